From an optimization exercise on the open Yosys and OpenROAD flow, aimed at small area; shortcuts taken in it are not production practice. At most, simulation tests tie the RTL to the original design; equivalence was not proved. Order is by start time. A run may have started before the one above it ended, and the first run may already hold edits. The series may have gaps, and a smaller design here may also do less where the tests do not look. The RTL of runs 6 and 7 was laid out without a check of its function.

**flow/run.sh**
```bash
#!/bin/bash
# synth_recipe.tcl (not shown) runs the flow's synth.tcl, then flattens the netlist and writes it again
# the make line also repeats each setting of config.mk as NAME=value (left out here)
make -C /OpenROAD-flow-scripts/flow DESIGN_CONFIG=/design/flow/config.mk WORK_HOME=/design/flow/orfs CLKGATE_MAP_FILE= SYNTH_SCRIPT=/design/flow/synth_recipe.tcl finish
```
**flow/config.mk**
```make
export PLATFORM = sky130hd
export DESIGN_NAME = mq
export DESIGN_NICKNAME = mq
export VERILOG_FILES = /design/flow/design.v
export SDC_FILE = /design/flow/constraint.sdc
export NUM_CORES = 4
export LEC_CHECK = 0
export CAP_MARGIN = 20
export CORE_MARGIN = 2
export CORE_UTILIZATION = 45
export PLACE_DENSITY = 0.6
export SLEW_MARGIN = 20
```
**flow/constraint.sdc**
```tcl
create_clock -name core_clock -period 12.0 [get_ports {clk}]
set_input_delay 2.4000 -clock core_clock [delete_from_list [all_inputs] [get_ports {clk}]]
set_output_delay 2.4000 -clock core_clock [all_outputs]
set_load 0.01 [all_outputs]
```
**flow/design.v**
```verilog
`timescale 1ns/10ps
module mq
     (  
	   MQ_out,
	   word_last_flag,
	   stop,
	   data_valid_pass_reg,
	   flush_over,
	   word_last_valid,
	   bit_enough_to_bpc,
	   one_codeblock_over,
	   PCXD,
	   flush,
	   clk,
	   rst,
	   rst_syn,
	   start_aga,
	   song_require,
	   block_all_bp_over);
output [15:0]MQ_out;  
output word_last_flag;
output stop;
output[1:0] data_valid_pass_reg;
output flush_over;
output[1:0]word_last_valid;
output bit_enough_to_bpc;
output one_codeblock_over;
input[7:0] PCXD;
input flush;           	
input clk,rst;
input rst_syn;
input start_aga;
input [13:0]song_require;
input block_all_bp_over;
reg flush_reg;
always @(posedge clk or negedge rst)
 if(!rst)
   flush_reg<=1'b0;
 else if(rst_syn)
	flush_reg<=1'b0;
 else if(start_aga) 
   flush_reg<=1'b0;
 else
   flush_reg<=flush;
reg[7:0] PCXD_reg;
always @(posedge clk or negedge rst)
 if(!rst)
	PCXD_reg<=8'b0;
  else if(rst_syn)
	PCXD_reg<=8'b0;
 else if(start_aga) begin
   PCXD_reg<=8'b0;
 end
 else
   PCXD_reg<=PCXD;
wire shift_judge_stop_end;
wire D=PCXD_reg[0];
wire[4:0]CX=PCXD_reg[5:1];
wire[1:0]pass=PCXD_reg[7:6];   
wire start_MQ=(pass==2'b00)? shift_judge_stop_end:1;
reg[4:0] cx_delay_for_stop;
reg[1:0] count_stop;
always @(posedge clk or negedge rst) begin
  if(!rst) begin
    cx_delay_for_stop <=5'b0;
  end
  else if(rst_syn)begin
	cx_delay_for_stop <=5'b0;
  end
  else if(start_aga) begin
    cx_delay_for_stop <=5'b0;
  end
  else if( flush_over==1'b1) begin
    cx_delay_for_stop <=5'b0;
  end
  else if(count_stop==1'b1) begin
    cx_delay_for_stop <= CX;
  end
end
parameter ind_cx0=6,
          ind_cx1=8,
		  ind_cx2_17=0,
		  ind_cx18=92;
reg[1:0] fsm_for_out_vlid_n;
reg[1:0] fsm_for_out_vlid;
parameter idle_out=2'b00,
          top_valid_out=2'b01,
		  normal_valid_out=2'b10;
always @(posedge clk or negedge rst) begin
  if(!rst) begin
    fsm_for_out_vlid <=2'b00;
  end
  else if(rst_syn)begin
	 fsm_for_out_vlid <=2'b00;
  end
  else if(start_aga) begin
    fsm_for_out_vlid <=2'b00;
  end
  else begin
    fsm_for_out_vlid <= fsm_for_out_vlid_n;
  end
end
always @(*) begin
  fsm_for_out_vlid_n = fsm_for_out_vlid;
  case(fsm_for_out_vlid)
    idle_out:             begin
	                       if({CX,D}!=6'b0) begin
						     if(pass!=2'b11) begin
							   fsm_for_out_vlid_n = normal_valid_out;
							 end
							 else begin
							   fsm_for_out_vlid_n = top_valid_out;
							 end
						   end
                           else begin
						       fsm_for_out_vlid_n = idle_out;
                           end
                         end	
    top_valid_out:        begin
                            if((pass==2'b10)||(pass==2'b01)) begin
							   fsm_for_out_vlid_n = normal_valid_out;
							end
                            else if(flush_over==1'b1) begin
                               fsm_for_out_vlid_n = idle_out;
                            end
                            else begin
                               fsm_for_out_vlid_n =  top_valid_out;
                            end
                          end	
	normal_valid_out:     begin
                            if(flush_over==1'b1) begin
                              fsm_for_out_vlid_n = idle_out;
                            end
                            else begin
                              fsm_for_out_vlid_n =  normal_valid_out;
                            end
                          end	
	default:			  begin			 
                             fsm_for_out_vlid_n =2'b11;
						  end
  endcase
end
wire top_valid;
wire normal_valid;
assign top_valid = (fsm_for_out_vlid == top_valid_out);
assign normal_valid = (fsm_for_out_vlid == normal_valid_out);
reg stop_delay;
reg flush_over;
reg [15:0]Qe1; 
wire MPS1;
wire D_eq_MPS1;
reg D_eq_MPS1_delay;
reg[4:0] CX1;
wire CX_eq_CX1;
reg[1:0] pass1;
wire pass_eq_pass1;
reg [6:0]NMPS1;
reg [6:0]NLPS1;
reg [6:0]index;
wire[6:0]index_next;  
wire[6:0]index_final;       
reg [6:0]index_cx0_sp,index_cx1_sp,index_cx2_sp,index_cx3_sp,index_cx4_sp,index_cx5_sp,index_cx6_sp;
reg [6:0]index_cx7_sp,index_cx8_sp,index_cx9_sp,index_cx10_sp,index_cx11_sp,index_cx12_sp,index_cx13_sp;
reg [6:0]index_cx14_sp,index_cx15_sp,index_cx16_sp,index_cx17_sp,index_cx18_sp;
reg [6:0]index_cx0_mrp,index_cx1_mrp,index_cx2_mrp,index_cx3_mrp,index_cx4_mrp,index_cx5_mrp,index_cx6_mrp;
reg [6:0]index_cx7_mrp,index_cx8_mrp,index_cx9_mrp,index_cx10_mrp,index_cx11_mrp,index_cx12_mrp,index_cx13_mrp;
reg [6:0]index_cx14_mrp,index_cx15_mrp,index_cx16_mrp,index_cx17_mrp,index_cx18_mrp;
reg [6:0]index_cx0_cp,index_cx1_cp,index_cx2_cp,index_cx3_cp,index_cx4_cp,index_cx5_cp,index_cx6_cp;
reg [6:0]index_cx7_cp,index_cx8_cp,index_cx9_cp,index_cx10_cp,index_cx11_cp,index_cx12_cp,index_cx13_cp;
reg [6:0]index_cx14_cp,index_cx15_cp,index_cx16_cp,index_cx17_cp,index_cx18_cp;
always @(*)
  begin
      case({pass,CX})
    	7'b0100000:   index=index_cx0_sp;
    	7'b0100001:   index=index_cx1_sp;
    	7'b0100010:   index=index_cx2_sp;
    	7'b0100011:   index=index_cx3_sp;
    	7'b0100100:   index=index_cx4_sp;
    	7'b0100101:   index=index_cx5_sp;   
    	7'b0100110:   index=index_cx6_sp;
    	7'b0100111:   index=index_cx7_sp;
    	7'b0101000:   index=index_cx8_sp;
    	7'b0101001:   index=index_cx9_sp;
    	7'b0101010:   index=index_cx10_sp;
    	7'b0101011:   index=index_cx11_sp;
    	7'b0101100:   index=index_cx12_sp;
    	7'b0101101:   index=index_cx13_sp;
    	7'b0101110:   index=index_cx14_sp;
    	7'b0101111:   index=index_cx15_sp;
    	7'b0110000:   index=index_cx16_sp;
    	7'b0110001:   index=index_cx17_sp;
    	7'b0110010:   index=index_cx18_sp;
		7'b1000000:   index=index_cx0_mrp;
    	7'b1000001:   index=index_cx1_mrp;
    	7'b1000010:   index=index_cx2_mrp;
    	7'b1000011:   index=index_cx3_mrp;
    	7'b1000100:   index=index_cx4_mrp;
    	7'b1000101:   index=index_cx5_mrp;   
    	7'b1000110:   index=index_cx6_mrp;
    	7'b1000111:   index=index_cx7_mrp;
    	7'b1001000:   index=index_cx8_mrp;
    	7'b1001001:   index=index_cx9_mrp;
    	7'b1001010:   index=index_cx10_mrp;
    	7'b1001011:   index=index_cx11_mrp;
    	7'b1001100:   index=index_cx12_mrp;
    	7'b1001101:   index=index_cx13_mrp;
    	7'b1001110:   index=index_cx14_mrp;
    	7'b1001111:   index=index_cx15_mrp;
    	7'b1010000:   index=index_cx16_mrp;
    	7'b1010001:   index=index_cx17_mrp;
    	7'b1010010:   index=index_cx18_mrp;
		7'b1100000:   index=index_cx0_cp;
    	7'b1100001:   index=index_cx1_cp;
    	7'b1100010:   index=index_cx2_cp;
    	7'b1100011:   index=index_cx3_cp;
    	7'b1100100:   index=index_cx4_cp;
    	7'b1100101:   index=index_cx5_cp;   
    	7'b1100110:   index=index_cx6_cp;
    	7'b1100111:   index=index_cx7_cp;
    	7'b1101000:   index=index_cx8_cp;
    	7'b1101001:   index=index_cx9_cp;
    	7'b1101010:   index=index_cx10_cp;
    	7'b1101011:   index=index_cx11_cp;
    	7'b1101100:   index=index_cx12_cp;
    	7'b1101101:   index=index_cx13_cp;
    	7'b1101110:   index=index_cx14_cp;
    	7'b1101111:   index=index_cx15_cp;
    	7'b1110000:   index=index_cx16_cp;
    	7'b1110001:   index=index_cx17_cp;
    	7'b1110010:   index=index_cx18_cp;
    	default:      index=7'b0;
      endcase
    end
 assign MPS1=(index_final[0]);
 assign D_eq_MPS1=(D==MPS1);
 always @(posedge clk or negedge rst)
  if(!rst)
	D_eq_MPS1_delay<=0;
   else if(rst_syn)begin
	D_eq_MPS1_delay<=0;
   end
  else if(start_aga) begin
   D_eq_MPS1_delay<=0;
  end
  else if(start_MQ&&(!stop_delay))
   D_eq_MPS1_delay<=D_eq_MPS1;
 always @(posedge clk or negedge rst)
	if(!rst)
		CX1<=0;
	else if(rst_syn)begin
		CX1<=0;
	end
	else if(start_aga) begin
		CX1<=0;
	end	 
	else if(shift_judge_stop_end)
		CX1<= cx_delay_for_stop;
	else if(start_MQ&&(!stop_delay))
		CX1<=CX;
 always @(posedge clk or negedge rst)
   if(!rst)
     pass1<=0;
	else if(rst_syn)begin
		 pass1<=0;
	end
   else if(start_aga) begin
     pass1<=0;
   end
   else if(shift_judge_stop_end)
     pass1<=pass1;
   else if(start_MQ&&(!stop_delay))
     pass1<=pass;
   else if(stop_delay==1'b1)
     pass1<= pass1;   
   else if(start_MQ==0)
     pass1<=0;
assign CX_eq_CX1=(CX1==CX);
assign pass_eq_pass1=(pass1==pass); 
wire renorm;
wire sel_index;
reg[6:0] index_delay;
always @(posedge clk or negedge rst) begin
  if(!rst) begin
    index_delay<=7'b0;
  end
  else if(rst_syn)begin
	index_delay<=7'b0;
  end
  else if(start_aga) begin
    index_delay<=7'b0;
  end
  else if(flush_over) begin
    index_delay<=7'b0;
  end
  else if(count_stop==1'b1) begin
    index_delay<=index_final;
  end
end
assign sel_index=(pass_eq_pass1 && CX_eq_CX1 && renorm);
assign index_final=(shift_judge_stop_end)? index_delay:(sel_index)? index_next:index;
reg[3:0] count_Qe0;
always @(posedge clk or negedge rst)
  if(!rst)
    begin
      Qe1<=16'b0;NMPS1<=0;NLPS1<=0;count_Qe0<=4'b0;
    end
	 else if(rst_syn)begin
		 Qe1<=16'b0;NMPS1<=0;NLPS1<=0;count_Qe0<=4'b0;
	 end
  else if(start_aga)
    begin
      Qe1<=16'b0;NMPS1<=0;NLPS1<=0;count_Qe0<=4'b0;
    end	
  else if(start_MQ&&(!stop_delay))
  case(index_final)
    0:
      begin
        Qe1<=16'h5601;NMPS1<=2;NLPS1<=3; count_Qe0<=1;
      end
    1:
      begin
        Qe1<=16'h5601;NMPS1<=3;NLPS1<=2; count_Qe0<=1;
      end
    2:
      begin
        Qe1<=16'h3401;NMPS1<=4;NLPS1<=12; count_Qe0<=2;
      end
    3:
      begin
        Qe1<=16'h3401;NMPS1<=5;NLPS1<=13; count_Qe0<=2;
      end
    4:
      begin
        Qe1<=16'h1801;NMPS1<=6;NLPS1<=18; count_Qe0<=3;
      end
    5:
      begin
        Qe1<=16'h1801;NMPS1<=7;NLPS1<=19; count_Qe0<=3;
      end
    6:
      begin
        Qe1<=16'h0ac1;NMPS1<=8;NLPS1<=24; count_Qe0<=4;
      end
    7:
      begin
        Qe1<=16'h0ac1;NMPS1<=9;NLPS1<=25; count_Qe0<=4;
      end
    8:
      begin
        Qe1<=16'h0521;NMPS1<=10;NLPS1<=58; count_Qe0<=5;
      end
    9:
      begin
        Qe1<=16'h0521;NMPS1<=11;NLPS1<=59; count_Qe0<=5;
      end
    10:
      begin
        Qe1<=16'h0221;NMPS1<=76;NLPS1<=66; count_Qe0<=6;
      end 
    11:
      begin
        Qe1<=16'h0221;NMPS1<=77;NLPS1<=67; count_Qe0<=6;
      end  
    12:
      begin
        Qe1<=16'h5601;NMPS1<=14;NLPS1<=13; count_Qe0<=1;
      end 
    13:
      begin
        Qe1<=16'h5601;NMPS1<=15;NLPS1<=12; count_Qe0<=1;
      end
    14:
      begin
        Qe1<=16'h5401;NMPS1<=16;NLPS1<=28; count_Qe0<=1;
      end 
    15:
      begin
        Qe1<=16'h5401;NMPS1<=17;NLPS1<=29; count_Qe0<=1;
      end  
    16:
      begin
        Qe1<=16'h4801;NMPS1<=18;NLPS1<=28; count_Qe0<=1;
      end 
    17:
      begin
        Qe1<=16'h4801;NMPS1<=19;NLPS1<=29; count_Qe0<=1;
      end
    18:
      begin
        Qe1<=16'h3801;NMPS1<=20;NLPS1<=28; count_Qe0<=2;
      end 
    19:
      begin
        Qe1<=16'h3801;NMPS1<=21;NLPS1<=29; count_Qe0<=2;
      end  
    20:
      begin
        Qe1<=16'h3001;NMPS1<=22;NLPS1<=34; count_Qe0<=2;
      end 
    21:
      begin
        Qe1<=16'h3001;NMPS1<=23;NLPS1<=35; count_Qe0<=2;
      end
    22:
      begin
        Qe1<=16'h2401;NMPS1<=24;NLPS1<=36; count_Qe0<=2;
      end 
    23:
      begin
        Qe1<=16'h2401;NMPS1<=25;NLPS1<=37; count_Qe0<=2;
      end  
    24:
      begin
        Qe1<=16'h1c01;NMPS1<=26;NLPS1<=40; count_Qe0<=3;
      end 
    25:
      begin
        Qe1<=16'h1c01;NMPS1<=27;NLPS1<=41; count_Qe0<=3;
      end  
    26:
      begin
        Qe1<=16'h1601;NMPS1<=58;NLPS1<=42; count_Qe0<=3;
      end 
    27:
      begin
        Qe1<=16'h1601;NMPS1<=59;NLPS1<=43; count_Qe0<=3;
      end  
    28:
      begin
        Qe1<=16'h5601;NMPS1<=30;NLPS1<=29; count_Qe0<=1;
      end 
    29:
      begin
        Qe1<=16'h5601;NMPS1<=31;NLPS1<=28; count_Qe0<=1;
      end 
    30:
      begin
        Qe1<=16'h5401;NMPS1<=32;NLPS1<=28; count_Qe0<=1;
      end
    31:
      begin
        Qe1<=16'h5401;NMPS1<=33;NLPS1<=29; count_Qe0<=1;
      end
    32:
      begin
        Qe1<=16'h5101;NMPS1<=34;NLPS1<=30; count_Qe0<=1;
      end
    33:
      begin
        Qe1<=16'h5101;NMPS1<=35;NLPS1<=31; count_Qe0<=1;
      end
    34:
      begin
        Qe1<=16'h4801;NMPS1<=36;NLPS1<=32; count_Qe0<=1;
      end
    35:
      begin
        Qe1<=16'h4801;NMPS1<=37;NLPS1<=33; count_Qe0<=1;
      end
    36:
      begin
        Qe1<=16'h3801;NMPS1<=38;NLPS1<=34; count_Qe0<=2;
      end
    37:
      begin
        Qe1<=16'h3801;NMPS1<=39;NLPS1<=35; count_Qe0<=2;
      end
    38:
      begin
        Qe1<=16'h3401;NMPS1<=40;NLPS1<=36; count_Qe0<=2;
      end
    39:
      begin
        Qe1<=16'h3401;NMPS1<=41;NLPS1<=37; count_Qe0<=2;
      end
    40:
      begin
        Qe1<=16'h3001;NMPS1<=42;NLPS1<=38; count_Qe0<=2;
      end 
    41:
      begin
        Qe1<=16'h3001;NMPS1<=43;NLPS1<=39; count_Qe0<=2;
      end  
    42:
      begin
        Qe1<=16'h2801;NMPS1<=44;NLPS1<=38; count_Qe0<=2;
      end 
    43:
      begin
        Qe1<=16'h2801;NMPS1<=45;NLPS1<=39; count_Qe0<=2;
      end
    44:
      begin
        Qe1<=16'h2401;NMPS1<=46;NLPS1<=40; count_Qe0<=2;
      end 
    45:
      begin
        Qe1<=16'h2401;NMPS1<=47;NLPS1<=41; count_Qe0<=2;
      end  
    46:
      begin
        Qe1<=16'h2201;NMPS1<=48;NLPS1<=42; count_Qe0<=2;
      end 
    47:
      begin
        Qe1<=16'h2201;NMPS1<=49;NLPS1<=43; count_Qe0<=2;
      end
    48:
      begin
        Qe1<=16'h1c01;NMPS1<=50;NLPS1<=44; count_Qe0<=3;
      end 
    49:
      begin
        Qe1<=16'h1c01;NMPS1<=51;NLPS1<=45; count_Qe0<=3;
      end  
    50:
      begin
        Qe1<=16'h1801;NMPS1<=52;NLPS1<=46; count_Qe0<=3;
      end 
    51:
      begin
        Qe1<=16'h1801;NMPS1<=53;NLPS1<=47; count_Qe0<=3;
      end
    52:
      begin
        Qe1<=16'h1601;NMPS1<=54;NLPS1<=48; count_Qe0<=3;
      end 
    53:
      begin
        Qe1<=16'h1601;NMPS1<=55;NLPS1<=49; count_Qe0<=3;
      end  
    54:
      begin
        Qe1<=16'h1401;NMPS1<=56;NLPS1<=50; count_Qe0<=3;
      end 
    55:
      begin
        Qe1<=16'h1401;NMPS1<=57;NLPS1<=51; count_Qe0<=3;
      end  
    56:
      begin
        Qe1<=16'h1201;NMPS1<=58;NLPS1<=52; count_Qe0<=3;
      end 
    57:
      begin
        Qe1<=16'h1201;NMPS1<=59;NLPS1<=53; count_Qe0<=3;
      end  
    58:
      begin
        Qe1<=16'h1101;NMPS1<=60;NLPS1<=54; count_Qe0<=3;
      end 
    59:
      begin
        Qe1<=16'h1101;NMPS1<=61;NLPS1<=55; count_Qe0<=3;
      end   
    60:
      begin
        Qe1<=16'h0ac1;NMPS1<=62;NLPS1<=56; count_Qe0<=4;
      end
    61:
      begin
        Qe1<=16'h0ac1;NMPS1<=63;NLPS1<=57; count_Qe0<=4;
      end
    62:
      begin
        Qe1<=16'h09c1;NMPS1<=64;NLPS1<=58; count_Qe0<=4;
      end
    63:
      begin
        Qe1<=16'h09c1;NMPS1<=65;NLPS1<=59; count_Qe0<=4;
      end
    64:
      begin
        Qe1<=16'h08a1;NMPS1<=66;NLPS1<=60; count_Qe0<=4;
      end
    65:
      begin
        Qe1<=16'h08a1;NMPS1<=67;NLPS1<=61; count_Qe0<=4;
      end
    66:
      begin
        Qe1<=16'h0521;NMPS1<=68;NLPS1<=62; count_Qe0<=5;
      end
    67:
      begin
        Qe1<=16'h0521;NMPS1<=69;NLPS1<=63; count_Qe0<=5;
      end
    68:
      begin
        Qe1<=16'h0441;NMPS1<=70;NLPS1<=64; count_Qe0<=5;
      end
    69:
      begin
        Qe1<=16'h0441;NMPS1<=71;NLPS1<=65; count_Qe0<=5;
      end
    70:
      begin
        Qe1<=16'h02a1;NMPS1<=72;NLPS1<=66; count_Qe0<=6;
      end 
    71:
      begin
        Qe1<=16'h02a1;NMPS1<=73;NLPS1<=67; count_Qe0<=6;
      end  
    72:
      begin
        Qe1<=16'h0221;NMPS1<=74;NLPS1<=68; count_Qe0<=6;
      end 
    73:
      begin
        Qe1<=16'h0221;NMPS1<=75;NLPS1<=69; count_Qe0<=6;
      end
    74:
      begin
        Qe1<=16'h0141;NMPS1<=76;NLPS1<=70; count_Qe0<=7;
      end 
    75:
      begin
        Qe1<=16'h0141;NMPS1<=77;NLPS1<=71; count_Qe0<=7;
      end  
    76:
      begin
        Qe1<=16'h0111;NMPS1<=78;NLPS1<=72; count_Qe0<=7;
      end 
    77:
      begin
        Qe1<=16'h0111;NMPS1<=79;NLPS1<=73; count_Qe0<=7;
      end
    78:
      begin
        Qe1<=16'h0085;NMPS1<=80;NLPS1<=74; count_Qe0<=8;
      end 
    79:
      begin
        Qe1<=16'h0085;NMPS1<=81;NLPS1<=75; count_Qe0<=8;
      end  
    80:
      begin
        Qe1<=16'h0049;NMPS1<=82;NLPS1<=76; count_Qe0<=9;
      end 
    81:
      begin
        Qe1<=16'h0049;NMPS1<=83;NLPS1<=77; count_Qe0<=9;
      end
    82:
      begin
        Qe1<=16'h0025;NMPS1<=84;NLPS1<=78; count_Qe0<=10;
      end 
    83:
      begin
        Qe1<=16'h0025;NMPS1<=85;NLPS1<=79; count_Qe0<=10;
      end  
    84:
      begin
        Qe1<=16'h0015;NMPS1<=86;NLPS1<=80; count_Qe0<=11;
      end 
    85:
      begin
        Qe1<=16'h0015;NMPS1<=87;NLPS1<=81; count_Qe0<=11;
      end  
    86:
      begin
        Qe1<=16'h0009;NMPS1<=88;NLPS1<=82; count_Qe0<=12;
      end 
    87:
      begin
        Qe1<=16'h0009;NMPS1<=89;NLPS1<=83; count_Qe0<=12;
      end  
    88:
      begin
        Qe1<=16'h0005;NMPS1<=90;NLPS1<=84; count_Qe0<=13;
      end 
    89:
      begin
        Qe1<=16'h0005;NMPS1<=91;NLPS1<=85; count_Qe0<=13;
      end   
    90:
      begin
        Qe1<=16'h0001;NMPS1<=90;NLPS1<=86; count_Qe0<=15;
      end 
    91:
      begin
        Qe1<=16'h0001;NMPS1<=91;NLPS1<=87; count_Qe0<=15;
      end  
    92:
      begin
        Qe1<=16'h5601;NMPS1<=92;NLPS1<=92; count_Qe0<=1;
      end 
    93:
      begin
        Qe1<=16'h5601;NMPS1<=93;NLPS1<=93; count_Qe0<=1;
      end  
    default:
      begin
        Qe1<=16'b0;NMPS1<=7'b0;NLPS1<=7'b0;count_Qe0<=4'b0;
      end    
  endcase
reg[3:0] count_flush_delay0;
parameter  sidle=2'b00;
parameter  s_flush_wait=2'b01;
parameter  s_flush=2'b11;
reg[1:0] state,nxstate;
always @(posedge clk or negedge rst)
  if(!rst)
   state<=sidle;
	else if(rst_syn)begin
		state<=sidle;
	end  
  else if(start_aga) begin
   state<=sidle;
  end   
  else 
   state<=nxstate;
always @(*)
  case(state)
  sidle:            if(flush_reg)
	                  nxstate=s_flush_wait;
			        else
			          nxstate=sidle;
  s_flush_wait:     if(!start_MQ)	
                      nxstate=s_flush;
					else
					  nxstate=s_flush_wait;
  s_flush:          if(count_flush_delay0==10)
	                  nxstate=sidle;
			        else
			          nxstate=s_flush;
  default:          nxstate=sidle;
  endcase	
always @(posedge clk or negedge rst)
  if(!rst)
    count_flush_delay0<=0;
  else if(rst_syn)
	count_flush_delay0<=0;
  else if(start_aga) 
    count_flush_delay0<=0;
  else if(flush_over)
    count_flush_delay0<=0;
  else if(state==s_flush)
    count_flush_delay0<=count_flush_delay0+1;
  else if(count_flush_delay0==11)
    count_flush_delay0<=0;
wire flush_en_delay0_0=(!flush_over)?((state==s_flush)&&(count_flush_delay0==0)):0;
wire flush_en_delay0_1=(!flush_over)?(count_flush_delay0==1):0;
wire flush_en_delay0_2=(!flush_over)?(count_flush_delay0==2):0;
wire flush_en_delay0_3=(!flush_over)?(count_flush_delay0==3):0;
wire flush_en_delay0_4=(!flush_over)?(count_flush_delay0==4):0;
wire flush_en_delay0_5=(!flush_over)?(count_flush_delay0==5):0;
wire flush_en_delay0_6=(!flush_over)?(count_flush_delay0==6):0;
wire flush_en_delay0_7=(!flush_over)?(count_flush_delay0==7):0;
wire flush_en_delay0_8=(!flush_over)?(count_flush_delay0==8):0;
wire flush_en_delay0_9=(!flush_over)?(count_flush_delay0==9):0;
wire flush_en_delay0_10=(!flush_over)?(count_flush_delay0==10):0;
wire flush_en_delay0_11=(!flush_over)?(count_flush_delay0==11):0;
reg start_MQ_delay1;
always @(posedge clk or negedge rst)
  if(!rst)
    start_MQ_delay1<=0;
  else if(rst_syn)
	start_MQ_delay1<=0;
  else if(start_aga)
    start_MQ_delay1<=0;
  else if((!flush_over)&&(!stop_delay))
    start_MQ_delay1<=start_MQ;
reg flush_delay1;
always @(posedge clk or negedge rst)
  if(!rst)
    flush_delay1<=0;
  else if(rst_syn)
	flush_delay1<=0;
  else if(start_aga)
    flush_delay1<=0;	
  else if(flush_over)
    flush_delay1<=0;
  else
    flush_delay1<=((state==s_flush)||(count_flush_delay0==11));
reg flush_en_delay1_sp,flush_en_delay1_mrp,flush_en_delay1_cp;
reg flush_en_delay1_0,flush_en_delay1_1,flush_en_delay1_2,flush_en_delay1_3,flush_en_delay1_4;
reg flush_en_delay1_5,flush_en_delay1_6,flush_en_delay1_7,flush_en_delay1_8;
reg flush_en_delay1_9,flush_en_delay1_10,flush_en_delay1_11;
always @(posedge clk or negedge rst)
  if(!rst)
    flush_en_delay1_0<=0;
  else if(rst_syn)
	flush_en_delay1_0<=0;
  else if(start_aga)
    flush_en_delay1_0<=0;
  else if(flush_over)
    flush_en_delay1_0<=0;
  else
    flush_en_delay1_0<=flush_en_delay0_0;
always @(posedge clk or negedge rst)
  if(!rst)
    flush_en_delay1_1<=0;
  else if(rst_syn)
	flush_en_delay1_1<=0;
  else if(start_aga) 
    flush_en_delay1_1<=0;
  else if(flush_over)
    flush_en_delay1_1<=0;
  else
    flush_en_delay1_1<=flush_en_delay0_1;
always @(posedge clk or negedge rst)
  if(!rst)
    flush_en_delay1_2<=0;
  else if(rst_syn)
	flush_en_delay1_2<=0;
  else if(start_aga) 
    flush_en_delay1_2<=0;		
  else if(flush_over)
    flush_en_delay1_2<=0;
  else
    flush_en_delay1_2<=flush_en_delay0_2;
always @(posedge clk or negedge rst)
  if(!rst)
    flush_en_delay1_3<=0;
  else if(rst_syn)
	flush_en_delay1_3<=0;
  else if(start_aga) 
    flush_en_delay1_3<=0;	
  else if(flush_over)
    flush_en_delay1_3<=0;
  else
    flush_en_delay1_3<=flush_en_delay0_3;
always @(posedge clk or negedge rst)
  if(!rst)
    flush_en_delay1_4<=0;
  else if(rst_syn)
	flush_en_delay1_4<=0;
  else if(start_aga) 
    flush_en_delay1_4<=0;
  else if(flush_over)
    flush_en_delay1_4<=0;
  else
    flush_en_delay1_4<=flush_en_delay0_4;
always @(posedge clk or negedge rst)
  if(!rst)
    flush_en_delay1_5<=0;
  else if(rst_syn)
	flush_en_delay1_5<=0;
  else if(start_aga) 
    flush_en_delay1_5<=0;
  else if(flush_over)
    flush_en_delay1_5<=0;
  else
    flush_en_delay1_5<=flush_en_delay0_5;
always @(posedge clk or negedge rst)
  if(!rst)
    flush_en_delay1_6<=0;
  else if(rst_syn)
	flush_en_delay1_6<=0;
  else if(start_aga) 
    flush_en_delay1_6<=0;
  else if(flush_over)
    flush_en_delay1_6<=0;
  else
    flush_en_delay1_6<=flush_en_delay0_6;
always @(posedge clk or negedge rst)
  if(!rst)
    flush_en_delay1_7<=0;
  else if(rst_syn)
	flush_en_delay1_7<=0;
  else if(start_aga) 
    flush_en_delay1_7<=0;
  else if(flush_over)
    flush_en_delay1_7<=0;
  else
    flush_en_delay1_7<=flush_en_delay0_7;
always @(posedge clk or negedge rst)
  if(!rst)
    flush_en_delay1_8<=0;
  else if(rst_syn)
	flush_en_delay1_8<=0;
  else if(start_aga) 
    flush_en_delay1_8<=0;	
  else if(flush_over)
    flush_en_delay1_8<=0;
  else
    flush_en_delay1_8<=flush_en_delay0_8;
always @(posedge clk or negedge rst)
  if(!rst)
    flush_en_delay1_9<=0;
  else if(rst_syn)
	flush_en_delay1_9<=0;
  else if(start_aga) 
    flush_en_delay1_9<=0;
  else if(flush_over)
    flush_en_delay1_9<=0;
  else
    flush_en_delay1_9<=flush_en_delay0_9;
always @(posedge clk or negedge rst)
  if(!rst)
    flush_en_delay1_10<=0;
  else if(rst_syn)
	flush_en_delay1_10<=0;
  else if(start_aga) 
    flush_en_delay1_10<=0;	
  else if(flush_over)
    flush_en_delay1_10<=0;
  else
    flush_en_delay1_10<=flush_en_delay0_10;
always @(posedge clk or negedge rst)
  if(!rst)
    flush_en_delay1_11<=0;
  else if(rst_syn)
	flush_en_delay1_11<=0;
  else if(start_aga) 
    flush_en_delay1_11<=0;
  else if(flush_over)
    flush_en_delay1_11<=0;
  else
    flush_en_delay1_11<=flush_en_delay0_11;
always @(posedge clk or negedge rst)
  if(!rst)
    flush_en_delay1_sp<=0;
  else if(rst_syn)
	flush_en_delay1_sp<=0;	
  else if(start_aga) 
    flush_en_delay1_sp<=0;
  else if(flush_over)
    flush_en_delay1_sp<=0;
  else
    flush_en_delay1_sp<=(flush_en_delay0_0||flush_en_delay0_2);
always @(posedge clk or negedge rst)
  if(!rst)
    flush_en_delay1_mrp<=0;
  else if(rst_syn)
	flush_en_delay1_mrp<=0;
  else if(start_aga) 
    flush_en_delay1_mrp<=0;
  else if(flush_over)
    flush_en_delay1_mrp<=0;
  else
    flush_en_delay1_mrp<=(flush_en_delay0_4||flush_en_delay0_6);
always @(posedge clk or negedge rst)
  if(!rst)
    flush_en_delay1_cp<=0;
  else if(rst_syn)
	flush_en_delay1_cp<=0;
  else if(start_aga) 
    flush_en_delay1_cp<=0;
  else if(flush_over)
    flush_en_delay1_cp<=0;
  else
    flush_en_delay1_cp<=(flush_en_delay0_8||flush_en_delay0_10);
wire space_judge;
wire[15:0]A_sub_Qe;
wire[15:0]A_sub_Qe_shift_1;
wire[15:0]A_sub_Qe_shift_2;
reg [1:0]count_A0_1;
assign renorm =(space_judge)? 1:(A_sub_Qe<16'h8000);
reg [15:0]A;
wire[15:0] A_temp;
assign index_next=(D_eq_MPS1_delay)?NMPS1:NLPS1;
wire [16:0]Qe1_t2={Qe1,1'b0};
assign space_judge=(D_eq_MPS1_delay)?(A<Qe1_t2):(A>=Qe1_t2);
assign A_sub_Qe=A-Qe1;
assign A_sub_Qe_shift_1={A_sub_Qe[14:0],1'b0};
assign A_sub_Qe_shift_2={A_sub_Qe[13:0],2'b0};
reg[15:0]A_temp_1;
always @(*)
 case(count_A0_1)
     0:  A_temp_1=A_sub_Qe;
     1:  A_temp_1=A_sub_Qe_shift_1;
     2:  A_temp_1=A_sub_Qe_shift_2;
 default:  A_temp_1=15'b0;
 endcase
reg[15:0] A_temp_2;
always @(*)
  case(count_Qe0)
    1:     A_temp_2={Qe1[14:0],1'b0};
	2:     A_temp_2={Qe1[13:0],2'b0};
	3:     A_temp_2={Qe1[12:0],3'b0};
	4:     A_temp_2={Qe1[11:0],4'b0};
	5:     A_temp_2={Qe1[10:0],5'b0};
	6:     A_temp_2={Qe1[9:0],6'b0};
	7:     A_temp_2={Qe1[8:0],7'b0};
	8:     A_temp_2={Qe1[7:0],8'b0};
	9:     A_temp_2={Qe1[6:0],9'b0};
    10:    A_temp_2={Qe1[5:0],10'b0};
	11:    A_temp_2={Qe1[4:0],11'b0};
	12:    A_temp_2={Qe1[3:0],12'b0};
	13:    A_temp_2={Qe1[2:0],13'b0};
	15:    A_temp_2={Qe1[0],15'b0};
default:   A_temp_2=16'b0;
  endcase
assign A_temp=(space_judge)? A_temp_2:A_temp_1;
always @(*)
  begin
    if(A_sub_Qe[15]==1'b1)
      count_A0_1=0;
    else if(A_sub_Qe[14]==1'b1)
      count_A0_1=1;
    else if(A_sub_Qe[13]==1'b1)
      count_A0_1=2;
    else
	  count_A0_1=2'b1;
  end
reg[3:0]count_A0; 
always @(*)
 if(space_judge)
  count_A0=count_Qe0;
 else 
  count_A0=count_A0_1;
 reg[15:0]A_sp,A_mrp,A_cp;
always @(posedge clk or negedge rst)
  begin
    if(!rst)
	  begin
	    A_sp<=16'h8000;
		A_mrp<=16'h8000;
		A_cp<=16'h8000;
	  end
	else if(rst_syn)begin
		A_sp<=16'h8000;
		A_mrp<=16'h8000;
		A_cp<=16'h8000;
	end
	else if(start_aga) begin
        A_sp<=16'h8000;
		A_mrp<=16'h8000;
		A_cp<=16'h8000;
	end
	else if(flush_over)
	  begin
	    A_sp<=16'h8000;
		A_mrp<=16'h8000;
		A_cp<=16'h8000;
	  end
	else if(start_MQ_delay1&&(!stop_delay))
	  begin
	    case(pass1)
	       2'b01:   A_sp<=A_temp;
	       2'b10:   A_mrp<=A_temp;
	       2'b11:   A_cp<=A_temp;
		endcase
	  end
  end
always @(*) 
 begin
   case(pass1)
    2'b01:     A=A_sp;
    2'b10:     A=A_mrp;
    2'b11:     A=A_cp;
    default:   A=16'b0;
   endcase
 end
always @(posedge clk or negedge rst)
  begin
    if(!rst)
	  begin
       index_cx0_sp<=ind_cx0;
       index_cx1_sp<=ind_cx1;
       index_cx2_sp<=ind_cx2_17; 
       index_cx3_sp<=ind_cx2_17;
       index_cx4_sp<=ind_cx2_17;
       index_cx5_sp<=ind_cx2_17; 
       index_cx6_sp<=ind_cx2_17;
       index_cx7_sp<=ind_cx2_17;
       index_cx8_sp<=ind_cx2_17;
       index_cx9_sp<=ind_cx2_17;
       index_cx10_sp<=ind_cx2_17;
       index_cx11_sp<=ind_cx2_17;
       index_cx12_sp<=ind_cx2_17;
       index_cx13_sp<=ind_cx2_17;
       index_cx14_sp<=ind_cx2_17;
       index_cx15_sp<=ind_cx2_17;
       index_cx16_sp<=ind_cx2_17;
       index_cx17_sp<=ind_cx2_17;
       index_cx18_sp<=ind_cx18;
	   index_cx0_mrp<=ind_cx0;
       index_cx1_mrp<=ind_cx1;
       index_cx2_mrp<=ind_cx2_17; 
       index_cx3_mrp<=ind_cx2_17;
       index_cx4_mrp<=ind_cx2_17;
       index_cx5_mrp<=ind_cx2_17; 
       index_cx6_mrp<=ind_cx2_17;
       index_cx7_mrp<=ind_cx2_17;
       index_cx8_mrp<=ind_cx2_17;
       index_cx9_mrp<=ind_cx2_17;
       index_cx10_mrp<=ind_cx2_17;
       index_cx11_mrp<=ind_cx2_17;
       index_cx12_mrp<=ind_cx2_17;
       index_cx13_mrp<=ind_cx2_17;
       index_cx14_mrp<=ind_cx2_17;
       index_cx15_mrp<=ind_cx2_17;
       index_cx16_mrp<=ind_cx2_17;
       index_cx17_mrp<=ind_cx2_17;
       index_cx18_mrp<=ind_cx18;
	   index_cx0_cp<=ind_cx0;
       index_cx1_cp<=ind_cx1;
       index_cx2_cp<=ind_cx2_17; 
       index_cx3_cp<=ind_cx2_17;
       index_cx4_cp<=ind_cx2_17;
       index_cx5_cp<=ind_cx2_17; 
       index_cx6_cp<=ind_cx2_17;
       index_cx7_cp<=ind_cx2_17;
       index_cx8_cp<=ind_cx2_17;
       index_cx9_cp<=ind_cx2_17;
       index_cx10_cp<=ind_cx2_17;
       index_cx11_cp<=ind_cx2_17;
       index_cx12_cp<=ind_cx2_17;
       index_cx13_cp<=ind_cx2_17;
       index_cx14_cp<=ind_cx2_17;
       index_cx15_cp<=ind_cx2_17;
       index_cx16_cp<=ind_cx2_17;
       index_cx17_cp<=ind_cx2_17;
       index_cx18_cp<=ind_cx18;
     end
	 else if(rst_syn)
	 begin
		index_cx0_sp<=ind_cx0;
		index_cx1_sp<=ind_cx1;
		index_cx2_sp<=ind_cx2_17; 
		index_cx3_sp<=ind_cx2_17;
		index_cx4_sp<=ind_cx2_17;
		index_cx5_sp<=ind_cx2_17; 
		index_cx6_sp<=ind_cx2_17;
		index_cx7_sp<=ind_cx2_17;
		index_cx8_sp<=ind_cx2_17;
		index_cx9_sp<=ind_cx2_17;
		index_cx10_sp<=ind_cx2_17;
		index_cx11_sp<=ind_cx2_17;
		index_cx12_sp<=ind_cx2_17;
		index_cx13_sp<=ind_cx2_17;
		index_cx14_sp<=ind_cx2_17;
		index_cx15_sp<=ind_cx2_17;
		index_cx16_sp<=ind_cx2_17;
		index_cx17_sp<=ind_cx2_17;
		index_cx18_sp<=ind_cx18;
		index_cx0_mrp<=ind_cx0;
		index_cx1_mrp<=ind_cx1;
		index_cx2_mrp<=ind_cx2_17;
		index_cx3_mrp<=ind_cx2_17;
		index_cx4_mrp<=ind_cx2_17;
		index_cx5_mrp<=ind_cx2_17;
		index_cx6_mrp<=ind_cx2_17;
		index_cx7_mrp<=ind_cx2_17;
		index_cx8_mrp<=ind_cx2_17;
		index_cx9_mrp<=ind_cx2_17;
		index_cx10_mrp<=ind_cx2_17;
		index_cx11_mrp<=ind_cx2_17;
		index_cx12_mrp<=ind_cx2_17;
		index_cx13_mrp<=ind_cx2_17;
		index_cx14_mrp<=ind_cx2_17;
		index_cx15_mrp<=ind_cx2_17;
		index_cx16_mrp<=ind_cx2_17;
		index_cx17_mrp<=ind_cx2_17;
		index_cx18_mrp<=ind_cx18;
		index_cx0_cp<=ind_cx0;
		index_cx1_cp<=ind_cx1;
		index_cx2_cp<=ind_cx2_17; 
		index_cx3_cp<=ind_cx2_17;
		index_cx4_cp<=ind_cx2_17;
		index_cx5_cp<=ind_cx2_17; 
		index_cx6_cp<=ind_cx2_17;
		index_cx7_cp<=ind_cx2_17;
		index_cx8_cp<=ind_cx2_17;
		index_cx9_cp<=ind_cx2_17;
		index_cx10_cp<=ind_cx2_17;
		index_cx11_cp<=ind_cx2_17;
		index_cx12_cp<=ind_cx2_17;
		index_cx13_cp<=ind_cx2_17;
		index_cx14_cp<=ind_cx2_17;
		index_cx15_cp<=ind_cx2_17;
		index_cx16_cp<=ind_cx2_17;
		index_cx17_cp<=ind_cx2_17;
		index_cx18_cp<=ind_cx18; 
	 end
	 else if(start_aga)
	  begin
       index_cx0_sp<=ind_cx0;
       index_cx1_sp<=ind_cx1;
       index_cx2_sp<=ind_cx2_17; 
       index_cx3_sp<=ind_cx2_17;
       index_cx4_sp<=ind_cx2_17;
       index_cx5_sp<=ind_cx2_17; 
       index_cx6_sp<=ind_cx2_17;
       index_cx7_sp<=ind_cx2_17;
       index_cx8_sp<=ind_cx2_17;
       index_cx9_sp<=ind_cx2_17;
       index_cx10_sp<=ind_cx2_17;
       index_cx11_sp<=ind_cx2_17;
       index_cx12_sp<=ind_cx2_17;
       index_cx13_sp<=ind_cx2_17;
       index_cx14_sp<=ind_cx2_17;
       index_cx15_sp<=ind_cx2_17;
       index_cx16_sp<=ind_cx2_17;
       index_cx17_sp<=ind_cx2_17;
       index_cx18_sp<=ind_cx18;
	   index_cx0_mrp<=ind_cx0;
       index_cx1_mrp<=ind_cx1;
       index_cx2_mrp<=ind_cx2_17; 
       index_cx3_mrp<=ind_cx2_17;
       index_cx4_mrp<=ind_cx2_17;
       index_cx5_mrp<=ind_cx2_17; 
       index_cx6_mrp<=ind_cx2_17;
       index_cx7_mrp<=ind_cx2_17;
       index_cx8_mrp<=ind_cx2_17;
       index_cx9_mrp<=ind_cx2_17;
       index_cx10_mrp<=ind_cx2_17;
       index_cx11_mrp<=ind_cx2_17;
       index_cx12_mrp<=ind_cx2_17;
       index_cx13_mrp<=ind_cx2_17;
       index_cx14_mrp<=ind_cx2_17;
       index_cx15_mrp<=ind_cx2_17;
       index_cx16_mrp<=ind_cx2_17;
       index_cx17_mrp<=ind_cx2_17;
       index_cx18_mrp<=ind_cx18;
	   index_cx0_cp<=ind_cx0;
       index_cx1_cp<=ind_cx1;
       index_cx2_cp<=ind_cx2_17; 
       index_cx3_cp<=ind_cx2_17;
       index_cx4_cp<=ind_cx2_17;
       index_cx5_cp<=ind_cx2_17; 
       index_cx6_cp<=ind_cx2_17;
       index_cx7_cp<=ind_cx2_17;
       index_cx8_cp<=ind_cx2_17;
       index_cx9_cp<=ind_cx2_17;
       index_cx10_cp<=ind_cx2_17;
       index_cx11_cp<=ind_cx2_17;
       index_cx12_cp<=ind_cx2_17;
       index_cx13_cp<=ind_cx2_17;
       index_cx14_cp<=ind_cx2_17;
       index_cx15_cp<=ind_cx2_17;
       index_cx16_cp<=ind_cx2_17;
       index_cx17_cp<=ind_cx2_17;
       index_cx18_cp<=ind_cx18;
     end
    else if(flush_over)
      begin
       index_cx0_sp<=ind_cx0;
       index_cx1_sp<=ind_cx1;
       index_cx2_sp<=ind_cx2_17;
       index_cx3_sp<=ind_cx2_17;
       index_cx4_sp<=ind_cx2_17;
       index_cx5_sp<=ind_cx2_17; 
       index_cx6_sp<=ind_cx2_17;
       index_cx7_sp<=ind_cx2_17;
       index_cx8_sp<=ind_cx2_17;
       index_cx9_sp<=ind_cx2_17;
       index_cx10_sp<=ind_cx2_17;
       index_cx11_sp<=ind_cx2_17;
       index_cx12_sp<=ind_cx2_17;
       index_cx13_sp<=ind_cx2_17;
       index_cx14_sp<=ind_cx2_17;
       index_cx15_sp<=ind_cx2_17;
       index_cx16_sp<=ind_cx2_17;
       index_cx17_sp<=ind_cx2_17;
       index_cx18_sp<=ind_cx18;
	   index_cx0_mrp<=ind_cx0;
       index_cx1_mrp<=ind_cx1;
       index_cx2_mrp<=ind_cx2_17; 
       index_cx3_mrp<=ind_cx2_17;
       index_cx4_mrp<=ind_cx2_17;
       index_cx5_mrp<=ind_cx2_17; 
       index_cx6_mrp<=ind_cx2_17;
       index_cx7_mrp<=ind_cx2_17;
       index_cx8_mrp<=ind_cx2_17;
       index_cx9_mrp<=ind_cx2_17;
       index_cx10_mrp<=ind_cx2_17;
       index_cx11_mrp<=ind_cx2_17;
       index_cx12_mrp<=ind_cx2_17;
       index_cx13_mrp<=ind_cx2_17;
       index_cx14_mrp<=ind_cx2_17;
       index_cx15_mrp<=ind_cx2_17;
       index_cx16_mrp<=ind_cx2_17;
       index_cx17_mrp<=ind_cx2_17;
       index_cx18_mrp<=ind_cx18;
	   index_cx0_cp<=ind_cx0;
       index_cx1_cp<=ind_cx1;
       index_cx2_cp<=ind_cx2_17; 
       index_cx3_cp<=ind_cx2_17;
       index_cx4_cp<=ind_cx2_17;
       index_cx5_cp<=ind_cx2_17; 
       index_cx6_cp<=ind_cx2_17;
       index_cx7_cp<=ind_cx2_17;
       index_cx8_cp<=ind_cx2_17;
       index_cx9_cp<=ind_cx2_17;
       index_cx10_cp<=ind_cx2_17;
       index_cx11_cp<=ind_cx2_17;
       index_cx12_cp<=ind_cx2_17;
       index_cx13_cp<=ind_cx2_17;
       index_cx14_cp<=ind_cx2_17;
       index_cx15_cp<=ind_cx2_17;
       index_cx16_cp<=ind_cx2_17;
       index_cx17_cp<=ind_cx2_17;
       index_cx18_cp<=ind_cx18;
      end
    else if(start_MQ_delay1&&renorm&&(!stop_delay))   
	  begin
       case({pass1,CX1})
           7'b0100000:   index_cx0_sp<=index_next;
           7'b0100001:   index_cx1_sp<=index_next;
           7'b0100010:   index_cx2_sp<=index_next;
           7'b0100011:   index_cx3_sp<=index_next;
           7'b0100100:   index_cx4_sp<=index_next;
           7'b0100101:   index_cx5_sp<=index_next;
           7'b0100110:   index_cx6_sp<=index_next;
           7'b0100111:   index_cx7_sp<=index_next;
           7'b0101000:   index_cx8_sp<=index_next;
           7'b0101001:   index_cx9_sp<=index_next;
           7'b0101010:  index_cx10_sp<=index_next;
           7'b0101011:  index_cx11_sp<=index_next;
           7'b0101100:  index_cx12_sp<=index_next;
           7'b0101101:  index_cx13_sp<=index_next;
           7'b0101110:  index_cx14_sp<=index_next;
           7'b0101111:  index_cx15_sp<=index_next;
           7'b0110000:  index_cx16_sp<=index_next;
           7'b0110001:  index_cx17_sp<=index_next;
           7'b0110010:  index_cx18_sp<=index_next;
		   7'b1000000:   index_cx0_mrp<=index_next;
           7'b1000001:   index_cx1_mrp<=index_next;
           7'b1000010:   index_cx2_mrp<=index_next;
           7'b1000011:   index_cx3_mrp<=index_next;
           7'b1000100:   index_cx4_mrp<=index_next;
           7'b1000101:   index_cx5_mrp<=index_next;
           7'b1000110:   index_cx6_mrp<=index_next;
           7'b1000111:   index_cx7_mrp<=index_next;
           7'b1001000:   index_cx8_mrp<=index_next;
           7'b1001001:   index_cx9_mrp<=index_next;
           7'b1001010:  index_cx10_mrp<=index_next;
           7'b1001011:  index_cx11_mrp<=index_next;
           7'b1001100:  index_cx12_mrp<=index_next;
           7'b1001101:  index_cx13_mrp<=index_next;
           7'b1001110:  index_cx14_mrp<=index_next;
           7'b1001111:  index_cx15_mrp<=index_next;
           7'b1010000:  index_cx16_mrp<=index_next;
           7'b1010001:  index_cx17_mrp<=index_next;
           7'b1010010:  index_cx18_mrp<=index_next;
		   7'b1100000:   index_cx0_cp<=index_next;
           7'b1100001:   index_cx1_cp<=index_next;
           7'b1100010:   index_cx2_cp<=index_next;
           7'b1100011:   index_cx3_cp<=index_next;
           7'b1100100:   index_cx4_cp<=index_next;
           7'b1100101:   index_cx5_cp<=index_next;
           7'b1100110:   index_cx6_cp<=index_next;
           7'b1100111:   index_cx7_cp<=index_next;
           7'b1101000:   index_cx8_cp<=index_next;
           7'b1101001:   index_cx9_cp<=index_next;
           7'b1101010:  index_cx10_cp<=index_next;
           7'b1101011:  index_cx11_cp<=index_next;
           7'b1101100:  index_cx12_cp<=index_next;
           7'b1101101:  index_cx13_cp<=index_next;
           7'b1101110:  index_cx14_cp<=index_next;
           7'b1101111:  index_cx15_cp<=index_next;
           7'b1110000:  index_cx16_cp<=index_next;
           7'b1110001:  index_cx17_cp<=index_next;
           7'b1110010:  index_cx18_cp<=index_next;
          default: 
            begin
              index_cx0_sp<=7'b0;
              index_cx1_sp<=7'b0;
              index_cx2_sp<=7'b0;
              index_cx3_sp<=7'b0;
              index_cx4_sp<=7'b0;
              index_cx5_sp<=7'b0; 
              index_cx6_sp<=7'b0;
              index_cx7_sp<=7'b0;
              index_cx8_sp<=7'b0;
              index_cx9_sp<=7'b0;
              index_cx10_sp<=7'b0;
              index_cx11_sp<=7'b0;
              index_cx12_sp<=7'b0;
              index_cx13_sp<=7'b0;
              index_cx14_sp<=7'b0;
              index_cx15_sp<=7'b0;
              index_cx16_sp<=7'b0;
              index_cx17_sp<=7'b0;
              index_cx18_sp<=7'b0;
			  index_cx0_mrp<=7'b0;
              index_cx1_mrp<=7'b0;
              index_cx2_mrp<=7'b0;
              index_cx3_mrp<=7'b0;
              index_cx4_mrp<=7'b0;
              index_cx5_mrp<=7'b0; 
              index_cx6_mrp<=7'b0;
              index_cx7_mrp<=7'b0;
              index_cx8_mrp<=7'b0;
              index_cx9_mrp<=7'b0;
              index_cx10_mrp<=7'b0;
              index_cx11_mrp<=7'b0;
              index_cx12_mrp<=7'b0;
              index_cx13_mrp<=7'b0;
              index_cx14_mrp<=7'b0;
              index_cx15_mrp<=7'b0;
              index_cx16_mrp<=7'b0;
              index_cx17_mrp<=7'b0;
              index_cx18_mrp<=7'b0;
			  index_cx0_cp<=7'b0;
              index_cx1_cp<=7'b0;
              index_cx2_cp<=7'b0;
              index_cx3_cp<=7'b0;
              index_cx4_cp<=7'b0;
              index_cx5_cp<=7'b0; 
              index_cx6_cp<=7'b0;
              index_cx7_cp<=7'b0;
              index_cx8_cp<=7'b0;
              index_cx9_cp<=7'b0;
              index_cx10_cp<=7'b0;
              index_cx11_cp<=7'b0;
              index_cx12_cp<=7'b0;
              index_cx13_cp<=7'b0;
              index_cx14_cp<=7'b0;
              index_cx15_cp<=7'b0;
              index_cx16_cp<=7'b0;
              index_cx17_cp<=7'b0;
              index_cx18_cp<=7'b0;
            end
          endcase
     end
  end	
 reg start_MQ_delay2;
always @(posedge clk or negedge rst)
  if(!rst)
    start_MQ_delay2<=0;
  else if(rst_syn)
	start_MQ_delay2<=0;
  else if(start_aga) 
    start_MQ_delay2<=0;
  else if((!flush_over)&&(!stop_delay))
    start_MQ_delay2<=start_MQ_delay1;
reg[1:0] pass2;
always @(posedge clk or negedge rst)
  if(!rst)
    pass2<=0;
  else if(rst_syn)
	pass2<=0;
  else if(start_aga)
    pass2<=0;
  else if(start_MQ_delay1&&(!stop_delay))
    pass2<=pass1;
  else if(start_MQ_delay1==0)
    pass2<=0;
reg space_judge_delay;
always @(posedge clk or negedge rst)
  if(!rst)
    space_judge_delay<=0;
  else if(rst_syn)
	space_judge_delay<=0;
  else if(start_aga)
    space_judge_delay<=0;
  else if(start_MQ_delay1&&(!stop_delay))
    space_judge_delay<=space_judge;
reg[15:0] Qe1_delay;
always @(posedge clk or negedge rst)
  if(!rst)
    Qe1_delay<=0;
  else if(rst_syn)
	Qe1_delay<=0;
  else if(start_aga) 
    Qe1_delay<=0;
  else if(start_MQ_delay1&&(!stop_delay))
    Qe1_delay<=Qe1;
reg[3:0] count_A0_delay1;
always @(posedge clk or negedge rst)
 if(!rst)
   count_A0_delay1<=0;
 else if(rst_syn)
	count_A0_delay1<=0;
 else if(start_aga) 
   count_A0_delay1<=0;
 else if(start_MQ_delay1&&(!stop_delay))
   count_A0_delay1<=count_A0;
reg flush_delay2;
always @(posedge clk or negedge rst)
  if(!rst)
    flush_delay2<=0;
  else if(rst_syn)
	flush_delay2<=0;
  else if(start_aga) 
    flush_delay2<=0;
  else if(flush_over)
    flush_delay2<=0;
  else
    flush_delay2<=flush_delay1;
reg flush_en_delay2_sp,flush_en_delay2_mrp,flush_en_delay2_cp;
reg flush_en_delay2_0,flush_en_delay2_3,flush_en_delay2_6;
reg flush_en_delay2_1,flush_en_delay2_4,flush_en_delay2_7;
reg flush_en_delay2_2,flush_en_delay2_5,flush_en_delay2_8;
reg flush_en_delay2_9,flush_en_delay2_10,flush_en_delay2_11;
always @(posedge clk or negedge rst)
  if(!rst)
    flush_en_delay2_0<=0;
  else if(rst_syn)
	flush_en_delay2_0<=0;
  else if(start_aga) 
    flush_en_delay2_0<=0;
  else if(flush_over)
    flush_en_delay2_0<=0;
  else
    flush_en_delay2_0<=flush_en_delay1_0;
always @(posedge clk or negedge rst)
  if(!rst)
    flush_en_delay2_3<=0;
  else if(rst_syn)
	flush_en_delay2_3<=0;
  else if(start_aga) 
    flush_en_delay2_3<=0;
  else if(flush_over)
    flush_en_delay2_3<=0;
  else
    flush_en_delay2_3<=flush_en_delay1_3;
always @(posedge clk or negedge rst)
  if(!rst)
    flush_en_delay2_6<=0;
  else if(rst_syn)
	flush_en_delay2_6<=0;
  else if(start_aga) 
    flush_en_delay2_6<=0;
  else if(flush_over)
    flush_en_delay2_6<=0;
  else
    flush_en_delay2_6<=flush_en_delay1_6;
always @(posedge clk or negedge rst)
  if(!rst)
    flush_en_delay2_1<=0;
  else if(rst_syn)
	flush_en_delay2_1<=0;
  else if(start_aga) 
    flush_en_delay2_1<=0;
  else if(flush_over)
    flush_en_delay2_1<=0;
  else
    flush_en_delay2_1<=flush_en_delay1_1;
always @(posedge clk or negedge rst)
  if(!rst)
    flush_en_delay2_4<=0;
  else if(rst_syn)
	flush_en_delay2_4<=0;
  else if(start_aga) 
    flush_en_delay2_4<=0;
  else if(flush_over)
    flush_en_delay2_4<=0;
  else
    flush_en_delay2_4<=flush_en_delay1_4;
always @(posedge clk or negedge rst)
  if(!rst)
    flush_en_delay2_7<=0;
  else if(rst_syn)
	flush_en_delay2_7<=0;
  else if(start_aga)
    flush_en_delay2_7<=0;
  else if(flush_over)
    flush_en_delay2_7<=0;
  else
    flush_en_delay2_7<=flush_en_delay1_7;
always @(posedge clk or negedge rst)
  if(!rst)
    flush_en_delay2_2<=0;
  else if(rst_syn)
	flush_en_delay2_2<=0;
  else if(start_aga) 
    flush_en_delay2_2<=0;
  else if(flush_over)
    flush_en_delay2_2<=0;
  else
    flush_en_delay2_2<=flush_en_delay1_2;
always @(posedge clk or negedge rst)
  if(!rst)
    flush_en_delay2_5<=0;
  else if(rst_syn)
	flush_en_delay2_5<=0;
  else if(start_aga) 
    flush_en_delay2_5<=0;
  else if(flush_over)
    flush_en_delay2_5<=0;
  else
    flush_en_delay2_5<=flush_en_delay1_5;
always @(posedge clk or negedge rst)
  if(!rst)
    flush_en_delay2_8<=0;
  else if(rst_syn)
	flush_en_delay2_8<=0;
  else if(start_aga)
    flush_en_delay2_8<=0;
  else if(flush_over)
    flush_en_delay2_8<=0;
  else
    flush_en_delay2_8<=flush_en_delay1_8;
always @(posedge clk or negedge rst)
  if(!rst)
    flush_en_delay2_9<=0;
  else if(rst_syn)
	flush_en_delay2_9<=0;
  else if(start_aga) 
    flush_en_delay2_9<=0;
  else if(flush_over)
    flush_en_delay2_9<=0;
  else
    flush_en_delay2_9<=flush_en_delay1_9;
always @(posedge clk or negedge rst)
  if(!rst)
    flush_en_delay2_10<=0;
  else if(rst_syn)
	flush_en_delay2_10<=0;
  else if(start_aga)
    flush_en_delay2_10<=0;
  else if(flush_over)
    flush_en_delay2_10<=0;
  else
    flush_en_delay2_10<=flush_en_delay1_10;
always @(posedge clk or negedge rst)
  if(!rst)
    flush_en_delay2_11<=0;
  else if(rst_syn)
	flush_en_delay2_11<=0;	
  else if(start_aga)
    flush_en_delay2_11<=0;
  else if(flush_over)
    flush_en_delay2_11<=0;
  else
    flush_en_delay2_11<=flush_en_delay1_11;	
always @(posedge clk or negedge rst)
  if(!rst)
    flush_en_delay2_sp<=0;
  else if(rst_syn)
	flush_en_delay2_sp<=0;
  else if(start_aga) 
    flush_en_delay2_sp<=0;
  else if(flush_over)
    flush_en_delay2_sp<=0;
  else
    flush_en_delay2_sp<=flush_en_delay1_sp;
always @(posedge clk or negedge rst)
  if(!rst)
    flush_en_delay2_mrp<=0;
  else if(rst_syn)
	flush_en_delay2_mrp<=0;
  else if(start_aga) 
    flush_en_delay2_mrp<=0;
  else if(flush_over)
    flush_en_delay2_mrp<=0;
  else
    flush_en_delay2_mrp<=flush_en_delay1_mrp;
always @(posedge clk or negedge rst)
  if(!rst)
    flush_en_delay2_cp<=0;
  else if(rst_syn)
	flush_en_delay2_cp<=0;
  else if(start_aga) 
    flush_en_delay2_cp<=0;
  else if(flush_over)
    flush_en_delay2_cp<=0;
  else
    flush_en_delay2_cp<=flush_en_delay1_cp;
reg [15:0]C16,C16_temp,C16_temp_reg;
reg carry_C16,carry_C16_reg; 
always @(*)
  begin
	C16_temp=C16;
	carry_C16=0;
	if(start_MQ_delay2)
		begin
		  if(space_judge_delay)
			begin
			  C16_temp=C16;
			end
		  else if(!space_judge_delay)
			begin
			  {carry_C16,C16_temp}=C16+Qe1_delay;
			end
		end
	else
	  begin
		C16_temp=16'b0;
		carry_C16=1'b0;
	  end
	end
reg[15:0] C16_temp_shift;
always @(*)
  case(count_A0_delay1)
    0:    C16_temp_shift=C16_temp;
	1:    C16_temp_shift={C16_temp[14:0],1'b0};
	2:    C16_temp_shift={C16_temp[13:0],2'b0};
	3:    C16_temp_shift={C16_temp[12:0],3'b0};
	4:    C16_temp_shift={C16_temp[11:0],4'b0};
	5:    C16_temp_shift={C16_temp[10:0],5'b0};
	6:    C16_temp_shift={C16_temp[9:0],6'b0};
	7:    C16_temp_shift={C16_temp[8:0],7'b0};
	8:    C16_temp_shift={C16_temp[7:0],8'b0};
	9:    C16_temp_shift={C16_temp[6:0],9'b0};
    10:   C16_temp_shift={C16_temp[5:0],10'b0};
	11:   C16_temp_shift={C16_temp[4:0],11'b0};
	12:   C16_temp_shift={C16_temp[3:0],12'b0};
	13:   C16_temp_shift={C16_temp[2:0],13'b0};
	15:   C16_temp_shift={C16_temp[0],15'b0};
default:  C16_temp_shift=16'b0;
  endcase  
reg[15:0]C16_sp,C16_mrp,C16_cp;
always @(posedge clk or negedge rst)
  begin
    if(!rst)
	  begin
		C16_sp<=16'h0000;
		C16_mrp<=16'h0000;
		C16_cp<=16'h0000;
	  end
	else if(rst_syn)
	begin
		C16_sp<=16'h0000;
		C16_mrp<=16'h0000;
	    C16_cp<=16'h0000;
	end
	else if(start_aga) begin
	    C16_sp<=16'h0000;
		C16_mrp<=16'h0000;
		C16_cp<=16'h0000;
	end
	else if(flush_over)
	  begin
		C16_sp<=16'h0000;
		C16_mrp<=16'h0000;
		C16_cp<=16'h0000;
	  end
	else if(start_MQ_delay2&&(!stop_delay))
	  begin
	    case(pass2)
	       2'b01:   C16_sp<=C16_temp_shift;
	       2'b10:   C16_mrp<=C16_temp_shift;
	       2'b11:   C16_cp<=C16_temp_shift;
	    endcase
	  end
  end
always @(*)
  begin
   case(pass2)
     2'b01:     C16=C16_sp;
     2'b10:     C16=C16_mrp;
     2'b11:     C16=C16_cp;
     default:   C16=16'b0;
   endcase
  end
always @(posedge clk or negedge rst)
  if(!rst)
    C16_temp_reg<=0;
  else if(rst_syn)
	C16_temp_reg<=0;
  else if(start_aga) 
    C16_temp_reg<=0;
  else if(start_MQ_delay2&&(!stop_delay))
    C16_temp_reg<=C16_temp;
always @(posedge clk or negedge rst)
  begin
    if(!rst)
      carry_C16_reg<=0;
	else if(rst_syn)
	  carry_C16_reg<=0;
	else if(start_aga) 
      carry_C16_reg<=0;
    else if(start_MQ_delay2&&(!stop_delay))
      carry_C16_reg<=carry_C16;
  end
reg[3:0] count_A0_reg;
always @(posedge clk or negedge rst)
 if(!rst)
   count_A0_reg<=0;
 else if(rst_syn)
   count_A0_reg<=0;
 else if(start_aga) 
   count_A0_reg<=0;
 else if(start_MQ_delay2&&(!stop_delay))
   count_A0_reg<=count_A0_delay1;
reg start_MQ_delay3;
always @(posedge clk or negedge rst)
  if(!rst)
    start_MQ_delay3<=0;
  else if(rst_syn)
	start_MQ_delay3<=0;	
  else if(start_aga) 
    start_MQ_delay3<=0;
  else if((!flush_over)&&(!stop_delay))
    start_MQ_delay3<=start_MQ_delay2;
reg[1:0] pass3;
always @(posedge clk or negedge rst)
  if(!rst)
    pass3<=0;
  else if(rst_syn)
	pass3<=0;
  else if(start_aga) 
    pass3<=0;
  else if(start_MQ_delay2&&(!stop_delay))
    pass3<=pass2;
  else if(start_MQ_delay2==0)
    pass3<=0;
reg flush_delay3;
always @(posedge clk or negedge rst)
  if(!rst)
    flush_delay3<=0;
  else if(rst_syn)
	flush_delay3<=0;
  else if(start_aga) 
    flush_delay3<=0;
  else if(flush_over)
    flush_delay3<=0;
  else
    flush_delay3<=flush_delay2;
reg flush_en_delay3_sp,flush_en_delay3_mrp,flush_en_delay3_cp;
reg flush_en_delay3_0,flush_en_delay3_3,flush_en_delay3_6;
reg flush_en_delay3_1,flush_en_delay3_4,flush_en_delay3_7;
reg flush_en_delay3_2,flush_en_delay3_5,flush_en_delay3_8;
reg flush_en_delay3_9,flush_en_delay3_10,flush_en_delay3_11;
always @(posedge clk or negedge rst)
  if(!rst)
    flush_en_delay3_0<=0;
	else if(rst_syn)
		flush_en_delay3_0<=0;
  else if(start_aga) begin
    flush_en_delay3_0<=0;
  end
  else if(flush_over)
    flush_en_delay3_0<=0;
  else
    flush_en_delay3_0<=flush_en_delay2_0;
always @(posedge clk or negedge rst)
  if(!rst)
    flush_en_delay3_3<=0;
	else if(rst_syn)
		flush_en_delay3_3<=0;
  else if(start_aga) begin
    flush_en_delay3_3<=0;
  end	
  else if(flush_over)
    flush_en_delay3_3<=0;
  else
    flush_en_delay3_3<=flush_en_delay2_3;
always @(posedge clk or negedge rst)
  if(!rst)
    flush_en_delay3_6<=0;
  else if(rst_syn)
	flush_en_delay3_6<=0;
  else if(start_aga)
    flush_en_delay3_6<=0;
  else if(flush_over)
    flush_en_delay3_6<=0;
  else
    flush_en_delay3_6<=flush_en_delay2_6;
always @(posedge clk or negedge rst)
  if(!rst)
    flush_en_delay3_1<=0;
  else if(rst_syn)
	flush_en_delay3_1<=0;
  else if(start_aga) 
    flush_en_delay3_1<=0;
  else if(flush_over)
    flush_en_delay3_1<=0;
  else
    flush_en_delay3_1<=flush_en_delay2_1;
always @(posedge clk or negedge rst)
  if(!rst)
    flush_en_delay3_4<=0;
  else if(rst_syn)
	flush_en_delay3_4<=0;
  else if(start_aga) 
    flush_en_delay3_4<=0;	
  else if(flush_over)
    flush_en_delay3_4<=0;
  else
    flush_en_delay3_4<=flush_en_delay2_4;
always @(posedge clk or negedge rst)
  if(!rst)
    flush_en_delay3_7<=0;
  else if(rst_syn)
	flush_en_delay3_7<=0;
  else if(start_aga) 
    flush_en_delay3_7<=0;	
  else if(flush_over)
    flush_en_delay3_7<=0;
  else
    flush_en_delay3_7<=flush_en_delay2_7;
always @(posedge clk or negedge rst)
  if(!rst)
    flush_en_delay3_2<=0;
  else if(rst_syn)
	flush_en_delay3_2<=0;
  else if(start_aga) 
    flush_en_delay3_2<=0;
  else if(flush_over)
    flush_en_delay3_2<=0;
  else
    flush_en_delay3_2<=flush_en_delay2_2;
always @(posedge clk or negedge rst)
  if(!rst)
    flush_en_delay3_5<=0;
  else if(rst_syn)
	flush_en_delay3_5<=0;
  else if(start_aga) 
    flush_en_delay3_5<=0;
  else if(flush_over)
    flush_en_delay3_5<=0;
  else
    flush_en_delay3_5<=flush_en_delay2_5;
always @(posedge clk or negedge rst)
  if(!rst)
    flush_en_delay3_8<=0;
  else if(rst_syn)
	flush_en_delay3_8<=0;
  else if(start_aga) 
    flush_en_delay3_8<=0;
  else if(flush_over)
    flush_en_delay3_8<=0;
  else
    flush_en_delay3_8<=flush_en_delay2_8;
always @(posedge clk or negedge rst)
  if(!rst)
    flush_en_delay3_9<=0;
  else if(rst_syn)
	flush_en_delay3_9<=0;
  else if(start_aga)
    flush_en_delay3_9<=0;
  else if(flush_over)
    flush_en_delay3_9<=0;
  else
    flush_en_delay3_9<=flush_en_delay2_9;
always @(posedge clk or negedge rst)
  if(!rst)
    flush_en_delay3_10<=0;
  else if(rst_syn)
	flush_en_delay3_10<=0;
  else if(start_aga) 
    flush_en_delay3_10<=0;
  else if(flush_over)
    flush_en_delay3_10<=0;
  else
    flush_en_delay3_10<=flush_en_delay2_10;
always @(posedge clk or negedge rst)
  if(!rst)
    flush_en_delay3_11<=0;
  else if(rst_syn)
	flush_en_delay3_11<=0;
  else if(start_aga) 
    flush_en_delay3_11<=0;
  else if(flush_over)
    flush_en_delay3_11<=0;
  else
    flush_en_delay3_11<=flush_en_delay2_11;
always @(posedge clk or negedge rst)
  if(!rst)
    flush_en_delay3_sp<=0;
  else if(rst_syn)
	flush_en_delay3_sp<=0;
  else if(start_aga) 
    flush_en_delay3_sp<=0;
  else if(flush_over)
    flush_en_delay3_sp<=0;
  else
    flush_en_delay3_sp<=flush_en_delay2_sp;
always @(posedge clk or negedge rst)
  if(!rst)
    flush_en_delay3_mrp<=0;
  else if(rst_syn)
	flush_en_delay3_mrp<=0;
  else if(start_aga) 
    flush_en_delay3_mrp<=0;
  else if(flush_over)
    flush_en_delay3_mrp<=0;
  else
    flush_en_delay3_mrp<=flush_en_delay2_mrp;
always @(posedge clk or negedge rst)
  if(!rst)
    flush_en_delay3_cp<=0;
  else if(rst_syn)
	flush_en_delay3_cp<=0;
  else if(start_aga) 
    flush_en_delay3_cp<=0;
  else if(flush_over)
    flush_en_delay3_cp<=0;
  else
    flush_en_delay3_cp<=flush_en_delay2_cp;
reg [27:0]C,C_temp;
reg [7:0]B;
reg [3:0]CT;
wire[11:0]C12_temp;
assign C12_temp=C[27:16]+carry_C16_reg;
reg [16:0]Temp;
always @(*)
   case({flush_en_delay3_0,flush_en_delay3_4,flush_en_delay3_8})
     3'b100:    Temp=C[15:0]+A_sp;
     3'b010:    Temp=C[15:0]+A_mrp;
     3'b001:    Temp=C[15:0]+A_cp;
	 default:   Temp=16'b0;
   endcase
 wire C_lt_Temp=(Temp>17'hffff);
 wire [27:0]C_set1={C[27:16],16'hffff};
 wire [27:0]C_temp_flush=(C_lt_Temp)?C_set1:(C_set1-16'h8000);
 reg[27:0] C_temp_flush_reg;
 always @(posedge clk or negedge rst)
   if(!rst)
     C_temp_flush_reg<=0;
	else if(rst_syn)
		C_temp_flush_reg<=0;
   else if(start_aga) begin
    C_temp_flush_reg<=0;
  end
  else
     C_temp_flush_reg<=C_temp_flush;
wire [3:0]num_shift;
assign num_shift=(flush_delay3)?CT:count_A0_reg;
always @(*)
  if(start_MQ_delay3)
    C_temp={C12_temp,C16_temp_reg};
  else if(flush_en_delay3_1||flush_en_delay3_5||flush_en_delay3_9)
    C_temp=C_temp_flush_reg;
  else if(flush_en_delay3_2||flush_en_delay3_6||flush_en_delay3_10)
    C_temp=C;
  else 
    C_temp=28'b0;
wire B_eq_ff=(B==8'hff);
wire B_eq_fe=(B==8'hfe);
reg [3:0]CT_add_1;
reg [7:0]B1;
reg B_add1;
always@(*)
  begin
    CT_add_1=7;B_add1=0;  
  case(CT)
    1:if(B_eq_ff) 
        begin
          B1=C_temp[26:19]; 
        end
      else if(C_temp[26]==1)
        begin
          B_add1=1;    
          if(B_eq_fe)
            B1={1'b0,C_temp[25:19]};
          else
            begin
              CT_add_1=8;
              B1=C_temp[25:18];
            end
        end
      else
        begin
          CT_add_1=8;
          B1=C_temp[25:18];
        end
    2:if(B_eq_ff) 
        begin
          B1=C_temp[25:18]; 
        end
      else if(C_temp[25]==1)
        begin
          B_add1=1;   
          if(B_eq_fe)
            B1={1'b0,C_temp[24:18]};
          else
            begin
              CT_add_1=8;
              B1=C_temp[24:17];
            end
        end
      else
        begin
          CT_add_1=8;
          B1=C_temp[24:17];
        end
    3:if(B_eq_ff) 
        begin
          B1=C_temp[24:17]; 
        end
      else if(C_temp[24]==1)
        begin
          B_add1=1;   
          if(B_eq_fe)
            B1={1'b0,C_temp[23:17]};
          else
            begin
              CT_add_1=8;
              B1=C_temp[23:16];
            end
        end
      else
        begin
          CT_add_1=8;
          B1=C_temp[23:16];
        end
    4:if(B_eq_ff) 
        begin
          B1=C_temp[23:16]; 
        end
      else if(C_temp[23]==1)
        begin
          B_add1=1;   
          if(B_eq_fe)
            B1={1'b0,C_temp[22:16]};
          else
            begin
              CT_add_1=8;
              B1=C_temp[22:15];
            end
        end
      else
        begin
          CT_add_1=8;
          B1=C_temp[22:15];
        end
    5:if(B_eq_ff) 
        begin
          B1=C_temp[22:15]; 
        end
      else if(C_temp[22]==1)
        begin
          B_add1=1;   
          if(B_eq_fe)
            B1={1'b0,C_temp[21:15]};
          else
            begin
              CT_add_1=8;
              B1=C_temp[21:14];
            end
        end
      else
        begin
          CT_add_1=8;
          B1=C_temp[21:14];
        end
    6:if(B_eq_ff) 
        begin
          B1=C_temp[21:14]; 
        end
      else if(C_temp[21]==1)
        begin
          B_add1=1;   
          if(B_eq_fe)
            B1={1'b0,C_temp[20:14]};
          else
            begin
              CT_add_1=8;
              B1=C_temp[20:13];
            end
        end
      else
        begin
          CT_add_1=8;
          B1=C_temp[20:13];
        end
    7:if(B_eq_ff) 
        begin
          B1=C_temp[20:13]; 
        end
      else if(C_temp[20]==1)
        begin
          B_add1=1;   
          if(B_eq_fe)
            B1={1'b0,C_temp[19:13]};
          else
            begin
              CT_add_1=8;
              B1=C_temp[19:12];
            end
        end
      else
        begin
          CT_add_1=8;
          B1=C_temp[19:12];
        end
    8:if(B_eq_ff) 
        begin
          B1=C_temp[19:12]; 
        end
      else if(C_temp[19]==1)
        begin
          B_add1=1;   
          if(B_eq_fe)
            B1={1'b0,C_temp[18:12]};
          else
            begin
              CT_add_1=8;
              B1=C_temp[18:11];
            end
        end
      else
        begin
          CT_add_1=8;
          B1=C_temp[18:11];
        end
    9:if(B_eq_ff) 
        begin
          B1=C_temp[18:11]; 
        end
      else if(C_temp[18]==1)
        begin
          B_add1=1;   
          if(B_eq_fe)
            B1={1'b0,C_temp[17:11]};
          else
            begin
              CT_add_1=8;
              B1=C_temp[17:10];
            end
        end
      else
        begin
          CT_add_1=8;
          B1=C_temp[17:10];
        end
    10:if(B_eq_ff) 
        begin
          B1=C_temp[17:10]; 
        end
      else if(C_temp[17]==1)
        begin
          B_add1=1;   
          if(B_eq_fe)
            B1={1'b0,C_temp[16:10]};
          else
            begin
              CT_add_1=8;
              B1=C_temp[16:9];
            end
        end
      else
        begin
          CT_add_1=8;
          B1=C_temp[16:9];
        end
    11:if(B_eq_ff) 
        begin
          B1=C_temp[16:9]; 
        end
      else if(C_temp[16]==1)
        begin
          B_add1=1;   
          if(B_eq_fe)
            B1={1'b0,C_temp[15:9]};
          else
            begin
              CT_add_1=8;
              B1=C_temp[15:8];
            end
        end
      else
        begin
          CT_add_1=8;
          B1=C_temp[15:8];
        end
    12:if(B_eq_ff) 
        begin
          B1=C_temp[15:8]; 
        end
      else if(C_temp[15]==1)
        begin
          B_add1=1;   
          if(B_eq_fe)
            B1={1'b0,C_temp[14:8]};
          else
            begin
              CT_add_1=8;
              B1=C_temp[14:7];
            end
        end
      else
        begin
          CT_add_1=8;
          B1=C_temp[14:7];
        end
     default:
        begin
          CT_add_1=4'b0;
          B_add1=1'b0;
          B1=8'b0;
        end 
  endcase
  end
wire [4:0]CT_plus_add_1_7=CT+7;
wire [4:0]CT_plus_add_1_8=CT+8;
wire SA_st_CT=(count_A0_reg<CT);
wire Bout_flag_flush;
assign Bout_flag_flush=(flush_delay3)? 1:0;
reg[1:0] Bout_flag_normal_f;
always @(*)
  if(SA_st_CT)
   Bout_flag_normal_f=0;
  else if(count_A0_reg>=CT+8)
   Bout_flag_normal_f=2;
  else if(count_A0_reg<CT+7)
   Bout_flag_normal_f=1;
  else if(CT_add_1[3])
   Bout_flag_normal_f=1;  
  else 
   Bout_flag_normal_f=2; 
reg fsm_for_first_sp;
reg fsm_for_first_sp_n;
always @(posedge clk or negedge rst) begin
  if(!rst) begin
    fsm_for_first_sp <=1'b0;
  end
  else if(rst_syn)begin
	fsm_for_first_sp <=1'b0;
  end
  else if(start_aga) begin
    fsm_for_first_sp <=1'b0;
  end
  else begin
    fsm_for_first_sp <= fsm_for_first_sp_n;
  end
end
always @(*) begin
  fsm_for_first_sp_n = fsm_for_first_sp;
  case(fsm_for_first_sp)
    0:             begin
	                 if((Bout_flag_normal_f!=0)&&(start_MQ_delay3==1)&&(pass3==2'b01)) begin
					  fsm_for_first_sp_n =1;
					 end
					 else begin
					  fsm_for_first_sp_n =0;
					 end
				   end
    1:             begin
	                if(flush_over==1) begin
					  fsm_for_first_sp_n =0;
					end
					else begin
					  fsm_for_first_sp_n =1;
					end
				   end
  endcase
end
reg fsm_for_first_mrp;
reg fsm_for_first_mrp_n;
always @(posedge clk or negedge rst) begin
  if(!rst) begin
    fsm_for_first_mrp <=1'b0;
  end
  else if(rst_syn)begin
	fsm_for_first_mrp <=1'b0;
  end
  else if(start_aga) begin
    fsm_for_first_mrp <=1'b0;
  end
  else begin
    fsm_for_first_mrp <= fsm_for_first_mrp_n;
  end
end
always @(*) begin
  fsm_for_first_mrp_n = fsm_for_first_mrp;
  case(fsm_for_first_mrp)
    0:             begin
	                 if((Bout_flag_normal_f!=0)&&(start_MQ_delay3==1)&&(pass3==2'b10)) begin
					  fsm_for_first_mrp_n =1;
					 end
					 else begin
					  fsm_for_first_mrp_n =0;
					 end
				   end
    1:             begin
	                if(flush_over==1) begin
					  fsm_for_first_mrp_n =0;
					end
					else begin
					  fsm_for_first_mrp_n =1;
					end
				   end
  endcase
end
reg fsm_for_first_cp;
reg fsm_for_first_cp_n;
always @(posedge clk or negedge rst) begin
  if(!rst) begin
    fsm_for_first_cp <=1'b0;
  end
  else if(rst_syn)begin
	fsm_for_first_cp <=1'b0;
  end
  else if(start_aga) begin
    fsm_for_first_cp <=1'b0;
  end
  else begin
    fsm_for_first_cp <= fsm_for_first_cp_n;
  end
end
always @(*) begin
  fsm_for_first_cp_n = fsm_for_first_cp;
  case(fsm_for_first_cp)
    0:             begin
	                 if((Bout_flag_normal_f!=0)&&(start_MQ_delay3==1)&&(pass3==2'b11)) begin
					  fsm_for_first_cp_n =1;
					 end
					 else begin
					  fsm_for_first_cp_n =0;
					 end
				   end
    1:             begin
	                if(flush_over==1) begin
					  fsm_for_first_cp_n =0;
					end
					else begin
					  fsm_for_first_cp_n =1;
					end
				   end
  endcase
end
reg stop_en;
wire[1:0] Bout_flag_normal;
assign Bout_flag_normal=(((fsm_for_first_sp==0)&&(pass3==2'b01))||((fsm_for_first_mrp==0)&&(pass3==2'b10))||((fsm_for_first_cp==0)&&(pass3==2'b11)))? ((stop_en==1'b1)? 3:0):Bout_flag_normal_f;
 reg[27:0] MASK_1,MASK_2;
 wire[3:0] SA_sub_CT=count_A0_reg-CT;
reg[1:0] sel_mask;
always @(*)begin
 case(CT_add_1)
  4'b0111:    sel_mask=2'b01;
  4'b1000:    sel_mask=2'b10;
  default: sel_mask=2'b00;
 endcase
 end
 always @(*)
   begin
     MASK_1=28'b0000000011111111111111111111;
	 MASK_2=28'b0000000001111111111111111111;
	 if(Bout_flag_flush)
	  begin
	    MASK_1=28'b0000000011111111111111111111;
	    MASK_2=28'b0000000001111111111111111111;
	  end
	 else if(!SA_st_CT)
	   begin
	    MASK_1=MASK_1<<(SA_sub_CT);
		MASK_2=MASK_2<<(SA_sub_CT);
	   end
	 else 
	  begin
	    MASK_1=28'b1;
		MASK_2=28'b1;
	  end	  
   end
reg[27:0] MASK;
always @(*)
 if(sel_mask==2'b01)
	MASK=MASK_1;
 else if(sel_mask==2'b10)
	MASK=MASK_2;
 else 
    MASK=28'b1;
 wire[27:0] C_temp_shift;
 assign C_temp_shift=C_temp<<num_shift;
 wire[27:0] C_temp_shift_fill0;
 assign C_temp_shift_fill0=C_temp_shift&MASK;
 reg[27:0] C_updated_1;
 always @(*)
  if(num_shift==0)
   C_updated_1=C_temp;
  else if(SA_st_CT&&(!flush_delay3)) 
   C_updated_1=C_temp_shift;
  else 
   C_updated_1=C_temp_shift_fill0;
 wire[27:0] C_aux;
 assign C_aux=C_temp<<CT;
wire[3:0] CT_f_1= CT-count_A0_reg; 
wire[3:0] CT_f_2_1= CT_plus_add_1_7-num_shift; 
wire[3:0] CT_f_2_2= CT_plus_add_1_8-num_shift; 
reg[3:0]CT_f;
always @(*)
    begin	   
	  if(SA_st_CT&&(!flush_delay3))  
        CT_f=CT_f_1;
      else if(CT_add_1[3])
        CT_f=CT_f_2_2;
	  else
	    CT_f=CT_f_2_1;
    end
always @(*)
  if(count_A0_reg>=CT+8)
    stop_en=1;
  else if(count_A0_reg<CT+7)
    stop_en=0;
  else if(CT_add_1==7)
    stop_en=1;
  else stop_en=0;
always @(posedge clk or negedge rst)
   if(!rst)
    count_stop<=0;
  else if(rst_syn)
	count_stop<=0;	
  else if(start_aga) 
    count_stop<=0;
  else if(flush_over)
    count_stop<=0;
  else if((count_stop!=0)||((stop_en)&&(count_stop==0)))
    count_stop<=count_stop+1;
wire stop_for_pipline4;
assign stop_for_pipline4=((count_stop==0)&&(stop_en))||(count_stop==1);
wire stop;
assign stop=(((count_stop==0)&&(stop_en))||(count_stop==1)||(count_stop==2));
always @(posedge clk or negedge rst)
  if(!rst)
   stop_delay<=0;
  else if(rst_syn)
   stop_delay<=0;
  else if(start_aga) 
   stop_delay<=0;
  else if(flush_over)
   stop_delay<=0;
  else 
   stop_delay<=stop;
reg stop_delay_delay;   
always @(posedge clk or negedge rst) begin
  if(!rst) begin
   stop_delay_delay <=0;
  end
  else if(rst_syn)begin
	stop_delay_delay <=0;
  end
  else if(start_aga) begin
   stop_delay_delay <=0;
  end
  else if(flush_over) begin
   stop_delay_delay <=0;
  end
  else begin
   stop_delay_delay <=stop_delay;
  end
end
assign shift_judge_stop_end = ((stop_delay_delay==1'b1)&&(stop_delay==1'b0));
reg stop_for_pipline4_delay;
always @(posedge clk or negedge rst)
  if(!rst)
   stop_for_pipline4_delay<=0;
   else if(rst_syn)begin
	stop_for_pipline4_delay<=0;
   end
  else if(start_aga) begin
   stop_for_pipline4_delay<=0;
  end
  else if(flush_over)
   stop_for_pipline4_delay<=0;
  else 
   stop_for_pipline4_delay<=stop_for_pipline4;
reg[1:0] sel_mask_delay;
reg[27:0] C_aux_delay;
reg[3:0] SA_sub_CT_delay;
reg[3:0] CT_add_1_delay;
reg[7:0] B1_delay;
reg[1:0] pass3_delay;
always @(posedge clk or negedge rst)
  if(!rst)
    sel_mask_delay<=0;
  else if(rst_syn)begin
  	sel_mask_delay<=0;
  end
  else if(start_aga) begin
    sel_mask_delay<=0;
  end
  else if(flush)
    sel_mask_delay<=0;
  else if(count_stop==0)
    sel_mask_delay<=sel_mask;
always @(posedge clk or negedge rst)
  if(!rst)
    C_aux_delay<=0;
  else if(rst_syn)
	C_aux_delay<=0;
  else if(start_aga) 
    C_aux_delay<=0;
  else if(flush)
    C_aux_delay<=0;
  else if(count_stop==0)
    C_aux_delay<=C_aux;
always @(posedge clk or negedge rst)
  if(!rst)
    SA_sub_CT_delay<=0;
  else if(rst_syn)
	SA_sub_CT_delay<=0;
  else if(start_aga) 
    SA_sub_CT_delay<=0;
  else if(flush)
    SA_sub_CT_delay<=0;
  else if(count_stop==0)
    SA_sub_CT_delay<=SA_sub_CT;
always @(posedge clk or negedge rst)
  if(!rst)
    CT_add_1_delay<=0;
  else if(rst_syn)
	CT_add_1_delay<=0;
  else if(start_aga) 
    CT_add_1_delay<=0;
  else if(flush)
    CT_add_1_delay<=0;
  else if(count_stop==0)
    CT_add_1_delay<=CT_add_1;
always @(posedge clk or negedge rst)
  if(!rst)
    B1_delay<=0;
  else if(rst_syn)
	B1_delay<=0;
  else if(start_aga) 
    B1_delay<=0;
  else if(flush)
    B1_delay<=0;
  else if(count_stop==0)
    B1_delay<=B1;
always @(posedge clk or negedge rst)
  if(!rst)
    pass3_delay<=0;
  else if(rst_syn)
	pass3_delay<=0;
  else if(start_aga)
    pass3_delay<=0;
  else if(flush)
    pass3_delay<=0;
  else if(count_stop==0)
    pass3_delay<=pass3;
reg [3:0] SA_sub_CT_S_1;
reg [3:0] CT_add_1_S_1;
reg [1:0] sel_mask_S;
reg [27:0] C_aux_S_1;
reg [7:0] B1_S_1;
reg[27:0] MASK_S;
always @(posedge clk or negedge rst)
  if(!rst)
    sel_mask_S<=0;
	else if(rst_syn)
	  sel_mask_S<=0;
  else if(start_aga) 
    sel_mask_S<=0;
  else if((stop_delay)&&(count_stop==1))
    sel_mask_S<=sel_mask_delay;
always @(posedge clk or negedge rst)
  if(!rst)
    C_aux_S_1<=0;
  else if(rst_syn)
	C_aux_S_1<=0;
  else if(start_aga) 
    C_aux_S_1<=0;
  else if((stop_delay)&&(count_stop==1))
    C_aux_S_1<=C_aux_delay;
always @(posedge clk or negedge rst)
  if(!rst)
    SA_sub_CT_S_1<=0;
  else if(rst_syn)
	SA_sub_CT_S_1<=0;
  else if(start_aga) 
    SA_sub_CT_S_1<=0;
  else if((stop_delay)&&(count_stop==1))
    SA_sub_CT_S_1<=SA_sub_CT_delay;
always @(posedge clk or negedge rst)
  if(!rst)
    CT_add_1_S_1<=0;
  else if(rst_syn)
	CT_add_1_S_1<=0;
  else if(start_aga) 
    CT_add_1_S_1<=0;
  else if((stop_delay)&&(count_stop==1))
    CT_add_1_S_1<=CT_add_1_delay;
always @(posedge clk or negedge rst)
  if(!rst)
    B1_S_1<=0;
  else if(rst_syn)
	B1_S_1<=0;
  else if(start_aga) 
    B1_S_1<=0;
  else if((stop_delay)&&(count_stop==1))
    B1_S_1<=B1_delay;
always @(*)
 if(sel_mask_S==2'b01)
	MASK_S=28'b0000000011111111111111111111;
 else if(sel_mask_S==2'b10)
	MASK_S=28'b0000000001111111111111111111;
 else 
    MASK_S=28'b1;
wire[27:0] C_temp_S_1;
assign C_temp_S_1=C_aux_S_1 & MASK_S;
wire[27:0] C_temp_shift_S_1;
assign C_temp_shift_S_1=C_temp_S_1 << CT_add_1_S_1 ;
wire[4:0] Sub_2_S;
assign Sub_2_S=SA_sub_CT_S_1 - CT_add_1_S_1 ;
reg [4:0] Sub_2_S_2;
reg [3:0] CT_add_1_S_2;
reg [3:0] SA_sub_CT_S_2;
reg [27:0] C_temp_shift_S_2;
reg [27:0] C_temp_S_2;
reg [7:0] B1_S_2;
always @(posedge clk or negedge rst)
  if(!rst)
    Sub_2_S_2<=0;
  else if(rst_syn)
	Sub_2_S_2<=0;	
  else if(start_aga) 
    Sub_2_S_2<=0;
  else if((stop_delay)&&(count_stop==2))
    Sub_2_S_2<=Sub_2_S;
always @(posedge clk or negedge rst)
  if(!rst)
    CT_add_1_S_2<=0;
  else if(rst_syn)
	CT_add_1_S_2<=0;
  else if(start_aga) 
    CT_add_1_S_2<=0;
  else if((stop_delay)&&(count_stop==2))
    CT_add_1_S_2<=CT_add_1_S_1;
always @(posedge clk or negedge rst)
  if(!rst)
    SA_sub_CT_S_2<=0;
  else if(rst_syn)
	SA_sub_CT_S_2<=0;
  else if(start_aga) 
    SA_sub_CT_S_2<=0;
  else if((stop_delay)&&(count_stop==2))
    SA_sub_CT_S_2<=SA_sub_CT_S_1;
always @(posedge clk or negedge rst)
  if(!rst)
    C_temp_shift_S_2<=0;
  else if(rst_syn)
	C_temp_shift_S_2<=0;
  else if(start_aga) 
    C_temp_shift_S_2<=0;
  else if((stop_delay)&&(count_stop==2))
    C_temp_shift_S_2<=C_temp_shift_S_1;
always @(posedge clk or negedge rst)
  if(!rst)
    C_temp_S_2<=0;
  else if(rst_syn)
	C_temp_S_2<=0;
  else if(start_aga) 
    C_temp_S_2<=0;
  else if((stop_delay)&&(count_stop==2))
    C_temp_S_2<=C_temp_S_1;
always @(posedge clk or negedge rst)
  if(!rst)
    B1_S_2<=0;
  else if(rst_syn)
    B1_S_2<=0;
  else if(start_aga)
    B1_S_2<=0;
  else if((stop_delay)&&(count_stop==2))
    B1_S_2<=B1_S_1;
reg[27:0] MASK_C2;
reg [3:0]CT_add_2;
wire sel_mask_2=(CT_add_2== 7);
always @(*)
 if(sel_mask_2)
	MASK_C2=28'b0000000011111111111111111111;
 else 
	MASK_C2=28'b0000000001111111111111111111;
wire[27:0] C_updated_2;
assign C_updated_2=((C_temp_shift_S_2 & MASK_C2) << Sub_2_S_2);
wire[27:0] C_mux;
assign C_mux=(count_stop==3)? C_updated_2:C_updated_1;
reg[27:0] C_sp,C_mrp,C_cp;
 always @(posedge clk or negedge rst)
  if(!rst)
    begin
	  C_sp<=28'b0;
	  C_mrp<=28'b0;
	  C_cp<=28'b0;
	end
	else if(rst_syn)
		begin
			C_sp<=28'b0;
			C_mrp<=28'b0;
			C_cp<=28'b0;
		end
  else if(start_aga) begin
      C_sp<=28'b0;
	  C_mrp<=28'b0;
	  C_cp<=28'b0;
  end
  else if(flush_over)
    begin
	  C_sp<=28'b0;
	  C_mrp<=28'b0;
	  C_cp<=28'b0;
	end
  else if((start_MQ_delay3&&(!stop_for_pipline4_delay))||flush_delay3)
    begin 
	  if(count_stop==3)
	   begin
	     if(pass3_delay==2'b01)
		  C_sp<=C_mux;
		 else if(pass3_delay==2'b10)
		  C_mrp<=C_mux;
		 else if(pass3_delay==2'b11)
		  C_cp<=C_mux;
	   end
	  else
       begin
	     if((pass3==2'b01)||(flush_en_delay3_1))
		  C_sp<=C_mux;
		 else if((pass3==2'b10)||(flush_en_delay3_5))
		  C_mrp<=C_mux;
		 else if((pass3==2'b11)||(flush_en_delay3_9))
		  C_cp<=C_mux;
	   end
	end
 always @(*)
 if((pass3==2'b01)||(flush_en_delay3_sp))
   C=C_sp;
  else if((pass3==2'b10)||(flush_en_delay3_mrp))
   C=C_mrp;
  else if((pass3==2'b11)||(flush_en_delay3_cp))
   C=C_cp;
  else 
   C=28'b0;
wire B1_eq_ff=(B1_S_2==8'hff);
wire B1_eq_fe=(B1_S_2==8'hfe);
reg [7:0]B2;
always@(*)
  begin
    CT_add_2=7; 
  case(CT_add_1_S_2)
	7:if(B1_eq_ff) 
        begin
          B2=C_temp_S_2[20:13]; 
        end
      else if(C_temp_S_2[20]==1)
        begin
          if(B1_eq_fe)
            B2={1'b0,C_temp_S_2[19:13]};
          else
            begin
              CT_add_2=8;
              B2=C_temp_S_2[19:12];
            end
        end
      else
        begin
          CT_add_2=8;
          B2=C_temp_S_2[19:12];
        end
    8:if(B1_eq_ff) 
        begin
          B2=C_temp_S_2[19:12]; 
        end
      else if(C_temp_S_2[19]==1)
        begin
          if(B1_eq_fe)
            B2={1'b0,C_temp_S_2[18:12]};
          else
            begin
              CT_add_2=8;
              B2=C_temp_S_2[18:11];
            end
        end
      else
        begin
          CT_add_2=8;
          B2=C_temp_S_2[18:11];
        end
	default:
        begin
          CT_add_2=4'b0;
          B2=8'b0;
        end 
  endcase
  end
wire [3:0] CT_s;
wire [4:0] CT_add_all=CT_add_1_S_2 + CT_add_2; 
assign CT_s=CT_add_all-SA_sub_CT_S_2;
wire[3:0] CT_mux;
wire sel_CT=(count_stop==3);
assign CT_mux=(sel_CT)? CT_s:CT_f;
reg[3:0] CT_sp,CT_mrp,CT_cp;
always @(posedge clk or negedge rst)
  begin
    if(!rst)
	  begin
	    CT_sp<=4'b1100;
		CT_mrp<=4'b1100;
		CT_cp<=4'b1100;
	  end
	else if(rst_syn)
		begin
			CT_sp<=4'b1100;
		    CT_mrp<=4'b1100;
			CT_cp<=4'b1100;
		end
    else if(start_aga) begin
      CT_sp<=4'b1100;
	  CT_mrp<=4'b1100;
	  CT_cp<=4'b1100;
    end
	else if(flush_over)
	  begin
	    CT_sp<=4'b1100;
		CT_mrp<=4'b1100;
		CT_cp<=4'b1100;
	  end
	else if((start_MQ_delay3&&(!stop_for_pipline4_delay))||flush_delay3)
	  begin
	    if(count_stop==3)
		  begin
	        if(pass3_delay==2'b01)
		      CT_sp<=CT_mux;
		    else if(pass3_delay==2'b10)
		      CT_mrp<=CT_mux;
		    else if(pass3_delay==2'b11)
		      CT_cp<=CT_mux;
	      end
		else
		  begin
            if((pass3==2'b01)||(flush_en_delay3_1))
		      CT_sp<=CT_mux;
		    else if((pass3==2'b10)||(flush_en_delay3_5))
		      CT_mrp<=CT_mux;
		    else if((pass3==2'b11)||(flush_en_delay3_9))
		      CT_cp<=CT_mux; 
          end
	  end
	end
 always @(*)
  if((pass3==2'b01)||(flush_en_delay3_1)||(flush_en_delay3_2))
   CT=CT_sp;
  else if((pass3==2'b10)||(flush_en_delay3_5)||(flush_en_delay3_6))
   CT=CT_mrp;
  else if((pass3==2'b11)||(flush_en_delay3_9)||(flush_en_delay3_10))
   CT=CT_cp;
  else
   CT=4'b0;
wire sel_B=(count_stop==3);
wire[7:0] B_mux;
assign B_mux=(sel_B)? B2:B1;
reg[7:0] B_sp,B_mrp,B_cp;
 always @(posedge clk or negedge rst)
  if(!rst)
    begin
	  B_sp<=8'b0;
	  B_mrp<=8'b0;
	  B_cp<=8'b0;
	end
	else if(rst_syn)
		begin
			B_sp<=8'b0;
		    B_mrp<=8'b0;
		    B_cp<=8'b0;
		end
    else if(start_aga) begin
      B_sp<=8'b0;
	  B_mrp<=8'b0;
	  B_cp<=8'b0;
    end
  else if(flush_over)
    begin
	  B_sp<=8'b0;
	  B_mrp<=8'b0;
	  B_cp<=8'b0;
	end
  else if((start_MQ_delay3&&(!stop_for_pipline4_delay))||flush_delay3)
    begin
	  if(count_stop==3)
	    begin
	      if(pass3_delay==2'b01)
		    B_sp<=B_mux;
		  else if(pass3_delay==2'b10)
		    B_mrp<=B_mux;
		  else if(pass3_delay==2'b11)
		    B_cp<=B_mux;
	    end
	  else
	    begin
		  if(((pass3==2'b01)&&(Bout_flag_normal_f[0]==1))||(flush_en_delay3_1)||(flush_en_delay3_2))
		    B_sp<=B_mux;
		  else if(((pass3==2'b10)&&(Bout_flag_normal_f[0]==1))||(flush_en_delay3_5)||(flush_en_delay3_6))
		    B_mrp<=B_mux;
		  else if(((pass3==2'b11)&&(Bout_flag_normal_f[0]==1))||(flush_en_delay3_9)||(flush_en_delay3_10))
		    B_cp<=B_mux;
	    end
	end
 always @(*)
  if((pass3==2'b01)||(flush_en_delay3_1)||(flush_en_delay3_2)||(flush_en_delay3_3))
   B=B_sp;
  else if((pass3==2'b10)||(flush_en_delay3_5)||(flush_en_delay3_6)||(flush_en_delay3_7))
   B=B_mrp;
  else if((pass3==2'b11)||(flush_en_delay3_9)||(flush_en_delay3_10)||(flush_en_delay3_11))
   B=B_cp;
  else
   B=8'b0;
wire work_en=(start_MQ_delay3&&(count_stop==0));
reg work_en_reg;
always @(posedge clk or negedge rst)
 if(!rst)
   work_en_reg<=0;
 else if(rst_syn)
	work_en_reg<=0;
 else work_en_reg<=work_en;
reg [1:0]Bout_flag_reg;
always @(posedge clk or negedge rst)
   if(!rst)
     Bout_flag_reg<=2'b00;
   else if(rst_syn)
	 Bout_flag_reg<=2'b00;
   else if(start_aga) 
     Bout_flag_reg<=2'b00;
   else 
     case({work_en,flush_delay3})
        2'b10:  Bout_flag_reg<=Bout_flag_normal;
        2'b01:	begin
		         if(((flush_en_delay3_1)&&(fsm_for_first_sp==0))||((flush_en_delay3_5)&&(fsm_for_first_mrp==0))||((flush_en_delay3_9)&&(fsm_for_first_cp==0))) begin
		          Bout_flag_reg<=0;
				 end
				 else begin
				  Bout_flag_reg<=Bout_flag_flush;	
				 end
				end	
       default: Bout_flag_reg<=2'b00;
	 endcase
reg[7:0] B_reg;
always @(posedge clk or negedge rst)
   if(!rst)
     B_reg<=8'b0;
   else if(rst_syn)
	 B_reg<=8'b0;
   else if(start_aga) 
     B_reg<=8'b0;
   else if(flush_over)
     B_reg<=8'b0;
   else if(work_en||flush_delay3)
     B_reg<=B;
reg[7:0] B1_reg;
always @(posedge clk or negedge rst)
   if(!rst)
     B1_reg<=8'b0;
   else if(rst_syn)
	 B1_reg<=8'b0;
   else if(start_aga) 
     B1_reg<=8'b0;
   else if(flush_over)
     B1_reg<=8'b0;
   else if(work_en)
     B1_reg<=B1;
reg B_add1_reg;
always @(posedge clk or negedge rst)
  if(!rst)
    begin
      B_add1_reg<=0; 
    end
	else if(rst_syn)begin
		B_add1_reg<=0; 
	end
  else if(start_aga) begin
     B_add1_reg<=0;
   end
  else if(flush_over)
    begin
      B_add1_reg<=0; 
    end
  else if(work_en||flush_en_delay3_1||flush_en_delay3_2||flush_en_delay3_5||flush_en_delay3_6||flush_en_delay3_9||flush_en_delay3_10)
    begin
      B_add1_reg<=B_add1; 
    end
 else  
    begin
      B_add1_reg<=0;
	end
reg flush_delay4;
always @(posedge clk or negedge rst)
  if(!rst)
    flush_delay4<=0;
  else if(rst_syn)begin
	flush_delay4<=0;
  end
  else if(start_aga) begin
    flush_delay4<=0;
  end
  else if(!flush_over)
    flush_delay4<=flush_delay3;
reg flush_en_delay4_1;
always @(posedge clk or negedge rst)
  if(!rst)
    flush_en_delay4_1<=0;
	else if(rst_syn)begin
	  flush_en_delay4_1<=0;
	end
  else if(start_aga) begin
    flush_en_delay4_1<=0;
  end
  else if(!flush_over)
    flush_en_delay4_1<=flush_en_delay3_1;
reg flush_en_delay4_2;
always @(posedge clk or negedge rst)
  if(!rst)
    flush_en_delay4_2<=0;
	else if(rst_syn)begin
		flush_en_delay4_2<=0;
	end
  else if(start_aga) begin
    flush_en_delay4_2<=0;
  end
  else if(!flush_over)
    flush_en_delay4_2<=flush_en_delay3_2;
reg flush_en_delay4_3;
always @(posedge clk or negedge rst)
  if(!rst)
    flush_en_delay4_3<=0;
  else if(rst_syn)
	  flush_en_delay4_3<=0;
  else if(start_aga) begin
    flush_en_delay4_3<=0;
  end
  else if(!flush_over)
    flush_en_delay4_3<=flush_en_delay3_3;
reg flush_en_delay4_5;
always @(posedge clk or negedge rst)
  if(!rst)
    flush_en_delay4_5<=0;
  else if(rst_syn)
    flush_en_delay4_5<=0;
  else if(start_aga) 
    flush_en_delay4_5<=0;
  else if(!flush_over)
    flush_en_delay4_5<=flush_en_delay3_5;
reg flush_en_delay4_6;
always @(posedge clk or negedge rst)
  if(!rst)
    flush_en_delay4_6<=0;
	else if(rst_syn)
	  flush_en_delay4_6<=0;
  else if(start_aga) 
    flush_en_delay4_6<=0;
  else if(!flush_over)
    flush_en_delay4_6<=flush_en_delay3_6;	
reg flush_en_delay4_7;
always @(posedge clk or negedge rst)
  if(!rst)
    flush_en_delay4_7<=0;
   else if(rst_syn)
		flush_en_delay4_7<=0;
  else if(start_aga) 
    flush_en_delay4_7<=0;
  else if(!flush_over)
    flush_en_delay4_7<=flush_en_delay3_7;
reg flush_en_delay4_9;
always @(posedge clk or negedge rst)
  if(!rst)
    flush_en_delay4_9<=0;
	else if(rst_syn)
	  flush_en_delay4_9<=0;
  else if(start_aga)
    flush_en_delay4_9<=0;
  else if(!flush_over)
    flush_en_delay4_9<=flush_en_delay3_9;
reg flush_en_delay4_10;
always @(posedge clk or negedge rst)
  if(!rst)
    flush_en_delay4_10<=0;
	else if(rst_syn)
	  flush_en_delay4_10<=0;
  else if(start_aga)
    flush_en_delay4_10<=0;
  else if(!flush_over)
    flush_en_delay4_10<=flush_en_delay3_10;
reg flush_en_delay4_11;
always @(posedge clk or negedge rst)
  if(!rst)
    flush_en_delay4_11<=0;
  else if(rst_syn)
	flush_en_delay4_11<=0;
  else if(start_aga) 
    flush_en_delay4_11<=0;
  else if(!flush_over)
    flush_en_delay4_11<=flush_en_delay3_11;
reg[1:0] pass4;
always @(posedge clk or negedge rst)
  if(!rst)
    pass4<=0;
  else if(rst_syn)
	pass4<=0;
  else if(start_aga) 
    pass4<=0;
  else if(work_en)
    pass4<=pass3;
  else if(start_MQ_delay3==0)
    pass4<=0;
reg [7:0]cache_sp,cache_mrp,cache_cp;
reg cache_flag_sp,cache_flag_mrp,cache_flag_cp;
wire en_sp,en_mrp,en_cp;
assign en_sp=((pass4==2'b01)||((flush_en_delay4_1)&&(fsm_for_first_sp==1))||flush_en_delay4_2);
assign en_mrp=((pass4==2'b10)||((flush_en_delay4_5)&&(fsm_for_first_mrp==1))||flush_en_delay4_6);
assign en_cp=((pass4==2'b11)||((flush_en_delay4_9)&&(fsm_for_first_cp==1))||flush_en_delay4_10);
wire [7:0]B_to_fifo=B_add1_reg?(B_reg+1):B_reg; 
always @(posedge clk or negedge rst)
  if(!rst)
     begin
      cache_sp<=8'b0;
	  cache_mrp<=8'b0;
	  cache_cp<=8'b0;
      cache_flag_sp<=0;
	  cache_flag_mrp<=0;
	  cache_flag_cp<=0;
     end 
	else if(rst_syn)
		begin
			cache_sp<=8'b0;
		    cache_mrp<=8'b0;
		    cache_cp<=8'b0;
		    cache_flag_sp<=0;
		    cache_flag_mrp<=0;
		    cache_flag_cp<=0;
		end
   else if(start_aga) begin
      cache_sp<=8'b0;
	  cache_mrp<=8'b0;
	  cache_cp<=8'b0;
      cache_flag_sp<=0;
	  cache_flag_mrp<=0;
	  cache_flag_cp<=0;
   end
   else if(flush_over)
     begin
      cache_sp<=8'b0;
	  cache_mrp<=8'b0;
	  cache_cp<=8'b0;
      cache_flag_sp<=0;
	  cache_flag_mrp<=0;
	  cache_flag_cp<=0;    
     end 
   else if(work_en_reg||flush_delay4)
     begin
      if(en_sp) 
	   begin
	     if(Bout_flag_reg==3) begin
		   cache_sp<=B1_reg;
		   cache_flag_sp<=1;
		 end
		 else if(cache_flag_sp==0)
          begin
	       if(Bout_flag_reg==1)
	        begin
	         cache_sp<=B_to_fifo;
	         cache_flag_sp<=1;
            end
	       else if(Bout_flag_reg==2)
		     cache_flag_sp<=0;
          end
         else if(cache_flag_sp==1)
          begin
           if(Bout_flag_reg==1)
              cache_flag_sp<=0;
	       else if(Bout_flag_reg==2)
	          begin
		       cache_sp<=B1_reg;
		       cache_flag_sp<=1;
       	      end   
          end
	   end  
	  else if(en_mrp)
	   begin
	    if(Bout_flag_reg==3) begin
		   cache_mrp<=B1_reg;
		   cache_flag_mrp<=1;
		 end
		else if(cache_flag_mrp==0)
          begin
	       if(Bout_flag_reg==1)
	        begin
	         cache_mrp<=B_to_fifo;
	         cache_flag_mrp<=1;
            end
	       else if(Bout_flag_reg==2)
		     cache_flag_mrp<=0;
          end
         else if(cache_flag_mrp==1)
          begin
           if(Bout_flag_reg==1)
              cache_flag_mrp<=0;
	       else if(Bout_flag_reg==2)
	          begin
		       cache_mrp<=B1_reg;
		       cache_flag_mrp<=1;
       	      end   
          end
	   end  
	  else if(en_cp)
	   begin
	    if(Bout_flag_reg==3) begin
		   cache_cp<=B1_reg;
		   cache_flag_cp<=1;
		 end
		else if(cache_flag_cp==0)
          begin
	       if(Bout_flag_reg==1)
	        begin
	         cache_cp<=B_to_fifo;
	         cache_flag_cp<=1;
            end
	       else if(Bout_flag_reg==2)
		     cache_flag_cp<=0;
          end
         else if(cache_flag_cp==1)
          begin
           if(Bout_flag_reg==1)
              cache_flag_cp<=0;
	       else if(Bout_flag_reg==2)
	          begin
		       cache_cp<=B1_reg;
		       cache_flag_cp<=1;
       	      end   
          end
	   end  
	 end	 
reg [2:0]sel3;
reg [15:0]data_to_fifo;
always @(*)
  if(en_sp||flush_en_delay4_3)
    case(sel3)  
      0:data_to_fifo={B_to_fifo,cache_sp};
      1:data_to_fifo={B1_reg,B_to_fifo};
      2:data_to_fifo={8'b0,cache_sp};
      3:data_to_fifo={8'b0,B_to_fifo};
      default:data_to_fifo=16'b0;
    endcase
  else if(en_mrp||flush_en_delay4_7)
    case(sel3)  
      0:data_to_fifo={B_to_fifo,cache_mrp};
      1:data_to_fifo={B1_reg,B_to_fifo};
      2:data_to_fifo={8'b0,cache_mrp};
      3:data_to_fifo={8'b0,B_to_fifo};
      default:data_to_fifo=16'b0;
    endcase
  else if(en_cp||flush_en_delay4_11)
    case(sel3)  
      0:data_to_fifo={B_to_fifo,cache_cp};
      1:data_to_fifo={B1_reg,B_to_fifo};
      2:data_to_fifo={8'b0,cache_cp};
      3:data_to_fifo={8'b0,B_to_fifo};
      default:data_to_fifo=16'b0;
    endcase
  else 
     data_to_fifo=16'b0;
reg [15:0] MQ_out; 
always @(posedge clk or negedge rst)
  if(!rst)
     MQ_out<=16'b0;
  else if(rst_syn)
	MQ_out<=16'b0;
  else if(start_aga) 
     MQ_out<=16'b0;
  else
     MQ_out<=data_to_fifo;
wire[1:0]  Bout_flag_reg_sp;
wire[1:0]  Bout_flag_reg_mrp;
wire[1:0]  Bout_flag_reg_cp;
assign Bout_flag_reg_sp=((pass4==2'b01)||((flush_en_delay4_1)&&(fsm_for_first_sp==1))||flush_en_delay4_2)? Bout_flag_reg:2'b0;
assign Bout_flag_reg_mrp=((pass4==2'b10)||((flush_en_delay4_5)&&(fsm_for_first_mrp==1))||flush_en_delay4_6)? Bout_flag_reg:2'b0;
assign Bout_flag_reg_cp=((pass4==2'b11)||((flush_en_delay4_9)&&(fsm_for_first_cp==1))||flush_en_delay4_10)? Bout_flag_reg:2'b0;
wire [1:0]sum_flag_sp=(Bout_flag_reg_sp==3)? 1:(cache_flag_sp+Bout_flag_reg_sp); 
wire [1:0]sum_flag_mrp=(Bout_flag_reg_mrp==3)? 1:(cache_flag_mrp+Bout_flag_reg_mrp); 
wire [1:0]sum_flag_cp=(Bout_flag_reg_cp==3)? 1:(cache_flag_cp+Bout_flag_reg_cp); 
reg word_last_flag;   
always @(posedge clk or negedge rst)
  if(!rst)
    word_last_flag<=0;
  else if(rst_syn)
	word_last_flag<=0;
  else if(start_aga) 
    word_last_flag<=0;
  else if(flush_en_delay4_2||flush_en_delay4_6||flush_en_delay4_10)
         case({flush_en_delay4_2,flush_en_delay4_6,flush_en_delay4_10})
		   3'b100:  word_last_flag<=(sum_flag_sp>1)?1:0;
		   3'b010:  word_last_flag<=(sum_flag_mrp>1)?1:0;
		   3'b001:  word_last_flag<=(sum_flag_cp>1)?1:0;
           default: word_last_flag<=1'b0;
         endcase
  else if(flush_en_delay4_3||flush_en_delay4_7||flush_en_delay4_11)  
         case({flush_en_delay4_3,flush_en_delay4_7,flush_en_delay4_11})
		   3'b100:  if(cache_flag_sp==1)
                          begin
                            if(B_to_fifo!=8'hff)
                              word_last_flag<=1;
                            else
                              word_last_flag<=0;
                          end
                    else if(B_to_fifo!=8'hff)
                              word_last_flag<=0; 
		   3'b010:  if(cache_flag_mrp==1)
                          begin
                            if(B_to_fifo!=8'hff)
                              word_last_flag<=1;
                            else
                              word_last_flag<=0;
                          end
                    else if(B_to_fifo!=8'hff)
                              word_last_flag<=0; 
		   3'b001:  if(cache_flag_cp==1)
                          begin
                            if(B_to_fifo!=8'hff)
                              word_last_flag<=1;
                            else
                              word_last_flag<=0;
                          end
                    else if(B_to_fifo!=8'hff)
                              word_last_flag<=0; 
		   default: word_last_flag<=1'b0;
         endcase
reg[1:0]word_last_valid;
always @(posedge clk or negedge rst)
  if(!rst)
    word_last_valid<=2'b00;
	else if(rst_syn)
	  word_last_valid<=2'b00;
  else if(start_aga)
    word_last_valid<=2'b00;
  else if(flush_en_delay4_2||flush_en_delay4_6||flush_en_delay4_10||flush_en_delay4_3||flush_en_delay4_7||flush_en_delay4_11)
    case({(flush_en_delay4_2||flush_en_delay4_3),(flush_en_delay4_6||flush_en_delay4_7),(flush_en_delay4_10||flush_en_delay4_11)})
     3'b100:  word_last_valid<=2'b01;
     3'b010:  word_last_valid<=2'b10;
     3'b001:  word_last_valid<=2'b11;
     default: word_last_valid<=2'b00;
    endcase
  else
    word_last_valid<=2'b00;
always @(*)
  begin
    sel3=7;
    if(flush_en_delay4_3)
	    begin
          if((cache_flag_sp==1)&&(B_to_fifo!=8'hff))
            sel3=0;
          else if((cache_flag_sp==1)&&(B_to_fifo==8'hff))
            sel3=2;
          else if((cache_flag_sp==0)&&(B_to_fifo!=8'hff))
            sel3=3;
        end
	else if(flush_en_delay4_7)
	    begin
          if((cache_flag_mrp==1)&&(B_to_fifo!=8'hff))
            sel3=0;
          else if((cache_flag_mrp==1)&&(B_to_fifo==8'hff))
            sel3=2;
          else if((cache_flag_mrp==0)&&(B_to_fifo!=8'hff))
            sel3=3;
        end
	else if(flush_en_delay4_11)
	    begin
          if((cache_flag_cp==1)&&(B_to_fifo!=8'hff))
            sel3=0;
          else if((cache_flag_cp==1)&&(B_to_fifo==8'hff))
            sel3=2;
          else if((cache_flag_cp==0)&&(B_to_fifo!=8'hff))
            sel3=3;
        end
    else if(((cache_flag_sp==1)&&(Bout_flag_reg)&&en_sp)||((cache_flag_mrp==1)&&(Bout_flag_reg)&&en_mrp)||((cache_flag_cp==1)&&(Bout_flag_reg)&&en_cp))
      sel3=0;
    else if(((cache_flag_sp==0)&&(Bout_flag_reg==2)&&(pass4==2'b01))||((cache_flag_mrp==0)&&(Bout_flag_reg==2)&&(pass4==2'b10))||((cache_flag_cp==0)&&(Bout_flag_reg==2)&&(pass4==2'b11)))
      sel3=1;
  end
wire data_valid_usual=(!flush_over)&&((sum_flag_sp>1)||(sum_flag_mrp>1)||(sum_flag_cp>1))&&((work_en_reg)||flush_delay4);
wire data_valid;
assign data_valid=(flush_en_delay4_3||flush_en_delay4_7||flush_en_delay4_11)?(flush_en_delay4_3&&((cache_flag_sp==1)||(B_to_fifo!=8'hff)))||(flush_en_delay4_7&&((cache_flag_mrp==1)||(B_to_fifo!=8'hff)))||(flush_en_delay4_11&&((cache_flag_cp==1)||(B_to_fifo!=8'hff))):data_valid_usual;
reg[1:0] data_valid_pass;
always @(*) begin
  if(data_valid_usual)
     case({en_sp,en_mrp,en_cp})   
      3'b100:    begin
	              if(normal_valid) begin
				    data_valid_pass=2'b01;
                  end
                  else begin
                    data_valid_pass=2'b00;
                  end
                 end
      3'b010:    begin
	              if(normal_valid) begin
				    data_valid_pass=2'b10;
                  end
                  else begin
                    data_valid_pass=2'b00;
                  end
                 end
      3'b001:    begin
	              if((top_valid)||(normal_valid)) begin
				    data_valid_pass=2'b11;
                  end
                  else begin
                    data_valid_pass=2'b00;
                  end
                 end
     default:    data_valid_pass=2'b00;
    endcase
  else if((flush_en_delay4_3||flush_en_delay4_7||flush_en_delay4_11)&& data_valid)
    case({flush_en_delay4_3,flush_en_delay4_7,flush_en_delay4_11})
      3'b100:   begin
	              if(normal_valid) begin
				    data_valid_pass=2'b01;
                  end
                  else begin
                    data_valid_pass=2'b00;
                  end
                 end
      3'b010:   begin
	              if(normal_valid) begin
				    data_valid_pass=2'b10;
                  end
                  else begin
                    data_valid_pass=2'b00;
                  end
                 end
      3'b001:   begin
	              if((top_valid)||(normal_valid)) begin
				    data_valid_pass=2'b11;
                  end
                  else begin
                    data_valid_pass=2'b00;
                  end
                 end
      default:  data_valid_pass=2'b00;
    endcase
  else 
    data_valid_pass=2'b00;
end
reg[1:0] data_valid_pass_reg;
always @(posedge clk or negedge rst)
  if(!rst)
     data_valid_pass_reg<=2'b00;
  else if(rst_syn)
	data_valid_pass_reg<=2'b00;
  else
     data_valid_pass_reg<=data_valid_pass;
reg flush_delay5_11,flush_delay6_11;
always @(posedge clk or negedge rst)
  if(!rst)
    begin
      flush_delay5_11<=0;
      flush_delay6_11<=0;
      flush_over<=0;
    end
	else if(rst_syn)
		begin
			flush_delay5_11<=0;
			flush_delay6_11<=0;
			flush_over<=0;	
		end
  else if(start_aga) begin
      flush_delay5_11<=0;
      flush_delay6_11<=0;
      flush_over<=0;
  end
  else if(!flush_over)
    begin
      flush_delay5_11<=flush_en_delay4_11;
      flush_delay6_11<=flush_delay5_11;
      flush_over<=flush_delay6_11;
    end
  else
    begin
      flush_delay5_11<=0;
      flush_delay6_11<=0;
      flush_over<=0;
    end
reg [13:0]count_mq_out;
reg flush_delay5;
reg one_codeblock_over;
always @(posedge clk or negedge rst)begin
	if(!rst)begin
		one_codeblock_over<=0;
	end
	else if(rst_syn)begin
		one_codeblock_over<=0;
	end
	else if((block_all_bp_over&&flush_over)||(start_aga==1'b1))begin
		one_codeblock_over<=1;
	end
	else begin
		one_codeblock_over<=0;
	end
end	
always @(posedge clk or negedge rst)begin
	if(!rst)begin
		count_mq_out<=0;
	end
	else if(rst_syn)begin
		count_mq_out<=0;
	end
	else if((block_all_bp_over&&flush_over)||(start_aga==1'b1))begin
		count_mq_out<=0;
	end
	else if(flush_delay5==0)begin
		if(data_valid_pass_reg!=0)begin
			count_mq_out<=count_mq_out+2;
		end
	end
	else if(flush_delay5==1)begin
		if(word_last_valid==0)begin
			if(data_valid_pass_reg!=0)begin
				count_mq_out<=count_mq_out+2;				
			end
		end
		else if(word_last_valid!=0)begin
			if((data_valid_pass_reg!=0)&&(word_last_flag==1'b1))begin
				count_mq_out<=count_mq_out+2;				
			end
			else if((data_valid_pass_reg!=0)&&(word_last_flag==1'b0))begin
				count_mq_out<=count_mq_out+1;
			end
		end
	end
end
reg bit_enough_to_bpc;
always @(posedge clk or negedge rst)begin
	if(!rst)begin
		bit_enough_to_bpc<=0;
	end
	else if(rst_syn)begin
		bit_enough_to_bpc<=0;
	end
	else if(flush_over)begin
		if(count_mq_out>=song_require)begin
			bit_enough_to_bpc<=1;
		end
		else begin
			bit_enough_to_bpc<=0;
		end
	end
	else begin
			bit_enough_to_bpc<=0;
	end	
end	
always @(posedge clk or negedge rst)
  if(!rst)
    flush_delay5<=0;
  else if(rst_syn)begin
	flush_delay5<=0;
  end  
 else if(start_aga) begin
    flush_delay5<=0;
 end
  else if(!flush_over)
    flush_delay5<=flush_delay4;
endmodule
```
==> metrics.md, run 1 <==
| Metric | Value |
|---|---|
| Unique masters post-synth | `120` |
| Biggest regs | `C_cp x27, C_mrp x27, C_sp x27` |
| Share of cells above drive strength 1 | `approximately 11%` |
| Skew final | `105 ps` |
| Die H | `378 um` |
| Setup CP Type | `register to output pin` |
| Footprint of the multi-input gates | `roughly 0.035 sq mm` |
| Worst R2R Setup Slack | `between 4000 and 5000 ps` |
| Setup Buffers After CTS | `0` |
| Die area | `between 0.1 and 0.15 sq mm` |
| Via count | `59,851` |
| CP Launch Type | `register` |
| Crit path largest cell delay | `690 ps` |
| Initial antenna violation count | `9` |
| Vias in the first global route | `between 50,000 and 60,000` |
| Ys flop type | `dfrtp_1` |
| H-tree depth | `3` |
| Register area | `0.0255 sq mm` |
| Clock Latency Late Sink | `810 ps` |
| CP max-delay cell | `dfrtp_1` |
| Final wirelength | `264 mm` |
| Wire per inst | `29.0 um` |
| Routed vias/inst | `6.56` |
| Post-Synthesis Cell Area | `0.0631 sq mm` |
| Total negative setup slack | `0 ps` |
| Final Max Tran Viols | `0` |
| Nets | `7,333` |
| Ys async rst share | `100%` |
| Hold crit path type | `register to register` |
| Mapped Nets | `between 7,000 and 8,000` |
| ANT nets after route | `0` |
| Yosys reg bits | `1,019` |
| CTS max path bufs | `3` |
| CTS Buf Count | `113` |
| Critical path fanouts, max | `27` |
| First drt pass iteration count | `8` |
| Worst slew margin | `between 10% and 20%` |
| CTS Sinks | `1,019` |
| Sequential fraction of the synthesis area | `40.5%` |
| RSZ-0062 raised after global routing | `no` |
| Post-synth EDFFs | `0` |
| Largest net degree at the start of global routing | `154` |
| Fin crit share | `79.0%` |
| Pre-CTS setup slack | `roughly 3300 ps` |
| Met3 global-route usage | `under 10%` |
| DIE WIDTH | `378 um` |
| Outcome | `no timing/DRC/antenna violations` |
| Worst-Margin Slew | `1310 ps` |
| Gp weighted congestion | `1.05` |
| CP cell instances | `nand2b_1, buf_4, nand2_1, a32oi_1, ha_1, ha_1, o2111a_1, a311o_1, nand2_1, or2_2, a211oi_2, buf_4, nor2_1, o21a_1, a211oi_4, a31oi_1, nor2b_1, nor2_1, nand2_1, clkdlybuf4s50_1` |
| GR Overflow Total | `0` |
| Global Route Usage Sum | `a little over a third` |
| # fillers | `13,272` |
| Root Buffer | `clkbuf_16` |
| Area growth, synth to finish | `10.6%` |
| CTS Hold Buffers Added | `0` |
| PnR worst setup slack | `2520 ps` |
| MaxCap Viol Count | `0` |
| Standard-cell row count | `137` |
| DPL Wire Length | `187 mm` |
| Final Critical Period | `9480 ps` |
| Most frequent CP cell | `nand2_1` |
| Hold Vio Cnt, Final | `0` |
| Met1 Use GR | `46.9%` |
| CP arrival | `7080 ps` |
| Mean Syn Cell Area | `8.63 sq um` |
| Syn Inst Count | `about 7,300` |
| Core ar. | `0.139 sq mm` |
| GR Layer Usage met2 | `55.6%` |
| I/O Buffers | `52` |
| Post-route DRC | `0` |
| First-pass GRT wire length | `391 mm` |
| Initial DRC Count | `7,455` |
| Finish-stage setup viols | `0` |
| Resize count post-CTS | `0` |
| Peak Freq | `106 MHz` |
| TritonCTS clock tree | `yes` |
| CP endpoint kind | `output pin` |
| Worst EP required | `9600 ps` |
| Ports | `53` |
| Clock transition at path regs | `approximately 60 ps` |
| Synthesis Warnings | `1` |
| GRT busiest layer | `met2` |
| Starting Density | `45.3%` |
==> kinds of logic after synthesis <==
group / count (synthesis) / synth area share, %
XOR/XNOR: 72 / 0.999
buffers and inverters: 684 / 4.23
adder cells (fa/ha/maj): 152 / 3.11
AO/OA/AOI/OAI: 2382 / 25.2
multiplexers: 468 / 8.03
flip-flops: 1019 / 40.5
AND/OR/NAND/NOR: 2538 / 18.0
==> cells in the final DEF (no fill, tap or decap), drive strengths merged, types with 79 or more instances in the layout <==
master,n
a211oi,111
a21oi,508
a22o,228
a22oi,134
and3,79
buf,220
clkbuf,165
dfrtp,989
ha,143
inv,130
mux2,197
mux2i,263
nand2,961
nand3,187
nor2,801
nor3,124
o21ai,616
o22ai,96
o31ai,101
==> worst max-delay path: cells and delay by family (launching register included) <==
kind	cells	cell delay (ps)
AO/OA/AOI/OAI	7	2240
flip-flops	1	690
AND/OR/NAND/NOR	8	1760
adder cells (fa/ha/maj)	2	490
buffers and inverters	3	1130
==> cell usage after synthesis (all sizes together), types with 65 or more instances <==
| library cell | n | share of area [%] |
|---|---|---|
| a21oi | 508 | 4.0 |
| nand2 | 961 | 5.7 |
| dfrtp | 989 | 39 |
| a211oi | 111 | 1.4 |
| inv | 128 | 0.76 |
| nor2 | 801 | 4.8 |
| mux2 | 197 | 3.6 |
| o31ai | 101 | 1.2 |
| and3 | 79 | 0.78 |
| buf | 109 | 0.81 |
| a22oi | 134 | 1.6 |
| ha | 143 | 2.8 |
| a31oi | 78 | 0.78 |
| nor3 | 124 | 1.0 |
| a22o | 228 | 3.2 |
| nand3 | 187 | 1.5 |
| and2 | 65 | 0.64 |
| mux2i | 263 | 4.2 |
| clkbuf | 439 | 2.6 |
| o22ai | 96 | 0.97 |
| o21ai | 616 | 4.9 |
==> final cells by class <==
type	instances	share of cell area, %
clock inverters	46	1.04
clock buffers	164	4.68
repair buffers	272	3.19
inverters	136	0.732
flip-flops and latches	1019	36.6
diodes	1	0.00359
multi-input cells	5612	50.4
well taps	1876	3.36
==> metal layers <==
metal  vias up  wire, um
met2      3130    117000
met5         -        55
met1     29441    106000
met4         8     19900
li1      26446         -
met3       826     21900
==> final timing paths <==
path	from	endpoint	cells past startpoint
min in group asynchronous	rst	count_A0_delay1[3]$_DFFE_PN0P_	1
min reg2reg	flush_en_delay1_mrp$_DFF_PN0_	flush_en_delay2_mrp$_DFF_PN0_	1
min	flush_en_delay1_mrp$_DFF_PN0_	flush_en_delay2_mrp$_DFF_PN0_	1
max in group asynchronous	rst	B1_reg[3]$_DFFE_PN0P_	3
max	pass3[0]$_DFFE_PN0P_	stop	20
max reg2reg	pass3[0]$_DFFE_PN0P_	CT_mrp[2]$_DFFE_PN1P_	23
==> stage by stage <==
step           hold WS [ps]  area, sq um  utilization [%]  cells
2_1_floorplan           439        63100                -   7315
3_3_place_gp            457        65700             47.2   8913
3_5_place_dp            464        65700             47.2   8914
4_1_cts                 436        69700             50.0   9124
5_1_grt                 446        69800             50.1   9125
6_report                445        69800             50.1   9126
Power of run 1 is not shown: the default activity estimate is doubtful for this run.
==> run 2: changes to the inputs <==
--- a/flow/design.v
+++ b/flow/design.v
@@ -301,397 +301,61 @@
 reg[3:0] count_Qe0;
+reg [6:0] idx1;
+reg [15:0] Qe1_sh;
 always @(posedge clk or negedge rst)
-  if(!rst)
-    begin
-      Qe1<=16'b0;NMPS1<=0;NLPS1<=0;count_Qe0<=4'b0;
-    end
-	 else if(rst_syn)begin
-		 Qe1<=16'b0;NMPS1<=0;NLPS1<=0;count_Qe0<=4'b0;
-	 end
-  else if(start_aga)
-    begin
-      Qe1<=16'b0;NMPS1<=0;NLPS1<=0;count_Qe0<=4'b0;
-    end	
-  else if(start_MQ&&(!stop_delay))
-  case(index_final)
-    0:
-      begin
-        Qe1<=16'h5601;NMPS1<=2;NLPS1<=3; count_Qe0<=1;
-      end
-    1:
-      begin
-        Qe1<=16'h5601;NMPS1<=3;NLPS1<=2; count_Qe0<=1;
-      end
-    2:
-      begin
-        Qe1<=16'h3401;NMPS1<=4;NLPS1<=12; count_Qe0<=2;
-      end
-    3:
-      begin
-        Qe1<=16'h3401;NMPS1<=5;NLPS1<=13; count_Qe0<=2;
-      end
-    4:
-      begin
-        Qe1<=16'h1801;NMPS1<=6;NLPS1<=18; count_Qe0<=3;
-      end
-    5:
-      begin
-        Qe1<=16'h1801;NMPS1<=7;NLPS1<=19; count_Qe0<=3;
-      end
-    6:
-      begin
-        Qe1<=16'h0ac1;NMPS1<=8;NLPS1<=24; count_Qe0<=4;
-      end
-    7:
-      begin
-        Qe1<=16'h0ac1;NMPS1<=9;NLPS1<=25; count_Qe0<=4;
-      end
-    8:
-      begin
-        Qe1<=16'h0521;NMPS1<=10;NLPS1<=58; count_Qe0<=5;
-      end
-    9:
-      begin
-        Qe1<=16'h0521;NMPS1<=11;NLPS1<=59; count_Qe0<=5;
-      end
-    10:
-      begin
-        Qe1<=16'h0221;NMPS1<=76;NLPS1<=66; count_Qe0<=6;
-      end 
-    11:
-      begin
-        Qe1<=16'h0221;NMPS1<=77;NLPS1<=67; count_Qe0<=6;
-      end  
-    12:
-      begin
-        Qe1<=16'h5601;NMPS1<=14;NLPS1<=13; count_Qe0<=1;
-      end 
-    13:
-      begin
-        Qe1<=16'h5601;NMPS1<=15;NLPS1<=12; count_Qe0<=1;
-      end
-    14:
-      begin
-        Qe1<=16'h5401;NMPS1<=16;NLPS1<=28; count_Qe0<=1;
-      end 
-    15:
-      begin
-        Qe1<=16'h5401;NMPS1<=17;NLPS1<=29; count_Qe0<=1;
-      end  
-    16:
-      begin
-        Qe1<=16'h4801;NMPS1<=18;NLPS1<=28; count_Qe0<=1;
-      end 
-    17:
-      begin
-        Qe1<=16'h4801;NMPS1<=19;NLPS1<=29; count_Qe0<=1;
-      end
-    18:
-      begin
-        Qe1<=16'h3801;NMPS1<=20;NLPS1<=28; count_Qe0<=2;
-      end 
-    19:
-      begin
-        Qe1<=16'h3801;NMPS1<=21;NLPS1<=29; count_Qe0<=2;
-      end  
-    20:
-      begin
-        Qe1<=16'h3001;NMPS1<=22;NLPS1<=34; count_Qe0<=2;
-      end 
-    21:
-      begin
-        Qe1<=16'h3001;NMPS1<=23;NLPS1<=35; count_Qe0<=2;
-      end
-    22:
-      begin
-        Qe1<=16'h2401;NMPS1<=24;NLPS1<=36; count_Qe0<=2;
-      end 
-    23:
-      begin
-        Qe1<=16'h2401;NMPS1<=25;NLPS1<=37; count_Qe0<=2;
-      end  
-    24:
-      begin
-        Qe1<=16'h1c01;NMPS1<=26;NLPS1<=40; count_Qe0<=3;
-      end 
-    25:
-      begin
-        Qe1<=16'h1c01;NMPS1<=27;NLPS1<=41; count_Qe0<=3;
-      end  
-    26:
-      begin
-        Qe1<=16'h1601;NMPS1<=58;NLPS1<=42; count_Qe0<=3;
-      end 
-    27:
-      begin
-        Qe1<=16'h1601;NMPS1<=59;NLPS1<=43; count_Qe0<=3;
-      end  
-    28:
-      begin
-        Qe1<=16'h5601;NMPS1<=30;NLPS1<=29; count_Qe0<=1;
-      end 
-    29:
-      begin
-        Qe1<=16'h5601;NMPS1<=31;NLPS1<=28; count_Qe0<=1;
-      end 
-    30:
-      begin
-        Qe1<=16'h5401;NMPS1<=32;NLPS1<=28; count_Qe0<=1;
-      end
-    31:
-      begin
-        Qe1<=16'h5401;NMPS1<=33;NLPS1<=29; count_Qe0<=1;
-      end
-    32:
-      begin
-        Qe1<=16'h5101;NMPS1<=34;NLPS1<=30; count_Qe0<=1;
-      end
-    33:
-      begin
-        Qe1<=16'h5101;NMPS1<=35;NLPS1<=31; count_Qe0<=1;
-      end
-    34:
-      begin
-        Qe1<=16'h4801;NMPS1<=36;NLPS1<=32; count_Qe0<=1;
-      end
-    35:
-      begin
-        Qe1<=16'h4801;NMPS1<=37;NLPS1<=33; count_Qe0<=1;
-      end
-    36:
-      begin
-        Qe1<=16'h3801;NMPS1<=38;NLPS1<=34; count_Qe0<=2;
-      end
-    37:
-      begin
-        Qe1<=16'h3801;NMPS1<=39;NLPS1<=35; count_Qe0<=2;
-      end
-    38:
-      begin
-        Qe1<=16'h3401;NMPS1<=40;NLPS1<=36; count_Qe0<=2;
-      end
-    39:
-      begin
-        Qe1<=16'h3401;NMPS1<=41;NLPS1<=37; count_Qe0<=2;
-      end
-    40:
-      begin
-        Qe1<=16'h3001;NMPS1<=42;NLPS1<=38; count_Qe0<=2;
-      end 
-    41:
-      begin
-        Qe1<=16'h3001;NMPS1<=43;NLPS1<=39; count_Qe0<=2;
-      end  
-    42:
-      begin
-        Qe1<=16'h2801;NMPS1<=44;NLPS1<=38; count_Qe0<=2;
-      end 
-    43:
-      begin
-        Qe1<=16'h2801;NMPS1<=45;NLPS1<=39; count_Qe0<=2;
-      end
-    44:
-      begin
-        Qe1<=16'h2401;NMPS1<=46;NLPS1<=40; count_Qe0<=2;
-      end 
-    45:
-      begin
-        Qe1<=16'h2401;NMPS1<=47;NLPS1<=41; count_Qe0<=2;
-      end  
-    46:
-      begin
-        Qe1<=16'h2201;NMPS1<=48;NLPS1<=42; count_Qe0<=2;
-      end 
-    47:
-      begin
-        Qe1<=16'h2201;NMPS1<=49;NLPS1<=43; count_Qe0<=2;
-      end
-    48:
-      begin
-        Qe1<=16'h1c01;NMPS1<=50;NLPS1<=44; count_Qe0<=3;
-      end 
-    49:
-      begin
-        Qe1<=16'h1c01;NMPS1<=51;NLPS1<=45; count_Qe0<=3;
-      end  
-    50:
-      begin
-        Qe1<=16'h1801;NMPS1<=52;NLPS1<=46; count_Qe0<=3;
-      end 
-    51:
-      begin
-        Qe1<=16'h1801;NMPS1<=53;NLPS1<=47; count_Qe0<=3;
-      end
-    52:
-      begin
-        Qe1<=16'h1601;NMPS1<=54;NLPS1<=48; count_Qe0<=3;
-      end 
-    53:
-      begin
-        Qe1<=16'h1601;NMPS1<=55;NLPS1<=49; count_Qe0<=3;
-      end  
-    54:
-      begin
-        Qe1<=16'h1401;NMPS1<=56;NLPS1<=50; count_Qe0<=3;
-      end 
-    55:
-      begin
-        Qe1<=16'h1401;NMPS1<=57;NLPS1<=51; count_Qe0<=3;
-      end  
-    56:
-      begin
-        Qe1<=16'h1201;NMPS1<=58;NLPS1<=52; count_Qe0<=3;
-      end 
-    57:
-      begin
-        Qe1<=16'h1201;NMPS1<=59;NLPS1<=53; count_Qe0<=3;
-      end  
-    58:
-      begin
-        Qe1<=16'h1101;NMPS1<=60;NLPS1<=54; count_Qe0<=3;
-      end 
-    59:
-      begin
-        Qe1<=16'h1101;NMPS1<=61;NLPS1<=55; count_Qe0<=3;
-      end   
-    60:
-      begin
-        Qe1<=16'h0ac1;NMPS1<=62;NLPS1<=56; count_Qe0<=4;
-      end
-    61:
-      begin
-        Qe1<=16'h0ac1;NMPS1<=63;NLPS1<=57; count_Qe0<=4;
-      end
-    62:
-      begin
-        Qe1<=16'h09c1;NMPS1<=64;NLPS1<=58; count_Qe0<=4;
-      end
-    63:
-      begin
-        Qe1<=16'h09c1;NMPS1<=65;NLPS1<=59; count_Qe0<=4;
-      end
-    64:
-      begin
-        Qe1<=16'h08a1;NMPS1<=66;NLPS1<=60; count_Qe0<=4;
-      end
-    65:
-      begin
-        Qe1<=16'h08a1;NMPS1<=67;NLPS1<=61; count_Qe0<=4;
-      end
-    66:
-      begin
-        Qe1<=16'h0521;NMPS1<=68;NLPS1<=62; count_Qe0<=5;
-      end
-    67:
-      begin
-        Qe1<=16'h0521;NMPS1<=69;NLPS1<=63; count_Qe0<=5;
-      end
-    68:
-      begin
-        Qe1<=16'h0441;NMPS1<=70;NLPS1<=64; count_Qe0<=5;
-      end
-    69:
-      begin
-        Qe1<=16'h0441;NMPS1<=71;NLPS1<=65; count_Qe0<=5;
-      end
-    70:
-      begin
-        Qe1<=16'h02a1;NMPS1<=72;NLPS1<=66; count_Qe0<=6;
-      end 
-    71:
-      begin
-        Qe1<=16'h02a1;NMPS1<=73;NLPS1<=67; count_Qe0<=6;
-      end  
-    72:
-      begin
-        Qe1<=16'h0221;NMPS1<=74;NLPS1<=68; count_Qe0<=6;
-      end 
-    73:
-      begin
-        Qe1<=16'h0221;NMPS1<=75;NLPS1<=69; count_Qe0<=6;
-      end
-    74:
-      begin
-        Qe1<=16'h0141;NMPS1<=76;NLPS1<=70; count_Qe0<=7;
-      end 
-    75:
-      begin
-        Qe1<=16'h0141;NMPS1<=77;NLPS1<=71; count_Qe0<=7;
-      end  
-    76:
-      begin
-        Qe1<=16'h0111;NMPS1<=78;NLPS1<=72; count_Qe0<=7;
-      end 
-    77:
-      begin
-        Qe1<=16'h0111;NMPS1<=79;NLPS1<=73; count_Qe0<=7;
-      end
-    78:
-      begin
-        Qe1<=16'h0085;NMPS1<=80;NLPS1<=74; count_Qe0<=8;
-      end 
-    79:
-      begin
-        Qe1<=16'h0085;NMPS1<=81;NLPS1<=75; count_Qe0<=8;
-      end  
-    80:
-      begin
-        Qe1<=16'h0049;NMPS1<=82;NLPS1<=76; count_Qe0<=9;
-      end 
-    81:
-      begin
-        Qe1<=16'h0049;NMPS1<=83;NLPS1<=77; count_Qe0<=9;
-      end
-    82:
-      begin
-        Qe1<=16'h0025;NMPS1<=84;NLPS1<=78; count_Qe0<=10;
-      end 
-    83:
-      begin
-        Qe1<=16'h0025;NMPS1<=85;NLPS1<=79; count_Qe0<=10;
-      end  
-    84:
-      begin
-        Qe1<=16'h0015;NMPS1<=86;NLPS1<=80; count_Qe0<=11;
-      end 
-    85:
-      begin
-        Qe1<=16'h0015;NMPS1<=87;NLPS1<=81; count_Qe0<=11;
-      end  
-    86:
-      begin
-        Qe1<=16'h0009;NMPS1<=88;NLPS1<=82; count_Qe0<=12;
-      end 
-    87:
-      begin
-        Qe1<=16'h0009;NMPS1<=89;NLPS1<=83; count_Qe0<=12;
-      end  
-    88:
-      begin
-        Qe1<=16'h0005;NMPS1<=90;NLPS1<=84; count_Qe0<=13;
-      end 
-    89:
-      begin
-        Qe1<=16'h0005;NMPS1<=91;NLPS1<=85; count_Qe0<=13;
-      end   
-    90:
-      begin
-        Qe1<=16'h0001;NMPS1<=90;NLPS1<=86; count_Qe0<=15;
-      end 
-    91:
-      begin
-        Qe1<=16'h0001;NMPS1<=91;NLPS1<=87; count_Qe0<=15;
-      end  
-    92:
-      begin
-        Qe1<=16'h5601;NMPS1<=92;NLPS1<=92; count_Qe0<=1;
-      end 
-    93:
-      begin
-        Qe1<=16'h5601;NMPS1<=93;NLPS1<=93; count_Qe0<=1;
-      end  
-    default:
-      begin
-        Qe1<=16'b0;NMPS1<=7'b0;NLPS1<=7'b0;count_Qe0<=4'b0;
-      end    
-  endcase
+  if(!rst) idx1<=7'd96;
+  else if(rst_syn) idx1<=7'd96;
+  else if(start_aga) idx1<=7'd96;
+  else if(start_MQ&&(!stop_delay)) idx1<=index_final;
+always @(*) begin
+  Qe1[0] = (idx1==7'd0)|(idx1==7'd1)|(idx1==7'd2)|(idx1==7'd3)|(idx1==7'd4)|(idx1==7'd5)|(idx1==7'd6)|(idx1==7'd7)|(idx1==7'd8)|(idx1==7'd9)|(idx1==7'd10)|(idx1==7'd11)|(idx1==7'd12)|(idx1==7'd13)|(idx1==7'd14)|(idx1==7'd15)|(idx1==7'd16)|(idx1==7'd17)|(idx1==7'd18)|(idx1==7'd19)|(idx1==7'd20)|(idx1==7'd21)|(idx1==7'd22)|(idx1==7'd23)|(idx1==7'd24)|(idx1==7'd25)|(idx1==7'd26)|(idx1==7'd27)|(idx1==7'd28)|(idx1==7'd29)|(idx1==7'd30)|(idx1==7'd31)|(idx1==7'd32)|(idx1==7'd33)|(idx1==7'd34)|(idx1==7'd35)|(idx1==7'd36)|(idx1==7'd37)|(idx1==7'd38)|(idx1==7'd39)|(idx1==7'd40)|(idx1==7'd41)|(idx1==7'd42)|(idx1==7'd43)|(idx1==7'd44)|(idx1==7'd45)|(idx1==7'd46)|(idx1==7'd47)|(idx1==7'd48)|(idx1==7'd49)|(idx1==7'd50)|(idx1==7'd51)|(idx1==7'd52)|(idx1==7'd53)|(idx1==7'd54)|(idx1==7'd55)|(idx1==7'd56)|(idx1==7'd57)|(idx1==7'd58)|(idx1==7'd59)|(idx1==7'd60)|(idx1==7'd61)|(idx1==7'd62)|(idx1==7'd63)|(idx1==7'd64)|(idx1==7'd65)|(idx1==7'd66)|(idx1==7'd67)|(idx1==7'd68)|(idx1==7'd69)|(idx1==7'd70)|(idx1==7'd71)|(idx1==7'd72)|(idx1==7'd73)|(idx1==7'd74)|(idx1==7'd75)|(idx1==7'd76)|(idx1==7'd77)|(idx1==7'd78)|(idx1==7'd79)|(idx1==7'd80)|(idx1==7'd81)|(idx1==7'd82)|(idx1==7'd83)|(idx1==7'd84)|(idx1==7'd85)|(idx1==7'd86)|(idx1==7'd87)|(idx1==7'd88)|(idx1==7'd89)|(idx1==7'd90)|(idx1==7'd91)|(idx1==7'd92)|(idx1==7'd93);
+  Qe1[1] = 1'b0;
+  Qe1[2] = (idx1==7'd78)|(idx1==7'd79)|(idx1==7'd82)|(idx1==7'd83)|(idx1==7'd84)|(idx1==7'd85)|(idx1==7'd88)|(idx1==7'd89);
+  Qe1[3] = (idx1==7'd80)|(idx1==7'd81)|(idx1==7'd86)|(idx1==7'd87);
+  Qe1[4] = (idx1==7'd76)|(idx1==7'd77)|(idx1==7'd84)|(idx1==7'd85);
+  Qe1[5] = (idx1==7'd8)|(idx1==7'd9)|(idx1==7'd10)|(idx1==7'd11)|(idx1==7'd64)|(idx1==7'd65)|(idx1==7'd66)|(idx1==7'd67)|(idx1==7'd70)|(idx1==7'd71)|(idx1==7'd72)|(idx1==7'd73)|(idx1==7'd82)|(idx1==7'd83);
+  Qe1[6] = (idx1==7'd6)|(idx1==7'd7)|(idx1==7'd60)|(idx1==7'd61)|(idx1==7'd62)|(idx1==7'd63)|(idx1==7'd68)|(idx1==7'd69)|(idx1==7'd74)|(idx1==7'd75)|(idx1==7'd80)|(idx1==7'd81);
+  Qe1[7] = (idx1==7'd6)|(idx1==7'd7)|(idx1==7'd60)|(idx1==7'd61)|(idx1==7'd62)|(idx1==7'd63)|(idx1==7'd64)|(idx1==7'd65)|(idx1==7'd70)|(idx1==7'd71)|(idx1==7'd78)|(idx1==7'd79);
+  Qe1[8] = (idx1==7'd8)|(idx1==7'd9)|(idx1==7'd32)|(idx1==7'd33)|(idx1==7'd58)|(idx1==7'd59)|(idx1==7'd62)|(idx1==7'd63)|(idx1==7'd66)|(idx1==7'd67)|(idx1==7'd74)|(idx1==7'd75)|(idx1==7'd76)|(idx1==7'd77);
+  Qe1[9] = (idx1==7'd0)|(idx1==7'd1)|(idx1==7'd6)|(idx1==7'd7)|(idx1==7'd10)|(idx1==7'd11)|(idx1==7'd12)|(idx1==7'd13)|(idx1==7'd26)|(idx1==7'd27)|(idx1==7'd28)|(idx1==7'd29)|(idx1==7'd46)|(idx1==7'd47)|(idx1==7'd52)|(idx1==7'd53)|(idx1==7'd56)|(idx1==7'd57)|(idx1==7'd60)|(idx1==7'd61)|(idx1==7'd70)|(idx1==7'd71)|(idx1==7'd72)|(idx1==7'd73)|(idx1==7'd92)|(idx1==7'd93);
+  Qe1[10] = (idx1==7'd0)|(idx1==7'd1)|(idx1==7'd2)|(idx1==7'd3)|(idx1==7'd8)|(idx1==7'd9)|(idx1==7'd12)|(idx1==7'd13)|(idx1==7'd14)|(idx1==7'd15)|(idx1==7'd22)|(idx1==7'd23)|(idx1==7'd24)|(idx1==7'd25)|(idx1==7'd26)|(idx1==7'd27)|(idx1==7'd28)|(idx1==7'd29)|(idx1==7'd30)|(idx1==7'd31)|(idx1==7'd38)|(idx1==7'd39)|(idx1==7'd44)|(idx1==7'd45)|(idx1==7'd48)|(idx1==7'd49)|(idx1==7'd52)|(idx1==7'd53)|(idx1==7'd54)|(idx1==7'd55)|(idx1==7'd66)|(idx1==7'd67)|(idx1==7'd68)|(idx1==7'd69)|(idx1==7'd92)|(idx1==7'd93);
+  Qe1[11] = (idx1==7'd4)|(idx1==7'd5)|(idx1==7'd6)|(idx1==7'd7)|(idx1==7'd16)|(idx1==7'd17)|(idx1==7'd18)|(idx1==7'd19)|(idx1==7'd24)|(idx1==7'd25)|(idx1==7'd34)|(idx1==7'd35)|(idx1==7'd36)|(idx1==7'd37)|(idx1==7'd42)|(idx1==7'd43)|(idx1==7'd48)|(idx1==7'd49)|(idx1==7'd50)|(idx1==7'd51)|(idx1==7'd60)|(idx1==7'd61)|(idx1==7'd62)|(idx1==7'd63)|(idx1==7'd64)|(idx1==7'd65);
+  Qe1[12] = (idx1==7'd0)|(idx1==7'd1)|(idx1==7'd2)|(idx1==7'd3)|(idx1==7'd4)|(idx1==7'd5)|(idx1==7'd12)|(idx1==7'd13)|(idx1==7'd14)|(idx1==7'd15)|(idx1==7'd18)|(idx1==7'd19)|(idx1==7'd20)|(idx1==7'd21)|(idx1==7'd24)|(idx1==7'd25)|(idx1==7'd26)|(idx1==7'd27)|(idx1==7'd28)|(idx1==7'd29)|(idx1==7'd30)|(idx1==7'd31)|(idx1==7'd32)|(idx1==7'd33)|(idx1==7'd36)|(idx1==7'd37)|(idx1==7'd38)|(idx1==7'd39)|(idx1==7'd40)|(idx1==7'd41)|(idx1==7'd48)|(idx1==7'd49)|(idx1==7'd50)|(idx1==7'd51)|(idx1==7'd52)|(idx1==7'd53)|(idx1==7'd54)|(idx1==7'd55)|(idx1==7'd56)|(idx1==7'd57)|(idx1==7'd58)|(idx1==7'd59)|(idx1==7'd92)|(idx1==7'd93);
+  Qe1[13] = (idx1==7'd2)|(idx1==7'd3)|(idx1==7'd18)|(idx1==7'd19)|(idx1==7'd20)|(idx1==7'd21)|(idx1==7'd22)|(idx1==7'd23)|(idx1==7'd36)|(idx1==7'd37)|(idx1==7'd38)|(idx1==7'd39)|(idx1==7'd40)|(idx1==7'd41)|(idx1==7'd42)|(idx1==7'd43)|(idx1==7'd44)|(idx1==7'd45)|(idx1==7'd46)|(idx1==7'd47);
+  Qe1[14] = (idx1==7'd0)|(idx1==7'd1)|(idx1==7'd12)|(idx1==7'd13)|(idx1==7'd14)|(idx1==7'd15)|(idx1==7'd16)|(idx1==7'd17)|(idx1==7'd28)|(idx1==7'd29)|(idx1==7'd30)|(idx1==7'd31)|(idx1==7'd32)|(idx1==7'd33)|(idx1==7'd34)|(idx1==7'd35)|(idx1==7'd92)|(idx1==7'd93);
+  Qe1[15] = 1'b0;
+  NMPS1[0] = (idx1==7'd1)|(idx1==7'd3)|(idx1==7'd5)|(idx1==7'd7)|(idx1==7'd9)|(idx1==7'd11)|(idx1==7'd13)|(idx1==7'd15)|(idx1==7'd17)|(idx1==7'd19)|(idx1==7'd21)|(idx1==7'd23)|(idx1==7'd25)|(idx1==7'd27)|(idx1==7'd29)|(idx1==7'd31)|(idx1==7'd33)|(idx1==7'd35)|(idx1==7'd37)|(idx1==7'd39)|(idx1==7'd41)|(idx1==7'd43)|(idx1==7'd45)|(idx1==7'd47)|(idx1==7'd49)|(idx1==7'd51)|(idx1==7'd53)|(idx1==7'd55)|(idx1==7'd57)|(idx1==7'd59)|(idx1==7'd61)|(idx1==7'd63)|(idx1==7'd65)|(idx1==7'd67)|(idx1==7'd69)|(idx1==7'd71)|(idx1==7'd73)|(idx1==7'd75)|(idx1==7'd77)|(idx1==7'd79)|(idx1==7'd81)|(idx1==7'd83)|(idx1==7'd85)|(idx1==7'd87)|(idx1==7'd89)|(idx1==7'd91)|(idx1==7'd93);
+  NMPS1[1] = (idx1==7'd0)|(idx1==7'd1)|(idx1==7'd4)|(idx1==7'd5)|(idx1==7'd8)|(idx1==7'd9)|(idx1==7'd12)|(idx1==7'd13)|(idx1==7'd16)|(idx1==7'd17)|(idx1==7'd20)|(idx1==7'd21)|(idx1==7'd24)|(idx1==7'd25)|(idx1==7'd26)|(idx1==7'd27)|(idx1==7'd28)|(idx1==7'd29)|(idx1==7'd32)|(idx1==7'd33)|(idx1==7'd36)|(idx1==7'd37)|(idx1==7'd40)|(idx1==7'd41)|(idx1==7'd44)|(idx1==7'd45)|(idx1==7'd48)|(idx1==7'd49)|(idx1==7'd52)|(idx1==7'd53)|(idx1==7'd56)|(idx1==7'd57)|(idx1==7'd60)|(idx1==7'd61)|(idx1==7'd64)|(idx1==7'd65)|(idx1==7'd68)|(idx1==7'd69)|(idx1==7'd72)|(idx1==7'd73)|(idx1==7'd76)|(idx1==7'd77)|(idx1==7'd80)|(idx1==7'd81)|(idx1==7'd84)|(idx1==7'd85)|(idx1==7'd88)|(idx1==7'd89)|(idx1==7'd90)|(idx1==7'd91);
+  NMPS1[2] = (idx1==7'd2)|(idx1==7'd3)|(idx1==7'd4)|(idx1==7'd5)|(idx1==7'd10)|(idx1==7'd11)|(idx1==7'd12)|(idx1==7'd13)|(idx1==7'd18)|(idx1==7'd19)|(idx1==7'd20)|(idx1==7'd21)|(idx1==7'd28)|(idx1==7'd29)|(idx1==7'd34)|(idx1==7'd35)|(idx1==7'd36)|(idx1==7'd37)|(idx1==7'd42)|(idx1==7'd43)|(idx1==7'd44)|(idx1==7'd45)|(idx1==7'd50)|(idx1==7'd51)|(idx1==7'd52)|(idx1==7'd53)|(idx1==7'd58)|(idx1==7'd59)|(idx1==7'd60)|(idx1==7'd61)|(idx1==7'd66)|(idx1==7'd67)|(idx1==7'd68)|(idx1==7'd69)|(idx1==7'd74)|(idx1==7'd75)|(idx1==7'd76)|(idx1==7'd77)|(idx1==7'd82)|(idx1==7'd83)|(idx1==7'd84)|(idx1==7'd85)|(idx1==7'd92)|(idx1==7'd93);
+  NMPS1[3] = (idx1==7'd6)|(idx1==7'd7)|(idx1==7'd8)|(idx1==7'd9)|(idx1==7'd10)|(idx1==7'd11)|(idx1==7'd12)|(idx1==7'd13)|(idx1==7'd22)|(idx1==7'd23)|(idx1==7'd24)|(idx1==7'd25)|(idx1==7'd26)|(idx1==7'd27)|(idx1==7'd28)|(idx1==7'd29)|(idx1==7'd38)|(idx1==7'd39)|(idx1==7'd40)|(idx1==7'd41)|(idx1==7'd42)|(idx1==7'd43)|(idx1==7'd44)|(idx1==7'd45)|(idx1==7'd54)|(idx1==7'd55)|(idx1==7'd56)|(idx1==7'd57)|(idx1==7'd58)|(idx1==7'd59)|(idx1==7'd60)|(idx1==7'd61)|(idx1==7'd70)|(idx1==7'd71)|(idx1==7'd72)|(idx1==7'd73)|(idx1==7'd74)|(idx1==7'd75)|(idx1==7'd76)|(idx1==7'd77)|(idx1==7'd86)|(idx1==7'd87)|(idx1==7'd88)|(idx1==7'd89)|(idx1==7'd90)|(idx1==7'd91)|(idx1==7'd92)|(idx1==7'd93);
+  NMPS1[4] = (idx1==7'd14)|(idx1==7'd15)|(idx1==7'd16)|(idx1==7'd17)|(idx1==7'd18)|(idx1==7'd19)|(idx1==7'd20)|(idx1==7'd21)|(idx1==7'd22)|(idx1==7'd23)|(idx1==7'd24)|(idx1==7'd25)|(idx1==7'd26)|(idx1==7'd27)|(idx1==7'd28)|(idx1==7'd29)|(idx1==7'd46)|(idx1==7'd47)|(idx1==7'd48)|(idx1==7'd49)|(idx1==7'd50)|(idx1==7'd51)|(idx1==7'd52)|(idx1==7'd53)|(idx1==7'd54)|(idx1==7'd55)|(idx1==7'd56)|(idx1==7'd57)|(idx1==7'd58)|(idx1==7'd59)|(idx1==7'd60)|(idx1==7'd61)|(idx1==7'd78)|(idx1==7'd79)|(idx1==7'd80)|(idx1==7'd81)|(idx1==7'd82)|(idx1==7'd83)|(idx1==7'd84)|(idx1==7'd85)|(idx1==7'd86)|(idx1==7'd87)|(idx1==7'd88)|(idx1==7'd89)|(idx1==7'd90)|(idx1==7'd91)|(idx1==7'd92)|(idx1==7'd93);
+  NMPS1[5] = (idx1==7'd26)|(idx1==7'd27)|(idx1==7'd30)|(idx1==7'd31)|(idx1==7'd32)|(idx1==7'd33)|(idx1==7'd34)|(idx1==7'd35)|(idx1==7'd36)|(idx1==7'd37)|(idx1==7'd38)|(idx1==7'd39)|(idx1==7'd40)|(idx1==7'd41)|(idx1==7'd42)|(idx1==7'd43)|(idx1==7'd44)|(idx1==7'd45)|(idx1==7'd46)|(idx1==7'd47)|(idx1==7'd48)|(idx1==7'd49)|(idx1==7'd50)|(idx1==7'd51)|(idx1==7'd52)|(idx1==7'd53)|(idx1==7'd54)|(idx1==7'd55)|(idx1==7'd56)|(idx1==7'd57)|(idx1==7'd58)|(idx1==7'd59)|(idx1==7'd60)|(idx1==7'd61);
+  NMPS1[6] = (idx1==7'd10)|(idx1==7'd11)|(idx1==7'd62)|(idx1==7'd63)|(idx1==7'd64)|(idx1==7'd65)|(idx1==7'd66)|(idx1==7'd67)|(idx1==7'd68)|(idx1==7'd69)|(idx1==7'd70)|(idx1==7'd71)|(idx1==7'd72)|(idx1==7'd73)|(idx1==7'd74)|(idx1==7'd75)|(idx1==7'd76)|(idx1==7'd77)|(idx1==7'd78)|(idx1==7'd79)|(idx1==7'd80)|(idx1==7'd81)|(idx1==7'd82)|(idx1==7'd83)|(idx1==7'd84)|(idx1==7'd85)|(idx1==7'd86)|(idx1==7'd87)|(idx1==7'd88)|(idx1==7'd89)|(idx1==7'd90)|(idx1==7'd91)|(idx1==7'd92)|(idx1==7'd93);
+  NLPS1[0] = (idx1==7'd0)|(idx1==7'd3)|(idx1==7'd5)|(idx1==7'd7)|(idx1==7'd9)|(idx1==7'd11)|(idx1==7'd12)|(idx1==7'd15)|(idx1==7'd17)|(idx1==7'd19)|(idx1==7'd21)|(idx1==7'd23)|(idx1==7'd25)|(idx1==7'd27)|(idx1==7'd28)|(idx1==7'd31)|(idx1==7'd33)|(idx1==7'd35)|(idx1==7'd37)|(idx1==7'd39)|(idx1==7'd41)|(idx1==7'd43)|(idx1==7'd45)|(idx1==7'd47)|(idx1==7'd49)|(idx1==7'd51)|(idx1==7'd53)|(idx1==7'd55)|(idx1==7'd57)|(idx1==7'd59)|(idx1==7'd61)|(idx1==7'd63)|(idx1==7'd65)|(idx1==7'd67)|(idx1==7'd69)|(idx1==7'd71)|(idx1==7'd73)|(idx1==7'd75)|(idx1==7'd77)|(idx1==7'd79)|(idx1==7'd81)|(idx1==7'd83)|(idx1==7'd85)|(idx1==7'd87)|(idx1==7'd89)|(idx1==7'd91)|(idx1==7'd93);
+  NLPS1[1] = (idx1==7'd0)|(idx1==7'd1)|(idx1==7'd4)|(idx1==7'd5)|(idx1==7'd8)|(idx1==7'd9)|(idx1==7'd10)|(idx1==7'd11)|(idx1==7'd20)|(idx1==7'd21)|(idx1==7'd26)|(idx1==7'd27)|(idx1==7'd32)|(idx1==7'd33)|(idx1==7'd36)|(idx1==7'd37)|(idx1==7'd40)|(idx1==7'd41)|(idx1==7'd42)|(idx1==7'd43)|(idx1==7'd46)|(idx1==7'd47)|(idx1==7'd50)|(idx1==7'd51)|(idx1==7'd54)|(idx1==7'd55)|(idx1==7'd58)|(idx1==7'd59)|(idx1==7'd62)|(idx1==7'd63)|(idx1==7'd66)|(idx1==7'd67)|(idx1==7'd70)|(idx1==7'd71)|(idx1==7'd74)|(idx1==7'd75)|(idx1==7'd78)|(idx1==7'd79)|(idx1==7'd82)|(idx1==7'd83)|(idx1==7'd86)|(idx1==7'd87)|(idx1==7'd90)|(idx1==7'd91);
+  NLPS1[2] = (idx1==7'd2)|(idx1==7'd3)|(idx1==7'd12)|(idx1==7'd13)|(idx1==7'd14)|(idx1==7'd15)|(idx1==7'd16)|(idx1==7'd17)|(idx1==7'd18)|(idx1==7'd19)|(idx1==7'd22)|(idx1==7'd23)|(idx1==7'd28)|(idx1==7'd29)|(idx1==7'd30)|(idx1==7'd31)|(idx1==7'd32)|(idx1==7'd33)|(idx1==7'd38)|(idx1==7'd39)|(idx1==7'd40)|(idx1==7'd41)|(idx1==7'd42)|(idx1==7'd43)|(idx1==7'd48)|(idx1==7'd49)|(idx1==7'd50)|(idx1==7'd51)|(idx1==7'd56)|(idx1==7'd57)|(idx1==7'd58)|(idx1==7'd59)|(idx1==7'd64)|(idx1==7'd65)|(idx1==7'd66)|(idx1==7'd67)|(idx1==7'd72)|(idx1==7'd73)|(idx1==7'd74)|(idx1==7'd75)|(idx1==7'd80)|(idx1==7'd81)|(idx1==7'd82)|(idx1==7'd83)|(idx1==7'd88)|(idx1==7'd89)|(idx1==7'd90)|(idx1==7'd91)|(idx1==7'd92)|(idx1==7'd93);
+  NLPS1[3] = (idx1==7'd2)|(idx1==7'd3)|(idx1==7'd6)|(idx1==7'd7)|(idx1==7'd8)|(idx1==7'd9)|(idx1==7'd12)|(idx1==7'd13)|(idx1==7'd14)|(idx1==7'd15)|(idx1==7'd16)|(idx1==7'd17)|(idx1==7'd18)|(idx1==7'd19)|(idx1==7'd24)|(idx1==7'd25)|(idx1==7'd26)|(idx1==7'd27)|(idx1==7'd28)|(idx1==7'd29)|(idx1==7'd30)|(idx1==7'd31)|(idx1==7'd32)|(idx1==7'd33)|(idx1==7'd44)|(idx1==7'd45)|(idx1==7'd46)|(idx1==7'd47)|(idx1==7'd48)|(idx1==7'd49)|(idx1==7'd50)|(idx1==7'd51)|(idx1==7'd60)|(idx1==7'd61)|(idx1==7'd62)|(idx1==7'd63)|(idx1==7'd64)|(idx1==7'd65)|(idx1==7'd66)|(idx1==7'd67)|(idx1==7'd76)|(idx1==7'd77)|(idx1==7'd78)|(idx1==7'd79)|(idx1==7'd80)|(idx1==7'd81)|(idx1==7'd82)|(idx1==7'd83)|(idx1==7'd92)|(idx1==7'd93);
+  NLPS1[4] = (idx1==7'd4)|(idx1==7'd5)|(idx1==7'd6)|(idx1==7'd7)|(idx1==7'd8)|(idx1==7'd9)|(idx1==7'd14)|(idx1==7'd15)|(idx1==7'd16)|(idx1==7'd17)|(idx1==7'd18)|(idx1==7'd19)|(idx1==7'd28)|(idx1==7'd29)|(idx1==7'd30)|(idx1==7'd31)|(idx1==7'd32)|(idx1==7'd33)|(idx1==7'd52)|(idx1==7'd53)|(idx1==7'd54)|(idx1==7'd55)|(idx1==7'd56)|(idx1==7'd57)|(idx1==7'd58)|(idx1==7'd59)|(idx1==7'd60)|(idx1==7'd61)|(idx1==7'd62)|(idx1==7'd63)|(idx1==7'd64)|(idx1==7'd65)|(idx1==7'd66)|(idx1==7'd67)|(idx1==7'd84)|(idx1==7'd85)|(idx1==7'd86)|(idx1==7'd87)|(idx1==7'd88)|(idx1==7'd89)|(idx1==7'd90)|(idx1==7'd91)|(idx1==7'd92)|(idx1==7'd93);
+  NLPS1[5] = (idx1==7'd8)|(idx1==7'd9)|(idx1==7'd20)|(idx1==7'd21)|(idx1==7'd22)|(idx1==7'd23)|(idx1==7'd24)|(idx1==7'd25)|(idx1==7'd26)|(idx1==7'd27)|(idx1==7'd34)|(idx1==7'd35)|(idx1==7'd36)|(idx1==7'd37)|(idx1==7'd38)|(idx1==7'd39)|(idx1==7'd40)|(idx1==7'd41)|(idx1==7'd42)|(idx1==7'd43)|(idx1==7'd44)|(idx1==7'd45)|(idx1==7'd46)|(idx1==7'd47)|(idx1==7'd48)|(idx1==7'd49)|(idx1==7'd50)|(idx1==7'd51)|(idx1==7'd52)|(idx1==7'd53)|(idx1==7'd54)|(idx1==7'd55)|(idx1==7'd56)|(idx1==7'd57)|(idx1==7'd58)|(idx1==7'd59)|(idx1==7'd60)|(idx1==7'd61)|(idx1==7'd62)|(idx1==7'd63)|(idx1==7'd64)|(idx1==7'd65)|(idx1==7'd66)|(idx1==7'd67);
+  NLPS1[6] = (idx1==7'd10)|(idx1==7'd11)|(idx1==7'd68)|(idx1==7'd69)|(idx1==7'd70)|(idx1==7'd71)|(idx1==7'd72)|(idx1==7'd73)|(idx1==7'd74)|(idx1==7'd75)|(idx1==7'd76)|(idx1==7'd77)|(idx1==7'd78)|(idx1==7'd79)|(idx1==7'd80)|(idx1==7'd81)|(idx1==7'd82)|(idx1==7'd83)|(idx1==7'd84)|(idx1==7'd85)|(idx1==7'd86)|(idx1==7'd87)|(idx1==7'd88)|(idx1==7'd89)|(idx1==7'd90)|(idx1==7'd91)|(idx1==7'd92)|(idx1==7'd93);
+  count_Qe0[0] = (idx1==7'd0)|(idx1==7'd1)|(idx1==7'd4)|(idx1==7'd5)|(idx1==7'd8)|(idx1==7'd9)|(idx1==7'd12)|(idx1==7'd13)|(idx1==7'd14)|(idx1==7'd15)|(idx1==7'd16)|(idx1==7'd17)|(idx1==7'd24)|(idx1==7'd25)|(idx1==7'd26)|(idx1==7'd27)|(idx1==7'd28)|(idx1==7'd29)|(idx1==7'd30)|(idx1==7'd31)|(idx1==7'd32)|(idx1==7'd33)|(idx1==7'd34)|(idx1==7'd35)|(idx1==7'd48)|(idx1==7'd49)|(idx1==7'd50)|(idx1==7'd51)|(idx1==7'd52)|(idx1==7'd53)|(idx1==7'd54)|(idx1==7'd55)|(idx1==7'd56)|(idx1==7'd57)|(idx1==7'd58)|(idx1==7'd59)|(idx1==7'd66)|(idx1==7'd67)|(idx1==7'd68)|(idx1==7'd69)|(idx1==7'd74)|(idx1==7'd75)|(idx1==7'd76)|(idx1==7'd77)|(idx1==7'd80)|(idx1==7'd81)|(idx1==7'd84)|(idx1==7'd85)|(idx1==7'd88)|(idx1==7'd89)|(idx1==7'd90)|(idx1==7'd91)|(idx1==7'd92)|(idx1==7'd93);
+  count_Qe0[1] = (idx1==7'd2)|(idx1==7'd3)|(idx1==7'd4)|(idx1==7'd5)|(idx1==7'd10)|(idx1==7'd11)|(idx1==7'd18)|(idx1==7'd19)|(idx1==7'd20)|(idx1==7'd21)|(idx1==7'd22)|(idx1==7'd23)|(idx1==7'd24)|(idx1==7'd25)|(idx1==7'd26)|(idx1==7'd27)|(idx1==7'd36)|(idx1==7'd37)|(idx1==7'd38)|(idx1==7'd39)|(idx1==7'd40)|(idx1==7'd41)|(idx1==7'd42)|(idx1==7'd43)|(idx1==7'd44)|(idx1==7'd45)|(idx1==7'd46)|(idx1==7'd47)|(idx1==7'd48)|(idx1==7'd49)|(idx1==7'd50)|(idx1==7'd51)|(idx1==7'd52)|(idx1==7'd53)|(idx1==7'd54)|(idx1==7'd55)|(idx1==7'd56)|(idx1==7'd57)|(idx1==7'd58)|(idx1==7'd59)|(idx1==7'd70)|(idx1==7'd71)|(idx1==7'd72)|(idx1==7'd73)|(idx1==7'd74)|(idx1==7'd75)|(idx1==7'd76)|(idx1==7'd77)|(idx1==7'd82)|(idx1==7'd83)|(idx1==7'd84)|(idx1==7'd85)|(idx1==7'd90)|(idx1==7'd91);
+  count_Qe0[2] = (idx1==7'd6)|(idx1==7'd7)|(idx1==7'd8)|(idx1==7'd9)|(idx1==7'd10)|(idx1==7'd11)|(idx1==7'd60)|(idx1==7'd61)|(idx1==7'd62)|(idx1==7'd63)|(idx1==7'd64)|(idx1==7'd65)|(idx1==7'd66)|(idx1==7'd67)|(idx1==7'd68)|(idx1==7'd69)|(idx1==7'd70)|(idx1==7'd71)|(idx1==7'd72)|(idx1==7'd73)|(idx1==7'd74)|(idx1==7'd75)|(idx1==7'd76)|(idx1==7'd77)|(idx1==7'd86)|(idx1==7'd87)|(idx1==7'd88)|(idx1==7'd89)|(idx1==7'd90)|(idx1==7'd91);
+  count_Qe0[3] = (idx1==7'd78)|(idx1==7'd79)|(idx1==7'd80)|(idx1==7'd81)|(idx1==7'd82)|(idx1==7'd83)|(idx1==7'd84)|(idx1==7'd85)|(idx1==7'd86)|(idx1==7'd87)|(idx1==7'd88)|(idx1==7'd89)|(idx1==7'd90)|(idx1==7'd91);
+  Qe1_sh[0] = 1'b0;
+  Qe1_sh[1] = (idx1==7'd0)|(idx1==7'd1)|(idx1==7'd12)|(idx1==7'd13)|(idx1==7'd14)|(idx1==7'd15)|(idx1==7'd16)|(idx1==7'd17)|(idx1==7'd28)|(idx1==7'd29)|(idx1==7'd30)|(idx1==7'd31)|(idx1==7'd32)|(idx1==7'd33)|(idx1==7'd34)|(idx1==7'd35)|(idx1==7'd92)|(idx1==7'd93);
+  Qe1_sh[2] = (idx1==7'd2)|(idx1==7'd3)|(idx1==7'd18)|(idx1==7'd19)|(idx1==7'd20)|(idx1==7'd21)|(idx1==7'd22)|(idx1==7'd23)|(idx1==7'd36)|(idx1==7'd37)|(idx1==7'd38)|(idx1==7'd39)|(idx1==7'd40)|(idx1==7'd41)|(idx1==7'd42)|(idx1==7'd43)|(idx1==7'd44)|(idx1==7'd45)|(idx1==7'd46)|(idx1==7'd47);
+  Qe1_sh[3] = (idx1==7'd4)|(idx1==7'd5)|(idx1==7'd24)|(idx1==7'd25)|(idx1==7'd26)|(idx1==7'd27)|(idx1==7'd48)|(idx1==7'd49)|(idx1==7'd50)|(idx1==7'd51)|(idx1==7'd52)|(idx1==7'd53)|(idx1==7'd54)|(idx1==7'd55)|(idx1==7'd56)|(idx1==7'd57)|(idx1==7'd58)|(idx1==7'd59);
+  Qe1_sh[4] = (idx1==7'd6)|(idx1==7'd7)|(idx1==7'd60)|(idx1==7'd61)|(idx1==7'd62)|(idx1==7'd63)|(idx1==7'd64)|(idx1==7'd65);
+  Qe1_sh[5] = (idx1==7'd8)|(idx1==7'd9)|(idx1==7'd66)|(idx1==7'd67)|(idx1==7'd68)|(idx1==7'd69);
+  Qe1_sh[6] = (idx1==7'd10)|(idx1==7'd11)|(idx1==7'd70)|(idx1==7'd71)|(idx1==7'd72)|(idx1==7'd73);
+  Qe1_sh[7] = (idx1==7'd74)|(idx1==7'd75)|(idx1==7'd76)|(idx1==7'd77);
+  Qe1_sh[8] = (idx1==7'd78)|(idx1==7'd79);
+  Qe1_sh[9] = (idx1==7'd32)|(idx1==7'd33)|(idx1==7'd64)|(idx1==7'd65)|(idx1==7'd80)|(idx1==7'd81);
+  Qe1_sh[10] = (idx1==7'd0)|(idx1==7'd1)|(idx1==7'd6)|(idx1==7'd7)|(idx1==7'd8)|(idx1==7'd9)|(idx1==7'd12)|(idx1==7'd13)|(idx1==7'd28)|(idx1==7'd29)|(idx1==7'd60)|(idx1==7'd61)|(idx1==7'd62)|(idx1==7'd63)|(idx1==7'd66)|(idx1==7'd67)|(idx1==7'd78)|(idx1==7'd79)|(idx1==7'd82)|(idx1==7'd83)|(idx1==7'd92)|(idx1==7'd93);
+  Qe1_sh[11] = (idx1==7'd0)|(idx1==7'd1)|(idx1==7'd6)|(idx1==7'd7)|(idx1==7'd10)|(idx1==7'd11)|(idx1==7'd12)|(idx1==7'd13)|(idx1==7'd14)|(idx1==7'd15)|(idx1==7'd28)|(idx1==7'd29)|(idx1==7'd30)|(idx1==7'd31)|(idx1==7'd46)|(idx1==7'd47)|(idx1==7'd58)|(idx1==7'd59)|(idx1==7'd60)|(idx1==7'd61)|(idx1==7'd62)|(idx1==7'd63)|(idx1==7'd64)|(idx1==7'd65)|(idx1==7'd68)|(idx1==7'd69)|(idx1==7'd70)|(idx1==7'd71)|(idx1==7'd72)|(idx1==7'd73)|(idx1==7'd76)|(idx1==7'd77)|(idx1==7'd84)|(idx1==7'd85)|(idx1==7'd92)|(idx1==7'd93);
+  Qe1_sh[12] = (idx1==7'd2)|(idx1==7'd3)|(idx1==7'd16)|(idx1==7'd17)|(idx1==7'd22)|(idx1==7'd23)|(idx1==7'd26)|(idx1==7'd27)|(idx1==7'd34)|(idx1==7'd35)|(idx1==7'd38)|(idx1==7'd39)|(idx1==7'd44)|(idx1==7'd45)|(idx1==7'd52)|(idx1==7'd53)|(idx1==7'd56)|(idx1==7'd57)|(idx1==7'd62)|(idx1==7'd63)|(idx1==7'd80)|(idx1==7'd81)|(idx1==7'd82)|(idx1==7'd83)|(idx1==7'd86)|(idx1==7'd87);
+  Qe1_sh[13] = (idx1==7'd0)|(idx1==7'd1)|(idx1==7'd6)|(idx1==7'd7)|(idx1==7'd8)|(idx1==7'd9)|(idx1==7'd12)|(idx1==7'd13)|(idx1==7'd14)|(idx1==7'd15)|(idx1==7'd18)|(idx1==7'd19)|(idx1==7'd24)|(idx1==7'd25)|(idx1==7'd26)|(idx1==7'd27)|(idx1==7'd28)|(idx1==7'd29)|(idx1==7'd30)|(idx1==7'd31)|(idx1==7'd32)|(idx1==7'd33)|(idx1==7'd36)|(idx1==7'd37)|(idx1==7'd42)|(idx1==7'd43)|(idx1==7'd48)|(idx1==7'd49)|(idx1==7'd52)|(idx1==7'd53)|(idx1==7'd54)|(idx1==7'd55)|(idx1==7'd60)|(idx1==7'd61)|(idx1==7'd66)|(idx1==7'd67)|(idx1==7'd70)|(idx1==7'd71)|(idx1==7'd74)|(idx1==7'd75)|(idx1==7'd84)|(idx1==7'd85)|(idx1==7'd88)|(idx1==7'd89)|(idx1==7'd92)|(idx1==7'd93);
+  Qe1_sh[14] = (idx1==7'd2)|(idx1==7'd3)|(idx1==7'd4)|(idx1==7'd5)|(idx1==7'd18)|(idx1==7'd19)|(idx1==7'd20)|(idx1==7'd21)|(idx1==7'd24)|(idx1==7'd25)|(idx1==7'd36)|(idx1==7'd37)|(idx1==7'd38)|(idx1==7'd39)|(idx1==7'd40)|(idx1==7'd41)|(idx1==7'd48)|(idx1==7'd49)|(idx1==7'd50)|(idx1==7'd51);
+  Qe1_sh[15] = (idx1==7'd0)|(idx1==7'd1)|(idx1==7'd2)|(idx1==7'd3)|(idx1==7'd4)|(idx1==7'd5)|(idx1==7'd6)|(idx1==7'd7)|(idx1==7'd8)|(idx1==7'd9)|(idx1==7'd10)|(idx1==7'd11)|(idx1==7'd12)|(idx1==7'd13)|(idx1==7'd14)|(idx1==7'd15)|(idx1==7'd16)|(idx1==7'd17)|(idx1==7'd18)|(idx1==7'd19)|(idx1==7'd20)|(idx1==7'd21)|(idx1==7'd22)|(idx1==7'd23)|(idx1==7'd24)|(idx1==7'd25)|(idx1==7'd26)|(idx1==7'd27)|(idx1==7'd28)|(idx1==7'd29)|(idx1==7'd30)|(idx1==7'd31)|(idx1==7'd32)|(idx1==7'd33)|(idx1==7'd34)|(idx1==7'd35)|(idx1==7'd36)|(idx1==7'd37)|(idx1==7'd38)|(idx1==7'd39)|(idx1==7'd40)|(idx1==7'd41)|(idx1==7'd42)|(idx1==7'd43)|(idx1==7'd44)|(idx1==7'd45)|(idx1==7'd46)|(idx1==7'd47)|(idx1==7'd48)|(idx1==7'd49)|(idx1==7'd50)|(idx1==7'd51)|(idx1==7'd52)|(idx1==7'd53)|(idx1==7'd54)|(idx1==7'd55)|(idx1==7'd56)|(idx1==7'd57)|(idx1==7'd58)|(idx1==7'd59)|(idx1==7'd60)|(idx1==7'd61)|(idx1==7'd62)|(idx1==7'd63)|(idx1==7'd64)|(idx1==7'd65)|(idx1==7'd66)|(idx1==7'd67)|(idx1==7'd68)|(idx1==7'd69)|(idx1==7'd70)|(idx1==7'd71)|(idx1==7'd72)|(idx1==7'd73)|(idx1==7'd74)|(idx1==7'd75)|(idx1==7'd76)|(idx1==7'd77)|(idx1==7'd78)|(idx1==7'd79)|(idx1==7'd80)|(idx1==7'd81)|(idx1==7'd82)|(idx1==7'd83)|(idx1==7'd84)|(idx1==7'd85)|(idx1==7'd86)|(idx1==7'd87)|(idx1==7'd88)|(idx1==7'd89)|(idx1==7'd90)|(idx1==7'd91)|(idx1==7'd92)|(idx1==7'd93);
+end
 reg[3:0] count_flush_delay0;
@@ -753,2 +417,39 @@
 wire flush_en_delay0_11=(!flush_over)?(count_flush_delay0==11):0;
+reg [3:0] fe_E1,fe_E2,fe_E3,fe_E4;
+wire [3:0] fe_E0=(flush_over)?4'd0:(count_flush_delay0==4'd0)?((state==s_flush)?4'd1:4'd0):(count_flush_delay0<=4'd11)?(count_flush_delay0+4'd1):4'd0;
+always @(posedge clk or negedge rst)
+  if(!rst) begin fe_E1<=0; fe_E2<=0; fe_E3<=0; end
+  else if(rst_syn) begin fe_E1<=0; fe_E2<=0; fe_E3<=0; end
+  else if(start_aga) begin fe_E1<=0; fe_E2<=0; fe_E3<=0; end
+  else if(flush_over) begin fe_E1<=0; fe_E2<=0; fe_E3<=0; end
+  else begin fe_E1<=fe_E0; fe_E2<=fe_E1; fe_E3<=fe_E2; end
+always @(posedge clk or negedge rst)
+  if(!rst) fe_E4<=0;
+  else if(rst_syn) fe_E4<=0;
+  else if(start_aga) fe_E4<=0;
+  else if(!flush_over) fe_E4<=fe_E3;
+wire flush_en_delay3_0=(fe_E3==4'd1);
+wire flush_en_delay3_1=(fe_E3==4'd2);
+wire flush_en_delay3_2=(fe_E3==4'd3);
+wire flush_en_delay3_3=(fe_E3==4'd4);
+wire flush_en_delay3_4=(fe_E3==4'd5);
+wire flush_en_delay3_5=(fe_E3==4'd6);
+wire flush_en_delay3_6=(fe_E3==4'd7);
+wire flush_en_delay3_7=(fe_E3==4'd8);
+wire flush_en_delay3_8=(fe_E3==4'd9);
+wire flush_en_delay3_9=(fe_E3==4'd10);
+wire flush_en_delay3_10=(fe_E3==4'd11);
+wire flush_en_delay3_11=(fe_E3==4'd12);
+wire flush_en_delay3_sp=flush_en_delay3_0||flush_en_delay3_2;
+wire flush_en_delay3_mrp=flush_en_delay3_4||flush_en_delay3_6;
+wire flush_en_delay3_cp=flush_en_delay3_8||flush_en_delay3_10;
+wire flush_en_delay4_1=(fe_E4==4'd2);
+wire flush_en_delay4_2=(fe_E4==4'd3);
+wire flush_en_delay4_3=(fe_E4==4'd4);
+wire flush_en_delay4_5=(fe_E4==4'd6);
+wire flush_en_delay4_6=(fe_E4==4'd7);
+wire flush_en_delay4_7=(fe_E4==4'd8);
+wire flush_en_delay4_9=(fe_E4==4'd10);
+wire flush_en_delay4_10=(fe_E4==4'd11);
+wire flush_en_delay4_11=(fe_E4==4'd12);
 reg start_MQ_delay1;
@@ -775,171 +476,2 @@
     flush_delay1<=((state==s_flush)||(count_flush_delay0==11));
-reg flush_en_delay1_sp,flush_en_delay1_mrp,flush_en_delay1_cp;
-reg flush_en_delay1_0,flush_en_delay1_1,flush_en_delay1_2,flush_en_delay1_3,flush_en_delay1_4;
-reg flush_en_delay1_5,flush_en_delay1_6,flush_en_delay1_7,flush_en_delay1_8;
-reg flush_en_delay1_9,flush_en_delay1_10,flush_en_delay1_11;
-always @(posedge clk or negedge rst)
-  if(!rst)
-    flush_en_delay1_0<=0;
-  else if(rst_syn)
-	flush_en_delay1_0<=0;
-  else if(start_aga)
-    flush_en_delay1_0<=0;
-  else if(flush_over)
-    flush_en_delay1_0<=0;
-  else
-    flush_en_delay1_0<=flush_en_delay0_0;
-always @(posedge clk or negedge rst)
-  if(!rst)
-    flush_en_delay1_1<=0;
-  else if(rst_syn)
-	flush_en_delay1_1<=0;
-  else if(start_aga) 
-    flush_en_delay1_1<=0;
-  else if(flush_over)
-    flush_en_delay1_1<=0;
-  else
-    flush_en_delay1_1<=flush_en_delay0_1;
-always @(posedge clk or negedge rst)
-  if(!rst)
-    flush_en_delay1_2<=0;
-  else if(rst_syn)
-	flush_en_delay1_2<=0;
-  else if(start_aga) 
-    flush_en_delay1_2<=0;		
-  else if(flush_over)
-    flush_en_delay1_2<=0;
-  else
-    flush_en_delay1_2<=flush_en_delay0_2;
-always @(posedge clk or negedge rst)
-  if(!rst)
-    flush_en_delay1_3<=0;
-  else if(rst_syn)
-	flush_en_delay1_3<=0;
-  else if(start_aga) 
-    flush_en_delay1_3<=0;	
-  else if(flush_over)
-    flush_en_delay1_3<=0;
-  else
-    flush_en_delay1_3<=flush_en_delay0_3;
-always @(posedge clk or negedge rst)
-  if(!rst)
-    flush_en_delay1_4<=0;
-  else if(rst_syn)
-	flush_en_delay1_4<=0;
-  else if(start_aga) 
-    flush_en_delay1_4<=0;
-  else if(flush_over)
-    flush_en_delay1_4<=0;
-  else
-    flush_en_delay1_4<=flush_en_delay0_4;
-always @(posedge clk or negedge rst)
-  if(!rst)
-    flush_en_delay1_5<=0;
-  else if(rst_syn)
-	flush_en_delay1_5<=0;
-  else if(start_aga) 
-    flush_en_delay1_5<=0;
-  else if(flush_over)
-    flush_en_delay1_5<=0;
-  else
-    flush_en_delay1_5<=flush_en_delay0_5;
-always @(posedge clk or negedge rst)
-  if(!rst)
-    flush_en_delay1_6<=0;
-  else if(rst_syn)
-	flush_en_delay1_6<=0;
-  else if(start_aga) 
-    flush_en_delay1_6<=0;
-  else if(flush_over)
-    flush_en_delay1_6<=0;
-  else
-    flush_en_delay1_6<=flush_en_delay0_6;
-always @(posedge clk or negedge rst)
-  if(!rst)
-    flush_en_delay1_7<=0;
-  else if(rst_syn)
-	flush_en_delay1_7<=0;
-  else if(start_aga) 
-    flush_en_delay1_7<=0;
-  else if(flush_over)
-    flush_en_delay1_7<=0;
-  else
-    flush_en_delay1_7<=flush_en_delay0_7;
-always @(posedge clk or negedge rst)
-  if(!rst)
-    flush_en_delay1_8<=0;
-  else if(rst_syn)
-	flush_en_delay1_8<=0;
-  else if(start_aga) 
-    flush_en_delay1_8<=0;	
-  else if(flush_over)
-    flush_en_delay1_8<=0;
-  else
-    flush_en_delay1_8<=flush_en_delay0_8;
-always @(posedge clk or negedge rst)
-  if(!rst)
-    flush_en_delay1_9<=0;
-  else if(rst_syn)
-	flush_en_delay1_9<=0;
-  else if(start_aga) 
-    flush_en_delay1_9<=0;
-  else if(flush_over)
-    flush_en_delay1_9<=0;
-  else
-    flush_en_delay1_9<=flush_en_delay0_9;
-always @(posedge clk or negedge rst)
-  if(!rst)
-    flush_en_delay1_10<=0;
-  else if(rst_syn)
-	flush_en_delay1_10<=0;
-  else if(start_aga) 
-    flush_en_delay1_10<=0;	
-  else if(flush_over)
-    flush_en_delay1_10<=0;
-  else
-    flush_en_delay1_10<=flush_en_delay0_10;
-always @(posedge clk or negedge rst)
-  if(!rst)
-    flush_en_delay1_11<=0;
-  else if(rst_syn)
-	flush_en_delay1_11<=0;
-  else if(start_aga) 
-    flush_en_delay1_11<=0;
-  else if(flush_over)
-    flush_en_delay1_11<=0;
-  else
-    flush_en_delay1_11<=flush_en_delay0_11;
-always @(posedge clk or negedge rst)
-  if(!rst)
-    flush_en_delay1_sp<=0;
-  else if(rst_syn)
-	flush_en_delay1_sp<=0;	
-  else if(start_aga) 
-    flush_en_delay1_sp<=0;
-  else if(flush_over)
-    flush_en_delay1_sp<=0;
-  else
-    flush_en_delay1_sp<=(flush_en_delay0_0||flush_en_delay0_2);
-always @(posedge clk or negedge rst)
-  if(!rst)
-    flush_en_delay1_mrp<=0;
-  else if(rst_syn)
-	flush_en_delay1_mrp<=0;
-  else if(start_aga) 
-    flush_en_delay1_mrp<=0;
-  else if(flush_over)
-    flush_en_delay1_mrp<=0;
-  else
-    flush_en_delay1_mrp<=(flush_en_delay0_4||flush_en_delay0_6);
-always @(posedge clk or negedge rst)
-  if(!rst)
-    flush_en_delay1_cp<=0;
-  else if(rst_syn)
-	flush_en_delay1_cp<=0;
-  else if(start_aga) 
-    flush_en_delay1_cp<=0;
-  else if(flush_over)
-    flush_en_delay1_cp<=0;
-  else
-    flush_en_delay1_cp<=(flush_en_delay0_8||flush_en_delay0_10);
 wire space_judge;
@@ -985,3 +517,3 @@
   endcase
-assign A_temp=(space_judge)? A_temp_2:A_temp_1;
+assign A_temp=(space_judge)? Qe1_sh:A_temp_1;
 always @(*)
@@ -1475,172 +1007,2 @@
     flush_delay2<=flush_delay1;
-reg flush_en_delay2_sp,flush_en_delay2_mrp,flush_en_delay2_cp;
-reg flush_en_delay2_0,flush_en_delay2_3,flush_en_delay2_6;
-reg flush_en_delay2_1,flush_en_delay2_4,flush_en_delay2_7;
-reg flush_en_delay2_2,flush_en_delay2_5,flush_en_delay2_8;
-reg flush_en_delay2_9,flush_en_delay2_10,flush_en_delay2_11;
-always @(posedge clk or negedge rst)
-  if(!rst)
-    flush_en_delay2_0<=0;
-  else if(rst_syn)
-	flush_en_delay2_0<=0;
-  else if(start_aga) 
-    flush_en_delay2_0<=0;
-  else if(flush_over)
-    flush_en_delay2_0<=0;
-  else
-    flush_en_delay2_0<=flush_en_delay1_0;
-always @(posedge clk or negedge rst)
-  if(!rst)
-    flush_en_delay2_3<=0;
-  else if(rst_syn)
-	flush_en_delay2_3<=0;
-  else if(start_aga) 
-    flush_en_delay2_3<=0;
-  else if(flush_over)
-    flush_en_delay2_3<=0;
-  else
-    flush_en_delay2_3<=flush_en_delay1_3;
-always @(posedge clk or negedge rst)
-  if(!rst)
-    flush_en_delay2_6<=0;
-  else if(rst_syn)
-	flush_en_delay2_6<=0;
-  else if(start_aga) 
-    flush_en_delay2_6<=0;
-  else if(flush_over)
-    flush_en_delay2_6<=0;
-  else
-    flush_en_delay2_6<=flush_en_delay1_6;
-always @(posedge clk or negedge rst)
-  if(!rst)
-    flush_en_delay2_1<=0;
-  else if(rst_syn)
-	flush_en_delay2_1<=0;
-  else if(start_aga) 
-    flush_en_delay2_1<=0;
-  else if(flush_over)
-    flush_en_delay2_1<=0;
-  else
-    flush_en_delay2_1<=flush_en_delay1_1;
-always @(posedge clk or negedge rst)
-  if(!rst)
-    flush_en_delay2_4<=0;
-  else if(rst_syn)
-	flush_en_delay2_4<=0;
-  else if(start_aga) 
-    flush_en_delay2_4<=0;
-  else if(flush_over)
-    flush_en_delay2_4<=0;
-  else
-    flush_en_delay2_4<=flush_en_delay1_4;
-always @(posedge clk or negedge rst)
-  if(!rst)
-    flush_en_delay2_7<=0;
-  else if(rst_syn)
-	flush_en_delay2_7<=0;
-  else if(start_aga)
-    flush_en_delay2_7<=0;
-  else if(flush_over)
-    flush_en_delay2_7<=0;
-  else
-    flush_en_delay2_7<=flush_en_delay1_7;
-always @(posedge clk or negedge rst)
-  if(!rst)
-    flush_en_delay2_2<=0;
-  else if(rst_syn)
-	flush_en_delay2_2<=0;
-  else if(start_aga) 
-    flush_en_delay2_2<=0;
-  else if(flush_over)
-    flush_en_delay2_2<=0;
-  else
-    flush_en_delay2_2<=flush_en_delay1_2;
-always @(posedge clk or negedge rst)
-  if(!rst)
-    flush_en_delay2_5<=0;
-  else if(rst_syn)
-	flush_en_delay2_5<=0;
-  else if(start_aga) 
-    flush_en_delay2_5<=0;
-  else if(flush_over)
-    flush_en_delay2_5<=0;
-  else
-    flush_en_delay2_5<=flush_en_delay1_5;
-always @(posedge clk or negedge rst)
-  if(!rst)
-    flush_en_delay2_8<=0;
-  else if(rst_syn)
-	flush_en_delay2_8<=0;
-  else if(start_aga)
-    flush_en_delay2_8<=0;
-  else if(flush_over)
-    flush_en_delay2_8<=0;
-  else
-    flush_en_delay2_8<=flush_en_delay1_8;
-always @(posedge clk or negedge rst)
-  if(!rst)
-    flush_en_delay2_9<=0;
-  else if(rst_syn)
-	flush_en_delay2_9<=0;
-  else if(start_aga) 
-    flush_en_delay2_9<=0;
-  else if(flush_over)
-    flush_en_delay2_9<=0;
-  else
-    flush_en_delay2_9<=flush_en_delay1_9;
-always @(posedge clk or negedge rst)
-  if(!rst)
-    flush_en_delay2_10<=0;
-  else if(rst_syn)
-	flush_en_delay2_10<=0;
-  else if(start_aga)
-    flush_en_delay2_10<=0;
-  else if(flush_over)
-    flush_en_delay2_10<=0;
-  else
-    flush_en_delay2_10<=flush_en_delay1_10;
-always @(posedge clk or negedge rst)
-  if(!rst)
-    flush_en_delay2_11<=0;
-  else if(rst_syn)
-	flush_en_delay2_11<=0;	
-  else if(start_aga)
-    flush_en_delay2_11<=0;
-  else if(flush_over)
-    flush_en_delay2_11<=0;
-  else
-    flush_en_delay2_11<=flush_en_delay1_11;	
-always @(posedge clk or negedge rst)
-  if(!rst)
-    flush_en_delay2_sp<=0;
-  else if(rst_syn)
-	flush_en_delay2_sp<=0;
-  else if(start_aga) 
-    flush_en_delay2_sp<=0;
-  else if(flush_over)
-    flush_en_delay2_sp<=0;
-  else
-    flush_en_delay2_sp<=flush_en_delay1_sp;
-always @(posedge clk or negedge rst)
-  if(!rst)
-    flush_en_delay2_mrp<=0;
-  else if(rst_syn)
-	flush_en_delay2_mrp<=0;
-  else if(start_aga) 
-    flush_en_delay2_mrp<=0;
-  else if(flush_over)
-    flush_en_delay2_mrp<=0;
-  else
-    flush_en_delay2_mrp<=flush_en_delay1_mrp;
-always @(posedge clk or negedge rst)
-  if(!rst)
-    flush_en_delay2_cp<=0;
-  else if(rst_syn)
-	flush_en_delay2_cp<=0;
-  else if(start_aga) 
-    flush_en_delay2_cp<=0;
-  else if(flush_over)
-    flush_en_delay2_cp<=0;
-  else
-    flush_en_delay2_cp<=flush_en_delay1_cp;
 reg [15:0]C16,C16_temp,C16_temp_reg;
@@ -1796,174 +1158,2 @@
     flush_delay3<=flush_delay2;
-reg flush_en_delay3_sp,flush_en_delay3_mrp,flush_en_delay3_cp;
-reg flush_en_delay3_0,flush_en_delay3_3,flush_en_delay3_6;
-reg flush_en_delay3_1,flush_en_delay3_4,flush_en_delay3_7;
-reg flush_en_delay3_2,flush_en_delay3_5,flush_en_delay3_8;
-reg flush_en_delay3_9,flush_en_delay3_10,flush_en_delay3_11;
-always @(posedge clk or negedge rst)
-  if(!rst)
-    flush_en_delay3_0<=0;
-	else if(rst_syn)
-		flush_en_delay3_0<=0;
-  else if(start_aga) begin
-    flush_en_delay3_0<=0;
-  end
-  else if(flush_over)
-    flush_en_delay3_0<=0;
-  else
-    flush_en_delay3_0<=flush_en_delay2_0;
-always @(posedge clk or negedge rst)
-  if(!rst)
-    flush_en_delay3_3<=0;
-	else if(rst_syn)
-		flush_en_delay3_3<=0;
-  else if(start_aga) begin
-    flush_en_delay3_3<=0;
-  end	
-  else if(flush_over)
-    flush_en_delay3_3<=0;
-  else
-    flush_en_delay3_3<=flush_en_delay2_3;
-always @(posedge clk or negedge rst)
-  if(!rst)
-    flush_en_delay3_6<=0;
-  else if(rst_syn)
-	flush_en_delay3_6<=0;
-  else if(start_aga)
-    flush_en_delay3_6<=0;
-  else if(flush_over)
-    flush_en_delay3_6<=0;
-  else
-    flush_en_delay3_6<=flush_en_delay2_6;
-always @(posedge clk or negedge rst)
-  if(!rst)
-    flush_en_delay3_1<=0;
-  else if(rst_syn)
-	flush_en_delay3_1<=0;
-  else if(start_aga) 
-    flush_en_delay3_1<=0;
-  else if(flush_over)
-    flush_en_delay3_1<=0;
-  else
-    flush_en_delay3_1<=flush_en_delay2_1;
-always @(posedge clk or negedge rst)
-  if(!rst)
-    flush_en_delay3_4<=0;
-  else if(rst_syn)
-	flush_en_delay3_4<=0;
-  else if(start_aga) 
-    flush_en_delay3_4<=0;	
-  else if(flush_over)
-    flush_en_delay3_4<=0;
-  else
-    flush_en_delay3_4<=flush_en_delay2_4;
-always @(posedge clk or negedge rst)
-  if(!rst)
-    flush_en_delay3_7<=0;
-  else if(rst_syn)
-	flush_en_delay3_7<=0;
-  else if(start_aga) 
-    flush_en_delay3_7<=0;	
-  else if(flush_over)
-    flush_en_delay3_7<=0;
-  else
-    flush_en_delay3_7<=flush_en_delay2_7;
-always @(posedge clk or negedge rst)
-  if(!rst)
-    flush_en_delay3_2<=0;
-  else if(rst_syn)
-	flush_en_delay3_2<=0;
-  else if(start_aga) 
-    flush_en_delay3_2<=0;
-  else if(flush_over)
-    flush_en_delay3_2<=0;
-  else
-    flush_en_delay3_2<=flush_en_delay2_2;
-always @(posedge clk or negedge rst)
-  if(!rst)
-    flush_en_delay3_5<=0;
-  else if(rst_syn)
-	flush_en_delay3_5<=0;
-  else if(start_aga) 
-    flush_en_delay3_5<=0;
-  else if(flush_over)
-    flush_en_delay3_5<=0;
-  else
-    flush_en_delay3_5<=flush_en_delay2_5;
-always @(posedge clk or negedge rst)
-  if(!rst)
-    flush_en_delay3_8<=0;
-  else if(rst_syn)
-	flush_en_delay3_8<=0;
-  else if(start_aga) 
-    flush_en_delay3_8<=0;
-  else if(flush_over)
-    flush_en_delay3_8<=0;
-  else
-    flush_en_delay3_8<=flush_en_delay2_8;
-always @(posedge clk or negedge rst)
-  if(!rst)
-    flush_en_delay3_9<=0;
-  else if(rst_syn)
-	flush_en_delay3_9<=0;
-  else if(start_aga)
-    flush_en_delay3_9<=0;
-  else if(flush_over)
-    flush_en_delay3_9<=0;
-  else
-    flush_en_delay3_9<=flush_en_delay2_9;
-always @(posedge clk or negedge rst)
-  if(!rst)
-    flush_en_delay3_10<=0;
-  else if(rst_syn)
-	flush_en_delay3_10<=0;
-  else if(start_aga) 
-    flush_en_delay3_10<=0;
-  else if(flush_over)
-    flush_en_delay3_10<=0;
-  else
-    flush_en_delay3_10<=flush_en_delay2_10;
-always @(posedge clk or negedge rst)
-  if(!rst)
-    flush_en_delay3_11<=0;
-  else if(rst_syn)
-	flush_en_delay3_11<=0;
-  else if(start_aga) 
-    flush_en_delay3_11<=0;
-  else if(flush_over)
-    flush_en_delay3_11<=0;
-  else
-    flush_en_delay3_11<=flush_en_delay2_11;
-always @(posedge clk or negedge rst)
-  if(!rst)
-    flush_en_delay3_sp<=0;
-  else if(rst_syn)
-	flush_en_delay3_sp<=0;
-  else if(start_aga) 
-    flush_en_delay3_sp<=0;
-  else if(flush_over)
-    flush_en_delay3_sp<=0;
-  else
-    flush_en_delay3_sp<=flush_en_delay2_sp;
-always @(posedge clk or negedge rst)
-  if(!rst)
-    flush_en_delay3_mrp<=0;
-  else if(rst_syn)
-	flush_en_delay3_mrp<=0;
-  else if(start_aga) 
-    flush_en_delay3_mrp<=0;
-  else if(flush_over)
-    flush_en_delay3_mrp<=0;
-  else
-    flush_en_delay3_mrp<=flush_en_delay2_mrp;
-always @(posedge clk or negedge rst)
-  if(!rst)
-    flush_en_delay3_cp<=0;
-  else if(rst_syn)
-	flush_en_delay3_cp<=0;
-  else if(start_aga) 
-    flush_en_delay3_cp<=0;
-  else if(flush_over)
-    flush_en_delay3_cp<=0;
-  else
-    flush_en_delay3_cp<=flush_en_delay2_cp;
 reg [27:0]C,C_temp;
@@ -1984,13 +1174,9 @@
  wire [27:0]C_temp_flush=(C_lt_Temp)?C_set1:(C_set1-16'h8000);
- reg[27:0] C_temp_flush_reg;
- always @(posedge clk or negedge rst)
-   if(!rst)
-     C_temp_flush_reg<=0;
-	else if(rst_syn)
-		C_temp_flush_reg<=0;
-   else if(start_aga) begin
-    C_temp_flush_reg<=0;
-  end
-  else
-     C_temp_flush_reg<=C_temp_flush;
+reg [11:0] ctf_hi; reg ctf_b15, ctf_lo;
+always @(posedge clk or negedge rst)
+  if(!rst) begin ctf_hi<=0; ctf_b15<=0; ctf_lo<=0; end
+  else if(rst_syn) begin ctf_hi<=0; ctf_b15<=0; ctf_lo<=0; end
+  else if(start_aga) begin ctf_hi<=0; ctf_b15<=0; ctf_lo<=0; end
+  else begin ctf_hi<=C[27:16]; ctf_b15<=C_lt_Temp; ctf_lo<=1'b1; end
+wire [27:0] C_temp_flush_reg={ctf_hi,ctf_b15&ctf_lo,{15{ctf_lo}}};
 wire [3:0]num_shift;
@@ -2526,7 +1712,2 @@
    stop_for_pipline4_delay<=stop_for_pipline4;
-reg[1:0] sel_mask_delay;
-reg[27:0] C_aux_delay;
-reg[3:0] SA_sub_CT_delay;
-reg[3:0] CT_add_1_delay;
-reg[7:0] B1_delay;
 reg[1:0] pass3_delay;
@@ -2534,59 +1715,2 @@
   if(!rst)
-    sel_mask_delay<=0;
-  else if(rst_syn)begin
-  	sel_mask_delay<=0;
-  end
-  else if(start_aga) begin
-    sel_mask_delay<=0;
-  end
-  else if(flush)
-    sel_mask_delay<=0;
-  else if(count_stop==0)
-    sel_mask_delay<=sel_mask;
-always @(posedge clk or negedge rst)
-  if(!rst)
-    C_aux_delay<=0;
-  else if(rst_syn)
-	C_aux_delay<=0;
-  else if(start_aga) 
-    C_aux_delay<=0;
-  else if(flush)
-    C_aux_delay<=0;
-  else if(count_stop==0)
-    C_aux_delay<=C_aux;
-always @(posedge clk or negedge rst)
-  if(!rst)
-    SA_sub_CT_delay<=0;
-  else if(rst_syn)
-	SA_sub_CT_delay<=0;
-  else if(start_aga) 
-    SA_sub_CT_delay<=0;
-  else if(flush)
-    SA_sub_CT_delay<=0;
-  else if(count_stop==0)
-    SA_sub_CT_delay<=SA_sub_CT;
-always @(posedge clk or negedge rst)
-  if(!rst)
-    CT_add_1_delay<=0;
-  else if(rst_syn)
-	CT_add_1_delay<=0;
-  else if(start_aga) 
-    CT_add_1_delay<=0;
-  else if(flush)
-    CT_add_1_delay<=0;
-  else if(count_stop==0)
-    CT_add_1_delay<=CT_add_1;
-always @(posedge clk or negedge rst)
-  if(!rst)
-    B1_delay<=0;
-  else if(rst_syn)
-	B1_delay<=0;
-  else if(start_aga) 
-    B1_delay<=0;
-  else if(flush)
-    B1_delay<=0;
-  else if(count_stop==0)
-    B1_delay<=B1;
-always @(posedge clk or negedge rst)
-  if(!rst)
     pass3_delay<=0;
@@ -2600,53 +1724,3 @@
     pass3_delay<=pass3;
-reg [3:0] SA_sub_CT_S_1;
-reg [3:0] CT_add_1_S_1;
-reg [1:0] sel_mask_S;
-reg [27:0] C_aux_S_1;
-reg [7:0] B1_S_1;
 reg[27:0] MASK_S;
-always @(posedge clk or negedge rst)
-  if(!rst)
-    sel_mask_S<=0;
-	else if(rst_syn)
-	  sel_mask_S<=0;
-  else if(start_aga) 
-    sel_mask_S<=0;
-  else if((stop_delay)&&(count_stop==1))
-    sel_mask_S<=sel_mask_delay;
-always @(posedge clk or negedge rst)
-  if(!rst)
-    C_aux_S_1<=0;
-  else if(rst_syn)
-	C_aux_S_1<=0;
-  else if(start_aga) 
-    C_aux_S_1<=0;
-  else if((stop_delay)&&(count_stop==1))
-    C_aux_S_1<=C_aux_delay;
-always @(posedge clk or negedge rst)
-  if(!rst)
-    SA_sub_CT_S_1<=0;
-  else if(rst_syn)
-	SA_sub_CT_S_1<=0;
-  else if(start_aga) 
-    SA_sub_CT_S_1<=0;
-  else if((stop_delay)&&(count_stop==1))
-    SA_sub_CT_S_1<=SA_sub_CT_delay;
-always @(posedge clk or negedge rst)
-  if(!rst)
-    CT_add_1_S_1<=0;
-  else if(rst_syn)
-	CT_add_1_S_1<=0;
-  else if(start_aga) 
-    CT_add_1_S_1<=0;
-  else if((stop_delay)&&(count_stop==1))
-    CT_add_1_S_1<=CT_add_1_delay;
-always @(posedge clk or negedge rst)
-  if(!rst)
-    B1_S_1<=0;
-  else if(rst_syn)
-	B1_S_1<=0;
-  else if(start_aga) 
-    B1_S_1<=0;
-  else if((stop_delay)&&(count_stop==1))
-    B1_S_1<=B1_delay;
 always @(*)
@@ -2658,2 +1732,12 @@
     MASK_S=28'b1;
+reg [1:0] sel_mask_S; reg [19:0] C_aux_M; reg [3:0] SA_sub_CT_S_1, CT_add_1_S_1; reg [7:0] B1_S_1;
+always @(posedge clk or negedge rst)
+  if(!rst) begin sel_mask_S<=0; C_aux_M<=0; SA_sub_CT_S_1<=0; CT_add_1_S_1<=0; B1_S_1<=0; end
+  else if(rst_syn) begin sel_mask_S<=0; C_aux_M<=0; SA_sub_CT_S_1<=0; CT_add_1_S_1<=0; B1_S_1<=0; end
+  else if(start_aga) begin sel_mask_S<=0; C_aux_M<=0; SA_sub_CT_S_1<=0; CT_add_1_S_1<=0; B1_S_1<=0; end
+  else if(count_stop==0) begin
+    if(flush) begin sel_mask_S<=0; C_aux_M<=0; SA_sub_CT_S_1<=0; CT_add_1_S_1<=0; B1_S_1<=0; end
+    else begin sel_mask_S<=sel_mask; C_aux_M<=C_aux[19:0]; SA_sub_CT_S_1<=SA_sub_CT; CT_add_1_S_1<=CT_add_1; B1_S_1<=B1; end
+  end
+wire [27:0] C_aux_S_1={8'b0,C_aux_M};
 wire[27:0] C_temp_S_1;
@@ -2664,62 +1748,8 @@
 assign Sub_2_S=SA_sub_CT_S_1 - CT_add_1_S_1 ;
-reg [4:0] Sub_2_S_2;
-reg [3:0] CT_add_1_S_2;
-reg [3:0] SA_sub_CT_S_2;
-reg [27:0] C_temp_shift_S_2;
-reg [27:0] C_temp_S_2;
-reg [7:0] B1_S_2;
-always @(posedge clk or negedge rst)
-  if(!rst)
-    Sub_2_S_2<=0;
-  else if(rst_syn)
-	Sub_2_S_2<=0;	
-  else if(start_aga) 
-    Sub_2_S_2<=0;
-  else if((stop_delay)&&(count_stop==2))
-    Sub_2_S_2<=Sub_2_S;
-always @(posedge clk or negedge rst)
-  if(!rst)
-    CT_add_1_S_2<=0;
-  else if(rst_syn)
-	CT_add_1_S_2<=0;
-  else if(start_aga) 
-    CT_add_1_S_2<=0;
-  else if((stop_delay)&&(count_stop==2))
-    CT_add_1_S_2<=CT_add_1_S_1;
-always @(posedge clk or negedge rst)
-  if(!rst)
-    SA_sub_CT_S_2<=0;
-  else if(rst_syn)
-	SA_sub_CT_S_2<=0;
-  else if(start_aga) 
-    SA_sub_CT_S_2<=0;
-  else if((stop_delay)&&(count_stop==2))
-    SA_sub_CT_S_2<=SA_sub_CT_S_1;
-always @(posedge clk or negedge rst)
-  if(!rst)
-    C_temp_shift_S_2<=0;
-  else if(rst_syn)
-	C_temp_shift_S_2<=0;
-  else if(start_aga) 
-    C_temp_shift_S_2<=0;
-  else if((stop_delay)&&(count_stop==2))
-    C_temp_shift_S_2<=C_temp_shift_S_1;
-always @(posedge clk or negedge rst)
-  if(!rst)
-    C_temp_S_2<=0;
-  else if(rst_syn)
-	C_temp_S_2<=0;
-  else if(start_aga) 
-    C_temp_S_2<=0;
-  else if((stop_delay)&&(count_stop==2))
-    C_temp_S_2<=C_temp_S_1;
-always @(posedge clk or negedge rst)
-  if(!rst)
-    B1_S_2<=0;
-  else if(rst_syn)
-    B1_S_2<=0;
-  else if(start_aga)
-    B1_S_2<=0;
-  else if((stop_delay)&&(count_stop==2))
-    B1_S_2<=B1_S_1;
+wire [4:0] Sub_2_S_2=Sub_2_S;
+wire [3:0] CT_add_1_S_2=CT_add_1_S_1;
+wire [3:0] SA_sub_CT_S_2=SA_sub_CT_S_1;
+wire [27:0] C_temp_shift_S_2=C_temp_shift_S_1;
+wire [27:0] C_temp_S_2=C_temp_S_1;
+wire [7:0] B1_S_2=B1_S_1;
 reg[27:0] MASK_C2;
@@ -3053,97 +2083,2 @@
     flush_delay4<=flush_delay3;
-reg flush_en_delay4_1;
-always @(posedge clk or negedge rst)
-  if(!rst)
-    flush_en_delay4_1<=0;
-	else if(rst_syn)begin
-	  flush_en_delay4_1<=0;
-	end
-  else if(start_aga) begin
-    flush_en_delay4_1<=0;
-  end
-  else if(!flush_over)
-    flush_en_delay4_1<=flush_en_delay3_1;
-reg flush_en_delay4_2;
-always @(posedge clk or negedge rst)
-  if(!rst)
-    flush_en_delay4_2<=0;
-	else if(rst_syn)begin
-		flush_en_delay4_2<=0;
-	end
-  else if(start_aga) begin
-    flush_en_delay4_2<=0;
-  end
-  else if(!flush_over)
-    flush_en_delay4_2<=flush_en_delay3_2;
-reg flush_en_delay4_3;
-always @(posedge clk or negedge rst)
-  if(!rst)
-    flush_en_delay4_3<=0;
-  else if(rst_syn)
-	  flush_en_delay4_3<=0;
-  else if(start_aga) begin
-    flush_en_delay4_3<=0;
-  end
-  else if(!flush_over)
-    flush_en_delay4_3<=flush_en_delay3_3;
-reg flush_en_delay4_5;
-always @(posedge clk or negedge rst)
-  if(!rst)
-    flush_en_delay4_5<=0;
-  else if(rst_syn)
-    flush_en_delay4_5<=0;
-  else if(start_aga) 
-    flush_en_delay4_5<=0;
-  else if(!flush_over)
-    flush_en_delay4_5<=flush_en_delay3_5;
-reg flush_en_delay4_6;
-always @(posedge clk or negedge rst)
-  if(!rst)
-    flush_en_delay4_6<=0;
-	else if(rst_syn)
-	  flush_en_delay4_6<=0;
-  else if(start_aga) 
-    flush_en_delay4_6<=0;
-  else if(!flush_over)
-    flush_en_delay4_6<=flush_en_delay3_6;	
-reg flush_en_delay4_7;
-always @(posedge clk or negedge rst)
-  if(!rst)
-    flush_en_delay4_7<=0;
-   else if(rst_syn)
-		flush_en_delay4_7<=0;
-  else if(start_aga) 
-    flush_en_delay4_7<=0;
-  else if(!flush_over)
-    flush_en_delay4_7<=flush_en_delay3_7;
-reg flush_en_delay4_9;
-always @(posedge clk or negedge rst)
-  if(!rst)
-    flush_en_delay4_9<=0;
-	else if(rst_syn)
-	  flush_en_delay4_9<=0;
-  else if(start_aga)
-    flush_en_delay4_9<=0;
-  else if(!flush_over)
-    flush_en_delay4_9<=flush_en_delay3_9;
-reg flush_en_delay4_10;
-always @(posedge clk or negedge rst)
-  if(!rst)
-    flush_en_delay4_10<=0;
-	else if(rst_syn)
-	  flush_en_delay4_10<=0;
-  else if(start_aga)
-    flush_en_delay4_10<=0;
-  else if(!flush_over)
-    flush_en_delay4_10<=flush_en_delay3_10;
-reg flush_en_delay4_11;
-always @(posedge clk or negedge rst)
-  if(!rst)
-    flush_en_delay4_11<=0;
-  else if(rst_syn)
-	flush_en_delay4_11<=0;
-  else if(start_aga) 
-    flush_en_delay4_11<=0;
-  else if(!flush_over)
-    flush_en_delay4_11<=flush_en_delay3_11;
 reg[1:0] pass4;
==> metrics.md, run 2 <==
| Metric | Value |
|---|---|
| Most common cell after layout, fill and taps aside | `nand2_1` |
| Starting Density | `45.5%` |
| Die H | `361 um` |
| Ports | `53` |
| Wire per inst | `between 20 and 30 um` |
| CP arrival | `7810 ps` |
| Critical path fanouts, max | `63` |
| Ys async rst share | `100%` |
| CTS Sinks | `872` |
| RSZ-0062 raised after global routing | `no` |
| Pre-CTS setup slack | `around 2700 ps` |
| DPL Wire Length | `about 180 mm` |
| Initial antenna violation count | `10` |
| Most frequent cell after synthesis | `nand2_1` |
| CP Buf/Inv Count | `6` |
| H-tree depth | `3` |
| DIE WIDTH | `361 um` |
| Worst-Margin Slew | `1240 ps` |
| Sequential fraction of the synthesis area | `38.1%` |
| Final Max Tran Viols | `0` |
| Top cell type's share of synthesized area | `36.7%` |
| Crit path largest cell delay | `750 ps` |
| Peak Freq | `97.9 MHz` |
| CTS Buf Count | `between 90 and 100` |
| Fin crit share | `about 85%` |
| Mapped Nets | `7,092` |
| Origin of the critical flop-to-flop path | `idx1[4]$_DFFE_PN0P_` |
| Initial DRC Count | `8,937` |
| Setup Buffers After CTS | `0` |
| Total negative setup slack | `0 ps` |
| Largest net degree at the start of global routing | `about 150` |
| Clock transition at path regs | `60 ps` |
| ANT nets after route | `0` |
| Die area | `0.130 sq mm` |
| Placed Instances | `8,288` |
| Core ar. | `0.126 sq mm` |
| Routed vias/inst | `6.78` |
| Outcome | `no timing/DRC/antenna violations` |
| Standard-cell row count | `130` |
| Most frequent CP cell | `buf_4` |
| Worst slew margin | `17.1%` |
| Hold crit path type | `register to register` |
| Worst setup path start | `fe_E3[2]$_DFF_PN0_` |
| Post-synth top area cell | `dfrtp_1` |
| Via count | `57,486` |
| Cell Count, Final, Fillers Out | `about 8,500` |
| Ys flop type | `dfrtp_1` |
| Synthesis Warnings | `1` |
| Hold path start | `C_cp[0]$_DFFE_PN0P_` |
| Root Buffer | `clkbuf_16` |
| Biggest regs | `C_cp x27, C_mrp x27, C_sp x27` |
| Vias in the first global route | `~52,000` |
| Clock Latency Late Sink | `770 ps` |
| Cell family with most CP delay | `compound AO/OA/AOI/OAI gates` |
| CTS Hold Buffers Added | `0` |
| # fillers | `12,126` |
| CP cell instances | `buf_4, inv_2, a21oi_4, a31oi_2, ha_1, inv_1, a211oi_2, o2111a_1, a211o_1, a211oi_1, buf_4, nor2_1, a2111oi_2, and3_1, a31oi_1, buf_4, nor2b_1, nor2_1, nand2_1, clkdlybuf4s50_1` |
| Share of cells above drive strength 1 | `roughly a tenth` |
| Mean Syn Cell Area | `about 8.3 sq um` |
| Hold Vio Cnt, Final | `0` |
| Skew final | `approximately 70 ps` |
| TritonCTS clock tree | `yes` |
| Syn Inst Count | `a little under 7,000` |
| MaxCap Viol Count | `0` |
| Post-synth EDFFs | `0` |
| CP Launch Type | `register` |
| Finish-stage setup viols | `0` |
| Post-Synthesis Cell Area | `0.0573 sq mm` |
| Gp weighted congestion | `1.03` |
| First drt pass iteration count | `9` |
| Yosys reg bits | `872` |
| GR Overflow Total | `0` |
| Post-synth top cells | `987 x nand2_1, 840 x dfrtp_1, 790 x nor2_1` |
| Post-route DRC | `0` |
| Largest cells by area after synthesis | `dfrtp_1 37%, nand2_1 6.5%, o31ai_1 5.2%` |
| Unique masters post-synth | `~110` |
| Worst EP required | `~9600 ps` |
| Global Route Usage Sum | `37.3%` |
| Nets | `roughly 6,900` |
| Resize count post-CTS | `0` |
| CP max-delay cell | `a21oi_4` |
| I/O Buffers | `52` |
| Commonest non-fill, non-tap cells in the layout | `985 x nand2_1, 835 x dfrtp_1, 782 x nor2_1` |
| Area growth, synth to finish | `10.0%` |
| Setup CP Type | `register to output pin` |
| CP endpoint kind | `output pin` |
| First-pass GRT wire length | `around 370 mm` |
| PnR worst setup slack | `around 1800 ps` |
| Final wirelength | `roughly 250 mm` |
| Final Critical Period | `10,210 ps` |
| CTS max path bufs | `3` |
## run 2: changes by cell type in the layout (fill, tap and decap cells not counted), sizes merged, moves of 30 or more
cell     change
mux2i       -81
and3        -31
mux2        -63
dfrtp      -149
nand3       -58
a22o       -117
o21ai      -119
o31ai      +299
o2111ai     +30
## run 2: path summary, 6_finish.rpt
| path | end | slack, ps | cells after the start |
|---|---|---|---|
| worst max-delay path | stop | 1790 | 20 |
| worst min-delay path | C_cp[0]$_DFFE_PN0P_ | 470 | 2 |
| worst max register to register | D_eq_MPS1_delay$_DFFE_PN0P_ | 3460 | 22 |
| worst min register to register | C_cp[0]$_DFFE_PN0P_ | 470 | 2 |
| max in group asynchronous | C_sp[22]$_DFFE_PN0P_ | 8040 | 3 |
| min in group asynchronous | index_cx9_mrp[6]$_DFFE_PN0P_ | 1600 | 1 |
## run 2: layout make-up
| cell class | count | area [sq um] | area share, % |
|---|---|---|---|
| Antenna cell | 1 | 2.50 | 0.00397 |
| Clock buffer | 143 | 2860 | 4.54 |
| Clock inverter | 44 | 624 | 0.990 |
| Inverter | 116 | 435 | 0.690 |
| Multi-Input combinational cell | 5402 | 33100 | 52.6 |
| Sequential cell | 872 | 21900 | 34.7 |
| Tap cell | 1650 | 2060 | 3.27 |
| Timing Repair Buffer | 250 | 2060 | 3.27 |
## run 2: logic make-up (layout without fill, tap and decap cells)
kind of cell    after synthesis  count (layout)  synth area share, %
xor+xnor                     73              73                 1.13
mux                         321             321                 6.07
compound gates             2436            2436                 28.6
other cells                   0               1                    0
simple gates               2433            2433                 18.6
buf+inv                     651             553                 4.39
flops                       872             872                 38.1
fa+ha+maj                   139             139                 3.14
## run 2: metal layers
layer,wire length (um),global-route usage (%)
met1,107000,54.7
met2,103000,52.9
met3,29800,9.81
met4,10000,12.3
met5,141,0
## run 2: per-stage QoR
stage / utilization (%) / instance area (sq um) / hold WS [ps]
2_1_floorplan: - / 57300 / 430
3_3_place_gp: 47.2 / 59500 / 450
3_5_place_dp: 47.2 / 59500 / 464
4_1_cts: 50.0 / 63000 / 478
5_1_grt: 50.0 / 63100 / 492
6_report: 50.0 / 63100 / 473
## run 2: worst register-to-register path: cells and delay by family (launching register included)
kind | cells | cell delay [ps]
flip-flops | 1 | 320
buffers and inverters | 5 | 1740
adder cells (fa/ha/maj) | 1 | 280
AO/OA/AOI/OAI | 7 | 2330
AND/OR/NAND/NOR | 8 | 3600
XOR/XNOR | 1 | 160
Power of run 2 is not shown: the default activity estimate is doubtful for this run.
==> run 3: changes to the inputs <==
--- a/flow/design.v
+++ b/flow/design.v
@@ -35,3 +35,3 @@
 reg flush_reg;
-always @(posedge clk or negedge rst)
+always @(posedge clk)
  if(!rst)
@@ -45,3 +45,3 @@
 reg[7:0] PCXD_reg;
-always @(posedge clk or negedge rst)
+always @(posedge clk)
  if(!rst)
@@ -62,3 +62,3 @@
 reg[1:0] count_stop;
-always @(posedge clk or negedge rst) begin
+always @(posedge clk) begin
   if(!rst) begin
@@ -88,3 +88,3 @@
 		  normal_valid_out=2'b10;
-always @(posedge clk or negedge rst) begin
+always @(posedge clk) begin
   if(!rst) begin
@@ -148,2 +148,4 @@
 reg flush_over;
+reg [4:0] fl_D; reg fl_W;
+wire fl_in=(fl_D>=5'd1)&&(fl_D<=5'd12);
 reg [15:0]Qe1; 
@@ -235,3 +237,3 @@
  assign D_eq_MPS1=(D==MPS1);
- always @(posedge clk or negedge rst)
+ always @(posedge clk)
   if(!rst)
@@ -246,3 +248,3 @@
    D_eq_MPS1_delay<=D_eq_MPS1;
- always @(posedge clk or negedge rst)
+ always @(posedge clk)
 	if(!rst)
@@ -259,3 +261,3 @@
 		CX1<=CX;
- always @(posedge clk or negedge rst)
+ always @(posedge clk)
    if(!rst)
@@ -281,3 +283,3 @@
 reg[6:0] index_delay;
-always @(posedge clk or negedge rst) begin
+always @(posedge clk) begin
   if(!rst) begin
@@ -303,3 +305,3 @@
 reg [15:0] Qe1_sh;
-always @(posedge clk or negedge rst)
+always @(posedge clk)
   if(!rst) idx1<=7'd96;
@@ -360,3 +362,3 @@
 end
-reg[3:0] count_flush_delay0;
+wire [3:0] count_flush_delay0=fl_in?(fl_D[3:0]-4'd1):4'd0;
 parameter  sidle=2'b00;
@@ -364,14 +366,4 @@
 parameter  s_flush=2'b11;
-reg[1:0] state,nxstate;
-always @(posedge clk or negedge rst)
-  if(!rst)
-   state<=sidle;
-	else if(rst_syn)begin
-		state<=sidle;
-	end  
-  else if(start_aga) begin
-   state<=sidle;
-  end   
-  else 
-   state<=nxstate;
+wire [1:0] state=((fl_D>=5'd1)&&(fl_D<=5'd11))?2'b11:(fl_W?2'b01:2'b00);
+reg [1:0] nxstate;
 always @(*)
@@ -392,15 +384,2 @@
   endcase	
-always @(posedge clk or negedge rst)
-  if(!rst)
-    count_flush_delay0<=0;
-  else if(rst_syn)
-	count_flush_delay0<=0;
-  else if(start_aga) 
-    count_flush_delay0<=0;
-  else if(flush_over)
-    count_flush_delay0<=0;
-  else if(state==s_flush)
-    count_flush_delay0<=count_flush_delay0+1;
-  else if(count_flush_delay0==11)
-    count_flush_delay0<=0;
 wire flush_en_delay0_0=(!flush_over)?((state==s_flush)&&(count_flush_delay0==0)):0;
@@ -417,15 +396,6 @@
 wire flush_en_delay0_11=(!flush_over)?(count_flush_delay0==11):0;
-reg [3:0] fe_E1,fe_E2,fe_E3,fe_E4;
+wire [4:0] fl_D3=fl_D-5'd3; wire [4:0] fl_D4=fl_D-5'd4;
+wire [3:0] fe_E3=((fl_D3>=5'd1)&&(fl_D3<=5'd12))?fl_D3[3:0]:4'd0;
+wire [3:0] fe_E4=((fl_D4>=5'd1)&&(fl_D4<=5'd12))?fl_D4[3:0]:4'd0;
 wire [3:0] fe_E0=(flush_over)?4'd0:(count_flush_delay0==4'd0)?((state==s_flush)?4'd1:4'd0):(count_flush_delay0<=4'd11)?(count_flush_delay0+4'd1):4'd0;
-always @(posedge clk or negedge rst)
-  if(!rst) begin fe_E1<=0; fe_E2<=0; fe_E3<=0; end
-  else if(rst_syn) begin fe_E1<=0; fe_E2<=0; fe_E3<=0; end
-  else if(start_aga) begin fe_E1<=0; fe_E2<=0; fe_E3<=0; end
-  else if(flush_over) begin fe_E1<=0; fe_E2<=0; fe_E3<=0; end
-  else begin fe_E1<=fe_E0; fe_E2<=fe_E1; fe_E3<=fe_E2; end
-always @(posedge clk or negedge rst)
-  if(!rst) fe_E4<=0;
-  else if(rst_syn) fe_E4<=0;
-  else if(start_aga) fe_E4<=0;
-  else if(!flush_over) fe_E4<=fe_E3;
 wire flush_en_delay3_0=(fe_E3==4'd1);
@@ -455,3 +425,3 @@
 reg start_MQ_delay1;
-always @(posedge clk or negedge rst)
+always @(posedge clk)
   if(!rst)
@@ -464,14 +434,3 @@
     start_MQ_delay1<=start_MQ;
-reg flush_delay1;
-always @(posedge clk or negedge rst)
-  if(!rst)
-    flush_delay1<=0;
-  else if(rst_syn)
-	flush_delay1<=0;
-  else if(start_aga)
-    flush_delay1<=0;	
-  else if(flush_over)
-    flush_delay1<=0;
-  else
-    flush_delay1<=((state==s_flush)||(count_flush_delay0==11));
+wire flush_delay1=(fl_D>=5'd2)&&(fl_D<=5'd13);
 wire space_judge;
@@ -536,35 +495,2 @@
  reg[15:0]A_sp,A_mrp,A_cp;
-always @(posedge clk or negedge rst)
-  begin
-    if(!rst)
-	  begin
-	    A_sp<=16'h8000;
-		A_mrp<=16'h8000;
-		A_cp<=16'h8000;
-	  end
-	else if(rst_syn)begin
-		A_sp<=16'h8000;
-		A_mrp<=16'h8000;
-		A_cp<=16'h8000;
-	end
-	else if(start_aga) begin
-        A_sp<=16'h8000;
-		A_mrp<=16'h8000;
-		A_cp<=16'h8000;
-	end
-	else if(flush_over)
-	  begin
-	    A_sp<=16'h8000;
-		A_mrp<=16'h8000;
-		A_cp<=16'h8000;
-	  end
-	else if(start_MQ_delay1&&(!stop_delay))
-	  begin
-	    case(pass1)
-	       2'b01:   A_sp<=A_temp;
-	       2'b10:   A_mrp<=A_temp;
-	       2'b11:   A_cp<=A_temp;
-		endcase
-	  end
-  end
 always @(*) 
@@ -578,369 +504,236 @@
  end
-always @(posedge clk or negedge rst)
-  begin
-    if(!rst)
-	  begin
-       index_cx0_sp<=ind_cx0;
-       index_cx1_sp<=ind_cx1;
-       index_cx2_sp<=ind_cx2_17; 
-       index_cx3_sp<=ind_cx2_17;
-       index_cx4_sp<=ind_cx2_17;
-       index_cx5_sp<=ind_cx2_17; 
-       index_cx6_sp<=ind_cx2_17;
-       index_cx7_sp<=ind_cx2_17;
-       index_cx8_sp<=ind_cx2_17;
-       index_cx9_sp<=ind_cx2_17;
-       index_cx10_sp<=ind_cx2_17;
-       index_cx11_sp<=ind_cx2_17;
-       index_cx12_sp<=ind_cx2_17;
-       index_cx13_sp<=ind_cx2_17;
-       index_cx14_sp<=ind_cx2_17;
-       index_cx15_sp<=ind_cx2_17;
-       index_cx16_sp<=ind_cx2_17;
-       index_cx17_sp<=ind_cx2_17;
-       index_cx18_sp<=ind_cx18;
-	   index_cx0_mrp<=ind_cx0;
-       index_cx1_mrp<=ind_cx1;
-       index_cx2_mrp<=ind_cx2_17; 
-       index_cx3_mrp<=ind_cx2_17;
-       index_cx4_mrp<=ind_cx2_17;
-       index_cx5_mrp<=ind_cx2_17; 
-       index_cx6_mrp<=ind_cx2_17;
-       index_cx7_mrp<=ind_cx2_17;
-       index_cx8_mrp<=ind_cx2_17;
-       index_cx9_mrp<=ind_cx2_17;
-       index_cx10_mrp<=ind_cx2_17;
-       index_cx11_mrp<=ind_cx2_17;
-       index_cx12_mrp<=ind_cx2_17;
-       index_cx13_mrp<=ind_cx2_17;
-       index_cx14_mrp<=ind_cx2_17;
-       index_cx15_mrp<=ind_cx2_17;
-       index_cx16_mrp<=ind_cx2_17;
-       index_cx17_mrp<=ind_cx2_17;
-       index_cx18_mrp<=ind_cx18;
-	   index_cx0_cp<=ind_cx0;
-       index_cx1_cp<=ind_cx1;
-       index_cx2_cp<=ind_cx2_17; 
-       index_cx3_cp<=ind_cx2_17;
-       index_cx4_cp<=ind_cx2_17;
-       index_cx5_cp<=ind_cx2_17; 
-       index_cx6_cp<=ind_cx2_17;
-       index_cx7_cp<=ind_cx2_17;
-       index_cx8_cp<=ind_cx2_17;
-       index_cx9_cp<=ind_cx2_17;
-       index_cx10_cp<=ind_cx2_17;
-       index_cx11_cp<=ind_cx2_17;
-       index_cx12_cp<=ind_cx2_17;
-       index_cx13_cp<=ind_cx2_17;
-       index_cx14_cp<=ind_cx2_17;
-       index_cx15_cp<=ind_cx2_17;
-       index_cx16_cp<=ind_cx2_17;
-       index_cx17_cp<=ind_cx2_17;
-       index_cx18_cp<=ind_cx18;
-     end
-	 else if(rst_syn)
-	 begin
-		index_cx0_sp<=ind_cx0;
-		index_cx1_sp<=ind_cx1;
-		index_cx2_sp<=ind_cx2_17; 
-		index_cx3_sp<=ind_cx2_17;
-		index_cx4_sp<=ind_cx2_17;
-		index_cx5_sp<=ind_cx2_17; 
-		index_cx6_sp<=ind_cx2_17;
-		index_cx7_sp<=ind_cx2_17;
-		index_cx8_sp<=ind_cx2_17;
-		index_cx9_sp<=ind_cx2_17;
-		index_cx10_sp<=ind_cx2_17;
-		index_cx11_sp<=ind_cx2_17;
-		index_cx12_sp<=ind_cx2_17;
-		index_cx13_sp<=ind_cx2_17;
-		index_cx14_sp<=ind_cx2_17;
-		index_cx15_sp<=ind_cx2_17;
-		index_cx16_sp<=ind_cx2_17;
-		index_cx17_sp<=ind_cx2_17;
-		index_cx18_sp<=ind_cx18;
-		index_cx0_mrp<=ind_cx0;
-		index_cx1_mrp<=ind_cx1;
-		index_cx2_mrp<=ind_cx2_17;
-		index_cx3_mrp<=ind_cx2_17;
-		index_cx4_mrp<=ind_cx2_17;
-		index_cx5_mrp<=ind_cx2_17;
-		index_cx6_mrp<=ind_cx2_17;
-		index_cx7_mrp<=ind_cx2_17;
-		index_cx8_mrp<=ind_cx2_17;
-		index_cx9_mrp<=ind_cx2_17;
-		index_cx10_mrp<=ind_cx2_17;
-		index_cx11_mrp<=ind_cx2_17;
-		index_cx12_mrp<=ind_cx2_17;
-		index_cx13_mrp<=ind_cx2_17;
-		index_cx14_mrp<=ind_cx2_17;
-		index_cx15_mrp<=ind_cx2_17;
-		index_cx16_mrp<=ind_cx2_17;
-		index_cx17_mrp<=ind_cx2_17;
-		index_cx18_mrp<=ind_cx18;
-		index_cx0_cp<=ind_cx0;
-		index_cx1_cp<=ind_cx1;
-		index_cx2_cp<=ind_cx2_17; 
-		index_cx3_cp<=ind_cx2_17;
-		index_cx4_cp<=ind_cx2_17;
-		index_cx5_cp<=ind_cx2_17; 
-		index_cx6_cp<=ind_cx2_17;
-		index_cx7_cp<=ind_cx2_17;
-		index_cx8_cp<=ind_cx2_17;
-		index_cx9_cp<=ind_cx2_17;
-		index_cx10_cp<=ind_cx2_17;
-		index_cx11_cp<=ind_cx2_17;
-		index_cx12_cp<=ind_cx2_17;
-		index_cx13_cp<=ind_cx2_17;
-		index_cx14_cp<=ind_cx2_17;
-		index_cx15_cp<=ind_cx2_17;
-		index_cx16_cp<=ind_cx2_17;
-		index_cx17_cp<=ind_cx2_17;
-		index_cx18_cp<=ind_cx18; 
-	 end
-	 else if(start_aga)
-	  begin
-       index_cx0_sp<=ind_cx0;
-       index_cx1_sp<=ind_cx1;
-       index_cx2_sp<=ind_cx2_17; 
-       index_cx3_sp<=ind_cx2_17;
-       index_cx4_sp<=ind_cx2_17;
-       index_cx5_sp<=ind_cx2_17; 
-       index_cx6_sp<=ind_cx2_17;
-       index_cx7_sp<=ind_cx2_17;
-       index_cx8_sp<=ind_cx2_17;
-       index_cx9_sp<=ind_cx2_17;
-       index_cx10_sp<=ind_cx2_17;
-       index_cx11_sp<=ind_cx2_17;
-       index_cx12_sp<=ind_cx2_17;
-       index_cx13_sp<=ind_cx2_17;
-       index_cx14_sp<=ind_cx2_17;
-       index_cx15_sp<=ind_cx2_17;
-       index_cx16_sp<=ind_cx2_17;
-       index_cx17_sp<=ind_cx2_17;
-       index_cx18_sp<=ind_cx18;
-	   index_cx0_mrp<=ind_cx0;
-       index_cx1_mrp<=ind_cx1;
-       index_cx2_mrp<=ind_cx2_17; 
-       index_cx3_mrp<=ind_cx2_17;
-       index_cx4_mrp<=ind_cx2_17;
-       index_cx5_mrp<=ind_cx2_17; 
-       index_cx6_mrp<=ind_cx2_17;
-       index_cx7_mrp<=ind_cx2_17;
-       index_cx8_mrp<=ind_cx2_17;
-       index_cx9_mrp<=ind_cx2_17;
-       index_cx10_mrp<=ind_cx2_17;
-       index_cx11_mrp<=ind_cx2_17;
-       index_cx12_mrp<=ind_cx2_17;
-       index_cx13_mrp<=ind_cx2_17;
-       index_cx14_mrp<=ind_cx2_17;
-       index_cx15_mrp<=ind_cx2_17;
-       index_cx16_mrp<=ind_cx2_17;
-       index_cx17_mrp<=ind_cx2_17;
-       index_cx18_mrp<=ind_cx18;
-	   index_cx0_cp<=ind_cx0;
-       index_cx1_cp<=ind_cx1;
-       index_cx2_cp<=ind_cx2_17; 
-       index_cx3_cp<=ind_cx2_17;
-       index_cx4_cp<=ind_cx2_17;
-       index_cx5_cp<=ind_cx2_17; 
-       index_cx6_cp<=ind_cx2_17;
-       index_cx7_cp<=ind_cx2_17;
-       index_cx8_cp<=ind_cx2_17;
-       index_cx9_cp<=ind_cx2_17;
-       index_cx10_cp<=ind_cx2_17;
-       index_cx11_cp<=ind_cx2_17;
-       index_cx12_cp<=ind_cx2_17;
-       index_cx13_cp<=ind_cx2_17;
-       index_cx14_cp<=ind_cx2_17;
-       index_cx15_cp<=ind_cx2_17;
-       index_cx16_cp<=ind_cx2_17;
-       index_cx17_cp<=ind_cx2_17;
-       index_cx18_cp<=ind_cx18;
-     end
-    else if(flush_over)
-      begin
-       index_cx0_sp<=ind_cx0;
-       index_cx1_sp<=ind_cx1;
-       index_cx2_sp<=ind_cx2_17;
-       index_cx3_sp<=ind_cx2_17;
-       index_cx4_sp<=ind_cx2_17;
-       index_cx5_sp<=ind_cx2_17; 
-       index_cx6_sp<=ind_cx2_17;
-       index_cx7_sp<=ind_cx2_17;
-       index_cx8_sp<=ind_cx2_17;
-       index_cx9_sp<=ind_cx2_17;
-       index_cx10_sp<=ind_cx2_17;
-       index_cx11_sp<=ind_cx2_17;
-       index_cx12_sp<=ind_cx2_17;
-       index_cx13_sp<=ind_cx2_17;
-       index_cx14_sp<=ind_cx2_17;
-       index_cx15_sp<=ind_cx2_17;
-       index_cx16_sp<=ind_cx2_17;
-       index_cx17_sp<=ind_cx2_17;
-       index_cx18_sp<=ind_cx18;
-	   index_cx0_mrp<=ind_cx0;
-       index_cx1_mrp<=ind_cx1;
-       index_cx2_mrp<=ind_cx2_17; 
-       index_cx3_mrp<=ind_cx2_17;
-       index_cx4_mrp<=ind_cx2_17;
-       index_cx5_mrp<=ind_cx2_17; 
-       index_cx6_mrp<=ind_cx2_17;
-       index_cx7_mrp<=ind_cx2_17;
-       index_cx8_mrp<=ind_cx2_17;
-       index_cx9_mrp<=ind_cx2_17;
-       index_cx10_mrp<=ind_cx2_17;
-       index_cx11_mrp<=ind_cx2_17;
-       index_cx12_mrp<=ind_cx2_17;
-       index_cx13_mrp<=ind_cx2_17;
-       index_cx14_mrp<=ind_cx2_17;
-       index_cx15_mrp<=ind_cx2_17;
-       index_cx16_mrp<=ind_cx2_17;
-       index_cx17_mrp<=ind_cx2_17;
-       index_cx18_mrp<=ind_cx18;
-	   index_cx0_cp<=ind_cx0;
-       index_cx1_cp<=ind_cx1;
-       index_cx2_cp<=ind_cx2_17; 
-       index_cx3_cp<=ind_cx2_17;
-       index_cx4_cp<=ind_cx2_17;
-       index_cx5_cp<=ind_cx2_17; 
-       index_cx6_cp<=ind_cx2_17;
-       index_cx7_cp<=ind_cx2_17;
-       index_cx8_cp<=ind_cx2_17;
-       index_cx9_cp<=ind_cx2_17;
-       index_cx10_cp<=ind_cx2_17;
-       index_cx11_cp<=ind_cx2_17;
-       index_cx12_cp<=ind_cx2_17;
-       index_cx13_cp<=ind_cx2_17;
-       index_cx14_cp<=ind_cx2_17;
-       index_cx15_cp<=ind_cx2_17;
-       index_cx16_cp<=ind_cx2_17;
-       index_cx17_cp<=ind_cx2_17;
-       index_cx18_cp<=ind_cx18;
-      end
-    else if(start_MQ_delay1&&renorm&&(!stop_delay))   
-	  begin
-       case({pass1,CX1})
-           7'b0100000:   index_cx0_sp<=index_next;
-           7'b0100001:   index_cx1_sp<=index_next;
-           7'b0100010:   index_cx2_sp<=index_next;
-           7'b0100011:   index_cx3_sp<=index_next;
-           7'b0100100:   index_cx4_sp<=index_next;
-           7'b0100101:   index_cx5_sp<=index_next;
-           7'b0100110:   index_cx6_sp<=index_next;
-           7'b0100111:   index_cx7_sp<=index_next;
-           7'b0101000:   index_cx8_sp<=index_next;
-           7'b0101001:   index_cx9_sp<=index_next;
-           7'b0101010:  index_cx10_sp<=index_next;
-           7'b0101011:  index_cx11_sp<=index_next;
-           7'b0101100:  index_cx12_sp<=index_next;
-           7'b0101101:  index_cx13_sp<=index_next;
-           7'b0101110:  index_cx14_sp<=index_next;
-           7'b0101111:  index_cx15_sp<=index_next;
-           7'b0110000:  index_cx16_sp<=index_next;
-           7'b0110001:  index_cx17_sp<=index_next;
-           7'b0110010:  index_cx18_sp<=index_next;
-		   7'b1000000:   index_cx0_mrp<=index_next;
-           7'b1000001:   index_cx1_mrp<=index_next;
-           7'b1000010:   index_cx2_mrp<=index_next;
-           7'b1000011:   index_cx3_mrp<=index_next;
-           7'b1000100:   index_cx4_mrp<=index_next;
-           7'b1000101:   index_cx5_mrp<=index_next;
-           7'b1000110:   index_cx6_mrp<=index_next;
-           7'b1000111:   index_cx7_mrp<=index_next;
-           7'b1001000:   index_cx8_mrp<=index_next;
-           7'b1001001:   index_cx9_mrp<=index_next;
-           7'b1001010:  index_cx10_mrp<=index_next;
-           7'b1001011:  index_cx11_mrp<=index_next;
-           7'b1001100:  index_cx12_mrp<=index_next;
-           7'b1001101:  index_cx13_mrp<=index_next;
-           7'b1001110:  index_cx14_mrp<=index_next;
-           7'b1001111:  index_cx15_mrp<=index_next;
-           7'b1010000:  index_cx16_mrp<=index_next;
-           7'b1010001:  index_cx17_mrp<=index_next;
-           7'b1010010:  index_cx18_mrp<=index_next;
-		   7'b1100000:   index_cx0_cp<=index_next;
-           7'b1100001:   index_cx1_cp<=index_next;
-           7'b1100010:   index_cx2_cp<=index_next;
-           7'b1100011:   index_cx3_cp<=index_next;
-           7'b1100100:   index_cx4_cp<=index_next;
-           7'b1100101:   index_cx5_cp<=index_next;
-           7'b1100110:   index_cx6_cp<=index_next;
-           7'b1100111:   index_cx7_cp<=index_next;
-           7'b1101000:   index_cx8_cp<=index_next;
-           7'b1101001:   index_cx9_cp<=index_next;
-           7'b1101010:  index_cx10_cp<=index_next;
-           7'b1101011:  index_cx11_cp<=index_next;
-           7'b1101100:  index_cx12_cp<=index_next;
-           7'b1101101:  index_cx13_cp<=index_next;
-           7'b1101110:  index_cx14_cp<=index_next;
-           7'b1101111:  index_cx15_cp<=index_next;
-           7'b1110000:  index_cx16_cp<=index_next;
-           7'b1110001:  index_cx17_cp<=index_next;
-           7'b1110010:  index_cx18_cp<=index_next;
-          default: 
-            begin
-              index_cx0_sp<=7'b0;
-              index_cx1_sp<=7'b0;
-              index_cx2_sp<=7'b0;
-              index_cx3_sp<=7'b0;
-              index_cx4_sp<=7'b0;
-              index_cx5_sp<=7'b0; 
-              index_cx6_sp<=7'b0;
-              index_cx7_sp<=7'b0;
-              index_cx8_sp<=7'b0;
-              index_cx9_sp<=7'b0;
-              index_cx10_sp<=7'b0;
-              index_cx11_sp<=7'b0;
-              index_cx12_sp<=7'b0;
-              index_cx13_sp<=7'b0;
-              index_cx14_sp<=7'b0;
-              index_cx15_sp<=7'b0;
-              index_cx16_sp<=7'b0;
-              index_cx17_sp<=7'b0;
-              index_cx18_sp<=7'b0;
-			  index_cx0_mrp<=7'b0;
-              index_cx1_mrp<=7'b0;
-              index_cx2_mrp<=7'b0;
-              index_cx3_mrp<=7'b0;
-              index_cx4_mrp<=7'b0;
-              index_cx5_mrp<=7'b0; 
-              index_cx6_mrp<=7'b0;
-              index_cx7_mrp<=7'b0;
-              index_cx8_mrp<=7'b0;
-              index_cx9_mrp<=7'b0;
-              index_cx10_mrp<=7'b0;
-              index_cx11_mrp<=7'b0;
-              index_cx12_mrp<=7'b0;
-              index_cx13_mrp<=7'b0;
-              index_cx14_mrp<=7'b0;
-              index_cx15_mrp<=7'b0;
-              index_cx16_mrp<=7'b0;
-              index_cx17_mrp<=7'b0;
-              index_cx18_mrp<=7'b0;
-			  index_cx0_cp<=7'b0;
-              index_cx1_cp<=7'b0;
-              index_cx2_cp<=7'b0;
-              index_cx3_cp<=7'b0;
-              index_cx4_cp<=7'b0;
-              index_cx5_cp<=7'b0; 
-              index_cx6_cp<=7'b0;
-              index_cx7_cp<=7'b0;
-              index_cx8_cp<=7'b0;
-              index_cx9_cp<=7'b0;
-              index_cx10_cp<=7'b0;
-              index_cx11_cp<=7'b0;
-              index_cx12_cp<=7'b0;
-              index_cx13_cp<=7'b0;
-              index_cx14_cp<=7'b0;
-              index_cx15_cp<=7'b0;
-              index_cx16_cp<=7'b0;
-              index_cx17_cp<=7'b0;
-              index_cx18_cp<=7'b0;
-            end
-          endcase
-     end
-  end	
+wire ctx_init=(!rst)|rst_syn|start_aga|flush_over;
+wire ctx_we=start_MQ_delay1&&renorm&&(!stop_delay);
+wire ctx_valid=(pass1!=2'b00)&&(CX1<=5'd18);
+wire ctx_zero=ctx_we&&(!ctx_valid);
+wire ctx_sel_0_sp=ctx_we&&(pass1==2'd1)&&(CX1==5'd0);
+wire ctx_w_0_sp=ctx_sel_0_sp&&(!ctx_init);
+wire ctx_h_0_sp=!(ctx_init||ctx_zero||ctx_sel_0_sp);
+always @(posedge clk) index_cx0_sp<=({7{ctx_w_0_sp}}&index_next)|({7{ctx_h_0_sp}}&index_cx0_sp)|({7{ctx_init}}&7'd6);
+wire ctx_sel_1_sp=ctx_we&&(pass1==2'd1)&&(CX1==5'd1);
+wire ctx_w_1_sp=ctx_sel_1_sp&&(!ctx_init);
+wire ctx_h_1_sp=!(ctx_init||ctx_zero||ctx_sel_1_sp);
+always @(posedge clk) index_cx1_sp<=({7{ctx_w_1_sp}}&index_next)|({7{ctx_h_1_sp}}&index_cx1_sp)|({7{ctx_init}}&7'd8);
+wire ctx_sel_2_sp=ctx_we&&(pass1==2'd1)&&(CX1==5'd2);
+wire ctx_w_2_sp=ctx_sel_2_sp&&(!ctx_init);
+wire ctx_h_2_sp=!(ctx_init||ctx_zero||ctx_sel_2_sp);
+always @(posedge clk) index_cx2_sp<=({7{ctx_w_2_sp}}&index_next)|({7{ctx_h_2_sp}}&index_cx2_sp)|({7{ctx_init}}&7'd0);
+wire ctx_sel_3_sp=ctx_we&&(pass1==2'd1)&&(CX1==5'd3);
+wire ctx_w_3_sp=ctx_sel_3_sp&&(!ctx_init);
+wire ctx_h_3_sp=!(ctx_init||ctx_zero||ctx_sel_3_sp);
+always @(posedge clk) index_cx3_sp<=({7{ctx_w_3_sp}}&index_next)|({7{ctx_h_3_sp}}&index_cx3_sp)|({7{ctx_init}}&7'd0);
+wire ctx_sel_4_sp=ctx_we&&(pass1==2'd1)&&(CX1==5'd4);
+wire ctx_w_4_sp=ctx_sel_4_sp&&(!ctx_init);
+wire ctx_h_4_sp=!(ctx_init||ctx_zero||ctx_sel_4_sp);
+always @(posedge clk) index_cx4_sp<=({7{ctx_w_4_sp}}&index_next)|({7{ctx_h_4_sp}}&index_cx4_sp)|({7{ctx_init}}&7'd0);
+wire ctx_sel_5_sp=ctx_we&&(pass1==2'd1)&&(CX1==5'd5);
+wire ctx_w_5_sp=ctx_sel_5_sp&&(!ctx_init);
+wire ctx_h_5_sp=!(ctx_init||ctx_zero||ctx_sel_5_sp);
+always @(posedge clk) index_cx5_sp<=({7{ctx_w_5_sp}}&index_next)|({7{ctx_h_5_sp}}&index_cx5_sp)|({7{ctx_init}}&7'd0);
+wire ctx_sel_6_sp=ctx_we&&(pass1==2'd1)&&(CX1==5'd6);
+wire ctx_w_6_sp=ctx_sel_6_sp&&(!ctx_init);
+wire ctx_h_6_sp=!(ctx_init||ctx_zero||ctx_sel_6_sp);
+always @(posedge clk) index_cx6_sp<=({7{ctx_w_6_sp}}&index_next)|({7{ctx_h_6_sp}}&index_cx6_sp)|({7{ctx_init}}&7'd0);
+wire ctx_sel_7_sp=ctx_we&&(pass1==2'd1)&&(CX1==5'd7);
+wire ctx_w_7_sp=ctx_sel_7_sp&&(!ctx_init);
+wire ctx_h_7_sp=!(ctx_init||ctx_zero||ctx_sel_7_sp);
+always @(posedge clk) index_cx7_sp<=({7{ctx_w_7_sp}}&index_next)|({7{ctx_h_7_sp}}&index_cx7_sp)|({7{ctx_init}}&7'd0);
+wire ctx_sel_8_sp=ctx_we&&(pass1==2'd1)&&(CX1==5'd8);
+wire ctx_w_8_sp=ctx_sel_8_sp&&(!ctx_init);
+wire ctx_h_8_sp=!(ctx_init||ctx_zero||ctx_sel_8_sp);
+always @(posedge clk) index_cx8_sp<=({7{ctx_w_8_sp}}&index_next)|({7{ctx_h_8_sp}}&index_cx8_sp)|({7{ctx_init}}&7'd0);
+wire ctx_sel_9_sp=ctx_we&&(pass1==2'd1)&&(CX1==5'd9);
+wire ctx_w_9_sp=ctx_sel_9_sp&&(!ctx_init);
+wire ctx_h_9_sp=!(ctx_init||ctx_zero||ctx_sel_9_sp);
+always @(posedge clk) index_cx9_sp<=({7{ctx_w_9_sp}}&index_next)|({7{ctx_h_9_sp}}&index_cx9_sp)|({7{ctx_init}}&7'd0);
+wire ctx_sel_10_sp=ctx_we&&(pass1==2'd1)&&(CX1==5'd10);
+wire ctx_w_10_sp=ctx_sel_10_sp&&(!ctx_init);
+wire ctx_h_10_sp=!(ctx_init||ctx_zero||ctx_sel_10_sp);
+always @(posedge clk) index_cx10_sp<=({7{ctx_w_10_sp}}&index_next)|({7{ctx_h_10_sp}}&index_cx10_sp)|({7{ctx_init}}&7'd0);
+wire ctx_sel_11_sp=ctx_we&&(pass1==2'd1)&&(CX1==5'd11);
+wire ctx_w_11_sp=ctx_sel_11_sp&&(!ctx_init);
+wire ctx_h_11_sp=!(ctx_init||ctx_zero||ctx_sel_11_sp);
+always @(posedge clk) index_cx11_sp<=({7{ctx_w_11_sp}}&index_next)|({7{ctx_h_11_sp}}&index_cx11_sp)|({7{ctx_init}}&7'd0);
+wire ctx_sel_12_sp=ctx_we&&(pass1==2'd1)&&(CX1==5'd12);
+wire ctx_w_12_sp=ctx_sel_12_sp&&(!ctx_init);
+wire ctx_h_12_sp=!(ctx_init||ctx_zero||ctx_sel_12_sp);
+always @(posedge clk) index_cx12_sp<=({7{ctx_w_12_sp}}&index_next)|({7{ctx_h_12_sp}}&index_cx12_sp)|({7{ctx_init}}&7'd0);
+wire ctx_sel_13_sp=ctx_we&&(pass1==2'd1)&&(CX1==5'd13);
+wire ctx_w_13_sp=ctx_sel_13_sp&&(!ctx_init);
+wire ctx_h_13_sp=!(ctx_init||ctx_zero||ctx_sel_13_sp);
+always @(posedge clk) index_cx13_sp<=({7{ctx_w_13_sp}}&index_next)|({7{ctx_h_13_sp}}&index_cx13_sp)|({7{ctx_init}}&7'd0);
+wire ctx_sel_14_sp=ctx_we&&(pass1==2'd1)&&(CX1==5'd14);
+wire ctx_w_14_sp=ctx_sel_14_sp&&(!ctx_init);
+wire ctx_h_14_sp=!(ctx_init||ctx_zero||ctx_sel_14_sp);
+always @(posedge clk) index_cx14_sp<=({7{ctx_w_14_sp}}&index_next)|({7{ctx_h_14_sp}}&index_cx14_sp)|({7{ctx_init}}&7'd0);
+wire ctx_sel_15_sp=ctx_we&&(pass1==2'd1)&&(CX1==5'd15);
+wire ctx_w_15_sp=ctx_sel_15_sp&&(!ctx_init);
+wire ctx_h_15_sp=!(ctx_init||ctx_zero||ctx_sel_15_sp);
+always @(posedge clk) index_cx15_sp<=({7{ctx_w_15_sp}}&index_next)|({7{ctx_h_15_sp}}&index_cx15_sp)|({7{ctx_init}}&7'd0);
+wire ctx_sel_16_sp=ctx_we&&(pass1==2'd1)&&(CX1==5'd16);
+wire ctx_w_16_sp=ctx_sel_16_sp&&(!ctx_init);
+wire ctx_h_16_sp=!(ctx_init||ctx_zero||ctx_sel_16_sp);
+always @(posedge clk) index_cx16_sp<=({7{ctx_w_16_sp}}&index_next)|({7{ctx_h_16_sp}}&index_cx16_sp)|({7{ctx_init}}&7'd0);
+wire ctx_sel_17_sp=ctx_we&&(pass1==2'd1)&&(CX1==5'd17);
+wire ctx_w_17_sp=ctx_sel_17_sp&&(!ctx_init);
+wire ctx_h_17_sp=!(ctx_init||ctx_zero||ctx_sel_17_sp);
+always @(posedge clk) index_cx17_sp<=({7{ctx_w_17_sp}}&index_next)|({7{ctx_h_17_sp}}&index_cx17_sp)|({7{ctx_init}}&7'd0);
+wire ctx_sel_18_sp=ctx_we&&(pass1==2'd1)&&(CX1==5'd18);
+wire ctx_w_18_sp=ctx_sel_18_sp&&(!ctx_init);
+wire ctx_h_18_sp=!(ctx_init||ctx_zero||ctx_sel_18_sp);
+always @(posedge clk) index_cx18_sp<=({7{ctx_w_18_sp}}&index_next)|({7{ctx_h_18_sp}}&index_cx18_sp)|({7{ctx_init}}&7'd92);
+wire ctx_sel_0_mrp=ctx_we&&(pass1==2'd2)&&(CX1==5'd0);
+wire ctx_w_0_mrp=ctx_sel_0_mrp&&(!ctx_init);
+wire ctx_h_0_mrp=!(ctx_init||ctx_zero||ctx_sel_0_mrp);
+always @(posedge clk) index_cx0_mrp<=({7{ctx_w_0_mrp}}&index_next)|({7{ctx_h_0_mrp}}&index_cx0_mrp)|({7{ctx_init}}&7'd6);
+wire ctx_sel_1_mrp=ctx_we&&(pass1==2'd2)&&(CX1==5'd1);
+wire ctx_w_1_mrp=ctx_sel_1_mrp&&(!ctx_init);
+wire ctx_h_1_mrp=!(ctx_init||ctx_zero||ctx_sel_1_mrp);
+always @(posedge clk) index_cx1_mrp<=({7{ctx_w_1_mrp}}&index_next)|({7{ctx_h_1_mrp}}&index_cx1_mrp)|({7{ctx_init}}&7'd8);
+wire ctx_sel_2_mrp=ctx_we&&(pass1==2'd2)&&(CX1==5'd2);
+wire ctx_w_2_mrp=ctx_sel_2_mrp&&(!ctx_init);
+wire ctx_h_2_mrp=!(ctx_init||ctx_zero||ctx_sel_2_mrp);
+always @(posedge clk) index_cx2_mrp<=({7{ctx_w_2_mrp}}&index_next)|({7{ctx_h_2_mrp}}&index_cx2_mrp)|({7{ctx_init}}&7'd0);
+wire ctx_sel_3_mrp=ctx_we&&(pass1==2'd2)&&(CX1==5'd3);
+wire ctx_w_3_mrp=ctx_sel_3_mrp&&(!ctx_init);
+wire ctx_h_3_mrp=!(ctx_init||ctx_zero||ctx_sel_3_mrp);
+always @(posedge clk) index_cx3_mrp<=({7{ctx_w_3_mrp}}&index_next)|({7{ctx_h_3_mrp}}&index_cx3_mrp)|({7{ctx_init}}&7'd0);
+wire ctx_sel_4_mrp=ctx_we&&(pass1==2'd2)&&(CX1==5'd4);
+wire ctx_w_4_mrp=ctx_sel_4_mrp&&(!ctx_init);
+wire ctx_h_4_mrp=!(ctx_init||ctx_zero||ctx_sel_4_mrp);
+always @(posedge clk) index_cx4_mrp<=({7{ctx_w_4_mrp}}&index_next)|({7{ctx_h_4_mrp}}&index_cx4_mrp)|({7{ctx_init}}&7'd0);
+wire ctx_sel_5_mrp=ctx_we&&(pass1==2'd2)&&(CX1==5'd5);
+wire ctx_w_5_mrp=ctx_sel_5_mrp&&(!ctx_init);
+wire ctx_h_5_mrp=!(ctx_init||ctx_zero||ctx_sel_5_mrp);
+always @(posedge clk) index_cx5_mrp<=({7{ctx_w_5_mrp}}&index_next)|({7{ctx_h_5_mrp}}&index_cx5_mrp)|({7{ctx_init}}&7'd0);
+wire ctx_sel_6_mrp=ctx_we&&(pass1==2'd2)&&(CX1==5'd6);
+wire ctx_w_6_mrp=ctx_sel_6_mrp&&(!ctx_init);
+wire ctx_h_6_mrp=!(ctx_init||ctx_zero||ctx_sel_6_mrp);
+always @(posedge clk) index_cx6_mrp<=({7{ctx_w_6_mrp}}&index_next)|({7{ctx_h_6_mrp}}&index_cx6_mrp)|({7{ctx_init}}&7'd0);
+wire ctx_sel_7_mrp=ctx_we&&(pass1==2'd2)&&(CX1==5'd7);
+wire ctx_w_7_mrp=ctx_sel_7_mrp&&(!ctx_init);
+wire ctx_h_7_mrp=!(ctx_init||ctx_zero||ctx_sel_7_mrp);
+always @(posedge clk) index_cx7_mrp<=({7{ctx_w_7_mrp}}&index_next)|({7{ctx_h_7_mrp}}&index_cx7_mrp)|({7{ctx_init}}&7'd0);
+wire ctx_sel_8_mrp=ctx_we&&(pass1==2'd2)&&(CX1==5'd8);
+wire ctx_w_8_mrp=ctx_sel_8_mrp&&(!ctx_init);
+wire ctx_h_8_mrp=!(ctx_init||ctx_zero||ctx_sel_8_mrp);
+always @(posedge clk) index_cx8_mrp<=({7{ctx_w_8_mrp}}&index_next)|({7{ctx_h_8_mrp}}&index_cx8_mrp)|({7{ctx_init}}&7'd0);
+wire ctx_sel_9_mrp=ctx_we&&(pass1==2'd2)&&(CX1==5'd9);
+wire ctx_w_9_mrp=ctx_sel_9_mrp&&(!ctx_init);
+wire ctx_h_9_mrp=!(ctx_init||ctx_zero||ctx_sel_9_mrp);
+always @(posedge clk) index_cx9_mrp<=({7{ctx_w_9_mrp}}&index_next)|({7{ctx_h_9_mrp}}&index_cx9_mrp)|({7{ctx_init}}&7'd0);
+wire ctx_sel_10_mrp=ctx_we&&(pass1==2'd2)&&(CX1==5'd10);
+wire ctx_w_10_mrp=ctx_sel_10_mrp&&(!ctx_init);
+wire ctx_h_10_mrp=!(ctx_init||ctx_zero||ctx_sel_10_mrp);
+always @(posedge clk) index_cx10_mrp<=({7{ctx_w_10_mrp}}&index_next)|({7{ctx_h_10_mrp}}&index_cx10_mrp)|({7{ctx_init}}&7'd0);
+wire ctx_sel_11_mrp=ctx_we&&(pass1==2'd2)&&(CX1==5'd11);
+wire ctx_w_11_mrp=ctx_sel_11_mrp&&(!ctx_init);
+wire ctx_h_11_mrp=!(ctx_init||ctx_zero||ctx_sel_11_mrp);
+always @(posedge clk) index_cx11_mrp<=({7{ctx_w_11_mrp}}&index_next)|({7{ctx_h_11_mrp}}&index_cx11_mrp)|({7{ctx_init}}&7'd0);
+wire ctx_sel_12_mrp=ctx_we&&(pass1==2'd2)&&(CX1==5'd12);
+wire ctx_w_12_mrp=ctx_sel_12_mrp&&(!ctx_init);
+wire ctx_h_12_mrp=!(ctx_init||ctx_zero||ctx_sel_12_mrp);
+always @(posedge clk) index_cx12_mrp<=({7{ctx_w_12_mrp}}&index_next)|({7{ctx_h_12_mrp}}&index_cx12_mrp)|({7{ctx_init}}&7'd0);
+wire ctx_sel_13_mrp=ctx_we&&(pass1==2'd2)&&(CX1==5'd13);
+wire ctx_w_13_mrp=ctx_sel_13_mrp&&(!ctx_init);
+wire ctx_h_13_mrp=!(ctx_init||ctx_zero||ctx_sel_13_mrp);
+always @(posedge clk) index_cx13_mrp<=({7{ctx_w_13_mrp}}&index_next)|({7{ctx_h_13_mrp}}&index_cx13_mrp)|({7{ctx_init}}&7'd0);
+wire ctx_sel_14_mrp=ctx_we&&(pass1==2'd2)&&(CX1==5'd14);
+wire ctx_w_14_mrp=ctx_sel_14_mrp&&(!ctx_init);
+wire ctx_h_14_mrp=!(ctx_init||ctx_zero||ctx_sel_14_mrp);
+always @(posedge clk) index_cx14_mrp<=({7{ctx_w_14_mrp}}&index_next)|({7{ctx_h_14_mrp}}&index_cx14_mrp)|({7{ctx_init}}&7'd0);
+wire ctx_sel_15_mrp=ctx_we&&(pass1==2'd2)&&(CX1==5'd15);
+wire ctx_w_15_mrp=ctx_sel_15_mrp&&(!ctx_init);
+wire ctx_h_15_mrp=!(ctx_init||ctx_zero||ctx_sel_15_mrp);
+always @(posedge clk) index_cx15_mrp<=({7{ctx_w_15_mrp}}&index_next)|({7{ctx_h_15_mrp}}&index_cx15_mrp)|({7{ctx_init}}&7'd0);
+wire ctx_sel_16_mrp=ctx_we&&(pass1==2'd2)&&(CX1==5'd16);
+wire ctx_w_16_mrp=ctx_sel_16_mrp&&(!ctx_init);
+wire ctx_h_16_mrp=!(ctx_init||ctx_zero||ctx_sel_16_mrp);
+always @(posedge clk) index_cx16_mrp<=({7{ctx_w_16_mrp}}&index_next)|({7{ctx_h_16_mrp}}&index_cx16_mrp)|({7{ctx_init}}&7'd0);
+wire ctx_sel_17_mrp=ctx_we&&(pass1==2'd2)&&(CX1==5'd17);
+wire ctx_w_17_mrp=ctx_sel_17_mrp&&(!ctx_init);
+wire ctx_h_17_mrp=!(ctx_init||ctx_zero||ctx_sel_17_mrp);
+always @(posedge clk) index_cx17_mrp<=({7{ctx_w_17_mrp}}&index_next)|({7{ctx_h_17_mrp}}&index_cx17_mrp)|({7{ctx_init}}&7'd0);
+wire ctx_sel_18_mrp=ctx_we&&(pass1==2'd2)&&(CX1==5'd18);
+wire ctx_w_18_mrp=ctx_sel_18_mrp&&(!ctx_init);
+wire ctx_h_18_mrp=!(ctx_init||ctx_zero||ctx_sel_18_mrp);
+always @(posedge clk) index_cx18_mrp<=({7{ctx_w_18_mrp}}&index_next)|({7{ctx_h_18_mrp}}&index_cx18_mrp)|({7{ctx_init}}&7'd92);
+wire ctx_sel_0_cp=ctx_we&&(pass1==2'd3)&&(CX1==5'd0);
+wire ctx_w_0_cp=ctx_sel_0_cp&&(!ctx_init);
+wire ctx_h_0_cp=!(ctx_init||ctx_zero||ctx_sel_0_cp);
+always @(posedge clk) index_cx0_cp<=({7{ctx_w_0_cp}}&index_next)|({7{ctx_h_0_cp}}&index_cx0_cp)|({7{ctx_init}}&7'd6);
+wire ctx_sel_1_cp=ctx_we&&(pass1==2'd3)&&(CX1==5'd1);
+wire ctx_w_1_cp=ctx_sel_1_cp&&(!ctx_init);
+wire ctx_h_1_cp=!(ctx_init||ctx_zero||ctx_sel_1_cp);
+always @(posedge clk) index_cx1_cp<=({7{ctx_w_1_cp}}&index_next)|({7{ctx_h_1_cp}}&index_cx1_cp)|({7{ctx_init}}&7'd8);
+wire ctx_sel_2_cp=ctx_we&&(pass1==2'd3)&&(CX1==5'd2);
+wire ctx_w_2_cp=ctx_sel_2_cp&&(!ctx_init);
+wire ctx_h_2_cp=!(ctx_init||ctx_zero||ctx_sel_2_cp);
+always @(posedge clk) index_cx2_cp<=({7{ctx_w_2_cp}}&index_next)|({7{ctx_h_2_cp}}&index_cx2_cp)|({7{ctx_init}}&7'd0);
+wire ctx_sel_3_cp=ctx_we&&(pass1==2'd3)&&(CX1==5'd3);
+wire ctx_w_3_cp=ctx_sel_3_cp&&(!ctx_init);
+wire ctx_h_3_cp=!(ctx_init||ctx_zero||ctx_sel_3_cp);
+always @(posedge clk) index_cx3_cp<=({7{ctx_w_3_cp}}&index_next)|({7{ctx_h_3_cp}}&index_cx3_cp)|({7{ctx_init}}&7'd0);
+wire ctx_sel_4_cp=ctx_we&&(pass1==2'd3)&&(CX1==5'd4);
+wire ctx_w_4_cp=ctx_sel_4_cp&&(!ctx_init);
+wire ctx_h_4_cp=!(ctx_init||ctx_zero||ctx_sel_4_cp);
+always @(posedge clk) index_cx4_cp<=({7{ctx_w_4_cp}}&index_next)|({7{ctx_h_4_cp}}&index_cx4_cp)|({7{ctx_init}}&7'd0);
+wire ctx_sel_5_cp=ctx_we&&(pass1==2'd3)&&(CX1==5'd5);
+wire ctx_w_5_cp=ctx_sel_5_cp&&(!ctx_init);
+wire ctx_h_5_cp=!(ctx_init||ctx_zero||ctx_sel_5_cp);
+always @(posedge clk) index_cx5_cp<=({7{ctx_w_5_cp}}&index_next)|({7{ctx_h_5_cp}}&index_cx5_cp)|({7{ctx_init}}&7'd0);
+wire ctx_sel_6_cp=ctx_we&&(pass1==2'd3)&&(CX1==5'd6);
+wire ctx_w_6_cp=ctx_sel_6_cp&&(!ctx_init);
+wire ctx_h_6_cp=!(ctx_init||ctx_zero||ctx_sel_6_cp);
+always @(posedge clk) index_cx6_cp<=({7{ctx_w_6_cp}}&index_next)|({7{ctx_h_6_cp}}&index_cx6_cp)|({7{ctx_init}}&7'd0);
+wire ctx_sel_7_cp=ctx_we&&(pass1==2'd3)&&(CX1==5'd7);
+wire ctx_w_7_cp=ctx_sel_7_cp&&(!ctx_init);
+wire ctx_h_7_cp=!(ctx_init||ctx_zero||ctx_sel_7_cp);
+always @(posedge clk) index_cx7_cp<=({7{ctx_w_7_cp}}&index_next)|({7{ctx_h_7_cp}}&index_cx7_cp)|({7{ctx_init}}&7'd0);
+wire ctx_sel_8_cp=ctx_we&&(pass1==2'd3)&&(CX1==5'd8);
+wire ctx_w_8_cp=ctx_sel_8_cp&&(!ctx_init);
+wire ctx_h_8_cp=!(ctx_init||ctx_zero||ctx_sel_8_cp);
+always @(posedge clk) index_cx8_cp<=({7{ctx_w_8_cp}}&index_next)|({7{ctx_h_8_cp}}&index_cx8_cp)|({7{ctx_init}}&7'd0);
+wire ctx_sel_9_cp=ctx_we&&(pass1==2'd3)&&(CX1==5'd9);
+wire ctx_w_9_cp=ctx_sel_9_cp&&(!ctx_init);
+wire ctx_h_9_cp=!(ctx_init||ctx_zero||ctx_sel_9_cp);
+always @(posedge clk) index_cx9_cp<=({7{ctx_w_9_cp}}&index_next)|({7{ctx_h_9_cp}}&index_cx9_cp)|({7{ctx_init}}&7'd0);
+wire ctx_sel_10_cp=ctx_we&&(pass1==2'd3)&&(CX1==5'd10);
+wire ctx_w_10_cp=ctx_sel_10_cp&&(!ctx_init);
+wire ctx_h_10_cp=!(ctx_init||ctx_zero||ctx_sel_10_cp);
+always @(posedge clk) index_cx10_cp<=({7{ctx_w_10_cp}}&index_next)|({7{ctx_h_10_cp}}&index_cx10_cp)|({7{ctx_init}}&7'd0);
+wire ctx_sel_11_cp=ctx_we&&(pass1==2'd3)&&(CX1==5'd11);
+wire ctx_w_11_cp=ctx_sel_11_cp&&(!ctx_init);
+wire ctx_h_11_cp=!(ctx_init||ctx_zero||ctx_sel_11_cp);
+always @(posedge clk) index_cx11_cp<=({7{ctx_w_11_cp}}&index_next)|({7{ctx_h_11_cp}}&index_cx11_cp)|({7{ctx_init}}&7'd0);
+wire ctx_sel_12_cp=ctx_we&&(pass1==2'd3)&&(CX1==5'd12);
+wire ctx_w_12_cp=ctx_sel_12_cp&&(!ctx_init);
+wire ctx_h_12_cp=!(ctx_init||ctx_zero||ctx_sel_12_cp);
+always @(posedge clk) index_cx12_cp<=({7{ctx_w_12_cp}}&index_next)|({7{ctx_h_12_cp}}&index_cx12_cp)|({7{ctx_init}}&7'd0);
+wire ctx_sel_13_cp=ctx_we&&(pass1==2'd3)&&(CX1==5'd13);
+wire ctx_w_13_cp=ctx_sel_13_cp&&(!ctx_init);
+wire ctx_h_13_cp=!(ctx_init||ctx_zero||ctx_sel_13_cp);
+always @(posedge clk) index_cx13_cp<=({7{ctx_w_13_cp}}&index_next)|({7{ctx_h_13_cp}}&index_cx13_cp)|({7{ctx_init}}&7'd0);
+wire ctx_sel_14_cp=ctx_we&&(pass1==2'd3)&&(CX1==5'd14);
+wire ctx_w_14_cp=ctx_sel_14_cp&&(!ctx_init);
+wire ctx_h_14_cp=!(ctx_init||ctx_zero||ctx_sel_14_cp);
+always @(posedge clk) index_cx14_cp<=({7{ctx_w_14_cp}}&index_next)|({7{ctx_h_14_cp}}&index_cx14_cp)|({7{ctx_init}}&7'd0);
+wire ctx_sel_15_cp=ctx_we&&(pass1==2'd3)&&(CX1==5'd15);
+wire ctx_w_15_cp=ctx_sel_15_cp&&(!ctx_init);
+wire ctx_h_15_cp=!(ctx_init||ctx_zero||ctx_sel_15_cp);
+always @(posedge clk) index_cx15_cp<=({7{ctx_w_15_cp}}&index_next)|({7{ctx_h_15_cp}}&index_cx15_cp)|({7{ctx_init}}&7'd0);
+wire ctx_sel_16_cp=ctx_we&&(pass1==2'd3)&&(CX1==5'd16);
+wire ctx_w_16_cp=ctx_sel_16_cp&&(!ctx_init);
+wire ctx_h_16_cp=!(ctx_init||ctx_zero||ctx_sel_16_cp);
+always @(posedge clk) index_cx16_cp<=({7{ctx_w_16_cp}}&index_next)|({7{ctx_h_16_cp}}&index_cx16_cp)|({7{ctx_init}}&7'd0);
+wire ctx_sel_17_cp=ctx_we&&(pass1==2'd3)&&(CX1==5'd17);
+wire ctx_w_17_cp=ctx_sel_17_cp&&(!ctx_init);
+wire ctx_h_17_cp=!(ctx_init||ctx_zero||ctx_sel_17_cp);
+always @(posedge clk) index_cx17_cp<=({7{ctx_w_17_cp}}&index_next)|({7{ctx_h_17_cp}}&index_cx17_cp)|({7{ctx_init}}&7'd0);
+wire ctx_sel_18_cp=ctx_we&&(pass1==2'd3)&&(CX1==5'd18);
+wire ctx_w_18_cp=ctx_sel_18_cp&&(!ctx_init);
+wire ctx_h_18_cp=!(ctx_init||ctx_zero||ctx_sel_18_cp);
+always @(posedge clk) index_cx18_cp<=({7{ctx_w_18_cp}}&index_next)|({7{ctx_h_18_cp}}&index_cx18_cp)|({7{ctx_init}}&7'd92);
  reg start_MQ_delay2;
-always @(posedge clk or negedge rst)
+always @(posedge clk)
   if(!rst)
@@ -954,3 +747,3 @@
 reg[1:0] pass2;
-always @(posedge clk or negedge rst)
+always @(posedge clk)
   if(!rst)
@@ -966,3 +759,3 @@
 reg space_judge_delay;
-always @(posedge clk or negedge rst)
+always @(posedge clk)
   if(!rst)
@@ -976,3 +769,3 @@
 reg[15:0] Qe1_delay;
-always @(posedge clk or negedge rst)
+always @(posedge clk)
   if(!rst)
@@ -986,3 +779,3 @@
 reg[3:0] count_A0_delay1;
-always @(posedge clk or negedge rst)
+always @(posedge clk)
  if(!rst)
@@ -995,14 +788,3 @@
    count_A0_delay1<=count_A0;
-reg flush_delay2;
-always @(posedge clk or negedge rst)
-  if(!rst)
-    flush_delay2<=0;
-  else if(rst_syn)
-	flush_delay2<=0;
-  else if(start_aga) 
-    flush_delay2<=0;
-  else if(flush_over)
-    flush_delay2<=0;
-  else
-    flush_delay2<=flush_delay1;
+wire flush_delay2=(fl_D>=5'd3)&&(fl_D<=5'd14);
 reg [15:0]C16,C16_temp,C16_temp_reg;
@@ -1051,36 +833,2 @@
 reg[15:0]C16_sp,C16_mrp,C16_cp;
-always @(posedge clk or negedge rst)
-  begin
-    if(!rst)
-	  begin
-		C16_sp<=16'h0000;
-		C16_mrp<=16'h0000;
-		C16_cp<=16'h0000;
-	  end
-	else if(rst_syn)
-	begin
-		C16_sp<=16'h0000;
-		C16_mrp<=16'h0000;
-	    C16_cp<=16'h0000;
-	end
-	else if(start_aga) begin
-	    C16_sp<=16'h0000;
-		C16_mrp<=16'h0000;
-		C16_cp<=16'h0000;
-	end
-	else if(flush_over)
-	  begin
-		C16_sp<=16'h0000;
-		C16_mrp<=16'h0000;
-		C16_cp<=16'h0000;
-	  end
-	else if(start_MQ_delay2&&(!stop_delay))
-	  begin
-	    case(pass2)
-	       2'b01:   C16_sp<=C16_temp_shift;
-	       2'b10:   C16_mrp<=C16_temp_shift;
-	       2'b11:   C16_cp<=C16_temp_shift;
-	    endcase
-	  end
-  end
 always @(*)
@@ -1094,3 +842,3 @@
   end
-always @(posedge clk or negedge rst)
+always @(posedge clk)
   if(!rst)
@@ -1103,3 +851,3 @@
     C16_temp_reg<=C16_temp;
-always @(posedge clk or negedge rst)
+always @(posedge clk)
   begin
@@ -1115,3 +863,3 @@
 reg[3:0] count_A0_reg;
-always @(posedge clk or negedge rst)
+always @(posedge clk)
  if(!rst)
@@ -1125,3 +873,3 @@
 reg start_MQ_delay3;
-always @(posedge clk or negedge rst)
+always @(posedge clk)
   if(!rst)
@@ -1135,3 +883,3 @@
 reg[1:0] pass3;
-always @(posedge clk or negedge rst)
+always @(posedge clk)
   if(!rst)
@@ -1146,14 +894,3 @@
     pass3<=0;
-reg flush_delay3;
-always @(posedge clk or negedge rst)
-  if(!rst)
-    flush_delay3<=0;
-  else if(rst_syn)
-	flush_delay3<=0;
-  else if(start_aga) 
-    flush_delay3<=0;
-  else if(flush_over)
-    flush_delay3<=0;
-  else
-    flush_delay3<=flush_delay2;
+wire flush_delay3=(fl_D>=5'd4)&&(fl_D<=5'd15);
 reg [27:0]C,C_temp;
@@ -1175,3 +912,3 @@
 reg [11:0] ctf_hi; reg ctf_b15, ctf_lo;
-always @(posedge clk or negedge rst)
+always @(posedge clk)
   if(!rst) begin ctf_hi<=0; ctf_b15<=0; ctf_lo<=0; end
@@ -1468,3 +1205,3 @@
 reg fsm_for_first_sp_n;
-always @(posedge clk or negedge rst) begin
+always @(posedge clk) begin
   if(!rst) begin
@@ -1505,3 +1242,3 @@
 reg fsm_for_first_mrp_n;
-always @(posedge clk or negedge rst) begin
+always @(posedge clk) begin
   if(!rst) begin
@@ -1542,3 +1279,3 @@
 reg fsm_for_first_cp_n;
-always @(posedge clk or negedge rst) begin
+always @(posedge clk) begin
   if(!rst) begin
@@ -1653,3 +1390,3 @@
   else stop_en=0;
-always @(posedge clk or negedge rst)
+always @(posedge clk)
    if(!rst)
@@ -1668,3 +1405,3 @@
 assign stop=(((count_stop==0)&&(stop_en))||(count_stop==1)||(count_stop==2));
-always @(posedge clk or negedge rst)
+always @(posedge clk)
   if(!rst)
@@ -1680,3 +1417,3 @@
 reg stop_delay_delay;   
-always @(posedge clk or negedge rst) begin
+always @(posedge clk) begin
   if(!rst) begin
@@ -1699,3 +1436,3 @@
 reg stop_for_pipline4_delay;
-always @(posedge clk or negedge rst)
+always @(posedge clk)
   if(!rst)
@@ -1713,3 +1450,3 @@
 reg[1:0] pass3_delay;
-always @(posedge clk or negedge rst)
+always @(posedge clk)
   if(!rst)
@@ -1733,3 +1470,3 @@
 reg [1:0] sel_mask_S; reg [19:0] C_aux_M; reg [3:0] SA_sub_CT_S_1, CT_add_1_S_1; reg [7:0] B1_S_1;
-always @(posedge clk or negedge rst)
+always @(posedge clk)
   if(!rst) begin sel_mask_S<=0; C_aux_M<=0; SA_sub_CT_S_1<=0; CT_add_1_S_1<=0; B1_S_1<=0; end
@@ -1767,47 +1504,2 @@
 reg[27:0] C_sp,C_mrp,C_cp;
- always @(posedge clk or negedge rst)
-  if(!rst)
-    begin
-	  C_sp<=28'b0;
-	  C_mrp<=28'b0;
-	  C_cp<=28'b0;
-	end
-	else if(rst_syn)
-		begin
-			C_sp<=28'b0;
-			C_mrp<=28'b0;
-			C_cp<=28'b0;
-		end
-  else if(start_aga) begin
-      C_sp<=28'b0;
-	  C_mrp<=28'b0;
-	  C_cp<=28'b0;
-  end
-  else if(flush_over)
-    begin
-	  C_sp<=28'b0;
-	  C_mrp<=28'b0;
-	  C_cp<=28'b0;
-	end
-  else if((start_MQ_delay3&&(!stop_for_pipline4_delay))||flush_delay3)
-    begin 
-	  if(count_stop==3)
-	   begin
-	     if(pass3_delay==2'b01)
-		  C_sp<=C_mux;
-		 else if(pass3_delay==2'b10)
-		  C_mrp<=C_mux;
-		 else if(pass3_delay==2'b11)
-		  C_cp<=C_mux;
-	   end
-	  else
-       begin
-	     if((pass3==2'b01)||(flush_en_delay3_1))
-		  C_sp<=C_mux;
-		 else if((pass3==2'b10)||(flush_en_delay3_5))
-		  C_mrp<=C_mux;
-		 else if((pass3==2'b11)||(flush_en_delay3_9))
-		  C_cp<=C_mux;
-	   end
-	end
  always @(*)
@@ -1880,49 +1572,2 @@
 reg[3:0] CT_sp,CT_mrp,CT_cp;
-always @(posedge clk or negedge rst)
-  begin
-    if(!rst)
-	  begin
-	    CT_sp<=4'b1100;
-		CT_mrp<=4'b1100;
-		CT_cp<=4'b1100;
-	  end
-	else if(rst_syn)
-		begin
-			CT_sp<=4'b1100;
-		    CT_mrp<=4'b1100;
-			CT_cp<=4'b1100;
-		end
-    else if(start_aga) begin
-      CT_sp<=4'b1100;
-	  CT_mrp<=4'b1100;
-	  CT_cp<=4'b1100;
-    end
-	else if(flush_over)
-	  begin
-	    CT_sp<=4'b1100;
-		CT_mrp<=4'b1100;
-		CT_cp<=4'b1100;
-	  end
-	else if((start_MQ_delay3&&(!stop_for_pipline4_delay))||flush_delay3)
-	  begin
-	    if(count_stop==3)
-		  begin
-	        if(pass3_delay==2'b01)
-		      CT_sp<=CT_mux;
-		    else if(pass3_delay==2'b10)
-		      CT_mrp<=CT_mux;
-		    else if(pass3_delay==2'b11)
-		      CT_cp<=CT_mux;
-	      end
-		else
-		  begin
-            if((pass3==2'b01)||(flush_en_delay3_1))
-		      CT_sp<=CT_mux;
-		    else if((pass3==2'b10)||(flush_en_delay3_5))
-		      CT_mrp<=CT_mux;
-		    else if((pass3==2'b11)||(flush_en_delay3_9))
-		      CT_cp<=CT_mux; 
-          end
-	  end
-	end
  always @(*)
@@ -1940,47 +1585,2 @@
 reg[7:0] B_sp,B_mrp,B_cp;
- always @(posedge clk or negedge rst)
-  if(!rst)
-    begin
-	  B_sp<=8'b0;
-	  B_mrp<=8'b0;
-	  B_cp<=8'b0;
-	end
-	else if(rst_syn)
-		begin
-			B_sp<=8'b0;
-		    B_mrp<=8'b0;
-		    B_cp<=8'b0;
-		end
-    else if(start_aga) begin
-      B_sp<=8'b0;
-	  B_mrp<=8'b0;
-	  B_cp<=8'b0;
-    end
-  else if(flush_over)
-    begin
-	  B_sp<=8'b0;
-	  B_mrp<=8'b0;
-	  B_cp<=8'b0;
-	end
-  else if((start_MQ_delay3&&(!stop_for_pipline4_delay))||flush_delay3)
-    begin
-	  if(count_stop==3)
-	    begin
-	      if(pass3_delay==2'b01)
-		    B_sp<=B_mux;
-		  else if(pass3_delay==2'b10)
-		    B_mrp<=B_mux;
-		  else if(pass3_delay==2'b11)
-		    B_cp<=B_mux;
-	    end
-	  else
-	    begin
-		  if(((pass3==2'b01)&&(Bout_flag_normal_f[0]==1))||(flush_en_delay3_1)||(flush_en_delay3_2))
-		    B_sp<=B_mux;
-		  else if(((pass3==2'b10)&&(Bout_flag_normal_f[0]==1))||(flush_en_delay3_5)||(flush_en_delay3_6))
-		    B_mrp<=B_mux;
-		  else if(((pass3==2'b11)&&(Bout_flag_normal_f[0]==1))||(flush_en_delay3_9)||(flush_en_delay3_10))
-		    B_cp<=B_mux;
-	    end
-	end
  always @(*)
@@ -1994,5 +1594,44 @@
    B=8'b0;
+wire clr_fo=(!rst)|rst_syn|start_aga|flush_over;
+wire A_sp_we=start_MQ_delay1&&(!stop_delay)&&(pass1==2'b01);
+always @(posedge clk) A_sp<=({16{A_sp_we&&!(clr_fo)}}&A_temp)|({16{!A_sp_we&&!(clr_fo)}}&A_sp)|({16{clr_fo}}&16'd32768);
+wire A_mrp_we=start_MQ_delay1&&(!stop_delay)&&(pass1==2'b10);
+always @(posedge clk) A_mrp<=({16{A_mrp_we&&!(clr_fo)}}&A_temp)|({16{!A_mrp_we&&!(clr_fo)}}&A_mrp)|({16{clr_fo}}&16'd32768);
+wire A_cp_we=start_MQ_delay1&&(!stop_delay)&&(pass1==2'b11);
+always @(posedge clk) A_cp<=({16{A_cp_we&&!(clr_fo)}}&A_temp)|({16{!A_cp_we&&!(clr_fo)}}&A_cp)|({16{clr_fo}}&16'd32768);
+wire C16_sp_we=start_MQ_delay2&&(!stop_delay)&&(pass2==2'b01);
+always @(posedge clk) C16_sp<=({16{C16_sp_we&&!(clr_fo)}}&C16_temp_shift)|({16{!C16_sp_we&&!(clr_fo)}}&C16_sp)|({16{clr_fo}}&16'd0);
+wire C16_mrp_we=start_MQ_delay2&&(!stop_delay)&&(pass2==2'b10);
+always @(posedge clk) C16_mrp<=({16{C16_mrp_we&&!(clr_fo)}}&C16_temp_shift)|({16{!C16_mrp_we&&!(clr_fo)}}&C16_mrp)|({16{clr_fo}}&16'd0);
+wire C16_cp_we=start_MQ_delay2&&(!stop_delay)&&(pass2==2'b11);
+always @(posedge clk) C16_cp<=({16{C16_cp_we&&!(clr_fo)}}&C16_temp_shift)|({16{!C16_cp_we&&!(clr_fo)}}&C16_cp)|({16{clr_fo}}&16'd0);
+wire c4_wr=(start_MQ_delay3&&(!stop_for_pipline4_delay))||flush_delay3;
+wire c4_s3=(count_stop==3);
+wire c4_sp=(pass3==2'b01)||(flush_en_delay3_1);
+wire c4_mrp=(!c4_sp)&&((pass3==2'b10)||(flush_en_delay3_5));
+wire c4_cp=(!c4_sp)&&(!c4_mrp)&&((pass3==2'b11)||(flush_en_delay3_9));
+wire C_sp_we=c4_wr&&(c4_s3?(pass3_delay==2'b01):c4_sp);
+always @(posedge clk) C_sp<=({28{C_sp_we&&!(clr_fo)}}&C_mux)|({28{!C_sp_we&&!(clr_fo)}}&C_sp)|({28{clr_fo}}&28'd0);
+wire C_mrp_we=c4_wr&&(c4_s3?(pass3_delay==2'b10):c4_mrp);
+always @(posedge clk) C_mrp<=({28{C_mrp_we&&!(clr_fo)}}&C_mux)|({28{!C_mrp_we&&!(clr_fo)}}&C_mrp)|({28{clr_fo}}&28'd0);
+wire C_cp_we=c4_wr&&(c4_s3?(pass3_delay==2'b11):c4_cp);
+always @(posedge clk) C_cp<=({28{C_cp_we&&!(clr_fo)}}&C_mux)|({28{!C_cp_we&&!(clr_fo)}}&C_cp)|({28{clr_fo}}&28'd0);
+wire CT_sp_we=c4_wr&&(c4_s3?(pass3_delay==2'b01):c4_sp);
+always @(posedge clk) CT_sp<=({4{CT_sp_we&&!(clr_fo)}}&CT_mux)|({4{!CT_sp_we&&!(clr_fo)}}&CT_sp)|({4{clr_fo}}&4'd12);
+wire CT_mrp_we=c4_wr&&(c4_s3?(pass3_delay==2'b10):c4_mrp);
+always @(posedge clk) CT_mrp<=({4{CT_mrp_we&&!(clr_fo)}}&CT_mux)|({4{!CT_mrp_we&&!(clr_fo)}}&CT_mrp)|({4{clr_fo}}&4'd12);
+wire CT_cp_we=c4_wr&&(c4_s3?(pass3_delay==2'b11):c4_cp);
+always @(posedge clk) CT_cp<=({4{CT_cp_we&&!(clr_fo)}}&CT_mux)|({4{!CT_cp_we&&!(clr_fo)}}&CT_cp)|({4{clr_fo}}&4'd12);
+wire b4_sp=((pass3==2'b01)&&(Bout_flag_normal_f[0]==1))||(flush_en_delay3_1)||(flush_en_delay3_2);
+wire b4_mrp=(!b4_sp)&&(((pass3==2'b10)&&(Bout_flag_normal_f[0]==1))||(flush_en_delay3_5)||(flush_en_delay3_6));
+wire b4_cp=(!b4_sp)&&(!b4_mrp)&&(((pass3==2'b11)&&(Bout_flag_normal_f[0]==1))||(flush_en_delay3_9)||(flush_en_delay3_10));
+wire B_sp_we=c4_wr&&(c4_s3?(pass3_delay==2'b01):b4_sp);
+always @(posedge clk) B_sp<=({8{B_sp_we&&!(clr_fo)}}&B_mux)|({8{!B_sp_we&&!(clr_fo)}}&B_sp)|({8{clr_fo}}&8'd0);
+wire B_mrp_we=c4_wr&&(c4_s3?(pass3_delay==2'b10):b4_mrp);
+always @(posedge clk) B_mrp<=({8{B_mrp_we&&!(clr_fo)}}&B_mux)|({8{!B_mrp_we&&!(clr_fo)}}&B_mrp)|({8{clr_fo}}&8'd0);
+wire B_cp_we=c4_wr&&(c4_s3?(pass3_delay==2'b11):b4_cp);
+always @(posedge clk) B_cp<=({8{B_cp_we&&!(clr_fo)}}&B_mux)|({8{!B_cp_we&&!(clr_fo)}}&B_cp)|({8{clr_fo}}&8'd0);
 wire work_en=(start_MQ_delay3&&(count_stop==0));
 reg work_en_reg;
-always @(posedge clk or negedge rst)
+always @(posedge clk)
  if(!rst)
@@ -2003,3 +1642,3 @@
 reg [1:0]Bout_flag_reg;
-always @(posedge clk or negedge rst)
+always @(posedge clk)
    if(!rst)
@@ -2024,3 +1663,3 @@
 reg[7:0] B_reg;
-always @(posedge clk or negedge rst)
+always @(posedge clk)
    if(!rst)
@@ -2036,3 +1675,3 @@
 reg[7:0] B1_reg;
-always @(posedge clk or negedge rst)
+always @(posedge clk)
    if(!rst)
@@ -2048,3 +1687,3 @@
 reg B_add1_reg;
-always @(posedge clk or negedge rst)
+always @(posedge clk)
   if(!rst)
@@ -2071,16 +1710,5 @@
 	end
-reg flush_delay4;
-always @(posedge clk or negedge rst)
-  if(!rst)
-    flush_delay4<=0;
-  else if(rst_syn)begin
-	flush_delay4<=0;
-  end
-  else if(start_aga) begin
-    flush_delay4<=0;
-  end
-  else if(!flush_over)
-    flush_delay4<=flush_delay3;
+wire flush_delay4=(fl_D>=5'd5)&&(fl_D<=5'd16);
 reg[1:0] pass4;
-always @(posedge clk or negedge rst)
+always @(posedge clk)
   if(!rst)
@@ -2102,3 +1730,3 @@
 wire [7:0]B_to_fifo=B_add1_reg?(B_reg+1):B_reg; 
-always @(posedge clk or negedge rst)
+always @(posedge clk)
   if(!rst)
@@ -2252,3 +1880,3 @@
 reg [15:0] MQ_out; 
-always @(posedge clk or negedge rst)
+always @(posedge clk)
   if(!rst)
@@ -2271,3 +1899,3 @@
 reg word_last_flag;   
-always @(posedge clk or negedge rst)
+always @(posedge clk)
   if(!rst)
@@ -2317,3 +1945,3 @@
 reg[1:0]word_last_valid;
-always @(posedge clk or negedge rst)
+always @(posedge clk)
   if(!rst)
@@ -2433,3 +2061,3 @@
 reg[1:0] data_valid_pass_reg;
-always @(posedge clk or negedge rst)
+always @(posedge clk)
   if(!rst)
@@ -2440,37 +2068,16 @@
      data_valid_pass_reg<=data_valid_pass;
-reg flush_delay5_11,flush_delay6_11;
-always @(posedge clk or negedge rst)
-  if(!rst)
-    begin
-      flush_delay5_11<=0;
-      flush_delay6_11<=0;
-      flush_over<=0;
-    end
-	else if(rst_syn)
-		begin
-			flush_delay5_11<=0;
-			flush_delay6_11<=0;
-			flush_over<=0;	
-		end
-  else if(start_aga) begin
-      flush_delay5_11<=0;
-      flush_delay6_11<=0;
-      flush_over<=0;
+always @(posedge clk)
+  if((!rst)||rst_syn||start_aga) begin fl_D<=5'd0; fl_W<=1'b0; flush_over<=1'b0; end
+  else begin
+    flush_over<=(fl_D==5'd18);
+    if(fl_D==5'd19) fl_D<=5'd0;
+    else if(fl_D!=5'd0) fl_D<=fl_D+5'd1;
+    else if(fl_W&&(!start_MQ)) fl_D<=5'd1;
+    if(fl_W) fl_W<=start_MQ;
+    else if(fl_D==5'd0) fl_W<=flush_reg;
   end
-  else if(!flush_over)
-    begin
-      flush_delay5_11<=flush_en_delay4_11;
-      flush_delay6_11<=flush_delay5_11;
-      flush_over<=flush_delay6_11;
-    end
-  else
-    begin
-      flush_delay5_11<=0;
-      flush_delay6_11<=0;
-      flush_over<=0;
-    end
 reg [13:0]count_mq_out;
-reg flush_delay5;
+wire flush_delay5=(fl_D>=5'd6)&&(fl_D<=5'd17);
 reg one_codeblock_over;
-always @(posedge clk or negedge rst)begin
+always @(posedge clk)begin
 	if(!rst)begin
@@ -2488,3 +2095,3 @@
 end	
-always @(posedge clk or negedge rst)begin
+always @(posedge clk)begin
 	if(!rst)begin
@@ -2520,3 +2127,3 @@
 reg bit_enough_to_bpc;
-always @(posedge clk or negedge rst)begin
+always @(posedge clk)begin
 	if(!rst)begin
@@ -2539,13 +2146,2 @@
 end	
-always @(posedge clk or negedge rst)
-  if(!rst)
-    flush_delay5<=0;
-  else if(rst_syn)begin
-	flush_delay5<=0;
-  end  
- else if(start_aga) begin
-    flush_delay5<=0;
- end
-  else if(!flush_over)
-    flush_delay5<=flush_delay4;
 endmodule
--- a/flow/config.mk
+++ b/flow/config.mk
@@ -7,2 +7,3 @@
 export LEC_CHECK = 0
+export ABC_AREA = 1
 export CAP_MARGIN = 20
==> metrics.md, run 3 <==
| Metric | Value |
|---|---|
| Clock transition at path regs | `60 ps` |
| Most frequent CP cell | `nand2_1` |
| Global Route Usage Sum | `36.0%` |
| Final wirelength | `217 mm` |
| Peak Freq | `just under 100 MHz` |
| FF-to-FF End | `index_cx6_cp[6]$_DFF_P_` |
| CTS Buf Count | `93` |
| CP max-delay cell | `dfxtp_1` |
| Worst-Margin Slew | `1160 ps` |
| Skew final | `67.9 ps` |
| CTS Sinks | `849` |
| H-tree depth | `3` |
| Hold path start | `C_cp[5]$_DFF_P_` |
| Worst R2R Setup Slack | `4010 ps` |
| Worst slew margin | `between 20 and 25%` |
| Fin crit share | `83.8%` |
| Initial DRC Count | `6,256` |
| Top Metal Used | `met5` |
| Standard-cell row count | `about 120` |
| Met2 routed WL | `95.0 mm` |
| Vias in the first global route | `roughly 50,000` |
| ANT nets after route | `0` |
| Post-synth EDFFs | `0` |
| Area growth, synth to finish | `10.2%` |
| Commonest non-fill, non-tap cells in the layout | `1,560 x nand2_1, 975 x inv_1, 849 x dfxtp_1` |
| Sequential fraction of the synthesis area | `33.6%` |
| TritonCTS clock tree | `yes` |
| Starting Density | `45.5%` |
| Die H | `339 um` |
| Share of cells above drive strength 1 | `5.40%` |
| Setup CP Type | `register to output pin` |
| Worst EP required | `9600 ps` |
| RSZ-0062 raised after global routing | `no` |
| Via count | `54,937` |
| Ys flop type | `dfxtp_1` |
| M1 WL | `~91 mm` |
| Yosys reg bits | `~850` |
| Final Max Tran Viols | `0` |
| GR Overflow Total | `0` |
| Root Buffer | `clkbuf_16` |
| Unique masters post-synth | `75` |
| Register area | `0.0170 sq mm` |
| Most frequent cell after synthesis | `nand2_1` |
| Critical path fanouts, max | `38` |
| CP endpoint kind | `output pin` |
| Hold EP | `C_cp[5]$_DFF_P_` |
| Mean Syn Cell Area | `6.58 sq um` |
| Post-synth top cells | `1,560 x nand2_1, 980 x inv_1, 849 x dfxtp_1` |
| Final instance area | `approximately 0.056 sq mm` |
| Post-synth top area cell | `dfxtp_1` |
| First-pass GRT wire length | `approximately 320 mm` |
| DPL Wire Length | `between 150 and 200 mm` |
| First drt pass iteration count | `6` |
| Post-route DRC | `0` |
| Ys async rst share | `0%` |
| Syn Inst Count | `7,683` |
| Nets | `7,766` |
| Die area | `0.115 sq mm` |
| Largest net degree at the start of global routing | `88` |
| DIE WIDTH | `339 um` |
| Mapped Nets | `7,852` |
| # fillers | `approximately 12,000` |
| Total negative setup slack | `0 ps` |
| CTS Hold Buffers Added | `0` |
| WHS Path Cells | `2` |
| Biggest regs | `C_cp x27, C_mrp x27, C_sp x27` |
| Origin of the critical flop-to-flop path | `idx1[1]$_SDFFE_PP0P_` |
| CTS max path bufs | `3` |
| Routed vias/inst | `6.00` |
| Core ar. | `0.111 sq mm` |
| Largest cells by area after synthesis | `dfxtp_1 34%, nand2_1 12%, inv_1 7.3%` |
| CP arrival | `between 7000 and 8000 ps` |
| Top cell type's share of synthesized area | `33.6%` |
| I/O Buffers | `52` |
| Hold Vio Cnt, Final | `0` |
| Crit path largest cell delay | `710 ps` |
| Ports | `53` |
| Setup Buffers After CTS | `0` |
| Most common cell after layout, fill and taps aside | `nand2_1` |
| Hold crit path type | `register to register` |
| Clock Latency Late Sink | `approximately 700 ps` |
| Final Critical Period | `10,050 ps` |
| Synthesis Warnings | `1` |
| Initial antenna violation count | `5` |
| Gp weighted congestion | `~1.1` |
| Worst Reg2Reg Path Length in Cells | `34` |
| Wire per inst | `23.7 um` |
| MaxCap Viol Count | `0` |
| Resize count post-CTS | `0` |
| Placed Instance Area | `about 0.052 sq mm` |
| Outcome | `no timing/DRC/antenna violations` |
| Finish-stage setup viols | `0` |
| Footprint of the multi-input gates | `0.0284 sq mm` |
| Post-Synthesis Cell Area | `0.0505 sq mm` |
| CP Launch Type | `register` |
| WL met3 | `roughly 19 mm` |
## run 3: how the worst max path moves through the flow
stage / end / slack, ps / cells after the start / start
after floorplan: stop / 5240 / 30 / fl_D[0]$_SDFFE_PP0P_
after global routing: stop / 1440 / 33 / fl_D[0]$_SDFFE_PP0P_
after global placement: stop / 2870 / 33 / fl_D[0]$_SDFFE_PP0P_
after CTS: stop / 2000 / 33 / fl_D[0]$_SDFFE_PP0P_
after detailed placement: stop / 2770 / 33 / fl_D[0]$_SDFFE_PP0P_
final: stop / 1950 / 33 / fl_D[0]$_SDFFE_PP0P_
## run 3: final cells by class
cell class | count | share of cell area [%]
diodes | 1 | 0.00449
clock buffers | 127 | 4.77
clock inverters | 44 | 1.23
inverters | 1021 | 6.91
multi-input cells | 5484 | 51.0
flip-flops and latches | 849 | 30.5
well taps | 1488 | 3.34
repair buffers | 148 | 2.22
## run 3: per-layer routing
layer	vias up	GRT usage [%]
met3	519	6.47
met2	2522	56.2
li1	25968	-
met4	2	17.6
met1	25926	47.9
met5	-	0
## run 3: worst max-delay path, delay by kind of cell, from the launching register on
| family | cells | cell delay [ps] |
|---|---|---|
| compound gates | 4 | 730 |
| fa+ha+maj | 3 | 920 |
| buf+inv | 9 | 2140 |
| flops | 1 | 710 |
| simple gates | 17 | 2390 |
## run 3: kinds of logic (layout without fill, tap and decap cells)
logic type / Yosys count / after routing / share of synthesized area, %
other: 0 / 1 / 0
xor gates and xnor gates: 50 / 50 / 0.867
AOI/OAI and AO/OA: 1971 / 1971 / 23.2
adders and majority gates: 141 / 141 / 3.61
DFF: 849 / 849 / 33.6
muxes: 18 / 18 / 0.357
buffers and inverters: 1350 / 1340 / 10.3
and+or+nand+nor: 3304 / 3304 / 27.9
## run 3: through the flow
step	hold WS, ps	cells	setup WS (ps)	utilization (%)
after global placement	436	8989	2870	47.2
after floorplan	418	7683	5240	-
after detailed placement	442	8990	2770	47.2
after global routing	463	9161	1440	50.2
final	451	9162	1950	50.2
after CTS	454	9161	2000	50.2
Power of run 3 is not shown: the default activity estimate is doubtful for this run.
==> run 4: changes to the inputs <==
--- a/flow/config.mk
+++ b/flow/config.mk
@@ -11,2 +11,3 @@
 export CORE_UTILIZATION = 45
+export CTS_BUF_LIST = sky130_fd_sc_hd__clkbuf_4
 export PLACE_DENSITY = 0.6
==> metrics.md, run 4 <==
| Metric | Value |
|---|---|
| Most common cell after layout, fill and taps aside | `nand2_1` |
| CP endpoint kind | `output pin` |
| Worst-Margin Slew | `1160 ps` |
| Clock transition at path regs | `70 ps` |
| Final Max Tran Viols | `0` |
| Post-synth top area cell | `dfxtp_1` |
| ANT nets after route | `0` |
| Yosys reg bits | `around 850` |
| Peak Freq | `95.1 MHz` |
| CTS Sinks | `about 850` |
| Cell Count, Final, Fillers Out | `9,388` |
| DIE WIDTH | `339 um` |
| Setup CP Type | `register to output pin` |
| Gp weighted congestion | `1.06` |
| Syn Inst Count | `7,683` |
| CTS Hold Buffers Added | `0` |
| Die area | `0.115 sq mm` |
| Share of cells above drive strength 1 | `7.76%` |
| Initial DRC Count | `about 6,300` |
| First-pass GRT wire length | `323 mm` |
| Core ar. | `0.111 sq mm` |
| CTS Buf Count | `228` |
| Global Route Usage Sum | `36.3%` |
| Sequential fraction of the synthesis area | `33.6%` |
| Footprint of the multi-input gates | `0.0284 sq mm` |
| Ports | `53` |
| Largest cells by area after synthesis | `dfxtp_1 34%, nand2_1 12%, inv_1 7.3%` |
| GR Layer Usage met2 | `56.2%` |
| GRT busiest layer | `met2` |
| Finish-stage setup viols | `0` |
| Largest net degree at the start of global routing | `88` |
| CTS max path bufs | `3` |
| Register area | `0.0170 sq mm` |
| CP max-delay cell | `dfxtp_1` |
| Met3 global-route usage | `8.08%` |
| Final wirelength | `~220 mm` |
| H-tree depth | `4` |
| Top cell type's share of synthesized area | `between 30% and 40%` |
| Resize count post-CTS | `0` |
| Total negative setup slack | `0 ps` |
| Area growth, synth to finish | `9.41%` |
| Worst EP required | `~9600 ps` |
| CP arrival | `8120 ps` |
| Starting Density | `45.5%` |
| Met1 Use GR | `47.3%` |
| Outcome | `no timing/DRC/antenna violations` |
| Mapped Nets | `7,852` |
| Post-synth top cells | `1,560 x nand2_1, 980 x inv_1, 849 x dfxtp_1` |
| # fillers | `11,752` |
| Standard-cell row count | `around 120` |
| Critical path fanouts, max | `38` |
| Wire per inst | `23.2 um` |
| CP Launch Type | `register` |
| Most frequent CP cell | `nand2_1` |
| Ys flop type | `dfxtp_1` |
| Vias in the first global route | `roughly 51,000` |
| Nets | `7,901` |
| DPL Wire Length | `between 150 and 200 mm` |
| Post-route DRC | `0` |
| Synthesis Warnings | `1` |
| Final Critical Period | `roughly 11,000 ps` |
| Mean Syn Cell Area | `6.58 sq um` |
| TritonCTS clock tree | `yes` |
| Setup Buffers After CTS | `0` |
| Placed Instances | `8,990` |
| Commonest non-fill, non-tap cells in the layout | `1,560 x nand2_1, 975 x inv_1, 849 x dfxtp_1` |
| GR Overflow Total | `0` |
| Post-Synthesis Cell Area | `0.0505 sq mm` |
| Via count | `55,855` |
| MaxCap Viol Count | `0` |
| First drt pass iteration count | `9` |
| Die H | `between 300 and 400 um` |
| Root Buffer | `clkbuf_4` |
| Post-synth EDFFs | `0` |
| Hold Vio Cnt, Final | `0` |
| Most frequent cell after synthesis | `nand2_1` |
| Routed vias/inst | `5.95` |
| Ys async rst share | `0%` |
| RSZ-0062 raised after global routing | `no` |
| Clock Latency Late Sink | `1200 ps` |
| Unique masters post-synth | `75` |
| I/O Buffers | `52` |
| Biggest regs | `C_cp x27, C_mrp x27, C_sp x27` |
| Worst slew margin | `between 20% and 30%` |
| Hold crit path type | `register to register` |
| Crit path largest cell delay | `720 ps` |
| Fin crit share | `87.6%` |
| Initial antenna violation count | `9` |
| Skew final | `92.9 ps` |
## run 4: cell count changes in the layout (fill, tap and decap cells not counted), moves of 3 or more
cell / before / now
bufinv_16: 12 / 2
clkbuf_1: 14 / 0
clkbuf_16: 93 / 0
clkbuf_4: 0 / 332
clkbuf_8: 20 / 0
clkinv_1: 15 / 53
clkinv_16: 5 / 0
clkinv_2: 16 / 10
clkinv_8: 0 / 3
clkinvlp_4: 5 / 0
diode_2: 1 / 4
inv_16: 0 / 4
## run 4: worst max-delay path: cells and delay by family (launching register included)
family,cells,cell delay [ps]
compound gates,4,730
fa+ha+maj,3,930
buf+inv,9,2130
flops,1,720
simple gates,17,2380
## run 4: through the flow
stage | worst slack [ps] | instance area (sq um) | utilization, % | hold WS (ps)
5_1_grt | 934 | 55300 | 49.8 | 464
2_1_floorplan | 5240 | 50500 | - | 418
4_1_cts | 1480 | 55300 | 49.8 | 454
6_report | 1480 | 55300 | 49.8 | 453
3_5_place_dp | 2770 | 52300 | 47.2 | 442
3_3_place_gp | 2870 | 52300 | 47.2 | 436
## run 4: kinds of logic (layout without fill, tap and decap cells)
kind of cell | Yosys count | after routing | share of synthesized area (%)
buf+inv | 1350 | 1563 | 10.3
compound gates | 1971 | 1971 | 23.2
flops | 849 | 849 | 33.6
xor+xnor | 50 | 50 | 0.867
other cells | 0 | 4 | 0
mux | 18 | 18 | 0.357
fa+ha+maj | 141 | 141 | 3.61
simple gates | 3304 | 3304 | 27.9
## run 4: cell type report
| type | count | area share (%) |
|---|---|---|
| inverters | 1021 | 6.96 |
| multi-input cells | 5484 | 51.4 |
| diodes | 4 | 0.0181 |
| repair buffers | 148 | 2.24 |
| flip-flops and latches | 849 | 30.7 |
| well taps | 1488 | 3.37 |
| clock inverters | 62 | 0.808 |
| clock buffers | 332 | 4.51 |
## run 4: worst paths after layout
| path | slack, ps | start | end | cells after the start |
|---|---|---|---|---|
| worst max-delay path | 1480 | fl_D[0]$_SDFFE_PP0P_ | stop | 33 |
| worst min-delay path | 450 | C_sp[21]$_DFF_P_ | C_sp[21]$_DFF_P_ | 2 |
| worst max register to register | 4070 | idx1[0]$_SDFFE_PP0P_ | index_cx2_sp[1]$_DFF_P_ | 35 |
| worst min register to register | 450 | C_sp[21]$_DFF_P_ | C_sp[21]$_DFF_P_ | 2 |
## run 4: layer usage
layer  vias up  share of wire [%]
li1      26383                  -
met4         4                5.5
met1     26095                 41
met2      2795                 44
met3       578                9.5
met5         -             0.0096
Power of run 4 is not shown: the default activity estimate is doubtful for this run.
==> run 5: changes to the inputs <==
--- a/flow/config.mk
+++ b/flow/config.mk
@@ -11,3 +11,3 @@
 export CORE_UTILIZATION = 45
-export CTS_BUF_LIST = sky130_fd_sc_hd__clkbuf_4
+export CTS_BUF_LIST = sky130_fd_sc_hd__clkbuf_8
 export PLACE_DENSITY = 0.6
==> metrics.md, run 5 <==
| Metric | Value |
|---|---|
| Sequential fraction of the synthesis area | `approximately a third` |
| Pre-CTS setup slack | `2770 ps` |
| Ys flop type | `dfxtp_1` |
| Hold crit path type | `register to register` |
| Syn Inst Count | `slightly below 8,000` |
| Register area | `0.0170 sq mm` |
| Yosys reg bits | `849` |
| CP arrival | `7820 ps` |
| Clock Latency Late Sink | `880 ps` |
| Finish-stage setup viols | `0` |
| CP endpoint kind | `output pin` |
| Post-Synthesis Cell Area | `0.0505 sq mm` |
| TritonCTS clock tree | `yes` |
| Most frequent CP cell | `nand2_1` |
| Setup Buffers After CTS | `0` |
| DPL Wire Length | `about 160 mm` |
| Fin crit share | `85.2%` |
| CTS max path bufs | `3` |
| Final Max Tran Viols | `0` |
| Synthesis Warnings | `1` |
| Most common cell after layout, fill and taps aside | `nand2_1` |
| First-pass GRT wire length | `322 mm` |
| Starting Density | `45.5%` |
| Total negative setup slack | `0 ps` |
| Worst-Margin Slew | `1200 ps` |
| Outcome | `no timing/DRC/antenna violations` |
| CTS Buf Count | `152` |
| Global Route Usage Sum | `36.3%` |
| Die area | `0.115 sq mm` |
| Wire per inst | `23.5 um` |
| Area growth, synth to finish | `9.77%` |
| Gp weighted congestion | `about 1.1` |
| Crit path largest cell delay | `710 ps` |
| Critical path fanouts, max | `38` |
| H-tree depth | `4` |
| I/O Buffers | `52` |
| Routed vias/inst | `5.97` |
| Commonest non-fill, non-tap cells in the layout | `1,560 x nand2_1, 1,022 x inv_1, 849 x dfxtp_1` |
| Worst setup path start | `fl_D[0]$_SDFFE_PP0P_` |
| Hold Slack | `452 ps` |
| Worst EP required | `9600 ps` |
| ANT nets after route | `0` |
| Clock transition at path regs | `60 ps` |
| Hold Vio Cnt, Final | `0` |
| Origin of the critical flop-to-flop path | `idx1[1]$_SDFFE_PP0P_` |
| Via count | `55,269` |
| Share of cells above drive strength 1 | `6.06%` |
| Initial antenna violation count | `5` |
| Unique masters post-synth | `75` |
| Setup CP Type | `register to output pin` |
| Core ar. | `around 0.11 sq mm` |
| CP max-delay cell | `dfxtp_1` |
| Peak Freq | `about 98 MHz` |
| Initial DRC Count | `approximately 6,200` |
| PnR worst setup slack | `1780 ps` |
| GR Overflow Total | `0` |
| Largest cells by area after synthesis | `dfxtp_1 34%, nand2_1 12%, inv_1 7.3%` |
| Nets | `around 8,000` |
| CP Launch Type | `register` |
| Die H | `339 um` |
| Ys async rst share | `0%` |
| Final Critical Period | `about 10,000 ps` |
| DIE WIDTH | `about 340 um` |
| Worst Setup EP | `stop` |
| Worst Reg2Reg Path Length in Cells | `34` |
| Post-synth top cells | `1,560 x nand2_1, 980 x inv_1, 849 x dfxtp_1` |
| RSZ-0062 raised after global routing | `no` |
| Standard-cell row count | `122` |
| Mean Syn Cell Area | `approximately 6.6 sq um` |
| Ports | `between 50 and 60` |
| Vias in the first global route | `50,644` |
| Worst R2R Setup Slack | `roughly 4000 ps` |
| FF-to-FF End | `index_cx6_cp[6]$_DFF_P_` |
| MaxCap Viol Count | `0` |
| Worst slew margin | `a little under a fifth` |
| Largest net degree at the start of global routing | `88` |
| CTS Hold Buffers Added | `0` |
| Skew final | `94.7 ps` |
| Post-route DRC | `0` |
| Root Buffer | `clkbuf_8` |
| Post-synth top area cell | `dfxtp_1` |
| Footprint of the multi-input gates | `approximately 0.028 sq mm` |
| Resize count post-CTS | `0` |
| # fillers | `11,633` |
| Most frequent cell after synthesis | `nand2_1` |
| CTS Sinks | `849` |
| Biggest regs | `C_cp x27, C_mrp x27, C_sp x27` |
| Final wirelength | `218 mm` |
| Post-synth EDFFs | `0` |
| Top cell type's share of synthesized area | `around a third` |
| Mapped Nets | `7,852` |
| First drt pass iteration count | `6` |
==> run 5: worst max-delay path: cells and delay by family, from the launching register on <==
kind / cells / cell delay, ps
and+or+nand+nor: 17 / 2390
buffers and inverters: 9 / 2150
adders and majority gates: 3 / 930
AOI/OAI and AO/OA: 4 / 730
DFF: 1 / 710
==> run 5: stage by stage <==
| stage | utilization [%] | area (sq um) | instances |
|---|---|---|---|
| 6_report | 50.0 | 55500 | 9253 |
| 5_1_grt | 50.0 | 55500 | 9251 |
| 4_1_cts | 50.0 | 55500 | 9250 |
| 3_5_place_dp | 47.2 | 52300 | 8990 |
| 3_3_place_gp | 47.2 | 52300 | 8989 |
| 2_1_floorplan | - | 50500 | 7683 |
==> run 5: logic make-up (layout without fill, tap and decap cells) <==
family	Yosys count	in the layout	share of synthesized area [%]
buf+inv	1350	1429	10.3
flops	849	849	33.6
simple gates	3304	3304	27.9
compound gates	1971	1971	23.2
fa+ha+maj	141	141	3.61
other cells	0	3	0
xor+xnor	50	50	0.867
mux	18	18	0.357
==> run 5: area by class of cell <==
type / instances / share of cell area, %
diodes: 3 / 0.0135
clock buffers: 182 / 4.52
clock inverters: 78 / 1.12
inverters: 1021 / 6.94
multi-input cells: 5484 / 51.2
flip-flops and latches: 849 / 30.6
well taps: 1488 / 3.36
repair buffers: 148 / 2.23
==> run 5: how the worst min path moves through the flow <==
stage	start	to	slack, ps	cells after the start
after global routing	C_cp[18]$_DFF_P_	C_cp[18]$_DFF_P_	460	2
after detailed placement	C_sp[26]$_DFF_P_	C_sp[26]$_DFF_P_	440	2
after CTS	C_mrp[21]$_DFF_P_	C_mrp[21]$_DFF_P_	450	2
final	C_cp[5]$_DFF_P_	C_cp[5]$_DFF_P_	450	2
after floorplan	C_sp[19]$_DFF_P_	C_sp[19]$_DFF_P_	420	2
after global placement	index_cx0_sp[6]$_DFF_P_	index_cx0_sp[6]$_DFF_P_	440	2
==> run 5: per-layer routing <==
metal  wire, um  track usage, %  share of wire, %  vias to the layer above
met3      19800            7.35               9.1                      544
li1           -               -                 -                    26108
met5          0               0                 0                        -
met4      12200            19.0               5.6                        0
met1      91400            47.7                42                    25943
met2      94500            56.1                43                     2674
Power of run 5 is not shown: the default activity estimate is doubtful for this run.
==> run 6: changes to the inputs <==
--- a/flow/design.v
+++ b/flow/design.v
@@ -934,253 +934,16 @@
 reg B_add1;
+wire[27:0] C_aux;
+assign C_aux=C_temp<<CT;
+wire ct_ok=(CT!=4'd0)&&(CT<=4'd12);
 always@(*)
   begin
-    CT_add_1=7;B_add1=0;  
-  case(CT)
-    1:if(B_eq_ff) 
-        begin
-          B1=C_temp[26:19]; 
-        end
-      else if(C_temp[26]==1)
-        begin
-          B_add1=1;    
-          if(B_eq_fe)
-            B1={1'b0,C_temp[25:19]};
-          else
-            begin
-              CT_add_1=8;
-              B1=C_temp[25:18];
-            end
-        end
-      else
-        begin
-          CT_add_1=8;
-          B1=C_temp[25:18];
-        end
-    2:if(B_eq_ff) 
-        begin
-          B1=C_temp[25:18]; 
-        end
-      else if(C_temp[25]==1)
-        begin
-          B_add1=1;   
-          if(B_eq_fe)
-            B1={1'b0,C_temp[24:18]};
-          else
-            begin
-              CT_add_1=8;
-              B1=C_temp[24:17];
-            end
-        end
-      else
-        begin
-          CT_add_1=8;
-          B1=C_temp[24:17];
-        end
-    3:if(B_eq_ff) 
-        begin
-          B1=C_temp[24:17]; 
-        end
-      else if(C_temp[24]==1)
-        begin
-          B_add1=1;   
-          if(B_eq_fe)
-            B1={1'b0,C_temp[23:17]};
-          else
-            begin
-              CT_add_1=8;
-              B1=C_temp[23:16];
-            end
-        end
-      else
-        begin
-          CT_add_1=8;
-          B1=C_temp[23:16];
-        end
-    4:if(B_eq_ff) 
-        begin
-          B1=C_temp[23:16]; 
-        end
-      else if(C_temp[23]==1)
-        begin
-          B_add1=1;   
-          if(B_eq_fe)
-            B1={1'b0,C_temp[22:16]};
-          else
-            begin
-              CT_add_1=8;
-              B1=C_temp[22:15];
-            end
-        end
-      else
-        begin
-          CT_add_1=8;
-          B1=C_temp[22:15];
-        end
-    5:if(B_eq_ff) 
-        begin
-          B1=C_temp[22:15]; 
-        end
-      else if(C_temp[22]==1)
-        begin
-          B_add1=1;   
-          if(B_eq_fe)
-            B1={1'b0,C_temp[21:15]};
-          else
-            begin
-              CT_add_1=8;
-              B1=C_temp[21:14];
-            end
-        end
-      else
-        begin
-          CT_add_1=8;
-          B1=C_temp[21:14];
-        end
-    6:if(B_eq_ff) 
-        begin
-          B1=C_temp[21:14]; 
-        end
-      else if(C_temp[21]==1)
-        begin
-          B_add1=1;   
-          if(B_eq_fe)
-            B1={1'b0,C_temp[20:14]};
-          else
-            begin
-              CT_add_1=8;
-              B1=C_temp[20:13];
-            end
-        end
-      else
-        begin
-          CT_add_1=8;
-          B1=C_temp[20:13];
-        end
-    7:if(B_eq_ff) 
-        begin
-          B1=C_temp[20:13]; 
-        end
-      else if(C_temp[20]==1)
-        begin
-          B_add1=1;   
-          if(B_eq_fe)
-            B1={1'b0,C_temp[19:13]};
-          else
-            begin
-              CT_add_1=8;
-              B1=C_temp[19:12];
-            end
-        end
-      else
-        begin
-          CT_add_1=8;
-          B1=C_temp[19:12];
-        end
-    8:if(B_eq_ff) 
-        begin
-          B1=C_temp[19:12]; 
-        end
-      else if(C_temp[19]==1)
-        begin
-          B_add1=1;   
-          if(B_eq_fe)
-            B1={1'b0,C_temp[18:12]};
-          else
-            begin
-              CT_add_1=8;
-              B1=C_temp[18:11];
-            end
-        end
-      else
-        begin
-          CT_add_1=8;
-          B1=C_temp[18:11];
-        end
-    9:if(B_eq_ff) 
-        begin
-          B1=C_temp[18:11]; 
-        end
-      else if(C_temp[18]==1)
-        begin
-          B_add1=1;   
-          if(B_eq_fe)
-            B1={1'b0,C_temp[17:11]};
-          else
-            begin
-              CT_add_1=8;
-              B1=C_temp[17:10];
-            end
-        end
-      else
-        begin
-          CT_add_1=8;
-          B1=C_temp[17:10];
-        end
-    10:if(B_eq_ff) 
-        begin
-          B1=C_temp[17:10]; 
-        end
-      else if(C_temp[17]==1)
-        begin
-          B_add1=1;   
-          if(B_eq_fe)
-            B1={1'b0,C_temp[16:10]};
-          else
-            begin
-              CT_add_1=8;
-              B1=C_temp[16:9];
-            end
-        end
-      else
-        begin
-          CT_add_1=8;
-          B1=C_temp[16:9];
-        end
-    11:if(B_eq_ff) 
-        begin
-          B1=C_temp[16:9]; 
-        end
-      else if(C_temp[16]==1)
-        begin
-          B_add1=1;   
-          if(B_eq_fe)
-            B1={1'b0,C_temp[15:9]};
-          else
-            begin
-              CT_add_1=8;
-              B1=C_temp[15:8];
-            end
-        end
-      else
-        begin
-          CT_add_1=8;
-          B1=C_temp[15:8];
-        end
-    12:if(B_eq_ff) 
-        begin
-          B1=C_temp[15:8]; 
-        end
-      else if(C_temp[15]==1)
-        begin
-          B_add1=1;   
-          if(B_eq_fe)
-            B1={1'b0,C_temp[14:8]};
-          else
-            begin
-              CT_add_1=8;
-              B1=C_temp[14:7];
-            end
-        end
-      else
-        begin
-          CT_add_1=8;
-          B1=C_temp[14:7];
-        end
-     default:
-        begin
-          CT_add_1=4'b0;
-          B_add1=1'b0;
-          B1=8'b0;
-        end 
-  endcase
+    CT_add_1=7;B_add1=0;B1=8'b0;
+    if(!ct_ok) begin CT_add_1=4'b0; B_add1=1'b0; B1=8'b0; end
+    else if(B_eq_ff) B1=C_aux[27:20];
+    else if(C_aux[27]==1) begin
+      B_add1=1;
+      if(B_eq_fe) B1={1'b0,C_aux[26:20]};
+      else begin CT_add_1=8; B1=C_aux[26:19]; end
+    end
+    else begin CT_add_1=8; B1=C_aux[26:19]; end
   end
@@ -1356,3 +1119,2 @@
  wire[27:0] C_temp_shift;
- assign C_temp_shift=C_temp<<num_shift;
  wire[27:0] C_temp_shift_fill0;
@@ -1367,4 +1129,2 @@
    C_updated_1=C_temp_shift_fill0;
- wire[27:0] C_aux;
- assign C_aux=C_temp<<CT;
 wire[3:0] CT_f_1= CT-count_A0_reg; 
@@ -1500,3 +1260,13 @@
 wire[27:0] C_updated_2;
-assign C_updated_2=((C_temp_shift_S_2 & MASK_C2) << Sub_2_S_2);
+wire [19:0] s2_mask_s=(sel_mask_S==2'b01)?20'hfffff:(sel_mask_S==2'b10)?20'h7ffff:20'h00001;
+wire [19:0] s2_mask_c2=(sel_mask_2)?20'hfffff:20'h7ffff;
+wire [19:0] s2_mask_c2k=(CT_add_1_S_1[3])?(s2_mask_c2>>8):(CT_add_1_S_1[0])?(s2_mask_c2>>7):s2_mask_c2;
+wire [19:0] s2_z=C_aux_M&s2_mask_s&s2_mask_c2k;
+wire s2_ok=(SA_sub_CT_S_1>=CT_add_1_S_1);
+wire sh_s3=(count_stop==3);
+wire [27:0] sh_in=sh_s3?(s2_ok?{8'b0,s2_z}:28'd0):C_temp;
+wire [3:0] sh_amt=sh_s3?SA_sub_CT_S_1:num_shift;
+wire [27:0] sh_out=sh_in<<sh_amt;
+assign C_temp_shift=sh_out;
+assign C_updated_2=sh_out;
 wire[27:0] C_mux;
--- a/flow/config.mk
+++ b/flow/config.mk
@@ -11,3 +11,4 @@
 export CORE_UTILIZATION = 45
-export CTS_BUF_LIST = sky130_fd_sc_hd__clkbuf_8
+export CTS_CLUSTER_DIAMETER = 80
+export CTS_CLUSTER_SIZE = 18
 export PLACE_DENSITY = 0.6
==> metrics.md, run 6 <==
| Metric | Value |
|---|---|
| Outcome | `no timing/DRC/antenna violations` |
| Core ar. | `0.105 sq mm` |
| Post-synth top cells | `1,369 x nand2_1, 904 x inv_1, 853 x dfxtp_1` |
| DIE WIDTH | `between 300 and 400 um` |
| Placed Instances | `8,171` |
| Hold crit path type | `register to register` |
| H-tree depth | `2` |
| Vias in the first global route | `around 45,000` |
| Wire per inst | `22.5 um` |
| I/O Buffers | `between 50 and 60` |
| MaxCap Viol Count | `0` |
| Ys flop type | `dfxtp_1` |
| Initial antenna violation count | `2` |
| First drt pass iteration count | `30` |
| CP endpoint kind | `output pin` |
| Peak Freq | `109 MHz` |
| Synthesis Warnings | `1` |
| Die area | `0.109 sq mm` |
| Syn Inst Count | `6,935` |
| TritonCTS clock tree | `yes` |
| Nets | `7,006` |
| Routed vias/inst | `5.94` |
| Finish-stage setup viols | `0` |
| Via count | `48,998` |
| CP max-delay cell | `dfxtp_1` |
| Sequential fraction of the synthesis area | `35.7%` |
| Post-synth top area cell | `dfxtp_1` |
| Initial DRC Count | `5,768` |
| Resize count post-CTS | `0` |
| DPL Wire Length | `138 mm` |
| Ports | `53` |
| Final Critical Period | `roughly 9200 ps` |
| # fillers | `10,995` |
| Post-Synthesis Cell Area | `0.0479 sq mm` |
| Post-synth EDFFs | `0` |
| Root Buffer | `clkbuf_16` |
| Cell Count, Final, Fillers Out | `8,244` |
| Worst setup path start | `fl_D[0]$_SDFFE_PP0P_` |
| Worst EP required | `9600 ps` |
| Top cell type's share of synthesized area | `35.7%` |
| Cell family with most CP delay | `simple AND/OR/NAND/NOR gates` |
| Yosys reg bits | `853` |
| Footprint of the multi-input gates | `0.0259 sq mm` |
| FF-to-FF End | `index_cx8_mrp[0]$_DFF_P_` |
| Placed Instance Area | `0.0494 sq mm` |
| Critical path fanouts, max | `25` |
| CP Buf/Inv Count | `6` |
| Unique masters post-synth | `82` |
| Hold Vio Cnt, Final | `0` |
| Setup Buffers After CTS | `0` |
| PnR worst setup slack | `2810 ps` |
| Ys async rst share | `0%` |
| Most common cell after layout, fill and taps aside | `nand2_1` |
| Worst slew margin | `25.4%` |
| Clock Latency Late Sink | `730 ps` |
| Origin of the critical flop-to-flop path | `idx1[6]$_SDFFE_PP1P_` |
| Stages on worst setup path | `31` |
| Most frequent CP cell | `nand2_1` |
| CTS Hold Buffers Added | `0` |
| Worst Setup EP | `stop` |
| Global Route Usage Sum | `roughly 33%` |
| Post-route DRC | `0` |
| Die H | `330 um` |
| Worst Reg2Reg Path Length in Cells | `35` |
| Register area | `0.0171 sq mm` |
| Biggest regs | `C_cp x28, C_mrp x28, C_sp x28` |
| CP arrival | `6790 ps` |
| CP Launch Type | `register` |
| Gp weighted congestion | `1.01` |
| Area growth, synth to finish | `6.70%` |
| Worst-Margin Slew | `1090 ps` |
| ANT nets after route | `0` |
| Final wirelength | `approximately 190 mm` |
| Largest cells by area after synthesis | `dfxtp_1 36%, nand2_1 11%, inv_1 7.1%` |
| Skew final | `61.8 ps` |
| Largest net degree at the start of global routing | `83` |
| Pre-CTS setup slack | `3570 ps` |
| Worst R2R Setup Slack | `4490 ps` |
| CTS max path bufs | `3` |
| Mapped Nets | `7,102` |
| Share of cells above drive strength 1 | `5.43%` |
| RSZ-0062 raised after global routing | `no` |
| GR Overflow Total | `0` |
| Crit path largest cell delay | `810 ps` |
| Final instance area | `0.0511 sq mm` |
| Mean Syn Cell Area | `6.90 sq um` |
| CTS Sinks | `853` |
| Standard-cell row count | `119` |
| Setup CP Type | `register to output pin` |
| Commonest non-fill, non-tap cells in the layout | `1,369 x nand2_1, 900 x inv_1, 853 x dfxtp_1` |
| Starting Density | `45.4%` |
| Most frequent cell after synthesis | `nand2_1` |
| Final Max Tran Viols | `0` |
| CTS Buf Count | `57` |
| Total negative setup slack | `0 ps` |
| Clock transition at path regs | `70 ps` |
| Fin crit share | `about 77%` |
| First-pass GRT wire length | `281 mm` |
==> run 6: changes by cell type after synthesis, sizes merged, moves of 66 or more <==
cell | previous run | this run
nand2 | 1596 | 1427
clkbuf | 243 | 177
nand3 | 636 | 489
o21ai | 790 | 715
inv | 1004 | 936
nor2 | 791 | 660
==> run 6: metrics by stage <==
stage	utilization, %	hold slack [ps]
2_1_floorplan	-	419
3_3_place_gp	46.9	437
3_5_place_dp	46.9	439
4_1_cts	48.5	453
5_1_grt	48.5	474
6_report	48.5	450
==> run 6: worst min-delay path by stage <==
stage                startpoint  cells after the start                to
2_1_floorplan  C_sp[21]$_DFF_P_                      2  C_sp[21]$_DFF_P_
3_3_place_gp   C_cp[26]$_DFF_P_                      2  C_cp[26]$_DFF_P_
3_5_place_dp    A_sp[9]$_DFF_P_                      2   A_sp[9]$_DFF_P_
4_1_cts         A_sp[9]$_DFF_P_                      2   A_sp[9]$_DFF_P_
5_1_grt        C_cp[22]$_DFF_P_                      2  C_cp[22]$_DFF_P_
6_report        A_sp[9]$_DFF_P_                      2   A_sp[9]$_DFF_P_
==> run 6: cells by family after synthesis <==
| family | synth area share (%) |
|---|---|
| buffers and inverters | 10.4 |
| muxes | 0.272 |
| AOI/OAI and AO/OA | 23.1 |
| DFF | 35.7 |
| adders and majority gates | 3.74 |
| and+or+nand+nor | 25.9 |
| xor gates and xnor gates | 0.949 |
==> run 6: layer usage <==
layer | GRT usage (%) | vias to the layer above | wire [um]
met2 | 53.7 | 2086 | 84100
met1 | 44.8 | 23220 | 80700
met3 | 4.70 | 394 | 13300
met5 | 0 | - | 17
li1 | - | 23296 | -
met4 | 12.1 | 2 | 7620
==> run 6: area by class of cell <==
class	instances	area share (%)
clock buffers	60	2.87
well taps	1391	3.41
inverters	961	7.10
repair buffers	123	2.06
clock inverters	12	0.407
diodes	1	0.00490
multi-input cells	4843	50.7
flip-flops and latches	853	33.4
==> run 6: worst register-to-register path, delay by kind of cell, from the launching register on <==
family          cells  cell delay [ps]
buf+inv             7             2340
fa+ha+maj           1              220
flops               1              360
compound gates      7             1470
simple gates       20             3090
Power of run 6 is not shown: the default activity estimate is doubtful for this run.
==> run 7: changes to the inputs <==
--- a/flow/config.mk
+++ b/flow/config.mk
@@ -11,4 +11,4 @@
 export CORE_UTILIZATION = 45
-export CTS_CLUSTER_DIAMETER = 80
-export CTS_CLUSTER_SIZE = 18
+export CTS_CLUSTER_DIAMETER = 100
+export CTS_CLUSTER_SIZE = 25
 export PLACE_DENSITY = 0.6
==> metrics.md, run 7 <==
| Metric | Value |
|---|---|
| Outcome | `no timing/DRC/antenna violations` |
| CTS Sinks | `853` |
| Wire per inst | `between 20 and 25 um` |
| Worst Reg2Reg Path Length in Cells | `35` |
| Post-Synthesis Cell Area | `0.0479 sq mm` |
| Ys async rst share | `0%` |
| CP max-delay cell | `dfxtp_1` |
| Fin crit share | `76.8%` |
| Post-synth EDFFs | `0` |
| Biggest regs | `C_cp x28, C_mrp x28, C_sp x28` |
| Crit path largest cell delay | `820 ps` |
| I/O Buffers | `52` |
| CTS max path bufs | `3` |
| Area growth, synth to finish | `5.94%` |
| Gp weighted congestion | `1.01` |
| FF-to-FF End | `index_cx8_mrp[0]$_DFF_P_` |
| Resize count post-CTS | `0` |
| TritonCTS clock tree | `yes` |
| Clock transition at path regs | `100 ps` |
| Die area | `0.109 sq mm` |
| Worst slew margin | `18.6%` |
| RSZ-0062 raised after global routing | `no` |
| Most frequent cell after synthesis | `nand2_1` |
| Post-route DRC | `0` |
| Synth Area in Simple Gates | `25.9%` |
| Mean Syn Cell Area | `6.90 sq um` |
| Unique masters post-synth | `slightly above 80` |
| WHS Path Cells | `2` |
| Worst R2R Setup Slack | `4430 ps` |
| Root Buffer | `clkbuf_16` |
| Finish-stage setup viols | `0` |
| Largest cells by area after synthesis | `dfxtp_1 36%, nand2_1 11%, inv_1 7.1%` |
| Mux contribution to synthesized area | `0.272%` |
| Syn Inst Count | `6,935` |
| Origin of the critical flop-to-flop path | `idx1[6]$_SDFFE_PP1P_` |
| CP Launch Type | `register` |
| Hold Vio Cnt, Final | `0` |
| Setup CP Type | `register to output pin` |
| First-pass GRT wire length | `about 280 mm` |
| H-tree depth | `2` |
| Worst EP required | `~9600 ps` |
| Yosys reg bits | `853` |
| Post-synth top cells | `1,369 x nand2_1, 904 x inv_1, 853 x dfxtp_1` |
| Post-Synth XOR/XNOR Area | `0.949%` |
| Critical path fanouts, max | `25` |
| Synthesis Warnings | `1` |
| Commonest non-fill, non-tap cells in the layout | `1,369 x nand2_1, 900 x inv_1, 853 x dfxtp_1` |
| Peak Freq | `109 MHz` |
| Final Max Tran Viols | `0` |
| CTS Buf Count | `44` |
| Setup Buffers After CTS | `0` |
| Largest net degree at the start of global routing | `83` |
| DPL Wire Length | `between 100 and 150 mm` |
| Die H | `about 330 um` |
| CTS Hold Buffers Added | `0` |
| Post-synth top area cell | `dfxtp_1` |
| Via count | `between 40,000 and 50,000` |
| Total negative setup slack | `0 ps` |
| Global Route Usage Sum | `33.1%` |
| Final wirelength | `185 mm` |
| Post-synthesis compound-gate area fraction | `around 23%` |
| Hold path start | `A_sp[9]$_DFF_P_` |
| Most common cell after layout, fill and taps aside | `nand2_1` |
| CP endpoint kind | `output pin` |
| Ys flop type | `dfxtp_1` |
| Standard-cell row count | `119` |
| ANT nets after route | `0` |
| Most frequent CP cell | `nand2_1` |
| MaxCap Viol Count | `0` |
| Top cell type's share of synthesized area | `35.7%` |
| Clock Latency Late Sink | `710 ps` |
| Post-synthesis adder-cell area fraction | `3.74%` |
| DIE WIDTH | `330 um` |
| Mapped Nets | `7,102` |
| Vias in the first global route | `45,161` |
| GR Overflow Total | `0` |
| First drt pass iteration count | `29` |
| Largest family of logic cells by synthesized area | `simple AND/OR/NAND/NOR gates` |
| Skew final | `61.4 ps` |
| Starting Density | `45.4%` |
| Worst-Margin Slew | `1210 ps` |
| Diodes inserted | `0` |
| Hold crit path type | `register to register` |
| Ports | `53` |
| Initial antenna violation count | `0` |
| Core ar. | `between 0.1 and 0.15 sq mm` |
| Nets | `6,993` |
| Routed vias/inst | `5.95` |
| Final Critical Period | `9210 ps` |
| Cell Count, Final, Fillers Out | `8,229` |
| CP arrival | `6810 ps` |
| Hold EP | `A_sp[9]$_DFF_P_` |
| Sequential fraction of the synthesis area | `between 30% and 40%` |
| Placed Instances | `roughly 8,200` |
| Share of cells above drive strength 1 | `5.22%` |
| Initial DRC Count | `5,708` |
[run 7: cell counts after synthesis]
No cell type changed its count.
[run 7: area by class of cell]
cell class	count	area (sq um)
fill	11039	54700
clock buffer	46	1120
sequential	853	17100
clock inverter	12	193
timing repair buffer	123	1050
tap	1391	1740
inverter	961	3630
multi-input combinational	4843	25900
[run 7: worst max path at each step]
stage,startpoint,end,cells past startpoint
2_1_floorplan,fl_D[0]$_SDFFE_PP0P_,stop,29
3_3_place_gp,fl_D[0]$_SDFFE_PP0P_,stop,31
3_5_place_dp,fl_D[0]$_SDFFE_PP0P_,stop,31
4_1_cts,fl_D[0]$_SDFFE_PP0P_,stop,31
5_1_grt,fl_D[0]$_SDFFE_PP0P_,stop,31
6_report,fl_D[0]$_SDFFE_PP0P_,stop,31
[run 7: worst max-delay path: cells and delay by family (launching register included)]
kind,cells,cell delay [ps]
flops,1,820
compound gates,4,1030
fa+ha+maj,3,1060
buf+inv,6,1090
simple gates,18,2070
[run 7: cell families after synthesis]
| family | after synthesis |
|---|---|
| AOI/OAI and AO/OA | 1820 |
| xor gates and xnor gates | 51 |
| adders and majority gates | 139 |
| buffers and inverters | 1239 |
| DFF | 853 |
| muxes | 13 |
| and+or+nand+nor | 2820 |
[run 7: layer usage]
metal	track usage (%)	vias to the layer above	wire (um)
met4	11.8	0	7210
met3	4.34	364	13600
met5	0	-	0
li1	-	23286	-
met2	53.6	2086	84000
met1	45.1	23194	80200
[run 7: through the flow]
step	utilization, %	hold slack, ps	setup WS (ps)	cell area [sq um]
2_1_floorplan	-	419	5320	47900
3_3_place_gp	46.9	437	3580	49400
3_5_place_dp	46.9	439	3570	49400
4_1_cts	48.1	458	2820	50700
5_1_grt	48.1	483	2300	50700
6_report	48.1	454	2790	50700
Power of run 7 is not shown: the default activity estimate is doubtful for this run.
## Run 8: large edit since run 7, in outline
flow/design.v: 1917 -> 1787 lines; modules unchanged: 0
  mq: edited, 1916 -> 1786 lines, shown in part
==> module mq, changes in run 8, first 5 of 346 lines <==
@@ -309,53 +309,56 @@
   else if(start_MQ&&(!stop_delay)) idx1<=index_final;
+reg [5:0] rom_ns, rom_ls; reg [0:0] rom_sw; reg rom_valid;
 always @(*) begin
-  Qe1[0] = (idx1==7'd0)|(idx1==7'd1)|(idx1==7'd2)|(idx1==7'd3)|(idx1==7'd4)|(idx1==7'd5)|(idx1==7'd6)|(idx1==7'd7)|(idx1==7'd8)|(idx1==7'd9)|(idx1==7'd10)|(idx1==7'd11)|(idx1==7'd12)|(idx1==7'd13)|(idx1==7'd14)|(idx1==7'd15)|(idx1==7'd16)|(idx1==7'd17)|(idx1==7'd18)|(idx1==7'd19)|(idx1==7'd20)|(idx1==7'd21)|(idx1==7'd22)|(idx1==7'd23)|(idx1==7'd24)|(idx1==7'd25)|(idx1==7'd26)|(idx1==7'd27)|(idx1==7'd28)|(idx1==7'd29)|(idx1==7'd30)|(idx1==7'd31)|(idx1==7'd32)|(idx1==7'd33)|(idx1==7'd34)|(idx1==7'd35)|(idx1==7'd36)|(idx1==7'd37)|(idx1==7'd38)|(idx1==7'd39)|(idx1==7'd40)|(idx1==7'd41)|(idx1==7'd42)|(idx1==7'd43)|(idx1==7'd44)|(idx1==7'd45)|(idx1==7'd46)|(idx1==7'd47)|(idx1==7'd48)|(idx1==7'd49)|(idx1==7'd50)|(idx1==7'd51)|(idx1==7'd52)|(idx1==7'd53)|(idx1==7'd54)|(idx1==7'd55)|(idx1==7'd56)|(idx1==7'd57)|(idx1==7'd58)|(idx1==7'd59)|(idx1==7'd60)|(idx1==7'd61)|(idx1==7'd62)|(idx1==7'd63)|(idx1==7'd64)|(idx1==7'd65)|(idx1==7'd66)|(idx1==7'd67)|(idx1==7'd68)|(idx1==7'd69)|(idx1==7'd70)|(idx1==7'd71)|(idx1==7'd72)|(idx1==7'd73)|(idx1==7'd74)|(idx1==7'd75)|(idx1==7'd76)|(idx1==7'd77)|(idx1==7'd78)|(idx1==7'd79)|(idx1==7'd80)|(idx1==7'd81)|(idx1==7'd82)|(idx1==7'd83)|(idx1==7'd84)|(idx1==7'd85)|(idx1==7'd86)|(idx1==7'd87)|(idx1==7'd88)|(idx1==7'd89)|(idx1==7'd90)|(idx1==7'd91)|(idx1==7'd92)|(idx1==7'd93);
--- a/flow/config.mk
+++ b/flow/config.mk
@@ -11,4 +11,4 @@
 export CORE_UTILIZATION = 45
-export CTS_CLUSTER_DIAMETER = 100
-export CTS_CLUSTER_SIZE = 25
+export CTS_CLUSTER_DIAMETER = 80
+export CTS_CLUSTER_SIZE = 18
 export PLACE_DENSITY = 0.6
==> metrics.md, run 8 <==
| Metric | Value |
|---|---|
| I/O Buffers | `52` |
| Unique masters post-synth | `just over 80` |
| Setup CP Type | `register to output pin` |
| Worst EP required | `9600 ps` |
| Post-Synthesis Cell Area | `0.0454 sq mm` |
| Largest net degree at the start of global routing | `120` |
| Crit path largest cell delay | `~840 ps` |
| Peak Freq | `95.6 MHz` |
| Clock Latency Late Sink | `710 ps` |
| First drt pass iteration count | `9` |
| Root Buffer | `clkbuf_16` |
| Critical path fanouts, max | `34` |
| Outcome | `no timing/DRC/antenna violations` |
| Resize count post-CTS | `0` |
| Starting Density | `between 40 and 50%` |
| Final Max Tran Viols | `0` |
| Core ar. | `0.100 sq mm` |
| Via count | `45,111` |
| Wire per inst | `21.9 um` |
| Setup Buffers After CTS | `0` |
| Initial antenna violation count | `2` |
| Sequential fraction of the synthesis area | `37.6%` |
| CP endpoint kind | `output pin` |
| Largest cells by area after synthesis | `dfxtp_1 38%, nand2_1 11%, inv_1 7.6%` |
| MaxCap Viol Count | `0` |
| Post-synth top cells | `1,341 x nand2_1, 925 x inv_1, 853 x dfxtp_1` |
| Biggest regs | `C_cp x28, C_mrp x28, C_sp x28` |
| Worst slew margin | `12.7%` |
| Fin crit share | `87.2%` |
| Total negative setup slack | `0 ps` |
| TritonCTS clock tree | `yes` |
| Post-synth top area cell | `dfxtp_1` |
| Yosys reg bits | `853` |
| Most common cell after layout, fill and taps aside | `nand2_1` |
| CP Buf/Inv Count | `6` |
| Die area | `0.104 sq mm` |
| Gp weighted congestion | `~1.1` |
| Post-synth EDFFs | `0` |
| CTS Sinks | `around 850` |
| CP arrival | `8060 ps` |
| Nets | `6,582` |
| Most frequent CP cell | `inv_1` |
| Syn Inst Count | `6,517` |
| CTS max path bufs | `3` |
| H-tree depth | `2` |
| Post-route DRC | `0` |
| RSZ-0062 raised after global routing | `no` |
| Hold crit path type | `register to register` |
| CP max-delay cell | `dfxtp_1` |
| ANT nets after route | `0` |
| Skew final | `26.8 ps` |
| Share of cells above drive strength 1 | `4.71%` |
| First-pass GRT wire length | `257 mm` |
| Global Route Usage Sum | `31.9%` |
| Mapped Nets | `6,680` |
| Area growth, synth to finish | `6.92%` |
| Ys flop type | `dfxtp_1` |
| Clock transition at path regs | `80 ps` |
| DPL Wire Length | `125 mm` |
| Most frequent cell after synthesis | `nand2_1` |
| Die H | `322 um` |
| CTS Hold Buffers Added | `0` |
| GR Overflow Total | `0` |
| Mean Syn Cell Area | `between 6 and 7 sq um` |
| Top cell type's share of synthesized area | `37.6%` |
| Ports | `53` |
| Standard-cell row count | `between 100 and 150` |
| Final wirelength | `169 mm` |
| Finish-stage setup viols | `0` |
| Commonest non-fill, non-tap cells in the layout | `1,341 x nand2_1, 921 x inv_1, 853 x dfxtp_1` |
| CP cell instances | `inv_1, ha_1, nor3_1, nand2_1, nor2_2, nor3_4, nand2_2, nand2_2, inv_2, o21ai_2, inv_1, ha_1, a21o_1, a21oi_1, xor2_1, inv_1, o21ai_0, a21oi_2, inv_1, o21ai_1, or2_1, clkdlybuf4s50_1` |
| Hold Slack | `447 ps` |
| Initial DRC Count | `slightly below 5,000` |
| Cell family with most CP delay | `buffers and inverters` |
| DIE WIDTH | `322 um` |
| Worst-Margin Slew | `1280 ps` |
| Hold Vio Cnt, Final | `0` |
| CTS Buf Count | `57` |
| Ys async rst share | `0%` |
| Vias in the first global route | `~42,000` |
| CP Launch Type | `register` |
| Synthesis Warnings | `1` |
| Final Critical Period | `10,460 ps` |
| Routed vias/inst | `5.83` |
## run 8: logic make-up after synthesis
family | synth area share [%]
muxes | 0.286
AOI/OAI and AO/OA | 22.9
adders and majority gates | 3.82
and+or+nand+nor | 24.1
buffers and inverters | 10.5
DFF | 37.6
xor gates and xnor gates | 0.845
## run 8: per-layer routing
layer  vias up  GRT usage [%]  wire (um)
met5         -              0         12
met4         2           16.8      10300
met3       446           4.38      12300
met2      1892           51.0      74900
met1     20931           41.8      71600
li1      21840              -          -
## run 8: tightest hold or removal path: cells and delay by family (launching register included)
family          cells  cell delay [ps]
compound gates      1               50
flops               1              310
buf+inv             1               40
## run 8: final cells by class
type	instances	area [sq um]
antenna	1	2.50
clock buffer	63	1510
clock inverter	12	184
fill	10365	51600
inverter	963	3620
multi-input combinational	4442	23700
sequential	853	17100
tap	1298	1620
timing repair buffer	102	908
## run 8: stage by stage
step	area (sq um)	worst slack [ps]	utilization, %	cells
after global placement	46900	2620	46.8	7657
after CTS	48600	1680	48.5	7733
after detailed placement	46900	2440	46.8	7658
after global routing	48600	1070	48.5	7733
final	48600	1540	48.5	7734
after floorplan	45400	5060	-	6517
## run 8: worst paths after layout
kind,start,endpoint,slack (ps),cells after the start
worst max-delay path,fl_D[0]$_SDFFE_PP0P_,stop,1540,22
worst min-delay path,cache_sp[5]$_SDFFE_PN0P_,cache_sp[5]$_SDFFE_PN0P_,450,2
worst max register to register,fl_D[0]$_SDFFE_PP0P_,C_mrp[6]$_DFF_P_,4340,26
worst min register to register,cache_sp[5]$_SDFFE_PN0P_,cache_sp[5]$_SDFFE_PN0P_,450,2
Power of run 8 is not shown: the default activity estimate is doubtful for this run.
==> run 9: changes to the inputs <==
--- a/flow/design.v
+++ b/flow/design.v
@@ -1506,8 +1506,12 @@
 reg [15:0]data_to_fifo;
+wire dm_sp=en_sp||flush_en_delay4_3;
+wire dm_mrp=(!dm_sp)&&(en_mrp||flush_en_delay4_7);
+wire dm_cp=(!dm_sp)&&(!dm_mrp)&&(en_cp||flush_en_delay4_11);
+wire [7:0] dm_cache=({8{dm_sp}}&cache_sp)|({8{dm_mrp}}&cache_mrp)|({8{dm_cp}}&cache_cp);
 always @(*)
-  if(en_sp||flush_en_delay4_3)
-    case(sel3)  
-      0:data_to_fifo={B_to_fifo,cache_sp};
+  if(dm_sp||dm_mrp||dm_cp)
+    case(sel3)
+      0:data_to_fifo={B_to_fifo,dm_cache};
       1:data_to_fifo={B1_reg,B_to_fifo};
-      2:data_to_fifo={8'b0,cache_sp};
+      2:data_to_fifo={8'b0,dm_cache};
       3:data_to_fifo={8'b0,B_to_fifo};
@@ -1515,19 +1519,3 @@
     endcase
-  else if(en_mrp||flush_en_delay4_7)
-    case(sel3)  
-      0:data_to_fifo={B_to_fifo,cache_mrp};
-      1:data_to_fifo={B1_reg,B_to_fifo};
-      2:data_to_fifo={8'b0,cache_mrp};
-      3:data_to_fifo={8'b0,B_to_fifo};
-      default:data_to_fifo=16'b0;
-    endcase
-  else if(en_cp||flush_en_delay4_11)
-    case(sel3)  
-      0:data_to_fifo={B_to_fifo,cache_cp};
-      1:data_to_fifo={B1_reg,B_to_fifo};
-      2:data_to_fifo={8'b0,cache_cp};
-      3:data_to_fifo={8'b0,B_to_fifo};
-      default:data_to_fifo=16'b0;
-    endcase
-  else 
+  else
      data_to_fifo=16'b0;
--- a/flow/config.mk
+++ b/flow/config.mk
@@ -11,4 +11,4 @@
 export CORE_UTILIZATION = 45
-export CTS_CLUSTER_DIAMETER = 80
-export CTS_CLUSTER_SIZE = 18
+export CTS_CLUSTER_DIAMETER = 100
+export CTS_CLUSTER_SIZE = 25
 export PLACE_DENSITY = 0.6
==> metrics.md, run 9 <==
| Metric | Value |
|---|---|
| RSZ-0062 raised after global routing | `no` |
| Share of cells above drive strength 1 | `3.89%` |
| CTS Sinks | `853` |
| Largest net degree at the start of global routing | `slightly below 80` |
| First-pass GRT wire length | `255 mm` |
| GR Overflow Total | `0` |
| CP arrival | `6830 ps` |
| Final Critical Period | `9230 ps` |
| Syn Inst Count | `6,530` |
| Gp weighted congestion | `0.976` |
| Wire per inst | `21.7 um` |
| Starting Density | `45.3%` |
| Post-synth EDFFs | `0` |
| Setup Buffers After CTS | `0` |
| Total negative setup slack | `0 ps` |
| Ys async rst share | `0%` |
| Die H | `321 um` |
| TritonCTS clock tree | `yes` |
| Post-synth top cells | `1,318 x nand2_1, 913 x inv_1, 853 x dfxtp_1` |
| Ports | `53` |
| Initial DRC Count | `4,908` |
| Worst slew margin | `29.6%` |
| Commonest non-fill, non-tap cells in the layout | `1,318 x nand2_1, 913 x inv_1, 853 x dfxtp_1` |
| Origin of the critical flop-to-flop path | `idx1[6]$_SDFFE_PP1P_` |
| Skew final | `41.8 ps` |
| Vias in the first global route | `41,754` |
| Register area | `0.0171 sq mm` |
| Mean Syn Cell Area | `6.93 sq um` |
| FF-to-FF End | `index_cx4_sp[3]$_DFF_P_` |
| Finish-stage setup viols | `0` |
| I/O Buffers | `52` |
| CP endpoint kind | `output pin` |
| CP max-delay cell | `dfxtp_1` |
| Post-synth top area cell | `dfxtp_1` |
| Via count | `45,184` |
| H-tree depth | `2` |
| Sequential fraction of the synthesis area | `37.7%` |
| Clock transition at path regs | `110 ps` |
| Footprint of the multi-input gates | `about 0.024 sq mm` |
| First drt pass iteration count | `10` |
| MaxCap Viol Count | `0` |
| Critical path fanouts, max | `26` |
| CP Launch Type | `register` |
| Largest cells by area after synthesis | `dfxtp_1 38%, nand2_1 11%, inv_1 7.6%` |
| Nets | `6,569` |
| Clock Latency Late Sink | `approximately 670 ps` |
| Core ar. | `between 0.09 and 0.1 sq mm` |
| Worst Setup EP | `stop` |
| Routed vias/inst | `5.85` |
| Outcome | `no timing/DRC/antenna violations` |
| Worst R2R Setup Slack | `4570 ps` |
| Crit path largest cell delay | `a little over 700 ps` |
| Standard-cell row count | `roughly 120` |
| Worst EP required | `9600 ps` |
| Resize count post-CTS | `0` |
| Worst Reg2Reg Path Length in Cells | `24` |
| Post-route DRC | `0` |
| Final Max Tran Viols | `0` |
| Hold Vio Cnt, Final | `0` |
| CTS Buf Count | `44` |
| Worst-Margin Slew | `about 1000 ps` |
| Die area | `slightly above 0.1 sq mm` |
| Final wirelength | `~170 mm` |
| Most frequent cell after synthesis | `nand2_1` |
| Mapped Nets | `about 6,700` |
| Top cell type's share of synthesized area | `between 30% and 40%` |
| Unique masters post-synth | `77` |
| CTS max path bufs | `3` |
| Post-Synthesis Cell Area | `roughly 0.045 sq mm` |
| Setup CP Type | `register to output pin` |
| # fillers | `10,355` |
| Yosys reg bits | `853` |
| Fin crit share | `76.9%` |
| Area growth, synth to finish | `6.16%` |
| Synthesis Warnings | `1` |
| DPL Wire Length | `~120 mm` |
| Worst setup path start | `fl_D[0]$_SDFFE_PP0P_` |
| Hold Slack | `452 ps` |
| Initial antenna violation count | `4` |
| Ys flop type | `dfxtp_1` |
| Peak Freq | `108 MHz` |
| Most common cell after layout, fill and taps aside | `nand2_1` |
| Global Route Usage Sum | `31.5%` |
| DIE WIDTH | `around 320 um` |
| ANT nets after route | `0` |
| Biggest regs | `C_cp x28, C_mrp x28, C_sp x28` |
| Hold crit path type | `register to register` |
| CTS Hold Buffers Added | `0` |
| Root Buffer | `clkbuf_16` |
-- run 9: cell types whose count changed in the layout (fill, tap and decap cells not counted), moves of 21 or more --
cell | before | now
o22ai_1 | 434 | 401
nand2_1 | 1341 | 1318
o21ai_0 | 580 | 538
o211ai_1 | 77 | 56
o21ai_1 | 53 | 119
nor2_1 | 457 | 500
a22oi_1 | 14 | 45
-- run 9: how the worst min path moves through the flow --
stage / start / end / slack (ps) / depth (start not counted)
final: cache_sp[6]$_SDFFE_PN0P_ / cache_sp[6]$_SDFFE_PN0P_ / 450 / 2
after global routing: cache_sp[0]$_SDFFE_PN0P_ / cache_sp[0]$_SDFFE_PN0P_ / 470 / 2
after detailed placement: cache_sp[3]$_SDFFE_PN0P_ / cache_sp[3]$_SDFFE_PN0P_ / 440 / 2
after CTS: cache_sp[3]$_SDFFE_PN0P_ / cache_sp[3]$_SDFFE_PN0P_ / 450 / 2
after global placement: cache_mrp[4]$_SDFFE_PN0P_ / cache_mrp[4]$_SDFFE_PN0P_ / 430 / 2
after floorplan: cache_sp[6]$_SDFFE_PN0P_ / cache_sp[6]$_SDFFE_PN0P_ / 420 / 2
-- run 9: per-layer routing --
layer	wire length, um	GRT usage [%]
met4	5750	10.4
met1	75800	44.6
met5	13	0
met3	11300	3.23
met2	74600	50.1
-- run 9: worst max-delay path, delay by kind of cell (launching register included) --
kind	cells	cell delay [ps]
buffers and inverters	5	900
and+or+nand+nor	17	2770
DFF	1	720
adders and majority gates	3	1000
AOI/OAI and AO/OA	4	760
-- run 9: cell families after synthesis --
family                     count (synthesis)  share of synthesized area [%]
muxes                                     19                          0.420
DFF                                      853                           37.7
and+or+nand+nor                         2543                           24.0
buffers and inverters                   1222                           10.5
AOI/OAI and AO/OA                       1714                           22.7
adders and majority gates                134                           3.81
xor gates and xnor gates                  45                          0.871
-- run 9: layout make-up --
cell class / instances / share of cell area, %
inverters: 957 / 7.50
flip-flops and latches: 853 / 35.6
multi-input cells: 4455 / 49.1
well taps: 1298 / 3.38
clock buffers: 49 / 2.40
clock inverters: 11 / 0.328
repair buffers: 96 / 1.77
diodes: 2 / 0.0104
-- run 9: per-stage QoR --
stage          instance area (sq um)  instances  setup slack [ps]  utilization (%)
5_1_grt                        48000       7719              2260             48.1
3_5_place_dp                   46700       7659              3530             46.8
2_1_floorplan                  45200       6530              5300                -
6_report                       48000       7721              2770             48.1
4_1_cts                        48000       7719              2800             48.1
3_3_place_gp                   46700       7659              3630             46.8
Power of run 9 is not shown: the default activity estimate is doubtful for this run.
==> run 10: changes to the inputs <==
--- a/flow/design.v
+++ b/flow/design.v
@@ -163,11 +163,20 @@
 wire[6:0]index_final;       
-reg [6:0]index_cx0_sp,index_cx1_sp,index_cx2_sp,index_cx3_sp,index_cx4_sp,index_cx5_sp,index_cx6_sp;
-reg [6:0]index_cx7_sp,index_cx8_sp,index_cx9_sp,index_cx10_sp,index_cx11_sp,index_cx12_sp,index_cx13_sp;
-reg [6:0]index_cx14_sp,index_cx15_sp,index_cx16_sp,index_cx17_sp,index_cx18_sp;
-reg [6:0]index_cx0_mrp,index_cx1_mrp,index_cx2_mrp,index_cx3_mrp,index_cx4_mrp,index_cx5_mrp,index_cx6_mrp;
-reg [6:0]index_cx7_mrp,index_cx8_mrp,index_cx9_mrp,index_cx10_mrp,index_cx11_mrp,index_cx12_mrp,index_cx13_mrp;
-reg [6:0]index_cx14_mrp,index_cx15_mrp,index_cx16_mrp,index_cx17_mrp,index_cx18_mrp;
-reg [6:0]index_cx0_cp,index_cx1_cp,index_cx2_cp,index_cx3_cp,index_cx4_cp,index_cx5_cp,index_cx6_cp;
-reg [6:0]index_cx7_cp,index_cx8_cp,index_cx9_cp,index_cx10_cp,index_cx11_cp,index_cx12_cp,index_cx13_cp;
-reg [6:0]index_cx14_cp,index_cx15_cp,index_cx16_cp,index_cx17_cp,index_cx18_cp;
+wire [6:0]index_cx0_sp,index_cx1_sp,index_cx2_sp,index_cx3_sp,index_cx4_sp,index_cx5_sp,index_cx6_sp;
+reg [6:0]n_index_cx0_sp,n_index_cx1_sp,n_index_cx2_sp,n_index_cx3_sp,n_index_cx4_sp,n_index_cx5_sp,n_index_cx6_sp;
+wire [6:0]index_cx7_sp,index_cx8_sp,index_cx9_sp,index_cx10_sp,index_cx11_sp,index_cx12_sp,index_cx13_sp;
+reg [6:0]n_index_cx7_sp,n_index_cx8_sp,n_index_cx9_sp,n_index_cx10_sp,n_index_cx11_sp,n_index_cx12_sp,n_index_cx13_sp;
+wire [6:0]index_cx14_sp,index_cx15_sp,index_cx16_sp,index_cx17_sp,index_cx18_sp;
+reg [6:0]n_index_cx14_sp,n_index_cx15_sp,n_index_cx16_sp,n_index_cx17_sp,n_index_cx18_sp;
+wire [6:0]index_cx0_mrp,index_cx1_mrp,index_cx2_mrp,index_cx3_mrp,index_cx4_mrp,index_cx5_mrp,index_cx6_mrp;
+reg [6:0]n_index_cx0_mrp,n_index_cx1_mrp,n_index_cx2_mrp,n_index_cx3_mrp,n_index_cx4_mrp,n_index_cx5_mrp,n_index_cx6_mrp;
+wire [6:0]index_cx7_mrp,index_cx8_mrp,index_cx9_mrp,index_cx10_mrp,index_cx11_mrp,index_cx12_mrp,index_cx13_mrp;
+reg [6:0]n_index_cx7_mrp,n_index_cx8_mrp,n_index_cx9_mrp,n_index_cx10_mrp,n_index_cx11_mrp,n_index_cx12_mrp,n_index_cx13_mrp;
+wire [6:0]index_cx14_mrp,index_cx15_mrp,index_cx16_mrp,index_cx17_mrp,index_cx18_mrp;
+reg [6:0]n_index_cx14_mrp,n_index_cx15_mrp,n_index_cx16_mrp,n_index_cx17_mrp,n_index_cx18_mrp;
+wire [6:0]index_cx0_cp,index_cx1_cp,index_cx2_cp,index_cx3_cp,index_cx4_cp,index_cx5_cp,index_cx6_cp;
+reg [6:0]n_index_cx0_cp,n_index_cx1_cp,n_index_cx2_cp,n_index_cx3_cp,n_index_cx4_cp,n_index_cx5_cp,n_index_cx6_cp;
+wire [6:0]index_cx7_cp,index_cx8_cp,index_cx9_cp,index_cx10_cp,index_cx11_cp,index_cx12_cp,index_cx13_cp;
+reg [6:0]n_index_cx7_cp,n_index_cx8_cp,n_index_cx9_cp,n_index_cx10_cp,n_index_cx11_cp,n_index_cx12_cp,n_index_cx13_cp;
+wire [6:0]index_cx14_cp,index_cx15_cp,index_cx16_cp,index_cx17_cp,index_cx18_cp;
+reg [6:0]n_index_cx14_cp,n_index_cx15_cp,n_index_cx16_cp,n_index_cx17_cp,n_index_cx18_cp;
 always @(*)
@@ -514,3 +523,4 @@
 wire ctx_h_0_sp=!(ctx_init||ctx_zero||ctx_sel_0_sp);
-always @(posedge clk) index_cx0_sp<=({7{ctx_w_0_sp}}&index_next)|({7{ctx_h_0_sp}}&index_cx0_sp)|({7{ctx_init}}&7'd6);
+always @(posedge clk) n_index_cx0_sp<=~(({7{ctx_w_0_sp}}&index_next)|({7{ctx_h_0_sp}}&index_cx0_sp)|({7{ctx_init}}&7'd6));
+assign index_cx0_sp=~n_index_cx0_sp;
 wire ctx_sel_1_sp=ctx_we&&(pass1==2'd1)&&(CX1==5'd1);
@@ -518,3 +528,4 @@
 wire ctx_h_1_sp=!(ctx_init||ctx_zero||ctx_sel_1_sp);
-always @(posedge clk) index_cx1_sp<=({7{ctx_w_1_sp}}&index_next)|({7{ctx_h_1_sp}}&index_cx1_sp)|({7{ctx_init}}&7'd8);
+always @(posedge clk) n_index_cx1_sp<=~(({7{ctx_w_1_sp}}&index_next)|({7{ctx_h_1_sp}}&index_cx1_sp)|({7{ctx_init}}&7'd8));
+assign index_cx1_sp=~n_index_cx1_sp;
 wire ctx_sel_2_sp=ctx_we&&(pass1==2'd1)&&(CX1==5'd2);
@@ -522,3 +533,4 @@
 wire ctx_h_2_sp=!(ctx_init||ctx_zero||ctx_sel_2_sp);
-always @(posedge clk) index_cx2_sp<=({7{ctx_w_2_sp}}&index_next)|({7{ctx_h_2_sp}}&index_cx2_sp)|({7{ctx_init}}&7'd0);
+always @(posedge clk) n_index_cx2_sp<=~(({7{ctx_w_2_sp}}&index_next)|({7{ctx_h_2_sp}}&index_cx2_sp)|({7{ctx_init}}&7'd0));
+assign index_cx2_sp=~n_index_cx2_sp;
 wire ctx_sel_3_sp=ctx_we&&(pass1==2'd1)&&(CX1==5'd3);
@@ -526,3 +538,4 @@
 wire ctx_h_3_sp=!(ctx_init||ctx_zero||ctx_sel_3_sp);
-always @(posedge clk) index_cx3_sp<=({7{ctx_w_3_sp}}&index_next)|({7{ctx_h_3_sp}}&index_cx3_sp)|({7{ctx_init}}&7'd0);
+always @(posedge clk) n_index_cx3_sp<=~(({7{ctx_w_3_sp}}&index_next)|({7{ctx_h_3_sp}}&index_cx3_sp)|({7{ctx_init}}&7'd0));
+assign index_cx3_sp=~n_index_cx3_sp;
 wire ctx_sel_4_sp=ctx_we&&(pass1==2'd1)&&(CX1==5'd4);
@@ -530,3 +543,4 @@
 wire ctx_h_4_sp=!(ctx_init||ctx_zero||ctx_sel_4_sp);
-always @(posedge clk) index_cx4_sp<=({7{ctx_w_4_sp}}&index_next)|({7{ctx_h_4_sp}}&index_cx4_sp)|({7{ctx_init}}&7'd0);
+always @(posedge clk) n_index_cx4_sp<=~(({7{ctx_w_4_sp}}&index_next)|({7{ctx_h_4_sp}}&index_cx4_sp)|({7{ctx_init}}&7'd0));
+assign index_cx4_sp=~n_index_cx4_sp;
 wire ctx_sel_5_sp=ctx_we&&(pass1==2'd1)&&(CX1==5'd5);
@@ -534,3 +548,4 @@
 wire ctx_h_5_sp=!(ctx_init||ctx_zero||ctx_sel_5_sp);
-always @(posedge clk) index_cx5_sp<=({7{ctx_w_5_sp}}&index_next)|({7{ctx_h_5_sp}}&index_cx5_sp)|({7{ctx_init}}&7'd0);
+always @(posedge clk) n_index_cx5_sp<=~(({7{ctx_w_5_sp}}&index_next)|({7{ctx_h_5_sp}}&index_cx5_sp)|({7{ctx_init}}&7'd0));
+assign index_cx5_sp=~n_index_cx5_sp;
 wire ctx_sel_6_sp=ctx_we&&(pass1==2'd1)&&(CX1==5'd6);
@@ -538,3 +553,4 @@
 wire ctx_h_6_sp=!(ctx_init||ctx_zero||ctx_sel_6_sp);
-always @(posedge clk) index_cx6_sp<=({7{ctx_w_6_sp}}&index_next)|({7{ctx_h_6_sp}}&index_cx6_sp)|({7{ctx_init}}&7'd0);
+always @(posedge clk) n_index_cx6_sp<=~(({7{ctx_w_6_sp}}&index_next)|({7{ctx_h_6_sp}}&index_cx6_sp)|({7{ctx_init}}&7'd0));
+assign index_cx6_sp=~n_index_cx6_sp;
 wire ctx_sel_7_sp=ctx_we&&(pass1==2'd1)&&(CX1==5'd7);
@@ -542,3 +558,4 @@
 wire ctx_h_7_sp=!(ctx_init||ctx_zero||ctx_sel_7_sp);
-always @(posedge clk) index_cx7_sp<=({7{ctx_w_7_sp}}&index_next)|({7{ctx_h_7_sp}}&index_cx7_sp)|({7{ctx_init}}&7'd0);
+always @(posedge clk) n_index_cx7_sp<=~(({7{ctx_w_7_sp}}&index_next)|({7{ctx_h_7_sp}}&index_cx7_sp)|({7{ctx_init}}&7'd0));
+assign index_cx7_sp=~n_index_cx7_sp;
 wire ctx_sel_8_sp=ctx_we&&(pass1==2'd1)&&(CX1==5'd8);
@@ -546,3 +563,4 @@
 wire ctx_h_8_sp=!(ctx_init||ctx_zero||ctx_sel_8_sp);
-always @(posedge clk) index_cx8_sp<=({7{ctx_w_8_sp}}&index_next)|({7{ctx_h_8_sp}}&index_cx8_sp)|({7{ctx_init}}&7'd0);
+always @(posedge clk) n_index_cx8_sp<=~(({7{ctx_w_8_sp}}&index_next)|({7{ctx_h_8_sp}}&index_cx8_sp)|({7{ctx_init}}&7'd0));
+assign index_cx8_sp=~n_index_cx8_sp;
 wire ctx_sel_9_sp=ctx_we&&(pass1==2'd1)&&(CX1==5'd9);
@@ -550,3 +568,4 @@
 wire ctx_h_9_sp=!(ctx_init||ctx_zero||ctx_sel_9_sp);
-always @(posedge clk) index_cx9_sp<=({7{ctx_w_9_sp}}&index_next)|({7{ctx_h_9_sp}}&index_cx9_sp)|({7{ctx_init}}&7'd0);
+always @(posedge clk) n_index_cx9_sp<=~(({7{ctx_w_9_sp}}&index_next)|({7{ctx_h_9_sp}}&index_cx9_sp)|({7{ctx_init}}&7'd0));
+assign index_cx9_sp=~n_index_cx9_sp;
 wire ctx_sel_10_sp=ctx_we&&(pass1==2'd1)&&(CX1==5'd10);
@@ -554,3 +573,4 @@
 wire ctx_h_10_sp=!(ctx_init||ctx_zero||ctx_sel_10_sp);
-always @(posedge clk) index_cx10_sp<=({7{ctx_w_10_sp}}&index_next)|({7{ctx_h_10_sp}}&index_cx10_sp)|({7{ctx_init}}&7'd0);
+always @(posedge clk) n_index_cx10_sp<=~(({7{ctx_w_10_sp}}&index_next)|({7{ctx_h_10_sp}}&index_cx10_sp)|({7{ctx_init}}&7'd0));
+assign index_cx10_sp=~n_index_cx10_sp;
 wire ctx_sel_11_sp=ctx_we&&(pass1==2'd1)&&(CX1==5'd11);
@@ -558,3 +578,4 @@
 wire ctx_h_11_sp=!(ctx_init||ctx_zero||ctx_sel_11_sp);
-always @(posedge clk) index_cx11_sp<=({7{ctx_w_11_sp}}&index_next)|({7{ctx_h_11_sp}}&index_cx11_sp)|({7{ctx_init}}&7'd0);
+always @(posedge clk) n_index_cx11_sp<=~(({7{ctx_w_11_sp}}&index_next)|({7{ctx_h_11_sp}}&index_cx11_sp)|({7{ctx_init}}&7'd0));
+assign index_cx11_sp=~n_index_cx11_sp;
 wire ctx_sel_12_sp=ctx_we&&(pass1==2'd1)&&(CX1==5'd12);
@@ -562,3 +583,4 @@
 wire ctx_h_12_sp=!(ctx_init||ctx_zero||ctx_sel_12_sp);
-always @(posedge clk) index_cx12_sp<=({7{ctx_w_12_sp}}&index_next)|({7{ctx_h_12_sp}}&index_cx12_sp)|({7{ctx_init}}&7'd0);
+always @(posedge clk) n_index_cx12_sp<=~(({7{ctx_w_12_sp}}&index_next)|({7{ctx_h_12_sp}}&index_cx12_sp)|({7{ctx_init}}&7'd0));
+assign index_cx12_sp=~n_index_cx12_sp;
 wire ctx_sel_13_sp=ctx_we&&(pass1==2'd1)&&(CX1==5'd13);
@@ -566,3 +588,4 @@
 wire ctx_h_13_sp=!(ctx_init||ctx_zero||ctx_sel_13_sp);
-always @(posedge clk) index_cx13_sp<=({7{ctx_w_13_sp}}&index_next)|({7{ctx_h_13_sp}}&index_cx13_sp)|({7{ctx_init}}&7'd0);
+always @(posedge clk) n_index_cx13_sp<=~(({7{ctx_w_13_sp}}&index_next)|({7{ctx_h_13_sp}}&index_cx13_sp)|({7{ctx_init}}&7'd0));
+assign index_cx13_sp=~n_index_cx13_sp;
 wire ctx_sel_14_sp=ctx_we&&(pass1==2'd1)&&(CX1==5'd14);
@@ -570,3 +593,4 @@
 wire ctx_h_14_sp=!(ctx_init||ctx_zero||ctx_sel_14_sp);
-always @(posedge clk) index_cx14_sp<=({7{ctx_w_14_sp}}&index_next)|({7{ctx_h_14_sp}}&index_cx14_sp)|({7{ctx_init}}&7'd0);
+always @(posedge clk) n_index_cx14_sp<=~(({7{ctx_w_14_sp}}&index_next)|({7{ctx_h_14_sp}}&index_cx14_sp)|({7{ctx_init}}&7'd0));
+assign index_cx14_sp=~n_index_cx14_sp;
 wire ctx_sel_15_sp=ctx_we&&(pass1==2'd1)&&(CX1==5'd15);
@@ -574,3 +598,4 @@
 wire ctx_h_15_sp=!(ctx_init||ctx_zero||ctx_sel_15_sp);
-always @(posedge clk) index_cx15_sp<=({7{ctx_w_15_sp}}&index_next)|({7{ctx_h_15_sp}}&index_cx15_sp)|({7{ctx_init}}&7'd0);
+always @(posedge clk) n_index_cx15_sp<=~(({7{ctx_w_15_sp}}&index_next)|({7{ctx_h_15_sp}}&index_cx15_sp)|({7{ctx_init}}&7'd0));
+assign index_cx15_sp=~n_index_cx15_sp;
 wire ctx_sel_16_sp=ctx_we&&(pass1==2'd1)&&(CX1==5'd16);
@@ -578,3 +603,4 @@
 wire ctx_h_16_sp=!(ctx_init||ctx_zero||ctx_sel_16_sp);
-always @(posedge clk) index_cx16_sp<=({7{ctx_w_16_sp}}&index_next)|({7{ctx_h_16_sp}}&index_cx16_sp)|({7{ctx_init}}&7'd0);
+always @(posedge clk) n_index_cx16_sp<=~(({7{ctx_w_16_sp}}&index_next)|({7{ctx_h_16_sp}}&index_cx16_sp)|({7{ctx_init}}&7'd0));
+assign index_cx16_sp=~n_index_cx16_sp;
 wire ctx_sel_17_sp=ctx_we&&(pass1==2'd1)&&(CX1==5'd17);
@@ -582,3 +608,4 @@
 wire ctx_h_17_sp=!(ctx_init||ctx_zero||ctx_sel_17_sp);
-always @(posedge clk) index_cx17_sp<=({7{ctx_w_17_sp}}&index_next)|({7{ctx_h_17_sp}}&index_cx17_sp)|({7{ctx_init}}&7'd0);
+always @(posedge clk) n_index_cx17_sp<=~(({7{ctx_w_17_sp}}&index_next)|({7{ctx_h_17_sp}}&index_cx17_sp)|({7{ctx_init}}&7'd0));
+assign index_cx17_sp=~n_index_cx17_sp;
 wire ctx_sel_18_sp=ctx_we&&(pass1==2'd1)&&(CX1==5'd18);
@@ -586,3 +613,4 @@
 wire ctx_h_18_sp=!(ctx_init||ctx_zero||ctx_sel_18_sp);
-always @(posedge clk) index_cx18_sp<=({7{ctx_w_18_sp}}&index_next)|({7{ctx_h_18_sp}}&index_cx18_sp)|({7{ctx_init}}&7'd92);
+always @(posedge clk) n_index_cx18_sp<=~(({7{ctx_w_18_sp}}&index_next)|({7{ctx_h_18_sp}}&index_cx18_sp)|({7{ctx_init}}&7'd92));
+assign index_cx18_sp=~n_index_cx18_sp;
 wire ctx_sel_0_mrp=ctx_we&&(pass1==2'd2)&&(CX1==5'd0);
@@ -590,3 +618,4 @@
 wire ctx_h_0_mrp=!(ctx_init||ctx_zero||ctx_sel_0_mrp);
-always @(posedge clk) index_cx0_mrp<=({7{ctx_w_0_mrp}}&index_next)|({7{ctx_h_0_mrp}}&index_cx0_mrp)|({7{ctx_init}}&7'd6);
+always @(posedge clk) n_index_cx0_mrp<=~(({7{ctx_w_0_mrp}}&index_next)|({7{ctx_h_0_mrp}}&index_cx0_mrp)|({7{ctx_init}}&7'd6));
+assign index_cx0_mrp=~n_index_cx0_mrp;
 wire ctx_sel_1_mrp=ctx_we&&(pass1==2'd2)&&(CX1==5'd1);
@@ -594,3 +623,4 @@
 wire ctx_h_1_mrp=!(ctx_init||ctx_zero||ctx_sel_1_mrp);
-always @(posedge clk) index_cx1_mrp<=({7{ctx_w_1_mrp}}&index_next)|({7{ctx_h_1_mrp}}&index_cx1_mrp)|({7{ctx_init}}&7'd8);
+always @(posedge clk) n_index_cx1_mrp<=~(({7{ctx_w_1_mrp}}&index_next)|({7{ctx_h_1_mrp}}&index_cx1_mrp)|({7{ctx_init}}&7'd8));
+assign index_cx1_mrp=~n_index_cx1_mrp;
 wire ctx_sel_2_mrp=ctx_we&&(pass1==2'd2)&&(CX1==5'd2);
@@ -598,3 +628,4 @@
 wire ctx_h_2_mrp=!(ctx_init||ctx_zero||ctx_sel_2_mrp);
-always @(posedge clk) index_cx2_mrp<=({7{ctx_w_2_mrp}}&index_next)|({7{ctx_h_2_mrp}}&index_cx2_mrp)|({7{ctx_init}}&7'd0);
+always @(posedge clk) n_index_cx2_mrp<=~(({7{ctx_w_2_mrp}}&index_next)|({7{ctx_h_2_mrp}}&index_cx2_mrp)|({7{ctx_init}}&7'd0));
+assign index_cx2_mrp=~n_index_cx2_mrp;
 wire ctx_sel_3_mrp=ctx_we&&(pass1==2'd2)&&(CX1==5'd3);
@@ -602,3 +633,4 @@
 wire ctx_h_3_mrp=!(ctx_init||ctx_zero||ctx_sel_3_mrp);
-always @(posedge clk) index_cx3_mrp<=({7{ctx_w_3_mrp}}&index_next)|({7{ctx_h_3_mrp}}&index_cx3_mrp)|({7{ctx_init}}&7'd0);
+always @(posedge clk) n_index_cx3_mrp<=~(({7{ctx_w_3_mrp}}&index_next)|({7{ctx_h_3_mrp}}&index_cx3_mrp)|({7{ctx_init}}&7'd0));
+assign index_cx3_mrp=~n_index_cx3_mrp;
 wire ctx_sel_4_mrp=ctx_we&&(pass1==2'd2)&&(CX1==5'd4);
@@ -606,3 +638,4 @@
 wire ctx_h_4_mrp=!(ctx_init||ctx_zero||ctx_sel_4_mrp);
-always @(posedge clk) index_cx4_mrp<=({7{ctx_w_4_mrp}}&index_next)|({7{ctx_h_4_mrp}}&index_cx4_mrp)|({7{ctx_init}}&7'd0);
+always @(posedge clk) n_index_cx4_mrp<=~(({7{ctx_w_4_mrp}}&index_next)|({7{ctx_h_4_mrp}}&index_cx4_mrp)|({7{ctx_init}}&7'd0));
+assign index_cx4_mrp=~n_index_cx4_mrp;
 wire ctx_sel_5_mrp=ctx_we&&(pass1==2'd2)&&(CX1==5'd5);
@@ -610,3 +643,4 @@
 wire ctx_h_5_mrp=!(ctx_init||ctx_zero||ctx_sel_5_mrp);
-always @(posedge clk) index_cx5_mrp<=({7{ctx_w_5_mrp}}&index_next)|({7{ctx_h_5_mrp}}&index_cx5_mrp)|({7{ctx_init}}&7'd0);
+always @(posedge clk) n_index_cx5_mrp<=~(({7{ctx_w_5_mrp}}&index_next)|({7{ctx_h_5_mrp}}&index_cx5_mrp)|({7{ctx_init}}&7'd0));
+assign index_cx5_mrp=~n_index_cx5_mrp;
 wire ctx_sel_6_mrp=ctx_we&&(pass1==2'd2)&&(CX1==5'd6);
@@ -614,3 +648,4 @@
 wire ctx_h_6_mrp=!(ctx_init||ctx_zero||ctx_sel_6_mrp);
-always @(posedge clk) index_cx6_mrp<=({7{ctx_w_6_mrp}}&index_next)|({7{ctx_h_6_mrp}}&index_cx6_mrp)|({7{ctx_init}}&7'd0);
+always @(posedge clk) n_index_cx6_mrp<=~(({7{ctx_w_6_mrp}}&index_next)|({7{ctx_h_6_mrp}}&index_cx6_mrp)|({7{ctx_init}}&7'd0));
+assign index_cx6_mrp=~n_index_cx6_mrp;
 wire ctx_sel_7_mrp=ctx_we&&(pass1==2'd2)&&(CX1==5'd7);
@@ -618,3 +653,4 @@
 wire ctx_h_7_mrp=!(ctx_init||ctx_zero||ctx_sel_7_mrp);
-always @(posedge clk) index_cx7_mrp<=({7{ctx_w_7_mrp}}&index_next)|({7{ctx_h_7_mrp}}&index_cx7_mrp)|({7{ctx_init}}&7'd0);
+always @(posedge clk) n_index_cx7_mrp<=~(({7{ctx_w_7_mrp}}&index_next)|({7{ctx_h_7_mrp}}&index_cx7_mrp)|({7{ctx_init}}&7'd0));
+assign index_cx7_mrp=~n_index_cx7_mrp;
 wire ctx_sel_8_mrp=ctx_we&&(pass1==2'd2)&&(CX1==5'd8);
@@ -622,3 +658,4 @@
 wire ctx_h_8_mrp=!(ctx_init||ctx_zero||ctx_sel_8_mrp);
-always @(posedge clk) index_cx8_mrp<=({7{ctx_w_8_mrp}}&index_next)|({7{ctx_h_8_mrp}}&index_cx8_mrp)|({7{ctx_init}}&7'd0);
+always @(posedge clk) n_index_cx8_mrp<=~(({7{ctx_w_8_mrp}}&index_next)|({7{ctx_h_8_mrp}}&index_cx8_mrp)|({7{ctx_init}}&7'd0));
+assign index_cx8_mrp=~n_index_cx8_mrp;
 wire ctx_sel_9_mrp=ctx_we&&(pass1==2'd2)&&(CX1==5'd9);
@@ -626,3 +663,4 @@
 wire ctx_h_9_mrp=!(ctx_init||ctx_zero||ctx_sel_9_mrp);
-always @(posedge clk) index_cx9_mrp<=({7{ctx_w_9_mrp}}&index_next)|({7{ctx_h_9_mrp}}&index_cx9_mrp)|({7{ctx_init}}&7'd0);
+always @(posedge clk) n_index_cx9_mrp<=~(({7{ctx_w_9_mrp}}&index_next)|({7{ctx_h_9_mrp}}&index_cx9_mrp)|({7{ctx_init}}&7'd0));
+assign index_cx9_mrp=~n_index_cx9_mrp;
 wire ctx_sel_10_mrp=ctx_we&&(pass1==2'd2)&&(CX1==5'd10);
@@ -630,3 +668,4 @@
 wire ctx_h_10_mrp=!(ctx_init||ctx_zero||ctx_sel_10_mrp);
-always @(posedge clk) index_cx10_mrp<=({7{ctx_w_10_mrp}}&index_next)|({7{ctx_h_10_mrp}}&index_cx10_mrp)|({7{ctx_init}}&7'd0);
+always @(posedge clk) n_index_cx10_mrp<=~(({7{ctx_w_10_mrp}}&index_next)|({7{ctx_h_10_mrp}}&index_cx10_mrp)|({7{ctx_init}}&7'd0));
+assign index_cx10_mrp=~n_index_cx10_mrp;
 wire ctx_sel_11_mrp=ctx_we&&(pass1==2'd2)&&(CX1==5'd11);
@@ -634,3 +673,4 @@
 wire ctx_h_11_mrp=!(ctx_init||ctx_zero||ctx_sel_11_mrp);
-always @(posedge clk) index_cx11_mrp<=({7{ctx_w_11_mrp}}&index_next)|({7{ctx_h_11_mrp}}&index_cx11_mrp)|({7{ctx_init}}&7'd0);
+always @(posedge clk) n_index_cx11_mrp<=~(({7{ctx_w_11_mrp}}&index_next)|({7{ctx_h_11_mrp}}&index_cx11_mrp)|({7{ctx_init}}&7'd0));
+assign index_cx11_mrp=~n_index_cx11_mrp;
 wire ctx_sel_12_mrp=ctx_we&&(pass1==2'd2)&&(CX1==5'd12);
@@ -638,3 +678,4 @@
 wire ctx_h_12_mrp=!(ctx_init||ctx_zero||ctx_sel_12_mrp);
-always @(posedge clk) index_cx12_mrp<=({7{ctx_w_12_mrp}}&index_next)|({7{ctx_h_12_mrp}}&index_cx12_mrp)|({7{ctx_init}}&7'd0);
+always @(posedge clk) n_index_cx12_mrp<=~(({7{ctx_w_12_mrp}}&index_next)|({7{ctx_h_12_mrp}}&index_cx12_mrp)|({7{ctx_init}}&7'd0));
+assign index_cx12_mrp=~n_index_cx12_mrp;
 wire ctx_sel_13_mrp=ctx_we&&(pass1==2'd2)&&(CX1==5'd13);
@@ -642,3 +683,4 @@
 wire ctx_h_13_mrp=!(ctx_init||ctx_zero||ctx_sel_13_mrp);
-always @(posedge clk) index_cx13_mrp<=({7{ctx_w_13_mrp}}&index_next)|({7{ctx_h_13_mrp}}&index_cx13_mrp)|({7{ctx_init}}&7'd0);
+always @(posedge clk) n_index_cx13_mrp<=~(({7{ctx_w_13_mrp}}&index_next)|({7{ctx_h_13_mrp}}&index_cx13_mrp)|({7{ctx_init}}&7'd0));
+assign index_cx13_mrp=~n_index_cx13_mrp;
 wire ctx_sel_14_mrp=ctx_we&&(pass1==2'd2)&&(CX1==5'd14);
@@ -646,3 +688,4 @@
 wire ctx_h_14_mrp=!(ctx_init||ctx_zero||ctx_sel_14_mrp);
-always @(posedge clk) index_cx14_mrp<=({7{ctx_w_14_mrp}}&index_next)|({7{ctx_h_14_mrp}}&index_cx14_mrp)|({7{ctx_init}}&7'd0);
+always @(posedge clk) n_index_cx14_mrp<=~(({7{ctx_w_14_mrp}}&index_next)|({7{ctx_h_14_mrp}}&index_cx14_mrp)|({7{ctx_init}}&7'd0));
+assign index_cx14_mrp=~n_index_cx14_mrp;
 wire ctx_sel_15_mrp=ctx_we&&(pass1==2'd2)&&(CX1==5'd15);
@@ -650,3 +693,4 @@
 wire ctx_h_15_mrp=!(ctx_init||ctx_zero||ctx_sel_15_mrp);
-always @(posedge clk) index_cx15_mrp<=({7{ctx_w_15_mrp}}&index_next)|({7{ctx_h_15_mrp}}&index_cx15_mrp)|({7{ctx_init}}&7'd0);
+always @(posedge clk) n_index_cx15_mrp<=~(({7{ctx_w_15_mrp}}&index_next)|({7{ctx_h_15_mrp}}&index_cx15_mrp)|({7{ctx_init}}&7'd0));
+assign index_cx15_mrp=~n_index_cx15_mrp;
 wire ctx_sel_16_mrp=ctx_we&&(pass1==2'd2)&&(CX1==5'd16);
@@ -654,3 +698,4 @@
 wire ctx_h_16_mrp=!(ctx_init||ctx_zero||ctx_sel_16_mrp);
-always @(posedge clk) index_cx16_mrp<=({7{ctx_w_16_mrp}}&index_next)|({7{ctx_h_16_mrp}}&index_cx16_mrp)|({7{ctx_init}}&7'd0);
+always @(posedge clk) n_index_cx16_mrp<=~(({7{ctx_w_16_mrp}}&index_next)|({7{ctx_h_16_mrp}}&index_cx16_mrp)|({7{ctx_init}}&7'd0));
+assign index_cx16_mrp=~n_index_cx16_mrp;
 wire ctx_sel_17_mrp=ctx_we&&(pass1==2'd2)&&(CX1==5'd17);
@@ -658,3 +703,4 @@
 wire ctx_h_17_mrp=!(ctx_init||ctx_zero||ctx_sel_17_mrp);
-always @(posedge clk) index_cx17_mrp<=({7{ctx_w_17_mrp}}&index_next)|({7{ctx_h_17_mrp}}&index_cx17_mrp)|({7{ctx_init}}&7'd0);
+always @(posedge clk) n_index_cx17_mrp<=~(({7{ctx_w_17_mrp}}&index_next)|({7{ctx_h_17_mrp}}&index_cx17_mrp)|({7{ctx_init}}&7'd0));
+assign index_cx17_mrp=~n_index_cx17_mrp;
 wire ctx_sel_18_mrp=ctx_we&&(pass1==2'd2)&&(CX1==5'd18);
@@ -662,3 +708,4 @@
 wire ctx_h_18_mrp=!(ctx_init||ctx_zero||ctx_sel_18_mrp);
-always @(posedge clk) index_cx18_mrp<=({7{ctx_w_18_mrp}}&index_next)|({7{ctx_h_18_mrp}}&index_cx18_mrp)|({7{ctx_init}}&7'd92);
+always @(posedge clk) n_index_cx18_mrp<=~(({7{ctx_w_18_mrp}}&index_next)|({7{ctx_h_18_mrp}}&index_cx18_mrp)|({7{ctx_init}}&7'd92));
+assign index_cx18_mrp=~n_index_cx18_mrp;
 wire ctx_sel_0_cp=ctx_we&&(pass1==2'd3)&&(CX1==5'd0);
@@ -666,3 +713,4 @@
 wire ctx_h_0_cp=!(ctx_init||ctx_zero||ctx_sel_0_cp);
-always @(posedge clk) index_cx0_cp<=({7{ctx_w_0_cp}}&index_next)|({7{ctx_h_0_cp}}&index_cx0_cp)|({7{ctx_init}}&7'd6);
+always @(posedge clk) n_index_cx0_cp<=~(({7{ctx_w_0_cp}}&index_next)|({7{ctx_h_0_cp}}&index_cx0_cp)|({7{ctx_init}}&7'd6));
+assign index_cx0_cp=~n_index_cx0_cp;
 wire ctx_sel_1_cp=ctx_we&&(pass1==2'd3)&&(CX1==5'd1);
@@ -670,3 +718,4 @@
 wire ctx_h_1_cp=!(ctx_init||ctx_zero||ctx_sel_1_cp);
-always @(posedge clk) index_cx1_cp<=({7{ctx_w_1_cp}}&index_next)|({7{ctx_h_1_cp}}&index_cx1_cp)|({7{ctx_init}}&7'd8);
+always @(posedge clk) n_index_cx1_cp<=~(({7{ctx_w_1_cp}}&index_next)|({7{ctx_h_1_cp}}&index_cx1_cp)|({7{ctx_init}}&7'd8));
+assign index_cx1_cp=~n_index_cx1_cp;
 wire ctx_sel_2_cp=ctx_we&&(pass1==2'd3)&&(CX1==5'd2);
@@ -674,3 +723,4 @@
 wire ctx_h_2_cp=!(ctx_init||ctx_zero||ctx_sel_2_cp);
-always @(posedge clk) index_cx2_cp<=({7{ctx_w_2_cp}}&index_next)|({7{ctx_h_2_cp}}&index_cx2_cp)|({7{ctx_init}}&7'd0);
+always @(posedge clk) n_index_cx2_cp<=~(({7{ctx_w_2_cp}}&index_next)|({7{ctx_h_2_cp}}&index_cx2_cp)|({7{ctx_init}}&7'd0));
+assign index_cx2_cp=~n_index_cx2_cp;
 wire ctx_sel_3_cp=ctx_we&&(pass1==2'd3)&&(CX1==5'd3);
@@ -678,3 +728,4 @@
 wire ctx_h_3_cp=!(ctx_init||ctx_zero||ctx_sel_3_cp);
-always @(posedge clk) index_cx3_cp<=({7{ctx_w_3_cp}}&index_next)|({7{ctx_h_3_cp}}&index_cx3_cp)|({7{ctx_init}}&7'd0);
+always @(posedge clk) n_index_cx3_cp<=~(({7{ctx_w_3_cp}}&index_next)|({7{ctx_h_3_cp}}&index_cx3_cp)|({7{ctx_init}}&7'd0));
+assign index_cx3_cp=~n_index_cx3_cp;
 wire ctx_sel_4_cp=ctx_we&&(pass1==2'd3)&&(CX1==5'd4);
@@ -682,3 +733,4 @@
 wire ctx_h_4_cp=!(ctx_init||ctx_zero||ctx_sel_4_cp);
-always @(posedge clk) index_cx4_cp<=({7{ctx_w_4_cp}}&index_next)|({7{ctx_h_4_cp}}&index_cx4_cp)|({7{ctx_init}}&7'd0);
+always @(posedge clk) n_index_cx4_cp<=~(({7{ctx_w_4_cp}}&index_next)|({7{ctx_h_4_cp}}&index_cx4_cp)|({7{ctx_init}}&7'd0));
+assign index_cx4_cp=~n_index_cx4_cp;
 wire ctx_sel_5_cp=ctx_we&&(pass1==2'd3)&&(CX1==5'd5);
@@ -686,3 +738,4 @@
 wire ctx_h_5_cp=!(ctx_init||ctx_zero||ctx_sel_5_cp);
-always @(posedge clk) index_cx5_cp<=({7{ctx_w_5_cp}}&index_next)|({7{ctx_h_5_cp}}&index_cx5_cp)|({7{ctx_init}}&7'd0);
+always @(posedge clk) n_index_cx5_cp<=~(({7{ctx_w_5_cp}}&index_next)|({7{ctx_h_5_cp}}&index_cx5_cp)|({7{ctx_init}}&7'd0));
+assign index_cx5_cp=~n_index_cx5_cp;
 wire ctx_sel_6_cp=ctx_we&&(pass1==2'd3)&&(CX1==5'd6);
@@ -690,3 +743,4 @@
 wire ctx_h_6_cp=!(ctx_init||ctx_zero||ctx_sel_6_cp);
-always @(posedge clk) index_cx6_cp<=({7{ctx_w_6_cp}}&index_next)|({7{ctx_h_6_cp}}&index_cx6_cp)|({7{ctx_init}}&7'd0);
+always @(posedge clk) n_index_cx6_cp<=~(({7{ctx_w_6_cp}}&index_next)|({7{ctx_h_6_cp}}&index_cx6_cp)|({7{ctx_init}}&7'd0));
+assign index_cx6_cp=~n_index_cx6_cp;
 wire ctx_sel_7_cp=ctx_we&&(pass1==2'd3)&&(CX1==5'd7);
@@ -694,3 +748,4 @@
 wire ctx_h_7_cp=!(ctx_init||ctx_zero||ctx_sel_7_cp);
-always @(posedge clk) index_cx7_cp<=({7{ctx_w_7_cp}}&index_next)|({7{ctx_h_7_cp}}&index_cx7_cp)|({7{ctx_init}}&7'd0);
+always @(posedge clk) n_index_cx7_cp<=~(({7{ctx_w_7_cp}}&index_next)|({7{ctx_h_7_cp}}&index_cx7_cp)|({7{ctx_init}}&7'd0));
+assign index_cx7_cp=~n_index_cx7_cp;
 wire ctx_sel_8_cp=ctx_we&&(pass1==2'd3)&&(CX1==5'd8);
@@ -698,3 +753,4 @@
 wire ctx_h_8_cp=!(ctx_init||ctx_zero||ctx_sel_8_cp);
-always @(posedge clk) index_cx8_cp<=({7{ctx_w_8_cp}}&index_next)|({7{ctx_h_8_cp}}&index_cx8_cp)|({7{ctx_init}}&7'd0);
+always @(posedge clk) n_index_cx8_cp<=~(({7{ctx_w_8_cp}}&index_next)|({7{ctx_h_8_cp}}&index_cx8_cp)|({7{ctx_init}}&7'd0));
+assign index_cx8_cp=~n_index_cx8_cp;
 wire ctx_sel_9_cp=ctx_we&&(pass1==2'd3)&&(CX1==5'd9);
@@ -702,3 +758,4 @@
 wire ctx_h_9_cp=!(ctx_init||ctx_zero||ctx_sel_9_cp);
-always @(posedge clk) index_cx9_cp<=({7{ctx_w_9_cp}}&index_next)|({7{ctx_h_9_cp}}&index_cx9_cp)|({7{ctx_init}}&7'd0);
+always @(posedge clk) n_index_cx9_cp<=~(({7{ctx_w_9_cp}}&index_next)|({7{ctx_h_9_cp}}&index_cx9_cp)|({7{ctx_init}}&7'd0));
+assign index_cx9_cp=~n_index_cx9_cp;
 wire ctx_sel_10_cp=ctx_we&&(pass1==2'd3)&&(CX1==5'd10);
@@ -706,3 +763,4 @@
 wire ctx_h_10_cp=!(ctx_init||ctx_zero||ctx_sel_10_cp);
-always @(posedge clk) index_cx10_cp<=({7{ctx_w_10_cp}}&index_next)|({7{ctx_h_10_cp}}&index_cx10_cp)|({7{ctx_init}}&7'd0);
+always @(posedge clk) n_index_cx10_cp<=~(({7{ctx_w_10_cp}}&index_next)|({7{ctx_h_10_cp}}&index_cx10_cp)|({7{ctx_init}}&7'd0));
+assign index_cx10_cp=~n_index_cx10_cp;
 wire ctx_sel_11_cp=ctx_we&&(pass1==2'd3)&&(CX1==5'd11);
@@ -710,3 +768,4 @@
 wire ctx_h_11_cp=!(ctx_init||ctx_zero||ctx_sel_11_cp);
-always @(posedge clk) index_cx11_cp<=({7{ctx_w_11_cp}}&index_next)|({7{ctx_h_11_cp}}&index_cx11_cp)|({7{ctx_init}}&7'd0);
+always @(posedge clk) n_index_cx11_cp<=~(({7{ctx_w_11_cp}}&index_next)|({7{ctx_h_11_cp}}&index_cx11_cp)|({7{ctx_init}}&7'd0));
+assign index_cx11_cp=~n_index_cx11_cp;
 wire ctx_sel_12_cp=ctx_we&&(pass1==2'd3)&&(CX1==5'd12);
@@ -714,3 +773,4 @@
 wire ctx_h_12_cp=!(ctx_init||ctx_zero||ctx_sel_12_cp);
-always @(posedge clk) index_cx12_cp<=({7{ctx_w_12_cp}}&index_next)|({7{ctx_h_12_cp}}&index_cx12_cp)|({7{ctx_init}}&7'd0);
+always @(posedge clk) n_index_cx12_cp<=~(({7{ctx_w_12_cp}}&index_next)|({7{ctx_h_12_cp}}&index_cx12_cp)|({7{ctx_init}}&7'd0));
+assign index_cx12_cp=~n_index_cx12_cp;
 wire ctx_sel_13_cp=ctx_we&&(pass1==2'd3)&&(CX1==5'd13);
@@ -718,3 +778,4 @@
 wire ctx_h_13_cp=!(ctx_init||ctx_zero||ctx_sel_13_cp);
-always @(posedge clk) index_cx13_cp<=({7{ctx_w_13_cp}}&index_next)|({7{ctx_h_13_cp}}&index_cx13_cp)|({7{ctx_init}}&7'd0);
+always @(posedge clk) n_index_cx13_cp<=~(({7{ctx_w_13_cp}}&index_next)|({7{ctx_h_13_cp}}&index_cx13_cp)|({7{ctx_init}}&7'd0));
+assign index_cx13_cp=~n_index_cx13_cp;
 wire ctx_sel_14_cp=ctx_we&&(pass1==2'd3)&&(CX1==5'd14);
@@ -722,3 +783,4 @@
 wire ctx_h_14_cp=!(ctx_init||ctx_zero||ctx_sel_14_cp);
-always @(posedge clk) index_cx14_cp<=({7{ctx_w_14_cp}}&index_next)|({7{ctx_h_14_cp}}&index_cx14_cp)|({7{ctx_init}}&7'd0);
+always @(posedge clk) n_index_cx14_cp<=~(({7{ctx_w_14_cp}}&index_next)|({7{ctx_h_14_cp}}&index_cx14_cp)|({7{ctx_init}}&7'd0));
+assign index_cx14_cp=~n_index_cx14_cp;
 wire ctx_sel_15_cp=ctx_we&&(pass1==2'd3)&&(CX1==5'd15);
@@ -726,3 +788,4 @@
 wire ctx_h_15_cp=!(ctx_init||ctx_zero||ctx_sel_15_cp);
-always @(posedge clk) index_cx15_cp<=({7{ctx_w_15_cp}}&index_next)|({7{ctx_h_15_cp}}&index_cx15_cp)|({7{ctx_init}}&7'd0);
+always @(posedge clk) n_index_cx15_cp<=~(({7{ctx_w_15_cp}}&index_next)|({7{ctx_h_15_cp}}&index_cx15_cp)|({7{ctx_init}}&7'd0));
+assign index_cx15_cp=~n_index_cx15_cp;
 wire ctx_sel_16_cp=ctx_we&&(pass1==2'd3)&&(CX1==5'd16);
@@ -730,3 +793,4 @@
 wire ctx_h_16_cp=!(ctx_init||ctx_zero||ctx_sel_16_cp);
-always @(posedge clk) index_cx16_cp<=({7{ctx_w_16_cp}}&index_next)|({7{ctx_h_16_cp}}&index_cx16_cp)|({7{ctx_init}}&7'd0);
+always @(posedge clk) n_index_cx16_cp<=~(({7{ctx_w_16_cp}}&index_next)|({7{ctx_h_16_cp}}&index_cx16_cp)|({7{ctx_init}}&7'd0));
+assign index_cx16_cp=~n_index_cx16_cp;
 wire ctx_sel_17_cp=ctx_we&&(pass1==2'd3)&&(CX1==5'd17);
@@ -734,3 +798,4 @@
 wire ctx_h_17_cp=!(ctx_init||ctx_zero||ctx_sel_17_cp);
-always @(posedge clk) index_cx17_cp<=({7{ctx_w_17_cp}}&index_next)|({7{ctx_h_17_cp}}&index_cx17_cp)|({7{ctx_init}}&7'd0);
+always @(posedge clk) n_index_cx17_cp<=~(({7{ctx_w_17_cp}}&index_next)|({7{ctx_h_17_cp}}&index_cx17_cp)|({7{ctx_init}}&7'd0));
+assign index_cx17_cp=~n_index_cx17_cp;
 wire ctx_sel_18_cp=ctx_we&&(pass1==2'd3)&&(CX1==5'd18);
@@ -738,3 +803,4 @@
 wire ctx_h_18_cp=!(ctx_init||ctx_zero||ctx_sel_18_cp);
-always @(posedge clk) index_cx18_cp<=({7{ctx_w_18_cp}}&index_next)|({7{ctx_h_18_cp}}&index_cx18_cp)|({7{ctx_init}}&7'd92);
+always @(posedge clk) n_index_cx18_cp<=~(({7{ctx_w_18_cp}}&index_next)|({7{ctx_h_18_cp}}&index_cx18_cp)|({7{ctx_init}}&7'd92));
+assign index_cx18_cp=~n_index_cx18_cp;
  reg start_MQ_delay2;
==> metrics.md, run 10 <==
| Metric | Value |
|---|---|
| Setup Buffers After CTS | `0` |
| I/O Buffers | `52` |
| Area growth, synth to finish | `6.39%` |
| Finish-stage setup viols | `0` |
| Vias in the first global route | `41,131` |
| # fillers | `10,394` |
| Mapped Nets | `6,614` |
| Starting Density | `between 40% and 50%` |
| CTS Hold Buffers Added | `0` |
| Peak Freq | `110 MHz` |
| Worst Setup EP | `stop` |
| Largest cells by area after synthesis | `dfxtp_1 38%, nand2_1 10%, o22ai_1 9.1%` |
| Routed vias/inst | `5.81` |
| Post-Route Utilization | `48.1%` |
| DPL Wire Length | `121 mm` |
| Hold Vio Cnt, Final | `0` |
| Ys flop type | `dfxtp_1` |
| CTS Buf Count | `43` |
| Resize count post-CTS | `0` |
| MaxCap Viol Count | `0` |
| Core ar. | `0.0997 sq mm` |
| Crit path largest cell delay | `around 550 ps` |
| Final wirelength | `roughly 170 mm` |
| Diodes inserted | `0` |
| Gp weighted congestion | `0.973` |
| Unique masters post-synth | `70` |
| Placed Instances | `roughly 7,600` |
| First-pass GRT wire length | `roughly 250 mm` |
| Top cell type's share of synthesized area | `37.9%` |
| Share of cells above drive strength 1 | `between 4 and 5%` |
| Largest net degree at the start of global routing | `67` |
| DIE WIDTH | `321 um` |
| GR Overflow Total | `0` |
| CTS max path bufs | `3` |
| Ports | `53` |
| Global Route Usage Sum | `~31%` |
| Post-synth top cells | `1,247 x nand2_1, 1,030 x inv_1, 853 x dfxtp_1` |
| Fin crit share | `75.9%` |
| Setup CP Type | `register to output pin` |
| Mean Syn Cell Area | `6.99 sq um` |
| Syn Inst Count | `6,452` |
| Final Critical Period | `9100 ps` |
| H-tree depth | `2` |
| Commonest non-fill, non-tap cells in the layout | `1,247 x nand2_1, 1,025 x inv_1, 853 x dfxtp_1` |
| Wire per inst | `around 22 um` |
| Post-route DRC | `0` |
| Worst Reg2Reg Path Length in Cells | `23` |
| ANT nets after route | `0` |
| TritonCTS clock tree | `yes` |
| Worst R2R Setup Slack | `4880 ps` |
| Via count | `44,462` |
| Hold crit path type | `register to register` |
| Worst slew margin | `15.3%` |
| Yosys reg bits | `about 850` |
| Post-synth EDFFs | `0` |
| Post-synth top area cell | `dfxtp_1` |
| CP endpoint kind | `output pin` |
| Root Buffer | `clkbuf_16` |
| Skew final | `35.2 ps` |
| Origin of the critical flop-to-flop path | `idx1[6]$_SDFFE_PP1P_` |
| Clock Latency Late Sink | `about 650 ps` |
| Critical path fanouts, max | `15` |
| Clock transition at path regs | `approximately 100 ps` |
| Worst-Margin Slew | `1260 ps` |
| Ys async rst share | `0%` |
| CP Launch Type | `register` |
| Die H | `321 um` |
| Total negative setup slack | `0 ps` |
| Final Max Tran Viols | `0` |
| CTS Sinks | `853` |
| Initial DRC Count | `between 4,000 and 5,000` |
| Cell Count, Final, Fillers Out | `about 7,700` |
| RSZ-0062 raised after global routing | `no` |
| CP max-delay cell | `nor2_2` |
| Standard-cell row count | `116` |
| Nets | `roughly 6,500` |
| Outcome | `no timing/DRC/antenna violations` |
| CP arrival | `6700 ps` |
| Initial antenna violation count | `1` |
| Worst EP required | `9600 ps` |
| Sequential fraction of the synthesis area | `37.9%` |
| Post-Synthesis Cell Area | `0.0451 sq mm` |
| Die area | `0.103 sq mm` |
| Synthesis Warnings | `1` |
| Most common cell after layout, fill and taps aside | `nand2_1` |
| Biggest regs | `C_cp x28, C_mrp x28, C_sp x28` |
| First drt pass iteration count | `6` |
| Worst setup path start | `fl_D[2]$_SDFFE_PP0P_` |
| FF-to-FF End | `n_index_cx1_sp[3]$_DFF_P_` |
| Most frequent cell after synthesis | `nand2_1` |
[run 10: changes by cell type after synthesis, moves of 11 or more]
cell | previous run | this run
o21ai_1 | 118 | 89
inv_1 | 913 | 1030
a22oi_1 | 45 | 22
nand3_1 | 434 | 320
o41ai_1 | 1 | 12
nand2_1 | 1318 | 1247
o21ai_0 | 539 | 373
a221oi_1 | 33 | 11
o22ai_1 | 401 | 653
nor2_1 | 508 | 468
[run 10: per-layer routing]
metal / wire (um) / up-vias / global-route usage (%)
li1: - / 21598 / -
met1: 72900 / 20965 / 42.0
met2: 75700 / 1596 / 51.2
met3: 9840 / 301 / 3.08
met4: 7630 / 2 / 12.9
met5: 12 / - / 0
[run 10: worst min-delay path by stage]
stage               cells after the start  slack (ps)              start                end
floorplan                               2         420   C_cp[21]$_DFF_P_   C_cp[21]$_DFF_P_
global placement                        2         440  C_mrp[27]$_DFF_P_  C_mrp[27]$_DFF_P_
detailed placement                      2         440   C_cp[27]$_DFF_P_   C_cp[27]$_DFF_P_
CTS                                     2         460   C_cp[27]$_DFF_P_   C_cp[27]$_DFF_P_
global route                            2         480  C_mrp[16]$_DFF_P_  C_mrp[16]$_DFF_P_
finish                                  2         460   C_cp[27]$_DFF_P_   C_cp[27]$_DFF_P_
[run 10: area by class of cell]
cell class                 count  area, sq um  area share, %
timing repair buffer          97          878           1.83
sequential                   853        17100           35.6
tap                         1298         1620           3.39
clock inverter                10          166          0.347
inverter                    1075         4040           8.43
clock buffer                  48         1140           2.37
multi-input combinational   4272        23000           48.0
[run 10: cell families (layout without fill, tap and decap cells)]
family / after synthesis / count (layout) / share of synthesized area (%)
flops: 853 / 853 / 37.9
fa+ha+maj: 134 / 134 / 3.82
mux: 20 / 20 / 0.444
compound gates: 1717 / 1717 / 23.2
buf+inv: 1327 / 1230 / 11.3
simple gates: 2355 / 2355 / 22.5
xor+xnor: 46 / 46 / 0.910
[run 10: stage by stage]
stage	worst slack, ps	cell area, sq um	hold slack (ps)
5_1_grt	2210	48000	477
3_5_place_dp	3560	46600	440
3_3_place_gp	3590	46600	438
6_report	2900	48000	458
2_1_floorplan	5220	45100	420
4_1_cts	2850	47900	460
[run 10: worst max-delay path, delay by kind of cell (launching register included)]
kind                     cells  cell delay [ps]
AND/OR/NAND/NOR             19             3200
buffers and inverters        4              860
adder cells (fa/ha/maj)      3              840
flip-flops                   1              530
AO/OA/AOI/OAI                3              460
XOR/XNOR                     1              170
Power of run 10 is not shown: the default activity estimate is doubtful for this run.
==> run 11: changes to the inputs <==
--- a/flow/config.mk
+++ b/flow/config.mk
@@ -11,4 +11,4 @@
 export CORE_UTILIZATION = 45
-export CTS_CLUSTER_DIAMETER = 100
-export CTS_CLUSTER_SIZE = 25
+export CTS_CLUSTER_DIAMETER = 120
+export CTS_CLUSTER_SIZE = 30
 export PLACE_DENSITY = 0.6
==> metrics.md, run 11 <==
| Metric | Value |
|---|---|
| Register area | `0.0171 sq mm` |
| H-tree depth | `2` |
| Outcome | `no timing/DRC/antenna violations` |
| Hold Vio Cnt, Final | `0` |
| Starting Density | `45.2%` |
| Hold crit path type | `register to register` |
| Nets | `6,497` |
| CTS Hold Buffers Added | `0` |
| Total negative setup slack | `0 ps` |
| Post-route DRC | `0` |
| Unique masters post-synth | `70` |
| CP arrival | `6730 ps` |
| RSZ-0062 raised after global routing | `no` |
| Ys flop type | `dfxtp_1` |
| CTS max path bufs | `3` |
| Post-synth top cells | `1,247 x nand2_1, 1,030 x inv_1, 853 x dfxtp_1` |
| Syn Inst Count | `6,452` |
| Sequential fraction of the synthesis area | `37.9%` |
| Largest cells by area after synthesis | `dfxtp_1 38%, nand2_1 10%, o22ai_1 9.1%` |
| Final Max Tran Viols | `0` |
| CTS Sinks | `853` |
| TritonCTS clock tree | `yes` |
| Cell Count, Final, Fillers Out | `7,645` |
| Final wirelength | `166 mm` |
| Worst EP required | `about 9600 ps` |
| Worst slew margin | `a little under a quarter` |
| Initial DRC Count | `4,350` |
| First drt pass iteration count | `7` |
| Standard-cell row count | `116` |
| Ports | `53` |
| Post-synth top area cell | `dfxtp_1` |
| Root Buffer | `clkbuf_16` |
| Skew final | `53.5 ps` |
| Initial antenna violation count | `1` |
| Biggest regs | `C_cp x28, C_mrp x28, C_sp x28` |
| Routed vias/inst | `5.83` |
| Mean Syn Cell Area | `approximately 7 sq um` |
| CTS Buf Count | `36` |
| CP endpoint kind | `output pin` |
| Largest net degree at the start of global routing | `67` |
| Share of cells above drive strength 1 | `4.03%` |
| Critical path fanouts, max | `33` |
| Via count | `44,580` |
| Top cell type's share of synthesized area | `37.9%` |
| CP Launch Type | `register` |
| Yosys reg bits | `853` |
| Mapped Nets | `roughly 6,600` |
| Finish-stage setup viols | `0` |
| Commonest non-fill, non-tap cells in the layout | `1,247 x nand2_1, 1,025 x inv_1, 853 x dfxtp_1` |
| Worst-Margin Slew | `1150 ps` |
| Die H | `approximately 320 um` |
| Setup CP Type | `register to output pin` |
| DPL Wire Length | `121 mm` |
| Vias in the first global route | `41,120` |
| Setup Buffers After CTS | `0` |
| Wire per inst | `21.7 um` |
| Post-Synthesis Cell Area | `0.0451 sq mm` |
| Resize count post-CTS | `0` |
| GR Overflow Total | `0` |
| Footprint of the multi-input gates | `about 0.023 sq mm` |
| Most frequent cell after synthesis | `nand2_1` |
| Final Critical Period | `9130 ps` |
| Area growth, synth to finish | `5.88%` |
| ANT nets after route | `0` |
| Clock Latency Late Sink | `670 ps` |
| Die area | `slightly above 0.1 sq mm` |
| Gp weighted congestion | `~0.97` |
| Most common cell after layout, fill and taps aside | `nand2_1` |
| Clock transition at path regs | `110 ps` |
| # fillers | `10,423` |
| Post-synth EDFFs | `0` |
| Peak Freq | `approximately 110 MHz` |
| I/O Buffers | `52` |
| Fin crit share | `76.1%` |
| Global Route Usage Sum | `between 30% and 40%` |
| Placed Instances | `7,594` |
| Diodes inserted | `0` |
| First-pass GRT wire length | `between 200 and 300 mm` |
| MaxCap Viol Count | `0` |
| Synthesis Warnings | `1` |
| Ys async rst share | `0%` |
| Core ar. | `0.0997 sq mm` |
| DIE WIDTH | `~320 um` |
run 11: worst paths after layout:
kind / start / endpoint / slack, ps / cells past startpoint
worst max-delay path: fl_D[2]$_SDFFE_PP0P_ / stop / 2870 / 27
worst min-delay path: C_cp[27]$_DFF_P_ / C_cp[27]$_DFF_P_ / 460 / 2
worst max register to register: idx1[6]$_SDFFE_PP1P_ / n_index_cx18_cp[4]$_DFF_P_ / 4830 / 23
worst min register to register: C_cp[27]$_DFF_P_ / C_cp[27]$_DFF_P_ / 460 / 2
run 11: per-stage QoR:
stage / instance area (sq um) / worst slack, ps / utilization, % / hold WS (ps)
floorplan: 45100 / 5220 / - / 420
global placement: 46600 / 3590 / 46.8 / 438
detailed placement: 46600 / 3560 / 46.8 / 440
CTS: 47700 / 2830 / 47.8 / 462
global route: 47700 / 2200 / 47.9 / 479
finish: 47700 / 2870 / 47.9 / 460
run 11: cells by family (layout without fill, tap and decap cells):
logic type / after synthesis / after routing / synth area share (%)
XOR/XNOR: 46 / 46 / 0.910
multiplexers: 20 / 20 / 0.444
adder cells (fa/ha/maj): 134 / 134 / 3.82
AND/OR/NAND/NOR: 2355 / 2355 / 22.5
AO/OA/AOI/OAI: 1717 / 1717 / 23.2
buffers and inverters: 1327 / 1222 / 11.3
flip-flops: 853 / 853 / 37.9
run 11: metal layers:
layer  GRT usage, %  vias to the layer above  wire (um)
met2           51.1                     1789      75500
li1               -                    21576          -
met1           42.1                    20888      72300
met3           2.99                      325      10600
met5              0                        -         12
met4           13.2                        2       7700
run 11: layout make-up:
cell class / count / area share (%)
Multi-Input combinational cell: 4272 / 48.3
Inverter: 1075 / 8.47
Tap cell: 1298 / 3.40
Sequential cell: 853 / 35.8
Timing Repair Buffer: 97 / 1.84
Clock inverter: 12 / 0.283
Clock buffer: 38 / 1.97
run 11: critical path: stages, from the launching register on:
cell and delay (ps):
dfxtp_1 540, inv_2 180, ha_1 310, nand2_1 90, nand2_1 60, nand2_2 200, nand2_1 90, a31oi_1 140
nand2_1 120, inv_2 100, nand2_2 80, nand2_4 120, inv_2 80, o21ai_4 730, inv_2 450, ha_1 330
inv_1 90, fa_1 200, nor2_1 50, nor2_1 380, inv_1 220, o21ai_0 280, nand2_1 90, inv_1 120
o21ai_4 100, o21ai_1 160, or2_1 200, clkdlybuf4s50_1 560
Power of run 11 is not shown: the default activity estimate is doubtful for this run.
==> run 12: changes to the inputs <==
--- a/flow/config.mk
+++ b/flow/config.mk
@@ -10,6 +10,6 @@
 export CORE_MARGIN = 2
-export CORE_UTILIZATION = 45
-export CTS_CLUSTER_DIAMETER = 120
-export CTS_CLUSTER_SIZE = 30
-export PLACE_DENSITY = 0.6
+export CORE_UTILIZATION = 60
+export CTS_CLUSTER_DIAMETER = 100
+export CTS_CLUSTER_SIZE = 25
+export PLACE_DENSITY = 0.72
 export SLEW_MARGIN = 20
==> metrics.md, run 12 <==
| Metric | Value |
|---|---|
| Outcome | `no timing/DRC/antenna violations` |
| Synth Area in Simple Gates | `between 20 and 25%` |
| Area growth, synth to finish | `5.13%` |
| Ys flop type | `dfxtp_1` |
| Post-Synth XOR/XNOR Area | `less than 1%` |
| First-pass GRT wire length | `between 200 and 250 mm` |
| Mux contribution to synthesized area | `less than 1%` |
| Finish-stage setup viols | `0` |
| Most frequent cell after synthesis | `nand2_1` |
| Setup CP Type | `register to output pin` |
| CP Buf/Inv Count | `5` |
| Top Metal Used | `met5` |
| Hold crit path type | `register to register` |
| Global Route Usage Sum | `38.7%` |
| Wire per inst | `21.1 um` |
| DPL Wire Length | `113 mm` |
| Peak Freq | `107 MHz` |
| DIE WIDTH | `278 um` |
| Hold Vio Cnt, Final | `0` |
| WL met3 | `13.8 mm` |
| Synthesis Warnings | `1` |
| CP arrival | `~7000 ps` |
| Fin crit share | `78.0%` |
| Final instance area | `0.0474 sq mm` |
| Root Buffer | `clkbuf_16` |
| Clock Latency Late Sink | `650 ps` |
| Commonest non-fill, non-tap cells in the layout | `1,247 x nand2_1, 1,025 x inv_1, 853 x dfxtp_1` |
| Stages on worst setup path | `33` |
| Largest net degree at the start of global routing | `177` |
| Nets | `6,500` |
| Worst EP required | `around 9600 ps` |
| Post-synth top cells | `1,247 x nand2_1, 1,030 x inv_1, 853 x dfxtp_1` |
| Standard-cell row count | `100` |
| Syn Inst Count | `6,452` |
| Placed Instance Area | `between 0.04 and 0.05 sq mm` |
| Post-Synthesis Cell Area | `between 0.04 and 0.05 sq mm` |
| Top cell type's share of synthesized area | `37.9%` |
| Mapped Nets | `6,614` |
| CTS Buf Count | `41` |
| M1 WL | `about 63 mm` |
| RSZ-0062 raised after global routing | `no` |
| Final Max Tran Viols | `0` |
| TritonCTS clock tree | `yes` |
| Core ar. | `0.0744 sq mm` |
| Gp weighted congestion | `around 1.0` |
| GR Overflow Total | `0` |
| Mean Syn Cell Area | `6.99 sq um` |
| Post-route DRC | `0` |
| Clock transition at path regs | `100 ps` |
| H-tree depth | `2` |
| CTS Sinks | `853` |
| Worst Reg2Reg Path Length in Cells | `25` |
| CTS max path bufs | `3` |
| Skew final | `45.6 ps` |
| Worst-Margin Slew | `between 1000 and 1500 ps` |
| Worst slew margin | `between 10% and 20%` |
| Ports | `53` |
| Sequential fraction of the synthesis area | `37.9%` |
| Share of cells above drive strength 1 | `under 10%` |
| Biggest regs | `C_cp x28, C_mrp x28, C_sp x28` |
| Most common cell after layout, fill and taps aside | `nand2_1` |
| WHS Path Cells | `2` |
| ANT nets after route | `0` |
| MaxCap Viol Count | `0` |
| First drt pass iteration count | `6` |
| CP endpoint kind | `output pin` |
| Yosys reg bits | `853` |
| Resize count post-CTS | `0` |
| Cell family with most CP delay | `simple AND/OR/NAND/NOR gates` |
| Setup Buffers After CTS | `0` |
| Post-synthesis adder-cell area fraction | `3.82%` |
| Final Critical Period | `about 9400 ps` |
| Vias in the first global route | `slightly above 40,000` |
| Crit path largest cell delay | `around 560 ps` |
| Post-synth EDFFs | `0` |
| Routed vias/inst | `a little over 6` |
| Starting Density | `between 60% and 70%` |
| Total negative setup slack | `0 ps` |
| Met2 routed WL | `68.0 mm` |
| Die H | `278 um` |
| Post-synthesis compound-gate area fraction | `between 20% and 30%` |
| Unique masters post-synth | `70` |
| Largest cells by area after synthesis | `dfxtp_1 38%, nand2_1 10%, o22ai_1 9.1%` |
| Final wirelength | `155 mm` |
| I/O Buffers | `52` |
| Initial DRC Count | `5,631` |
| Most frequent CP cell | `nand2_1` |
| Diodes inserted | `0` |
| CTS Hold Buffers Added | `0` |
| Via count | `45,289` |
| Critical path fanouts, max | `15` |
| Ys async rst share | `0%` |
| Die area | `0.0773 sq mm` |
| CP Launch Type | `register` |
| Initial antenna violation count | `2` |
| Post-synth top area cell | `dfxtp_1` |
| Largest family of logic cells by synthesized area | `compound AO/OA/AOI/OAI gates` |
| CP max-delay cell | `nor2_2` |
## run 12: cell counts after synthesis
Identical to the previous run, type by type.
## run 12: metrics by stage
step	hold WS, ps	util, %	setup slack [ps]	instances
after floorplan	420	-	5220	6452
after global placement	435	62.1	3470	7264
after detailed placement	441	62.1	3430	7264
after CTS	459	63.7	2730	7315
after global routing	484	63.7	2130	7315
final	458	63.7	2640	7315
## run 12: cell type report
class,instances,area (sq um)
clock buffers,42,1030
repair buffers,95,856
clock inverters,9,145
flip-flops and latches,853,17100
inverters,1075,4040
fillers,6996,27100
multi-input cells,4272,23000
well taps,969,1210
## run 12: path summary, 6_finish.rpt
| check | start | to | slack (ps) |
|---|---|---|---|
| worst min-delay path | C_sp[11]$_DFF_P_ | C_sp[11]$_DFF_P_ | 460 |
| worst max register to register | idx1[6]$_SDFFE_PP1P_ | n_index_cx18_mrp[4]$_DFF_P_ | 4860 |
| worst min register to register | C_sp[11]$_DFF_P_ | C_sp[11]$_DFF_P_ | 460 |
| worst max-delay path | fl_D[2]$_SDFFE_PP0P_ | stop | 2640 |
## run 12: logic make-up (layout without fill, tap and decap cells)
logic type	after synthesis	count (layout)
compound gates	1717	1717
xor+xnor	46	46
fa+ha+maj	134	134
buf+inv	1327	1221
flops	853	853
mux	20	20
simple gates	2355	2355
## run 12: per-layer routing
| layer | vias up | GRT usage (%) |
|---|---|---|
| li1 | 21598 | - |
| met1 | 20976 | 50.8 |
| met2 | 2267 | 60.6 |
| met3 | 446 | 5.99 |
| met4 | 2 | 22.5 |
| met5 | - | 0 |
## run 12: worst register-to-register path: stages, from the launching register on
cell and delay (ps):
dfxtp_1 410, nor2_1 120, inv_1 390, nor2_1 100, inv_1 240, nand2_1 80, inv_1 200, nand2_1 110
nor3_1 170, nand4_1 180, nor3_1 700, ha_1 270, nand4_1 150, nor3_1 330, nand2_1 110, o2111ai_1 150
a21oi_1 90, nand2_1 80, nand2_1 390, inv_1 690, nor2_2 260, nor2_4 840, nand2_1 460, nand2_1 360
o221ai_1 160, inv_1 90
Power of run 12 is not shown: the default activity estimate is doubtful for this run.
==> run 13: changes to the inputs <==
--- a/flow/config.mk
+++ b/flow/config.mk
@@ -12,3 +12,3 @@
 export CTS_CLUSTER_DIAMETER = 100
-export CTS_CLUSTER_SIZE = 25
+export CTS_CLUSTER_SIZE = 28
 export PLACE_DENSITY = 0.72
==> metrics.md, run 13 <==
| Metric | Value |
|---|---|
| Outcome | `no timing/DRC/antenna violations` |
| Setup Buffers After CTS | `0` |
| Area growth, synth to finish | `4.96%` |
| GRT busiest layer | `met2` |
| Via count | `approximately 45,000` |
| CTS Hold Buffers Added | `0` |
| Largest cells by area after synthesis | `dfxtp_1 38%, nand2_1 10%, o22ai_1 9.1%` |
| Nets | `6,496` |
| Met1 Use GR | `approximately half` |
| Total negative setup slack | `0 ps` |
| Biggest regs | `C_cp x28, C_mrp x28, C_sp x28` |
| Ports | `53` |
| Most frequent cell after synthesis | `nand2_1` |
| CP Launch Type | `register` |
| Starting Density | `about 60%` |
| H-tree depth | `2` |
| Clock transition at path regs | `110 ps` |
| Post-Synthesis Cell Area | `0.0451 sq mm` |
| Routed vias/inst | `6.20` |
| Most frequent CP cell | `nand3_1` |
| Fin crit share | `78.4%` |
| Worst slew margin | `a little over a tenth` |
| Peak Freq | `106 MHz` |
| Post-synth EDFFs | `0` |
| Final Critical Period | `9410 ps` |
| # fillers | `around 7,000` |
| Mapped Nets | `6,614` |
| Met3 global-route usage | `approximately 5.6%` |
| First drt pass iteration count | `6` |
| Post-synth top cells | `1,247 x nand2_1, 1,030 x inv_1, 853 x dfxtp_1` |
| Die H | `278 um` |
| Worst-Margin Slew | `~1300 ps` |
| Largest net degree at the start of global routing | `177` |
| Sequential fraction of the synthesis area | `between 30 and 40%` |
| Critical path fanouts, max | `15` |
| Commonest non-fill, non-tap cells in the layout | `1,247 x nand2_1, 1,025 x inv_1, 853 x dfxtp_1` |
| Ys async rst share | `0%` |
| Finish-stage setup viols | `0` |
| GR Overflow Total | `0` |
| Final Max Tran Viols | `0` |
| CTS Buf Count | `37` |
| Initial DRC Count | `5,420` |
| Diodes inserted | `0` |
| CP arrival | `about 7000 ps` |
| Global Route Usage Sum | `38.6%` |
| I/O Buffers | `52` |
| Post-route DRC | `0` |
| DPL Wire Length | `113 mm` |
| Hold crit path type | `register to register` |
| Wire per inst | `21.2 um` |
| Footprint of the multi-input gates | `0.0230 sq mm` |
| Skew final | `about 45 ps` |
| First-pass GRT wire length | `237 mm` |
| Clock Latency Late Sink | `640 ps` |
| Unique masters post-synth | `70` |
| Post-synth top area cell | `dfxtp_1` |
| Resize count post-CTS | `0` |
| Register area | `0.0171 sq mm` |
| Vias in the first global route | `41,037` |
| Gp weighted congestion | `1.04` |
| CP Buf/Inv Count | `4` |
| MaxCap Viol Count | `0` |
| Standard-cell row count | `100` |
| Hold Vio Cnt, Final | `0` |
| Ys flop type | `dfxtp_1` |
| ANT nets after route | `0` |
| Syn Inst Count | `6,452` |
| CP endpoint kind | `output pin` |
| Worst EP required | `around 9600 ps` |
| Die area | `0.0773 sq mm` |
| Top cell type's share of synthesized area | `37.9%` |
| Mean Syn Cell Area | `6.99 sq um` |
| CTS max path bufs | `3` |
| Cell family with most CP delay | `simple AND/OR/NAND/NOR gates` |
| CP max-delay cell | `nor2_2` |
| DIE WIDTH | `278 um` |
| Synthesis Warnings | `1` |
| Final wirelength | `155 mm` |
| GR Layer Usage met2 | `60.7%` |
| Most common cell after layout, fill and taps aside | `nand2_1` |
| Share of cells above drive strength 1 | `under 10%` |
| Yosys reg bits | `about 850` |
| CTS Sinks | `853` |
| Setup CP Type | `register to output pin` |
| Crit path largest cell delay | `580 ps` |
| Initial antenna violation count | `1` |
| Root Buffer | `clkbuf_16` |
| TritonCTS clock tree | `yes` |
| RSZ-0062 raised after global routing | `no` |
| Core ar. | `0.0744 sq mm` |
run 13: cell counts after synthesis:
No cell type changed its count.
run 13: layout make-up:
| class | count | area share (%) |
|---|---|---|
| well taps | 969 | 2.56 |
| flip-flops and latches | 853 | 36.1 |
| repair buffers | 95 | 1.81 |
| multi-input cells | 4272 | 48.7 |
| inverters | 1075 | 8.54 |
| clock buffers | 38 | 2.01 |
| clock inverters | 7 | 0.317 |
run 13: final timing paths:
check,start,to,slack (ps),depth (start not counted)
worst max-delay path,fl_D[2]$_SDFFE_PP0P_,stop,2590,31
worst min-delay path,C_cp[20]$_DFF_P_,C_cp[20]$_DFF_P_,460,2
worst min register to register,C_cp[20]$_DFF_P_,C_cp[20]$_DFF_P_,460,2
worst max register to register,idx1[6]$_SDFFE_PP1P_,n_index_cx18_mrp[4]$_DFF_P_,4930,25
run 13: cells by family (layout without fill, tap and decap cells):
| logic type | Yosys count | count (layout) | share of synthesized area [%] |
|---|---|---|---|
| and+or+nand+nor | 2355 | 2355 | 22.5 |
| AOI/OAI and AO/OA | 1717 | 1717 | 23.2 |
| buffers and inverters | 1327 | 1215 | 11.3 |
| DFF | 853 | 853 | 37.9 |
| adders and majority gates | 134 | 134 | 3.82 |
| xor gates and xnor gates | 46 | 46 | 0.910 |
| muxes | 20 | 20 | 0.444 |
run 13: worst reg2reg max path: stages, from the launching register on:
cell and delay (ps):
dfxtp_1 410, nor2_1 120, inv_1 380, nor2_1 100, inv_1 240, nand2_1 80, inv_1 200, nand2_1 110
nor3_1 170, nand4_1 160, nor3_1 690, ha_1 280, nand4_1 140, nor3_1 320, nand2_1 110, o2111ai_1 160
a21oi_1 90, nand2_1 70, nand2_1 390, inv_1 690, nor2_2 250, nor2_4 840, nand2_1 450, nand2_1 350
o221ai_1 160, inv_1 90
run 13: per-stage QoR:
step                setup WS (ps)  hold WS, ps  area [sq um]  util, %  instances
finish                       2590          461         47300     63.6       7309
global route                 2100          485         47300     63.6       7309
CTS                          2710          461         47300     63.6       7309
detailed placement           3430          441         46200     62.1       7264
global placement             3470          435         46200     62.1       7264
floorplan                    5220          420         45100        -       6452
run 13: per-layer routing:
| metal | wire length, um | share of wire, % | vias to the layer above |
|---|---|---|---|
| met5 | 0 | 0 | - |
| met4 | 10100 | 6.5 | 0 |
| met3 | 14100 | 9.1 | 453 |
| met2 | 67800 | 44 | 2386 |
| met1 | 62700 | 41 | 20905 |
| li1 | - | - | 21575 |
Power of run 13 is not shown: the default activity estimate is doubtful for this run.
==> run 14: changes to the inputs <==
--- a/flow/config.mk
+++ b/flow/config.mk
@@ -10,6 +10,6 @@
 export CORE_MARGIN = 2
-export CORE_UTILIZATION = 60
+export CORE_UTILIZATION = 70
 export CTS_CLUSTER_DIAMETER = 100
-export CTS_CLUSTER_SIZE = 28
-export PLACE_DENSITY = 0.72
+export CTS_CLUSTER_SIZE = 25
+export PLACE_DENSITY = 0.8
 export SLEW_MARGIN = 20
==> metrics.md, run 14 <==
| Metric | Value |
|---|---|
| Outcome | `no timing/DRC/antenna violations` |
| Die area | `~0.066 sq mm` |
| Post-Synth XOR/XNOR Area | `0.910%` |
| Post-synthesis compound-gate area fraction | `23.2%` |
| DPL Wire Length | `approximately 110 mm` |
| WL met3 | `18.7 mm` |
| Post-route DRC | `0` |
| Mux contribution to synthesized area | `0.444%` |
| Most frequent cell after synthesis | `nand2_1` |
| TritonCTS clock tree | `yes` |
| Share of cells above drive strength 1 | `3.93%` |
| CTS Buf Count | `41` |
| Register area | `0.0171 sq mm` |
| RSZ-0062 raised after global routing | `no` |
| Biggest regs | `C_cp x28, C_mrp x28, C_sp x28` |
| Initial antenna violation count | `0` |
| Initial DRC Count | `~7,000` |
| Synthesis Warnings | `1` |
| CTS Sinks | `853` |
| DIE WIDTH | `258 um` |
| Fin crit share | `78.1%` |
| Critical path fanouts, max | `15` |
| Sequential fraction of the synthesis area | `37.9%` |
| Mean Syn Cell Area | `6.99 sq um` |
| CP Launch Type | `register` |
| Die H | `258 um` |
| Met2 routed WL | `just under 70 mm` |
| Largest net degree at the start of global routing | `74` |
| Core ar. | `0.0641 sq mm` |
| Synth Area in Simple Gates | `between 20 and 25%` |
| CTS max path bufs | `3` |
| Routed vias/inst | `6.60` |
| Hold crit path type | `register to register` |
| Area growth, synth to finish | `4.70%` |
| Ports | `53` |
| Post-synthesis adder-cell area fraction | `roughly 3.8%` |
| CP arrival | `roughly 7000 ps` |
| Starting Density | `70.3%` |
| # fillers | `4,937` |
| Standard-cell row count | `93` |
| Top cell type's share of synthesized area | `37.9%` |
| ANT nets after route | `0` |
| Post-synth top area cell | `dfxtp_1` |
| Vias in the first global route | `44,066` |
| Largest family of logic cells by synthesized area | `compound AO/OA/AOI/OAI gates` |
| M1 WL | `56.7 mm` |
| Gp weighted congestion | `1.08` |
| Finish-stage setup viols | `0` |
| First drt pass iteration count | `9` |
| Commonest non-fill, non-tap cells in the layout | `1,247 x nand2_1, 1,025 x inv_1, 853 x dfxtp_1` |
| H-tree depth | `2` |
| Worst slew margin | `12.4%` |
| Clock transition at path regs | `110 ps` |
| CP endpoint kind | `output pin` |
| Mapped Nets | `~6,600` |
| Ys flop type | `dfxtp_1` |
| Total negative setup slack | `0 ps` |
| Syn Inst Count | `6,452` |
| Via count | `47,484` |
| Largest cells by area after synthesis | `dfxtp_1 38%, nand2_1 10%, o22ai_1 9.1%` |
| Ys async rst share | `0%` |
| Resize count post-CTS | `0` |
| Post-Synthesis Cell Area | `0.0451 sq mm` |
| First-pass GRT wire length | `241 mm` |
| Footprint of the multi-input gates | `approximately 0.023 sq mm` |
| Post-synth EDFFs | `0` |
| I/O Buffers | `52` |
| CTS Hold Buffers Added | `0` |
| Diodes inserted | `0` |
| Final Max Tran Viols | `0` |
| GR Overflow Total | `0` |
| MaxCap Viol Count | `0` |
| Yosys reg bits | `853` |
| Worst-Margin Slew | `~1300 ps` |
| Final wirelength | `156 mm` |
| Most common cell after layout, fill and taps aside | `nand2_1` |
| Setup Buffers After CTS | `0` |
| Peak Freq | `107 MHz` |
| Wire per inst | `approximately 22 um` |
| Crit path largest cell delay | `630 ps` |
| Top Metal Used | `met4` |
| Nets | `6,498` |
| Unique masters post-synth | `70` |
| Root Buffer | `clkbuf_16` |
| Setup CP Type | `register to output pin` |
| Post-synth top cells | `1,247 x nand2_1, 1,030 x inv_1, 853 x dfxtp_1` |
| Worst EP required | `9600 ps` |
| CP max-delay cell | `clkdlybuf4s50_1` |
| Clock Latency Late Sink | `660 ps` |
| Final Critical Period | `9380 ps` |
| Hold Vio Cnt, Final | `0` |
| Skew final | `54.9 ps` |
| Global Route Usage Sum | `between 40% and 50%` |
[run 14: cell counts after synthesis]
No cell type changed its count.
[run 14: per-stage QoR]
step | hold WS, ps | worst slack (ps) | utilization [%] | instances | cell area [sq um]
floorplan | 420 | 5220 | - | 6452 | 45100
global placement | 433 | 3660 | 71.8 | 7147 | 46000
detailed placement | 442 | 3550 | 71.8 | 7147 | 46000
CTS | 460 | 2850 | 73.6 | 7196 | 47200
global route | 473 | 2230 | 73.6 | 7197 | 47200
finish | 459 | 2620 | 73.6 | 7197 | 47200
[run 14: worst max-delay path, delay by kind of cell, from the launching register on]
kind | cells | cell delay, ps
AOI/OAI and AO/OA | 3 | 580
xor gates and xnor gates | 1 | 170
DFF | 1 | 540
and+or+nand+nor | 19 | 3190
adders and majority gates | 3 | 860
buffers and inverters | 4 | 1000
[run 14: layer usage]
metal	GRT usage [%]	vias to the layer above
li1	-	21594
met1	56.6	21527
met2	70.2	3526
met3	8.84	837
met4	32.1	0
met5	0	-
[run 14: kinds of logic after synthesis]
logic type               after synthesis
multiplexers                          20
AND/OR/NAND/NOR                     2355
XOR/XNOR                              46
flip-flops                           853
buffers and inverters               1327
AO/OA/AOI/OAI                       1717
adder cells (fa/ha/maj)              134
[run 14: worst paths after layout]
kind / depth (start not counted) / startpoint / end / slack (ps)
max: 30 / fl_D[2]$_SDFFE_PP0P_ / stop / 2620
min: 2 / C_cp[25]$_DFF_P_ / C_cp[25]$_DFF_P_ / 460
max reg2reg: 24 / idx1[6]$_SDFFE_PP1P_ / n_index_cx11_cp[1]$_DFF_P_ / 5200
min reg2reg: 2 / C_cp[25]$_DFF_P_ / C_cp[25]$_DFF_P_ / 460
[run 14: cell type report]
class	count	share of cell area, %
Multi-Input combinational cell	4272	48.8
Sequential cell	853	36.2
Inverter	1075	8.56
Tap cell	855	2.27
Clock buffer	42	2.20
Timing Repair Buffer	93	1.75
Clock inverter	7	0.244
Power of run 14 is not shown: the default activity estimate is doubtful for this run.
==> run 15: changes to the inputs <==
--- a/flow/config.mk
+++ b/flow/config.mk
@@ -11,2 +11,3 @@
 export CORE_UTILIZATION = 70
+export CTS_BUF_LIST = sky130_fd_sc_hd__clkbuf_8 sky130_fd_sc_hd__clkbuf_16
 export CTS_CLUSTER_DIAMETER = 100
==> metrics.md, run 15 <==
| Metric | Value |
|---|---|
| Vias in the first global route | `44,066` |
| Hold crit path type | `register to register` |
| Ys async rst share | `0%` |
| Hold path start | `C_cp[25]$_DFF_P_` |
| CP endpoint kind | `output pin` |
| First drt pass iteration count | `9` |
| Die H | `258 um` |
| Pre-CTS setup slack | `3550 ps` |
| Final wirelength | `156 mm` |
| CP Launch Type | `register` |
| Yosys reg bits | `853` |
| Synthesis Warnings | `1` |
| TritonCTS clock tree | `yes` |
| Via count | `47,484` |
| CP max-delay cell | `clkdlybuf4s50_1` |
| Origin of the critical flop-to-flop path | `idx1[6]$_SDFFE_PP1P_` |
| Setup CP Type | `register to output pin` |
| Post-Synthesis Cell Area | `0.0451 sq mm` |
| Resize count post-CTS | `0` |
| Final instance area | `0.0472 sq mm` |
| Root Buffer | `clkbuf_16` |
| Unique masters post-synth | `70` |
| First-pass GRT wire length | `241 mm` |
| ANT nets after route | `0` |
| Standard-cell row count | `93` |
| Routed vias/inst | `6.60` |
| Core ar. | `0.0641 sq mm` |
| Worst slew margin | `12.4%` |
| Cell family with most CP delay | `simple AND/OR/NAND/NOR gates` |
| Biggest regs | `C_cp x28, C_mrp x28, C_sp x28` |
| Skew final | `~55 ps` |
| CTS Sinks | `853` |
| CP Buf/Inv Count | `4` |
| Finish-stage setup viols | `0` |
| CTS Buf Count | `41` |
| Diodes inserted | `0` |
| Starting Density | `70.3%` |
| Area growth, synth to finish | `4.70%` |
| # fillers | `just under 5,000` |
| GRT busiest layer | `met2` |
| Mean Syn Cell Area | `6.99 sq um` |
| Total negative setup slack | `0 ps` |
| Clock Latency Late Sink | `between 600 and 700 ps` |
| Worst R2R Setup Slack | `around 5200 ps` |
| Setup Buffers After CTS | `0` |
| Share of cells above drive strength 1 | `under 10%` |
| Hold Vio Cnt, Final | `0` |
| Final Critical Period | `9380 ps` |
| Post-synth top cells | `1,247 x nand2_1, 1,030 x inv_1, 853 x dfxtp_1` |
| Ys flop type | `dfxtp_1` |
| Mapped Nets | `6,614` |
| Clock transition at path regs | `~110 ps` |
| MaxCap Viol Count | `0` |
| Worst EP required | `between 9000 and 10,000 ps` |
| Initial antenna violation count | `0` |
| Post-synth EDFFs | `0` |
| I/O Buffers | `52` |
| Worst setup path start | `fl_D[2]$_SDFFE_PP0P_` |
| Crit path largest cell delay | `approximately 630 ps` |
| PnR worst setup slack | `2620 ps` |
| H-tree depth | `2` |
| Global Route Usage Sum | `45.2%` |
| CTS max path bufs | `3` |
| GR Layer Usage met2 | `70.2%` |
| Post-route DRC | `0` |
| Post-Route Utilization | `73.6%` |
| CP arrival | `6980 ps` |
| Critical path fanouts, max | `15` |
| GR Overflow Total | `0` |
| Initial DRC Count | `6,969` |
| Peak Freq | `107 MHz` |
| Final Max Tran Viols | `0` |
| Die area | `about 0.066 sq mm` |
| Most common cell after layout, fill and taps aside | `nand2_1` |
| Sequential fraction of the synthesis area | `37.9%` |
| Outcome | `no timing/DRC/antenna violations` |
| Most frequent cell after synthesis | `nand2_1` |
| Syn Inst Count | `around 6,500` |
| Met3 global-route usage | `between 8 and 9%` |
| Ports | `53` |
| Met1 Use GR | `56.6%` |
| CTS Hold Buffers Added | `0` |
| Nets | `6,498` |
| Fin crit share | `78.1%` |
| Wire per inst | `21.6 um` |
| Gp weighted congestion | `1.08` |
| Commonest non-fill, non-tap cells in the layout | `1,247 x nand2_1, 1,025 x inv_1, 853 x dfxtp_1` |
| DIE WIDTH | `approximately 260 um` |
| Post-synth top area cell | `dfxtp_1` |
| Largest cells by area after synthesis | `dfxtp_1 38%, nand2_1 10%, o22ai_1 9.1%` |
| DPL Wire Length | `between 100 and 150 mm` |
| Top cell type's share of synthesized area | `37.9%` |
| RSZ-0062 raised after global routing | `no` |
| Worst-Margin Slew | `~1300 ps` |
| Placed Instance Area | `~0.046 sq mm` |
| Largest net degree at the start of global routing | `74` |
[run 15: cell counts after synthesis]
No cell type changed its count.
[run 15: path summary, 6_finish.rpt]
| path | to | cells after the start |
|---|---|---|
| min reg2reg | C_cp[25]$_DFF_P_ | 2 |
| max | stop | 30 |
| max reg2reg | n_index_cx11_cp[1]$_DFF_P_ | 24 |
| min | C_cp[25]$_DFF_P_ | 2 |
[run 15: metal layers]
layer,vias to the layer above,part of all wire [%]
li1,21594,-
met1,21527,36
met2,3526,43
met3,837,12
met4,0,8.4
met5,-,0
[run 15: cell type report]
type,count,area [sq um],share of cell area (%)
Inverter,1075,4040,8.56
Clock inverter,7,115,0.244
Tap cell,855,1070,2.27
Multi-Input combinational cell,4272,23000,48.8
Clock buffer,42,1040,2.20
Sequential cell,853,17100,36.2
Timing Repair Buffer,93,828,1.75
[run 15: worst min-delay path, stage by stage, from the launching register on]
cell and delay, ps:
dfxtp_1 320, nand2_1 60, nand2_1 40
[run 15: cell families (layout without fill, tap and decap cells)]
family,after synthesis,after routing,share of synthesized area [%]
compound gates,1717,1717,23.2
buf+inv,1327,1217,11.3
fa+ha+maj,134,134,3.82
simple gates,2355,2355,22.5
xor+xnor,46,46,0.910
mux,20,20,0.444
flops,853,853,37.9
[run 15: per-stage QoR]
step	hold slack (ps)	cells
2_1_floorplan	420	6452
3_3_place_gp	433	7147
3_5_place_dp	442	7147
4_1_cts	460	7196
5_1_grt	473	7197
6_report	459	7197
Power of run 15 is not shown: the default activity estimate is doubtful for this run.
==> run 16: changes to the inputs <==
--- a/flow/design.v
+++ b/flow/design.v
@@ -163,20 +163,11 @@
 wire[6:0]index_final;       
-wire [6:0]index_cx0_sp,index_cx1_sp,index_cx2_sp,index_cx3_sp,index_cx4_sp,index_cx5_sp,index_cx6_sp;
-reg [6:0]n_index_cx0_sp,n_index_cx1_sp,n_index_cx2_sp,n_index_cx3_sp,n_index_cx4_sp,n_index_cx5_sp,n_index_cx6_sp;
-wire [6:0]index_cx7_sp,index_cx8_sp,index_cx9_sp,index_cx10_sp,index_cx11_sp,index_cx12_sp,index_cx13_sp;
-reg [6:0]n_index_cx7_sp,n_index_cx8_sp,n_index_cx9_sp,n_index_cx10_sp,n_index_cx11_sp,n_index_cx12_sp,n_index_cx13_sp;
-wire [6:0]index_cx14_sp,index_cx15_sp,index_cx16_sp,index_cx17_sp,index_cx18_sp;
-reg [6:0]n_index_cx14_sp,n_index_cx15_sp,n_index_cx16_sp,n_index_cx17_sp,n_index_cx18_sp;
-wire [6:0]index_cx0_mrp,index_cx1_mrp,index_cx2_mrp,index_cx3_mrp,index_cx4_mrp,index_cx5_mrp,index_cx6_mrp;
-reg [6:0]n_index_cx0_mrp,n_index_cx1_mrp,n_index_cx2_mrp,n_index_cx3_mrp,n_index_cx4_mrp,n_index_cx5_mrp,n_index_cx6_mrp;
-wire [6:0]index_cx7_mrp,index_cx8_mrp,index_cx9_mrp,index_cx10_mrp,index_cx11_mrp,index_cx12_mrp,index_cx13_mrp;
-reg [6:0]n_index_cx7_mrp,n_index_cx8_mrp,n_index_cx9_mrp,n_index_cx10_mrp,n_index_cx11_mrp,n_index_cx12_mrp,n_index_cx13_mrp;
-wire [6:0]index_cx14_mrp,index_cx15_mrp,index_cx16_mrp,index_cx17_mrp,index_cx18_mrp;
-reg [6:0]n_index_cx14_mrp,n_index_cx15_mrp,n_index_cx16_mrp,n_index_cx17_mrp,n_index_cx18_mrp;
-wire [6:0]index_cx0_cp,index_cx1_cp,index_cx2_cp,index_cx3_cp,index_cx4_cp,index_cx5_cp,index_cx6_cp;
-reg [6:0]n_index_cx0_cp,n_index_cx1_cp,n_index_cx2_cp,n_index_cx3_cp,n_index_cx4_cp,n_index_cx5_cp,n_index_cx6_cp;
-wire [6:0]index_cx7_cp,index_cx8_cp,index_cx9_cp,index_cx10_cp,index_cx11_cp,index_cx12_cp,index_cx13_cp;
-reg [6:0]n_index_cx7_cp,n_index_cx8_cp,n_index_cx9_cp,n_index_cx10_cp,n_index_cx11_cp,n_index_cx12_cp,n_index_cx13_cp;
-wire [6:0]index_cx14_cp,index_cx15_cp,index_cx16_cp,index_cx17_cp,index_cx18_cp;
-reg [6:0]n_index_cx14_cp,n_index_cx15_cp,n_index_cx16_cp,n_index_cx17_cp,n_index_cx18_cp;
+reg [6:0]index_cx0_sp,index_cx1_sp,index_cx2_sp,index_cx3_sp,index_cx4_sp,index_cx5_sp,index_cx6_sp;
+reg [6:0]index_cx7_sp,index_cx8_sp,index_cx9_sp,index_cx10_sp,index_cx11_sp,index_cx12_sp,index_cx13_sp;
+reg [6:0]index_cx14_sp,index_cx15_sp,index_cx16_sp,index_cx17_sp,index_cx18_sp;
+reg [6:0]index_cx0_mrp,index_cx1_mrp,index_cx2_mrp,index_cx3_mrp,index_cx4_mrp,index_cx5_mrp,index_cx6_mrp;
+reg [6:0]index_cx7_mrp,index_cx8_mrp,index_cx9_mrp,index_cx10_mrp,index_cx11_mrp,index_cx12_mrp,index_cx13_mrp;
+reg [6:0]index_cx14_mrp,index_cx15_mrp,index_cx16_mrp,index_cx17_mrp,index_cx18_mrp;
+reg [6:0]index_cx0_cp,index_cx1_cp,index_cx2_cp,index_cx3_cp,index_cx4_cp,index_cx5_cp,index_cx6_cp;
+reg [6:0]index_cx7_cp,index_cx8_cp,index_cx9_cp,index_cx10_cp,index_cx11_cp,index_cx12_cp,index_cx13_cp;
+reg [6:0]index_cx14_cp,index_cx15_cp,index_cx16_cp,index_cx17_cp,index_cx18_cp;
 always @(*)
@@ -520,2 +511,7 @@
 wire ctx_zero=ctx_we&&(!ctx_valid);
+wire ctx_clr0=ctx_init||ctx_zero;
+wire [6:0] ctx_d0=ctx_clr0?7'd0:index_next;
+wire [6:0] ctx_d6=ctx_init?7'd6:ctx_d0;
+wire [6:0] ctx_d8=ctx_init?7'd8:ctx_d0;
+wire [6:0] ctx_d92=ctx_init?7'd92:ctx_d0;
 wire ctx_sel_0_sp=ctx_we&&(pass1==2'd1)&&(CX1==5'd0);
@@ -523,4 +519,3 @@
 wire ctx_h_0_sp=!(ctx_init||ctx_zero||ctx_sel_0_sp);
-always @(posedge clk) n_index_cx0_sp<=~(({7{ctx_w_0_sp}}&index_next)|({7{ctx_h_0_sp}}&index_cx0_sp)|({7{ctx_init}}&7'd6));
-assign index_cx0_sp=~n_index_cx0_sp;
+always @(posedge clk) if(ctx_clr0||ctx_sel_0_sp) index_cx0_sp<=ctx_d6;
 wire ctx_sel_1_sp=ctx_we&&(pass1==2'd1)&&(CX1==5'd1);
@@ -528,4 +523,3 @@
 wire ctx_h_1_sp=!(ctx_init||ctx_zero||ctx_sel_1_sp);
-always @(posedge clk) n_index_cx1_sp<=~(({7{ctx_w_1_sp}}&index_next)|({7{ctx_h_1_sp}}&index_cx1_sp)|({7{ctx_init}}&7'd8));
-assign index_cx1_sp=~n_index_cx1_sp;
+always @(posedge clk) if(ctx_clr0||ctx_sel_1_sp) index_cx1_sp<=ctx_d8;
 wire ctx_sel_2_sp=ctx_we&&(pass1==2'd1)&&(CX1==5'd2);
@@ -533,4 +527,3 @@
 wire ctx_h_2_sp=!(ctx_init||ctx_zero||ctx_sel_2_sp);
-always @(posedge clk) n_index_cx2_sp<=~(({7{ctx_w_2_sp}}&index_next)|({7{ctx_h_2_sp}}&index_cx2_sp)|({7{ctx_init}}&7'd0));
-assign index_cx2_sp=~n_index_cx2_sp;
+always @(posedge clk) if(ctx_clr0||ctx_sel_2_sp) index_cx2_sp<=ctx_d0;
 wire ctx_sel_3_sp=ctx_we&&(pass1==2'd1)&&(CX1==5'd3);
@@ -538,4 +531,3 @@
 wire ctx_h_3_sp=!(ctx_init||ctx_zero||ctx_sel_3_sp);
-always @(posedge clk) n_index_cx3_sp<=~(({7{ctx_w_3_sp}}&index_next)|({7{ctx_h_3_sp}}&index_cx3_sp)|({7{ctx_init}}&7'd0));
-assign index_cx3_sp=~n_index_cx3_sp;
+always @(posedge clk) if(ctx_clr0||ctx_sel_3_sp) index_cx3_sp<=ctx_d0;
 wire ctx_sel_4_sp=ctx_we&&(pass1==2'd1)&&(CX1==5'd4);
@@ -543,4 +535,3 @@
 wire ctx_h_4_sp=!(ctx_init||ctx_zero||ctx_sel_4_sp);
-always @(posedge clk) n_index_cx4_sp<=~(({7{ctx_w_4_sp}}&index_next)|({7{ctx_h_4_sp}}&index_cx4_sp)|({7{ctx_init}}&7'd0));
-assign index_cx4_sp=~n_index_cx4_sp;
+always @(posedge clk) if(ctx_clr0||ctx_sel_4_sp) index_cx4_sp<=ctx_d0;
 wire ctx_sel_5_sp=ctx_we&&(pass1==2'd1)&&(CX1==5'd5);
@@ -548,4 +539,3 @@
 wire ctx_h_5_sp=!(ctx_init||ctx_zero||ctx_sel_5_sp);
-always @(posedge clk) n_index_cx5_sp<=~(({7{ctx_w_5_sp}}&index_next)|({7{ctx_h_5_sp}}&index_cx5_sp)|({7{ctx_init}}&7'd0));
-assign index_cx5_sp=~n_index_cx5_sp;
+always @(posedge clk) if(ctx_clr0||ctx_sel_5_sp) index_cx5_sp<=ctx_d0;
 wire ctx_sel_6_sp=ctx_we&&(pass1==2'd1)&&(CX1==5'd6);
@@ -553,4 +543,3 @@
 wire ctx_h_6_sp=!(ctx_init||ctx_zero||ctx_sel_6_sp);
-always @(posedge clk) n_index_cx6_sp<=~(({7{ctx_w_6_sp}}&index_next)|({7{ctx_h_6_sp}}&index_cx6_sp)|({7{ctx_init}}&7'd0));
-assign index_cx6_sp=~n_index_cx6_sp;
+always @(posedge clk) if(ctx_clr0||ctx_sel_6_sp) index_cx6_sp<=ctx_d0;
 wire ctx_sel_7_sp=ctx_we&&(pass1==2'd1)&&(CX1==5'd7);
@@ -558,4 +547,3 @@
 wire ctx_h_7_sp=!(ctx_init||ctx_zero||ctx_sel_7_sp);
-always @(posedge clk) n_index_cx7_sp<=~(({7{ctx_w_7_sp}}&index_next)|({7{ctx_h_7_sp}}&index_cx7_sp)|({7{ctx_init}}&7'd0));
-assign index_cx7_sp=~n_index_cx7_sp;
+always @(posedge clk) if(ctx_clr0||ctx_sel_7_sp) index_cx7_sp<=ctx_d0;
 wire ctx_sel_8_sp=ctx_we&&(pass1==2'd1)&&(CX1==5'd8);
@@ -563,4 +551,3 @@
 wire ctx_h_8_sp=!(ctx_init||ctx_zero||ctx_sel_8_sp);
-always @(posedge clk) n_index_cx8_sp<=~(({7{ctx_w_8_sp}}&index_next)|({7{ctx_h_8_sp}}&index_cx8_sp)|({7{ctx_init}}&7'd0));
-assign index_cx8_sp=~n_index_cx8_sp;
+always @(posedge clk) if(ctx_clr0||ctx_sel_8_sp) index_cx8_sp<=ctx_d0;
 wire ctx_sel_9_sp=ctx_we&&(pass1==2'd1)&&(CX1==5'd9);
@@ -568,4 +555,3 @@
 wire ctx_h_9_sp=!(ctx_init||ctx_zero||ctx_sel_9_sp);
-always @(posedge clk) n_index_cx9_sp<=~(({7{ctx_w_9_sp}}&index_next)|({7{ctx_h_9_sp}}&index_cx9_sp)|({7{ctx_init}}&7'd0));
-assign index_cx9_sp=~n_index_cx9_sp;
+always @(posedge clk) if(ctx_clr0||ctx_sel_9_sp) index_cx9_sp<=ctx_d0;
 wire ctx_sel_10_sp=ctx_we&&(pass1==2'd1)&&(CX1==5'd10);
@@ -573,4 +559,3 @@
 wire ctx_h_10_sp=!(ctx_init||ctx_zero||ctx_sel_10_sp);
-always @(posedge clk) n_index_cx10_sp<=~(({7{ctx_w_10_sp}}&index_next)|({7{ctx_h_10_sp}}&index_cx10_sp)|({7{ctx_init}}&7'd0));
-assign index_cx10_sp=~n_index_cx10_sp;
+always @(posedge clk) if(ctx_clr0||ctx_sel_10_sp) index_cx10_sp<=ctx_d0;
 wire ctx_sel_11_sp=ctx_we&&(pass1==2'd1)&&(CX1==5'd11);
@@ -578,4 +563,3 @@
 wire ctx_h_11_sp=!(ctx_init||ctx_zero||ctx_sel_11_sp);
-always @(posedge clk) n_index_cx11_sp<=~(({7{ctx_w_11_sp}}&index_next)|({7{ctx_h_11_sp}}&index_cx11_sp)|({7{ctx_init}}&7'd0));
-assign index_cx11_sp=~n_index_cx11_sp;
+always @(posedge clk) if(ctx_clr0||ctx_sel_11_sp) index_cx11_sp<=ctx_d0;
 wire ctx_sel_12_sp=ctx_we&&(pass1==2'd1)&&(CX1==5'd12);
@@ -583,4 +567,3 @@
 wire ctx_h_12_sp=!(ctx_init||ctx_zero||ctx_sel_12_sp);
-always @(posedge clk) n_index_cx12_sp<=~(({7{ctx_w_12_sp}}&index_next)|({7{ctx_h_12_sp}}&index_cx12_sp)|({7{ctx_init}}&7'd0));
-assign index_cx12_sp=~n_index_cx12_sp;
+always @(posedge clk) if(ctx_clr0||ctx_sel_12_sp) index_cx12_sp<=ctx_d0;
 wire ctx_sel_13_sp=ctx_we&&(pass1==2'd1)&&(CX1==5'd13);
@@ -588,4 +571,3 @@
 wire ctx_h_13_sp=!(ctx_init||ctx_zero||ctx_sel_13_sp);
-always @(posedge clk) n_index_cx13_sp<=~(({7{ctx_w_13_sp}}&index_next)|({7{ctx_h_13_sp}}&index_cx13_sp)|({7{ctx_init}}&7'd0));
-assign index_cx13_sp=~n_index_cx13_sp;
+always @(posedge clk) if(ctx_clr0||ctx_sel_13_sp) index_cx13_sp<=ctx_d0;
 wire ctx_sel_14_sp=ctx_we&&(pass1==2'd1)&&(CX1==5'd14);
@@ -593,4 +575,3 @@
 wire ctx_h_14_sp=!(ctx_init||ctx_zero||ctx_sel_14_sp);
-always @(posedge clk) n_index_cx14_sp<=~(({7{ctx_w_14_sp}}&index_next)|({7{ctx_h_14_sp}}&index_cx14_sp)|({7{ctx_init}}&7'd0));
-assign index_cx14_sp=~n_index_cx14_sp;
+always @(posedge clk) if(ctx_clr0||ctx_sel_14_sp) index_cx14_sp<=ctx_d0;
 wire ctx_sel_15_sp=ctx_we&&(pass1==2'd1)&&(CX1==5'd15);
@@ -598,4 +579,3 @@
 wire ctx_h_15_sp=!(ctx_init||ctx_zero||ctx_sel_15_sp);
-always @(posedge clk) n_index_cx15_sp<=~(({7{ctx_w_15_sp}}&index_next)|({7{ctx_h_15_sp}}&index_cx15_sp)|({7{ctx_init}}&7'd0));
-assign index_cx15_sp=~n_index_cx15_sp;
+always @(posedge clk) if(ctx_clr0||ctx_sel_15_sp) index_cx15_sp<=ctx_d0;
 wire ctx_sel_16_sp=ctx_we&&(pass1==2'd1)&&(CX1==5'd16);
@@ -603,4 +583,3 @@
 wire ctx_h_16_sp=!(ctx_init||ctx_zero||ctx_sel_16_sp);
-always @(posedge clk) n_index_cx16_sp<=~(({7{ctx_w_16_sp}}&index_next)|({7{ctx_h_16_sp}}&index_cx16_sp)|({7{ctx_init}}&7'd0));
-assign index_cx16_sp=~n_index_cx16_sp;
+always @(posedge clk) if(ctx_clr0||ctx_sel_16_sp) index_cx16_sp<=ctx_d0;
 wire ctx_sel_17_sp=ctx_we&&(pass1==2'd1)&&(CX1==5'd17);
@@ -608,4 +587,3 @@
 wire ctx_h_17_sp=!(ctx_init||ctx_zero||ctx_sel_17_sp);
-always @(posedge clk) n_index_cx17_sp<=~(({7{ctx_w_17_sp}}&index_next)|({7{ctx_h_17_sp}}&index_cx17_sp)|({7{ctx_init}}&7'd0));
-assign index_cx17_sp=~n_index_cx17_sp;
+always @(posedge clk) if(ctx_clr0||ctx_sel_17_sp) index_cx17_sp<=ctx_d0;
 wire ctx_sel_18_sp=ctx_we&&(pass1==2'd1)&&(CX1==5'd18);
@@ -613,4 +591,3 @@
 wire ctx_h_18_sp=!(ctx_init||ctx_zero||ctx_sel_18_sp);
-always @(posedge clk) n_index_cx18_sp<=~(({7{ctx_w_18_sp}}&index_next)|({7{ctx_h_18_sp}}&index_cx18_sp)|({7{ctx_init}}&7'd92));
-assign index_cx18_sp=~n_index_cx18_sp;
+always @(posedge clk) if(ctx_clr0||ctx_sel_18_sp) index_cx18_sp<=ctx_d92;
 wire ctx_sel_0_mrp=ctx_we&&(pass1==2'd2)&&(CX1==5'd0);
@@ -618,4 +595,3 @@
 wire ctx_h_0_mrp=!(ctx_init||ctx_zero||ctx_sel_0_mrp);
-always @(posedge clk) n_index_cx0_mrp<=~(({7{ctx_w_0_mrp}}&index_next)|({7{ctx_h_0_mrp}}&index_cx0_mrp)|({7{ctx_init}}&7'd6));
-assign index_cx0_mrp=~n_index_cx0_mrp;
+always @(posedge clk) if(ctx_clr0||ctx_sel_0_mrp) index_cx0_mrp<=ctx_d6;
 wire ctx_sel_1_mrp=ctx_we&&(pass1==2'd2)&&(CX1==5'd1);
@@ -623,4 +599,3 @@
 wire ctx_h_1_mrp=!(ctx_init||ctx_zero||ctx_sel_1_mrp);
-always @(posedge clk) n_index_cx1_mrp<=~(({7{ctx_w_1_mrp}}&index_next)|({7{ctx_h_1_mrp}}&index_cx1_mrp)|({7{ctx_init}}&7'd8));
-assign index_cx1_mrp=~n_index_cx1_mrp;
+always @(posedge clk) if(ctx_clr0||ctx_sel_1_mrp) index_cx1_mrp<=ctx_d8;
 wire ctx_sel_2_mrp=ctx_we&&(pass1==2'd2)&&(CX1==5'd2);
@@ -628,4 +603,3 @@
 wire ctx_h_2_mrp=!(ctx_init||ctx_zero||ctx_sel_2_mrp);
-always @(posedge clk) n_index_cx2_mrp<=~(({7{ctx_w_2_mrp}}&index_next)|({7{ctx_h_2_mrp}}&index_cx2_mrp)|({7{ctx_init}}&7'd0));
-assign index_cx2_mrp=~n_index_cx2_mrp;
+always @(posedge clk) if(ctx_clr0||ctx_sel_2_mrp) index_cx2_mrp<=ctx_d0;
 wire ctx_sel_3_mrp=ctx_we&&(pass1==2'd2)&&(CX1==5'd3);
@@ -633,4 +607,3 @@
 wire ctx_h_3_mrp=!(ctx_init||ctx_zero||ctx_sel_3_mrp);
-always @(posedge clk) n_index_cx3_mrp<=~(({7{ctx_w_3_mrp}}&index_next)|({7{ctx_h_3_mrp}}&index_cx3_mrp)|({7{ctx_init}}&7'd0));
-assign index_cx3_mrp=~n_index_cx3_mrp;
+always @(posedge clk) if(ctx_clr0||ctx_sel_3_mrp) index_cx3_mrp<=ctx_d0;
 wire ctx_sel_4_mrp=ctx_we&&(pass1==2'd2)&&(CX1==5'd4);
@@ -638,4 +611,3 @@
 wire ctx_h_4_mrp=!(ctx_init||ctx_zero||ctx_sel_4_mrp);
-always @(posedge clk) n_index_cx4_mrp<=~(({7{ctx_w_4_mrp}}&index_next)|({7{ctx_h_4_mrp}}&index_cx4_mrp)|({7{ctx_init}}&7'd0));
-assign index_cx4_mrp=~n_index_cx4_mrp;
+always @(posedge clk) if(ctx_clr0||ctx_sel_4_mrp) index_cx4_mrp<=ctx_d0;
 wire ctx_sel_5_mrp=ctx_we&&(pass1==2'd2)&&(CX1==5'd5);
@@ -643,4 +615,3 @@
 wire ctx_h_5_mrp=!(ctx_init||ctx_zero||ctx_sel_5_mrp);
-always @(posedge clk) n_index_cx5_mrp<=~(({7{ctx_w_5_mrp}}&index_next)|({7{ctx_h_5_mrp}}&index_cx5_mrp)|({7{ctx_init}}&7'd0));
-assign index_cx5_mrp=~n_index_cx5_mrp;
+always @(posedge clk) if(ctx_clr0||ctx_sel_5_mrp) index_cx5_mrp<=ctx_d0;
 wire ctx_sel_6_mrp=ctx_we&&(pass1==2'd2)&&(CX1==5'd6);
@@ -648,4 +619,3 @@
 wire ctx_h_6_mrp=!(ctx_init||ctx_zero||ctx_sel_6_mrp);
-always @(posedge clk) n_index_cx6_mrp<=~(({7{ctx_w_6_mrp}}&index_next)|({7{ctx_h_6_mrp}}&index_cx6_mrp)|({7{ctx_init}}&7'd0));
-assign index_cx6_mrp=~n_index_cx6_mrp;
+always @(posedge clk) if(ctx_clr0||ctx_sel_6_mrp) index_cx6_mrp<=ctx_d0;
 wire ctx_sel_7_mrp=ctx_we&&(pass1==2'd2)&&(CX1==5'd7);
@@ -653,4 +623,3 @@
 wire ctx_h_7_mrp=!(ctx_init||ctx_zero||ctx_sel_7_mrp);
-always @(posedge clk) n_index_cx7_mrp<=~(({7{ctx_w_7_mrp}}&index_next)|({7{ctx_h_7_mrp}}&index_cx7_mrp)|({7{ctx_init}}&7'd0));
-assign index_cx7_mrp=~n_index_cx7_mrp;
+always @(posedge clk) if(ctx_clr0||ctx_sel_7_mrp) index_cx7_mrp<=ctx_d0;
 wire ctx_sel_8_mrp=ctx_we&&(pass1==2'd2)&&(CX1==5'd8);
@@ -658,4 +627,3 @@
 wire ctx_h_8_mrp=!(ctx_init||ctx_zero||ctx_sel_8_mrp);
-always @(posedge clk) n_index_cx8_mrp<=~(({7{ctx_w_8_mrp}}&index_next)|({7{ctx_h_8_mrp}}&index_cx8_mrp)|({7{ctx_init}}&7'd0));
-assign index_cx8_mrp=~n_index_cx8_mrp;
+always @(posedge clk) if(ctx_clr0||ctx_sel_8_mrp) index_cx8_mrp<=ctx_d0;
 wire ctx_sel_9_mrp=ctx_we&&(pass1==2'd2)&&(CX1==5'd9);
@@ -663,4 +631,3 @@
 wire ctx_h_9_mrp=!(ctx_init||ctx_zero||ctx_sel_9_mrp);
-always @(posedge clk) n_index_cx9_mrp<=~(({7{ctx_w_9_mrp}}&index_next)|({7{ctx_h_9_mrp}}&index_cx9_mrp)|({7{ctx_init}}&7'd0));
-assign index_cx9_mrp=~n_index_cx9_mrp;
+always @(posedge clk) if(ctx_clr0||ctx_sel_9_mrp) index_cx9_mrp<=ctx_d0;
 wire ctx_sel_10_mrp=ctx_we&&(pass1==2'd2)&&(CX1==5'd10);
@@ -668,4 +635,3 @@
 wire ctx_h_10_mrp=!(ctx_init||ctx_zero||ctx_sel_10_mrp);
-always @(posedge clk) n_index_cx10_mrp<=~(({7{ctx_w_10_mrp}}&index_next)|({7{ctx_h_10_mrp}}&index_cx10_mrp)|({7{ctx_init}}&7'd0));
-assign index_cx10_mrp=~n_index_cx10_mrp;
+always @(posedge clk) if(ctx_clr0||ctx_sel_10_mrp) index_cx10_mrp<=ctx_d0;
 wire ctx_sel_11_mrp=ctx_we&&(pass1==2'd2)&&(CX1==5'd11);
@@ -673,4 +639,3 @@
 wire ctx_h_11_mrp=!(ctx_init||ctx_zero||ctx_sel_11_mrp);
-always @(posedge clk) n_index_cx11_mrp<=~(({7{ctx_w_11_mrp}}&index_next)|({7{ctx_h_11_mrp}}&index_cx11_mrp)|({7{ctx_init}}&7'd0));
-assign index_cx11_mrp=~n_index_cx11_mrp;
+always @(posedge clk) if(ctx_clr0||ctx_sel_11_mrp) index_cx11_mrp<=ctx_d0;
 wire ctx_sel_12_mrp=ctx_we&&(pass1==2'd2)&&(CX1==5'd12);
@@ -678,4 +643,3 @@
 wire ctx_h_12_mrp=!(ctx_init||ctx_zero||ctx_sel_12_mrp);
-always @(posedge clk) n_index_cx12_mrp<=~(({7{ctx_w_12_mrp}}&index_next)|({7{ctx_h_12_mrp}}&index_cx12_mrp)|({7{ctx_init}}&7'd0));
-assign index_cx12_mrp=~n_index_cx12_mrp;
+always @(posedge clk) if(ctx_clr0||ctx_sel_12_mrp) index_cx12_mrp<=ctx_d0;
 wire ctx_sel_13_mrp=ctx_we&&(pass1==2'd2)&&(CX1==5'd13);
@@ -683,4 +647,3 @@
 wire ctx_h_13_mrp=!(ctx_init||ctx_zero||ctx_sel_13_mrp);
-always @(posedge clk) n_index_cx13_mrp<=~(({7{ctx_w_13_mrp}}&index_next)|({7{ctx_h_13_mrp}}&index_cx13_mrp)|({7{ctx_init}}&7'd0));
-assign index_cx13_mrp=~n_index_cx13_mrp;
+always @(posedge clk) if(ctx_clr0||ctx_sel_13_mrp) index_cx13_mrp<=ctx_d0;
 wire ctx_sel_14_mrp=ctx_we&&(pass1==2'd2)&&(CX1==5'd14);
@@ -688,4 +651,3 @@
 wire ctx_h_14_mrp=!(ctx_init||ctx_zero||ctx_sel_14_mrp);
-always @(posedge clk) n_index_cx14_mrp<=~(({7{ctx_w_14_mrp}}&index_next)|({7{ctx_h_14_mrp}}&index_cx14_mrp)|({7{ctx_init}}&7'd0));
-assign index_cx14_mrp=~n_index_cx14_mrp;
+always @(posedge clk) if(ctx_clr0||ctx_sel_14_mrp) index_cx14_mrp<=ctx_d0;
 wire ctx_sel_15_mrp=ctx_we&&(pass1==2'd2)&&(CX1==5'd15);
@@ -693,4 +655,3 @@
 wire ctx_h_15_mrp=!(ctx_init||ctx_zero||ctx_sel_15_mrp);
-always @(posedge clk) n_index_cx15_mrp<=~(({7{ctx_w_15_mrp}}&index_next)|({7{ctx_h_15_mrp}}&index_cx15_mrp)|({7{ctx_init}}&7'd0));
-assign index_cx15_mrp=~n_index_cx15_mrp;
+always @(posedge clk) if(ctx_clr0||ctx_sel_15_mrp) index_cx15_mrp<=ctx_d0;
 wire ctx_sel_16_mrp=ctx_we&&(pass1==2'd2)&&(CX1==5'd16);
@@ -698,4 +659,3 @@
 wire ctx_h_16_mrp=!(ctx_init||ctx_zero||ctx_sel_16_mrp);
-always @(posedge clk) n_index_cx16_mrp<=~(({7{ctx_w_16_mrp}}&index_next)|({7{ctx_h_16_mrp}}&index_cx16_mrp)|({7{ctx_init}}&7'd0));
-assign index_cx16_mrp=~n_index_cx16_mrp;
+always @(posedge clk) if(ctx_clr0||ctx_sel_16_mrp) index_cx16_mrp<=ctx_d0;
 wire ctx_sel_17_mrp=ctx_we&&(pass1==2'd2)&&(CX1==5'd17);
@@ -703,4 +663,3 @@
 wire ctx_h_17_mrp=!(ctx_init||ctx_zero||ctx_sel_17_mrp);
-always @(posedge clk) n_index_cx17_mrp<=~(({7{ctx_w_17_mrp}}&index_next)|({7{ctx_h_17_mrp}}&index_cx17_mrp)|({7{ctx_init}}&7'd0));
-assign index_cx17_mrp=~n_index_cx17_mrp;
+always @(posedge clk) if(ctx_clr0||ctx_sel_17_mrp) index_cx17_mrp<=ctx_d0;
 wire ctx_sel_18_mrp=ctx_we&&(pass1==2'd2)&&(CX1==5'd18);
@@ -708,4 +667,3 @@
 wire ctx_h_18_mrp=!(ctx_init||ctx_zero||ctx_sel_18_mrp);
-always @(posedge clk) n_index_cx18_mrp<=~(({7{ctx_w_18_mrp}}&index_next)|({7{ctx_h_18_mrp}}&index_cx18_mrp)|({7{ctx_init}}&7'd92));
-assign index_cx18_mrp=~n_index_cx18_mrp;
+always @(posedge clk) if(ctx_clr0||ctx_sel_18_mrp) index_cx18_mrp<=ctx_d92;
 wire ctx_sel_0_cp=ctx_we&&(pass1==2'd3)&&(CX1==5'd0);
@@ -713,4 +671,3 @@
 wire ctx_h_0_cp=!(ctx_init||ctx_zero||ctx_sel_0_cp);
-always @(posedge clk) n_index_cx0_cp<=~(({7{ctx_w_0_cp}}&index_next)|({7{ctx_h_0_cp}}&index_cx0_cp)|({7{ctx_init}}&7'd6));
-assign index_cx0_cp=~n_index_cx0_cp;
+always @(posedge clk) if(ctx_clr0||ctx_sel_0_cp) index_cx0_cp<=ctx_d6;
 wire ctx_sel_1_cp=ctx_we&&(pass1==2'd3)&&(CX1==5'd1);
@@ -718,4 +675,3 @@
 wire ctx_h_1_cp=!(ctx_init||ctx_zero||ctx_sel_1_cp);
-always @(posedge clk) n_index_cx1_cp<=~(({7{ctx_w_1_cp}}&index_next)|({7{ctx_h_1_cp}}&index_cx1_cp)|({7{ctx_init}}&7'd8));
-assign index_cx1_cp=~n_index_cx1_cp;
+always @(posedge clk) if(ctx_clr0||ctx_sel_1_cp) index_cx1_cp<=ctx_d8;
 wire ctx_sel_2_cp=ctx_we&&(pass1==2'd3)&&(CX1==5'd2);
@@ -723,4 +679,3 @@
 wire ctx_h_2_cp=!(ctx_init||ctx_zero||ctx_sel_2_cp);
-always @(posedge clk) n_index_cx2_cp<=~(({7{ctx_w_2_cp}}&index_next)|({7{ctx_h_2_cp}}&index_cx2_cp)|({7{ctx_init}}&7'd0));
-assign index_cx2_cp=~n_index_cx2_cp;
+always @(posedge clk) if(ctx_clr0||ctx_sel_2_cp) index_cx2_cp<=ctx_d0;
 wire ctx_sel_3_cp=ctx_we&&(pass1==2'd3)&&(CX1==5'd3);
@@ -728,4 +683,3 @@
 wire ctx_h_3_cp=!(ctx_init||ctx_zero||ctx_sel_3_cp);
-always @(posedge clk) n_index_cx3_cp<=~(({7{ctx_w_3_cp}}&index_next)|({7{ctx_h_3_cp}}&index_cx3_cp)|({7{ctx_init}}&7'd0));
-assign index_cx3_cp=~n_index_cx3_cp;
+always @(posedge clk) if(ctx_clr0||ctx_sel_3_cp) index_cx3_cp<=ctx_d0;
 wire ctx_sel_4_cp=ctx_we&&(pass1==2'd3)&&(CX1==5'd4);
@@ -733,4 +687,3 @@
 wire ctx_h_4_cp=!(ctx_init||ctx_zero||ctx_sel_4_cp);
-always @(posedge clk) n_index_cx4_cp<=~(({7{ctx_w_4_cp}}&index_next)|({7{ctx_h_4_cp}}&index_cx4_cp)|({7{ctx_init}}&7'd0));
-assign index_cx4_cp=~n_index_cx4_cp;
+always @(posedge clk) if(ctx_clr0||ctx_sel_4_cp) index_cx4_cp<=ctx_d0;
 wire ctx_sel_5_cp=ctx_we&&(pass1==2'd3)&&(CX1==5'd5);
@@ -738,4 +691,3 @@
 wire ctx_h_5_cp=!(ctx_init||ctx_zero||ctx_sel_5_cp);
-always @(posedge clk) n_index_cx5_cp<=~(({7{ctx_w_5_cp}}&index_next)|({7{ctx_h_5_cp}}&index_cx5_cp)|({7{ctx_init}}&7'd0));
-assign index_cx5_cp=~n_index_cx5_cp;
+always @(posedge clk) if(ctx_clr0||ctx_sel_5_cp) index_cx5_cp<=ctx_d0;
 wire ctx_sel_6_cp=ctx_we&&(pass1==2'd3)&&(CX1==5'd6);
@@ -743,4 +695,3 @@
 wire ctx_h_6_cp=!(ctx_init||ctx_zero||ctx_sel_6_cp);
-always @(posedge clk) n_index_cx6_cp<=~(({7{ctx_w_6_cp}}&index_next)|({7{ctx_h_6_cp}}&index_cx6_cp)|({7{ctx_init}}&7'd0));
-assign index_cx6_cp=~n_index_cx6_cp;
+always @(posedge clk) if(ctx_clr0||ctx_sel_6_cp) index_cx6_cp<=ctx_d0;
 wire ctx_sel_7_cp=ctx_we&&(pass1==2'd3)&&(CX1==5'd7);
@@ -748,4 +699,3 @@
 wire ctx_h_7_cp=!(ctx_init||ctx_zero||ctx_sel_7_cp);
-always @(posedge clk) n_index_cx7_cp<=~(({7{ctx_w_7_cp}}&index_next)|({7{ctx_h_7_cp}}&index_cx7_cp)|({7{ctx_init}}&7'd0));
-assign index_cx7_cp=~n_index_cx7_cp;
+always @(posedge clk) if(ctx_clr0||ctx_sel_7_cp) index_cx7_cp<=ctx_d0;
 wire ctx_sel_8_cp=ctx_we&&(pass1==2'd3)&&(CX1==5'd8);
@@ -753,4 +703,3 @@
 wire ctx_h_8_cp=!(ctx_init||ctx_zero||ctx_sel_8_cp);
-always @(posedge clk) n_index_cx8_cp<=~(({7{ctx_w_8_cp}}&index_next)|({7{ctx_h_8_cp}}&index_cx8_cp)|({7{ctx_init}}&7'd0));
-assign index_cx8_cp=~n_index_cx8_cp;
+always @(posedge clk) if(ctx_clr0||ctx_sel_8_cp) index_cx8_cp<=ctx_d0;
 wire ctx_sel_9_cp=ctx_we&&(pass1==2'd3)&&(CX1==5'd9);
@@ -758,4 +707,3 @@
 wire ctx_h_9_cp=!(ctx_init||ctx_zero||ctx_sel_9_cp);
-always @(posedge clk) n_index_cx9_cp<=~(({7{ctx_w_9_cp}}&index_next)|({7{ctx_h_9_cp}}&index_cx9_cp)|({7{ctx_init}}&7'd0));
-assign index_cx9_cp=~n_index_cx9_cp;
+always @(posedge clk) if(ctx_clr0||ctx_sel_9_cp) index_cx9_cp<=ctx_d0;
 wire ctx_sel_10_cp=ctx_we&&(pass1==2'd3)&&(CX1==5'd10);
@@ -763,4 +711,3 @@
 wire ctx_h_10_cp=!(ctx_init||ctx_zero||ctx_sel_10_cp);
-always @(posedge clk) n_index_cx10_cp<=~(({7{ctx_w_10_cp}}&index_next)|({7{ctx_h_10_cp}}&index_cx10_cp)|({7{ctx_init}}&7'd0));
-assign index_cx10_cp=~n_index_cx10_cp;
+always @(posedge clk) if(ctx_clr0||ctx_sel_10_cp) index_cx10_cp<=ctx_d0;
 wire ctx_sel_11_cp=ctx_we&&(pass1==2'd3)&&(CX1==5'd11);
@@ -768,4 +715,3 @@
 wire ctx_h_11_cp=!(ctx_init||ctx_zero||ctx_sel_11_cp);
-always @(posedge clk) n_index_cx11_cp<=~(({7{ctx_w_11_cp}}&index_next)|({7{ctx_h_11_cp}}&index_cx11_cp)|({7{ctx_init}}&7'd0));
-assign index_cx11_cp=~n_index_cx11_cp;
+always @(posedge clk) if(ctx_clr0||ctx_sel_11_cp) index_cx11_cp<=ctx_d0;
 wire ctx_sel_12_cp=ctx_we&&(pass1==2'd3)&&(CX1==5'd12);
@@ -773,4 +719,3 @@
 wire ctx_h_12_cp=!(ctx_init||ctx_zero||ctx_sel_12_cp);
-always @(posedge clk) n_index_cx12_cp<=~(({7{ctx_w_12_cp}}&index_next)|({7{ctx_h_12_cp}}&index_cx12_cp)|({7{ctx_init}}&7'd0));
-assign index_cx12_cp=~n_index_cx12_cp;
+always @(posedge clk) if(ctx_clr0||ctx_sel_12_cp) index_cx12_cp<=ctx_d0;
 wire ctx_sel_13_cp=ctx_we&&(pass1==2'd3)&&(CX1==5'd13);
@@ -778,4 +723,3 @@
 wire ctx_h_13_cp=!(ctx_init||ctx_zero||ctx_sel_13_cp);
-always @(posedge clk) n_index_cx13_cp<=~(({7{ctx_w_13_cp}}&index_next)|({7{ctx_h_13_cp}}&index_cx13_cp)|({7{ctx_init}}&7'd0));
-assign index_cx13_cp=~n_index_cx13_cp;
+always @(posedge clk) if(ctx_clr0||ctx_sel_13_cp) index_cx13_cp<=ctx_d0;
 wire ctx_sel_14_cp=ctx_we&&(pass1==2'd3)&&(CX1==5'd14);
@@ -783,4 +727,3 @@
 wire ctx_h_14_cp=!(ctx_init||ctx_zero||ctx_sel_14_cp);
-always @(posedge clk) n_index_cx14_cp<=~(({7{ctx_w_14_cp}}&index_next)|({7{ctx_h_14_cp}}&index_cx14_cp)|({7{ctx_init}}&7'd0));
-assign index_cx14_cp=~n_index_cx14_cp;
+always @(posedge clk) if(ctx_clr0||ctx_sel_14_cp) index_cx14_cp<=ctx_d0;
 wire ctx_sel_15_cp=ctx_we&&(pass1==2'd3)&&(CX1==5'd15);
@@ -788,4 +731,3 @@
 wire ctx_h_15_cp=!(ctx_init||ctx_zero||ctx_sel_15_cp);
-always @(posedge clk) n_index_cx15_cp<=~(({7{ctx_w_15_cp}}&index_next)|({7{ctx_h_15_cp}}&index_cx15_cp)|({7{ctx_init}}&7'd0));
-assign index_cx15_cp=~n_index_cx15_cp;
+always @(posedge clk) if(ctx_clr0||ctx_sel_15_cp) index_cx15_cp<=ctx_d0;
 wire ctx_sel_16_cp=ctx_we&&(pass1==2'd3)&&(CX1==5'd16);
@@ -793,4 +735,3 @@
 wire ctx_h_16_cp=!(ctx_init||ctx_zero||ctx_sel_16_cp);
-always @(posedge clk) n_index_cx16_cp<=~(({7{ctx_w_16_cp}}&index_next)|({7{ctx_h_16_cp}}&index_cx16_cp)|({7{ctx_init}}&7'd0));
-assign index_cx16_cp=~n_index_cx16_cp;
+always @(posedge clk) if(ctx_clr0||ctx_sel_16_cp) index_cx16_cp<=ctx_d0;
 wire ctx_sel_17_cp=ctx_we&&(pass1==2'd3)&&(CX1==5'd17);
@@ -798,4 +739,3 @@
 wire ctx_h_17_cp=!(ctx_init||ctx_zero||ctx_sel_17_cp);
-always @(posedge clk) n_index_cx17_cp<=~(({7{ctx_w_17_cp}}&index_next)|({7{ctx_h_17_cp}}&index_cx17_cp)|({7{ctx_init}}&7'd0));
-assign index_cx17_cp=~n_index_cx17_cp;
+always @(posedge clk) if(ctx_clr0||ctx_sel_17_cp) index_cx17_cp<=ctx_d0;
 wire ctx_sel_18_cp=ctx_we&&(pass1==2'd3)&&(CX1==5'd18);
@@ -803,4 +743,3 @@
 wire ctx_h_18_cp=!(ctx_init||ctx_zero||ctx_sel_18_cp);
-always @(posedge clk) n_index_cx18_cp<=~(({7{ctx_w_18_cp}}&index_next)|({7{ctx_h_18_cp}}&index_cx18_cp)|({7{ctx_init}}&7'd92));
-assign index_cx18_cp=~n_index_cx18_cp;
+always @(posedge clk) if(ctx_clr0||ctx_sel_18_cp) index_cx18_cp<=ctx_d92;
  reg start_MQ_delay2;
--- a/flow/config.mk
+++ b/flow/config.mk
@@ -11,3 +11,2 @@
 export CORE_UTILIZATION = 70
-export CTS_BUF_LIST = sky130_fd_sc_hd__clkbuf_8 sky130_fd_sc_hd__clkbuf_16
 export CTS_CLUSTER_DIAMETER = 100
==> metrics.md, run 16 <==
| Metric | Value |
|---|---|
| Outcome | `no timing/DRC/antenna violations` |
| Hold crit path type | `register to register` |
| Initial antenna violation count | `5` |
| Skew final | `45.9 ps` |
| Ys flop type | `dfxtp_1` |
| Top cell type's share of synthesized area | `between 20% and 30%` |
| Via count | `43,551` |
| Peak Freq | `~110 MHz` |
| Global Route Usage Sum | `between 40 and 50%` |
| Unique masters post-synth | `86` |
| CP cell instances | `inv_1, ha_1, clkinv_1, nor3_2, nand2_1, nand2_2, inv_4, nand2_1, o21ai_2, buf_4, inv_2, ha_1, a21o_1, a21oi_1, xor2_1, inv_1, o21ai_0, a21oi_2, inv_1, o21ai_1, or2_1, clkdlybuf4s50_1` |
| CP Buf/Inv Count | `8` |
| Initial DRC Count | `7,997` |
| Post-route DRC | `0` |
| Critical path fanouts, max | `31` |
| Hold path start | `C_cp[26]$_DFF_P_` |
| TritonCTS clock tree | `yes` |
| Register area | `0.0211 sq mm` |
| # fillers | `~4,400` |
| Largest net degree at the start of global routing | `65` |
| Final Max Tran Viols | `0` |
| CTS Buf Count | `42` |
| Most frequent cell after synthesis | `nand2_1` |
| Worst EP required | `9600 ps` |
| Post-Synthesis Cell Area | `approximately 0.045 sq mm` |
| Mux contribution to synthesized area | `0.358%` |
| Ys async rst share | `0%` |
| Vias in the first global route | `between 40,000 and 50,000` |
| FF-to-FF End | `index_cx18_mrp[6]$_DFFE_PP_` |
| CTS max path bufs | `3` |
| Cell family with most CP delay | `buffers and inverters` |
| CTS Sinks | `853` |
| Most frequent CP cell | `inv_1` |
| Post-synth top area cell | `edfxtp_1` |
| CP max-delay cell | `dfxtp_1` |
| Gp weighted congestion | `1.11` |
| Resize count post-CTS | `0` |
| Setup CP Type | `register to output pin` |
| Crit path largest cell delay | `around 800 ps` |
| Origin of the critical flop-to-flop path | `idx1[5]$_SDFFE_PP1P_` |
| Final wirelength | `between 150 and 200 mm` |
| Nets | `~5,600` |
| Mapped Nets | `5,636` |
| Largest cells by area after synthesis | `edfxtp_1 27%, dfxtp_1 20%, nand2_1 10%` |
| Post-synth top cells | `1,222 x nand2_1, 596 x inv_1, 454 x dfxtp_1` |
| Setup Buffers After CTS | `0` |
| Standard-cell row count | `92` |
| CP Launch Type | `register` |
| I/O Buffers | `52` |
| Die area | `approximately 0.066 sq mm` |
| CP arrival | `approximately 7000 ps` |
| Post-synthesis adder-cell area fraction | `3.88%` |
| PnR worst setup slack | `2510 ps` |
| Starting Density | `between 70% and 80%` |
| RSZ-0062 raised after global routing | `no` |
| Wire per inst | `25.8 um` |
| Post-Synth XOR/XNOR Area | `less than 1%` |
| Root Buffer | `clkbuf_16` |
| Pre-CTS setup slack | `3390 ps` |
| DIE WIDTH | `around 260 um` |
| Synth Area in Simple Gates | `a little over a fifth` |
| Final Critical Period | `9490 ps` |
| CTS Hold Buffers Added | `0` |
| Syn Inst Count | `5,473` |
| Clock transition at path regs | `roughly 110 ps` |
| DPL Wire Length | `119 mm` |
| Share of cells above drive strength 1 | `5.14%` |
| Die H | `257 um` |
| Hold Vio Cnt, Final | `0` |
| First drt pass iteration count | `8` |
| H-tree depth | `2` |
| GR Overflow Total | `0` |
| Fin crit share | `79.1%` |
| Mean Syn Cell Area | `around 8.2 sq um` |
| Sequential fraction of the synthesis area | `47.2%` |
| Synthesis Warnings | `1` |
| First-pass GRT wire length | `around 240 mm` |
| Worst slew margin | `23.1%` |
| Hold EP | `C_cp[26]$_DFF_P_` |
| Area growth, synth to finish | `5.66%` |
| Worst R2R Setup Slack | `4730 ps` |
| Finish-stage setup viols | `0` |
| Worst-Margin Slew | `1140 ps` |
| Yosys reg bits | `853` |
| Footprint of the multi-input gates | `0.0204 sq mm` |
| Routed vias/inst | `6.92` |
| Total negative setup slack | `0 ps` |
| Post-synth EDFFs | `399` |
| Worst Reg2Reg Path Length in Cells | `24` |
| MaxCap Viol Count | `0` |
| WHS Path Cells | `2` |
| CP endpoint kind | `output pin` |
| Biggest regs | `C_cp x28, C_mrp x28, C_sp x28` |
| ANT nets after route | `0` |
| Commonest non-fill, non-tap cells in the layout | `1,222 x nand2_1, 595 x inv_1, 454 x dfxtp_1` |
| Core ar. | `0.0631 sq mm` |
| Ports | `between 50 and 60` |
| Post-synthesis compound-gate area fraction | `18.7%` |
| Most common cell after layout, fill and taps aside | `nand2_1` |
| Largest family of logic cells by synthesized area | `simple AND/OR/NAND/NOR gates` |
| Clock Latency Late Sink | `660 ps` |
run 16: worst max-delay path by stage:
stage | start | endpoint | cells after the start
after floorplan | fl_D[0]$_SDFFE_PP0P_ | stop | 23
after global placement | fl_D[0]$_SDFFE_PP0P_ | stop | 22
after detailed placement | fl_D[0]$_SDFFE_PP0P_ | stop | 22
after CTS | fl_D[0]$_SDFFE_PP0P_ | stop | 22
after global routing | fl_D[0]$_SDFFE_PP0P_ | stop | 22
final | fl_D[0]$_SDFFE_PP0P_ | stop | 22
run 16: final cells by class:
cell class                      count  share of cell area (%)
Clock inverter                      9                   0.345
Clock buffer                       60                    2.39
Antenna cell                        1                 0.00530
Multi-Input combinational cell   3778                    43.3
Inverter                          639                    5.10
Timing Repair Buffer              106                    2.01
Sequential cell                   853                    44.6
Tap cell                          846                    2.24
run 16: stage by stage:
stage	utilization, %	hold slack, ps	cells	cell area, sq um
after floorplan	-	426	5473	44700
after global placement	72.7	441	6217	45800
after detailed placement	72.7	449	6217	45800
after CTS	74.7	464	6286	47100
after global routing	74.8	486	6291	47200
final	74.8	464	6292	47200
run 16: worst min-delay path, cell delays in order (launching register included):
cell and delay, ps:
dfxtp_1 320, nand2_1 60, nand2_1 50
run 16: per-layer routing:
metal	wire (um)	up-vias	global-route usage, %
li1	-	18813	-
met1	59200	20111	64.6
met3	26600	756	16.2
met4	8370	8	18.9
met5	101	-	0.731
met2	68200	3863	70.6
run 16: cell families (layout without fill, tap and decap cells):
kind of cell,Yosys count,count (layout)
multiplexers,16,16
AO/OA/AOI/OAI,1349,1349
other,0,1
AND/OR/NAND/NOR,2238,2238
adder cells (fa/ha/maj),135,135
XOR/XNOR,40,40
flip-flops,853,853
buffers and inverters,842,814
Power of run 16 is not shown: the default activity estimate is doubtful for this run.

static timing again, ports no longer ideal:
The flow's constraints put no driver on any port. The routed layouts listed below were extracted and timed again, unchanged, in two steps.
Step 1: set_driving_cell puts a clkbuf_16 on clk and a buf_2 on each other input, an assumption about the parent block.
Step 2 adds t to the input delays and takes it off the output delays; t is the mean of the earliest and latest rising clock arrival at the registers after step 1. Input paths then give back, and output paths get back, about the clock's delay inside the block.
Three values: no drivers, after step 1, after step 2; two values: the first two.
run | t (ns) | setup slack, ns | worst setup path after step 2 | slew at the worst register clock pin (ns) | pins driven straight from the clock port
run 1 | 0.839 | 2.522 / 2.442 / 3.280 | register to output | 0.07 / 0.07 | 1
run 2 | 0.805 | 1.789 / 1.717 / 2.522 | register to output | 0.07 / 0.07 | 1
run 3 | 0.758 | 1.950 / 1.872 / 2.630 | register to output | 0.08 / 0.08 | 1
run 4 | 1.213 | 1.482 / 1.414 / 2.627 | register to output | 0.08 / 0.08 | 1
run 5 | 0.901 | 1.777 / 1.709 / 2.610 | register to output | 0.08 / 0.08 | 1
run 6 | 0.770 | 2.810 / 2.740 / 3.510 | register to output | 0.09 / 0.09 | 1
run 7 | 0.748 | 2.788 / 2.717 / 3.465 | register to output | 0.11 / 0.11 | 1
run 8 | 0.772 | 1.542 / 1.469 / 2.241 | register to output | 0.09 / 0.09 | 1
run 9 | 0.730 | 2.773 / 2.696 / 3.426 | register to output | 0.11 / 0.11 | 1
run 10 | 0.701 | 2.896 / 2.832 / 3.533 | register to output | 0.11 / 0.11 | 1
run 11 | 0.713 | 2.868 / 2.799 / 3.512 | register to output | 0.13 / 0.13 | 1
run 12 | 0.699 | 2.639 / 2.572 / 3.270 | register to output | 0.11 / 0.11 | 1
run 13 | 0.681 | 2.588 / 2.520 / 3.201 | register to output | 0.12 / 0.12 | 1
run 14 | 0.698 | 2.622 / 2.559 / 3.256 | register to output | 0.11 / 0.11 | 1
run 15 | 0.698 | 2.622 / 2.559 / 3.256 | register to output | 0.11 / 0.11 | 1
run 16 | 0.713 | 2.510 / 2.440 / 3.153 | register to output | 0.11 / 0.11 | 1
After both steps every run listed still meets setup and hold.
